This is an optimization exercise on Yosys and OpenROAD, whose aim is a short achievable clock period and few clock cycles, not a production implementation. At most, simulation tests tie the RTL to the original design; equivalence was not proved. The runs stand in the order in which they began. Some may have run side by side, so a run need not build on the results above it, and the first need not be the original design. The series may have gaps, and a smaller design here may also do less where the tests do not look. The RTL of runs 4 to 8, 11 to 19, 21 to 30, 32 to 35, 38, 43 to 45, 50, 52 and 54 to 56 was laid out without a check of its function.

File: flow/run.sh
#!/bin/bash
# synth_recipe.tcl (not shown) runs the flow's synth.tcl, then flattens the netlist and writes it again
# the make line also repeats each setting of config.mk as NAME=value (left out here)
make -C /OpenROAD-flow-scripts/flow DESIGN_CONFIG=/design/flow/config.mk WORK_HOME=/design/flow/orfs CLKGATE_MAP_FILE= SYNTH_SCRIPT=/design/flow/synth_recipe.tcl finish
File: flow/config.mk
export PLATFORM = sky130hd
export DESIGN_NAME = datapath
export DESIGN_NICKNAME = datapath
export VERILOG_FILES = /design/flow/design.v
export SDC_FILE = /design/flow/constraint.sdc
export NUM_CORES = 8
export LEC_CHECK = 0
export CAP_MARGIN = 20
export CORE_MARGIN = 2
export CORE_UTILIZATION = 40
export SETUP_SLACK_MARGIN = 0.15
export SLEW_MARGIN = 20
File: flow/constraint.sdc
create_clock -name core_clock -period 5.8 [get_ports {clock}]
set_input_delay 1.1600 -clock core_clock [delete_from_list [all_inputs] [get_ports {clock}]]
set_output_delay 1.1600 -clock core_clock [all_outputs]
set_load 0.01 [all_outputs]
File: flow/design.v
module ALU (input [31:0] a, b,input [3:0] f, output reg [31:0] y);
  wire [31:0] BB ;
  wire [31:0] S ;
  wire   cout ;
  wire   lt ;
  assign BB = (f[3]) ? ~b : b ;
  assign {cout, S} = f[3] + a + BB ;
  assign lt = (a[31] ^ b[31]) ? a[31] : S[31] ;  
  always @ * begin
   case (f[2:0])  
    3'b000 : y = a & BB; 
    3'b001 : y = a | BB; 
    3'b010 : y = S; 
    3'b011 : y = {31'd0, lt}; 
    3'b100 : y = {31'd0, ~cout}; 
    3'b101 : y = a ^ BB ; 
    3'b110 : y = a ~^ BB;  
    default: y = 32'b0;
   endcase
  end
 endmodule
module register(input [31:0] D, input R, Clk, En, output reg [31:0] Q);  
always @(posedge Clk)
begin
	if(R==1'b1) begin
		Q <= 32'b0;
	end else if (En==1'b1) begin
		Q <= D;
	end
end
endmodule
module reg_file(input [4:0] pr1, pr2, wr, input [31:0] wd, input write, clk, reset, output [31:0] rd1, rd2);  
reg [31:0] register[31:0];
integer i;
assign rd1 = (pr1 == 5'b0) ? 32'b0 : (write == 1'b1 && wr == pr1) ? wd : register[pr1];
assign rd2 = (pr2 == 5'b0) ? 32'b0 : (write == 1'b1 && wr == pr2) ? wd : register[pr2];
always @(posedge clk)
begin
	if(reset==1'b1) begin
		for (i = 0; i < 32; i = i + 1) begin
			register[i] <= 32'b0;
		end
	end
	else if(write==1'b1 && wr != 5'b0) begin
		register[wr] <= wd;
	end
end
endmodule
module multiplier(input [31:0] a, b, input clk, reset, start, is_signed, output [63:0] s, output busy, output finish);
reg [6:0] count;
reg running;
reg [63:0] c, d, r;
assign s = r;
assign busy = running;
assign finish = running & (count == 7'd63);
always @(posedge clk)
begin
	if(reset==1'b1) begin
		running <= 1'b0;
		count <= 7'b0;
	end else if(running==1'b0) begin
		if(start==1'b1) begin
			c <= is_signed==1'b1 ? {{32{a[31]}},a} : {32'b0, a};
			d <= is_signed==1'b1 ? {{32{b[31]}},b} : {32'b0, b};
			r <= 64'b0;
			count <= 7'b0;
			running <= 1'b1;
		end
	end else begin
		if(c[0]==1'b1) r <= r + d;
		c <= c >> 1;
		d <= d << 1;
		count <= count + 7'd1;
		if(count == 7'd63) running <= 1'b0;
	end
end
endmodule
module controller(input [5:0] op,funct,
               output  memtoreg, memwrite,
               output  regdst, regwrite,
               output  jump, b_eq, b_nq,
               output  start_mult, mult_sign,
               output  [1:0] alusrc,
               output  [1:0] out_select,
               output  [3:0] aluop); 
reg [16:0] controls; 
assign {memtoreg, memwrite, regdst, regwrite, jump, b_eq, b_nq,
 start_mult, mult_sign, alusrc, out_select, aluop} = controls; 
always@(*)
case(op) 
6'b000000: begin
case(funct)
                6'b011000: controls = 17'b00000001100000111; 
                6'b011001: controls = 17'b00000001000000111; 
                6'b010000: controls = 17'b00110000000100111; 
                6'b010010: controls = 17'b00110000000110111; 
                6'b100000: controls = 17'b00110000000000010; 
                6'b100001: controls = 17'b00110000000000010; 
                6'b100010: controls = 17'b00110000000001010; 
                6'b100011: controls = 17'b00110000000001010; 
                6'b100100: controls = 17'b00110000000000000; 
                6'b100101: controls = 17'b00110000000000001; 
                6'b100110: controls = 17'b00110000000000101; 
                6'b000001: controls = 17'b00110000000000110; 
                6'b101010: controls = 17'b00110000000001011; 
                6'b101011: controls = 17'b00110000000001100; 
                default:   controls = 17'b00110000000000111;  
endcase
end
6'b001000: controls = 17'b00010000001000010;  
6'b001001: controls = 17'b00010000001000010;  
6'b001100: controls = 17'b00010000010000000;  
6'b001101: controls = 17'b00010000010000001;  
6'b001110: controls = 17'b00010000010000101;  
6'b001010: controls = 17'b00010000001001011;  
6'b001011: controls = 17'b00010000001001100;  
6'b100011: controls = 17'b10010000001000010;  
6'b101011: controls = 17'b01000000001000010;  
6'b001111: controls = 17'b00010000000010111;  
6'b000010: controls = 17'b00001000000000111;  
6'b000100: controls = 17'b00000100000000111;  
6'b000101: controls = 17'b00000010000000111;  
default:   controls = 17'b00000000000000111;  
endcase
endmodule
module hazard( 
input [4:0]rsE,rtE,rsD,rtD,
input [4:0]WriteRegM,WriteRegW,WriteRegE,
input multstall,
input BranchD,RegWriteE,RegWriteM, RegWriteW,MemtoRegE,MemtoRegM,
output flushE,stallF,stallD,stallE,ForwardAD,ForwardBD,
output reg [1:0]ForwardAE, ForwardBE);
 always @ * begin
if ((rsE != 5'b0) & (rsE== WriteRegM) & (RegWriteM == 1'b1))
                        ForwardAE = 2'b10; 
else if ((rsE != 5'b0) & (rsE== WriteRegW) & (RegWriteW == 1'b1))
                        ForwardAE = 2'b01;
else
    ForwardAE = 2'b00;
if ((rtE != 5'b0) & (rtE== WriteRegM) & (RegWriteM == 1'b1))
                        ForwardBE = 2'b10; 
else if ((rtE != 5'b0) & (rtE== WriteRegW) & (RegWriteW == 1'b1))
                        ForwardBE = 2'b01;
else
    ForwardBE = 2'b00;
end
assign ForwardAD = (rsD != 5'b0) &(rsD == WriteRegM) & RegWriteM; 
assign ForwardBD = (rtD != 5'b0) & (rtD == WriteRegM) & RegWriteM;
wire branchstall = BranchD & RegWriteE & (WriteRegE == rsD | WriteRegE == rtD) | BranchD & MemtoRegM & (WriteRegM == rsD | WriteRegM == rtD);
wire lwstall = ((rsD==rtE) | (rtD==rtE)) & MemtoRegE;
assign stallF = lwstall | branchstall | multstall;
assign stallD = stallF;
assign flushE = lwstall | branchstall;
assign stallE = multstall;
endmodule
module decodestage ( input [31:0] instr,
                     input [31:0] pcplus4f,
                     input clk, reset,
                     input enable, clear,
                     output reg[31:0] pcplus4d,
                     output reg[31:0] instrd);
always@(posedge clk)
begin
if(reset == 1'b1) begin
pcplus4d <= 32'b0;
instrd <= 32'b0;
end else if(enable == 1'b1) begin
if(clear == 1'b1) begin
pcplus4d <= 32'b0;
instrd <= 32'b0;
end else begin
pcplus4d <= pcplus4f;
instrd <= instr;
end
end
end
endmodule
module executionstage (input RegWriteD,
                      input MemtoRegD,
                      input MemWriteD,start_multD,mult_signD,
                      input [3:0] ALUControlD,
		      input [1:0] outSelectD, alusrcD,
		      input [4:0] RsD, RtD, RdD,
		      input [31:0] s_id, z_id, r_d1, r_d2,
                      input clk, reset, RegDstD,
                      input FlushE,enable,
		      output reg [31:0] s_ie, z_ie, r_e1, r_e2,
                      output reg RegWriteE,
                      output reg MemtoRegE,
                      output reg MemWriteE,start_multE,mult_signE,
		      output reg [4:0] RsE, RtE, RdE,
                      output reg [3:0] ALUControlE,
		      output reg [1:0] outSelectE, alusrcE,
                      output reg RegDstE);
always@(posedge clk)
begin
if(reset == 1'b1 || (enable == 1'b1 && FlushE == 1'b1))
begin
RegWriteE <= 1'b0;
MemtoRegE <= 1'b0;
MemWriteE <= 1'b0;
start_multE <= 1'b0;
mult_signE <= 1'b0;
ALUControlE <= 4'b0;
outSelectE <= 2'b0;
alusrcE <= 2'b0;
RegDstE <= 1'b0;
RsE <= 5'b0;
RtE <= 5'b0;
RdE <= 5'b0;
s_ie <= 32'b0;
z_ie <= 32'b0;
r_e1 <= 32'b0;
r_e2 <= 32'b0;
end
else if(enable==1'b1)
begin
 RegWriteE <= RegWriteD;
 MemtoRegE <= MemtoRegD;
 MemWriteE <= MemWriteD;
 start_multE <= start_multD;
 mult_signE <= mult_signD;
 ALUControlE <= ALUControlD;
 outSelectE <= outSelectD;
 alusrcE <= alusrcD;
 RegDstE <= RegDstD;
 RsE <= RsD;
 RtE <= RtD;
 RdE <= RdD;
 s_ie <= s_id;
 z_ie <= z_id;
 r_e1 <= r_d1;
 r_e2 <= r_d2;
end
end
endmodule
module memstage (input RegWriteE,
                 input MemtoRegE,
                 input MemWriteE,
                 input clk,enable,reset,
		 input [4:0] wr_e,
		 input [31:0] wd_e, o_e,
		 output reg [4:0] wr_m,
                 output reg RegWriteM,
                 output reg MemtoRegM,
		 output reg [31:0] wd_m, ao_m,
                 output reg MemWriteM);
always@(posedge clk)
begin
	if (reset == 1'b1) begin
		RegWriteM <= 1'b0;
		MemtoRegM <= 1'b0;
		MemWriteM <= 1'b0;
		wr_m <= 5'b0;
		wd_m <= 32'b0;
		ao_m <= 32'b0;
	end
	else begin
		RegWriteM <= RegWriteE & enable;
		MemtoRegM <= MemtoRegE & enable;
		MemWriteM <= MemWriteE & enable;
		wr_m <= wr_e;
		wd_m <= wd_e;
		ao_m <= o_e;
	end
end
endmodule
module writestage (input RegWriteM,
                   input MemtoRegM,
                   input clk,reset,
		   input [4:0] wr_m,
		   input [31:0] ao_m, rd_m,
		   output reg [4:0] wr_w,
		   output reg [31:0] ao_w, rd_w,
                   output reg RegWriteW,
                   output reg MemtoRegW);
always@(posedge clk)
begin
	if (reset == 1'b1)begin
		RegWriteW <= 1'b0;
		MemtoRegW <= 1'b0;
		wr_w <= 5'b0;
		ao_w <= 32'b0;
		rd_w <= 32'b0;
	end
	else begin
		RegWriteW <= RegWriteM;
		MemtoRegW <= MemtoRegM;
		wr_w <= wr_m;
		ao_w <= ao_m;
		rd_w <= rd_m;
	end
end
endmodule
module FourMux(input [31:0] A, B, C, D, input [1:0] Ctrl, output [31:0] sel);  
assign sel = (Ctrl[1]==1'b1) ? ((Ctrl[0]==1'b1) ? D : C) : ((Ctrl[0]==1'b1) ? B : A);
endmodule
module TwoShift(input [31:0] A, output [31:0] B);  
assign B = {A[29:0],2'b00};
endmodule
module SignExt(input [15:0] A, output [31:0] B);  
assign B = {{16{A[15]}},A};
endmodule
module ZeroExt(input [15:0] A, output [31:0] B);  
assign B = {16'b0,A};
endmodule
module datapath (input clock, reset,
		 output [31:0] imem_addr,
		 input  [31:0] imem_rdata,
		 output        dmem_we,
		 output [31:0] dmem_addr, dmem_wdata,
		 input  [31:0] dmem_rdata);
wire [31:0] pc_j, pc_f, p_c, p_pc, pc_4f, pc_4d, pc_bd, sign_id, sign_idk, zero_id, r_w, e_1, e_2, eq_1, eq_2;
wire [31:0] inst, inst_d, sign_ie, zero_ie;
wire [31:0] eq_e1, eq_e2, src_ae, wd_e, src_be, ao_e, ao_m, ao_w, wd_m, rd_m, rd_w;
wire [31:0] m_hi, m_lo, o_e;
wire [63:0] m_s;
wire [4:0] rs_d, rt_d, rd_d, rs_e, rt_e, rd_e, wr_e, wr_m, wr_w;
wire eq_r, pc_deq, pc_dne;
wire m_g, m_w, r_dst, r_wd, jump, b_eq, b_nq, start_mult, mult_sign;
wire m_ge, m_we, r_dste, r_we, start_multe, mult_signe;
wire r_wm, m_gm, m_wm, r_ww, m_gw;
wire [1:0] alusrc, out_select, alusrc_e, out_select_e;
wire [3:0] aluop, aluop_e;
wire [1:0] f_ae, f_be;
wire f_ad, f_bd, f_e, s_e, s_d, s_f;
wire m_stall, m_busy, m_finish;
reg m_done;
writestage w_stage(.RegWriteM(r_wm),.MemtoRegM(m_gm),.clk(clock),.reset(reset),.wr_m(wr_m),.wr_w(wr_w),
		   .RegWriteW(r_ww),.MemtoRegW(m_gw),.ao_m(ao_m),.rd_m(rd_m),.ao_w(ao_w),.rd_w(rd_w));
memstage m_stage(.RegWriteE(r_we),.MemtoRegE(m_ge),.MemWriteE(m_we),.clk(clock),.enable(~s_e),.wd_m(wd_m),.ao_m(ao_m),.wd_e(wd_e),.o_e(o_e),
		 .reset(reset),.wr_e(wr_e),.wr_m(wr_m),.RegWriteM(r_wm),.MemtoRegM(m_gm),.MemWriteM(m_wm));
executionstage e_stage(.RegWriteD(r_wd),.MemtoRegD(m_g),.MemWriteD(m_w),.start_multD(start_mult),.mult_signD(mult_sign),.ALUControlD(aluop),.outSelectD(out_select),
	       .RsD(rs_d),.RtD(rt_d),.RdD(rd_d),.s_id(sign_id),.z_id(zero_id),.alusrcD(alusrc),.clk(clock),.reset(reset),.RegDstD(r_dst),.FlushE(f_e),
	       .enable(~s_e),.s_ie(sign_ie),.z_ie(zero_ie),.RegWriteE(r_we),.MemtoRegE(m_ge),.MemWriteE(m_we),.start_multE(start_multe),.mult_signE(mult_signe),
	       .RsE(rs_e),.RtE(rt_e),.RdE(rd_e),.ALUControlE(aluop_e),.outSelectE(out_select_e),.alusrcE(alusrc_e),.RegDstE(r_dste),.r_d1(e_1),.r_d2(e_2),.r_e1(eq_e1),.r_e2(eq_e2));
decodestage d_stage(.instr(inst),.pcplus4f(pc_4f),.clk(clock),.reset(reset),.enable(~s_d),.clear((pc_deq|pc_dne|jump)),.pcplus4d(pc_4d),.instrd(inst_d));
register i_stage(.D(p_pc),.R(reset),.Clk(clock),.En(~s_f),.Q(pc_f));
hazard Hazard(.rsE(rs_e),.rtE(rt_e),.rsD(rs_d),.rtD(rt_d),.WriteRegM(wr_m),.WriteRegW(wr_w),.WriteRegE(wr_e),.multstall(m_stall),.BranchD((b_eq|b_nq)),
	       .RegWriteE(r_we),.RegWriteM(r_wm),.RegWriteW(r_ww),.flushE(f_e),.MemtoRegE(m_ge),.MemtoRegM(m_gm),.stallF(s_f),.stallD(s_d),.stallE(s_e),
	       .ForwardAD(f_ad),.ForwardBD(f_bd),.ForwardAE(f_ae),.ForwardBE(f_be));
controller control(.op(inst_d[31:26]),.funct(inst_d[5:0]),.memtoreg(m_g),.memwrite(m_w),.regdst(r_dst),.regwrite(r_wd),.jump(jump),
		   .b_eq(b_eq),.b_nq(b_nq),.start_mult(start_mult),.mult_sign(mult_sign),.alusrc(alusrc),.out_select(out_select),.aluop(aluop));
reg_file Register(.pr1(inst_d[25:21]),.pr2(inst_d[20:16]),.wr(wr_w),.wd(r_w),.write(r_ww),.clk(clock),.reset(reset),.rd1(e_1),.rd2(e_2));
multiplier mul(.a(src_ae),.b(wd_e),.clk(clock),.reset(reset),.start(start_multe & ~m_done),.is_signed(mult_signe),.s(m_s),.busy(m_busy),.finish(m_finish));
assign m_hi = m_s[63:32];
assign m_lo = m_s[31:0];
assign m_stall = start_multe & ~m_done;
always @(posedge clock)
begin
	if (reset == 1'b1) m_done <= 1'b0;
	else if (m_finish == 1'b1) m_done <= 1'b1;
	else if (m_stall == 1'b0) m_done <= 1'b0;
end
FourMux output_e(.A(ao_e),.B({zero_ie[15:0],16'b0}),.C(m_hi),.D(m_lo),.Ctrl(out_select_e),.sel(o_e));
ALU alunit(.a(src_ae),.b(src_be),.f(aluop_e),.y(ao_e));
FourMux out_srcb(.A(wd_e),.B(sign_ie),.C(zero_ie),.D(32'b0),.Ctrl(alusrc_e),.sel(src_be));
FourMux mux_ra(.A(eq_e1),.B(r_w),.C(ao_m),.D(32'b0),.Ctrl(f_ae),.sel(src_ae));
FourMux mux_rb(.A(eq_e2),.B(r_w),.C(ao_m),.D(32'b0),.Ctrl(f_be),.sel(wd_e));
SignExt sign_imm(.A(inst_d[15:0]),.B(sign_id));
ZeroExt zero_imm(.A(inst_d[15:0]),.B(zero_id));
TwoShift shift_imm(.A(sign_id),.B(sign_idk));
assign inst = imem_rdata;
assign imem_addr = pc_f;
assign rd_m = dmem_rdata;
assign dmem_addr = ao_m;
assign dmem_wdata = wd_m;
assign dmem_we = m_wm;
assign r_w = m_gw==1'b1 ? rd_w : ao_w;
assign wr_e = r_dste==1'b1 ? rd_e : rt_e;
assign rs_d = inst_d[25:21];
assign rt_d = inst_d[20:16];
assign rd_d = inst_d[15:11];
assign eq_1 = f_ad==1'b1 ? ao_m : e_1;
assign eq_2 = f_bd==1'b1 ? ao_m : e_2;
assign eq_r = eq_1==eq_2;
assign pc_deq = eq_r & b_eq;
assign pc_dne = ~eq_r & b_nq;
assign pc_bd = sign_idk + pc_4d;
assign pc_4f = pc_f + 32'h4;
assign p_c = (pc_deq|pc_dne)==1'b1 ? pc_bd : pc_4f;
assign pc_j = {pc_4d[31:28], inst_d[25:0],2'b00};
assign p_pc = jump==1'b1 ? pc_j : p_c;
endmodule
==> flow_metrics.py, run 1 <==
metrics = {
    "synthesis": {
        "synth_edf_count": 1216,
        "yosysTopAreaCellShare": 0.4228,
        "synthArstFlopShare": 0,
        "ys_ff_latch": 1587,
        "synthesis.area_sq_um": 86360,
        "synthTopCellsByArea": "edfxtp_1, mux4_2, dfxtp_1",
        "ys_warn_count": 11,
        "yosysTopAreaCell": "edfxtp_1",
        "synth_seq_area_share": 0.5088,
        "synth_area_per_cell_sq_um": 11.64,
        "syn_inst": 7418,
        "synth_cell_types": 94,
        "synth_ff_type": "edfxtp_1",
    },
    "clocking": {
        "h-tree-depth": 4,
        "clk_pin_slew_worst_paths_ns": 0.06,
        "insertion_delay_ns": 0.84,
        "clockBufferDepth": 3,
        "cts_sinks": 1587,
        "cts_hold_buf": 0,
        "cts_root_buf": "clkbuf_16",
        "cts_tree": "built",
        "cts_buffers": 173,
    },
    "layout": {
        "area_growth_pct": 15.35,
        "layout.cells.most_common_list": "nor2_1, edfxtp_1, nand2_1",
        "final_common_cell": "nor2_1",
        "finalNetCount": 7867,
        "final_cells": 10632,
        "drive_above_1_share": 0.2038,
    },
    "sta": {
        "final_hold_viol_count": 0,
        "drv_slew": 0,
        "worst_pin_slew_ns": 1.115,
        "setup_viol_count_final": 0,
        "fin_crit_ns": 5.507,
        "timing.final.crit_share": 0.9494,
        "fin_worst_skew_ns": 0.06865,
        "tns_ns": 0,
        "rsz0062_at_grt": "true",
        "fmax_mhz": 181.6,
        "relSlewSlack": 0.2567,
    },
    "placed_design": {
        "port-buffer-count": 162,
        "numPlacedInstances": 10280,
        "dp_hpwl_mm": 210.2,
        "gp_congestion": 0.9498,
    },
    "route": {
        "route.detailed.drc": 0,
        "routed_wl_mm": 317.7,
        "ant_nets": 0,
        "vias_per_cell": 6.162,
        "vias": 65519,
        "first_pass_iters": 8,
        "drt_iter0_drc": 8418,
        "post_drt_wl_per_cell_microns": 29.88,
    },
    "global_route": {
        "busiest_layer": "met2",
        "met1_usage": 0.3649,
        "use_met2": 0.4574,
        "grt-ovfl-total": 0,
        "met3_usage": 0.06376,
        "grt_antenna_before_repair": 13,
        "grtUsageTotal": 0.2828,
        "grt_max_degree": 110,
        "grt_pass1_wl_mm": 452.7,
        "grt_pass1_vias": 64394,
    },
    "job": {
        "max-cap-violations": 0,
    },
    "worst_setup_path": {
        "startpoint_type": "flip-flop",
        "path_max_fanout": 19,
        "path_class": "flip-flop to flip-flop",
        "critical_path_required_ns": 6.50,
        "critPathCaptureType": "flip-flop",
        "cp.arrival_ns": 6.21,
    },
    "run_status": {
        "status": "timing/DRC/antenna clean",
    },
    "floorplanning": {
        "core_area_sq_um": 214600,
        "initial_core_util": 0.4024,
        "die_area_sq_um": 219600,
        "core.rowCount": 170,
        "die_width_microns": 468.7,
        "pin_count": 163,
        "die_h_microns": 468.7,
    },
    "hold_path": {
        "hold_class": "flip-flop to flip-flop",
    },
}
layout make-up:
class                   instances  area (sq um)
multi-input cells            5096         40010
clock inverters               103         994.7
well taps                    2838          3551
fillers                     19197        115000
repair buffers                636          5763
diodes                          7         17.52
inverters                     146         555.5
flip-flops and latches       1587         43980
clock buffers                 219          4741
cells by family (layout without fill, tap and decap cells):
kind of cell | Yosys count | count (layout) | synth area share
buf+inv | 766 | 1104 | 0.03812
xor+xnor | 229 | 229 | 0.02322
simple gates | 2635 | 2635 | 0.1311
flops | 1587 | 1587 | 0.5088
compound gates | 1135 | 1135 | 0.08455
mux | 904 | 904 | 0.1906
other cells | 1 | 39 | 0.00004342
fa+ha+maj | 161 | 161 | 0.02359
flip-flops by register name (all words and copies together), names as in the netlist, 2 cells and up, named ones only:
register	cells
w_stage.rd_w	32
e_stage.RdE	5
m_stage.wd_m	32
d_stage.pcplus4d	32
i_stage.Q	32
m_stage.ao_m	32
w_stage.ao_w	32
e_stage.RtE	5
mul.d	64
e_stage.r_e2	32
e_stage.outSelectE	2
e_stage.s_ie	11
Register.register	1024
e_stage.alusrcE	2
mul.r	64
e_stage.ALUControlE	4
e_stage.r_e1	32
m_stage.wr_m	5
e_stage.RsE	5
mul.count	7
d_stage.instrd	32
mul.c	64
w_stage.wr_w	5
per-stage QoR:
stage | util | hold WS [ns] | cell area [sq um] | setup WS, ns
6_report | 0.4641 | 0.4523 | 99610 | 0.2935
5_1_grt | 0.4641 | 0.4593 | 99610 | 0.07052
4_1_cts | 0.4624 | 0.4519 | 99240 | 0.1717
3_5_place_dp | 0.4356 | 0.4455 | 93480 | -0.00007416
3_3_place_gp | 0.4355 | 0.4372 | 93470 | -0.06942
2_1_floorplan | - | 0.4267 | 86480 | 0.2347
Yosys cell counts (all sizes together) (45+ instances only):
cell type	count
xor2	94
and2	105
mux2	113
mux4	581
o21ai	291
a21o	53
edfxtp	1216
mux2i	210
buf	176
a21oi	287
dfxtp	371
nand3	103
a211oi	45
nor3	91
clkbuf	444
nand2	688
inv	143
a22oi	116
ha	158
and3	73
nor2	1330
xnor2	135
nor2b	96
per-layer routing:
metal	part of all wire	wire length (microns)
met3	0.11	33910
met5	0.00016	51
met4	0.051	16070
met1	0.38	119600
met2	0.47	148000
final timing paths:
check,slack [ns],to,cells after the start,startpoint
min,0.45,e_stage.r_e2[28]$_SDFFE_PP0N_,2,e_stage.r_e2[28]$_SDFFE_PP0N_
min reg2reg,0.45,e_stage.r_e2[28]$_SDFFE_PP0N_,2,e_stage.r_e2[28]$_SDFFE_PP0N_
max,0.29,i_stage.Q[5]$_SDFFE_PP0N_,19,flip-flop
max reg2reg,0.29,i_stage.Q[5]$_SDFFE_PP0N_,19,flip-flop
timing repair:
action	4_1_cts	5_1_grt
pin swaps	1	15
gates cloned	0	2
buffers inserted	0	20
endpoints found under the setup margin	80	92
gates resized for setup	5	44
critical path, cell delays in order (launching register included):
cell and delay, ns:
dfxtp_4 0.62, buf_12 0.23, nor2b_1 0.69, a221oi_1 0.28
a221oi_1 0.47, o32a_1 0.39, a21oi_2 0.17, mux2i_1 0.15
or4_1 0.55, o21ai_1 0.24, nor4_2 0.10, buf_4 0.17
and2_1 0.18, a22oi_4 0.22, buf_12 0.18, buf_4 0.20
nor3b_1 0.07, a21oi_1 0.13, o21ai_1 0.08, a32o_1 0.20
Testbench counts, summed over its fixed seeds: cycles 100,346.
Power of run 1 is not shown: the default activity estimate is doubtful for this run.
## Run 2: large edit since run 1, in outline
flow/design.v: 384 -> 263 lines; modules unchanged: 0
  mul_stage1: new, 38 lines, not shown
  mul_stage2: new, 19 lines, not shown
  datapath: edited, 78 -> 206 lines, shown in part
  removed: ALU, register, reg_file, multiplier, controller, hazard, decodestage, executionstage, memstage, writestage, FourMux, TwoShift, SignExt, ZeroExt
==> module datapath as of run 2, first 25 of 206 lines <==
module datapath (input clock, reset,
		 output [31:0] imem_addr,
		 input  [31:0] imem_rdata,
		 output        dmem_we,
		 output [31:0] dmem_addr, dmem_wdata,
		 input  [31:0] dmem_rdata);
reg [31:0] pc_f;
reg        v_d;
reg [31:0] ins_d, pc4_d, alt_d;
reg        pred_d;
reg [31:0] a_e, b_e, sd_e, alt_e;
reg        fa_e, fb_e, fs_e;
reg        we_e, ld_e, st_e, beq_e, bne_e, pred_e, mul_e, msg_e;
reg [4:0]  wr_e;
reg        s_add_e, s_sub_e, s_and_e, s_or_e, s_xor_e, s_xnor_e, s_slt_e, s_sltu_e, s_hi_e, s_lo_e;
reg [31:0] res_m, sd_m;
reg        we_m, ld_m, st_m;
reg [4:0]  wr_m;
reg [31:0] ma, mb;
reg        msg, mv1;
reg [383:0] mrows;
reg [63:0] cs_s, cs_c;
reg [31:0] rf [1:31];
wire stall_d, redirect;
wire [31:0] redirect_pc;
==> flow_metrics.py, run 2 <==
metrics = {
    "run_status": {
        "status": "timing/DRC/antenna clean",
    },
    "layout": {
        "final_area_sq_um": 127700,
        "final_cells": 12987,
        "largest_reg_flops": 1024,
        "final_common_cell": "edfxtp_1",
        "top_regs": "rf: 1024 flops, mrows: 278 flops, cs_s: 64 flops",
        "largest-register": "rf",
        "layout.cells.most_common_list": "edfxtp_1, nor2_1, mux4_2",
        "finalNetCount": 9984,
        "area_growth_pct": 11.91,
        "drive_above_1_share": 0.1557,
    },
    "global_route": {
        "grt-ovfl-total": 0,
        "grt_max_degree": 145,
        "grtUsageTotal": 0.2756,
        "grt_pass1_vias": 80607,
        "grt_pass1_wl_mm": 578.4,
        "grt_antenna_before_repair": 26,
    },
    "sta": {
        "rsz0062_at_grt": "false",
        "fmax_mhz": 187.3,
        "tns_ns": 0,
        "setup_slack_ns": 0.4599,
        "worst_pin_slew_ns": 1.209,
        "fin_worst_skew_ns": 0.1225,
        "relSlewSlack": 0.1943,
        "setup_viol_count_final": 0,
        "timing.final.crit_share": 0.9207,
        "fin_crit_ns": 5.340,
        "drv_slew": 0,
        "final_hold_viol_count": 0,
    },
    "synthesis": {
        "yosys.area_share.simple": 0.07671,
        "synth_edf_count": 1555,
        "ys_warn_count": 7,
        "synthesis.area_sq_um": 114100,
        "synthAdderAreaFrac": 0.1341,
        "synth_compound_area_frac": 0.08310,
        "yosysTopAreaCellShare": 0.4091,
        "synth_top_family_by_area": "multiplexers",
        "synth_area_per_cell_sq_um": 12.39,
        "synthMuxAreaShare": 0.1488,
        "ys_ff_latch": 1826,
        "synthXorXnorAreaFrac": 0.05257,
        "yosysTopAreaCell": "edfxtp_1",
        "synthTopCellsByArea": "edfxtp_1, mux4_2, fa_1",
        "synthMostInstantiatedCell": "edfxtp_1",
        "syn_inst": 9212,
        "synthTopCellsByCount": "edfxtp_1, nor2_1, clkbuf_1",
        "synth_seq_area_share": 0.4567,
        "synth_cell_types": 89,
        "synth_ff_type": "edfxtp_1",
        "synthArstFlopShare": 0,
    },
    "route": {
        "routed_wl_mm": 402.9,
        "ant_nets": 0,
        "post_drt_wl_per_cell_microns": 31.02,
        "first_pass_iters": 6,
        "drt_iter0_drc": 10322,
        "vias_per_cell": 6.156,
        "vias": 79949,
        "route.detailed.drc": 0,
    },
    "worst_setup_path": {
        "startpoint_type": "flip-flop",
        "path_class": "flip-flop to flip-flop",
        "path_max_fanout": 14,
        "critical_path_required_ns": 6.60,
        "path_common_cell": "buf_4",
        "cp_top_family": "simple AND/OR/NAND/NOR gates",
        "critPathCaptureType": "flip-flop",
        "cp.arrival_ns": 6.14,
        "worstPathCellList": "buf_4 -> buf_4 -> mux2i_1 -> ha_1 -> nor3_1 -> nand3_1 -> nor4_4 -> buf_4 -> mux2_2 -> mux2i_4 -> nand2_1 -> a2111oi_0 -> o31ai_1 -> o211a_1",
        "slowest_delay_ns": 0.54,
        "cp_slowest_cell": "nor3_1",
        "crit_buf_inv": 3,
    },
    "placed_design": {
        "post-place-ws_ns": 0.06325,
        "port-buffer-count": 162,
        "gp_congestion": 0.9423,
        "placed_area_sq_um": 120400,
        "dp_hpwl_mm": 269.6,
        "numPlacedInstances": 12575,
    },
    "clocking": {
        "cts_setup_buffers": 0,
        "clk_pin_slew_worst_paths_ns": 0.06,
        "h-tree-depth": 4,
        "cts_buffers": 211,
        "insertion_delay_ns": 0.95,
        "cts_sinks": 1826,
        "clockBufferDepth": 4,
        "cts_root_buf": "clkbuf_16",
        "cts_tree": "built",
    },
    "floorplanning": {
        "die_area_sq_um": 289600,
        "initial_core_util": 0.4012,
        "die_width_microns": 538.2,
        "core.rowCount": 196,
        "die_h_microns": 538.2,
        "pin_count": 163,
        "core_area_sq_um": 284500,
    },
    "hold_path": {
        "hold_class": "flip-flop to flip-flop",
    },
    "job": {
        "max-cap-violations": 0,
    },
}
[run 2: changes by cell type after synthesis, sizes merged, moves of 62 or more]
cell | previous run | this run
fa | 3 | 573
and2 | 105 | 43
clkbuf | 444 | 714
edfxtp | 1216 | 1555
nor2 | 1330 | 1261
xnor2 | 135 | 236
a22oi | 116 | 480
inv | 143 | 619
nand2 | 688 | 391
o21ai | 291 | 211
ha | 158 | 306
xor2 | 94 | 449
dfxtp | 371 | 271
mux2 | 113 | 50
[run 2: per-layer routing]
metal	up-vias	part of all wire	global-route usage	routed length [microns]
li1	32869	-	-	-
met1	41099	0.37	0.3601	150800
met2	4981	0.46	0.4357	186300
met3	986	0.11	0.06483	44660
met4	14	0.052	0.1267	20990
met5	-	0.00023	0	91
[run 2: final timing paths]
path                            start                     to  slack, ns  depth (start not counted)
setup / recovery         fa_e$_DFF_P_  pc_f[30]$_SDFFE_PP0P_       0.46                         14
hold / removal    alt_d[17]$_DFFE_PN_      alt_e[17]$_DFF_P_       0.34                          0
setup reg to reg         fa_e$_DFF_P_  pc_f[30]$_SDFFE_PP0P_       0.46                         14
hold reg to reg   alt_d[17]$_DFFE_PN_      alt_e[17]$_DFF_P_       0.34                          0
[run 2: what timing repair did]
| action | CTS | global route |
|---|---|---|
| setup endpoints to repair | 10 | 13 |
| gates resized for setup | 1 | 2 |
| hold buffers | 0 | 0 |
| pin swaps | 0 | 0 |
[run 2: cell type report]
class | instances | area [sq um]
antenna | 9 | 22.52
clock buffer | 284 | 5839
clock inverter | 106 | 1065
fill | 25497 | 156700
inverter | 622 | 2335
multi-input combinational | 5929 | 57260
sequential | 1826 | 52170
tap | 3762 | 4707
timing repair buffer | 449 | 4330
[run 2: stage by stage]
stage	util	hold slack [ns]
6_report	0.4490	0.3371
4_1_cts	0.4477	0.3354
2_1_floorplan	-	0.3233
3_3_place_gp	0.4232	0.3239
5_1_grt	0.4489	0.3416
3_5_place_dp	0.4234	0.3269
Testbench counts for the RTL of run 2, summed over its fixed seeds: cycles 55,984.
Power of run 2 is not shown: the default activity estimate is doubtful for this run.
==> run 3: changes to the inputs <==
--- a/flow/config.mk
+++ b/flow/config.mk
@@ -9,4 +9,4 @@
 export CORE_MARGIN = 2
 export CORE_UTILIZATION = 40
-export SETUP_SLACK_MARGIN = 0.15
+export SETUP_SLACK_MARGIN = 3.0
 export SLEW_MARGIN = 20
==> flow_metrics.py, run 3 <==
metrics = {
    "synthesis": {
        "yosysTopAreaCellShare": 0.4091,
        "ys_ff_latch": 1826,
        "synth_edf_count": 1555,
        "synthArstFlopShare": 0,
        "syn_inst": 9212,
        "synthTopCellsByArea": "edfxtp_1, mux4_2, fa_1",
        "synthTopCellsByCount": "edfxtp_1, nor2_1, clkbuf_1",
        "synth_ff_type": "edfxtp_1",
        "synth_cell_types": 89,
        "yosysTopAreaCell": "edfxtp_1",
        "synth_area_per_cell_sq_um": 12.39,
        "synthesis.area_sq_um": 114100,
        "synth_seq_area_share": 0.4567,
        "synthMostInstantiatedCell": "edfxtp_1",
        "ys_warn_count": 7,
    },
    "floorplanning": {
        "die_width_microns": 538.2,
        "initial_core_util": 0.4012,
        "pin_count": 163,
        "die_h_microns": 538.2,
        "die_area_sq_um": 289600,
        "core_area_sq_um": 284500,
        "core.rowCount": 196,
    },
    "route": {
        "route.detailed.drc": 0,
        "first_pass_iters": 8,
        "drt_iter0_drc": 11888,
        "vias_per_cell": 6.274,
        "ant_nets": 0,
        "post_drt_wl_per_cell_microns": 33.54,
        "routed_wl_mm": 461.8,
        "vias": 86398,
    },
    "sta": {
        "worst_pin_slew_ns": 1.216,
        "relSlewSlack": 0.1734,
        "tns_ns": 0,
        "timing.final.crit_share": 0.7475,
        "fin_worst_skew_ns": 0.09109,
        "fmax_mhz": 230.6,
        "fin_crit_ns": 4.336,
        "final_hold_viol_count": 0,
        "setup_viol_count_final": 0,
        "drv_slew": 0,
        "rsz0062_at_grt": "true",
    },
    "worst_setup_path": {
        "cp_top_family": "compound AO/OA/AOI/OAI gates",
        "cp.arrival_ns": 5.03,
        "critical_path_required_ns": 6.49,
        "crit_buf_inv": 0,
        "worstPathCellList": "mux2i_4 -> ha_4 -> o21ba_4 -> or4_4 -> a31oi_4 -> a221o_1 -> a221oi_4 -> o211a_1 -> o21ai_2 -> a31oi_1 -> o21bai_1 -> fa_1 -> a21oi_2 -> o311a_1 -> o21ai_1 -> a21oi_1 -> o211ai_1",
        "path_max_fanout": 7,
        "worst-path-stages": 17,
        "slowest_delay_ns": 0.48,
        "r2r-start": "fa_e$_DFF_P_",
        "path_class": "flip-flop to flip-flop",
        "startpoint_type": "flip-flop",
        "cp_slowest_cell": "dfxtp_4",
        "r2r_cells": 17,
        "r2r-end": "res_m[31]$_DFF_P_",
        "rrSetupSlack_ns": 1.46,
        "critPathCaptureType": "flip-flop",
    },
    "layout": {
        "largest_reg_flops": 1024,
        "finalNetCount": 10769,
        "final_cells": 13770,
        "area_growth_pct": 28.42,
        "layout.cells.most_common_list": "edfxtp_1, nor2_1, mux4_2",
        "top_regs": "rf: 1024 flops, mrows: 278 flops, cs_s: 64 flops",
        "drive_above_1_share": 0.3543,
        "largest-register": "rf",
        "final_common_cell": "edfxtp_1",
        "nFillCells": 23582,
    },
    "hold_path": {
        "hp-start": "alt_d[20]$_DFFE_PN_",
        "worstHoldPathCells": 0,
        "hold_class": "flip-flop to flip-flop",
        "min_to": "alt_e[20]$_DFF_P_",
    },
    "clocking": {
        "clockBufferDepth": 4,
        "cts_tree": "built",
        "cts_root_buf": "clkbuf_16",
        "cts_setup_buffers": 486,
        "cts_sinks": 1826,
        "clk_pin_slew_worst_paths_ns": 0.06,
        "ctsResizeCount": 1724,
        "h-tree-depth": 4,
        "cts_hold_buf": 0,
        "cts_buffers": 215,
        "insertion_delay_ns": 0.92,
    },
    "placed_design": {
        "numPlacedInstances": 12555,
        "port-buffer-count": 162,
        "dp_hpwl_mm": 268.1,
        "gp_congestion": 0.9284,
    },
    "global_route": {
        "grt_antenna_before_repair": 21,
        "grt_max_degree": 148,
        "grt_pass1_vias": 87115,
        "grt-ovfl-total": 0,
        "grtUsageTotal": 0.3109,
        "grt_pass1_wl_mm": 643.3,
    },
    "run_status": {
        "status": "timing/DRC/antenna clean",
    },
    "job": {
        "max-cap-violations": 0,
    },
}
## run 3: cell counts after synthesis
No cell type changed its count.
## run 3: cells by family (layout without fill, tap and decap cells)
kind of cell | count (synthesis) | count (layout) | share of synthesized area
simple gates | 2071 | 2071 | 0.07671
flops | 1826 | 1826 | 0.4567
buf+inv | 1457 | 2235 | 0.04815
compound gates | 1404 | 1406 | 0.08310
mux | 890 | 895 | 0.1488
fa+ha+maj | 879 | 879 | 0.1341
xor+xnor | 685 | 685 | 0.05257
other cells | 0 | 11 | 0
## run 3: stage by stage
| stage | hold WS [ns] | area (sq um) | setup WS [ns] | util |
|---|---|---|---|---|
| after CTS | 0.3044 | 141400 | 1.515 | 0.4969 |
| after floorplan | 0.3233 | 115000 | 1.761 | - |
| after global routing | 0.3151 | 146600 | 1.377 | 0.5152 |
| final | 0.3006 | 146600 | 1.464 | 0.5152 |
| after detailed placement | 0.3285 | 120900 | 0.7710 | 0.4250 |
| after global placement | 0.3247 | 120700 | 0.8128 | 0.4243 |
## run 3: layer usage
| layer | wire, microns | vias to the layer above | GRT usage |
|---|---|---|---|
| met3 | 57630 | 1543 | 0.09146 |
| li1 | - | 34489 | - |
| met1 | 160700 | 44103 | 0.3843 |
| met4 | 36720 | 16 | 0.2022 |
| met2 | 206700 | 6247 | 0.4753 |
| met5 | 160 | - | 0 |
## run 3: worst max-delay path by stage
stage / start / endpoint / slack [ns]
final: fa_e$_DFF_P_ / res_m[31]$_DFF_P_ / 1.46
after detailed placement: fa_e$_DFF_P_ / pc_f[23]$_SDFFE_PP0P_ / 0.77
after global placement: fa_e$_DFF_P_ / pc_f[18]$_SDFFE_PP0P_ / 0.81
after global routing: fa_e$_DFF_P_ / res_m[31]$_DFF_P_ / 1.38
after floorplan: fb_e$_DFF_P_ / res_m[31]$_DFF_P_ / 1.76
after CTS: fb_e$_DFF_P_ / res_m[31]$_DFF_P_ / 1.51
## run 3: final cells by class
cell class	instances	area, sq um	area share
Clock inverter	110	1069	0.007290
Multi-Input combinational cell	5936	64450	0.4397
Clock buffer	280	5876	0.04009
Tap cell	3762	4707	0.03211
Antenna cell	11	27.53	0.0001878
Inverter	622	2376	0.01621
Timing Repair Buffer	1223	15710	0.1072
Sequential cell	1826	52350	0.3572
Power of run 3 is not shown: the default activity estimate is doubtful for this run.
## Run 4: large edit since run 3, in outline
flow/design.v: 263 -> 324 lines; modules unchanged: 0
  csa64: new, 4 lines
  booth_enc: new, 11 lines, not shown
  mul_pp: new, 31 lines, not shown
  mul_red: new, 12 lines, not shown
  mul_fin: new, 8 lines, not shown
  datapath: edited, 206 -> 258 lines, shown in part
  removed: mul_stage1, mul_stage2
==> module csa64 as of run 4 <==
module csa64(input [63:0] x, y, z, output [63:0] s, c);
assign s = x ^ y ^ z;
assign c = ((x & y) | (x & z) | (y & z)) << 1;
endmodule
==> module datapath, changes in run 4, first 14 of 304 lines <==
@@ -6,24 +6,28 @@
 		 input  [31:0] dmem_rdata);
 reg [31:0] pc_f;
-reg        v_d;
-reg [31:0] ins_d, pc4_d, alt_d;
-reg        pred_d;
+reg        v_d, pred_d;
+reg [31:0] ins_d, pc4_d, btgt_d;
 reg [31:0] a_e, b_e, sd_e, alt_e;
-reg        fa_e, fb_e, fs_e;
-reg        we_e, ld_e, st_e, beq_e, bne_e, pred_e, mul_e, msg_e;
+reg        sld_e, lta_e, ltb_e;
+reg        we_e, ld_e, st_e, br_e, brl_e, bne_e, pred_e, mul_e, msg_e;
 reg [4:0]  wr_e;
==> flow_metrics.py, run 4 <==
metrics = {
    "job": {
        "max-cap-violations": 0,
    },
    "route": {
        "first_pass_iters": 7,
        "vias": 91641,
        "routed_wl_mm": 490.7,
        "drt_iter0_drc": 13969,
        "wl_met1_mm": 173.5,
        "highest_layer": "met5",
        "route.detailed.drc": 0,
        "post_drt_wl_per_cell_microns": 33.89,
        "met3_length_mm": 66.09,
        "ant_nets": 0,
        "met2_length_mm": 215.6,
        "vias_per_cell": 6.328,
    },
    "layout": {
        "final_common_cell": "edfxtp_1",
        "layout.cells.most_common_list": "edfxtp_1, nor2_1, buf_4",
        "finalNetCount": 11033,
        "largest_reg_flops": 1024,
        "largest-register": "rf",
        "area_growth_pct": 22.13,
        "drive_above_1_share": 0.2976,
        "top_regs": "rf: 1024 flops, mrows8: 336 flops, mrows3: 164 flops",
    },
    "worst_setup_path": {
        "worst-path-stages": 13,
        "critical_path_required_ns": 6.61,
        "r2r_cells": 13,
        "slowest_delay_ns": 0.44,
        "crit_buf_inv": 3,
        "path_class": "flip-flop to flip-flop",
        "path_max_fanout": 4,
        "worstPathCellList": "inv_2 -> ha_4 -> or4_4 -> nor3_4 -> buf_4 -> o31a_1 -> nor3_4 -> o211ai_1 -> xnor2_1 -> a222oi_1 -> buf_4 -> a311o_1 -> a311oi_2",
        "cp_slowest_cell": "or4_4",
        "critPathCaptureType": "flip-flop",
        "cp_top_family": "compound AO/OA/AOI/OAI gates",
        "startpoint_type": "flip-flop",
        "cp.arrival_ns": 4.09,
    },
    "hold_path": {
        "worstHoldPathCells": 0,
        "hold_class": "flip-flop to flip-flop",
    },
    "sta": {
        "drv_slew": 0,
        "final_hold_viol_count": 0,
        "rsz0062_at_grt": "true",
        "worst_pin_slew_ns": 1.202,
        "relSlewSlack": 0.1931,
        "fin_crit_ns": 3.287,
        "whs_ns": 0.2929,
        "tns_ns": 0,
        "timing.final.crit_share": 0.5667,
        "fmax_mhz": 304.3,
        "fin_worst_skew_ns": 0.1674,
        "setup_viol_count_final": 0,
    },
    "clocking": {
        "insertion_delay_ns": 1.02,
        "cts_buffers": 241,
        "h-tree-depth": 4,
        "clockBufferDepth": 4,
        "cts_sinks": 2172,
        "cts_root_buf": "clkbuf_16",
        "cts_tree": "built",
        "clk_pin_slew_worst_paths_ns": 0.07,
    },
    "synthesis": {
        "synth_cell_types": 98,
        "synthTopCellsByCount": "edfxtp_1, nor2_1, clkbuf_1",
        "yosysTopAreaCellShare": 0.4341,
        "synth_seq_area_share": 0.4941,
        "synth_ff_type": "edfxtp_1",
        "synthTopCellsByArea": "edfxtp_1, mux4_2, fa_1",
        "synthesis.area_sq_um": 124500,
        "syn_inst": 9684,
        "synthArstFlopShare": 0,
        "synthMostInstantiatedCell": "edfxtp_1",
        "ys_warn_count": 2,
        "synth_edf_count": 1799,
        "yosysTopAreaCell": "edfxtp_1",
        "ys_ff_latch": 2172,
        "synth_area_per_cell_sq_um": 12.85,
    },
    "floorplanning": {
        "die_h_microns": 561.8,
        "die_width_microns": 561.8,
        "pin_count": 163,
        "initial_core_util": 0.4026,
        "core_area_sq_um": 309100,
        "core.rowCount": 204,
        "die_area_sq_um": 315600,
    },
    "placed_design": {
        "gp_congestion": 0.9651,
        "port-buffer-count": 162,
        "dp_hpwl_mm": 307.2,
    },
    "run_status": {
        "status": "timing/DRC/antenna clean",
    },
    "global_route": {
        "grt_antenna_before_repair": 24,
        "grtUsageTotal": 0.3024,
        "grt-ovfl-total": 0,
        "grt_pass1_wl_mm": 682.9,
        "grt_max_degree": 84,
        "grt_pass1_vias": 91187,
    },
}
## run 4: cell count changes after synthesis, sizes merged, moves of 71 or more
cell	change
edfxtp	+244
mux2i	-106
a21oi	-94
xnor2	+214
dfxtp	+102
inv	-78
nand2	+74
o21ai	+90
a22oi	+71
## run 4: logic make-up after synthesis
logic type / share of synthesized area
other: 0.00003013
xor gates and xnor gates: 0.05848
adders and majority gates: 0.1183
DFF: 0.4941
AOI/OAI and AO/OA: 0.08577
and+or+nand+nor: 0.07004
buffers and inverters: 0.04446
muxes: 0.1288
## run 4: repair_timing
| item | 4_1_cts | 5_1_grt |
|---|---|---|
| hold buffers | 0 | 0 |
| setup buffers | 357 | 174 |
| resized for setup | 1365 | 559 |
| endpoints found under the setup margin | 1065 | 506 |
| pin swaps | 231 | 302 |
| cloned | 31 | 14 |
## run 4: routing by layer
metal	vias up	GRT usage
met5	-	0
met3	1654	0.09242
met1	46516	0.3851
li1	36211	-
met2	7250	0.4536
met4	10	0.1818
## run 4: path summary, 6_finish.rpt
path	from	slack [ns]	endpoint
worst max register to register	b_e[9]$_DFF_P_	2.51	b_e[23]$_DFF_P_
worst min-delay path	alt_e[24]$_DFF_P_	0.29	alt_l[24]$_DFF_P_
worst min register to register	alt_e[24]$_DFF_P_	0.29	alt_l[24]$_DFF_P_
worst max-delay path	b_e[9]$_DFF_P_	2.51	b_e[23]$_DFF_P_
## run 4: per-stage QoR
stage | worst slack [ns] | utilization | std cells | instance area [sq um]
floorplan | 1.681 | - | 9684 | 124700
global placement | 1.086 | 0.4243 | 13432 | 131200
detailed placement | 1.156 | 0.4245 | 13434 | 131200
CTS | 2.534 | 0.4779 | 14273 | 147700
global route | 2.462 | 0.4916 | 14463 | 152000
finish | 2.513 | 0.4917 | 14481 | 152000
## run 4: layout make-up
class	instances	area (sq um)
Clock buffer	312	6683
Inverter	542	2120
Timing Repair Buffer	1062	11000
Multi-Input combinational cell	6114	63680
Tap cell	4120	5155
Antenna cell	20	50.05
Fill cell	26254	157100
Sequential cell	2172	61810
Clock inverter	139	1496
Power of run 4 is not shown: the default activity estimate is doubtful for this run.
--- run 5: outline of the changes from run 4 ---
flow/design.v: 324 -> 335 lines; modules unchanged: 5
  datapath: edited, 258 -> 269 lines, not shown
==> flow_metrics.py, run 5 <==
metrics = {
    "synthesis": {
        "synth_seq_area_share": 0.4989,
        "synthesis.area_sq_um": 125500,
        "synth_ff_type": "edfxtp_1",
        "ys_ff_latch": 2228,
        "synthArstFlopShare": 0,
        "synth_cell_types": 89,
        "yosysTopAreaCell": "edfxtp_1",
        "yosysTopAreaCellShare": 0.4308,
        "synth_area_per_cell_sq_um": 12.93,
        "synthTopCellsByArea": "edfxtp_1, mux4_2, fa_1",
        "synthMostInstantiatedCell": "edfxtp_1",
        "synthTopCellsByCount": "edfxtp_1, nor2_1, clkbuf_1",
        "synth_edf_count": 1801,
        "syn_inst": 9706,
        "ys_warn_count": 2,
    },
    "floorplanning": {
        "die_h_microns": 564.2,
        "initial_core_util": 0.4022,
        "die_width_microns": 564.2,
        "core.rowCount": 205,
        "core_area_sq_um": 312200,
        "pin_count": 163,
        "taps": 4140,
        "die_area_sq_um": 318300,
    },
    "clocking": {
        "cts_tree": "built",
        "h-tree-depth": 5,
        "clockBufferDepth": 4,
        "cts_hold_buf": 0,
        "insertion_delay_ns": 0.92,
        "cts_buffers": 262,
        "cts_root_buf": "clkbuf_16",
        "cts_sinks": 2228,
        "clk_pin_slew_worst_paths_ns": 0.06,
    },
    "worst_setup_path": {
        "startpoint_type": "flip-flop",
        "cp_slowest_cell": "or4_4",
        "worstPathCellList": "inv_4 -> ha_4 -> or4_4 -> nor4_4 -> o31ai_4 -> a211o_4 -> buf_4 -> buf_6 -> a21oi_4 -> o21ai_2 -> xnor2_1 -> buf_4 -> mux2i_4 -> o221ai_2 -> xnor2_1",
        "cp_top_family": "compound AO/OA/AOI/OAI gates",
        "r2r_cells": 15,
        "critical_path_required_ns": 6.59,
        "r2r-start": "b_e[7]$_DFF_P_",
        "rrSetupSlack_ns": 2.42,
        "critPathCaptureType": "flip-flop",
        "r2r-end": "b_e[24]$_DFF_P_",
        "slowest_delay_ns": 0.57,
        "path_class": "flip-flop to flip-flop",
        "path_max_fanout": 6,
        "cp.arrival_ns": 4.17,
        "crit_buf_inv": 4,
    },
    "route": {
        "vias_per_cell": 6.205,
        "route.detailed.drc": 0,
        "post_drt_wl_per_cell_microns": 32.95,
        "vias": 89157,
        "drt_iter0_drc": 12481,
        "routed_wl_mm": 473.5,
        "ant_nets": 0,
        "first_pass_iters": 7,
    },
    "layout": {
        "final_common_cell": "edfxtp_1",
        "final_util": 0.4835,
        "nClkBuffers": 338,
        "largest_reg_flops": 1024,
        "nFillCells": 26765,
        "inv_count": 526,
        "area_growth_pct": 20.22,
        "largest-register": "rf",
        "final_cells": 14369,
        "seqCellArea_sq_um": 63050,
        "layout.cells.most_common_list": "edfxtp_1, nor2_1, mux4_2",
        "multi_input_area_share": 0.4143,
        "buffer_area_frac": 0.06303,
        "antenna_cells": 7,
        "buffers_excl_clock": 910,
        "largest_class": "sequential cells",
        "drive_above_1_share": 0.2784,
        "sh_seq_area": 0.4178,
        "clkCellAreaFrac": 0.05686,
        "top_regs": "rf: 1024 flops, mrows8: 336 flops, mrows3: 164 flops",
        "multi_input_gates": 6082,
        "finalNetCount": 10910,
        "nFlopsAndLatches": 2228,
        "multiInputGateArea_sq_um": 62530,
    },
    "global_route": {
        "grt_pass1_vias": 89631,
        "grt-ovfl-total": 0,
        "grtUsageTotal": 0.2892,
        "grt_pass1_wl_mm": 659.3,
        "grt_antenna_before_repair": 16,
        "grt_max_degree": 141,
    },
    "placed_design": {
        "dp_hpwl_mm": 299.1,
        "gp_congestion": 0.9955,
        "numPlacedInstances": 13427,
        "port-buffer-count": 162,
    },
    "sta": {
        "fin_crit_ns": 3.380,
        "tns_ns": 0,
        "fin_worst_skew_ns": 0.1047,
        "worst_pin_slew_ns": 1.178,
        "final_hold_viol_count": 0,
        "fmax_mhz": 295.8,
        "relSlewSlack": 0.2063,
        "timing.final.crit_share": 0.5828,
        "setup_viol_count_final": 0,
        "whs_ns": 0.3408,
        "drv_slew": 0,
        "rsz0062_at_grt": "true",
    },
    "hold_path": {
        "min_to": "alt_l[26]$_DFF_P_",
        "hold_class": "flip-flop to flip-flop",
        "worstHoldPathCells": 0,
        "hp-start": "alt_e[26]$_DFF_P_",
    },
    "job": {
        "max-cap-violations": 0,
    },
    "run_status": {
        "status": "timing/DRC/antenna clean",
    },
}
[run 5: cell count changes in the layout (fill, tap and decap cells not counted), moves of 28 or more]
cell	previous run	this run
dfxtp_4	70	98
nor2_1	1168	1250
dfxtp_1	254	285
a21oi_1	100	223
buf_12	90	53
nand2_1	371	335
buf_4	618	502
mux4_2	602	640
[run 5: how the worst max path moves through the flow]
| stage | startpoint | end | slack (ns) | cells past startpoint |
|---|---|---|---|---|
| 2_1_floorplan | mv1$_SDFF_PP0_ | pc_f[4]$_SDFFE_PP0P_ | 1.52 | 13 |
| 3_3_place_gp | imem_rdata[0] | pc_f[20]$_SDFFE_PP0P_ | 0.60 | 16 |
| 3_5_place_dp | imem_rdata[0] | pc_f[20]$_SDFFE_PP0P_ | 0.90 | 16 |
| 4_1_cts | b_e[7]$_DFF_P_ | sd_e[26]$_DFF_P_ | 2.46 | 13 |
| 5_1_grt | b_e[7]$_DFF_P_ | b_e[24]$_DFF_P_ | 2.36 | 15 |
| 6_report | b_e[7]$_DFF_P_ | b_e[24]$_DFF_P_ | 2.42 | 15 |
[run 5: repair_timing]
item | in CTS | in global routing
endpoints found under the setup margin | 1321 | 513
gates resized for setup | 1240 | 346
cloned | 23 | 21
setup buffers | 249 | 166
pin swaps | 215 | 175
[run 5: layer usage]
metal / global-route usage / vias up / share of wire
met5: 0 / - / 0.00015
met4: 0.1638 / 10 / 0.066
met3: 0.06729 / 1198 / 0.12
met2: 0.4277 / 6338 / 0.44
met1: 0.3918 / 45797 / 0.38
li1: - / 35814 / -
[run 5: cells by family after synthesis]
group | share of synthesized area
compound gates | 0.07981
xor+xnor | 0.06007
fa+ha+maj | 0.1173
buf+inv | 0.04268
flops | 0.4989
mux | 0.1341
other cells | 0.00002987
simple gates | 0.06707
[run 5: per-stage QoR]
step | setup slack, ns | area (sq um)
6_report | 2.420 | 150900
2_1_floorplan | 1.519 | 125900
4_1_cts | 2.456 | 147500
5_1_grt | 2.356 | 150900
3_5_place_dp | 0.9041 | 132300
3_3_place_gp | 0.6008 | 132200
Power of run 5 is not shown: the default activity estimate is doubtful for this run.
==> run 6: changes to the inputs <==
==> flow/flow/run.sh (new file) <==
#!/bin/bash
# Layout flow: the standard flow, with synthesis mapping the logic through ABC with a
# delay-oriented script (flow/speed.abc) in place of the default one. Everything else,
# including the registers that synthesis produces, is the standard flow's.
set -euo pipefail
here=$(pwd)
bash standard.sh SYNTH_SCRIPT=$here/flow/synth.tcl finish > $here/standard.log 2>&1
==> flow/flow/speed.abc (new file) <==
&get -n
&st
&dch
&nf
&put
buffer -c
topo
stime -c
upsize -c
dnsize -c
==> flow/flow/synth.tcl (new file) <==
# The standard flow's synthesis script, with the ABC mapping script replaced by flow/speed.abc
set ::speed_abc [file join [file dirname [file normalize [info script]]] speed.abc]
proc abc {args} {
  set i [lsearch $args -script]
  lset args [expr {$i + 1}] $::speed_abc
  yosys abc {*}$args
}
source [file join [file dirname [file dirname [file normalize [info script]]]] synth_recipe.tcl]
==> flow/standard.sh (new file) <==
#!/bin/bash
# synth_recipe.tcl (not shown) runs the flow's synth.tcl, then flattens the netlist and writes it again
# the make line also repeats each setting of config.mk as NAME=value (left out here)
make -C /OpenROAD-flow-scripts/flow DESIGN_CONFIG=/design/flow/config.mk WORK_HOME=/design/flow/orfs CLKGATE_MAP_FILE= SYNTH_SCRIPT=/design/flow/synth_recipe.tcl "${@:-finish}"
removed: flow/run.sh
==> flow_metrics.py, run 6 <==
metrics = {
    "run_status": {
        "status": "timing/DRC/antenna clean",
    },
    "layout": {
        "nClkBuffers": 325,
        "largest_reg_flops": 1024,
        "drive_above_1_share": 0.2570,
        "buffers_excl_clock": 910,
        "sh_seq_area": 0.4173,
        "nFlopsAndLatches": 2228,
        "final_common_cell": "edfxtp_1",
        "area_growth_pct": 20.08,
        "layout.cells.most_common_list": "edfxtp_1, nor2_1, fa_1",
        "finalNetCount": 11367,
        "antenna_cells": 32,
        "clkCellAreaFrac": 0.05473,
        "seqCellArea_sq_um": 62970,
        "multi_input_gates": 6543,
        "top_regs": "rf: 1024 flops, mrows8: 336 flops, mrows3: 164 flops",
        "nFillCells": 27012,
        "inv_count": 541,
        "largest_class": "sequential cells",
        "largest-register": "rf",
        "multiInputGateArea_sq_um": 62920,
        "multi_input_area_share": 0.4170,
        "buffer_area_frac": 0.06164,
    },
    "sta": {
        "rsz0062_at_grt": "true",
        "timing.final.crit_share": 0.5455,
        "relSlewSlack": 0.1328,
        "fmax_mhz": 316.1,
        "tns_ns": 0,
        "final_hold_viol_count": 0,
        "fin_worst_skew_ns": 0.1337,
        "worst_pin_slew_ns": 1.292,
        "setup_viol_count_final": 0,
        "fin_crit_ns": 3.164,
        "drv_slew": 0,
    },
    "global_route": {
        "grt_antenna_before_repair": 42,
        "grt_max_degree": 179,
        "grt_pass1_wl_mm": 697.4,
        "grt-ovfl-total": 0,
        "grt_pass1_vias": 92731,
        "grtUsageTotal": 0.3061,
    },
    "clocking": {
        "cts_hold_buf": 0,
        "cts_sinks": 2228,
        "cts_root_buf": "clkbuf_16",
        "cts_tree": "built",
        "clk_pin_slew_worst_paths_ns": 0.07,
        "insertion_delay_ns": 0.98,
        "h-tree-depth": 4,
        "cts_buffers": 243,
        "clockBufferDepth": 4,
    },
    "worst_setup_path": {
        "critPathCaptureType": "flip-flop",
        "cp.arrival_ns": 4.04,
        "slowest_delay_ns": 0.42,
        "cp_top_family": "simple AND/OR/NAND/NOR gates",
        "worstPathCellList": "buf_12 -> nand2b_4 -> or3b_4 -> or3b_4 -> and4bb_4 -> a21boi_4 -> o21a_4 -> buf_12 -> buf_12 -> inv_16 -> buf_16 -> a21oi_4 -> nand2_1 -> a31oi_1",
        "crit_buf_inv": 5,
        "critical_path_required_ns": 6.68,
        "path_max_fanout": 6,
        "path_common_cell": "buf_12",
        "path_class": "flip-flop to flip-flop",
        "cp_slowest_cell": "edfxtp_1",
        "startpoint_type": "flip-flop",
    },
    "floorplanning": {
        "die_h_microns": 564.5,
        "core.rowCount": 205,
        "taps": 4140,
        "die_area_sq_um": 318600,
        "core_area_sq_um": 312200,
        "pin_count": 163,
        "initial_core_util": 0.4026,
        "die_width_microns": 564.5,
    },
    "placed_design": {
        "gp_congestion": 0.9952,
        "dp_hpwl_mm": 327.6,
        "port-buffer-count": 162,
    },
    "synthesis": {
        "synthTopCellsByArea": "edfxtp_1, mux4_2, fa_1",
        "syn_inst": 10225,
        "synthMostInstantiatedCell": "edfxtp_1",
        "ys_warn_count": 2,
        "synthesis.area_sq_um": 125700,
        "synth_edf_count": 1801,
        "ys_ff_latch": 2228,
        "synthArstFlopShare": 0,
        "synth_area_per_cell_sq_um": 12.29,
        "synth_seq_area_share": 0.4984,
        "yosysTopAreaCellShare": 0.4304,
        "synth_ff_type": "edfxtp_1",
        "synthTopCellsByCount": "edfxtp_1, nor2_1, clkbuf_1",
        "synth_cell_types": 94,
        "yosysTopAreaCell": "edfxtp_1",
    },
    "route": {
        "post_drt_wl_per_cell_microns": 33.61,
        "routed_wl_mm": 499.0,
        "ant_nets": 0,
        "vias_per_cell": 6.346,
        "route.detailed.drc": 0,
        "vias": 94211,
        "drt_iter0_drc": 14814,
        "first_pass_iters": 8,
    },
    "job": {
        "max-cap-violations": 0,
    },
    "hold_path": {
        "hold_class": "flip-flop to flip-flop",
    },
}
## run 6: cell count changes after synthesis, sizes merged, moves of 22 or more
cell	before	now
nor2	1282	1546
o22ai	8	32
a21o	49	16
a22oi	515	546
o32ai	10	58
mux4	640	512
o21ai	266	528
a21oi	343	380
clkbuf	749	771
buf	126	152
a211oi	17	63
nand3	78	32
mux2	135	46
## run 6: repair_timing
action / 4_1_cts / 5_1_grt
gates resized for setup: 1263 / 447
endpoints found under the setup margin: 1261 / 626
gates cloned: 38 / 7
pin swaps: 176 / 182
setup buffers: 238 / 108
## run 6: per-stage QoR
stage / instances / cell area [sq um] / hold slack [ns] / worst slack, ns / utilization
after CTS: 14698 / 147800 / 0.3386 / 2.674 / 0.4734
after global placement: 13970 / 132500 / 0.3285 / 0.9797 / 0.4246
after global routing: 14835 / 150900 / 0.3524 / 2.533 / 0.4833
after detailed placement: 13970 / 132500 / 0.3348 / 1.079 / 0.4246
final: 14846 / 150900 / 0.3461 / 2.636 / 0.4834
after floorplan: 10225 / 125800 / 0.3272 / 1.769 / -
## run 6: logic make-up (layout without fill, tap and decap cells)
family,after synthesis,count (layout),synth area share
other cells,1,33,0.00002984
simple gates,2240,2243,0.07323
compound gates,1976,1976,0.1049
mux,635,637,0.1020
fa+ha+maj,834,834,0.1172
buf+inv,1459,1903,0.04482
flops,2228,2228,0.4984
xor+xnor,852,852,0.05938
## run 6: final timing paths
kind	slack (ns)	cells after the start	startpoint	end
min	0.35	0	alt_e[0]$_SDFF_PN0_	alt_l[0]$_DFF_P_
max	2.64	14	ins_d[4]$_DFFE_PP_	pc_f[1]$_SDFFE_PP0P_
min reg2reg	0.35	0	alt_e[0]$_SDFF_PN0_	alt_l[0]$_DFF_P_
max reg2reg	2.64	14	ins_d[4]$_DFFE_PP_	pc_f[1]$_SDFFE_PP0P_
## run 6: layer usage
layer / up-vias / GRT usage / wire, microns
li1: 37531 / - / -
met1: 47985 / 0.4069 / 185500
met2: 7203 / 0.4511 / 215300
met3: 1458 / 0.08493 / 64280
met4: 34 / 0.1720 / 33580
met5: - / 0.0002976 / 238
Power of run 6 is not shown: the default activity estimate is doubtful for this run.
--- run 7: outline of the changes from run 6 ---
flow/design.v: 335 -> 359 lines; modules unchanged: 5
  datapath: edited, 269 -> 293 lines, not shown
removed: flow/flow/run.sh
removed: flow/flow/speed.abc
removed: flow/flow/synth.tcl
removed: flow/standard.sh
==> flow/run.sh (new file) <==
#!/bin/bash
# synth_recipe.tcl (not shown) runs the flow's synth.tcl, then flattens the netlist and writes it again
# the make line also repeats each setting of config.mk as NAME=value (left out here)
make -C /OpenROAD-flow-scripts/flow DESIGN_CONFIG=/design/flow/config.mk WORK_HOME=/design/flow/orfs CLKGATE_MAP_FILE= SYNTH_SCRIPT=/design/flow/synth_recipe.tcl finish
--- a/flow/config.mk
+++ b/flow/config.mk
@@ -9,4 +9,4 @@
 export CORE_MARGIN = 2
 export CORE_UTILIZATION = 40
-export SETUP_SLACK_MARGIN = 3.0
+export SETUP_SLACK_MARGIN = 3.2
 export SLEW_MARGIN = 20
==> flow_metrics.py, run 7 <==
metrics = {
    "synthesis": {
        "ys_ff_latch": 2196,
        "synthTopCellsByArea": "edfxtp_1, fa_1, dfxtp_1",
        "yosysTopAreaCell": "edfxtp_1",
        "yosysTopAreaCellShare": 0.4633,
        "synth_compound_area_frac": 0.1489,
        "synthesis.area_sq_um": 118800,
        "synth_edf_count": 1832,
        "synth_area_per_cell_sq_um": 11.79,
        "synth_ff_type": "edfxtp_1",
        "synth_top_family_by_area": "compound AO/OA/AOI/OAI gates",
        "synthAdderAreaFrac": 0.1240,
        "synthArstFlopShare": 0,
        "synthMuxAreaShare": 0.01331,
        "synthXorXnorAreaFrac": 0.06238,
        "synth_seq_area_share": 0.5246,
        "synthMostInstantiatedCell": "edfxtp_1",
        "syn_inst": 10074,
        "synth_cell_types": 93,
        "yosys.area_share.simple": 0.08321,
        "synthTopCellsByCount": "edfxtp_1, nor2_1, a22oi_1",
        "ys_warn_count": 2,
    },
    "route": {
        "ant_nets": 0,
        "vias_per_cell": 6.868,
        "met2_length_mm": 228.1,
        "highest_layer": "met5",
        "met3_length_mm": 95.42,
        "drt_iter0_drc": 20194,
        "vias": 101093,
        "first_pass_iters": 11,
        "wl_met1_mm": 202.8,
        "routed_wl_mm": 580.3,
        "post_drt_wl_per_cell_microns": 39.42,
        "route.detailed.drc": 0,
    },
    "global_route": {
        "grt_pass1_wl_mm": 777.1,
        "grtUsageTotal": 0.3705,
        "grt_pass1_vias": 95644,
        "grt_max_degree": 171,
        "grt-ovfl-total": 0,
        "grt_antenna_before_repair": 37,
    },
    "layout": {
        "finalNetCount": 11431,
        "final_common_cell": "edfxtp_1",
        "area_growth_pct": 23.55,
        "largest-register": "rf",
        "final_util": 0.4956,
        "final_cells": 14720,
        "largest_reg_flops": 992,
        "layout.cells.most_common_list": "edfxtp_1, nor2_1, a22oi_1",
        "top_regs": "rf: 992 flops, mrows8: 336 flops, mrows3: 164 flops",
        "multiInputGateArea_sq_um": 57570,
        "nFillCells": 25606,
        "seqCellArea_sq_um": 62700,
        "drive_above_1_share": 0.2410,
    },
    "worst_setup_path": {
        "cp_top_family": "buffers and inverters",
        "cp.arrival_ns": 2.11,
        "worstPathCellList": "clkdlybuf4s50_1",
        "crit_buf_inv": 1,
        "critPathCaptureType": "output pin",
        "cp_slowest_cell": "clkdlybuf4s50_1",
        "slowest_delay_ns": 0.61,
        "critical_path_required_ns": 4.64,
        "path_class": "flip-flop to output pin",
        "path_max_fanout": 4,
        "startpoint_type": "flip-flop",
    },
    "placed_design": {
        "dp_hpwl_mm": 343.5,
        "gp_congestion": 0.9904,
        "numPlacedInstances": 13678,
        "port-buffer-count": 162,
    },
    "clocking": {
        "clockBufferDepth": 4,
        "cts_root_buf": "clkbuf_16",
        "insertion_delay_ns": 1.04,
        "cts_buffers": 242,
        "h-tree-depth": 4,
        "clk_pin_slew_worst_paths_ns": 0.06,
        "cts_sinks": 2196,
        "cts_hold_buf": 0,
        "cts_tree": "built",
    },
    "floorplanning": {
        "core.rowCount": 200,
        "die_h_microns": 548.9,
        "core_area_sq_um": 296000,
        "die_width_microns": 548.9,
        "pin_count": 163,
        "die_area_sq_um": 301300,
        "initial_core_util": 0.4011,
    },
    "sta": {
        "fin_crit_ns": 3.275,
        "final_hold_viol_count": 0,
        "worst_pin_slew_ns": 1.237,
        "rsz0062_at_grt": "true",
        "setup_viol_count_final": 0,
        "timing.final.crit_share": 0.5646,
        "tns_ns": 0,
        "whs_ns": 0.3526,
        "fin_worst_skew_ns": 0.1606,
        "fmax_mhz": 305.4,
        "relSlewSlack": 0.1752,
        "drv_slew": 0,
    },
    "hold_path": {
        "hold_class": "flip-flop to flip-flop",
    },
    "job": {
        "max-cap-violations": 0,
    },
    "run_status": {
        "status": "timing/DRC/antenna clean",
    },
}
-- run 7: stage by stage --
step	area [sq um]	setup slack, ns
floorplan	118900	1.861
global placement	125800	0.8606
detailed placement	125900	0.8537
CTS	143100	2.457
global route	146600	2.426
finish	146700	2.525
-- run 7: what timing repair did --
| action | 4_1_cts | 5_1_grt |
|---|---|---|
| pin swaps | 320 | 282 |
| cloned | 20 | 7 |
| setup buffers | 385 | 135 |
| gates resized for setup | 1847 | 513 |
| endpoints found under the setup margin | 1643 | 1093 |
-- run 7: path summary, 6_finish.rpt --
| path | from | end | slack (ns) | cells past startpoint |
|---|---|---|---|---|
| worst max register to register | b_e[8]$_DFF_P_ | b_e[24]$_DFF_P_ | 2.55 | 12 |
| worst min register to register | alt_e[31]$_DFF_P_ | alt_l[31]$_DFF_P_ | 0.35 | 0 |
| worst min-delay path | alt_e[31]$_DFF_P_ | alt_l[31]$_DFF_P_ | 0.35 | 0 |
| worst max-delay path | pc_f[31]$_SDFFE_PP0P_ | imem_addr[31] | 2.53 | 1 |
-- run 7: final cells by class --
cell class | instances | share of cell area
antenna | 43 | 0.0007334
clock buffer | 309 | 0.04537
clock inverter | 142 | 0.01082
inverter | 483 | 0.01289
multi-input combinational | 6518 | 0.3924
sequential | 2196 | 0.4274
tap | 3939 | 0.03359
timing repair buffer | 1090 | 0.07685
-- run 7: metal layers --
metal,vias up,global-route usage
met3,2857,0.1629
met2,10215,0.5031
met1,50131,0.4738
met5,-,0.01250
met4,47,0.2444
li1,37843,-
-- run 7: cell families after synthesis --
family          count (synthesis)
simple gates                 2285
other cells                     1
xor+xnor                      845
buf+inv                      1370
fa+ha+maj                     834
mux                           149
compound gates               2394
flops                        2196
Power of run 7 is not shown: the default activity estimate is doubtful for this run.
==> run 8: changes to the inputs <==
==> flow/flow/run.sh (new file) <==
#!/bin/bash
# Layout flow: the standard flow, with synthesis mapping the logic through ABC with a
# delay-oriented script (flow/speed.abc) in place of the default one. Everything else,
# including the registers that synthesis produces, is the standard flow's.
set -euo pipefail
here=$(pwd)
bash standard.sh SYNTH_SCRIPT=$here/flow/synth.tcl finish > $here/standard.log 2>&1
==> flow/flow/speed.abc (new file) <==
&get -n
&st
&dch
&nf
&put
buffer -c
topo
stime -c
upsize -c
dnsize -c
==> flow/flow/synth.tcl (new file) <==
# The standard flow's synthesis script, with the ABC mapping script replaced by flow/speed.abc
set ::speed_abc [file join [file dirname [file normalize [info script]]] speed.abc]
proc abc {args} {
  set i [lsearch $args -script]
  lset args [expr {$i + 1}] $::speed_abc
  yosys abc {*}$args
}
source [file join [file dirname [file dirname [file normalize [info script]]]] synth_recipe.tcl]
==> flow/standard.sh (new file) <==
#!/bin/bash
# synth_recipe.tcl (not shown) runs the flow's synth.tcl, then flattens the netlist and writes it again
# the make line also repeats each setting of config.mk as NAME=value (left out here)
make -C /OpenROAD-flow-scripts/flow DESIGN_CONFIG=/design/flow/config.mk WORK_HOME=/design/flow/orfs CLKGATE_MAP_FILE= SYNTH_SCRIPT=/design/flow/synth_recipe.tcl "${@:-finish}"
removed: flow/run.sh
==> flow_metrics.py, run 8 <==
metrics = {
    "run_status": {
        "status": "timing/DRC/antenna clean",
    },
    "global_route": {
        "grt_pass1_wl_mm": 680.8,
        "grtUsageTotal": 0.3133,
        "grt_max_degree": 124,
        "grt_pass1_vias": 91782,
        "grt-ovfl-total": 0,
        "grt_antenna_before_repair": 33,
    },
    "floorplanning": {
        "initial_core_util": 0.4022,
        "die_area_sq_um": 300100,
        "die_h_microns": 547.8,
        "core_area_sq_um": 294100,
        "die_width_microns": 547.8,
        "pin_count": 163,
        "core.rowCount": 199,
    },
    "worst_setup_path": {
        "r2r-start": "rtx_d[8]$_DFFE_PN_",
        "path_max_fanout": 2,
        "critPathCaptureType": "flip-flop",
        "rrSetupSlack_ns": 2.52,
        "cp.arrival_ns": 4.13,
        "startpoint_type": "flip-flop",
        "critical_path_required_ns": 6.65,
        "path_class": "flip-flop to flip-flop",
        "critPathLaunch": "rtx_d[8]$_DFFE_PN_",
    },
    "synthesis": {
        "synth_area_per_cell_sq_um": 11.69,
        "synth_ff_type": "edfxtp_1",
        "synth_cell_types": 90,
        "synth_seq_area_share": 0.5267,
        "synthTopCellsByArea": "edfxtp_1, fa_1, dfxtp_1",
        "synth_edf_count": 1832,
        "ys_ff_latch": 2196,
        "synthArstFlopShare": 0,
        "yosysTopAreaCellShare": 0.4651,
        "synthTopCellsByCount": "edfxtp_1, nor2_1, clkbuf_1",
        "synthMostInstantiatedCell": "edfxtp_1",
        "ys_warn_count": 2,
        "yosysTopAreaCell": "edfxtp_1",
        "syn_inst": 10116,
        "synthesis.area_sq_um": 118300,
    },
    "placed_design": {
        "post-place-ws_ns": 1.076,
        "port-buffer-count": 162,
        "placed_area_sq_um": 125000,
        "gp_congestion": 1.012,
        "dp_hpwl_mm": 322.9,
    },
    "sta": {
        "fin_crit_ns": 3.279,
        "relSlewSlack": 0.1758,
        "final_hold_viol_count": 0,
        "rsz0062_at_grt": "true",
        "timing.final.crit_share": 0.5654,
        "fin_worst_skew_ns": 0.1168,
        "setup_viol_count_final": 0,
        "fmax_mhz": 304.9,
        "worst_pin_slew_ns": 1.212,
        "setup_slack_ns": 2.521,
        "drv_slew": 0,
        "tns_ns": 0,
    },
    "route": {
        "vias_per_cell": 6.397,
        "post_drt_wl_per_cell_microns": 33.21,
        "drt_iter0_drc": 18413,
        "route.detailed.drc": 0,
        "routed_wl_mm": 491.0,
        "vias": 94575,
        "ant_nets": 0,
        "first_pass_iters": 12,
    },
    "hold_path": {
        "hold_class": "flip-flop to flip-flop",
        "hp-start": "alt_e[14]$_DFF_P_",
    },
    "layout": {
        "final_area_sq_um": 147900,
        "final_util": 0.5030,
        "largest_reg_flops": 992,
        "top_regs": "rf: 992 flops, mrows8: 336 flops, mrows3: 164 flops",
        "area_growth_pct": 25.06,
        "largest-register": "rf",
        "drive_above_1_share": 0.2564,
        "final_common_cell": "edfxtp_1",
        "layout.cells.most_common_list": "edfxtp_1, nor2_1, a22oi_1",
        "finalNetCount": 11540,
    },
    "clocking": {
        "cts_buffers": 242,
        "clk_pin_slew_worst_paths_ns": 0.06,
        "cts_root_buf": "clkbuf_16",
        "cts_hold_buf": 0,
        "clockBufferDepth": 4,
        "cts_sinks": 2196,
        "h-tree-depth": 4,
        "cts_tree": "built",
        "insertion_delay_ns": 1.00,
    },
    "job": {
        "max-cap-violations": 0,
    },
}
-- run 8: per-stage QoR --
stage	std cells	hold slack, ns
5_1_grt	14781	0.3229
4_1_cts	14515	0.3217
2_1_floorplan	10116	0.3249
6_report	14785	0.2977
3_5_place_dp	13665	0.3337
3_3_place_gp	13663	0.3267
-- run 8: cells by family after synthesis --
logic type	synth area share
AOI/OAI and AO/OA	0.1400
xor gates and xnor gates	0.06286
adders and majority gates	0.1245
buffers and inverters	0.04493
DFF	0.5267
muxes	0.01013
other	0.00003170
and+or+nand+nor	0.09083
-- run 8: cell type report --
cell class / count / area, sq um
Inverter: 508 / 1954
Clock buffer: 306 / 6570
Tap cell: 3919 / 4903
Clock inverter: 148 / 1599
Antenna cell: 16 / 40.04
Timing Repair Buffer: 1167 / 11920
Multi-Input combinational cell: 6525 / 58210
Sequential cell: 2196 / 62720
Fill cell: 25140 / 146100
-- run 8: critical path: stages (launching register included) --
cell and delay (ns):
edfxtp_1 0.57, buf_6 0.20, buf_6 0.12, a222oi_1 0.36, nand4_1 0.56, a211oi_2 0.35, nand4_1 0.31, o21ai_4 0.36
a22oi_2 0.10, a21oi_2 0.13, xnor2_1 0.11
-- run 8: routing by layer --
layer | share of wire | track usage | routed length (microns) | up-vias
met5 | 0.00014 | 0 | 69 | -
met4 | 0.078 | 0.2003 | 38370 | 10
met3 | 0.13 | 0.07669 | 64490 | 1414
met2 | 0.43 | 0.4609 | 210000 | 7488
met1 | 0.36 | 0.4138 | 178100 | 47412
li1 | - | - | - | 38251
-- run 8: worst paths after layout --
| kind | to | cells after the start |
|---|---|---|
| setup / recovery | b_e[21]$_DFF_P_ | 10 |
| hold reg to reg | alt_l[14]$_DFF_P_ | 0 |
| hold / removal | alt_l[14]$_DFF_P_ | 0 |
| setup reg to reg | b_e[21]$_DFF_P_ | 10 |
-- run 8: what timing repair did --
action / 4_1_cts / 5_1_grt
endpoints found under the setup margin: 1874 / 859
gates resized for setup: 1881 / 738
buffers inserted: 371 / 240
pin swaps: 375 / 469
cloned: 25 / 12
Power of run 8 is not shown: the default activity estimate is doubtful for this run.
==> run 9: changes to the inputs <==
--- a/flow/design.v
+++ b/flow/design.v
@@ -73,7 +73,6 @@
 reg [31:0] pc_f;
 reg        v_d, pred_d;
-reg [31:0] ins_d, pc4_d, btgt_d;
+reg [31:0] ins_d, pc4_d, btgt_d, rsv_d, rtv_d;
 reg        he_rs, he_rt, hm_rs, hm_rt;	 
-reg [31:0] rsx_d, rtx_d;		 
 reg        mf_d, ldst_d;
 reg [31:0] a_e, b_e, sd_e, alt_e;
@@ -87,4 +86,7 @@
 reg        bl_m, bne_l, pred_l;
 reg [31:0] alt_l, cmpa_l, cmpb_l;
+reg [31:0] wd_w;
+reg        we_w;
+reg [4:0]  wr_w;
 reg [31:0] ma, hi0, hi1;
 reg [32:0] lo;
@@ -139,10 +141,10 @@
 wire urt_f = ralu_f | mul_f;
 wire mf_f = rt0_f & (fn_f == 6'h10 | fn_f == 6'h12);
-reg [31:0] rsx_f, rtx_f;
-integer z;
-always @* for (z = 0; z < 32; z = z + 1) begin
-	rsx_f[z] = (rs_f == z) && (z != 0);
-	rtx_f[z] = (rt_f == z) && (z != 0);
-end
+wire [31:0] rf_rs = (rs_f == 5'b0) ? 32'b0 : rf[rs_f];
+wire [31:0] rf_rt = (rt_f == 5'b0) ? 32'b0 : rf[rt_f];
+wire [31:0] rsw_f = (we_w & (wr_w == rs_f)) ? wd_w : rf_rs;
+wire [31:0] rtw_f = (we_w & (wr_w == rt_f)) ? wd_w : rf_rt;
+wire [31:0] rsv_f = (we_m & (wr_m == rs_f)) ? memval : rsw_f;
+wire [31:0] rtv_f = (we_m & (wr_m == rt_f)) ? memval : rtw_f;
 wire [5:0] op = ins_d[31:26];
 wire [5:0] fn = ins_d[5:0];
@@ -184,16 +186,6 @@
 wire hit_e_rs = he_rs & we_e;
 wire hit_e_rt = he_rt & we_e;
-reg [31:0] rf_rs, rf_rt;
-integer y;
-always @* begin
-	rf_rs = 32'b0;
-	rf_rt = 32'b0;
-	for (y = 1; y < 32; y = y + 1) begin
-		rf_rs = rf_rs | ({32{rsx_d[y]}} & rf[y]);
-		rf_rt = rf_rt | ({32{rtx_d[y]}} & rf[y]);
-	end
-end
-wire [31:0] v_rs = (hm_rs & we_m) ? memval : rf_rs;
-wire [31:0] v_rt = (hm_rt & we_m) ? memval : rf_rt;
+wire [31:0] v_rs = (hm_rs & we_m) ? memval : rsv_d;
+wire [31:0] v_rt = (hm_rt & we_m) ? memval : rtv_d;
 wire ld_use = ldst_d & we_e;
 wire mf_wait = mf_d & (mul_e | mv1 | mv2);
@@ -206,4 +198,6 @@
 	ldst_d <= ~stall_d & v_d & i_lw & ((wr_d == rs_f & urs_f) | (wr_d == rt_f & urt_f));
 	if (stall_d) begin
+		rsv_d <= v_rs;
+		rtv_d <= v_rt;
 		hm_rs <= wr_e == rs;
 		hm_rt <= wr_e == rt;
@@ -213,6 +207,6 @@
 		btgt_d <= btgt_f;
 		pred_d <= pred_f;
-		rsx_d <= rsx_f;
-		rtx_d <= rtx_f;
+		rsv_d <= rsv_f;
+		rtv_d <= rtv_f;
 		mf_d <= mf_f;
 		he_rs <= wr_d == rs_f;
@@ -348,4 +342,11 @@
 assign dmem_wdata = sd_m;
 assign dmem_we = st_m;
+always @(posedge clock)
+begin
+	if (reset) we_w <= 1'b0;
+	else we_w <= we_m;
+	wr_w <= wr_m;
+	wd_w <= memval;
+end
 integer k;
 always @(posedge clock)
@@ -353,6 +354,6 @@
 	if (reset) begin
 		for (k = 1; k < 32; k = k + 1) rf[k] <= 32'b0;
-	end else if (we_m) begin
-		rf[wr_m] <= memval;
+	end else if (we_w) begin
+		rf[wr_w] <= wd_w;
 	end
 end
--- a/flow/config.mk
+++ b/flow/config.mk
@@ -6,7 +6,8 @@
 export NUM_CORES = 8
 export LEC_CHECK = 0
-export CAP_MARGIN = 20
+export CAP_MARGIN = 25
 export CORE_MARGIN = 2
-export CORE_UTILIZATION = 40
+export CORE_UTILIZATION = 60
+export PLACE_DENSITY = 0.68
 export SETUP_SLACK_MARGIN = 3.2
 export SLEW_MARGIN = 20
==> flow_metrics.py, run 9 <==
metrics = {
    "route": {
        "vias": 99354,
        "first_pass_iters": 11,
        "ant_nets": 0,
        "post_drt_wl_per_cell_microns": 37.24,
        "routed_wl_mm": 518.5,
        "route.detailed.drc": 0,
        "drt_iter0_drc": 17123,
        "vias_per_cell": 7.134,
    },
    "sta": {
        "fmax_mhz": 320.9,
        "setup_viol_count_final": 0,
        "fin_crit_ns": 3.116,
        "tns_ns": 0,
        "timing.final.crit_share": 0.5372,
        "rsz0062_at_grt": "true",
        "drv_slew": 0,
        "relSlewSlack": 0.1658,
        "final_hold_viol_count": 0,
        "worst_pin_slew_ns": 1.238,
        "fin_worst_skew_ns": 0.04222,
        "setup_slack_ns": 2.684,
    },
    "layout": {
        "top_regs": "rf: 1024 flops, mrows8: 336 flops, mrows3: 164 flops",
        "area_growth_pct": 21.85,
        "largest-register": "rf",
        "final_common_cell": "edfxtp_1",
        "multiInputGateArea_sq_um": 67450,
        "drive_above_1_share": 0.3003,
        "finalNetCount": 11751,
        "seqCellArea_sq_um": 63860,
        "nFillCells": 13796,
        "largest_reg_flops": 1024,
        "layout.cells.most_common_list": "edfxtp_1, and2_1, buf_4",
    },
    "worst_setup_path": {
        "crit_buf_inv": 7,
        "critical_path_required_ns": 6.45,
        "r2r-end": "mrows8[63]$_DFFE_PP_",
        "rrSetupSlack_ns": 2.68,
        "critPathCaptureType": "flip-flop",
        "startpoint_type": "flip-flop",
        "r2r-start": "ma[31]$_DFFE_PP_",
        "cp_top_family": "adder cells",
        "worst-path-stages": 12,
        "cp.arrival_ns": 3.76,
        "path_class": "flip-flop to flip-flop",
        "path_common_cell": "buf_12",
        "path_max_fanout": 6,
        "r2r_cells": 12,
        "slowest_delay_ns": 0.54,
        "critPathLaunch": "ma[31]$_DFFE_PP_",
        "cp_slowest_cell": "edfxtp_1",
        "worstPathCellList": "buf_12 -> and2_4 -> buf_12 -> buf_16 -> o21ai_4 -> xnor2_2 -> buf_12 -> inv_4 -> fa_2 -> buf_12 -> fa_2 -> inv_1",
        "cp-endpoint": "mrows8[63]$_DFFE_PP_",
    },
    "clocking": {
        "clockBufferDepth": 3,
        "cts_buffers": 239,
        "insertion_delay_ns": 0.92,
        "cts_tree": "built",
        "h-tree-depth": 4,
        "clk_pin_slew_worst_paths_ns": 0.06,
        "cts_sinks": 2268,
        "cts_root_buf": "clkbuf_16",
    },
    "floorplanning": {
        "pin_count": 163,
        "die_area_sq_um": 219700,
        "die_h_microns": 468.7,
        "initial_core_util": 0.6037,
        "die_width_microns": 468.7,
        "core_area_sq_um": 214600,
        "core.rowCount": 170,
    },
    "global_route": {
        "grt_pass1_vias": 97512,
        "use_met2": 0.6865,
        "met3_usage": 0.1416,
        "met1_usage": 0.5569,
        "grt-ovfl-total": 0,
        "busiest_layer": "met2",
        "grt_max_degree": 134,
        "grtUsageTotal": 0.4588,
        "grt_pass1_wl_mm": 710.7,
        "grt_antenna_before_repair": 34,
    },
    "placed_design": {
        "gp_congestion": 1.058,
        "dp_hpwl_mm": 310.9,
        "port-buffer-count": 162,
        "post-place-ws_ns": 1.219,
    },
    "synthesis": {
        "synthesis.area_sq_um": 129600,
        "ys_ff_latch": 2268,
        "synthTopCellsByArea": "edfxtp_1, mux4_2, fa_1",
        "synthTopCellsByCount": "edfxtp_1, and2_1, clkbuf_1",
        "yosysTopAreaCellShare": 0.4176,
        "synth_seq_area_share": 0.4896,
        "synth_ff_type": "edfxtp_1",
        "synth_area_per_cell_sq_um": 12.46,
        "syn_inst": 10400,
        "yosysTopAreaCell": "edfxtp_1",
        "synthMostInstantiatedCell": "edfxtp_1",
        "ys_warn_count": 2,
        "synth_cell_types": 90,
        "synthArstFlopShare": 0,
        "synth_edf_count": 1802,
    },
    "hold_path": {
        "hold_class": "flip-flop to flip-flop",
        "hp-start": "alt_e[21]$_DFF_P_",
        "min_to": "alt_l[21]$_DFF_P_",
        "worstHoldPathCells": 0,
    },
    "job": {
        "max-cap-violations": 0,
    },
    "run_status": {
        "status": "timing/DRC/antenna clean",
    },
}
==> run 9: worst reg2reg max path, cell delays in order (launching register included) <==
cell and delay [ns]:
edfxtp_1 0.54, buf_12 0.14, and2_4 0.17, buf_12 0.13, buf_16 0.15, o21ai_4 0.09, xnor2_2 0.22, buf_12 0.18
inv_4 0.04, fa_2 0.47, buf_12 0.17, fa_2 0.53, inv_1 0.04
==> run 9: per-stage QoR <==
step,instance area [sq um],instances,utilization,hold WS (ns)
2_1_floorplan,130100,10400,-,0.3241
3_3_place_gp,134200,12775,0.6252,0.3277
3_5_place_dp,134400,12789,0.6262,0.3319
4_1_cts,152400,13646,0.7101,0.3473
5_1_grt,157800,13902,0.7353,0.3520
6_report,157900,13926,0.7356,0.3450
==> run 9: repair_timing <==
item,in CTS,in global routing
gates resized for setup,1831,726
endpoints found under the setup margin,1633,1065
cloned,44,28
pin swaps,306,313
hold buffers,0,0
endpoints found under the hold margin,0,0
buffers inserted,360,218
==> run 9: cells by family (layout without fill, tap and decap cells) <==
logic type               after synthesis  in the layout  share of synthesized area
buffers and inverters               1489           2138                    0.04431
flip-flops                          2268           2268                     0.4896
XOR/XNOR                             868            868                    0.05867
AO/OA/AOI/OAI                       2114           2115                     0.1051
adder cells (fa/ha/maj)              834            834                     0.1137
AND/OR/NAND/NOR                     2181           2194                    0.08862
multiplexers                         645            645                    0.09991
other                                  1             26                 0.00002894
==> run 9: layout make-up <==
| cell class | count | share of cell area |
|---|---|---|
| diodes | 25 | 0.0003963 |
| clock inverters | 135 | 0.009368 |
| inverters | 539 | 0.01396 |
| multi-input cells | 6657 | 0.4272 |
| flip-flops and latches | 2268 | 0.4045 |
| repair buffers | 1144 | 0.07923 |
| repair inverters | 2 | 0.0001030 |
| well taps | 2838 | 0.02249 |
| clock buffers | 318 | 0.04272 |
==> run 9: per-layer routing <==
metal	wire (microns)	vias to the layer above
li1	-	38563
met2	227400	9077
met1	166100	49167
met3	73140	2519
met4	51690	28
met5	198	-
Testbench counts for the RTL of run 9, summed over its fixed seeds: cycles 54,880.
Power of run 9 is not shown: the default activity estimate is doubtful for this run.
==> run 10: changes to the inputs <==
--- a/flow/config.mk
+++ b/flow/config.mk
@@ -8,6 +8,5 @@
 export CAP_MARGIN = 25
 export CORE_MARGIN = 2
-export CORE_UTILIZATION = 60
-export PLACE_DENSITY = 0.68
+export CORE_UTILIZATION = 40
 export SETUP_SLACK_MARGIN = 3.2
 export SLEW_MARGIN = 20
==> flow_metrics.py, run 10 <==
metrics = {
    "run_status": {
        "status": "timing/DRC/antenna clean",
    },
    "global_route": {
        "grt_pass1_vias": 96493,
        "grtUsageTotal": 0.3093,
        "grt_antenna_before_repair": 42,
        "grt_pass1_wl_mm": 729.7,
        "grt_max_degree": 122,
        "grt-ovfl-total": 0,
    },
    "clocking": {
        "cts_setup_buffers": 314,
        "ctsResizeCount": 1886,
        "clk_pin_slew_worst_paths_ns": 0.06,
        "insertion_delay_ns": 0.92,
        "cts_root_buf": "clkbuf_16",
        "cts_buffers": 266,
        "cts_tree": "built",
        "clockBufferDepth": 4,
        "cts_sinks": 2268,
        "h-tree-depth": 5,
        "cts_hold_buf": 0,
    },
    "floorplanning": {
        "die_h_microns": 573.1,
        "die_area_sq_um": 328500,
        "pin_count": 163,
        "initial_core_util": 0.4028,
        "core_area_sq_um": 321700,
        "core.rowCount": 208,
        "die_width_microns": 573.1,
    },
    "route": {
        "ant_nets": 0,
        "vias_per_cell": 6.299,
        "vias": 96898,
        "post_drt_wl_per_cell_microns": 34.30,
        "routed_wl_mm": 527.7,
        "route.detailed.drc": 0,
        "first_pass_iters": 9,
        "drt_iter0_drc": 14223,
    },
    "placed_design": {
        "gp_congestion": 0.9874,
        "port-buffer-count": 162,
        "dp_hpwl_mm": 318.6,
    },
    "synthesis": {
        "synth_edf_count": 1802,
        "synthXorXnorAreaFrac": 0.05867,
        "ys_warn_count": 2,
        "synth_top_family_by_area": "adder cells",
        "synthTopCellsByCount": "edfxtp_1, and2_1, clkbuf_1",
        "synthMuxAreaShare": 0.09991,
        "syn_inst": 10400,
        "synthesis.area_sq_um": 129600,
        "synthMostInstantiatedCell": "edfxtp_1",
        "synthTopCellsByArea": "edfxtp_1, mux4_2, fa_1",
        "yosysTopAreaCellShare": 0.4176,
        "synth_compound_area_frac": 0.1051,
        "ys_ff_latch": 2268,
        "synth_ff_type": "edfxtp_1",
        "synth_cell_types": 90,
        "yosys.area_share.simple": 0.08862,
        "synthArstFlopShare": 0,
        "synth_seq_area_share": 0.4896,
        "yosysTopAreaCell": "edfxtp_1",
        "synthAdderAreaFrac": 0.1137,
        "synth_area_per_cell_sq_um": 12.46,
    },
    "worst_setup_path": {
        "worstPathCellList": "ha_4 -> ha_4 -> a31o_4 -> a21oi_4 -> o21ai_2 -> a21oi_2 -> o21ai_2 -> a41o_1 -> a21oi_4 -> o31ai_4 -> xor2_4",
        "path_class": "flip-flop to flip-flop",
        "cp_top_family": "compound AO/OA/AOI/OAI gates",
        "startpoint_type": "flip-flop",
        "cp.arrival_ns": 3.58,
        "crit_buf_inv": 0,
        "critical_path_required_ns": 6.41,
        "cp_slowest_cell": "edfxtp_1",
        "slowest_delay_ns": 0.42,
        "rrSetupSlack_ns": 2.82,
        "path_max_fanout": 3,
        "critPathCaptureType": "flip-flop",
    },
    "sta": {
        "setup_viol_count_final": 0,
        "drv_slew": 0,
        "timing.final.crit_share": 0.5133,
        "fmax_mhz": 335.9,
        "final_hold_viol_count": 0,
        "relSlewSlack": 0.2630,
        "fin_crit_ns": 2.977,
        "rsz0062_at_grt": "true",
        "fin_worst_skew_ns": 0.09293,
        "worst_pin_slew_ns": 1.104,
        "whs_ns": 0.3270,
        "tns_ns": 0,
    },
    "hold_path": {
        "hold_class": "flip-flop to flip-flop",
    },
    "layout": {
        "area_growth_pct": 23.45,
        "layout.cells.most_common_list": "edfxtp_1, and2_1, buf_4",
        "finalNetCount": 11739,
        "largest-register": "rf",
        "final_util": 0.4973,
        "largest_reg_flops": 1024,
        "drive_above_1_share": 0.2936,
        "final_common_cell": "edfxtp_1",
        "top_regs": "rf: 1024 flops, mrows8: 336 flops, mrows3: 164 flops",
    },
    "job": {
        "max-cap-violations": 0,
    },
}
-- run 10: cell types whose count changed in the layout (fill, tap and decap cells not counted), moves of 17 or more --
cell       delta
clkbuf_1     +29
buf_2        -43
nor2_4       +17
nor2_2       -23
fa_2         -25
clkbuf_16    +19
fa_1         +25
-- run 10: worst reg2reg max path, stage by stage (launching register included) --
cell and delay (ns):
edfxtp_1 0.42, ha_4 0.19, ha_4 0.25, a31o_4 0.25, a21oi_4 0.23, o21ai_2 0.10
a21oi_2 0.21, o21ai_2 0.12, a41o_1 0.30, a21oi_4 0.28, o31ai_4 0.12, xor2_4 0.22
-- run 10: final cells by class --
| cell class | instances | area (sq um) |
|---|---|---|
| diodes | 21 | 52.55 |
| clock buffers | 373 | 7458 |
| clock inverters | 114 | 1111 |
| fillers | 27580 | 161700 |
| inverters | 539 | 2157 |
| multi-input cells | 6655 | 67580 |
| flip-flops and latches | 2268 | 63870 |
| well taps | 4305 | 5386 |
| repair buffers | 1109 | 12340 |
-- run 10: kinds of logic after synthesis --
family	count (synthesis)
buffers and inverters	1489
adder cells (fa/ha/maj)	834
AO/OA/AOI/OAI	2114
AND/OR/NAND/NOR	2181
other	1
flip-flops	2268
XOR/XNOR	868
multiplexers	645
-- run 10: metal layers --
layer	part of all wire	track usage	routed length, microns
met2	0.44	0.4665	232000
met4	0.064	0.1677	33770
met3	0.13	0.07841	66290
met1	0.37	0.4089	195500
met5	0.00037	0.002033	194
-- run 10: final timing paths --
| path | end | from | cells after the start |
|---|---|---|---|
| min | alt_l[9]$_DFF_P_ | alt_e[9]$_DFF_P_ | 0 |
| max | lo[31]$_DFFE_PP_ | mrows3[3]$_DFFE_PP_ | 11 |
| min reg2reg | alt_l[9]$_DFF_P_ | alt_e[9]$_DFF_P_ | 0 |
| max reg2reg | lo[31]$_DFFE_PP_ | mrows3[3]$_DFFE_PP_ | 11 |
-- run 10: per-stage QoR --
stage                     area, sq um  setup WS (ns)  instances
after floorplan                130100          1.954      10400
after detailed placement       136400          1.035      14241
after CTS                      154300          2.895      15089
after global routing           159900          2.773      15364
after global placement         136100          1.015      14222
final                          160000          2.823      15384
Power of run 10 is not shown: the default activity estimate is doubtful for this run.
--- run 11: outline of the changes from run 10 ---
flow/design.v: 360 -> 372 lines; modules unchanged: 4
  mul_red3: new, 3 lines
  mul_fin: edited, 8 -> 8 lines, not shown
  datapath: edited, 294 -> 303 lines, not shown
==> module mul_red3 as of run 11 <==
module mul_red3(input [191:0] rows, output [63:0] s, c);
csa64 c0(.x(rows[0 +: 64]), .y(rows[64 +: 64]), .z(rows[128 +: 64]), .s(s), .c(c));
endmodule
==> flow_metrics.py, run 11 <==
metrics = {
    "synthesis": {
        "synthAdderAreaFrac": 0.1171,
        "synthMostInstantiatedCell": "edfxtp_1",
        "synth_seq_area_share": 0.4779,
        "synth_cell_types": 82,
        "synth_top_family_by_area": "adder cells",
        "synthesis.area_sq_um": 125800,
        "yosysTopAreaCell": "edfxtp_1",
        "yosys.area_share.simple": 0.09226,
        "yosysTopAreaCellShare": 0.2911,
        "syn_inst": 10479,
        "synth_area_per_cell_sq_um": 12.01,
        "synth_compound_area_frac": 0.1088,
        "synthArstFlopShare": 0,
        "synthTopCellsByArea": "edfxtp_1, dfxtp_1, mux4_2",
        "synth_ff_type": "edfxtp_1",
        "synth_edf_count": 1220,
        "synthTopCellsByCount": "edfxtp_1, dfxtp_1, and2_1",
        "ys_warn_count": 2,
        "ys_ff_latch": 2394,
        "synthMuxAreaShare": 0.09833,
        "synthXorXnorAreaFrac": 0.06083,
    },
    "clocking": {
        "clockBufferDepth": 4,
        "cts_tree": "built",
        "clk_pin_slew_worst_paths_ns": 0.07,
        "h-tree-depth": 5,
        "cts_sinks": 2394,
        "insertion_delay_ns": 0.93,
        "cts_buffers": 272,
        "cts_root_buf": "clkbuf_16",
    },
    "global_route": {
        "grt_pass1_vias": 94838,
        "grt_antenna_before_repair": 38,
        "grt_max_degree": 97,
        "met3_usage": 0.07468,
        "grt_pass1_wl_mm": 701.9,
        "use_met2": 0.4674,
        "grt-ovfl-total": 0,
        "grtUsageTotal": 0.3087,
        "busiest_layer": "met2",
        "met1_usage": 0.3871,
    },
    "layout": {
        "drive_above_1_share": 0.2625,
        "seqCellArea_sq_um": 60630,
        "finalNetCount": 11698,
        "area_growth_pct": 22.06,
        "final_common_cell": "edfxtp_1",
        "largest-register": "rf",
        "largest_reg_flops": 1024,
        "final_cells": 15174,
        "top_regs": "rf: 1024 flops, mrows8: 336 flops, mrows3: 164 flops",
        "multiInputGateArea_sq_um": 65630,
        "layout.cells.most_common_list": "edfxtp_1, and2_1, dfxtp_1",
        "nFillCells": 27098,
    },
    "sta": {
        "fin_crit_ns": 3.044,
        "setup_viol_count_final": 0,
        "final_hold_viol_count": 0,
        "timing.final.crit_share": 0.5248,
        "fmax_mhz": 328.5,
        "fin_worst_skew_ns": 0.1112,
        "drv_slew": 0,
        "worst_pin_slew_ns": 1.210,
        "relSlewSlack": 0.1845,
        "rsz0062_at_grt": "true",
        "tns_ns": 0,
    },
    "placed_design": {
        "dp_hpwl_mm": 313.7,
        "gp_congestion": 0.9738,
        "numPlacedInstances": 14125,
        "port-buffer-count": 162,
    },
    "floorplanning": {
        "die_area_sq_um": 319100,
        "pin_count": 163,
        "core_area_sq_um": 312400,
        "core.rowCount": 205,
        "die_width_microns": 564.9,
        "initial_core_util": 0.4028,
        "die_h_microns": 564.9,
    },
    "worst_setup_path": {
        "path_class": "flip-flop to flip-flop",
        "worstPathCellList": "inv_2 -> ha_4 -> nor4_4 -> nand4_1 -> nor3_2 -> and4b_2 -> buf_12 -> a21oi_4 -> buf_6 -> buf_6 -> buf_6 -> buf_6 -> buf_16 -> buf_8 -> nand3_1 -> a31oi_1",
        "critPathCaptureType": "flip-flop",
        "startpoint_type": "flip-flop",
        "critical_path_required_ns": 6.65,
        "r2r-start": "a_e[15]$_SDFF_PP0_",
        "r2r_cells": 16,
        "rrSetupSlack_ns": 2.76,
        "critPathLaunch": "a_e[15]$_SDFF_PP0_",
        "cp-endpoint": "pc_f[10]$_SDFFE_PP0P_",
        "slowest_delay_ns": 0.36,
        "cp_slowest_cell": "nor4_4",
        "r2r-end": "pc_f[10]$_SDFFE_PP0P_",
        "path_common_cell": "buf_6",
        "cp.arrival_ns": 3.89,
        "path_max_fanout": 6,
    },
    "route": {
        "first_pass_iters": 10,
        "drt_iter0_drc": 13528,
        "ant_nets": 0,
        "wl_met1_mm": 186.0,
        "routed_wl_mm": 507.1,
        "post_drt_wl_per_cell_microns": 33.42,
        "met3_length_mm": 56.92,
        "vias_per_cell": 6.207,
        "highest_layer": "met5",
        "route.detailed.drc": 0,
        "vias": 94191,
        "met2_length_mm": 222.4,
    },
    "hold_path": {
        "worstHoldPathCells": 0,
        "hold_class": "flip-flop to flip-flop",
    },
    "run_status": {
        "status": "timing/DRC/antenna clean",
    },
    "job": {
        "max-cap-violations": 0,
    },
}
run 11: changes by cell type in the layout (fill, tap and decap cells not counted), moves of 34 or more:
cell	change
dfxtp_1	+661
edfxtp_1	-582
buf_4	-133
a21oi_1	+55
dfxtp_2	+45
a31oi_1	+43
buf_6	-41
a221oi_2	+37
fa_1	+37
fa_2	-37
a21oi_4	-34
run 11: critical path: cells and delay by family, from the launching register on:
family	cells	cell delay, ns
simple gates	5	1.15
fa+ha+maj	1	0.25
buf+inv	8	0.84
compound gates	2	0.35
flops	1	0.35
run 11: per-stage QoR:
stage | utilization | hold WS [ns] | worst slack (ns) | instance area (sq um)
2_1_floorplan | - | 0.3096 | 2.517 | 127700
3_3_place_gp | 0.4235 | 0.3171 | 0.7888 | 132300
3_5_place_dp | 0.4245 | 0.3132 | 1.237 | 132600
4_1_cts | 0.4785 | 0.3090 | 2.874 | 149500
5_1_grt | 0.4916 | 0.3290 | 2.659 | 153600
6_report | 0.4916 | 0.3183 | 2.756 | 153600
run 11: repair_timing:
action | CTS | global route
gates cloned | 66 | 24
buffers inserted | 280 | 162
resized for setup | 1512 | 435
pin swaps | 188 | 205
hold buffers | 0 | 0
setup endpoints to repair | 1490 | 986
run 11: how the worst min path moves through the flow:
stage	from	to	slack (ns)
final	mrows8[1]$_DFF_P_	mrows3[1]$_DFF_P_	0.32
after global routing	mrows3[6]$_DFF_P_	mrows2[6]$_DFF_P_	0.33
after CTS	mrows8[1]$_DFF_P_	mrows3[1]$_DFF_P_	0.31
after detailed placement	mrows8[1]$_DFF_P_	mrows3[1]$_DFF_P_	0.31
after global placement	mrows3[0]$_DFF_P_	mrows2[0]$_DFF_P_	0.32
after floorplan	mrows3[0]$_DFF_P_	mrows2[0]$_DFF_P_	0.31
run 11: final cells by class:
type	instances	area share
flip-flops and latches	2394	0.3947
repair inverters	4	0.0006436
repair buffers	947	0.07115
clock inverters	123	0.008651
clock buffers	373	0.04968
diodes	14	0.0002281
well taps	4140	0.03373
inverters	533	0.01389
multi-input cells	6646	0.4273
Power of run 11 is not shown: the default activity estimate is doubtful for this run.
==> run 12: changes to the inputs <==
--- a/flow/config.mk
+++ b/flow/config.mk
@@ -9,4 +9,4 @@
 export CORE_MARGIN = 2
 export CORE_UTILIZATION = 40
-export SETUP_SLACK_MARGIN = 3.2
+export SETUP_SLACK_MARGIN = 3.5
 export SLEW_MARGIN = 20
==> flow_metrics.py, run 12 <==
metrics = {
    "clocking": {
        "cts_sinks": 2394,
        "cts_root_buf": "clkbuf_16",
        "cts_buffers": 277,
        "insertion_delay_ns": 0.95,
        "h-tree-depth": 5,
        "clockBufferDepth": 4,
        "clk_pin_slew_worst_paths_ns": 0.06,
        "cts_hold_buf": 0,
        "cts_tree": "built",
    },
    "sta": {
        "relSlewSlack": 0.2601,
        "timing.final.crit_share": 0.5421,
        "fin_crit_ns": 3.144,
        "fin_worst_skew_ns": 0.08048,
        "worst_pin_slew_ns": 1.108,
        "drv_slew": 0,
        "fmax_mhz": 318.1,
        "rsz0062_at_grt": "true",
        "setup_viol_count_final": 0,
        "tns_ns": 0,
        "final_hold_viol_count": 0,
    },
    "synthesis": {
        "synthesis.area_sq_um": 125800,
        "synth_seq_area_share": 0.4779,
        "syn_inst": 10479,
        "yosysTopAreaCell": "edfxtp_1",
        "synth_cell_types": 82,
        "synthTopCellsByArea": "edfxtp_1, dfxtp_1, mux4_2",
        "synth_edf_count": 1220,
        "ys_warn_count": 2,
        "synthMostInstantiatedCell": "edfxtp_1",
        "synth_ff_type": "edfxtp_1",
        "synthTopCellsByCount": "edfxtp_1, dfxtp_1, and2_1",
        "synthArstFlopShare": 0,
        "synth_area_per_cell_sq_um": 12.01,
        "yosysTopAreaCellShare": 0.2911,
        "ys_ff_latch": 2394,
    },
    "worst_setup_path": {
        "cp.arrival_ns": 3.97,
        "cp_slowest_cell": "dfxtp_4",
        "startpoint_type": "flip-flop",
        "path_common_cell": "buf_6",
        "path_max_fanout": 6,
        "critPathCaptureType": "flip-flop",
        "worstPathCellList": "inv_6 -> ha_4 -> nor4_4 -> nand4_1 -> nor3_2 -> and4b_2 -> buf_12 -> a21oi_4 -> buf_6 -> buf_6 -> buf_12 -> o21ai_4 -> buf_6 -> nor2_4 -> a21oi_2 -> a21oi_1",
        "r2r-start": "b_e[19]$_DFF_P_",
        "slowest_delay_ns": 0.39,
        "critical_path_required_ns": 6.63,
        "path_class": "flip-flop to flip-flop",
        "critPathLaunch": "b_e[19]$_DFF_P_",
    },
    "layout": {
        "layout.cells.most_common_list": "edfxtp_1, and2_1, dfxtp_1",
        "drive_above_1_share": 0.3188,
        "multiInputGateArea_sq_um": 68520,
        "top_regs": "rf: 1024 flops, mrows8: 336 flops, mrows3: 164 flops",
        "largest-register": "rf",
        "final_common_cell": "edfxtp_1",
        "nFillCells": 26100,
        "seqCellArea_sq_um": 60730,
        "largest_reg_flops": 1024,
        "finalNetCount": 11999,
        "area_growth_pct": 28.19,
    },
    "floorplanning": {
        "pin_count": 163,
        "die_width_microns": 564.9,
        "die_area_sq_um": 319100,
        "initial_core_util": 0.4028,
        "core_area_sq_um": 312400,
        "die_h_microns": 564.9,
        "core.rowCount": 205,
    },
    "route": {
        "vias": 97165,
        "first_pass_iters": 6,
        "post_drt_wl_per_cell_microns": 34.20,
        "routed_wl_mm": 529.6,
        "ant_nets": 0,
        "route.detailed.drc": 0,
        "vias_per_cell": 6.276,
        "drt_iter0_drc": 14546,
    },
    "global_route": {
        "grt_max_degree": 70,
        "grt-ovfl-total": 0,
        "grt_pass1_wl_mm": 725.8,
        "grt_antenna_before_repair": 40,
        "grt_pass1_vias": 96471,
        "grtUsageTotal": 0.3208,
    },
    "run_status": {
        "status": "timing/DRC/antenna clean",
    },
    "placed_design": {
        "dp_hpwl_mm": 306.4,
        "gp_congestion": 0.9644,
        "port-buffer-count": 162,
    },
    "hold_path": {
        "hold_class": "flip-flop to flip-flop",
        "hp-start": "alt_e[19]$_DFF_P_",
    },
    "job": {
        "max-cap-violations": 0,
    },
}
[run 12: cell counts after synthesis]
No cell type changed its count.
[run 12: worst paths after layout]
kind / slack [ns] / cells after the start / end
min: 0.32 / 0 / alt_l[19]$_DFF_P_
max reg2reg: 2.66 / 16 / pc_f[31]$_SDFFE_PP0P_
max: 2.66 / 16 / pc_f[31]$_SDFFE_PP0P_
min reg2reg: 0.32 / 0 / alt_l[19]$_DFF_P_
[run 12: cells by family after synthesis]
logic type                 share of synthesized area
DFF                                           0.4779
adders and majority gates                     0.1171
buffers and inverters                        0.04474
muxes                                        0.09833
and+or+nand+nor                              0.09226
other                                     0.00002980
AOI/OAI and AO/OA                             0.1088
xor gates and xnor gates                     0.06083
[run 12: repair_timing]
action | 4_1_cts | 5_1_grt
cloned | 107 | 25
pin swaps | 367 | 407
resized for setup | 2204 | 716
setup buffers | 487 | 271
hold endpoints to repair | 0 | 0
setup endpoints to repair | 2154 | 1459
[run 12: layout make-up]
type / instances / share of cell area
Multi-Input combinational cell: 6652 / 0.4248
Inverter: 533 / 0.01329
Timing Repair inverter: 5 / 0.0006826
Timing Repair Buffer: 1236 / 0.09691
Clock buffer: 359 / 0.04639
Clock inverter: 143 / 0.009013
Tap cell: 4140 / 0.03211
Sequential cell: 2394 / 0.3765
Antenna cell: 20 / 0.0003103
[run 12: critical path, delay by kind of cell, from the launching register on]
kind | cells | cell delay (ns)
compound gates | 4 | 0.45
fa+ha+maj | 1 | 0.25
buf+inv | 6 | 0.68
flops | 1 | 0.39
simple gates | 5 | 1.30
[run 12: per-layer routing]
metal | share of wire | up-vias | track usage
met4 | 0.074 | 22 | 0.1956
met3 | 0.13 | 1605 | 0.09578
met5 | 0.00028 | - | 0
met1 | 0.37 | 49414 | 0.4172
li1 | - | 38753 | -
met2 | 0.43 | 7371 | 0.4702
[run 12: stage by stage]
stage	std cells	area, sq um	setup WS (ns)	hold WS (ns)	util
floorplan	10479	128700	2.517	0.3096	-
global placement	14056	132400	1.025	0.3151	0.4237
detailed placement	14067	132600	1.108	0.3121	0.4244
CTS	15163	155300	2.757	0.3153	0.4970
global route	15471	161300	2.568	0.3321	0.5162
finish	15482	161300	2.656	0.3156	0.5163
Power of run 12 is not shown: the default activity estimate is doubtful for this run.
==> run 13: changes to the inputs <==
--- a/flow/config.mk
+++ b/flow/config.mk
@@ -9,4 +9,6 @@
 export CORE_MARGIN = 2
 export CORE_UTILIZATION = 40
-export SETUP_SLACK_MARGIN = 3.5
+export CTS_CLUSTER_DIAMETER = 120
+export CTS_CLUSTER_SIZE = 25
+export SETUP_SLACK_MARGIN = 3.2
 export SLEW_MARGIN = 20
==> flow_metrics.py, run 13 <==
metrics = {
    "run_status": {
        "status": "timing/DRC/antenna clean",
    },
    "layout": {
        "finalNetCount": 11455,
        "layout.cells.most_common_list": "edfxtp_1, and2_1, dfxtp_1",
        "final_util": 0.4686,
        "final_area_sq_um": 146400,
        "largest-register": "rf",
        "area_growth_pct": 16.34,
        "final_common_cell": "edfxtp_1",
        "nFillCells": 27775,
        "final_cells": 14784,
        "largest_reg_flops": 1024,
        "drive_above_1_share": 0.2360,
        "top_regs": "rf: 1024 flops, mrows8: 336 flops, mrows3: 164 flops",
    },
    "route": {
        "routed_wl_mm": 495.4,
        "route.detailed.drc": 0,
        "post_drt_wl_per_cell_microns": 33.51,
        "ant_nets": 0,
        "drt_iter0_drc": 12823,
        "vias_per_cell": 6.214,
        "first_pass_iters": 9,
        "vias": 91861,
    },
    "clocking": {
        "insertion_delay_ns": 0.97,
        "cts_sinks": 2394,
        "clk_pin_slew_worst_paths_ns": 0.10,
        "cts_tree": "built",
        "clockBufferDepth": 4,
        "h-tree-depth": 3,
        "cts_root_buf": "clkbuf_16",
        "cts_buffers": 112,
    },
    "synthesis": {
        "synth_seq_area_share": 0.4779,
        "ys_warn_count": 2,
        "synth_ff_type": "edfxtp_1",
        "synthAdderAreaFrac": 0.1171,
        "synthXorXnorAreaFrac": 0.06083,
        "syn_inst": 10479,
        "synthTopCellsByCount": "edfxtp_1, dfxtp_1, and2_1",
        "synth_compound_area_frac": 0.1088,
        "synth_edf_count": 1220,
        "ys_ff_latch": 2394,
        "synthMuxAreaShare": 0.09833,
        "yosysTopAreaCell": "edfxtp_1",
        "yosysTopAreaCellShare": 0.2911,
        "synth_cell_types": 82,
        "synthTopCellsByArea": "edfxtp_1, dfxtp_1, mux4_2",
        "synthMostInstantiatedCell": "edfxtp_1",
        "synthArstFlopShare": 0,
        "synth_top_family_by_area": "adder cells",
        "synth_area_per_cell_sq_um": 12.01,
        "yosys.area_share.simple": 0.09226,
        "synthesis.area_sq_um": 125800,
    },
    "placed_design": {
        "numPlacedInstances": 14125,
        "placed_area_sq_um": 132600,
        "post-place-ws_ns": 1.237,
        "dp_hpwl_mm": 313.7,
        "gp_congestion": 0.9738,
        "port-buffer-count": 162,
    },
    "floorplanning": {
        "initial_core_util": 0.4028,
        "core_area_sq_um": 312400,
        "die_width_microns": 564.9,
        "pin_count": 163,
        "die_h_microns": 564.9,
        "die_area_sq_um": 319100,
        "core.rowCount": 205,
    },
    "global_route": {
        "grt_pass1_wl_mm": 690.1,
        "grt_pass1_vias": 92838,
        "grt_antenna_before_repair": 29,
        "grt-ovfl-total": 0,
        "grt_max_degree": 97,
        "grtUsageTotal": 0.3034,
    },
    "sta": {
        "fin_crit_ns": 2.976,
        "whs_ns": 0.3403,
        "timing.final.crit_share": 0.5132,
        "fin_worst_skew_ns": 0.1453,
        "worst_pin_slew_ns": 1.038,
        "tns_ns": 0,
        "fmax_mhz": 336.0,
        "final_hold_viol_count": 0,
        "drv_slew": 0,
        "rsz0062_at_grt": "true",
        "relSlewSlack": 0.3005,
        "setup_slack_ns": 2.824,
        "setup_viol_count_final": 0,
    },
    "worst_setup_path": {
        "cp.arrival_ns": 3.82,
        "r2r-start": "b_e[26]$_DFF_P_",
        "r2r_cells": 15,
        "path_max_fanout": 5,
        "critPathCaptureType": "flip-flop",
        "path_class": "input port to flip-flop",
        "startpoint_type": "input port",
        "critical_path_required_ns": 6.65,
        "r2r-end": "pc_f[25]$_SDFFE_PP0P_",
        "rrSetupSlack_ns": 2.84,
    },
    "hold_path": {
        "worstHoldPathCells": 0,
        "hold_class": "flip-flop to flip-flop",
        "min_to": "mrows2[4]$_DFF_P_",
        "hp-start": "mrows3[4]$_DFF_P_",
    },
    "job": {
        "max-cap-violations": 0,
    },
}
[run 13: cell types whose count changed in the layout (fill, tap and decap cells not counted), moves of 46 or more]
cell       before  now
buf_12        201   76
buf_16         88   36
buf_4         526  433
buf_6         269  183
clkbuf_16     300  126
o21ai_0       291  387
o21ai_2        92   46
[run 13: layout make-up]
cell class	instances	area, sq um	area share
clock inverter	9	167.7	0.001145
timing repair inverter	4	87.58	0.0005983
timing repair buffer	866	9786	0.06684
tap	4140	5180	0.03538
antenna	13	32.53	0.0002222
multi-input combinational	6644	65220	0.4455
clock buffer	181	3114	0.02127
sequential	2394	60670	0.4144
inverter	533	2136	0.01459
[run 13: layer usage]
layer / part of all wire / GRT usage / up-vias
met4: 0.081 / 0.2064 / 8
met5: 0.000091 / 0.0005952 / -
met1: 0.37 / 0.3854 / 46996
met3: 0.11 / 0.06457 / 1409
met2: 0.44 / 0.4654 / 6074
li1: - / - / 37374
[run 13: how the worst max path moves through the flow]
stage | start | to | slack (ns) | cells after the start
2_1_floorplan | imem_rdata[0] | pc_f[26]$_SDFFE_PP0P_ | 2.52 | 15
3_3_place_gp | ma[31]$_DFF_P_ | mrows8[37]$_DFF_P_ | 0.79 | 8
3_5_place_dp | imem_rdata[0] | pc_f[19]$_SDFFE_PP0P_ | 1.24 | 15
4_1_cts | b_e[25]$_DFF_P_ | pc_f[31]$_SDFFE_PP0P_ | 2.88 | 16
5_1_grt | b_e[30]$_DFF_P_ | pc_f[28]$_SDFFE_PP0P_ | 2.69 | 15
6_report | dmem_rdata[28] | b_e[28]$_DFF_P_ | 2.82 | 7
[run 13: worst max-delay path, cell delays in order]
cell and delay, ns:
clkdlybuf4s50_1 0.73, mux2i_2 0.60, nor2_1 0.08, a21oi_1 0.69
a21oi_1 0.15, o22ai_1 0.24, xnor2_2 0.15
[run 13: repair_timing]
item                                     CTS  global route
hold buffers                               0             0
endpoints found under the setup margin  1490           663
gates resized for setup                 1524           371
cloned                                    60            13
pin swaps                                182           180
setup buffers                            260           115
endpoints found under the hold margin      0             0
Power of run 13 is not shown: the default activity estimate is doubtful for this run.
==> run 14: changes to the inputs <==
--- a/flow/design.v
+++ b/flow/design.v
@@ -74,5 +74,6 @@
 		 output [31:0] dmem_addr, dmem_wdata,
 		 input  [31:0] dmem_rdata);
-reg [31:0] pc_f;
+reg [31:2] pcw;		 
+wire [31:0] pc_f = {pcw, 2'b00};
 reg        v_d, pred_d;
 reg [31:0] ins_d, pc4_d, rsv_d, rtv_d;
@@ -85,5 +86,5 @@
 reg        we_e, ld_e, st_e, br_e, brl_e, bne_e, pred_e, mul_e, msg_e, kill_e;
 reg [4:0]  wr_e;
-reg        arith_e, sub_e, xp_e, xg_e, xt_e, xn_e, sls_e, slu_e, mhi_e, mlo_e;
+reg        arith_e, sub_e, xp_e, xg_e, xt_e, xn_e, xb_e, sls_e, slu_e, mhi_e, mlo_e;
 reg [31:0] res_m, sd_m;
 reg        we_m, ld_m, st_m;
@@ -122,7 +123,7 @@
 always @(posedge clock)
 begin
-	if (reset) pc_f <= 32'b0;
-	else if (redirect | stall_d) pc_f <= redirect ? redirect_pc : pc_f;
-	else pc_f <= npc_f;
+	if (reset) pcw <= 30'b0;
+	else if (redirect) pcw <= redirect_pc[31:2];
+	else if (~stall_d) pcw <= npc_f[31:2];
 end
 assign imem_addr = pc_f;
@@ -247,5 +248,5 @@
 	pred_e <= pred_d;
 	alt_e <= pred_d ? pc4_d : btgt_d;
-	a_e <= i_lui ? 32'b0 : hit_e_rs ? res_e : v_rs;
+	a_e <= hit_e_rs ? res_e : v_rs;
 	b_e <= fbp ? res_e : fbn ? ~res_e : bpre;
 	sd_e <= hit_e_rt ? res_e : v_rt;
@@ -258,6 +259,7 @@
 	xp_e <= f_add | i_add | i_lw | i_sw | f_sub | f_xor | i_xor;
 	xg_e <= f_and | i_and;
-	xt_e <= f_or | i_or | i_lui;
+	xt_e <= f_or | i_or;
 	xn_e <= f_xnor;
+	xb_e <= i_lui;
 	sls_e <= f_slt | i_slt;
 	slu_e <= f_sltu | i_sltu;
@@ -272,5 +274,5 @@
 wire [31:0] hi = lo[32] ? hi1 : hi0;
 wire [31:0] x = ({32{xp_e}} & p0) | ({32{xg_e}} & g0) | ({32{xt_e}} & t0) | ({32{xn_e}} & ~p0)
-	      | ({32{mhi_e}} & hi) | ({32{mlo_e}} & lo[31:0]);
+	      | ({32{xb_e}} & b_e) | ({32{mhi_e}} & hi) | ({32{mlo_e}} & lo[31:0]);
 reg [31:0] g, p, gn, pn;
 integer i, l;
--- a/flow/config.mk
+++ b/flow/config.mk
@@ -9,6 +9,4 @@
 export CORE_MARGIN = 2
 export CORE_UTILIZATION = 40
-export CTS_CLUSTER_DIAMETER = 120
-export CTS_CLUSTER_SIZE = 25
 export SETUP_SLACK_MARGIN = 3.2
 export SLEW_MARGIN = 20
==> flow_metrics.py, run 14 <==
metrics = {
    "run_status": {
        "status": "timing/DRC/antenna clean",
    },
    "route": {
        "post_drt_wl_per_cell_microns": 33.25,
        "vias": 93770,
        "vias_per_cell": 6.235,
        "routed_wl_mm": 500.1,
        "first_pass_iters": 10,
        "ant_nets": 0,
        "route.detailed.drc": 0,
        "drt_iter0_drc": 13494,
    },
    "layout": {
        "nFlopsAndLatches": 2387,
        "nFillCells": 27145,
        "finalNetCount": 11575,
        "largest_class": "multi-input combinational cells",
        "sh_seq_area": 0.3992,
        "nClkBuffers": 344,
        "multi_input_gates": 6613,
        "top_regs": "rf: 1024 flops, mrows8: 336 flops, mrows3: 164 flops",
        "seqCellArea_sq_um": 60470,
        "final_area_sq_um": 151500,
        "layout.cells.most_common_list": "edfxtp_1, and2_1, dfxtp_1",
        "buffer_area_frac": 0.06147,
        "inv_count": 533,
        "multi_input_area_share": 0.4313,
        "multiInputGateArea_sq_um": 65330,
        "drive_above_1_share": 0.2518,
        "clkCellAreaFrac": 0.05984,
        "largest_reg_flops": 1024,
        "largest-register": "rf",
        "buffers_excl_clock": 871,
        "final_common_cell": "edfxtp_1",
        "area_growth_pct": 20.45,
        "antenna_cells": 12,
    },
    "worst_setup_path": {
        "path_max_fanout": 6,
        "cp.arrival_ns": 3.73,
        "path_class": "flip-flop to flip-flop",
        "critical_path_required_ns": 6.61,
        "critPathCaptureType": "flip-flop",
        "startpoint_type": "flip-flop",
    },
    "clocking": {
        "cts_sinks": 2387,
        "cts_tree": "built",
        "clk_pin_slew_worst_paths_ns": 0.07,
        "clockBufferDepth": 4,
        "cts_hold_buf": 0,
        "insertion_delay_ns": 0.96,
        "cts_buffers": 269,
        "h-tree-depth": 5,
        "cts_root_buf": "clkbuf_16",
    },
    "synthesis": {
        "synth_ff_type": "edfxtp_1",
        "synth_cell_types": 86,
        "ys_warn_count": 2,
        "synthMostInstantiatedCell": "edfxtp_1",
        "yosysTopAreaCellShare": 0.2909,
        "synth_edf_count": 1218,
        "synthesis.area_sq_um": 125700,
        "synth_seq_area_share": 0.4770,
        "synthTopCellsByArea": "edfxtp_1, dfxtp_1, mux4_2",
        "syn_inst": 10449,
        "synthArstFlopShare": 0,
        "yosysTopAreaCell": "edfxtp_1",
        "synthTopCellsByCount": "edfxtp_1, dfxtp_1, and2_1",
        "ys_ff_latch": 2387,
        "synth_area_per_cell_sq_um": 12.03,
    },
    "floorplanning": {
        "taps": 4140,
        "die_area_sq_um": 318900,
        "die_h_microns": 564.7,
        "core.rowCount": 205,
        "core_area_sq_um": 312400,
        "pin_count": 163,
        "die_width_microns": 564.7,
        "initial_core_util": 0.4025,
    },
    "global_route": {
        "grt_antenna_before_repair": 39,
        "grt_pass1_vias": 92587,
        "grtUsageTotal": 0.3028,
        "grt_max_degree": 72,
        "grt_pass1_wl_mm": 691.3,
        "grt-ovfl-total": 0,
    },
    "sta": {
        "fmax_mhz": 342.8,
        "setup_viol_count_final": 0,
        "worst_pin_slew_ns": 1.059,
        "timing.final.crit_share": 0.5029,
        "fin_worst_skew_ns": 0.1118,
        "whs_ns": 0.2989,
        "fin_crit_ns": 2.917,
        "rsz0062_at_grt": "true",
        "tns_ns": 0,
        "drv_slew": 0,
        "relSlewSlack": 0.2889,
        "final_hold_viol_count": 0,
    },
    "job": {
        "max-cap-violations": 0,
    },
    "placed_design": {
        "gp_congestion": 0.9702,
        "placed_area_sq_um": 132300,
        "port-buffer-count": 160,
        "dp_hpwl_mm": 306.8,
    },
    "hold_path": {
        "hold_class": "flip-flop to flip-flop",
    },
}
## run 14: cell count changes after synthesis, moves of 21 or more
cell / previous run / this run
nand2b_1: 9 / 37
a21o_1: 63 / 41
a211oi_1: 72 / 15
o21ai_0: 482 / 541
o21ai_1: 107 / 5
o211ai_1: 71 / 98
a222oi_1: 32 / 64
nor2_1: 493 / 522
a221oi_1: 106 / 85
a31oi_1: 60 / 30
## run 14: repair_timing
action	in CTS	in global routing
gates cloned	30	17
endpoints found under the setup margin	1264	390
setup buffers	246	147
pin swaps	172	192
gates resized for setup	1383	512
## run 14: final timing paths
check / to / depth (start not counted) / start / slack [ns]
hold reg to reg: mrows2[0]$_DFF_P_ / 0 / mrows3[0]$_DFF_P_ / 0.30
hold / removal: mrows2[0]$_DFF_P_ / 0 / mrows3[0]$_DFF_P_ / 0.30
setup reg to reg: pcw[11]$_SDFFE_PP0P_ / 11 / cmpa_l[7]$_DFF_P_ / 2.88
setup / recovery: pcw[11]$_SDFFE_PP0P_ / 11 / cmpa_l[7]$_DFF_P_ / 2.88
## run 14: worst max-delay path, cell delays in order (launching register included)
cell and delay, ns:
dfxtp_1 0.35, xnor2_2 0.12, nand4_1 0.28, nor4_4 0.60, buf_4 0.23, a31oi_4 0.13, a21oi_4 0.22, buf_12 0.13
and2_4 0.20, o21ai_2 0.07, or3_4 0.39, a21oi_2 0.14
## run 14: stage by stage
| step | setup slack (ns) | instances | util |
|---|---|---|---|
| after detailed placement | 1.373 | 14102 | 0.4234 |
| final | 2.883 | 15040 | 0.4848 |
| after CTS | 2.867 | 14862 | 0.4726 |
| after global placement | 1.114 | 14091 | 0.4227 |
| after floorplan | 2.737 | 10451 | - |
| after global routing | 2.823 | 15035 | 0.4848 |
## run 14: cells by family after synthesis
logic type | synth area share
AOI/OAI and AO/OA | 0.1062
xor gates and xnor gates | 0.06053
adders and majority gates | 0.1171
buffers and inverters | 0.04432
DFF | 0.4770
muxes | 0.09982
other | 0.00002982
and+or+nand+nor | 0.09497
## run 14: layer usage
metal	GRT usage	up-vias	share of wire
met4	0.1545	22	0.060
met1	0.3999	47674	0.37
met2	0.4504	6882	0.43
li1	-	37756	-
met3	0.09044	1436	0.13
met5	0	-	0.00032
Power of run 14 is not shown: the default activity estimate is doubtful for this run.
==> run 15: changes to the inputs <==
--- a/flow/design.v
+++ b/flow/design.v
@@ -77,5 +77,5 @@
 wire [31:0] pc_f = {pcw, 2'b00};
 reg        v_d, pred_d;
-reg [31:0] ins_d, pc4_d, rsv_d, rtv_d;
+reg [31:0] ins_d, pc4_d, pcj_d, rsv_d, rtv_d;
 reg [16:0] blo_d;
 reg [13:0] pch_d;
@@ -120,5 +120,22 @@
 wire pred_f = ((beq_f & (same_f | ins_f[15])) | (bne_f & ~same_f)) & (blo_f[16] == ins_f[15]);
 wire [31:0] jtgt_f = {pc4_f[31:28], ins_f[25:0], 2'b00};
-wire [31:0] npc_f = jmp_f ? jtgt_f : pred_f ? btgt_f : pc4_f;
+localparam NJ = 4;
+localparam NJB = 2;
+reg [NJ-1:0] jv;
+reg [29:0] jtag [0:NJ-1];
+reg [29:0] jdst [0:NJ-1];
+reg [NJ-1:0] jhit_f;
+reg [29:0] jt_f;
+integer u;
+always @* begin
+	jt_f = 30'b0;
+	for (u = 0; u < NJ; u = u + 1) begin
+		jhit_f[u] = jv[u] & (jtag[u] == pc4_f[31:2]);
+		jt_f = jt_f | ({30{jhit_f[u]}} & jdst[u]);
+	end
+end
+wire fold_f = |jhit_f;
+wire [31:0] seq_f = fold_f ? {jt_f, 2'b00} : pc4_f;
+wire [31:0] npc_f = jmp_f ? jtgt_f : pred_f ? btgt_f : seq_f;
 always @(posedge clock)
 begin
@@ -201,5 +218,6 @@
 	end else begin
 		ins_d <= ins_f;
-		pc4_d <= pc4_f;
+		pc4_d <= seq_f;
+		pcj_d <= pc4_f;
 		blo_d <= blo_f;
 		pch_d <= pc_f[31:18];
@@ -214,4 +232,22 @@
 	end
 end
+wire i_j = op == 6'b000010;
+wire [29:0] jpc_d = pcj_d[31:2] - 30'd1;
+reg [NJ-1:0] jdup;
+integer w;
+always @* for (w = 0; w < NJ; w = w + 1) jdup[w] = jv[w] & (jtag[w] == jpc_d);
+reg [NJB-1:0] jptr;
+always @(posedge clock)
+begin
+	if (reset) begin
+		jv <= {NJ{1'b0}};
+		jptr <= {NJB{1'b0}};
+	end else if (v_d & i_j & ~(|jdup)) begin
+		jv[jptr] <= 1'b1;
+		jtag[jptr] <= jpc_d;
+		jdst[jptr] <= {pcj_d[31:28], ins_d[25:0]};
+		jptr <= jptr + 1'b1;
+	end
+end
 wire [31:0] res_e;
 wire fb_d = hit_e_rt & ~use_imm;
==> flow_metrics.py, run 15 <==
metrics = {
    "run_status": {
        "status": "timing/DRC/antenna clean",
    },
    "synthesis": {
        "synth_compound_area_frac": 0.09743,
        "syn_inst": 11391,
        "synth_ff_type": "edfxtp_1",
        "synthAdderAreaFrac": 0.1062,
        "synth_area_per_cell_sq_um": 12.23,
        "yosysTopAreaCellShare": 0.3207,
        "synth_edf_count": 1488,
        "synthTopCellsByArea": "edfxtp_1, dfxtp_1, mux4_2",
        "synth_cell_types": 94,
        "synthXorXnorAreaFrac": 0.07749,
        "synthTopCellsByCount": "edfxtp_1, dfxtp_1, and2_1",
        "synthArstFlopShare": 0,
        "synthMostInstantiatedCell": "edfxtp_1",
        "synth_top_family_by_area": "adder cells",
        "ys_warn_count": 2,
        "yosys.area_share.simple": 0.09472,
        "ys_ff_latch": 2663,
        "synthesis.area_sq_um": 139300,
        "yosysTopAreaCell": "edfxtp_1",
        "synth_seq_area_share": 0.4896,
        "synthMuxAreaShare": 0.09184,
    },
    "clocking": {
        "h-tree-depth": 5,
        "cts_root_buf": "clkbuf_16",
        "cts_buffers": 299,
        "ctsResizeCount": 1811,
        "clockBufferDepth": 4,
        "cts_hold_buf": 0,
        "cts_tree": "built",
        "cts_sinks": 2663,
        "insertion_delay_ns": 0.95,
        "cts_setup_buffers": 439,
        "clk_pin_slew_worst_paths_ns": 0.07,
    },
    "worst_setup_path": {
        "critical_path_required_ns": 6.41,
        "critPathCaptureType": "flip-flop",
        "r2r_cells": 15,
        "r2r-start": "pcj_d[12]$_DFFE_PN_",
        "rrSetupSlack_ns": 1.80,
        "path_class": "flip-flop to flip-flop",
        "startpoint_type": "flip-flop",
        "path_max_fanout": 6,
        "cp.arrival_ns": 4.61,
        "r2r-end": "jdst[0][6]$_DFFE_PP_",
    },
    "global_route": {
        "grt_pass1_vias": 102176,
        "grt_pass1_wl_mm": 756.7,
        "grt-ovfl-total": 0,
        "grtUsageTotal": 0.2965,
        "grt_antenna_before_repair": 31,
        "grt_max_degree": 95,
    },
    "layout": {
        "largest_reg_flops": 1024,
        "layout.cells.most_common_list": "edfxtp_1, dfxtp_1, and2_1",
        "drive_above_1_share": 0.2771,
        "largest-register": "rf",
        "final_area_sq_um": 172900,
        "finalNetCount": 12897,
        "final_cells": 16831,
        "area_growth_pct": 24.08,
        "top_regs": "rf: 1024 flops, mrows8: 336 flops, mrows3: 164 flops",
        "final_util": 0.4989,
        "final_common_cell": "edfxtp_1",
    },
    "hold_path": {
        "hold_class": "flip-flop to flip-flop",
        "hp-start": "alt_e[18]$_DFF_P_",
        "min_to": "alt_l[18]$_DFF_P_",
        "worstHoldPathCells": 0,
    },
    "sta": {
        "setup_slack_ns": 1.800,
        "final_hold_viol_count": 0,
        "relSlewSlack": 0.2299,
        "worst_pin_slew_ns": 1.143,
        "setup_viol_count_final": 0,
        "fin_crit_ns": 4.000,
        "fmax_mhz": 250.0,
        "fin_worst_skew_ns": 0.05898,
        "timing.final.crit_share": 0.6897,
        "whs_ns": 0.3246,
        "rsz0062_at_grt": "true",
        "tns_ns": 0,
        "drv_slew": 0,
    },
    "route": {
        "ant_nets": 0,
        "routed_wl_mm": 541.5,
        "vias": 102053,
        "route.detailed.drc": 0,
        "post_drt_wl_per_cell_microns": 32.17,
        "drt_iter0_drc": 14270,
        "vias_per_cell": 6.063,
        "first_pass_iters": 7,
    },
    "floorplanning": {
        "initial_core_util": 0.4021,
        "die_width_microns": 594.2,
        "core.rowCount": 216,
        "die_area_sq_um": 353000,
        "core_area_sq_um": 346500,
        "pin_count": 163,
        "die_h_microns": 594.2,
    },
    "placed_design": {
        "gp_congestion": 0.9451,
        "placed_area_sq_um": 147400,
        "dp_hpwl_mm": 345.3,
        "port-buffer-count": 160,
        "post-place-ws_ns": 0.8794,
        "numPlacedInstances": 15513,
    },
    "job": {
        "max-cap-violations": 0,
    },
}
run 15: changes by cell type after synthesis, sizes merged, moves of 49 or more:
cell,before,now
xnor3,0,56
xor2,405,525
inv,531,582
nor2,523,611
nand4,51,112
edfxtp,1218,1488
xnor2,464,562
clkbuf,794,843
run 15: cells by family (layout without fill, tap and decap cells):
| logic type | Yosys count | after routing |
|---|---|---|
| DFF | 2663 | 2663 |
| and+or+nand+nor | 2493 | 2503 |
| AOI/OAI and AO/OA | 2043 | 2043 |
| buffers and inverters | 1575 | 2408 |
| xor gates and xnor gates | 1143 | 1143 |
| adders and majority gates | 839 | 839 |
| muxes | 634 | 634 |
| other | 1 | 20 |
run 15: cell type report:
cell class	count	area, sq um
Clock buffer	423	8502
Timing Repair Buffer	1279	14380
Antenna cell	17	42.54
Tap cell	4578	5728
Clock inverter	122	1341
Inverter	584	2321
Multi-Input combinational cell	7165	71880
Fill cell	29572	173600
Sequential cell	2663	68670
run 15: layer usage:
layer	GRT usage	vias up	part of all wire
li1	-	41942	-
met4	0.1636	6	0.065
met3	0.05906	1430	0.11
met5	0	-	0.000076
met2	0.4616	6662	0.45
met1	0.3888	52013	0.38
run 15: worst max-delay path, stage by stage (launching register included):
cell	delay, ns
edfxtp_1	0.46
buf_4	0.17
or4_4	0.52
nor4_4	0.41
nand3_2	0.18
xor2_4	0.22
buf_4	0.17
xor2_1	0.13
nand4_1	0.17
nor3_2	0.08
nand4_1	0.10
nand2_2	0.08
nor3_4	0.31
and3_4	0.33
buf_8	0.17
buf_12	0.14
run 15: worst max-delay path by stage:
stage	to	depth (start not counted)	startpoint
final	jdst[0][6]$_DFFE_PP_	15	pcj_d[12]$_DFFE_PN_
after global routing	jtag[0][5]$_DFFE_PP_	15	pcj_d[12]$_DFFE_PN_
after CTS	jdst[3][10]$_DFFE_PP_	13	pcj_d[12]$_DFFE_PN_
after detailed placement	pcw[2]$_SDFFE_PP0P_	16	imem_rdata[0]
after global placement	pcw[17]$_SDFFE_PP0P_	14	imem_rdata[1]
after floorplan	pcw[13]$_SDFFE_PP0P_	17	imem_rdata[0]
Power of run 15 is not shown: the default activity estimate is doubtful for this run.
==> run 16: changes to the inputs <==
--- a/flow/design.v
+++ b/flow/design.v
@@ -77,5 +77,7 @@
 wire [31:0] pc_f = {pcw, 2'b00};
 reg        v_d, pred_d;
-reg [31:0] ins_d, pc4_d, pcj_d, rsv_d, rtv_d;
+reg [31:0] ins_d, pc4_d, rsv_d, rtv_d;
+reg [31:2] pcs_d;
+reg [3:0]  pj4_d;
 reg [16:0] blo_d;
 reg [13:0] pch_d;
@@ -131,5 +133,5 @@
 	jt_f = 30'b0;
 	for (u = 0; u < NJ; u = u + 1) begin
-		jhit_f[u] = jv[u] & (jtag[u] == pc4_f[31:2]);
+		jhit_f[u] = jv[u] & (jtag[u] == pcw);
 		jt_f = jt_f | ({30{jhit_f[u]}} & jdst[u]);
 	end
@@ -219,5 +221,6 @@
 		ins_d <= ins_f;
 		pc4_d <= seq_f;
-		pcj_d <= pc4_f;
+		pcs_d <= pcw;
+		pj4_d <= pc4_f[31:28];
 		blo_d <= blo_f;
 		pch_d <= pc_f[31:18];
@@ -233,19 +236,26 @@
 end
 wire i_j = op == 6'b000010;
-wire [29:0] jpc_d = pcj_d[31:2] - 30'd1;
+reg        jq_v;
+reg [29:0] jq_tag, jq_dst;
 reg [NJ-1:0] jdup;
 integer w;
-always @* for (w = 0; w < NJ; w = w + 1) jdup[w] = jv[w] & (jtag[w] == jpc_d);
+always @* for (w = 0; w < NJ; w = w + 1) jdup[w] = jv[w] & (jtag[w] == jq_tag);
 reg [NJB-1:0] jptr;
 always @(posedge clock)
 begin
+	jq_tag <= pcs_d - 30'd1;
+	jq_dst <= {pj4_d, ins_d[25:0]};
 	if (reset) begin
+		jq_v <= 1'b0;
 		jv <= {NJ{1'b0}};
 		jptr <= {NJB{1'b0}};
-	end else if (v_d & i_j & ~(|jdup)) begin
-		jv[jptr] <= 1'b1;
-		jtag[jptr] <= jpc_d;
-		jdst[jptr] <= {pcj_d[31:28], ins_d[25:0]};
-		jptr <= jptr + 1'b1;
+	end else begin
+		jq_v <= v_d & i_j;
+		if (jq_v & ~(|jdup)) begin
+			jv[jptr] <= 1'b1;
+			jtag[jptr] <= jq_tag;
+			jdst[jptr] <= jq_dst;
+			jptr <= jptr + 1'b1;
+		end
 	end
 end
==> flow_metrics.py, run 16 <==
metrics = {
    "worst_setup_path": {
        "critPathLaunch": "jtag[2][7]$_DFFE_PP_",
        "worstPathCellList": "xor2_2 -> or4_1 -> or4_4 -> nor3_4 -> buf_6 -> buf_8 -> buf_12 -> or4_4 -> o211ai_1 -> or2_4 -> o211ai_1 -> a31oi_1",
        "r2r_cells": 12,
        "critical_path_required_ns": 6.60,
        "cp_slowest_cell": "or4_1",
        "slowest_delay_ns": 0.54,
        "cp_top_family": "simple AND/OR/NAND/NOR gates",
        "r2r-start": "jtag[2][7]$_DFFE_PP_",
        "rrSetupSlack_ns": 2.53,
        "path_max_fanout": 7,
        "cp-endpoint": "pcw[11]$_SDFFE_PP0P_",
        "worst-path-stages": 12,
        "startpoint_type": "flip-flop",
        "r2r-end": "pcw[11]$_SDFFE_PP0P_",
        "cp.arrival_ns": 4.07,
        "path_class": "flip-flop to flip-flop",
        "critPathCaptureType": "flip-flop",
        "crit_buf_inv": 3,
    },
    "sta": {
        "whs_ns": 0.3266,
        "fin_crit_ns": 3.269,
        "final_hold_viol_count": 0,
        "timing.final.crit_share": 0.5636,
        "rsz0062_at_grt": "true",
        "setup_viol_count_final": 0,
        "fin_worst_skew_ns": 0.07647,
        "fmax_mhz": 305.9,
        "tns_ns": 0,
        "worst_pin_slew_ns": 1.230,
        "drv_slew": 0,
        "relSlewSlack": 0.1710,
    },
    "placed_design": {
        "gp_congestion": 0.9801,
        "dp_hpwl_mm": 346.9,
        "placed_area_sq_um": 148200,
        "port-buffer-count": 160,
    },
    "route": {
        "first_pass_iters": 8,
        "post_drt_wl_per_cell_microns": 32.29,
        "routed_wl_mm": 552.3,
        "vias_per_cell": 6.168,
        "route.detailed.drc": 0,
        "ant_nets": 0,
        "drt_iter0_drc": 15358,
        "vias": 105498,
    },
    "floorplanning": {
        "initial_core_util": 0.4018,
        "core_area_sq_um": 349400,
        "die_area_sq_um": 355800,
        "core.rowCount": 217,
        "die_width_microns": 596.5,
        "pin_count": 163,
        "die_h_microns": 596.5,
    },
    "layout": {
        "top_regs": "rf: 1024 flops, mrows8: 336 flops, mrows3: 164 flops",
        "drive_above_1_share": 0.2702,
        "layout.cells.most_common_list": "edfxtp_1, dfxtp_1, and2_1",
        "area_growth_pct": 23.69,
        "largest-register": "rf",
        "final_common_cell": "edfxtp_1",
        "final_area_sq_um": 173700,
        "largest_reg_flops": 1024,
        "finalNetCount": 13145,
        "nFillCells": 29881,
    },
    "global_route": {
        "grt_antenna_before_repair": 23,
        "grt_pass1_wl_mm": 768.4,
        "grtUsageTotal": 0.2992,
        "grt-ovfl-total": 0,
        "grt_pass1_vias": 104341,
        "grt_max_degree": 99,
    },
    "synthesis": {
        "syn_inst": 11658,
        "ys_warn_count": 2,
        "synth_edf_count": 1478,
        "synthTopCellsByCount": "edfxtp_1, dfxtp_1, and2_1",
        "synth_area_per_cell_sq_um": 12.04,
        "synth_seq_area_share": 0.4923,
        "synth_ff_type": "edfxtp_1",
        "synth_cell_types": 88,
        "yosysTopAreaCell": "edfxtp_1",
        "yosysTopAreaCellShare": 0.3161,
        "synthesis.area_sq_um": 140400,
        "synthArstFlopShare": 0,
        "ys_ff_latch": 2714,
        "synthTopCellsByArea": "edfxtp_1, dfxtp_1, mux4_2",
        "synthMostInstantiatedCell": "edfxtp_1",
    },
    "clocking": {
        "insertion_delay_ns": 0.97,
        "cts_hold_buf": 0,
        "cts_sinks": 2714,
        "clockBufferDepth": 4,
        "clk_pin_slew_worst_paths_ns": 0.06,
        "cts_tree": "built",
        "h-tree-depth": 5,
        "cts_root_buf": "clkbuf_16",
        "cts_buffers": 301,
    },
    "job": {
        "max-cap-violations": 0,
    },
    "hold_path": {
        "hp-start": "mrows3[0]$_DFF_P_",
        "worstHoldPathCells": 0,
        "hold_class": "flip-flop to flip-flop",
        "min_to": "mrows2[0]$_DFF_P_",
    },
    "run_status": {
        "status": "timing/DRC/antenna clean",
    },
}
==> run 16: timing repair <==
item / 4_1_cts / 5_1_grt
gates resized for setup: 1741 / 679
setup endpoints to repair: 1997 / 1188
buffers inserted: 387 / 272
pin swaps: 279 / 296
gates cloned: 66 / 27
==> run 16: cell type report <==
cell class	instances	area, sq um	area share
Sequential cell	2714	69700	0.4013
Inverter	602	2407	0.01386
Clock inverter	150	1568	0.009027
Multi-Input combinational cell	7379	72070	0.4150
Timing Repair inverter	1	6.256	0.00003602
Clock buffer	403	8352	0.04809
Antenna cell	15	37.54	0.0002161
Timing Repair Buffer	1241	13790	0.07939
Tap cell	4599	5754	0.03313
==> run 16: stage by stage <==
step / utilization / setup slack [ns] / cells
2_1_floorplan: - / 2.565 / 11660
3_3_place_gp: 0.4230 / 0.9392 / 15761
3_5_place_dp: 0.4242 / 1.013 / 15780
4_1_cts: 0.4814 / 2.623 / 16786
5_1_grt: 0.4969 / 2.503 / 17091
6_report: 0.4970 / 2.531 / 17104
==> run 16: worst reg2reg max path: cells and delay by family, from the launching register on <==
kind                   cells  cell delay (ns)
AND/OR/NAND/NOR            5             1.73
flip-flops                 1             0.45
AO/OA/AOI/OAI              3             0.42
buffers and inverters      3             0.35
XOR/XNOR                   1             0.18
==> run 16: per-layer routing <==
layer | up-vias | track usage | wire, microns
met5 | - | 0 | 41
met3 | 1506 | 0.06032 | 63510
li1 | 42986 | - | -
met1 | 53669 | 0.4024 | 208800
met4 | 6 | 0.1713 | 38000
met2 | 7331 | 0.4503 | 241900
==> run 16: cell families (layout without fill, tap and decap cells) <==
kind of cell / Yosys count / in the layout / synth area share
flip-flops: 2714 / 2714 / 0.4923
AO/OA/AOI/OAI: 2214 / 2216 / 0.1046
XOR/XNOR: 1068 / 1068 / 0.06662
other: 1 / 18 / 0.00002671
AND/OR/NAND/NOR: 2599 / 2628 / 0.09688
multiplexers: 625 / 625 / 0.09036
buffers and inverters: 1598 / 2397 / 0.04383
adder cells (fa/ha/maj): 839 / 839 / 0.1053
Power of run 16 is not shown: the default activity estimate is doubtful for this run.
==> run 17: changes to the inputs <==
--- a/flow/design.v
+++ b/flow/design.v
@@ -78,8 +78,6 @@
 reg        v_d, pred_d;
 reg [31:0] ins_d, pc4_d, rsv_d, rtv_d;
-reg [31:2] pcs_d;
-reg [3:0]  pj4_d;
 reg [16:0] blo_d;
-reg [13:0] pch_d;
+reg [13:0] pch_d, pchi_d, pchd_d;
 reg        he_rs, he_rt, hm_rs, hm_rt;	 
 reg        mf_d, ldst_d;
@@ -100,5 +98,5 @@
 reg [32:0] lo;
 reg [50:0] mdig;
-reg        msg, mv1, mv2, mv3, mv4;
+reg        msg, mv1, mv2, mv3;
 reg [511:0] mrows8;
 reg [191:0] mrows3;
@@ -122,22 +120,5 @@
 wire pred_f = ((beq_f & (same_f | ins_f[15])) | (bne_f & ~same_f)) & (blo_f[16] == ins_f[15]);
 wire [31:0] jtgt_f = {pc4_f[31:28], ins_f[25:0], 2'b00};
-localparam NJ = 4;
-localparam NJB = 2;
-reg [NJ-1:0] jv;
-reg [29:0] jtag [0:NJ-1];
-reg [29:0] jdst [0:NJ-1];
-reg [NJ-1:0] jhit_f;
-reg [29:0] jt_f;
-integer u;
-always @* begin
-	jt_f = 30'b0;
-	for (u = 0; u < NJ; u = u + 1) begin
-		jhit_f[u] = jv[u] & (jtag[u] == pcw);
-		jt_f = jt_f | ({30{jhit_f[u]}} & jdst[u]);
-	end
-end
-wire fold_f = |jhit_f;
-wire [31:0] seq_f = fold_f ? {jt_f, 2'b00} : pc4_f;
-wire [31:0] npc_f = jmp_f ? jtgt_f : pred_f ? btgt_f : seq_f;
+wire [31:0] npc_f = jmp_f ? jtgt_f : pred_f ? btgt_f : pc4_f;
 always @(posedge clock)
 begin
@@ -220,9 +201,9 @@
 	end else begin
 		ins_d <= ins_f;
-		pc4_d <= seq_f;
-		pcs_d <= pcw;
-		pj4_d <= pc4_f[31:28];
+		pc4_d <= pc4_f;
 		blo_d <= blo_f;
 		pch_d <= pc_f[31:18];
+		pchi_d <= pc_f[31:18] + 14'd1;
+		pchd_d <= pc_f[31:18] - 14'd1;
 		pred_d <= pred_f;
 		rsv_d <= rsv_f;
@@ -235,41 +216,8 @@
 	end
 end
-wire i_j = op == 6'b000010;
-reg        jq_v;
-reg [29:0] jq_tag, jq_dst;
-reg [NJ-1:0] jdup;
-integer w;
-always @* for (w = 0; w < NJ; w = w + 1) jdup[w] = jv[w] & (jtag[w] == jq_tag);
-reg [NJB-1:0] jptr;
-always @(posedge clock)
-begin
-	jq_tag <= pcs_d - 30'd1;
-	jq_dst <= {pj4_d, ins_d[25:0]};
-	if (reset) begin
-		jq_v <= 1'b0;
-		jv <= {NJ{1'b0}};
-		jptr <= {NJB{1'b0}};
-	end else begin
-		jq_v <= v_d & i_j;
-		if (jq_v & ~(|jdup)) begin
-			jv[jptr] <= 1'b1;
-			jtag[jptr] <= jq_tag;
-			jdst[jptr] <= jq_dst;
-			jptr <= jptr + 1'b1;
-		end
-	end
-end
 wire [31:0] res_e;
 wire fb_d = hit_e_rt & ~use_imm;
 wire [31:0] v_b = use_imm ? imm_d : v_rt;
-reg  [13:0] bhi_inc, bhi_dec;
-integer q;
-always @* begin
-	for (q = 0; q < 14; q = q + 1) begin
-		bhi_inc[q] = pch_d[q] ^ ((pch_d & ((14'd1 << q) - 14'd1)) == ((14'd1 << q) - 14'd1));
-		bhi_dec[q] = pch_d[q] ^ ((pch_d & ((14'd1 << q) - 14'd1)) == 14'd0);
-	end
-end
-wire [13:0] bhi_d = (blo_d[16] == ins_d[15]) ? pch_d : blo_d[16] ? bhi_inc : bhi_dec;
+wire [13:0] bhi_d = (blo_d[16] == ins_d[15]) ? pch_d : blo_d[16] ? pchi_d : pchd_d;
 wire [31:0] btgt_d = {bhi_d, blo_d[15:0], 2'b00};
 wire [31:0] bpre = sub_d ? ~v_b : v_b;
@@ -380,10 +328,9 @@
 begin
 	if (reset) begin
-		mv1 <= 1'b0; mv2 <= 1'b0; mv3 <= 1'b0; mv4 <= 1'b0;
+		mv1 <= 1'b0; mv2 <= 1'b0; mv3 <= 1'b0;
 	end else begin
 		mv1 <= mul_e & go_e;
 		mv2 <= mv1;
 		mv3 <= mv2;
-		mv4 <= mv3;
 	end
 	ma <= a_e;
@@ -392,10 +339,8 @@
 	mrows8 <= rows8;
 	mrows3 <= rows3;
-	mrows2 <= rows2;
-	if (mv4) begin
-		lo <= plo;
-		hi0 <= phi0;
-		hi1 <= phi1;
-	end
+	if (mv3) mrows2 <= rows2;
+	lo <= plo;
+	hi0 <= phi0;
+	hi1 <= phi1;
 end
 assign dmem_addr = res_m;
==> flow_metrics.py, run 17 <==
metrics = {
    "route": {
        "post_drt_wl_per_cell_microns": 32.87,
        "vias_per_cell": 6.182,
        "route.detailed.drc": 0,
        "routed_wl_mm": 502.1,
        "wl_met1_mm": 186.6,
        "highest_layer": "met5",
        "drt_iter0_drc": 13691,
        "met2_length_mm": 218.6,
        "ant_nets": 0,
        "first_pass_iters": 9,
        "met3_length_mm": 64.41,
        "vias": 94421,
    },
    "clocking": {
        "cts_tree": "built",
        "cts_setup_buffers": 235,
        "cts_root_buf": "clkbuf_16",
        "cts_hold_buf": 0,
        "cts_buffers": 275,
        "cts_sinks": 2413,
        "clk_pin_slew_worst_paths_ns": 0.06,
        "clockBufferDepth": 4,
        "insertion_delay_ns": 0.90,
        "ctsResizeCount": 1399,
        "h-tree-depth": 5,
    },
    "worst_setup_path": {
        "critPathLaunch": "b_e[26]$_DFF_P_",
        "worstPathCellList": "inv_4 -> ha_4 -> nor4_4 -> nand4_1 -> buf_4 -> nor3_4 -> and4b_2 -> or2_4 -> buf_12 -> nor2_4 -> a22oi_2 -> a211oi_2",
        "slowest_delay_ns": 0.36,
        "critical_path_required_ns": 6.59,
        "r2r-start": "b_e[26]$_DFF_P_",
        "startpoint_type": "flip-flop",
        "rrSetupSlack_ns": 2.71,
        "r2r-end": "pcw[29]$_SDFFE_PP0P_",
        "cp-endpoint": "pcw[29]$_SDFFE_PP0P_",
        "path_class": "flip-flop to flip-flop",
        "cp_slowest_cell": "dfxtp_4",
        "critPathCaptureType": "flip-flop",
        "r2r_cells": 12,
        "cp.arrival_ns": 3.88,
        "path_max_fanout": 6,
    },
    "synthesis": {
        "yosysTopAreaCellShare": 0.2994,
        "synthMostInstantiatedCell": "edfxtp_1",
        "synth_ff_type": "edfxtp_1",
        "ys_ff_latch": 2413,
        "synthTopCellsByArea": "edfxtp_1, dfxtp_1, mux4_2",
        "synth_cell_types": 86,
        "synthArstFlopShare": 0,
        "synthTopCellsByCount": "edfxtp_1, dfxtp_1, and2_1",
        "synth_edf_count": 1271,
        "ys_warn_count": 2,
        "synth_seq_area_share": 0.4788,
        "yosysTopAreaCell": "edfxtp_1",
        "syn_inst": 10577,
        "synthesis.area_sq_um": 127500,
        "synth_area_per_cell_sq_um": 12.05,
    },
    "layout": {
        "nFillCells": 27673,
        "final_cells": 15274,
        "final_common_cell": "edfxtp_1",
        "finalNetCount": 11770,
        "final_area_sq_um": 153200,
        "largest_reg_flops": 1024,
        "top_regs": "rf: 1024 flops, mrows8: 336 flops, mrows3: 164 flops",
        "area_growth_pct": 20.22,
        "largest-register": "rf",
        "layout.cells.most_common_list": "edfxtp_1, and2_1, dfxtp_1",
        "drive_above_1_share": 0.2518,
        "final_util": 0.4826,
    },
    "sta": {
        "setup_viol_count_final": 0,
        "rsz0062_at_grt": "true",
        "drv_slew": 0,
        "relSlewSlack": 0.2983,
        "final_hold_viol_count": 0,
        "worst_pin_slew_ns": 1.048,
        "timing.final.crit_share": 0.5333,
        "fmax_mhz": 323.3,
        "tns_ns": 0,
        "fin_crit_ns": 3.093,
        "setup_slack_ns": 2.707,
        "whs_ns": 0.3174,
        "fin_worst_skew_ns": 0.07818,
    },
    "global_route": {
        "use_met2": 0.4436,
        "grt_antenna_before_repair": 40,
        "met3_usage": 0.09093,
        "grt_pass1_wl_mm": 690.5,
        "met1_usage": 0.3858,
        "grt-ovfl-total": 0,
        "grt_pass1_vias": 93542,
        "grtUsageTotal": 0.2971,
        "grt_max_degree": 67,
        "busiest_layer": "met2",
    },
    "floorplanning": {
        "pin_count": 163,
        "die_width_microns": 568.5,
        "core.rowCount": 207,
        "initial_core_util": 0.4014,
        "die_h_microns": 568.5,
        "die_area_sq_um": 323200,
        "core_area_sq_um": 317500,
    },
    "placed_design": {
        "post-place-ws_ns": 1.119,
        "numPlacedInstances": 14273,
        "dp_hpwl_mm": 307.8,
        "placed_area_sq_um": 133600,
        "port-buffer-count": 160,
        "gp_congestion": 0.9771,
    },
    "job": {
        "max-cap-violations": 0,
    },
    "run_status": {
        "status": "timing/DRC/antenna clean",
    },
    "hold_path": {
        "hold_class": "flip-flop to flip-flop",
    },
}
==> run 17: cell types whose count changed after synthesis, sizes merged, moves of 75 or more <==
| cell | previous run | this run |
|---|---|---|
| nand2 | 475 | 368 |
| edfxtp | 1478 | 1271 |
| xor2 | 516 | 418 |
| dfxtp | 1236 | 1142 |
| inv | 601 | 526 |
| xnor2 | 552 | 455 |
==> run 17: critical path, delay by kind of cell, from the launching register on <==
family / cells / cell delay (ns)
buffers and inverters: 3 / 0.39
AO/OA/AOI/OAI: 2 / 0.38
AND/OR/NAND/NOR: 6 / 1.64
flip-flops: 1 / 0.36
adder cells (fa/ha/maj): 1 / 0.25
==> run 17: how the worst min path moves through the flow <==
stage,end,start,cells after the start,slack (ns)
after global placement,mrows3[1]$_DFF_P_,mrows8[1]$_DFF_P_,0,0.31
after floorplan,mrows3[1]$_DFF_P_,mrows8[1]$_DFF_P_,0,0.31
after CTS,alt_l[15]$_DFF_P_,alt_e[15]$_DFF_P_,0,0.31
after global routing,alt_l[15]$_DFF_P_,alt_e[15]$_DFF_P_,0,0.33
final,alt_l[15]$_DFF_P_,alt_e[15]$_DFF_P_,0,0.32
after detailed placement,mrows3[3]$_DFF_P_,mrows8[3]$_DFF_P_,0,0.31
==> run 17: logic make-up (layout without fill, tap and decap cells) <==
| group | after synthesis | in the layout | share of synthesized area |
|---|---|---|---|
| AND/OR/NAND/NOR | 2326 | 2336 | 0.09523 |
| multiplexers | 659 | 659 | 0.1034 |
| XOR/XNOR | 873 | 873 | 0.06004 |
| buffers and inverters | 1474 | 1958 | 0.04444 |
| other | 1 | 22 | 0.00002942 |
| AO/OA/AOI/OAI | 1995 | 1997 | 0.1023 |
| flip-flops | 2413 | 2413 | 0.4788 |
| adder cells (fa/ha/maj) | 836 | 836 | 0.1157 |
==> run 17: cell type report <==
cell class | instances | area (sq um) | share of cell area
antenna | 19 | 47.55 | 0.0003103
sequential | 2413 | 61520 | 0.4014
clock inverter | 109 | 1081 | 0.007054
timing repair buffer | 946 | 9993 | 0.06521
multi-input combinational | 6704 | 65410 | 0.4268
inverter | 527 | 2137 | 0.01395
timing repair inverter | 1 | 8.758 | 0.00005715
tap | 4180 | 5230 | 0.03413
clock buffer | 375 | 7818 | 0.05101
Power of run 17 is not shown: the default activity estimate is doubtful for this run.
==> run 18: changes to the inputs <==
--- a/flow/design.v
+++ b/flow/design.v
@@ -78,4 +78,6 @@
 reg        v_d, pred_d;
 reg [31:0] ins_d, pc4_d, rsv_d, rtv_d;
+reg [31:2] pcs_d;
+reg [3:0]  pj4_d;
 reg [16:0] blo_d;
 reg [13:0] pch_d, pchi_d, pchd_d;
@@ -120,5 +122,29 @@
 wire pred_f = ((beq_f & (same_f | ins_f[15])) | (bne_f & ~same_f)) & (blo_f[16] == ins_f[15]);
 wire [31:0] jtgt_f = {pc4_f[31:28], ins_f[25:0], 2'b00};
-wire [31:0] npc_f = jmp_f ? jtgt_f : pred_f ? btgt_f : pc4_f;
+localparam NJ = 4;
+localparam NJB = 2;
+reg [NJ-1:0] jv;
+reg [29:0] jtag [0:NJ-1];
+reg [29:0] jdst [0:NJ-1];
+reg [NJ-1:0] jhit_f;
+reg [29:0] jt_f;
+integer u;
+always @* begin
+	jt_f = 30'b0;
+	for (u = 0; u < NJ; u = u + 1) begin
+		jhit_f[u] = jv[u] & (jtag[u] == pcw);
+		jt_f = jt_f | ({30{jhit_f[u]}} & jdst[u]);
+	end
+end
+reg        fold_q;
+reg [29:0] fdst_q;
+wire [31:0] seq_f = fold_q ? {fdst_q, 2'b00} : pc4_f;
+wire [31:0] npc_f = jmp_f ? jtgt_f : pred_f ? btgt_f : seq_f;
+always @(posedge clock)
+begin
+	if (reset | redirect) fold_q <= 1'b0;
+	else if (~stall_d) fold_q <= (|jhit_f) & ~fold_q & ~jmp_f & ~pred_f;
+	if (~stall_d) fdst_q <= jt_f;
+end
 always @(posedge clock)
 begin
@@ -201,5 +227,7 @@
 	end else begin
 		ins_d <= ins_f;
-		pc4_d <= pc4_f;
+		pc4_d <= seq_f;
+		pcs_d <= pcw;
+		pj4_d <= pc4_f[31:28];
 		blo_d <= blo_f;
 		pch_d <= pc_f[31:18];
@@ -216,4 +244,33 @@
 	end
 end
+wire i_j = op == 6'b000010;
+reg        jq_v, jq2_v;
+reg [29:0] jq_tag, jq_dst, jq2_tag, jq2_dst;
+reg [NJ-1:0] jdup;
+integer w;
+always @* for (w = 0; w < NJ; w = w + 1) jdup[w] = jv[w] & (jtag[w] == jq_tag);
+reg [NJB-1:0] jptr;
+always @(posedge clock)
+begin
+	jq_tag <= pcs_d - 30'd2;
+	jq_dst <= {pj4_d, ins_d[25:0]};
+	jq2_tag <= jq_tag;
+	jq2_dst <= jq_dst;
+	if (reset) begin
+		jq_v <= 1'b0;
+		jq2_v <= 1'b0;
+		jv <= {NJ{1'b0}};
+		jptr <= {NJB{1'b0}};
+	end else begin
+		jq_v <= v_d & i_j;
+		jq2_v <= jq_v & ~(|jdup);
+		if (jq2_v) begin
+			jv[jptr] <= 1'b1;
+			jtag[jptr] <= jq2_tag;
+			jdst[jptr] <= jq2_dst;
+			jptr <= jptr + 1'b1;
+		end
+	end
+end
 wire [31:0] res_e;
 wire fb_d = hit_e_rt & ~use_imm;
==> flow_metrics.py, run 18 <==
metrics = {
    "clocking": {
        "cts_sinks": 2832,
        "cts_tree": "built",
        "h-tree-depth": 5,
        "clockBufferDepth": 4,
        "cts_buffers": 322,
        "clk_pin_slew_worst_paths_ns": 0.06,
        "insertion_delay_ns": 0.97,
        "cts_root_buf": "clkbuf_16",
    },
    "layout": {
        "top_regs": "rf: 1024 flops, mrows8: 336 flops, mrows3: 164 flops",
        "final_area_sq_um": 173800,
        "drive_above_1_share": 0.2520,
        "final_common_cell": "edfxtp_1",
        "largest-register": "rf",
        "final_cells": 17201,
        "finalNetCount": 13059,
        "final_util": 0.4882,
        "area_growth_pct": 21.49,
        "layout.cells.most_common_list": "edfxtp_1, dfxtp_1, and2_1",
        "largest_reg_flops": 1024,
        "nFillCells": 30878,
    },
    "global_route": {
        "grt_pass1_wl_mm": 808.6,
        "grt_max_degree": 118,
        "grt_antenna_before_repair": 42,
        "grt_pass1_vias": 105186,
        "grtUsageTotal": 0.3148,
        "grt-ovfl-total": 0,
    },
    "synthesis": {
        "synth_cell_types": 84,
        "synth_seq_area_share": 0.5056,
        "synth_edf_count": 1561,
        "ys_ff_latch": 2832,
        "synthArstFlopShare": 0,
        "syn_inst": 11708,
        "synthesis.area_sq_um": 143000,
        "synthTopCellsByCount": "edfxtp_1, dfxtp_1, and2_1",
        "synthTopCellsByArea": "edfxtp_1, dfxtp_1, mux4_2",
        "ys_warn_count": 2,
        "synthMostInstantiatedCell": "edfxtp_1",
        "synth_ff_type": "edfxtp_1",
        "yosysTopAreaCell": "edfxtp_1",
        "yosysTopAreaCellShare": 0.3277,
        "synth_area_per_cell_sq_um": 12.22,
    },
    "route": {
        "vias": 105564,
        "first_pass_iters": 9,
        "routed_wl_mm": 588.5,
        "vias_per_cell": 6.137,
        "post_drt_wl_per_cell_microns": 34.21,
        "drt_iter0_drc": 15275,
        "ant_nets": 0,
        "route.detailed.drc": 0,
    },
    "worst_setup_path": {
        "path_max_fanout": 6,
        "path_class": "input port to flip-flop",
        "startpoint_type": "input port",
        "critPathCaptureType": "flip-flop",
        "cp.arrival_ns": 3.85,
        "critical_path_required_ns": 6.59,
    },
    "floorplanning": {
        "core.rowCount": 219,
        "die_area_sq_um": 362400,
        "die_h_microns": 602.0,
        "core_area_sq_um": 355900,
        "die_width_microns": 602.0,
        "initial_core_util": 0.4018,
        "pin_count": 163,
    },
    "sta": {
        "whs_ns": 0.3251,
        "setup_slack_ns": 2.746,
        "final_hold_viol_count": 0,
        "fmax_mhz": 327.5,
        "worst_pin_slew_ns": 1.273,
        "fin_crit_ns": 3.054,
        "fin_worst_skew_ns": 0.09394,
        "relSlewSlack": 0.1458,
        "tns_ns": 0,
        "drv_slew": 0,
        "setup_viol_count_final": 0,
        "timing.final.crit_share": 0.5265,
        "rsz0062_at_grt": "true",
    },
    "run_status": {
        "status": "timing/DRC/antenna clean",
    },
    "placed_design": {
        "dp_hpwl_mm": 380.6,
        "post-place-ws_ns": 1.002,
        "port-buffer-count": 160,
        "numPlacedInstances": 16021,
        "gp_congestion": 0.9703,
        "placed_area_sq_um": 151000,
    },
    "job": {
        "max-cap-violations": 0,
    },
    "hold_path": {
        "hold_class": "flip-flop to flip-flop",
    },
}
## run 18: repair_timing
item / in CTS / in global routing
endpoints found under the setup margin: 1666 / 745
setup buffers: 311 / 190
cloned: 38 / 17
resized for setup: 1506 / 588
hold buffers: 0 / 0
pin swaps: 183 / 271
## run 18: routing by layer
layer | up-vias | share of wire | global-route usage | wire length [microns]
li1 | 42941 | - | - | -
met1 | 54009 | 0.37 | 0.4067 | 220600
met2 | 7048 | 0.44 | 0.4755 | 258200
met3 | 1554 | 0.11 | 0.07851 | 66580
met4 | 12 | 0.073 | 0.1943 | 42980
met5 | - | 0.00012 | 0 | 69
## run 18: cells by family (layout without fill, tap and decap cells)
group,Yosys count,in the layout,synth area share
AO/OA/AOI/OAI,2318,2318,0.1067
AND/OR/NAND/NOR,2453,2455,0.08934
buffers and inverters,1622,2328,0.04347
flip-flops,2832,2832,0.5056
multiplexers,645,645,0.09022
adder cells (fa/ha/maj),841,841,0.1036
XOR/XNOR,996,996,0.06099
other,1,35,0.00002622
## run 18: final cells by class
type / count / area [sq um] / share of cell area
clock inverters: 163 / 1609 / 0.009260
flip-flops and latches: 2832 / 72860 / 0.4193
repair buffers: 1107 / 12090 / 0.06958
diodes: 32 / 80.08 / 0.0004608
clock buffers: 427 / 8980 / 0.05168
multi-input cells: 7258 / 69630 / 0.4007
inverters: 631 / 2570 / 0.01479
well taps: 4751 / 5944 / 0.03421
## run 18: final timing paths
check                 startpoint                   end  slack, ns  depth (start not counted)
max                imem_rdata[5]  pcw[22]$_SDFFE_PP0P_       2.75                         13
min           jq_dst[11]$_DFF_P_   jq2_dst[11]$_DFF_P_       0.33                          0
max reg2reg  pcw[2]$_SDFFE_PP0P_  pcw[22]$_SDFFE_PP0P_       2.83                         16
min reg2reg   jq_dst[11]$_DFF_P_   jq2_dst[11]$_DFF_P_       0.33                          0
## run 18: critical path, stage by stage
cell and delay (ns):
clkdlybuf4s15_2 0.43, ha_4 0.29, a21o_1 0.18, a31o_2 0.29, o211ai_4 0.24, a21oi_2 0.10
a311oi_4 0.29, nor2_4 0.12, buf_4 0.18, buf_16 0.13, a22o_1 0.19, a21oi_2 0.15
nor3_1 0.06
Power of run 18 is not shown: the default activity estimate is doubtful for this run.
==> run 19: changes to the inputs <==
--- a/flow/design.v
+++ b/flow/design.v
@@ -86,5 +86,5 @@
 reg [31:0] a_e, b_e, sd_e, alt_e;
 reg        sld_e, lta_e, ltb_e;
-reg        we_e, ld_e, st_e, br_e, brl_e, bne_e, pred_e, mul_e, msg_e, kill_e;
+reg        we_e, ld_e, st_e, br_e, brl_e, inv_e, eq_e, mul_e, msg_e, kill_e;
 reg [4:0]  wr_e;
 reg        arith_e, sub_e, xp_e, xg_e, xt_e, xn_e, xb_e, sls_e, slu_e, mhi_e, mlo_e;
@@ -92,6 +92,6 @@
 reg        we_m, ld_m, st_m;
 reg [4:0]  wr_m;
-reg        bl_m, bne_l, pred_l;
-reg [31:0] alt_l, cmpa_l, cmpb_l;
+reg        bl_m, inv_l, eq_l;
+reg [31:0] alt_l;
 reg [31:0] wd_w;
 reg        we_w;
@@ -295,7 +295,7 @@
 	end
 	wr_e <= wr_d;
-	bne_e <= i_bne;
+	inv_e <= i_bne ^ pred_d;	 
+	eq_e <= v_rs == v_rt;
 	msg_e <= ~fn[0];
-	pred_e <= pred_d;
 	alt_e <= pred_d ? pc4_d : btgt_d;
 	a_e <= hit_e_rs ? res_e : v_rs;
@@ -305,5 +305,5 @@
 	lta_e <= hit_e_rs & ld_e;
 	ltb_e <= hit_e_rt & ld_e;
-	brl_e <= ld_e & (hit_e_rs | hit_e_rt);
+	brl_e <= hit_e_rs | hit_e_rt;
 	arith_e <= f_add | i_add | i_lw | i_sw | f_sub;
 	sub_e <= sub_d;
@@ -344,10 +344,7 @@
 wire lt = (sls_e & (p0[31] ? ~g[30] : a[31])) | (slu_e & ~g[31]);
 assign res_e = {r[31:1], r[0] | lt};
-wire eq = a_e == b_e;
-wire taken_e = bne_e ^ eq;
-wire redirect_e = br_e & ~kill_e & ~brl_e & (taken_e != pred_e);
+wire redirect_e = br_e & ~kill_e & ~brl_e & (eq_e ^ inv_e);
 wire go_e = ~kill_e & ~redirect_m;	 
-wire eq_l = cmpa_l == cmpb_l;
-assign redirect_m = bl_m & ((bne_l ^ eq_l) != pred_l);
+assign redirect_m = bl_m & (eq_l ^ inv_l);
 assign redirect = redirect_m | redirect_e;
 assign redirect_pc = redirect_m ? alt_l : alt_e;
@@ -365,9 +362,7 @@
 	res_m <= res_e;
 	sd_m <= sld_e ? dmem_rdata : sd_e;
-	bne_l <= bne_e;
-	pred_l <= pred_e;
+	inv_l <= inv_e;
 	alt_l <= alt_e;
-	cmpa_l <= lta_e ? dmem_rdata : a_e;
-	cmpb_l <= ltb_e ? dmem_rdata : b_e;
+	eq_l <= (lta_e ? dmem_rdata : a_e) == (ltb_e ? dmem_rdata : b_e);
 end
 wire [50:0] dig;
==> flow_metrics.py, run 19 <==
metrics = {
    "run_status": {
        "status": "timing/DRC/antenna clean",
    },
    "placed_design": {
        "dp_hpwl_mm": 353.9,
        "numPlacedInstances": 15859,
        "post-place-ws_ns": 1.053,
        "gp_congestion": 0.9634,
        "placed_area_sq_um": 149700,
        "port-buffer-count": 160,
    },
    "global_route": {
        "grt-ovfl-total": 0,
        "grt_antenna_before_repair": 44,
        "grt_pass1_wl_mm": 778.8,
        "grt_pass1_vias": 104315,
        "grtUsageTotal": 0.3026,
        "grt_max_degree": 69,
    },
    "floorplanning": {
        "initial_core_util": 0.4025,
        "die_width_microns": 600.2,
        "core.rowCount": 218,
        "core_area_sq_um": 353200,
        "pin_count": 163,
        "die_h_microns": 600.2,
        "die_area_sq_um": 360200,
    },
    "synthesis": {
        "synth_ff_type": "edfxtp_1",
        "synth_edf_count": 1561,
        "synth_area_per_cell_sq_um": 12.28,
        "yosysTopAreaCell": "edfxtp_1",
        "synthTopCellsByArea": "edfxtp_1, dfxtp_1, mux4_2",
        "ys_warn_count": 2,
        "synth_cell_types": 85,
        "synthTopCellsByCount": "edfxtp_1, dfxtp_1, and2_1",
        "syn_inst": 11578,
        "synthesis.area_sq_um": 142200,
        "synth_seq_area_share": 0.4997,
        "synthArstFlopShare": 0,
        "ys_ff_latch": 2768,
        "yosysTopAreaCellShare": 0.3297,
        "synthMostInstantiatedCell": "edfxtp_1",
    },
    "clocking": {
        "insertion_delay_ns": 0.96,
        "cts_root_buf": "clkbuf_16",
        "cts_tree": "built",
        "cts_sinks": 2768,
        "clk_pin_slew_worst_paths_ns": 0.06,
        "cts_buffers": 311,
        "h-tree-depth": 5,
        "clockBufferDepth": 4,
    },
    "worst_setup_path": {
        "startpoint_type": "input port",
        "critPathCaptureType": "flip-flop",
        "critical_path_required_ns": 6.64,
        "r2r_cells": 15,
        "path_class": "input port to flip-flop",
        "worstPathCellList": "buf_2 -> inv_12 -> ha_4 -> inv_4 -> fa_2 -> nand3_4 -> a21oi_4 -> o211ai_1 -> a21o_1 -> nand3_4 -> buf_12 -> buf_12 -> o21ai_4 -> buf_6 -> a21oi_2 -> a211oi_1",
        "worst-path-stages": 16,
        "cp_top_family": "compound AO/OA/AOI/OAI gates",
        "crit_buf_inv": 6,
        "cp.arrival_ns": 3.73,
        "cp_slowest_cell": "fa_2",
        "path_max_fanout": 8,
        "slowest_delay_ns": 0.42,
    },
    "hold_path": {
        "worstHoldPathCells": 0,
        "hold_class": "flip-flop to flip-flop",
    },
    "sta": {
        "final_hold_viol_count": 0,
        "fmax_mhz": 345.9,
        "relSlewSlack": 0.2828,
        "setup_slack_ns": 2.909,
        "timing.final.crit_share": 0.4984,
        "worst_pin_slew_ns": 1.071,
        "setup_viol_count_final": 0,
        "drv_slew": 0,
        "fin_worst_skew_ns": 0.06919,
        "fin_crit_ns": 2.891,
        "rsz0062_at_grt": "true",
        "tns_ns": 0,
    },
    "route": {
        "route.detailed.drc": 0,
        "vias": 105030,
        "post_drt_wl_per_cell_microns": 33.06,
        "drt_iter0_drc": 15019,
        "routed_wl_mm": 565.3,
        "first_pass_iters": 9,
        "vias_per_cell": 6.141,
        "ant_nets": 0,
    },
    "layout": {
        "final_area_sq_um": 173400,
        "layout.cells.most_common_list": "edfxtp_1, dfxtp_1, and2_1",
        "nFillCells": 30490,
        "area_growth_pct": 21.99,
        "final_cells": 17102,
        "final_common_cell": "edfxtp_1",
        "finalNetCount": 12986,
        "seqCellArea_sq_um": 71540,
        "largest_reg_flops": 1024,
        "drive_above_1_share": 0.2567,
        "top_regs": "rf: 1024 flops, mrows8: 336 flops, mrows3: 164 flops",
        "largest-register": "rf",
        "multiInputGateArea_sq_um": 70370,
    },
    "job": {
        "max-cap-violations": 0,
    },
}
==> run 19: cell types whose count changed after synthesis, sizes merged, moves of 35 or more <==
cell and change:
inv -36, dfxtp -64, o21ai -187, a22o -39
nand2 -83, nor2 +70, xor2 +35, a21oi +39
a22oi +43, mux2i +59
==> run 19: per-stage QoR <==
step,util,hold slack [ns]
2_1_floorplan,-,0.3096
3_3_place_gp,0.4227,0.3097
3_5_place_dp,0.4238,0.3121
4_1_cts,0.4762,0.3229
5_1_grt,0.4909,0.3303
6_report,0.4910,0.3187
==> run 19: per-layer routing <==
layer  up-vias  wire [microns]  GRT usage
met5         -             199  0.0008021
met4        24           40940     0.1848
met3      1646           62460    0.07055
met2      7245          254900     0.4704
met1     53379          206900     0.3831
li1      42736               -          -
==> run 19: final cells by class <==
| type | count | area share |
|---|---|---|
| Inverter | 596 | 0.01369 |
| Tap cell | 4730 | 0.03413 |
| Timing Repair inverter | 1 | 0.00005050 |
| Clock inverter | 154 | 0.009148 |
| Clock buffer | 422 | 0.05102 |
| Timing Repair Buffer | 1153 | 0.07320 |
| Sequential cell | 2768 | 0.4125 |
| Antenna cell | 30 | 0.0004329 |
| Multi-Input combinational cell | 7248 | 0.4058 |
==> run 19: timing repair <==
action | CTS | global route
hold buffers | 0 | 0
pin swaps | 205 | 279
cloned | 38 | 20
setup buffers | 298 | 281
resized for setup | 1576 | 591
endpoints found under the setup margin | 1312 | 680
==> run 19: cell families (layout without fill, tap and decap cells) <==
family,Yosys count,after routing,synth area share
DFF,2768,2768,0.4997
and+or+nand+nor,2478,2485,0.09113
AOI/OAI and AO/OA,2156,2156,0.1016
buffers and inverters,1571,2326,0.04247
xor gates and xnor gates,1026,1026,0.06326
adders and majority gates,841,841,0.1042
muxes,737,737,0.09756
other,1,33,0.00002638
==> run 19: path summary, 6_finish.rpt <==
path                                           from                   end  slack, ns
worst max-delay path                  imem_rdata[0]  pcw[24]$_SDFFE_PP0P_       2.91
worst min-delay path             jq_dst[26]$_DFF_P_   jq2_dst[26]$_DFF_P_       0.32
worst max register to register  pcw[2]$_SDFFE_PP0P_  pcw[24]$_SDFFE_PP0P_       2.94
worst min register to register   jq_dst[26]$_DFF_P_   jq2_dst[26]$_DFF_P_       0.32
Power of run 19 is not shown: the default activity estimate is doubtful for this run.
==> run 20: changes to the inputs <==
--- a/flow/design.v
+++ b/flow/design.v
@@ -78,6 +78,4 @@
 reg        v_d, pred_d;
 reg [31:0] ins_d, pc4_d, rsv_d, rtv_d;
-reg [31:2] pcs_d;
-reg [3:0]  pj4_d;
 reg [16:0] blo_d;
 reg [13:0] pch_d, pchi_d, pchd_d;
@@ -122,29 +120,5 @@
 wire pred_f = ((beq_f & (same_f | ins_f[15])) | (bne_f & ~same_f)) & (blo_f[16] == ins_f[15]);
 wire [31:0] jtgt_f = {pc4_f[31:28], ins_f[25:0], 2'b00};
-localparam NJ = 4;
-localparam NJB = 2;
-reg [NJ-1:0] jv;
-reg [29:0] jtag [0:NJ-1];
-reg [29:0] jdst [0:NJ-1];
-reg [NJ-1:0] jhit_f;
-reg [29:0] jt_f;
-integer u;
-always @* begin
-	jt_f = 30'b0;
-	for (u = 0; u < NJ; u = u + 1) begin
-		jhit_f[u] = jv[u] & (jtag[u] == pcw);
-		jt_f = jt_f | ({30{jhit_f[u]}} & jdst[u]);
-	end
-end
-reg        fold_q;
-reg [29:0] fdst_q;
-wire [31:0] seq_f = fold_q ? {fdst_q, 2'b00} : pc4_f;
-wire [31:0] npc_f = jmp_f ? jtgt_f : pred_f ? btgt_f : seq_f;
-always @(posedge clock)
-begin
-	if (reset | redirect) fold_q <= 1'b0;
-	else if (~stall_d) fold_q <= (|jhit_f) & ~fold_q & ~jmp_f & ~pred_f;
-	if (~stall_d) fdst_q <= jt_f;
-end
+wire [31:0] npc_f = jmp_f ? jtgt_f : pred_f ? btgt_f : pc4_f;
 always @(posedge clock)
 begin
@@ -227,7 +201,5 @@
 	end else begin
 		ins_d <= ins_f;
-		pc4_d <= seq_f;
-		pcs_d <= pcw;
-		pj4_d <= pc4_f[31:28];
+		pc4_d <= pc4_f;
 		blo_d <= blo_f;
 		pch_d <= pc_f[31:18];
@@ -244,33 +216,4 @@
 	end
 end
-wire i_j = op == 6'b000010;
-reg        jq_v, jq2_v;
-reg [29:0] jq_tag, jq_dst, jq2_tag, jq2_dst;
-reg [NJ-1:0] jdup;
-integer w;
-always @* for (w = 0; w < NJ; w = w + 1) jdup[w] = jv[w] & (jtag[w] == jq_tag);
-reg [NJB-1:0] jptr;
-always @(posedge clock)
-begin
-	jq_tag <= pcs_d - 30'd2;
-	jq_dst <= {pj4_d, ins_d[25:0]};
-	jq2_tag <= jq_tag;
-	jq2_dst <= jq_dst;
-	if (reset) begin
-		jq_v <= 1'b0;
-		jq2_v <= 1'b0;
-		jv <= {NJ{1'b0}};
-		jptr <= {NJB{1'b0}};
-	end else begin
-		jq_v <= v_d & i_j;
-		jq2_v <= jq_v & ~(|jdup);
-		if (jq2_v) begin
-			jv[jptr] <= 1'b1;
-			jtag[jptr] <= jq2_tag;
-			jdst[jptr] <= jq2_dst;
-			jptr <= jptr + 1'b1;
-		end
-	end
-end
 wire [31:0] res_e;
 wire fb_d = hit_e_rt & ~use_imm;
==> flow_metrics.py, run 20 <==
metrics = {
    "floorplanning": {
        "core_area_sq_um": 315000,
        "die_h_microns": 566.5,
        "pin_count": 163,
        "die_width_microns": 566.5,
        "initial_core_util": 0.4019,
        "core.rowCount": 206,
        "die_area_sq_um": 321000,
    },
    "synthesis": {
        "synth_seq_area_share": 0.4720,
        "synthTopCellsByCount": "edfxtp_1, dfxtp_1, and2_1",
        "ys_warn_count": 2,
        "synth_ff_type": "edfxtp_1",
        "synth_area_per_cell_sq_um": 12.08,
        "synthTopCellsByArea": "edfxtp_1, dfxtp_1, mux4_2",
        "synthesis.area_sq_um": 126600,
        "syn_inst": 10478,
        "synthMostInstantiatedCell": "edfxtp_1",
        "yosysTopAreaCellShare": 0.3015,
        "synth_cell_types": 90,
        "synth_edf_count": 1271,
        "yosysTopAreaCell": "edfxtp_1",
        "synthArstFlopShare": 0,
        "ys_ff_latch": 2349,
    },
    "worst_setup_path": {
        "cp.arrival_ns": 3.59,
        "path_max_fanout": 10,
        "worstPathCellList": "buf_12 -> mux2i_4 -> o21ai_4 -> xor2_1 -> nor4_2 -> nand4_1 -> nor2_2",
        "r2r-start": "ld_m$_SDFF_PP0_",
        "startpoint_type": "flip-flop",
        "cp_slowest_cell": "nand4_1",
        "critPathLaunch": "ld_m$_SDFF_PP0_",
        "critPathCaptureType": "flip-flop",
        "cp-endpoint": "eq_e$_DFF_P_",
        "r2r-end": "eq_e$_DFF_P_",
        "r2r_cells": 7,
        "slowest_delay_ns": 0.49,
        "path_class": "flip-flop to flip-flop",
        "rrSetupSlack_ns": 3.01,
        "critical_path_required_ns": 6.59,
    },
    "route": {
        "ant_nets": 0,
        "drt_iter0_drc": 12192,
        "vias_per_cell": 5.995,
        "first_pass_iters": 10,
        "route.detailed.drc": 0,
        "vias": 91053,
        "routed_wl_mm": 457.0,
        "post_drt_wl_per_cell_microns": 30.09,
    },
    "layout": {
        "final_cells": 15187,
        "final_common_cell": "edfxtp_1",
        "nFillCells": 27487,
        "finalNetCount": 11651,
        "drive_above_1_share": 0.2539,
        "seqCellArea_sq_um": 60240,
        "multiInputGateArea_sq_um": 66330,
        "largest_reg_flops": 1024,
        "area_growth_pct": 20.48,
        "final_area_sq_um": 152500,
        "top_regs": "rf: 1024 flops, mrows8: 336 flops, mrows3: 164 flops",
        "final_util": 0.4842,
        "largest-register": "rf",
        "layout.cells.most_common_list": "edfxtp_1, and2_1, dfxtp_1",
    },
    "sta": {
        "setup_slack_ns": 3.007,
        "final_hold_viol_count": 0,
        "fin_crit_ns": 2.793,
        "whs_ns": 0.3277,
        "timing.final.crit_share": 0.4816,
        "setup_viol_count_final": 0,
        "relSlewSlack": 0.3332,
        "tns_ns": 0,
        "drv_slew": 0,
        "fin_worst_skew_ns": 0.06099,
        "fmax_mhz": 358.0,
        "rsz0062_at_grt": "true",
        "worst_pin_slew_ns": 1.000,
    },
    "global_route": {
        "grt_antenna_before_repair": 51,
        "grt_max_degree": 84,
        "grtUsageTotal": 0.2757,
        "grt_pass1_vias": 91675,
        "grt_pass1_wl_mm": 649.4,
        "grt-ovfl-total": 0,
    },
    "placed_design": {
        "placed_area_sq_um": 133200,
        "gp_congestion": 0.9201,
        "post-place-ws_ns": 1.147,
        "dp_hpwl_mm": 294.4,
        "port-buffer-count": 160,
        "numPlacedInstances": 14153,
    },
    "clocking": {
        "clockBufferDepth": 4,
        "cts_root_buf": "clkbuf_16",
        "cts_hold_buf": 0,
        "cts_buffers": 273,
        "cts_tree": "built",
        "clk_pin_slew_worst_paths_ns": 0.06,
        "h-tree-depth": 5,
        "cts_sinks": 2349,
        "insertion_delay_ns": 0.92,
    },
    "hold_path": {
        "hold_class": "flip-flop to flip-flop",
        "worstHoldPathCells": 0,
    },
    "run_status": {
        "status": "timing/DRC/antenna clean",
    },
    "job": {
        "max-cap-violations": 0,
    },
}
run 20: worst min-delay path by stage:
stage,to,slack [ns],start
after floorplan,mrows3[1]$_DFF_P_,0.31,mrows8[1]$_DFF_P_
after CTS,mrows3[3]$_DFF_P_,0.33,mrows8[3]$_DFF_P_
after detailed placement,mrows3[3]$_DFF_P_,0.32,mrows8[3]$_DFF_P_
after global placement,mrows3[1]$_DFF_P_,0.32,mrows8[1]$_DFF_P_
final,mrows3[3]$_DFF_P_,0.33,mrows8[3]$_DFF_P_
after global routing,mrows3[3]$_DFF_P_,0.33,mrows8[3]$_DFF_P_
run 20: area by class of cell:
cell class,instances,share of cell area
Antenna cell,55,0.0009025
Clock buffer,364,0.04986
Clock inverter,134,0.008344
Inverter,496,0.01290
Multi-Input combinational cell,6704,0.4350
Sequential cell,2349,0.3950
Tap cell,4160,0.03413
Timing Repair Buffer,924,0.06383
Timing Repair inverter,1,0.00005743
run 20: critical path: cells and delay by family, from the launching register on:
kind / cells / cell delay, ns
AND/OR/NAND/NOR: 3 / 1.24
flip-flops: 1 / 0.45
multiplexers: 1 / 0.41
buffers and inverters: 1 / 0.21
XOR/XNOR: 1 / 0.20
AO/OA/AOI/OAI: 1 / 0.16
run 20: metal layers:
metal	part of all wire	up-vias	GRT usage
met5	0.00013	-	0
met3	0.098	1007	0.05232
met2	0.44	5516	0.4127
met4	0.058	8	0.1521
li1	-	38000	-
met1	0.40	46522	0.3770
run 20: timing repair:
item,in CTS,in global routing
pin swaps,153,219
endpoints found under the setup margin,1846,519
setup buffers,253,176
cloned,30,17
gates resized for setup,1493,460
run 20: logic make-up after synthesis:
family                   Yosys count  share of synthesized area
XOR/XNOR                         911                    0.06303
other                              1                 0.00002963
multiplexers                     755                     0.1110
AND/OR/NAND/NOR                 2247                    0.09297
buffers and inverters           1435                    0.04403
adder cells (fa/ha/maj)          836                     0.1166
flip-flops                      2349                     0.4720
AO/OA/AOI/OAI                   1944                     0.1004
Testbench counts for the RTL of run 20, summed over its fixed seeds: cycles 55,593.
Power of run 20 is not shown: the default activity estimate is doubtful for this run.
--- run 21: outline of the changes from run 20 ---
flow/design.v: 360 -> 423 lines; modules unchanged: 6
  datapath: edited, 291 -> 354 lines, not shown
==> flow_metrics.py, run 21 <==
metrics = {
    "run_status": {
        "status": "timing/DRC/antenna clean",
    },
    "layout": {
        "final_common_cell": "edfxtp_1",
        "nFillCells": 31144,
        "finalNetCount": 12880,
        "largest-register": "rf",
        "area_growth_pct": 20.21,
        "drive_above_1_share": 0.2431,
        "layout.cells.most_common_list": "edfxtp_1, dfxtp_1, and2_1",
        "top_regs": "rf: 1024 flops, mrows8: 336 flops, mrows3: 164 flops",
        "largest_reg_flops": 1024,
    },
    "worst_setup_path": {
        "path_max_fanout": 8,
        "critPathCaptureType": "flip-flop",
        "rrSetupSlack_ns": 2.96,
        "critical_path_required_ns": 6.55,
        "startpoint_type": "input port",
        "r2r-start": "pcw[8]$_SDFFE_PP0P_",
        "r2r_cells": 12,
        "critPathLaunch": "imem_rdata[16]",
        "cp.arrival_ns": 3.76,
        "r2r-end": "pcw[28]$_SDFFE_PP0P_",
        "path_class": "input port to flip-flop",
        "cp-endpoint": "rtv_d[15]$_DFF_P_",
    },
    "synthesis": {
        "syn_inst": 11639,
        "synthArstFlopShare": 0,
        "synth_area_per_cell_sq_um": 12.36,
        "synthTopCellsByArea": "edfxtp_1, dfxtp_1, mux4_2",
        "yosysTopAreaCell": "edfxtp_1",
        "synth_edf_count": 1561,
        "synthMostInstantiatedCell": "edfxtp_1",
        "synth_seq_area_share": 0.5025,
        "synth_cell_types": 87,
        "ys_warn_count": 2,
        "synth_ff_type": "edfxtp_1",
        "yosysTopAreaCellShare": 0.3259,
        "synthesis.area_sq_um": 143900,
        "synthTopCellsByCount": "edfxtp_1, dfxtp_1, and2_1",
        "ys_ff_latch": 2830,
    },
    "floorplanning": {
        "die_h_microns": 603.7,
        "core_area_sq_um": 358700,
        "initial_core_util": 0.4011,
        "core.rowCount": 220,
        "pin_count": 163,
        "die_area_sq_um": 364400,
        "die_width_microns": 603.7,
    },
    "route": {
        "vias_per_cell": 6.163,
        "first_pass_iters": 10,
        "routed_wl_mm": 568.2,
        "ant_nets": 0,
        "vias": 105227,
        "post_drt_wl_per_cell_microns": 33.28,
        "route.detailed.drc": 0,
        "drt_iter0_drc": 14646,
    },
    "sta": {
        "final_hold_viol_count": 0,
        "tns_ns": 0,
        "drv_slew": 0,
        "fin_crit_ns": 3.014,
        "timing.final.crit_share": 0.5196,
        "worst_pin_slew_ns": 1.302,
        "fin_worst_skew_ns": 0.1028,
        "setup_viol_count_final": 0,
        "rsz0062_at_grt": "true",
        "fmax_mhz": 331.8,
        "relSlewSlack": 0.1285,
    },
    "clocking": {
        "clockBufferDepth": 4,
        "cts_tree": "built",
        "clk_pin_slew_worst_paths_ns": 0.06,
        "cts_sinks": 2830,
        "insertion_delay_ns": 0.97,
        "cts_hold_buf": 0,
        "cts_buffers": 311,
        "h-tree-depth": 5,
        "cts_root_buf": "clkbuf_16",
    },
    "placed_design": {
        "gp_congestion": 0.9795,
        "port-buffer-count": 160,
        "dp_hpwl_mm": 349.0,
    },
    "hold_path": {
        "hp-start": "jq_dst[22]$_DFF_P_",
        "min_to": "jq2_dst[22]$_DFF_P_",
        "hold_class": "flip-flop to flip-flop",
        "worstHoldPathCells": 0,
    },
    "job": {
        "max-cap-violations": 0,
    },
    "global_route": {
        "grt_pass1_vias": 104904,
        "grt_antenna_before_repair": 58,
        "grt_pass1_wl_mm": 782.5,
        "met3_usage": 0.07163,
        "busiest_layer": "met2",
        "grt_max_degree": 103,
        "met1_usage": 0.3789,
        "grtUsageTotal": 0.3000,
        "use_met2": 0.4549,
        "grt-ovfl-total": 0,
    },
}
run 21: kinds of logic after synthesis:
family / Yosys count / share of synthesized area
other cells: 1 / 0.00002607
mux: 758 / 0.09794
flops: 2830 / 0.5025
simple gates: 2430 / 0.08872
compound gates: 2173 / 0.1029
fa+ha+maj: 841 / 0.1030
xor+xnor: 1031 / 0.06277
buf+inv: 1575 / 0.04221
run 21: metal layers:
layer	vias to the layer above	share of wire	routed length, microns
met5	-	0.00014	79
met4	14	0.080	45490
met3	1713	0.11	62600
met2	7243	0.44	252000
met1	53552	0.37	208100
li1	42705	-	-
run 21: layout make-up:
| cell class | instances | area [sq um] | area share |
|---|---|---|---|
| clock buffer | 441 | 8959 | 0.05181 |
| multi-input combinational | 7241 | 70320 | 0.4067 |
| antenna | 71 | 177.7 | 0.001027 |
| timing repair inverter | 1 | 11.26 | 0.00006512 |
| tap | 4773 | 5972 | 0.03454 |
| sequential | 2830 | 72760 | 0.4208 |
| clock inverter | 130 | 1229 | 0.007105 |
| inverter | 585 | 2362 | 0.01366 |
| timing repair buffer | 1003 | 11130 | 0.06435 |
run 21: through the flow:
stage | utilization | setup WS (ns) | instance area (sq um) | cells | hold WS [ns]
after floorplan | - | 2.611 | 145200 | 11641 | 0.3096
after global placement | 0.4215 | 1.129 | 151200 | 15918 | 0.3096
after detailed placement | 0.4220 | 1.145 | 151400 | 15927 | 0.3121
after CTS | 0.4702 | 2.918 | 168600 | 16794 | 0.3059
after global routing | 0.4820 | 2.930 | 172900 | 17063 | 0.3119
final | 0.4821 | 2.786 | 172900 | 17075 | 0.3109
run 21: worst max-delay path: stages:
cell and delay [ns]:
buf_16 0.14, buf_16 0.17, buf_16 0.14, mux4_2 0.51, nor2_1 0.10, o32ai_1 0.09
o211ai_1 1.04, a221o_1 0.28, o21ai_1 0.07
run 21: repair_timing:
action | 4_1_cts | 5_1_grt
gates cloned | 33 | 18
pin swaps | 181 | 223
endpoints found under the setup margin | 1020 | 742
gates resized for setup | 1471 | 494
setup buffers | 263 | 182
Power of run 21 is not shown: the default activity estimate is doubtful for this run.
==> run 22: changes to the inputs <==
--- a/flow/design.v
+++ b/flow/design.v
@@ -76,5 +76,5 @@
 reg [31:2] pcw;		 
 wire [31:0] pc_f = {pcw, 2'b00};
-reg        v_d, pred_d;
+reg        v_d, pred_d, spred_d, lpf_d;
 reg [31:0] ins_d, pc4_d, rsv_d, rtv_d;
 reg [31:2] pcs_d;
@@ -112,4 +112,12 @@
 wire [4:0]  rt_f = ins_f[20:16];
 wire [31:0] pc4_f = pc_f + 32'd4;
+localparam NL = 8;
+reg [NL-1:0] lv, lconf;
+reg [29:0] ltag [0:NL-1];
+reg [7:0]  lcnt [0:NL-1];
+reg [7:0]  ltrip [0:NL-1];
+reg        lflip_q;
+reg [29:0] pcs_e, pcs_l;
+reg        cinv_e, cinv_l, lpf_e, lpf_l;
 wire [5:0]  op_f = ins_f[31:26];
 wire jmp_f = op_f == 6'b000010;
@@ -120,5 +128,7 @@
 wire [16:0] blo_f = blo_x[17:1];
 wire [31:0] btgt_f = {pc_f[31:18], blo_f[15:0], 2'b00};
-wire pred_f = (beq_f & (same_f | ins_f[15])) | (bne_f & ~same_f);
+wire spred_f = (beq_f & (same_f | ins_f[15])) | (bne_f & ~same_f);
+wire lpf_f = lflip_q & (beq_f | bne_f);	 
+wire pred_f = spred_f ^ lpf_f;
 wire [31:0] jtgt_f = {pc4_f[31:28], ins_f[25:0], 2'b00};
 localparam NJ = 4;
@@ -147,4 +157,17 @@
 	if (~stall_d) fdst_q <= jt_f;
 end
+wire [29:0] lkey = fold_q ? fdst_q : pcw + 30'd1;
+reg lflip_n;
+integer li;
+always @* begin
+	lflip_n = 1'b0;
+	for (li = 0; li < NL; li = li + 1)
+		lflip_n = lflip_n | (lv[li] & lconf[li] & (ltag[li] == lkey) & (lcnt[li] == ltrip[li]));
+end
+always @(posedge clock)
+begin
+	if (reset | redirect) lflip_q <= 1'b0;
+	else if (~stall_d) lflip_q <= lflip_n & ~jmp_f & ~pred_f;
+end
 always @(posedge clock)
 begin
@@ -235,4 +258,6 @@
 		pchd_d <= pc_f[31:18] - 14'd1;
 		pred_d <= pred_f;
+		spred_d <= spred_f;
+		lpf_d <= lpf_f;
 		rsv_d <= rsv_f;
 		rtv_d <= rtv_f;
@@ -296,4 +321,7 @@
 	wr_e <= wr_d;
 	inv_e <= i_bne ^ pred_d;	 
+	cinv_e <= i_bne ^ spred_d;	 
+	lpf_e <= lpf_d;
+	pcs_e <= pcs_d;
 	eq_e <= v_rs == v_rt;
 	msg_e <= ~fn[0];
@@ -352,4 +380,41 @@
 assign redirect_m = bl_m & (misp_l | crs_l);
 assign redirect = redirect_m | redirect_e;
+wire lu_m = bl_m;
+wire lu_e = br_e & ~kill_e & ~brl_e & ~redirect_m;
+wire lu_v = lu_m | lu_e;
+wire [29:0] lu_pc = lu_m ? pcs_l : pcs_e;
+wire lu_go = lu_m ? ~(eq_l ^ cinv_l) : ~(eq_e ^ cinv_e);	 
+wire lu_lpf = lu_m ? lpf_l : lpf_e;
+reg [NL-1:0] lu_hit;
+integer lj;
+always @* for (lj = 0; lj < NL; lj = lj + 1) lu_hit[lj] = lv[lj] & (ltag[lj] == lu_pc);
+reg [2:0] lptr;
+integer lk;
+always @(posedge clock)
+begin
+	if (reset) begin
+		lv <= {NL{1'b0}};
+		lptr <= 3'b0;
+	end else if (lu_v) begin
+		if (|lu_hit) begin
+			for (lk = 0; lk < NL; lk = lk + 1) if (lu_hit[lk]) begin
+				if (lu_go) begin
+					if (lcnt[lk] != 8'hff) lcnt[lk] <= lcnt[lk] + 8'd1;
+					if (lu_lpf) lconf[lk] <= 1'b0;
+				end else begin
+					ltrip[lk] <= lcnt[lk];
+					lconf[lk] <= lcnt[lk] != 8'hff;
+					lcnt[lk] <= 8'd0;
+				end
+			end
+		end else if (~lu_go) begin
+			lv[lptr] <= 1'b1;
+			lconf[lptr] <= 1'b0;
+			ltag[lptr] <= lu_pc;
+			lcnt[lptr] <= 8'd0;
+			lptr <= lptr + 3'd1;
+		end
+	end
+end
 assign redirect_pc = redirect_m ? ((crs_l & ~misp_l) ? bt_l : alt_l) : ((crs_e & ~misp_e) ? bt_e : alt_e);
 always @(posedge clock)
@@ -367,4 +432,7 @@
 	sd_m <= sld_e ? dmem_rdata : sd_e;
 	inv_l <= inv_e;
+	cinv_l <= cinv_e;
+	lpf_l <= lpf_e;
+	pcs_l <= pcs_e;
 	alt_l <= alt_e;
 	bt_l <= bt_e;
==> flow_metrics.py, run 22 <==
metrics = {
    "sta": {
        "rsz0062_at_grt": "true",
        "fmax_mhz": 247.5,
        "fin_crit_ns": 4.040,
        "timing.final.crit_share": 0.6965,
        "worst_pin_slew_ns": 1.188,
        "setup_viol_count_final": 0,
        "relSlewSlack": 0.2059,
        "drv_slew": 0,
        "tns_ns": 0,
        "fin_worst_skew_ns": 0.1106,
        "setup_slack_ns": 1.760,
        "final_hold_viol_count": 0,
    },
    "worst_setup_path": {
        "r2r_cells": 20,
        "path_max_fanout": 12,
        "critical_path_required_ns": 6.45,
        "cp_slowest_cell": "dfxtp_4",
        "path_class": "flip-flop to flip-flop",
        "r2r-start": "bl_m$_SDFF_PP0_",
        "cp.arrival_ns": 4.69,
        "critPathLaunch": "bl_m$_SDFF_PP0_",
        "startpoint_type": "flip-flop",
        "rrSetupSlack_ns": 1.76,
        "slowest_delay_ns": 0.36,
        "worstPathCellList": "buf_12 -> buf_12 -> buf_4 -> mux2i_4 -> buf_4 -> clkbuf_16 -> nor2_2 -> a21oi_1 -> nand4_1 -> nor4_4 -> buf_4 -> nor3_4 -> nand3b_4 -> nor3b_4 -> nand2_4 -> or2_4 -> buf_6 -> nor2_4 -> buf_12 -> buf_16",
        "critPathCaptureType": "flip-flop",
        "r2r-end": "ltag[5][6]$_DFFE_PP_",
    },
    "layout": {
        "final_cells": 20439,
        "nFillCells": 35979,
        "sh_seq_area": 0.4151,
        "inv_count": 684,
        "area_growth_pct": 22.56,
        "seqCellArea_sq_um": 84950,
        "final_area_sq_um": 204600,
        "nClkBuffers": 511,
        "multiInputGateArea_sq_um": 82020,
        "drive_above_1_share": 0.2472,
        "largest_class": "sequential cells",
        "antenna_cells": 75,
        "finalNetCount": 15471,
        "clkCellAreaFrac": 0.06017,
        "buffers_excl_clock": 1428,
        "multi_input_area_share": 0.4008,
        "largest-register": "rf",
        "top_regs": "rf: 1024 flops, mrows8: 336 flops, ltag: 240 flops",
        "layout.cells.most_common_list": "edfxtp_1, dfxtp_1, and2_1",
        "nFlopsAndLatches": 3282,
        "largest_reg_flops": 1024,
        "final_common_cell": "edfxtp_1",
        "buffer_area_frac": 0.07623,
        "multi_input_gates": 8791,
    },
    "hold_path": {
        "hp-start": "jq_dst[17]$_DFF_P_",
        "hold_class": "flip-flop to flip-flop",
        "min_to": "jq2_dst[17]$_DFF_P_",
        "worstHoldPathCells": 0,
    },
    "synthesis": {
        "synthesis.area_sq_um": 167000,
        "yosysTopAreaCell": "edfxtp_1",
        "synth_area_per_cell_sq_um": 12.08,
        "synthTopCellsByArea": "edfxtp_1, dfxtp_1, mux4_2",
        "synth_seq_area_share": 0.5059,
        "yosysTopAreaCellShare": 0.3372,
        "ys_warn_count": 3,
        "synthMostInstantiatedCell": "edfxtp_1",
        "synth_ff_type": "edfxtp_1",
        "synth_edf_count": 1875,
        "syn_inst": 13824,
        "ys_ff_latch": 3282,
        "synthTopCellsByCount": "edfxtp_1, dfxtp_1, and2_1",
        "synthArstFlopShare": 0,
        "synth_cell_types": 102,
    },
    "placed_design": {
        "port-buffer-count": 160,
        "gp_congestion": 0.9543,
        "numPlacedInstances": 18871,
        "post-place-ws_ns": 0.6231,
        "dp_hpwl_mm": 427.8,
        "placed_area_sq_um": 176100,
    },
    "clocking": {
        "cts_buffers": 365,
        "cts_sinks": 3282,
        "cts_hold_buf": 0,
        "h-tree-depth": 5,
        "clockBufferDepth": 4,
        "clk_pin_slew_worst_paths_ns": 0.06,
        "cts_tree": "built",
        "insertion_delay_ns": 1.03,
        "cts_root_buf": "clkbuf_16",
    },
    "floorplanning": {
        "taps": 5497,
        "core_area_sq_um": 416000,
        "initial_core_util": 0.4014,
        "die_width_microns": 650.1,
        "die_h_microns": 650.1,
        "die_area_sq_um": 422600,
        "core.rowCount": 237,
        "pin_count": 163,
    },
    "route": {
        "drt_iter0_drc": 16731,
        "vias_per_cell": 6.082,
        "ant_nets": 0,
        "routed_wl_mm": 670.0,
        "first_pass_iters": 11,
        "route.detailed.drc": 0,
        "vias": 124310,
        "post_drt_wl_per_cell_microns": 32.78,
    },
    "global_route": {
        "grt_pass1_vias": 121211,
        "grt_antenna_before_repair": 68,
        "grt-ovfl-total": 0,
        "grt_max_degree": 136,
        "grt_pass1_wl_mm": 921.0,
        "grtUsageTotal": 0.3042,
    },
    "run_status": {
        "status": "timing/DRC/antenna clean",
    },
    "job": {
        "max-cap-violations": 0,
    },
}
run 22: cell types whose count changed after synthesis, sizes merged, moves of 61 or more:
cell and delta:
a21oi +108, nand2 +175, xnor2 +284, edfxtp +314, nor2 +177, dfxtp +138
a22oi +78, nand4 +76, o21ai +72, o2bb2ai +61, xor2 +71, inv +95
nor4 +89
run 22: how the worst max path moves through the flow:
stage | depth (start not counted) | to
after global placement | 10 | ltag[0][23]$_DFFE_PP_
after CTS | 19 | ltag[5][2]$_DFFE_PP_
final | 20 | ltag[5][6]$_DFFE_PP_
after floorplan | 14 | ltag[1][0]$_DFFE_PP_
after global routing | 18 | lcnt[6][4]$_SDFFE_PP0P_
after detailed placement | 14 | lcnt[6][4]$_SDFFE_PP0P_
run 22: metrics by stage:
stage | hold WS [ns] | utilization
3_5_place_dp | 0.3121 | 0.4234
3_3_place_gp | 0.3105 | 0.4231
2_1_floorplan | 0.3096 | -
4_1_cts | 0.3206 | 0.4796
5_1_grt | 0.3249 | 0.4918
6_report | 0.3194 | 0.4919
run 22: what timing repair did:
item / 4_1_cts / 5_1_grt
endpoints found under the setup margin: 2277 / 1303
resized for setup: 1775 / 645
gates cloned: 49 / 21
pin swaps: 275 / 287
setup buffers: 519 / 221
run 22: cell families (layout without fill, tap and decap cells):
group           count (synthesis)  count (layout)  synth area share
fa+ha+maj                     853             853           0.08963
flops                        3282            3282            0.5059
other cells                     1              78        0.00002246
mux                           768             769           0.08589
simple gates                 3150            3158           0.09834
xor+xnor                     1386            1386           0.07270
compound gates               2621            2622            0.1069
buf+inv                      1763            2794           0.04063
run 22: critical path: cells and delay by family (launching register included):
family / cells / cell delay [ns]
mux: 1 / 0.19
simple gates: 9 / 1.57
buf+inv: 9 / 1.43
flops: 1 / 0.36
compound gates: 1 / 0.06
run 22: per-layer routing:
layer / vias up / global-route usage / routed length (microns)
met3: 1786 / 0.06937 / 68760
met2: 7990 / 0.4676 / 298100
li1: 51653 / - / -
met5: - / 0 / 211
met1: 62857 / 0.3834 / 248500
met4: 24 / 0.2053 / 54430
Power of run 22 is not shown: the default activity estimate is doubtful for this run.
==> run 23: changes to the inputs <==
==> flow/flow/run.sh (replaced) <==
#!/bin/bash
# Layout flow: the standard flow, with synthesis mapping the logic through ABC with a
# delay-oriented script (flow/speed.abc) in place of the default one, and the timing
# repair after global routing run with pessimistic wire parasitics (flow/pre_grt.tcl).
# Everything else, including the registers that synthesis produces, is the standard flow's.
set -euo pipefail
here=$(pwd)
bash standard.sh SYNTH_SCRIPT=$here/flow/synth.tcl PRE_GLOBAL_ROUTE_TCL=$here/flow/pre_grt.tcl finish > $here/standard.log 2>&1
==> flow/flow/pre_grt.tcl (new file) <==
set rc_scale 1.25
foreach {layer c r} {li1 1.499e-04 7.176e-02 met1 1.72375e-04 8.929e-04 met2 1.36233e-04 8.929e-04
                     met3 2.14962e-04 1.567e-04 met4 1.48128e-04 1.567e-04 met5 1.54087e-04 1.781e-05} {
  set_layer_rc -layer $layer -capacitance [expr {$c * $rc_scale}] -resistance [expr {$r * $rc_scale}]
}
set_wire_rc -signal -layer met1
set_wire_rc -clock -layer met3
==> flow_metrics.py, run 23 <==
metrics = {
    "route": {
        "ant_nets": 0,
        "post_drt_wl_per_cell_microns": 32.97,
        "drt_iter0_drc": 17522,
        "vias": 125757,
        "vias_per_cell": 6.096,
        "route.detailed.drc": 0,
        "first_pass_iters": 12,
        "routed_wl_mm": 680.2,
    },
    "synthesis": {
        "yosysTopAreaCellShare": 0.3372,
        "yosysTopAreaCell": "edfxtp_1",
        "synthXorXnorAreaFrac": 0.07270,
        "synth_compound_area_frac": 0.1069,
        "yosys.area_share.simple": 0.09834,
        "synthAdderAreaFrac": 0.08963,
        "synth_area_per_cell_sq_um": 12.08,
        "synthMuxAreaShare": 0.08589,
        "ys_ff_latch": 3282,
        "synth_cell_types": 102,
        "synthesis.area_sq_um": 167000,
        "synthArstFlopShare": 0,
        "synthMostInstantiatedCell": "edfxtp_1",
        "synthTopCellsByArea": "edfxtp_1, dfxtp_1, mux4_2",
        "synth_edf_count": 1875,
        "synth_seq_area_share": 0.5059,
        "synth_ff_type": "edfxtp_1",
        "synthTopCellsByCount": "edfxtp_1, dfxtp_1, and2_1",
        "syn_inst": 13824,
        "ys_warn_count": 3,
        "synth_top_family_by_area": "compound AO/OA/AOI/OAI gates",
    },
    "worst_setup_path": {
        "critPathCaptureType": "flip-flop",
        "startpoint_type": "flip-flop",
        "cp.arrival_ns": 4.71,
        "path_class": "flip-flop to flip-flop",
        "path_max_fanout": 7,
        "r2r_cells": 18,
        "rrSetupSlack_ns": 1.75,
        "critical_path_required_ns": 6.46,
        "r2r-end": "ltag[5][6]$_DFFE_PP_",
        "r2r-start": "bl_m$_SDFF_PP0_",
    },
    "sta": {
        "drv_slew": 0,
        "fin_crit_ns": 4.053,
        "fmax_mhz": 246.7,
        "final_hold_viol_count": 0,
        "worst_pin_slew_ns": 1.063,
        "timing.final.crit_share": 0.6989,
        "tns_ns": 0,
        "rsz0062_at_grt": "true",
        "setup_viol_count_final": 0,
        "fin_worst_skew_ns": 0.1035,
        "relSlewSlack": 0.2883,
    },
    "global_route": {
        "grt_antenna_before_repair": 66,
        "grt-ovfl-total": 0,
        "grt_pass1_wl_mm": 921.0,
        "grtUsageTotal": 0.3042,
        "grt_max_degree": 136,
        "grt_pass1_vias": 121211,
    },
    "layout": {
        "area_growth_pct": 25.43,
        "buffers_excl_clock": 1619,
        "buffer_area_frac": 0.08784,
        "nFlopsAndLatches": 3282,
        "final_cells": 20631,
        "clkCellAreaFrac": 0.05879,
        "largest_reg_flops": 1024,
        "nFillCells": 35379,
        "multiInputGateArea_sq_um": 83940,
        "final_util": 0.5034,
        "inv_count": 685,
        "antenna_cells": 73,
        "top_regs": "rf: 1024 flops, mrows8: 336 flops, ltag: 240 flops",
        "sh_seq_area": 0.4058,
        "drive_above_1_share": 0.2742,
        "final_common_cell": "edfxtp_1",
        "layout.cells.most_common_list": "edfxtp_1, dfxtp_1, and2_1",
        "multi_input_gates": 8793,
        "multi_input_area_share": 0.4008,
        "finalNetCount": 15665,
        "nClkBuffers": 511,
        "largest-register": "rf",
        "seqCellArea_sq_um": 84990,
        "largest_class": "sequential cells",
    },
    "clocking": {
        "cts_tree": "built",
        "clk_pin_slew_worst_paths_ns": 0.06,
        "clockBufferDepth": 4,
        "h-tree-depth": 5,
        "cts_root_buf": "clkbuf_16",
        "cts_sinks": 3282,
        "cts_buffers": 365,
        "insertion_delay_ns": 1.04,
    },
    "hold_path": {
        "hp-start": "pj4_d[2]$_DFFE_PN_",
        "worstHoldPathCells": 0,
        "min_to": "jq_dst[28]$_DFF_P_",
        "hold_class": "flip-flop to flip-flop",
    },
    "floorplanning": {
        "pin_count": 163,
        "initial_core_util": 0.4014,
        "taps": 5497,
        "core_area_sq_um": 416000,
        "die_h_microns": 650.1,
        "die_area_sq_um": 422600,
        "die_width_microns": 650.1,
        "core.rowCount": 237,
    },
    "placed_design": {
        "numPlacedInstances": 18871,
        "gp_congestion": 0.9543,
        "port-buffer-count": 160,
        "dp_hpwl_mm": 427.8,
    },
    "run_status": {
        "status": "timing/DRC/antenna clean",
    },
    "job": {
        "max-cap-violations": 0,
    },
}
==> run 23: worst max-delay path by stage <==
stage | startpoint | slack [ns] | end | depth (start not counted)
after floorplan | bl_m$_SDFF_PP0_ | 2.18 | ltag[1][0]$_DFFE_PP_ | 14
after global placement | bl_m$_SDFF_PP0_ | 0.60 | ltag[0][23]$_DFFE_PP_ | 10
after detailed placement | bl_m$_SDFF_PP0_ | 0.62 | lcnt[6][4]$_SDFFE_PP0P_ | 14
after CTS | bl_m$_SDFF_PP0_ | 1.92 | ltag[5][2]$_DFFE_PP_ | 19
after global routing | bl_m$_SDFF_PP0_ | 1.55 | ltag[5][4]$_DFFE_PP_ | 19
final | bl_m$_SDFF_PP0_ | 1.75 | ltag[5][6]$_DFFE_PP_ | 18
==> run 23: stage by stage <==
| step | setup WS [ns] | cell area (sq um) | hold slack [ns] |
|---|---|---|---|
| 6_report | 1.747 | 209400 | 0.3186 |
| 5_1_grt | 1.548 | 209400 | 0.3261 |
| 4_1_cts | 1.923 | 199500 | 0.3206 |
| 3_5_place_dp | 0.6231 | 176100 | 0.3121 |
| 3_3_place_gp | 0.6028 | 176000 | 0.3105 |
| 2_1_floorplan | 2.177 | 168600 | 0.3096 |
==> run 23: worst max-delay path: stages, from the launching register on <==
cell,delay [ns]
dfxtp_4,0.36
buf_12,0.15
buf_4,0.14
mux2i_4,0.18
buf_12,0.16
buf_4,0.17
xnor2_1,0.55
nor4_1,0.12
o2111ai_1,0.19
nor4_4,0.12
nor3_4,0.18
nand3b_4,0.13
nor3b_4,0.28
nand2_4,0.07
or2_4,0.30
buf_6,0.15
nor2_4,0.12
buf_12,0.14
buf_16,0.14
==> run 23: per-layer routing <==
metal | vias to the layer above | wire length [microns] | GRT usage
met4 | 16 | 55180 | 0.2053
met2 | 8215 | 303800 | 0.4676
li1 | 52091 | - | -
met5 | - | 88 | 0
met1 | 63521 | 248900 | 0.3834
met3 | 1914 | 72270 | 0.06937
==> run 23: timing repair <==
item	in CTS	in global routing
pin swaps	275	408
buffers inserted	519	396
resized for setup	1775	1289
endpoints found under the setup margin	2277	2133
endpoints found under the hold margin	0	0
hold buffers	0	0
gates cloned	49	39
Power of run 23 is not shown: the default activity estimate is doubtful for this run.
==> run 24: changes to the inputs <==
--- a/flow/design.v
+++ b/flow/design.v
@@ -120,4 +120,7 @@
 reg [29:0] pcs_e, pcs_l;
 reg        cinv_e, cinv_l, lpf_e, lpf_l;
+reg [NL-1:0] lhit_d, lhit_e, lhit_l;
+integer lh;
+always @* for (lh = 0; lh < NL; lh = lh + 1) lhit_d[lh] = lv[lh] & (ltag[lh] == pcs_d);
 wire [5:0]  op_f = ins_f[31:26];
 wire jmp_f = op_f == 6'b000010;
@@ -324,4 +327,5 @@
 	lpf_e <= lpf_d;
 	pcs_e <= pcs_d;
+	lhit_e <= lhit_d;
 	eq_e <= v_rs == v_rt;
 	msg_e <= ~fn[0];
@@ -386,7 +390,5 @@
 wire lu_go = lu_m ? ~(eq_l ^ cinv_l) : ~(eq_e ^ cinv_e);	 
 wire lu_lpf = lu_m ? lpf_l : lpf_e;
-reg [NL-1:0] lu_hit;
-integer lj;
-always @* for (lj = 0; lj < NL; lj = lj + 1) lu_hit[lj] = lv[lj] & (ltag[lj] == lu_pc);
+wire [NL-1:0] lu_hit = lu_m ? lhit_l : lhit_e;	 
 reg [2:0] lptr;
 integer lk;
@@ -435,4 +437,5 @@
 	lpf_l <= lpf_e;
 	pcs_l <= pcs_e;
+	lhit_l <= lhit_e;
 	alt_l <= alt_e;
 	bt_l <= bt_e;
==> flow/flow/run.sh (replaced) <==
#!/bin/bash
# Layout flow: the standard flow, with synthesis mapping the logic through ABC with a
# delay-oriented script (flow/speed.abc) in place of the default one. Everything else,
# including the registers that synthesis produces, is the standard flow's.
set -euo pipefail
here=$(pwd)
bash standard.sh SYNTH_SCRIPT=$here/flow/synth.tcl finish > $here/standard.log 2>&1
removed: flow/flow/pre_grt.tcl
==> flow_metrics.py, run 24 <==
metrics = {
    "run_status": {
        "status": "timing/DRC/antenna clean",
    },
    "placed_design": {
        "numPlacedInstances": 18496,
        "dp_hpwl_mm": 418.0,
        "placed_area_sq_um": 173900,
        "port-buffer-count": 160,
        "gp_congestion": 1.006,
        "post-place-ws_ns": 1.090,
    },
    "worst_setup_path": {
        "startpoint_type": "flip-flop",
        "path_common_cell": "buf_4",
        "critPathCaptureType": "flip-flop",
        "critical_path_required_ns": 6.74,
        "path_class": "flip-flop to flip-flop",
        "cp_slowest_cell": "a2111oi_4",
        "worstPathCellList": "buf_12 -> ha_4 -> mux2i_2 -> buf_4 -> a2111oi_1 -> buf_4 -> o2111ai_1 -> nor4_2 -> nand4b_1 -> a2111oi_4 -> nand4_1 -> nor4bb_4 -> nor4_1 -> a211o_1 -> a21boi_2",
        "slowest_delay_ns": 0.47,
        "path_max_fanout": 17,
        "cp.arrival_ns": 4.77,
    },
    "clocking": {
        "cts_hold_buf": 0,
        "clockBufferDepth": 4,
        "cts_sinks": 3298,
        "cts_buffers": 361,
        "cts_tree": "built",
        "insertion_delay_ns": 1.01,
        "cts_root_buf": "clkbuf_16",
        "h-tree-depth": 5,
        "clk_pin_slew_worst_paths_ns": 0.07,
    },
    "floorplanning": {
        "core.rowCount": 235,
        "pin_count": 163,
        "die_h_microns": 646.6,
        "die_width_microns": 646.6,
        "core_area_sq_um": 410500,
        "die_area_sq_um": 418100,
        "initial_core_util": 0.4024,
    },
    "sta": {
        "worst_pin_slew_ns": 1.014,
        "drv_slew": 0,
        "setup_viol_count_final": 0,
        "fmax_mhz": 261.6,
        "fin_worst_skew_ns": 0.07783,
        "timing.final.crit_share": 0.6590,
        "tns_ns": 0,
        "whs_ns": 0.3194,
        "final_hold_viol_count": 0,
        "rsz0062_at_grt": "true",
        "setup_slack_ns": 1.978,
        "fin_crit_ns": 3.822,
        "relSlewSlack": 0.3178,
    },
    "layout": {
        "drive_above_1_share": 0.2390,
        "layout.cells.most_common_list": "edfxtp_1, dfxtp_1, and2_1",
        "final_cells": 19933,
        "seqCellArea_sq_um": 85220,
        "final_area_sq_um": 200100,
        "final_util": 0.4876,
        "finalNetCount": 15008,
        "largest-register": "rf",
        "area_growth_pct": 21.15,
        "nFillCells": 35683,
        "final_common_cell": "edfxtp_1",
        "multiInputGateArea_sq_um": 79020,
        "top_regs": "rf: 1024 flops, mrows8: 336 flops, ltag: 240 flops",
        "largest_reg_flops": 1024,
    },
    "route": {
        "routed_wl_mm": 647.6,
        "drt_iter0_drc": 16921,
        "first_pass_iters": 14,
        "route.detailed.drc": 0,
        "vias": 121798,
        "vias_per_cell": 6.110,
        "ant_nets": 0,
        "post_drt_wl_per_cell_microns": 32.49,
    },
    "synthesis": {
        "synth_compound_area_frac": 0.1064,
        "synthTopCellsByArea": "edfxtp_1, dfxtp_1, mux4_2",
        "ys_ff_latch": 3298,
        "synthAdderAreaFrac": 0.09061,
        "yosys.area_share.simple": 0.09220,
        "synthMuxAreaShare": 0.08683,
        "synth_top_family_by_area": "compound AO/OA/AOI/OAI gates",
        "synthMostInstantiatedCell": "edfxtp_1",
        "synthTopCellsByCount": "edfxtp_1, dfxtp_1, and2_1",
        "yosysTopAreaCell": "edfxtp_1",
        "synth_edf_count": 1875,
        "synth_ff_type": "edfxtp_1",
        "synth_cell_types": 88,
        "syn_inst": 13530,
        "synth_seq_area_share": 0.5133,
        "ys_warn_count": 3,
        "synthArstFlopShare": 0,
        "synth_area_per_cell_sq_um": 12.21,
        "yosysTopAreaCellShare": 0.3409,
        "synthesis.area_sq_um": 165200,
        "synthXorXnorAreaFrac": 0.06872,
    },
    "job": {
        "max-cap-violations": 0,
    },
    "global_route": {
        "grt_antenna_before_repair": 70,
        "grt_max_degree": 78,
        "grt_pass1_wl_mm": 895.9,
        "grt-ovfl-total": 0,
        "grtUsageTotal": 0.2987,
        "grt_pass1_vias": 117990,
    },
    "hold_path": {
        "hold_class": "flip-flop to flip-flop",
    },
}
run 24: cell count changes in the layout (fill, tap and decap cells not counted), sizes merged, moves of 52 or more:
| cell | delta |
|---|---|
| clkbuf | -87 |
| a221oi | +69 |
| xnor2 | -66 |
| a21oi | -52 |
| buf | -327 |
| nor2 | -154 |
| inv | +54 |
| nand2 | -54 |
| o22ai | +68 |
run 24: repair_timing:
item / CTS / global route
hold endpoints to repair: 0 / 0
gates cloned: 41 / 15
setup endpoints to repair: 1570 / 957
gates resized for setup: 1715 / 544
pin swaps: 244 / 236
buffers inserted: 403 / 220
run 24: worst max-delay path: cells and delay by family (launching register included):
kind	cells	cell delay (ns)
DFF	1	0.34
adders and majority gates	1	0.25
buffers and inverters	3	0.56
AOI/OAI and AO/OA	5	1.40
muxes	1	0.07
and+or+nand+nor	5	1.12
run 24: layout make-up:
type	count	share of cell area
antenna	86	0.001075
clock buffer	459	0.04979
clock inverter	211	0.01151
inverter	758	0.01514
multi-input combinational	8415	0.3948
sequential	3298	0.4258
tap	5451	0.03408
timing repair buffer	1254	0.06772
timing repair inverter	1	0.00004376
run 24: path summary, 6_finish.rpt:
path / start / slack (ns) / endpoint / depth (start not counted)
max reg2reg: pcw[3]$_SDFFE_PP0P_ / 1.98 / lflip_q$_SDFFE_PP0N_ / 15
min reg2reg: mrows8[3]$_DFF_P_ / 0.32 / mrows3[3]$_DFF_P_ / 0
min: mrows8[3]$_DFF_P_ / 0.32 / mrows3[3]$_DFF_P_ / 0
max: pcw[3]$_SDFFE_PP0P_ / 1.98 / lflip_q$_SDFFE_PP0N_ / 15
run 24: cells by family after synthesis:
family | Yosys count
AOI/OAI and AO/OA | 2576
xor gates and xnor gates | 1296
adders and majority gates | 853
buffers and inverters | 1833
DFF | 3298
muxes | 780
other | 1
and+or+nand+nor | 2893
run 24: per-layer routing:
metal | track usage | part of all wire
met4 | 0.2110 | 0.082
met2 | 0.4505 | 0.44
met3 | 0.06393 | 0.10
met5 | 0 | 0.00019
met1 | 0.3825 | 0.37
Power of run 24 is not shown: the default activity estimate is doubtful for this run.
==> run 25: changes to the inputs <==
==> flow/flow/run.sh (replaced) <==
#!/bin/bash
# Layout flow: the standard flow, with synthesis mapping the logic through ABC with a
# delay-oriented script (flow/speed.abc) in place of the default one, and the timing
# repair after global routing run with pessimistic wire parasitics (flow/pre_grt.tcl).
# Everything else, including the registers that synthesis produces, is the standard flow's.
set -euo pipefail
here=$(pwd)
bash standard.sh SYNTH_SCRIPT=$here/flow/synth.tcl PRE_GLOBAL_ROUTE_TCL=$here/flow/pre_grt.tcl finish > $here/standard.log 2>&1
==> flow/flow/pre_grt.tcl (new file) <==
set rc_scale 1.25
foreach {layer c r} {li1 1.499e-04 7.176e-02 met1 1.72375e-04 8.929e-04 met2 1.36233e-04 8.929e-04
                     met3 2.14962e-04 1.567e-04 met4 1.48128e-04 1.567e-04 met5 1.54087e-04 1.781e-05} {
  set_layer_rc -layer $layer -capacitance [expr {$c * $rc_scale}] -resistance [expr {$r * $rc_scale}]
}
set_wire_rc -signal -layer met1
set_wire_rc -clock -layer met3
==> flow_metrics.py, run 25 <==
metrics = {
    "layout": {
        "final_area_sq_um": 204100,
        "drive_above_1_share": 0.2640,
        "largest-register": "rf",
        "top_regs": "rf: 1024 flops, mrows8: 336 flops, ltag: 240 flops",
        "final_cells": 20129,
        "finalNetCount": 15194,
        "final_util": 0.4972,
        "layout.cells.most_common_list": "edfxtp_1, dfxtp_1, and2_1",
        "nFillCells": 35228,
        "largest_reg_flops": 1024,
        "final_common_cell": "edfxtp_1",
        "area_growth_pct": 23.55,
    },
    "synthesis": {
        "synthMostInstantiatedCell": "edfxtp_1",
        "synthArstFlopShare": 0,
        "ys_ff_latch": 3298,
        "synthesis.area_sq_um": 165200,
        "yosysTopAreaCellShare": 0.3409,
        "synthTopCellsByCount": "edfxtp_1, dfxtp_1, and2_1",
        "synth_area_per_cell_sq_um": 12.21,
        "yosysTopAreaCell": "edfxtp_1",
        "synth_ff_type": "edfxtp_1",
        "synth_seq_area_share": 0.5133,
        "syn_inst": 13530,
        "synth_cell_types": 88,
        "ys_warn_count": 3,
        "synth_edf_count": 1875,
        "synthTopCellsByArea": "edfxtp_1, dfxtp_1, mux4_2",
    },
    "sta": {
        "tns_ns": 0,
        "fin_crit_ns": 3.906,
        "worst_pin_slew_ns": 0.9613,
        "timing.final.crit_share": 0.6734,
        "fmax_mhz": 256.0,
        "drv_slew": 0,
        "final_hold_viol_count": 0,
        "fin_worst_skew_ns": 0.07238,
        "setup_viol_count_final": 0,
        "relSlewSlack": 0.3591,
        "rsz0062_at_grt": "true",
    },
    "hold_path": {
        "hold_class": "flip-flop to flip-flop",
        "hp-start": "alt_e[28]$_DFF_P_",
    },
    "clocking": {
        "insertion_delay_ns": 1.00,
        "cts_root_buf": "clkbuf_16",
        "cts_tree": "built",
        "cts_buffers": 361,
        "clk_pin_slew_worst_paths_ns": 0.07,
        "cts_sinks": 3298,
        "h-tree-depth": 5,
        "clockBufferDepth": 4,
    },
    "worst_setup_path": {
        "cp_slowest_cell": "o21ai_0",
        "critPathLaunch": "pcw[3]$_SDFFE_PP0P_",
        "path_class": "flip-flop to flip-flop",
        "slowest_delay_ns": 0.65,
        "path_common_cell": "nor4_2",
        "r2r-start": "pcw[3]$_SDFFE_PP0P_",
        "critical_path_required_ns": 6.74,
        "cp.arrival_ns": 4.85,
        "worstPathCellList": "buf_12 -> ha_4 -> buf_6 -> and4_1 -> a21oi_1 -> o21a_1 -> o21ai_0 -> nand4_1 -> nor4_2 -> o2111ai_1 -> nor4_2 -> nor4_4 -> a211o_1 -> a21boi_2",
        "path_max_fanout": 4,
        "startpoint_type": "flip-flop",
        "critPathCaptureType": "flip-flop",
    },
    "floorplanning": {
        "die_width_microns": 646.6,
        "core.rowCount": 235,
        "pin_count": 163,
        "die_h_microns": 646.6,
        "initial_core_util": 0.4024,
        "die_area_sq_um": 418100,
        "core_area_sq_um": 410500,
    },
    "route": {
        "routed_wl_mm": 653.9,
        "ant_nets": 0,
        "vias": 123126,
        "drt_iter0_drc": 17385,
        "first_pass_iters": 13,
        "vias_per_cell": 6.117,
        "post_drt_wl_per_cell_microns": 32.48,
        "route.detailed.drc": 0,
    },
    "placed_design": {
        "gp_congestion": 1.006,
        "dp_hpwl_mm": 418.0,
        "numPlacedInstances": 18496,
        "port-buffer-count": 160,
        "placed_area_sq_um": 173900,
    },
    "global_route": {
        "grt_max_degree": 78,
        "grt_pass1_wl_mm": 895.9,
        "grtUsageTotal": 0.2987,
        "grt_pass1_vias": 117990,
        "grt_antenna_before_repair": 76,
        "grt-ovfl-total": 0,
    },
    "run_status": {
        "status": "timing/DRC/antenna clean",
    },
    "job": {
        "max-cap-violations": 0,
    },
}
[run 25: cell counts after synthesis]
Identical to the previous run, type by type.
[run 25: path summary, 6_finish.rpt]
| kind | end | slack [ns] | cells after the start |
|---|---|---|---|
| setup reg to reg | lflip_q$_SDFFE_PP0N_ | 1.89 | 14 |
| hold reg to reg | alt_l[28]$_DFF_P_ | 0.32 | 0 |
| setup / recovery | lflip_q$_SDFFE_PP0N_ | 1.89 | 14 |
| hold / removal | alt_l[28]$_DFF_P_ | 0.32 | 0 |
[run 25: logic make-up after synthesis]
kind of cell	count (synthesis)	synth area share
mux	780	0.08683
buf+inv	1833	0.04196
compound gates	2576	0.1064
fa+ha+maj	853	0.09061
other cells	1	0.00002270
simple gates	2893	0.09220
flops	3298	0.5133
xor+xnor	1296	0.06872
[run 25: metrics by stage]
step	hold slack (ns)	worst slack, ns
floorplan	0.3096	2.254
global placement	0.3099	0.9353
detailed placement	0.3121	1.090
CTS	0.3236	2.130
global route	0.3297	1.533
finish	0.3189	1.894
[run 25: timing repair]
item / CTS / global route
endpoints found under the setup margin: 1570 / 1413
hold buffers: 0 / 0
setup buffers: 403 / 392
pin swaps: 244 / 295
gates cloned: 41 / 30
gates resized for setup: 1715 / 1032
[run 25: area by class of cell]
| class | count | area, sq um | share of cell area |
|---|---|---|---|
| clock buffer | 459 | 9965 | 0.04883 |
| tap | 5451 | 6820 | 0.03342 |
| multi-input combinational | 8421 | 80530 | 0.3946 |
| inverter | 758 | 3090 | 0.01514 |
| timing repair inverter | 1 | 8.758 | 0.00004292 |
| timing repair buffer | 1434 | 15860 | 0.07773 |
| clock inverter | 211 | 2303 | 0.01129 |
| sequential | 3298 | 85260 | 0.4178 |
| antenna | 96 | 240.2 | 0.001177 |
[run 25: metal layers]
layer / track usage / routed length (microns)
met1: 0.3825 / 241600
met2: 0.4505 / 289300
met3: 0.06393 / 68550
met4: 0.2110 / 54210
met5: 0 / 293
[run 25: worst max-delay path: cells and delay by family (launching register included)]
| family | cells | cell delay (ns) |
|---|---|---|
| AOI/OAI and AO/OA | 6 | 1.69 |
| and+or+nand+nor | 5 | 1.40 |
| DFF | 1 | 0.36 |
| buffers and inverters | 2 | 0.22 |
| adders and majority gates | 1 | 0.16 |
Power of run 25 is not shown: the default activity estimate is doubtful for this run.
--- run 26: outline of the changes from run 25 ---
flow/design.v: 494 -> 456 lines; modules unchanged: 6
  datapath: edited, 425 -> 387 lines, not shown
removed: flow/flow/pre_grt.tcl
==> flow/flow/run.sh (replaced) <==
#!/bin/bash
# Layout flow: the standard flow, with synthesis mapping the logic through ABC with a
# delay-oriented script (flow/speed.abc) in place of the default one. Everything else,
# including the registers that synthesis produces, is the standard flow's.
set -euo pipefail
here=$(pwd)
bash standard.sh SYNTH_SCRIPT=$here/flow/synth.tcl finish > $here/standard.log 2>&1
==> flow_metrics.py, run 26 <==
metrics = {
    "sta": {
        "fmax_mhz": 344.2,
        "fin_worst_skew_ns": 0.1044,
        "rsz0062_at_grt": "true",
        "fin_crit_ns": 2.905,
        "timing.final.crit_share": 0.5009,
        "final_hold_viol_count": 0,
        "relSlewSlack": 0.2308,
        "worst_pin_slew_ns": 1.154,
        "tns_ns": 0,
        "setup_viol_count_final": 0,
        "drv_slew": 0,
    },
    "clocking": {
        "cts_sinks": 2736,
        "cts_root_buf": "clkbuf_16",
        "clk_pin_slew_worst_paths_ns": 0.06,
        "h-tree-depth": 5,
        "cts_tree": "built",
        "clockBufferDepth": 4,
        "cts_hold_buf": 0,
        "insertion_delay_ns": 0.97,
        "cts_buffers": 315,
    },
    "worst_setup_path": {
        "path_max_fanout": 5,
        "critical_path_required_ns": 6.53,
        "critPathCaptureType": "flip-flop",
        "startpoint_type": "flip-flop",
        "r2r-start": "b_e[9]$_DFF_P_",
        "crit_buf_inv": 4,
        "cp.arrival_ns": 3.64,
        "cp_top_family": "compound AO/OA/AOI/OAI gates",
        "path_class": "flip-flop to flip-flop",
        "cp_slowest_cell": "a2111oi_4",
        "worstPathCellList": "buf_6 -> clkinvlp_4 -> ha_4 -> nor2_4 -> nand4_1 -> a21oi_4 -> o31ai_4 -> buf_6 -> a2111oi_4 -> o21ai_1 -> o211ai_1 -> and3_1 -> buf_6 -> o21ai_2",
        "slowest_delay_ns": 0.35,
        "critPathLaunch": "b_e[9]$_DFF_P_",
        "path_common_cell": "buf_6",
    },
    "layout": {
        "nFillCells": 30813,
        "finalNetCount": 13041,
        "seqCellArea_sq_um": 69900,
        "largest-register": "rf",
        "area_growth_pct": 20.40,
        "layout.cells.most_common_list": "edfxtp_1, dfxtp_1, and2_1",
        "drive_above_1_share": 0.2413,
        "final_common_cell": "edfxtp_1",
        "largest_reg_flops": 1024,
        "top_regs": "rf: 1024 flops, mrows8: 336 flops, mrows3: 164 flops",
        "multiInputGateArea_sq_um": 71890,
    },
    "floorplanning": {
        "core_area_sq_um": 353000,
        "core.rowCount": 218,
        "initial_core_util": 0.4024,
        "die_area_sq_um": 359900,
        "die_width_microns": 599.9,
        "pin_count": 163,
        "die_h_microns": 599.9,
    },
    "global_route": {
        "grt_antenna_before_repair": 51,
        "grtUsageTotal": 0.2967,
        "grt_pass1_wl_mm": 769.2,
        "grt_pass1_vias": 105651,
        "grt_max_degree": 93,
        "grt-ovfl-total": 0,
    },
    "route": {
        "first_pass_iters": 10,
        "vias": 105634,
        "ant_nets": 0,
        "wl_met1_mm": 209.0,
        "route.detailed.drc": 0,
        "vias_per_cell": 6.159,
        "met3_length_mm": 66.37,
        "met2_length_mm": 234.5,
        "routed_wl_mm": 547.2,
        "post_drt_wl_per_cell_microns": 31.90,
        "drt_iter0_drc": 15154,
        "highest_layer": "met5",
    },
    "job": {
        "max-cap-violations": 0,
    },
    "synthesis": {
        "synthArstFlopShare": 0,
        "synth_seq_area_share": 0.4880,
        "yosysTopAreaCell": "edfxtp_1",
        "synthTopCellsByCount": "edfxtp_1, dfxtp_1, and2_1",
        "synth_ff_type": "edfxtp_1",
        "synthMostInstantiatedCell": "edfxtp_1",
        "yosysTopAreaCellShare": 0.3072,
        "synth_area_per_cell_sq_um": 12.03,
        "syn_inst": 11805,
        "synth_cell_types": 89,
        "ys_ff_latch": 2736,
        "ys_warn_count": 3,
        "synth_edf_count": 1453,
        "synthesis.area_sq_um": 142000,
        "synthTopCellsByArea": "edfxtp_1, dfxtp_1, mux4_2",
    },
    "placed_design": {
        "gp_congestion": 0.9666,
        "port-buffer-count": 160,
        "dp_hpwl_mm": 339.3,
    },
    "run_status": {
        "status": "timing/DRC/antenna clean",
    },
    "hold_path": {
        "hold_class": "flip-flop to flip-flop",
        "hp-start": "a_e[6]$_DFF_P_",
    },
}
[run 26: changes by cell type in the layout (fill, tap and decap cells not counted), moves of 78 or more]
cell	change
o22ai_1	-102
buf_12	-101
xnor2_1	-88
edfxtp_1	-422
inv_1	-118
buf_6	-97
a22oi_1	-78
dfxtp_1	-166
mux2i_1	-78
buf_4	-237
[run 26: final timing paths]
check                                 endpoint  slack (ns)  cells past startpoint
worst max register to register  a_e[0]$_DFF_P_        2.89                     14
worst min register to register   ma[6]$_DFF_P_        0.30                      0
worst max-delay path            a_e[0]$_DFF_P_        2.89                     14
worst min-delay path             ma[6]$_DFF_P_        0.30                      0
[run 26: routing by layer]
layer / vias to the layer above / GRT usage
li1: 43177 / -
met1: 53692 / 0.3936
met2: 7234 / 0.4374
met3: 1515 / 0.07908
met4: 16 / 0.1708
met5: - / 0.002005
[run 26: cell type report]
cell class | instances | share of cell area
Clock inverter | 143 | 0.009145
Antenna cell | 41 | 0.0005999
Inverter | 588 | 0.01342
Clock buffer | 429 | 0.05113
Sequential cell | 2736 | 0.4087
Timing Repair Buffer | 970 | 0.06205
Tap cell | 4730 | 0.03461
Multi-Input combinational cell | 7515 | 0.4203
[run 26: repair_timing]
item,4_1_cts,5_1_grt
resized for setup,1508,533
endpoints found under the setup margin,1507,866
setup buffers,251,177
cloned,51,10
pin swaps,169,245
[run 26: kinds of logic after synthesis]
kind of cell	Yosys count	synth area share
other	1	0.00002640
buffers and inverters	1565	0.04202
adder cells (fa/ha/maj)	849	0.1050
XOR/XNOR	1122	0.06937
AO/OA/AOI/OAI	2231	0.1059
AND/OR/NAND/NOR	2632	0.09644
multiplexers	669	0.09326
flip-flops	2736	0.4880
[run 26: metrics by stage]
stage	area (sq um)	hold slack [ns]	setup WS, ns	std cells	util
floorplan	143400	0.3096	2.684	11807	-
global placement	149200	0.3149	0.8124	16039	0.4227
detailed placement	149400	0.3158	1.143	16048	0.4232
CTS	167000	0.2979	2.924	16922	0.4731
global route	171000	0.3058	2.827	17150	0.4845
finish	171000	0.3026	2.895	17152	0.4845
Power of run 26 is not shown: the default activity estimate is doubtful for this run.
--- run 27: outline of the changes from run 26 ---
flow/design.v: 456 -> 509 lines; modules unchanged: 6
  datapath: edited, 387 -> 440 lines, not shown
==> flow_metrics.py, run 27 <==
metrics = {
    "job": {
        "max-cap-violations": 0,
    },
    "sta": {
        "timing.final.crit_share": 0.5206,
        "relSlewSlack": 0.2233,
        "drv_slew": 0,
        "setup_viol_count_final": 0,
        "fin_crit_ns": 3.020,
        "final_hold_viol_count": 0,
        "fin_worst_skew_ns": 0.1056,
        "rsz0062_at_grt": "true",
        "fmax_mhz": 331.2,
        "tns_ns": 0,
        "worst_pin_slew_ns": 1.164,
    },
    "hold_path": {
        "hp-start": "jq_dst[13]$_DFF_P_",
        "min_to": "jq2_dst[13]$_DFF_P_",
        "worstHoldPathCells": 0,
        "hold_class": "flip-flop to flip-flop",
    },
    "global_route": {
        "met3_usage": 0.06396,
        "grtUsageTotal": 0.2932,
        "met1_usage": 0.3788,
        "grt_antenna_before_repair": 47,
        "grt_max_degree": 98,
        "grt_pass1_wl_mm": 856.9,
        "busiest_layer": "met2",
        "grt-ovfl-total": 0,
        "use_met2": 0.4453,
        "grt_pass1_vias": 113789,
    },
    "worst_setup_path": {
        "critical_path_required_ns": 4.64,
        "cp.arrival_ns": 1.86,
        "r2r_cells": 8,
        "path_max_fanout": 8,
        "startpoint_type": "flip-flop",
        "path_class": "flip-flop to output pin",
        "rrSetupSlack_ns": 2.84,
        "critPathCaptureType": "output pin",
        "slowest_delay_ns": 0.37,
        "r2r-end": "mrows2[50]$_DFFE_PP_",
        "cp_slowest_cell": "dfxtp_4",
        "worstPathCellList": "buf_6 -> clkdlybuf4s15_1",
        "critPathLaunch": "pcw[10]$_SDFFE_PP0P_",
        "r2r-start": "mrows8[191]$_DFF_P_",
    },
    "route": {
        "first_pass_iters": 9,
        "post_drt_wl_per_cell_microns": 31.75,
        "route.detailed.drc": 0,
        "vias": 117030,
        "vias_per_cell": 6.019,
        "highest_layer": "met5",
        "met2_length_mm": 270.9,
        "routed_wl_mm": 617.3,
        "wl_met1_mm": 231.8,
        "drt_iter0_drc": 15711,
        "ant_nets": 0,
        "met3_length_mm": 65.01,
    },
    "floorplanning": {
        "die_width_microns": 636.3,
        "core_area_sq_um": 398600,
        "die_h_microns": 636.3,
        "pin_count": 163,
        "die_area_sq_um": 404900,
        "initial_core_util": 0.4013,
        "core.rowCount": 232,
    },
    "synthesis": {
        "synth_cell_types": 106,
        "ys_ff_latch": 3072,
        "synth_area_per_cell_sq_um": 12.02,
        "yosysTopAreaCellShare": 0.3430,
        "synth_edf_count": 1827,
        "synth_seq_area_share": 0.4989,
        "synthMostInstantiatedCell": "edfxtp_1",
        "synth_ff_type": "edfxtp_1",
        "synthTopCellsByCount": "edfxtp_1, dfxtp_1, and2_1",
        "ys_warn_count": 3,
        "yosysTopAreaCell": "edfxtp_1",
        "synthesis.area_sq_um": 159900,
        "synthArstFlopShare": 0,
        "synthTopCellsByArea": "edfxtp_1, dfxtp_1, mux4_2",
        "syn_inst": 13305,
    },
    "clocking": {
        "h-tree-depth": 5,
        "cts_sinks": 3072,
        "cts_buffers": 345,
        "cts_root_buf": "clkbuf_16",
        "clk_pin_slew_worst_paths_ns": 0.06,
        "clockBufferDepth": 4,
        "cts_tree": "built",
        "insertion_delay_ns": 1.01,
        "cts_hold_buf": 0,
    },
    "layout": {
        "top_regs": "rf: 1024 flops, mrows8: 336 flops, mrows2: 123 flops",
        "seqCellArea_sq_um": 80300,
        "final_util": 0.4887,
        "final_cells": 19443,
        "multiInputGateArea_sq_um": 78840,
        "largest_reg_flops": 1024,
        "finalNetCount": 14785,
        "area_growth_pct": 21.77,
        "final_common_cell": "edfxtp_1",
        "layout.cells.most_common_list": "edfxtp_1, dfxtp_1, and2_1",
        "nFillCells": 34625,
        "largest-register": "rf",
        "drive_above_1_share": 0.2511,
    },
    "placed_design": {
        "numPlacedInstances": 18107,
        "port-buffer-count": 160,
        "gp_congestion": 0.9992,
        "dp_hpwl_mm": 395.2,
    },
    "run_status": {
        "status": "timing/DRC/antenna clean",
    },
}
## run 27: cell types whose count changed after synthesis, moves of 63 or more
| cell | before | now |
|---|---|---|
| inv_1 | 581 | 861 |
| edfxtp_1 | 1453 | 1827 |
| xor2_1 | 513 | 811 |
| buf_2 | 63 | 137 |
| nor4_1 | 78 | 184 |
| a22oi_1 | 536 | 599 |
| o21ai_0 | 486 | 556 |
| nor2_1 | 617 | 695 |
## run 27: final cells by class
type	instances	share of cell area
timing repair buffer	1251	0.07113
antenna	26	0.0003341
inverter	872	0.01761
clock buffer	463	0.05023
sequential	3072	0.4123
multi-input combinational	8322	0.4048
clock inverter	172	0.009752
tap	5265	0.03382
## run 27: how the worst max path moves through the flow
stage | slack [ns] | cells past startpoint | endpoint
after CTS | 2.73 | 2 | imem_addr[10]
after floorplan | 2.72 | 12 | pcw[24]$_SDFFE_PP0P_
after global routing | 2.77 | 2 | imem_addr[10]
after global placement | 1.06 | 11 | pcw[18]$_SDFFE_PP0P_
final | 2.78 | 2 | imem_addr[10]
after detailed placement | 1.07 | 11 | pcw[20]$_SDFFE_PP0P_
## run 27: repair_timing
item | CTS | global route
endpoints found under the setup margin | 2466 | 1033
cloned | 50 | 18
pin swaps | 235 | 284
gates resized for setup | 1713 | 641
buffers inserted | 396 | 210
## run 27: stage by stage
step	cell area [sq um]	hold slack, ns	setup slack, ns
4_1_cts	190000	0.3246	2.726
3_5_place_dp	168700	0.3121	1.066
2_1_floorplan	161400	0.3096	2.724
6_report	194800	0.3196	2.780
5_1_grt	194700	0.3302	2.768
3_3_place_gp	168500	0.3098	1.061
## run 27: kinds of logic (layout without fill, tap and decap cells)
logic type,count (synthesis),after routing,synth area share
adders and majority gates,855,855,0.09374
buffers and inverters,1928,2758,0.04704
xor gates and xnor gates,1443,1443,0.07919
AOI/OAI and AO/OA,2419,2421,0.1012
and+or+nand+nor,2877,2890,0.09467
DFF,3072,3072,0.4989
muxes,710,710,0.08529
other,1,29,0.00002345
## run 27: critical path, delay by kind of cell (launching register included)
family   cells  cell delay (ns)
buf+inv      2             0.48
flops        1             0.37
Power of run 27 is not shown: the default activity estimate is doubtful for this run.
==> run 28: changes to the inputs <==
--- a/flow/design.v
+++ b/flow/design.v
@@ -79,5 +79,4 @@
 reg [31:0] ins_d, pc4_d, rsv_d, rtv_d;
 reg [31:2] pcs_d;
-reg [3:0]  pj4_d;
 reg [16:0] blo_d;
 reg [13:0] pch_d, pchi_d, pchd_d;
@@ -136,29 +135,5 @@
 wire pred_f = spred_f ^ lpf_f;
 wire [31:0] jtgt_f = {pc4_f[31:28], ins_f[25:0], 2'b00};
-localparam NJ = 4;
-localparam NJB = 2;
-reg [NJ-1:0] jv;
-reg [29:0] jtag [0:NJ-1];
-reg [29:0] jdst [0:NJ-1];
-reg [NJ-1:0] jhit_f;
-reg [29:0] jt_f;
-integer u;
-always @* begin
-	jt_f = 30'b0;
-	for (u = 0; u < NJ; u = u + 1) begin
-		jhit_f[u] = jv[u] & (jtag[u] == pcw);
-		jt_f = jt_f | ({30{jhit_f[u]}} & jdst[u]);
-	end
-end
-reg        fold_q;
-reg [29:0] fdst_q;
-wire [31:0] seq_f = fold_q ? {fdst_q, 2'b00} : pc4_f;
-wire [31:0] npc_f = jmp_f ? jtgt_f : pred_f ? btgt_f : seq_f;
-always @(posedge clock)
-begin
-	if (reset | redirect) fold_q <= 1'b0;
-	else if (~stall_d) fold_q <= (|jhit_f) & ~fold_q & ~jmp_f & ~pred_f;
-	if (~stall_d) fdst_q <= jt_f;
-end
+wire [31:0] npc_f = jmp_f ? jtgt_f : pred_f ? btgt_f : pc4_f;
 reg lflip_n;
 integer li;
@@ -166,5 +141,5 @@
 	lflip_n = 1'b0;
 	for (li = 0; li < NL; li = li + 1)
-		lflip_n = lflip_n | (lv[li] & lconf[li] & (fold_q ? (ltag[li] == fdst_q[LTB-1:0]) : (ltagp[li] == pcw[LTB+1:2])) & (lcnt[li] == ltrip[li]));
+		lflip_n = lflip_n | (lv[li] & lconf[li] & (ltagp[li] == pcw[LTB+1:2]) & (lcnt[li] == ltrip[li]));
 end
 always @(posedge clock)
@@ -262,7 +237,6 @@
 	end else begin
 		ins_d <= ins_f;
-		pc4_d <= seq_f;
+		pc4_d <= pc4_f;
 		pcs_d <= pcw;
-		pj4_d <= pc4_f[31:28];
 		blo_d <= blo_f;
 		pch_d <= pc_f[31:18];
@@ -281,33 +255,4 @@
 	end
 end
-wire i_j = op == 6'b000010;
-reg        jq_v, jq2_v;
-reg [29:0] jq_tag, jq_dst, jq2_tag, jq2_dst;
-reg [NJ-1:0] jdup;
-integer w;
-always @* for (w = 0; w < NJ; w = w + 1) jdup[w] = jv[w] & (jtag[w] == jq_tag);
-reg [NJB-1:0] jptr;
-always @(posedge clock)
-begin
-	jq_tag <= pcs_d - 30'd2;
-	jq_dst <= {pj4_d, ins_d[25:0]};
-	jq2_tag <= jq_tag;
-	jq2_dst <= jq_dst;
-	if (reset) begin
-		jq_v <= 1'b0;
-		jq2_v <= 1'b0;
-		jv <= {NJ{1'b0}};
-		jptr <= {NJB{1'b0}};
-	end else begin
-		jq_v <= v_d & i_j;
-		jq2_v <= jq_v & ~(|jdup);
-		if (jq2_v) begin
-			jv[jptr] <= 1'b1;
-			jtag[jptr] <= jq2_tag;
-			jdst[jptr] <= jq2_dst;
-			jptr <= jptr + 1'b1;
-		end
-	end
-end
 wire [31:0] res_e;
 wire fb_d = hit_e_rt & ~use_imm;
==> flow_metrics.py, run 28 <==
metrics = {
    "placed_design": {
        "gp_congestion": 1.002,
        "dp_hpwl_mm": 345.3,
        "post-place-ws_ns": 0.8601,
        "port-buffer-count": 160,
    },
    "floorplanning": {
        "die_area_sq_um": 362700,
        "die_h_microns": 602.2,
        "core_area_sq_um": 355900,
        "initial_core_util": 0.4022,
        "pin_count": 163,
        "die_width_microns": 602.2,
        "core.rowCount": 219,
    },
    "global_route": {
        "busiest_layer": "met2",
        "use_met2": 0.4460,
        "grt_pass1_wl_mm": 768.7,
        "grt_pass1_vias": 105771,
        "grt-ovfl-total": 0,
        "grtUsageTotal": 0.2907,
        "met1_usage": 0.3759,
        "grt_antenna_before_repair": 27,
        "met3_usage": 0.06547,
        "grt_max_degree": 77,
    },
    "layout": {
        "layout.cells.most_common_list": "edfxtp_1, and2_1, dfxtp_1",
        "final_common_cell": "edfxtp_1",
        "area_growth_pct": 20.50,
        "largest_reg_flops": 1024,
        "largest-register": "rf",
        "finalNetCount": 13357,
        "top_regs": "rf: 1024 flops, mrows8: 336 flops, mrows2: 123 flops",
        "drive_above_1_share": 0.2488,
        "nFillCells": 30925,
        "multiInputGateArea_sq_um": 72340,
        "seqCellArea_sq_um": 69460,
    },
    "worst_setup_path": {
        "critPathLaunch": "imem_rdata[16]",
        "cp_slowest_cell": "o211ai_1",
        "r2r_cells": 7,
        "critPathCaptureType": "flip-flop",
        "cp_top_family": "compound AO/OA/AOI/OAI gates",
        "worst-path-stages": 11,
        "slowest_delay_ns": 0.56,
        "rrSetupSlack_ns": 2.77,
        "path_max_fanout": 6,
        "crit_buf_inv": 5,
        "cp.arrival_ns": 3.81,
        "r2r-end": "mrows2[59]$_DFFE_PP_",
        "path_class": "input port to flip-flop",
        "critical_path_required_ns": 6.55,
        "cp-endpoint": "rtv_d[3]$_DFF_P_",
        "startpoint_type": "input port",
        "worstPathCellList": "buf_16 -> buf_12 -> buf_16 -> buf_12 -> buf_16 -> mux4_2 -> nand2_1 -> o211ai_1 -> o211ai_1 -> a221o_1 -> o21ai_1",
        "r2r-start": "mrows8[127]$_DFF_P_",
        "path_common_cell": "buf_16",
    },
    "route": {
        "wl_met1_mm": 206.0,
        "drt_iter0_drc": 14028,
        "route.detailed.drc": 0,
        "vias_per_cell": 6.064,
        "first_pass_iters": 8,
        "ant_nets": 0,
        "highest_layer": "met5",
        "post_drt_wl_per_cell_microns": 31.04,
        "met3_length_mm": 56.78,
        "vias": 105897,
        "met2_length_mm": 242.4,
        "routed_wl_mm": 542.0,
    },
    "synthesis": {
        "yosys.area_share.simple": 0.09800,
        "synth_cell_types": 86,
        "yosysTopAreaCell": "edfxtp_1",
        "synthTopCellsByArea": "edfxtp_1, dfxtp_1, mux4_2",
        "synthMostInstantiatedCell": "edfxtp_1",
        "synth_top_family_by_area": "adder cells",
        "synthXorXnorAreaFrac": 0.07446,
        "synthesis.area_sq_um": 143200,
        "synth_edf_count": 1549,
        "synthTopCellsByCount": "edfxtp_1, dfxtp_1, and2_1",
        "ys_ff_latch": 2667,
        "yosysTopAreaCellShare": 0.3249,
        "synth_area_per_cell_sq_um": 11.87,
        "ys_warn_count": 3,
        "synth_ff_type": "edfxtp_1",
        "synth_seq_area_share": 0.4813,
        "synthMuxAreaShare": 0.09435,
        "synth_compound_area_frac": 0.09976,
        "synthAdderAreaFrac": 0.1042,
        "synthArstFlopShare": 0,
        "syn_inst": 12063,
    },
    "clocking": {
        "cts_hold_buf": 0,
        "clk_pin_slew_worst_paths_ns": 0.06,
        "cts_sinks": 2667,
        "cts_tree": "built",
        "cts_root_buf": "clkbuf_16",
        "insertion_delay_ns": 0.94,
        "clockBufferDepth": 4,
        "cts_buffers": 304,
        "h-tree-depth": 5,
    },
    "sta": {
        "drv_slew": 0,
        "worst_pin_slew_ns": 1.189,
        "fin_crit_ns": 3.060,
        "setup_slack_ns": 2.740,
        "final_hold_viol_count": 0,
        "rsz0062_at_grt": "true",
        "tns_ns": 0,
        "setup_viol_count_final": 0,
        "timing.final.crit_share": 0.5275,
        "relSlewSlack": 0.2070,
        "fin_worst_skew_ns": 0.07380,
        "fmax_mhz": 326.8,
    },
    "run_status": {
        "status": "timing/DRC/antenna clean",
    },
    "job": {
        "max-cap-violations": 0,
    },
    "hold_path": {
        "hold_class": "flip-flop to flip-flop",
    },
}
[run 28: cell count changes in the layout (fill, tap and decap cells not counted), moves of 56 or more]
cell,previous run,this run
dfxtp_1,1028,906
inv_1,776,713
xor2_1,774,553
edfxtp_1,1827,1549
nand2_1,398,342
a22oi_1,576,518
buf_4,722,613
[run 28: cells by family (layout without fill, tap and decap cells)]
family | count (synthesis) | after routing
other cells | 1 | 22
xor+xnor | 1217 | 1217
buf+inv | 1790 | 2414
simple gates | 2687 | 2690
flops | 2667 | 2667
fa+ha+maj | 849 | 849
mux | 698 | 698
compound gates | 2154 | 2156
[run 28: layout make-up]
class                   count  share of cell area
repair inverters            1          0.00005077
clock inverters           126            0.007152
diodes                     19           0.0002756
inverters                 794             0.01790
flip-flops and latches   2667              0.4027
multi-input cells        7613              0.4194
well taps                4751             0.03446
clock buffers             432             0.05103
repair buffers           1061             0.06708
[run 28: repair_timing]
action,in CTS,in global routing
pin swaps,223,344
gates resized for setup,1551,587
cloned,40,16
setup endpoints to repair,1586,591
setup buffers,278,181
[run 28: how the worst min path moves through the flow]
stage / start / endpoint / slack (ns) / cells after the start
2_1_floorplan: mrows2[0]$_DFFE_PP_ / lo[0]$_DFF_P_ / 0.32 / 0
3_3_place_gp: bt_e[5]$_DFF_P_ / bt_l[5]$_DFF_P_ / 0.33 / 0
3_5_place_dp: bt_e[26]$_DFF_P_ / bt_l[26]$_DFF_P_ / 0.33 / 0
4_1_cts: ltg_e[5]$_DFF_P_ / ltg_l[5]$_DFF_P_ / 0.34 / 0
5_1_grt: bt_e[26]$_DFF_P_ / bt_l[26]$_DFF_P_ / 0.35 / 0
6_report: ltg_e[5]$_DFF_P_ / ltg_l[5]$_DFF_P_ / 0.34 / 0
[run 28: metrics by stage]
step | hold WS, ns | cells | util | area, sq um
after floorplan | 0.3233 | 12065 | - | 144500
after CTS | 0.3424 | 17244 | 0.4726 | 168200
after detailed placement | 0.3322 | 16368 | 0.4236 | 150800
final | 0.3417 | 17464 | 0.4846 | 172500
after global placement | 0.3274 | 16357 | 0.4230 | 150600
after global routing | 0.3516 | 17459 | 0.4846 | 172500
Power of run 28 is not shown: the default activity estimate is doubtful for this run.
==> run 29: changes to the inputs <==
--- a/flow/design.v
+++ b/flow/design.v
@@ -79,4 +79,5 @@
 reg [31:0] ins_d, pc4_d, rsv_d, rtv_d;
 reg [31:2] pcs_d;
+reg [3:0]  pj4_d;
 reg [16:0] blo_d;
 reg [13:0] pch_d, pchi_d, pchd_d;
@@ -135,5 +136,29 @@
 wire pred_f = spred_f ^ lpf_f;
 wire [31:0] jtgt_f = {pc4_f[31:28], ins_f[25:0], 2'b00};
-wire [31:0] npc_f = jmp_f ? jtgt_f : pred_f ? btgt_f : pc4_f;
+localparam NJ = 4;
+localparam NJB = 2;
+reg [NJ-1:0] jv;
+reg [29:0] jtag [0:NJ-1];
+reg [29:0] jdst [0:NJ-1];
+reg [NJ-1:0] jhit_f;
+reg [29:0] jt_f;
+integer u;
+always @* begin
+	jt_f = 30'b0;
+	for (u = 0; u < NJ; u = u + 1) begin
+		jhit_f[u] = jv[u] & (jtag[u] == pcw);
+		jt_f = jt_f | ({30{jhit_f[u]}} & jdst[u]);
+	end
+end
+reg        fold_q;
+reg [29:0] fdst_q;
+wire [31:0] seq_f = fold_q ? {fdst_q, 2'b00} : pc4_f;
+wire [31:0] npc_f = jmp_f ? jtgt_f : pred_f ? btgt_f : seq_f;
+always @(posedge clock)
+begin
+	if (reset | redirect) fold_q <= 1'b0;
+	else if (~stall_d) fold_q <= (|jhit_f) & ~fold_q & ~jmp_f & ~pred_f;
+	if (~stall_d) fdst_q <= jt_f;
+end
 reg lflip_n;
 integer li;
@@ -141,5 +166,5 @@
 	lflip_n = 1'b0;
 	for (li = 0; li < NL; li = li + 1)
-		lflip_n = lflip_n | (lv[li] & lconf[li] & (ltagp[li] == pcw[LTB+1:2]) & (lcnt[li] == ltrip[li]));
+		lflip_n = lflip_n | (lv[li] & lconf[li] & (fold_q ? (ltag[li] == fdst_q[LTB-1:0]) : (ltagp[li] == pcw[LTB+1:2])) & (lcnt[li] == ltrip[li]));
 end
 always @(posedge clock)
@@ -237,6 +262,7 @@
 	end else begin
 		ins_d <= ins_f;
-		pc4_d <= pc4_f;
+		pc4_d <= seq_f;
 		pcs_d <= pcw;
+		pj4_d <= pc4_f[31:28];
 		blo_d <= blo_f;
 		pch_d <= pc_f[31:18];
@@ -255,4 +281,33 @@
 	end
 end
+wire i_j = op == 6'b000010;
+reg        jq_v, jq2_v;
+reg [29:0] jq_tag, jq_dst, jq2_tag, jq2_dst;
+reg [NJ-1:0] jdup;
+integer w;
+always @* for (w = 0; w < NJ; w = w + 1) jdup[w] = jv[w] & (jtag[w] == jq_tag);
+reg [NJB-1:0] jptr;
+always @(posedge clock)
+begin
+	jq_tag <= pcs_d - 30'd2;
+	jq_dst <= {pj4_d, ins_d[25:0]};
+	jq2_tag <= jq_tag;
+	jq2_dst <= jq_dst;
+	if (reset) begin
+		jq_v <= 1'b0;
+		jq2_v <= 1'b0;
+		jv <= {NJ{1'b0}};
+		jptr <= {NJB{1'b0}};
+	end else begin
+		jq_v <= v_d & i_j;
+		jq2_v <= jq_v & ~(|jdup);
+		if (jq2_v) begin
+			jv[jptr] <= 1'b1;
+			jtag[jptr] <= jq2_tag;
+			jdst[jptr] <= jq2_dst;
+			jptr <= jptr + 1'b1;
+		end
+	end
+end
 wire [31:0] res_e;
 wire fb_d = hit_e_rt & ~use_imm;
@@ -424,9 +479,11 @@
 		mv2 <= mv1;
 	end
-	ma <= a_e;
-	mdig <= dig;
-	msg <= msg_e;
+	if (mul_e & go_e) begin
+		ma <= a_e;
+		mdig <= dig;
+		msg <= msg_e;
+	end
 	mrows8 <= rows8;
-	if (mv2) mrows2 <= rows2;
+	mrows2 <= rows2;
 	lo <= plo;
 	hi0 <= phi0;
==> flow_metrics.py, run 29 <==
metrics = {
    "run_status": {
        "status": "timing/DRC/antenna clean",
    },
    "synthesis": {
        "synthTopCellsByCount": "edfxtp_1, dfxtp_1, and2_1",
        "ys_warn_count": 3,
        "synthMuxAreaShare": 0.08511,
        "synthArstFlopShare": 0,
        "synthTopCellsByArea": "edfxtp_1, dfxtp_1, mux4_2",
        "syn_inst": 13293,
        "synth_compound_area_frac": 0.1020,
        "synthesis.area_sq_um": 159300,
        "ys_ff_latch": 3072,
        "synth_cell_types": 93,
        "synthXorXnorAreaFrac": 0.07933,
        "synth_ff_type": "edfxtp_1",
        "yosys.area_share.simple": 0.09517,
        "yosysTopAreaCellShare": 0.3368,
        "synth_edf_count": 1787,
        "synth_seq_area_share": 0.4983,
        "synth_area_per_cell_sq_um": 11.99,
        "synthAdderAreaFrac": 0.09402,
        "yosysTopAreaCell": "edfxtp_1",
        "synth_top_family_by_area": "compound AO/OA/AOI/OAI gates",
        "synthMostInstantiatedCell": "edfxtp_1",
    },
    "clocking": {
        "clk_pin_slew_worst_paths_ns": 0.07,
        "insertion_delay_ns": 1.06,
        "cts_root_buf": "clkbuf_16",
        "cts_hold_buf": 0,
        "cts_buffers": 346,
        "clockBufferDepth": 4,
        "cts_tree": "built",
        "cts_sinks": 3072,
        "h-tree-depth": 5,
    },
    "layout": {
        "final_common_cell": "edfxtp_1",
        "drive_above_1_share": 0.2362,
        "layout.cells.most_common_list": "edfxtp_1, dfxtp_1, and2_1",
        "finalNetCount": 14745,
        "area_growth_pct": 21.27,
        "largest-register": "rf",
        "top_regs": "rf: 1024 flops, mrows8: 336 flops, mrows2: 123 flops",
        "largest_reg_flops": 1024,
    },
    "floorplanning": {
        "die_h_microns": 635.1,
        "die_width_microns": 635.1,
        "pin_count": 163,
        "core.rowCount": 231,
        "core_area_sq_um": 396300,
        "die_area_sq_um": 403400,
        "initial_core_util": 0.4021,
    },
    "sta": {
        "setup_viol_count_final": 0,
        "fmax_mhz": 332.4,
        "tns_ns": 0,
        "fin_crit_ns": 3.009,
        "timing.final.crit_share": 0.5187,
        "worst_pin_slew_ns": 1.276,
        "rsz0062_at_grt": "true",
        "final_hold_viol_count": 0,
        "relSlewSlack": 0.1416,
        "fin_worst_skew_ns": 0.1235,
        "drv_slew": 0,
    },
    "route": {
        "first_pass_iters": 9,
        "ant_nets": 0,
        "drt_iter0_drc": 15547,
        "vias": 116516,
        "routed_wl_mm": 607.0,
        "route.detailed.drc": 0,
        "post_drt_wl_per_cell_microns": 31.35,
        "vias_per_cell": 6.018,
    },
    "global_route": {
        "grtUsageTotal": 0.2873,
        "grt-ovfl-total": 0,
        "grt_max_degree": 100,
        "grt_antenna_before_repair": 31,
        "grt_pass1_vias": 113493,
        "grt_pass1_wl_mm": 843.2,
    },
    "worst_setup_path": {
        "cp_slowest_cell": "dfxtp_4",
        "critPathCaptureType": "flip-flop",
        "path_max_fanout": 6,
        "critical_path_required_ns": 6.61,
        "crit_buf_inv": 5,
        "slowest_delay_ns": 0.37,
        "startpoint_type": "flip-flop",
        "cp_top_family": "buffers and inverters",
        "cp.arrival_ns": 3.82,
        "worstPathCellList": "buf_12 -> buf_12 -> nand4_1 -> buf_6 -> nor4_4 -> buf_4 -> and3_4 -> buf_6 -> nand2_4 -> xnor2_2 -> mux2_4 -> a221o_1 -> o211ai_1 -> a21oi_1",
        "path_class": "flip-flop to flip-flop",
    },
    "placed_design": {
        "gp_congestion": 1.014,
        "port-buffer-count": 160,
        "dp_hpwl_mm": 372.1,
    },
    "job": {
        "max-cap-violations": 0,
    },
    "hold_path": {
        "hold_class": "flip-flop to flip-flop",
    },
}
-- run 29: cell types whose count changed in the layout (fill, tap and decap cells not counted), moves of 40 or more --
cell	before	now
edfxtp_1	1549	1787
dfxtp_1	906	1103
xor2_1	553	729
o21ai_0	316	405
buf_4	613	696
inv_1	713	779
o22ai_1	87	146
clkbuf_16	336	386
a22o_1	1	45
nor2_2	63	19
a21oi_1	318	359
nand2_1	342	382
nor4_1	71	111
-- run 29: final timing paths --
check	from	to	slack, ns	cells after the start
worst max-delay path	pcw[8]$_SDFFE_PP0P_	pcw[20]$_SDFFE_PP0P_	2.79	14
worst max register to register	pcw[8]$_SDFFE_PP0P_	pcw[20]$_SDFFE_PP0P_	2.79	14
worst min register to register	jq_dst[24]$_DFF_P_	jq2_dst[24]$_DFF_P_	0.25	0
worst min-delay path	jq_dst[24]$_DFF_P_	jq2_dst[24]$_DFF_P_	0.25	0
-- run 29: area by class of cell --
cell class | count | area, sq um
antenna | 12 | 30.03
clock buffer | 474 | 9686
clock inverter | 156 | 1772
fill | 34279 | 203000
inverter | 864 | 3415
multi-input combinational | 8327 | 78230
sequential | 3072 | 79840
tap | 5242 | 6559
timing repair buffer | 1214 | 13680
-- run 29: per-layer routing --
layer | track usage | up-vias | share of wire
met2 | 0.4403 | 7246 | 0.44
li1 | - | 48674 | -
met4 | 0.1750 | 16 | 0.074
met1 | 0.3733 | 58824 | 0.38
met3 | 0.06135 | 1756 | 0.11
met5 | 0.002481 | - | 0.00038
-- run 29: per-stage QoR --
stage               setup slack [ns]  cells  hold slack (ns)  cell area [sq um]  utilization
floorplan                      2.389  13295           0.3096             160400            -
global placement               1.322  17997           0.3100             166900       0.4213
detailed placement             1.349  18009           0.3121             167100       0.4217
CTS                            2.825  19066           0.2395             187900       0.4742
global route                   2.779  19353           0.2336             193200       0.4875
finish                         2.791  19361           0.2508             193200       0.4876
-- run 29: timing repair --
action,4_1_cts,5_1_grt
gates cloned,51,38
pin swaps,240,299
endpoints found under the hold margin,0,0
setup endpoints to repair,1773,803
buffers inserted,376,245
gates resized for setup,1659,584
Power of run 29 is not shown: the default activity estimate is doubtful for this run.
==> run 30: changes to the inputs <==
==> flow/flow/run.sh (replaced) <==
#!/bin/bash
# Layout flow: the standard flow, with synthesis mapping the logic through ABC with a
# delay-oriented script (flow/speed.abc) in place of the default one, and the timing
# repair after global routing run with pessimistic wire parasitics (flow/pre_grt.tcl).
# Everything else, including the registers that synthesis produces, is the standard flow's.
set -euo pipefail
here=$(pwd)
bash standard.sh SYNTH_SCRIPT=$here/flow/synth.tcl PRE_GLOBAL_ROUTE_TCL=$here/flow/pre_grt.tcl finish > $here/standard.log 2>&1
==> flow/flow/pre_grt.tcl (new file) <==
set rc_scale 1.25
foreach {layer c r} {li1 1.499e-04 7.176e-02 met1 1.72375e-04 8.929e-04 met2 1.36233e-04 8.929e-04
                     met3 2.14962e-04 1.567e-04 met4 1.48128e-04 1.567e-04 met5 1.54087e-04 1.781e-05} {
  set_layer_rc -layer $layer -capacitance [expr {$c * $rc_scale}] -resistance [expr {$r * $rc_scale}]
}
set_wire_rc -signal -layer met1
set_wire_rc -clock -layer met3
==> flow_metrics.py, run 30 <==
metrics = {
    "placed_design": {
        "gp_congestion": 1.014,
        "dp_hpwl_mm": 372.1,
        "port-buffer-count": 160,
        "numPlacedInstances": 18009,
    },
    "clocking": {
        "cts_hold_buf": 0,
        "clockBufferDepth": 4,
        "h-tree-depth": 5,
        "cts_sinks": 3072,
        "cts_root_buf": "clkbuf_16",
        "cts_tree": "built",
        "cts_buffers": 346,
        "clk_pin_slew_worst_paths_ns": 0.07,
        "insertion_delay_ns": 1.05,
    },
    "synthesis": {
        "synth_top_family_by_area": "compound AO/OA/AOI/OAI gates",
        "synthMostInstantiatedCell": "edfxtp_1",
        "synth_area_per_cell_sq_um": 11.99,
        "synth_seq_area_share": 0.4983,
        "yosysTopAreaCell": "edfxtp_1",
        "synthXorXnorAreaFrac": 0.07933,
        "yosys.area_share.simple": 0.09517,
        "yosysTopAreaCellShare": 0.3368,
        "synth_edf_count": 1787,
        "synthAdderAreaFrac": 0.09402,
        "synth_compound_area_frac": 0.1020,
        "synthesis.area_sq_um": 159300,
        "synthTopCellsByArea": "edfxtp_1, dfxtp_1, mux4_2",
        "synth_ff_type": "edfxtp_1",
        "ys_ff_latch": 3072,
        "ys_warn_count": 3,
        "synthMuxAreaShare": 0.08511,
        "synthTopCellsByCount": "edfxtp_1, dfxtp_1, and2_1",
        "syn_inst": 13293,
        "synth_cell_types": 93,
        "synthArstFlopShare": 0,
    },
    "layout": {
        "area_growth_pct": 23.73,
        "largest-register": "rf",
        "largest_reg_flops": 1024,
        "drive_above_1_share": 0.2632,
        "finalNetCount": 14917,
        "final_common_cell": "edfxtp_1",
        "layout.cells.most_common_list": "edfxtp_1, dfxtp_1, and2_1",
        "nFillCells": 33801,
        "final_cells": 19535,
        "top_regs": "rf: 1024 flops, mrows8: 336 flops, mrows2: 123 flops",
    },
    "global_route": {
        "grt_max_degree": 100,
        "grt_antenna_before_repair": 25,
        "grt_pass1_vias": 113485,
        "grtUsageTotal": 0.2873,
        "grt_pass1_wl_mm": 843.1,
        "grt-ovfl-total": 0,
    },
    "floorplanning": {
        "core_area_sq_um": 396300,
        "die_width_microns": 635.1,
        "die_h_microns": 635.1,
        "die_area_sq_um": 403400,
        "pin_count": 163,
        "initial_core_util": 0.4021,
        "core.rowCount": 231,
    },
    "sta": {
        "worst_pin_slew_ns": 1.094,
        "final_hold_viol_count": 0,
        "rsz0062_at_grt": "true",
        "fin_crit_ns": 2.990,
        "timing.final.crit_share": 0.5155,
        "fmax_mhz": 334.4,
        "relSlewSlack": 0.2710,
        "tns_ns": 0,
        "fin_worst_skew_ns": 0.1225,
        "drv_slew": 0,
        "setup_viol_count_final": 0,
    },
    "run_status": {
        "status": "timing/DRC/antenna clean",
    },
    "route": {
        "ant_nets": 0,
        "first_pass_iters": 10,
        "post_drt_wl_per_cell_microns": 31.41,
        "vias_per_cell": 6.026,
        "routed_wl_mm": 613.5,
        "route.detailed.drc": 0,
        "vias": 117724,
        "drt_iter0_drc": 15854,
    },
    "hold_path": {
        "hold_class": "flip-flop to flip-flop",
        "worstHoldPathCells": 0,
        "min_to": "jq2_dst[24]$_DFF_P_",
        "hp-start": "jq_dst[24]$_DFF_P_",
    },
    "worst_setup_path": {
        "cp_slowest_cell": "dfxtp_4",
        "cp_top_family": "simple AND/OR/NAND/NOR gates",
        "cp.arrival_ns": 3.80,
        "critPathCaptureType": "flip-flop",
        "r2r_cells": 14,
        "r2r-start": "pcw[8]$_SDFFE_PP0P_",
        "crit_buf_inv": 5,
        "startpoint_type": "flip-flop",
        "worstPathCellList": "buf_12 -> buf_12 -> nand4_1 -> buf_6 -> nor4_4 -> buf_4 -> and3_4 -> buf_6 -> nand2_2 -> xnor2_1 -> mux2_4 -> a221o_1 -> o211ai_1 -> a21oi_1",
        "slowest_delay_ns": 0.36,
        "critical_path_required_ns": 6.61,
        "path_max_fanout": 6,
        "rrSetupSlack_ns": 2.81,
        "path_class": "flip-flop to flip-flop",
        "r2r-end": "pcw[20]$_SDFFE_PP0P_",
    },
    "job": {
        "max-cap-violations": 0,
    },
}
run 30: cell counts after synthesis:
Identical to the previous run, type by type.
run 30: worst max path at each step:
stage                              startpoint                   end  slack, ns  cells past startpoint
after global placement         imem_rdata[16]  pcw[31]$_SDFFE_PP0P_       1.32                      9
after detailed placement       imem_rdata[16]      rtv_d[5]$_DFF_P_       1.35                      9
final                     pcw[8]$_SDFFE_PP0P_  pcw[20]$_SDFFE_PP0P_       2.81                     14
after global routing      pcw[3]$_SDFFE_PP0P_  lflip_q$_SDFFE_PP0N_       2.56                     11
after CTS                 mrows8[127]$_DFF_P_    mrows2[62]$_DFF_P_       2.83                      7
after floorplan                 inv_l$_DFF_P_       ma[0]$_DFFE_PP_       2.39                      4
run 30: logic make-up after synthesis:
group,after synthesis
flops,3072
simple gates,2880
compound gates,2424
buf+inv,1919
xor+xnor,1441
fa+ha+maj,854
mux,702
other cells,1
run 30: cell type report:
class                           count  area (sq um)  area share
Multi-Input combinational cell   8324         79820      0.4049
Clock inverter                    156          1772    0.008988
Clock buffer                      474          9686     0.04913
Sequential cell                  3072         79880      0.4052
Antenna cell                       14         35.03   0.0001777
Tap cell                         5242          6559     0.03327
Inverter                          864          3442     0.01746
Timing Repair inverter              1         11.26  0.00005713
Timing Repair Buffer             1388         15910     0.08072
run 30: through the flow:
step | setup WS [ns] | cell area [sq um] | hold WS, ns | util
2_1_floorplan | 2.389 | 160400 | 0.3096 | -
3_3_place_gp | 1.322 | 166900 | 0.3100 | 0.4213
3_5_place_dp | 1.349 | 167100 | 0.3121 | 0.4217
4_1_cts | 2.825 | 187900 | 0.2395 | 0.4742
5_1_grt | 2.557 | 197100 | 0.2292 | 0.4974
6_report | 2.810 | 197100 | 0.2569 | 0.4975
run 30: metal layers:
metal	global-route usage	vias to the layer above	wire length (microns)
met5	0.002481	-	194
met4	0.1751	10	46540
met3	0.06113	1869	64350
met2	0.4403	7365	271200
met1	0.3733	59472	231300
li1	-	49008	-
run 30: what timing repair did:
item / CTS / global route
buffers inserted: 376 / 405
gates cloned: 51 / 44
setup endpoints to repair: 1773 / 1678
pin swaps: 240 / 394
resized for setup: 1659 / 1141
Power of run 30 is not shown: the default activity estimate is doubtful for this run.
==> run 31: changes to the inputs <==
--- a/flow/design.v
+++ b/flow/design.v
@@ -100,6 +100,7 @@
 reg [32:0] lo;
 reg [50:0] mdig;
-reg        msg, mv1, mv2;
+reg        msg, mv1, mv2, mv3;
 reg [511:0] mrows8;
+reg [191:0] mrows3;
 reg [127:0] mrows2;
 reg [31:0] rf [1:31];
@@ -115,5 +116,4 @@
 reg [NL-1:0] lv, lconf;
 reg [LTB-1:0] ltag [0:NL-1];
-reg [LTB-1:0] ltagp [0:NL-1];	 
 reg [7:0]  lcnt [0:NL-1];
 reg [7:0]  ltrip [0:NL-1];
@@ -161,4 +161,5 @@
 	if (~stall_d) fdst_q <= jt_f;
 end
+wire [LTB-1:0] lkey = fold_q ? fdst_q[LTB-1:0] : pcw[LTB+1:2] + 1'b1;
 reg lflip_n;
 integer li;
@@ -166,5 +167,5 @@
 	lflip_n = 1'b0;
 	for (li = 0; li < NL; li = li + 1)
-		lflip_n = lflip_n | (lv[li] & lconf[li] & (fold_q ? (ltag[li] == fdst_q[LTB-1:0]) : (ltagp[li] == pcw[LTB+1:2])) & (lcnt[li] == ltrip[li]));
+		lflip_n = lflip_n | (lv[li] & lconf[li] & (ltag[li] == lkey) & (lcnt[li] == ltrip[li]));
 end
 always @(posedge clock)
@@ -247,5 +248,5 @@
 	    (~hs & ~ht & eq_rr);
 wire ld_use = ldst_d & we_e;
-wire mf_wait = mf_d & (mul_e | mv1 | mv2);
+wire mf_wait = mf_d & (mul_e | mv1 | mv2 | mv3);
 assign stall_d = v_d & (ld_use | mf_wait);
 wire go_d = v_d & ~stall_d;
@@ -428,5 +429,4 @@
 				lconf[lptr] <= 1'b0;
 				ltag[lptr] <= lq_tag;
-				ltagp[lptr] <= lq_tag - 1'b1;
 				lcnt[lptr] <= 8'd0;
 				lptr <= lptr + 3'd1;
@@ -469,21 +469,21 @@
 mul_pp  mpp(.a(ma), .sgn(msg), .dig(mdig), .rows(rows8));
 mul_red mrd(.rows(mrows8), .out(rows3));
-mul_red3 mr3(.rows(rows3), .s(rows2[63:0]), .c(rows2[127:64]));
+mul_red3 mr3(.rows(mrows3), .s(rows2[63:0]), .c(rows2[127:64]));
 mul_fin mfn(.rows(mrows2), .lo(plo), .hi0(phi0), .hi1(phi1));
 always @(posedge clock)
 begin
 	if (reset) begin
-		mv1 <= 1'b0; mv2 <= 1'b0;
+		mv1 <= 1'b0; mv2 <= 1'b0; mv3 <= 1'b0;
 	end else begin
 		mv1 <= mul_e & go_e;
 		mv2 <= mv1;
+		mv3 <= mv2;
 	end
-	if (mul_e & go_e) begin
-		ma <= a_e;
-		mdig <= dig;
-		msg <= msg_e;
-	end
+	ma <= a_e;
+	mdig <= dig;
+	msg <= msg_e;
 	mrows8 <= rows8;
-	mrows2 <= rows2;
+	mrows3 <= rows3;
+	if (mv3) mrows2 <= rows2;
 	lo <= plo;
 	hi0 <= phi0;
==> flow/flow/run.sh (replaced) <==
#!/bin/bash
# Layout flow: the standard flow, with synthesis mapping the logic through ABC with a
# delay-oriented script (flow/speed.abc) in place of the default one. Everything else,
# including the registers that synthesis produces, is the standard flow's.
set -euo pipefail
here=$(pwd)
bash standard.sh SYNTH_SCRIPT=$here/flow/synth.tcl finish > $here/standard.log 2>&1
removed: flow/flow/pre_grt.tcl
==> flow_metrics.py, run 31 <==
metrics = {
    "layout": {
        "largest_class": "sequential cells",
        "buffer_area_frac": 0.06268,
        "largest_reg_flops": 1024,
        "layout.cells.most_common_list": "edfxtp_1, dfxtp_1, and2_1",
        "nFillCells": 34551,
        "multi_input_gates": 8174,
        "finalNetCount": 14370,
        "inv_count": 695,
        "area_growth_pct": 19.76,
        "sh_seq_area": 0.4255,
        "final_common_cell": "edfxtp_1",
        "final_cells": 19030,
        "buffers_excl_clock": 1089,
        "final_area_sq_um": 189800,
        "largest-register": "rf",
        "seqCellArea_sq_um": 80760,
        "nClkBuffers": 451,
        "drive_above_1_share": 0.2273,
        "nFlopsAndLatches": 3141,
        "multi_input_area_share": 0.4010,
        "antenna_cells": 42,
        "top_regs": "rf: 1024 flops, mrows8: 336 flops, mrows3: 164 flops",
        "multiInputGateArea_sq_um": 76100,
        "clkCellAreaFrac": 0.06125,
        "final_util": 0.4804,
    },
    "worst_setup_path": {
        "path_class": "flip-flop to flip-flop",
        "startpoint_type": "flip-flop",
        "worstPathCellList": "buf_8 -> buf_6 -> and4_1 -> and4_1 -> o31ai_4 -> buf_6 -> xnor2_1 -> o2111ai_1 -> nor4_2 -> nor4bb_4 -> a31o_1 -> a21boi_1",
        "r2r-end": "lflip_q$_SDFFE_PP0N_",
        "crit_buf_inv": 3,
        "cp_slowest_cell": "nor4_2",
        "slowest_delay_ns": 0.39,
        "r2r_cells": 12,
        "critPathCaptureType": "flip-flop",
        "cp_top_family": "simple AND/OR/NAND/NOR gates",
        "critPathLaunch": "pcw[10]$_SDFFE_PP0P_",
        "rrSetupSlack_ns": 2.89,
        "critical_path_required_ns": 6.70,
        "worst-path-stages": 12,
        "r2r-start": "pcw[10]$_SDFFE_PP0P_",
        "cp-endpoint": "lflip_q$_SDFFE_PP0N_",
        "path_max_fanout": 8,
        "cp.arrival_ns": 3.81,
    },
    "floorplanning": {
        "initial_core_util": 0.4011,
        "die_h_microns": 633.4,
        "taps": 5242,
        "pin_count": 163,
        "core.rowCount": 231,
        "core_area_sq_um": 395100,
        "die_width_microns": 633.4,
        "die_area_sq_um": 401200,
    },
    "synthesis": {
        "synthTopCellsByCount": "edfxtp_1, dfxtp_1, and2_1",
        "yosysTopAreaCellShare": 0.3280,
        "synthMostInstantiatedCell": "edfxtp_1",
        "synthesis.area_sq_um": 158500,
        "yosysTopAreaCell": "edfxtp_1",
        "synth_ff_type": "edfxtp_1",
        "syn_inst": 13042,
        "synthArstFlopShare": 0,
        "synth_seq_area_share": 0.5061,
        "synthTopCellsByArea": "edfxtp_1, dfxtp_1, mux4_2",
        "synth_area_per_cell_sq_um": 12.15,
        "synth_edf_count": 1731,
        "ys_warn_count": 3,
        "ys_ff_latch": 3141,
        "synth_cell_types": 106,
    },
    "clocking": {
        "clk_pin_slew_worst_paths_ns": 0.06,
        "h-tree-depth": 5,
        "cts_tree": "built",
        "cts_buffers": 348,
        "cts_root_buf": "clkbuf_16",
        "clockBufferDepth": 4,
        "cts_sinks": 3141,
        "insertion_delay_ns": 1.06,
    },
    "placed_design": {
        "dp_hpwl_mm": 389.0,
        "numPlacedInstances": 17783,
        "placed_area_sq_um": 166300,
        "post-place-ws_ns": 1.204,
        "gp_congestion": 1.006,
        "port-buffer-count": 160,
    },
    "global_route": {
        "grt_antenna_before_repair": 76,
        "grt-ovfl-total": 0,
        "grt_pass1_wl_mm": 842.2,
        "grtUsageTotal": 0.2924,
        "grt_pass1_vias": 111620,
        "grt_max_degree": 71,
    },
    "route": {
        "vias_per_cell": 6.120,
        "post_drt_wl_per_cell_microns": 32.02,
        "routed_wl_mm": 609.3,
        "route.detailed.drc": 0,
        "first_pass_iters": 10,
        "ant_nets": 0,
        "vias": 116469,
        "drt_iter0_drc": 17111,
    },
    "run_status": {
        "status": "timing/DRC/antenna clean",
    },
    "sta": {
        "fmax_mhz": 344.1,
        "setup_slack_ns": 2.894,
        "relSlewSlack": 0.1959,
        "setup_viol_count_final": 0,
        "fin_worst_skew_ns": 0.1397,
        "drv_slew": 0,
        "worst_pin_slew_ns": 1.176,
        "whs_ns": 0.3221,
        "tns_ns": 0,
        "final_hold_viol_count": 0,
        "fin_crit_ns": 2.906,
        "timing.final.crit_share": 0.5010,
        "rsz0062_at_grt": "true",
    },
    "hold_path": {
        "hold_class": "flip-flop to flip-flop",
    },
    "job": {
        "max-cap-violations": 0,
    },
}
## run 31: cell count changes after synthesis, moves of 28 or more
| cell | delta |
|---|---|
| xor2_1 | -267 |
| inv_1 | -171 |
| dfxtp_1 | +125 |
| edfxtp_1 | -56 |
| a22oi_1 | +55 |
| nor4_1 | -55 |
| a221o_1 | -51 |
| o21ai_1 | -51 |
| o22ai_1 | +45 |
| xnor2_1 | +41 |
| o221ai_1 | +34 |
| mux2i_1 | +32 |
| o32ai_1 | +29 |
| nand3_1 | -28 |
## run 31: repair_timing
| item | in CTS | in global routing |
|---|---|---|
| hold buffers | 0 | 0 |
| gates cloned | 30 | 25 |
| resized for setup | 1607 | 489 |
| setup endpoints to repair | 1812 | 775 |
| setup buffers | 306 | 197 |
| pin swaps | 191 | 212 |
## run 31: logic make-up (layout without fill, tap and decap cells)
family	count (synthesis)	count (layout)	synth area share
xor+xnor	1215	1215	0.06727
simple gates	2888	2894	0.09538
mux	732	733	0.08761
buf+inv	1737	2431	0.04237
flops	3141	3141	0.5061
compound gates	2473	2474	0.1066
fa+ha+maj	855	855	0.09460
other cells	1	45	0.00002366
## run 31: worst min-delay path by stage
stage / start / end / slack, ns / cells after the start
final: jq_dst[10]$_DFF_P_ / jq2_dst[10]$_DFF_P_ / 0.32 / 0
after global placement: jq_dst[8]$_DFF_P_ / jq2_dst[8]$_DFF_P_ / 0.31 / 0
after global routing: jq_dst[22]$_DFF_P_ / jq2_dst[22]$_DFF_P_ / 0.33 / 0
after CTS: jq_dst[10]$_DFF_P_ / jq2_dst[10]$_DFF_P_ / 0.32 / 0
after floorplan: jq_dst[0]$_DFF_P_ / jq2_dst[0]$_DFF_P_ / 0.31 / 0
after detailed placement: mrows8[3]$_DFF_P_ / mrows3[3]$_DFF_P_ / 0.31 / 0
## run 31: layer usage
metal	GRT usage	wire (microns)
met1	0.3829	228600
met2	0.4342	264000
met3	0.06684	68650
met4	0.1926	47770
met5	0	353
Testbench counts for the RTL of run 31, summed over its fixed seeds: cycles 52,628.
Power of run 31 is not shown: the default activity estimate is doubtful for this run.
==> run 32: changes to the inputs <==
--- a/flow/design.v
+++ b/flow/design.v
@@ -100,7 +100,6 @@
 reg [32:0] lo;
 reg [50:0] mdig;
-reg        msg, mv1, mv2, mv3;
+reg        msg, mv1, mv2;
 reg [511:0] mrows8;
-reg [191:0] mrows3;
 reg [127:0] mrows2;
 reg [31:0] rf [1:31];
@@ -116,4 +115,5 @@
 reg [NL-1:0] lv, lconf;
 reg [LTB-1:0] ltag [0:NL-1];
+reg [LTB-1:0] ltagp [0:NL-1];	 
 reg [7:0]  lcnt [0:NL-1];
 reg [7:0]  ltrip [0:NL-1];
@@ -161,5 +161,4 @@
 	if (~stall_d) fdst_q <= jt_f;
 end
-wire [LTB-1:0] lkey = fold_q ? fdst_q[LTB-1:0] : pcw[LTB+1:2] + 1'b1;
 reg lflip_n;
 integer li;
@@ -167,5 +166,5 @@
 	lflip_n = 1'b0;
 	for (li = 0; li < NL; li = li + 1)
-		lflip_n = lflip_n | (lv[li] & lconf[li] & (ltag[li] == lkey) & (lcnt[li] == ltrip[li]));
+		lflip_n = lflip_n | (lv[li] & lconf[li] & (fold_q ? (ltag[li] == fdst_q[LTB-1:0]) : (ltagp[li] == pcw[LTB+1:2])) & (lcnt[li] == ltrip[li]));
 end
 always @(posedge clock)
@@ -248,5 +247,5 @@
 	    (~hs & ~ht & eq_rr);
 wire ld_use = ldst_d & we_e;
-wire mf_wait = mf_d & (mul_e | mv1 | mv2 | mv3);
+wire mf_wait = mf_d & (mul_e | mv1 | mv2);
 assign stall_d = v_d & (ld_use | mf_wait);
 wire go_d = v_d & ~stall_d;
@@ -429,4 +428,5 @@
 				lconf[lptr] <= 1'b0;
 				ltag[lptr] <= lq_tag;
+				ltagp[lptr] <= lq_tag - 1'b1;
 				lcnt[lptr] <= 8'd0;
 				lptr <= lptr + 3'd1;
@@ -469,14 +469,13 @@
 mul_pp  mpp(.a(ma), .sgn(msg), .dig(mdig), .rows(rows8));
 mul_red mrd(.rows(mrows8), .out(rows3));
-mul_red3 mr3(.rows(mrows3), .s(rows2[63:0]), .c(rows2[127:64]));
+mul_red3 mr3(.rows(rows3), .s(rows2[63:0]), .c(rows2[127:64]));
 mul_fin mfn(.rows(mrows2), .lo(plo), .hi0(phi0), .hi1(phi1));
 always @(posedge clock)
 begin
 	if (reset) begin
-		mv1 <= 1'b0; mv2 <= 1'b0; mv3 <= 1'b0;
+		mv1 <= 1'b0; mv2 <= 1'b0;
 	end else begin
 		mv1 <= mul_e & go_e;
 		mv2 <= mv1;
-		mv3 <= mv2;
 	end
 	ma <= a_e;
@@ -484,6 +483,5 @@
 	msg <= msg_e;
 	mrows8 <= rows8;
-	mrows3 <= rows3;
-	if (mv3) mrows2 <= rows2;
+	if (mv2) mrows2 <= rows2;
 	lo <= plo;
 	hi0 <= phi0;
--- a/flow/config.mk
+++ b/flow/config.mk
@@ -9,4 +9,5 @@
 export CORE_MARGIN = 2
 export CORE_UTILIZATION = 40
+export PLACE_DENSITY = 0.72
 export SETUP_SLACK_MARGIN = 3.2
 export SLEW_MARGIN = 20
==> flow_metrics.py, run 32 <==
metrics = {
    "placed_design": {
        "placed_area_sq_um": 168400,
        "gp_congestion": 1.031,
        "post-place-ws_ns": 1.293,
        "dp_hpwl_mm": 392.4,
        "port-buffer-count": 160,
    },
    "synthesis": {
        "synthArstFlopShare": 0,
        "syn_inst": 13305,
        "ys_ff_latch": 3072,
        "synth_ff_type": "edfxtp_1",
        "yosysTopAreaCell": "edfxtp_1",
        "ys_warn_count": 3,
        "synthMostInstantiatedCell": "edfxtp_1",
        "synthXorXnorAreaFrac": 0.07919,
        "synth_compound_area_frac": 0.1012,
        "yosysTopAreaCellShare": 0.3430,
        "synthMuxAreaShare": 0.08529,
        "synth_cell_types": 106,
        "synthesis.area_sq_um": 159900,
        "synth_seq_area_share": 0.4989,
        "synthTopCellsByCount": "edfxtp_1, dfxtp_1, and2_1",
        "synth_top_family_by_area": "compound AO/OA/AOI/OAI gates",
        "synthTopCellsByArea": "edfxtp_1, dfxtp_1, mux4_2",
        "yosys.area_share.simple": 0.09467,
        "synth_area_per_cell_sq_um": 12.02,
        "synth_edf_count": 1827,
        "synthAdderAreaFrac": 0.09374,
    },
    "sta": {
        "fin_crit_ns": 3.008,
        "final_hold_viol_count": 0,
        "setup_slack_ns": 2.792,
        "tns_ns": 0,
        "fmax_mhz": 332.4,
        "timing.final.crit_share": 0.5187,
        "worst_pin_slew_ns": 1.089,
        "fin_worst_skew_ns": 0.06092,
        "rsz0062_at_grt": "true",
        "drv_slew": 0,
        "relSlewSlack": 0.2706,
        "setup_viol_count_final": 0,
    },
    "clocking": {
        "h-tree-depth": 5,
        "cts_tree": "built",
        "cts_hold_buf": 0,
        "clockBufferDepth": 4,
        "insertion_delay_ns": 0.99,
        "cts_sinks": 3072,
        "cts_buffers": 322,
        "clk_pin_slew_worst_paths_ns": 0.06,
        "cts_root_buf": "clkbuf_16",
    },
    "layout": {
        "drive_above_1_share": 0.2484,
        "layout.cells.most_common_list": "edfxtp_1, dfxtp_1, and2_1",
        "top_regs": "rf: 1024 flops, mrows8: 336 flops, mrows2: 123 flops",
        "final_area_sq_um": 193600,
        "largest_reg_flops": 1024,
        "area_growth_pct": 21.04,
        "final_common_cell": "edfxtp_1",
        "largest-register": "rf",
        "finalNetCount": 14779,
        "final_util": 0.4857,
    },
    "worst_setup_path": {
        "startpoint_type": "flip-flop",
        "cp.arrival_ns": 3.68,
        "path_max_fanout": 3,
        "cp_slowest_cell": "fa_2",
        "critical_path_required_ns": 6.47,
        "critPathCaptureType": "flip-flop",
        "path_common_cell": "fa_2",
        "cp_top_family": "adder cells",
        "worstPathCellList": "fa_2 -> buf_12 -> inv_8 -> fa_1 -> inv_2 -> fa_2 -> fa_2",
        "path_class": "flip-flop to flip-flop",
        "slowest_delay_ns": 0.65,
        "crit_buf_inv": 3,
    },
    "route": {
        "post_drt_wl_per_cell_microns": 31.30,
        "ant_nets": 0,
        "first_pass_iters": 12,
        "vias_per_cell": 6.153,
        "vias": 119554,
        "drt_iter0_drc": 18174,
        "routed_wl_mm": 608.1,
        "route.detailed.drc": 0,
    },
    "hold_path": {
        "hold_class": "flip-flop to flip-flop",
    },
    "global_route": {
        "grt_antenna_before_repair": 60,
        "grtUsageTotal": 0.2854,
        "grt_pass1_wl_mm": 838.8,
        "grt_max_degree": 74,
        "grt-ovfl-total": 0,
        "grt_pass1_vias": 114955,
    },
    "floorplanning": {
        "initial_core_util": 0.4013,
        "pin_count": 163,
        "die_width_microns": 636.3,
        "die_h_microns": 636.3,
        "die_area_sq_um": 404900,
        "core_area_sq_um": 398600,
        "core.rowCount": 232,
    },
    "run_status": {
        "status": "timing/DRC/antenna clean",
    },
    "job": {
        "max-cap-violations": 0,
    },
}
run 32: cell count changes in the layout (fill, tap and decap cells not counted), sizes merged, moves of 30 or more:
cell | before | now
buf | 997 | 1188
dfxtp | 1410 | 1245
edfxtp | 1731 | 1827
inv | 701 | 863
nand4 | 109 | 79
nor2 | 735 | 698
nor4 | 127 | 188
o21ai | 494 | 578
o22ai | 205 | 146
or2 | 53 | 17
xnor2 | 709 | 632
xor2 | 506 | 811
run 32: worst paths after layout:
kind	start	end	depth (start not counted)	slack (ns)
setup / recovery	mrows8[127]$_DFF_P_	mrows2[62]$_DFFE_PP_	7	2.79
hold / removal	jq_dst[20]$_DFF_P_	jq2_dst[20]$_DFF_P_	0	0.32
setup reg to reg	mrows8[127]$_DFF_P_	mrows2[62]$_DFFE_PP_	7	2.79
hold reg to reg	jq_dst[20]$_DFF_P_	jq2_dst[20]$_DFF_P_	0	0.32
run 32: final cells by class:
type,instances,area (sq um)
Fill cell,33520,205000
Sequential cell,3072,80360
Multi-Input combinational cell,8314,78850
Timing Repair Buffer,1275,13640
Clock buffer,439,9112
Tap cell,5265,6588
Inverter,872,3438
Clock inverter,152,1496
Antenna cell,40,100.1
Timing Repair inverter,1,8.758
run 32: kinds of logic after synthesis:
group                      Yosys count
buffers and inverters             1928
other                                1
DFF                               3072
xor gates and xnor gates          1443
AOI/OAI and AO/OA                 2419
muxes                              710
adders and majority gates          855
and+or+nand+nor                   2877
run 32: per-stage QoR:
| step | hold WS, ns | instances |
|---|---|---|
| 2_1_floorplan | 0.3096 | 13307 |
| 3_5_place_dp | 0.3121 | 18080 |
| 4_1_cts | 0.3141 | 19052 |
| 5_1_grt | 0.3185 | 19416 |
| 3_3_place_gp | 0.3101 | 18063 |
| 6_report | 0.3214 | 19430 |
run 32: timing repair:
action                      CTS  global route
gates cloned                 28            23
resized for setup          1648           679
pin swaps                   206           282
setup endpoints to repair  1761          1351
buffers inserted            353           313
run 32: metal layers:
layer,vias to the layer above,part of all wire,track usage
li1,48739,-,-
met1,59503,0.36,0.3646
met2,9058,0.43,0.4171
met4,30,0.087,0.2057
met3,2224,0.13,0.07854
met5,-,0.00034,0
Power of run 32 is not shown: the default activity estimate is doubtful for this run.
==> run 33: changes to the inputs <==
--- a/flow/design.v
+++ b/flow/design.v
@@ -479,9 +479,11 @@
 		mv2 <= mv1;
 	end
-	ma <= a_e;
-	mdig <= dig;
-	msg <= msg_e;
+	if (mul_e & go_e) begin
+		ma <= a_e;
+		mdig <= dig;
+		msg <= msg_e;
+	end
 	mrows8 <= rows8;
-	if (mv2) mrows2 <= rows2;
+	mrows2 <= rows2;
 	lo <= plo;
 	hi0 <= phi0;
--- a/flow/config.mk
+++ b/flow/config.mk
@@ -9,5 +9,6 @@
 export CORE_MARGIN = 2
 export CORE_UTILIZATION = 40
-export PLACE_DENSITY = 0.72
+export CTS_CLUSTER_DIAMETER = 120
+export CTS_CLUSTER_SIZE = 25
 export SETUP_SLACK_MARGIN = 3.2
 export SLEW_MARGIN = 20
==> flow_metrics.py, run 33 <==
metrics = {
    "route": {
        "vias_per_cell": 6.042,
        "ant_nets": 0,
        "post_drt_wl_per_cell_microns": 31.64,
        "drt_iter0_drc": 15802,
        "route.detailed.drc": 0,
        "first_pass_iters": 8,
        "vias": 115002,
        "routed_wl_mm": 602.4,
    },
    "synthesis": {
        "synthArstFlopShare": 0,
        "synth_edf_count": 1787,
        "yosysTopAreaCell": "edfxtp_1",
        "synthTopCellsByArea": "edfxtp_1, dfxtp_1, mux4_2",
        "synth_area_per_cell_sq_um": 11.99,
        "yosysTopAreaCellShare": 0.3368,
        "synth_ff_type": "edfxtp_1",
        "synthesis.area_sq_um": 159300,
        "synthTopCellsByCount": "edfxtp_1, dfxtp_1, and2_1",
        "synthMostInstantiatedCell": "edfxtp_1",
        "syn_inst": 13293,
        "synth_cell_types": 93,
        "ys_warn_count": 3,
        "synth_seq_area_share": 0.4983,
        "ys_ff_latch": 3072,
    },
    "floorplanning": {
        "core_area_sq_um": 396300,
        "die_area_sq_um": 403400,
        "pin_count": 163,
        "die_h_microns": 635.1,
        "core.rowCount": 231,
        "initial_core_util": 0.4021,
        "die_width_microns": 635.1,
    },
    "clocking": {
        "insertion_delay_ns": 0.98,
        "cts_hold_buf": 0,
        "cts_tree": "built",
        "cts_root_buf": "clkbuf_16",
        "clk_pin_slew_worst_paths_ns": 0.11,
        "cts_buffers": 149,
        "cts_sinks": 3072,
        "h-tree-depth": 4,
        "clockBufferDepth": 4,
    },
    "global_route": {
        "grt_pass1_wl_mm": 838.4,
        "met3_usage": 0.06200,
        "use_met2": 0.4428,
        "busiest_layer": "met2",
        "grt_max_degree": 100,
        "met1_usage": 0.3722,
        "grtUsageTotal": 0.2865,
        "grt_pass1_vias": 111643,
        "grt-ovfl-total": 0,
        "grt_antenna_before_repair": 30,
    },
    "run_status": {
        "status": "timing/DRC/antenna clean",
    },
    "layout": {
        "layout.cells.most_common_list": "edfxtp_1, dfxtp_1, and2_1",
        "top_regs": "rf: 1024 flops, mrows8: 336 flops, mrows2: 123 flops",
        "final_common_cell": "edfxtp_1",
        "largest-register": "rf",
        "area_growth_pct": 17.19,
        "drive_above_1_share": 0.2249,
        "largest_reg_flops": 1024,
        "finalNetCount": 14615,
    },
    "sta": {
        "tns_ns": 0,
        "setup_viol_count_final": 0,
        "relSlewSlack": 0.2262,
        "drv_slew": 0,
        "final_hold_viol_count": 0,
        "timing.final.crit_share": 0.5067,
        "rsz0062_at_grt": "true",
        "fin_crit_ns": 2.939,
        "worst_pin_slew_ns": 1.151,
        "fmax_mhz": 340.2,
        "fin_worst_skew_ns": 0.08921,
    },
    "worst_setup_path": {
        "path_class": "flip-flop to flip-flop",
        "startpoint_type": "flip-flop",
        "cp.arrival_ns": 3.79,
        "cp_slowest_cell": "fa_2",
        "slowest_delay_ns": 0.57,
        "path_max_fanout": 6,
        "rrSetupSlack_ns": 2.86,
        "critPathCaptureType": "flip-flop",
        "worstPathCellList": "clkinvlp_4 -> buf_6 -> fa_2 -> fa_1 -> fa_1 -> inv_1 -> fa_2",
        "critical_path_required_ns": 6.65,
    },
    "placed_design": {
        "gp_congestion": 1.014,
        "dp_hpwl_mm": 372.1,
        "port-buffer-count": 160,
    },
    "hold_path": {
        "hold_class": "flip-flop to flip-flop",
    },
    "job": {
        "max-cap-violations": 0,
    },
}
run 33: routing by layer:
layer | part of all wire | routed length (microns)
met1 | 0.38 | 228600
met2 | 0.44 | 267600
met3 | 0.11 | 63300
met4 | 0.071 | 42660
met5 | 0.00034 | 205
run 33: kinds of logic after synthesis:
family / synth area share
mux: 0.08511
compound gates: 0.1020
flops: 0.4983
simple gates: 0.09517
xor+xnor: 0.07933
fa+ha+maj: 0.09402
other cells: 0.00002354
buf+inv: 0.04609
run 33: what timing repair did:
action                                  4_1_cts  5_1_grt
endpoints found under the setup margin     1852      678
gates cloned                                 64       25
pin swaps                                   248      324
setup buffers                               397      291
resized for setup                          1638      639
endpoints found under the hold margin         0        0
run 33: critical path: cells and delay by family (launching register included):
kind | cells | cell delay, ns
adders and majority gates | 4 | 2.07
buffers and inverters | 3 | 0.41
DFF | 1 | 0.40
run 33: stage by stage:
| stage | worst slack, ns | hold slack [ns] | instance area, sq um | utilization | std cells |
|---|---|---|---|---|---|
| floorplan | 2.389 | 0.3096 | 160400 | - | 13295 |
| CTS | 2.865 | 0.2937 | 181000 | 0.4568 | 18708 |
| global route | 2.805 | 0.3092 | 186700 | 0.4711 | 19028 |
| detailed placement | 1.349 | 0.3121 | 167100 | 0.4217 | 18009 |
| finish | 2.861 | 0.3030 | 186700 | 0.4712 | 19035 |
| global placement | 1.322 | 0.3100 | 166900 | 0.4213 | 17997 |
run 33: worst paths after layout:
check | start | endpoint | cells after the start
setup / recovery | mrows8[63]$_DFF_P_ | mrows2[45]$_DFF_P_ | 7
hold / removal | bt_e[18]$_DFF_P_ | bt_l[18]$_DFF_P_ | 0
setup reg to reg | mrows8[63]$_DFF_P_ | mrows2[45]$_DFF_P_ | 7
hold reg to reg | bt_e[18]$_DFF_P_ | bt_l[18]$_DFF_P_ | 0
run 33: final cells by class:
cell class	count	area, sq um
Fill cell	34960	209600
Sequential cell	3072	79850
Multi-Input combinational cell	8323	78270
Timing Repair Buffer	1285	14280
Tap cell	5242	6559
Clock buffer	215	4061
Inverter	864	3397
Clock inverter	23	266.5
Antenna cell	11	27.53
Power of run 33 is not shown: the default activity estimate is doubtful for this run.
==> run 34: changes to the inputs <==
--- a/flow/design.v
+++ b/flow/design.v
@@ -79,5 +79,4 @@
 reg [31:0] ins_d, pc4_d, rsv_d, rtv_d;
 reg [31:2] pcs_d;
-reg [3:0]  pj4_d;
 reg [16:0] blo_d;
 reg [13:0] pch_d, pchi_d, pchd_d;
@@ -136,29 +135,5 @@
 wire pred_f = spred_f ^ lpf_f;
 wire [31:0] jtgt_f = {pc4_f[31:28], ins_f[25:0], 2'b00};
-localparam NJ = 4;
-localparam NJB = 2;
-reg [NJ-1:0] jv;
-reg [29:0] jtag [0:NJ-1];
-reg [29:0] jdst [0:NJ-1];
-reg [NJ-1:0] jhit_f;
-reg [29:0] jt_f;
-integer u;
-always @* begin
-	jt_f = 30'b0;
-	for (u = 0; u < NJ; u = u + 1) begin
-		jhit_f[u] = jv[u] & (jtag[u] == pcw);
-		jt_f = jt_f | ({30{jhit_f[u]}} & jdst[u]);
-	end
-end
-reg        fold_q;
-reg [29:0] fdst_q;
-wire [31:0] seq_f = fold_q ? {fdst_q, 2'b00} : pc4_f;
-wire [31:0] npc_f = jmp_f ? jtgt_f : pred_f ? btgt_f : seq_f;
-always @(posedge clock)
-begin
-	if (reset | redirect) fold_q <= 1'b0;
-	else if (~stall_d) fold_q <= (|jhit_f) & ~fold_q & ~jmp_f & ~pred_f;
-	if (~stall_d) fdst_q <= jt_f;
-end
+wire [31:0] npc_f = jmp_f ? jtgt_f : pred_f ? btgt_f : pc4_f;
 reg lflip_n;
 integer li;
@@ -166,5 +141,5 @@
 	lflip_n = 1'b0;
 	for (li = 0; li < NL; li = li + 1)
-		lflip_n = lflip_n | (lv[li] & lconf[li] & (fold_q ? (ltag[li] == fdst_q[LTB-1:0]) : (ltagp[li] == pcw[LTB+1:2])) & (lcnt[li] == ltrip[li]));
+		lflip_n = lflip_n | (lv[li] & lconf[li] & (ltagp[li] == pcw[LTB+1:2]) & (lcnt[li] == ltrip[li]));
 end
 always @(posedge clock)
@@ -262,7 +237,6 @@
 	end else begin
 		ins_d <= ins_f;
-		pc4_d <= seq_f;
+		pc4_d <= pc4_f;
 		pcs_d <= pcw;
-		pj4_d <= pc4_f[31:28];
 		blo_d <= blo_f;
 		pch_d <= pc_f[31:18];
@@ -281,33 +255,4 @@
 	end
 end
-wire i_j = op == 6'b000010;
-reg        jq_v, jq2_v;
-reg [29:0] jq_tag, jq_dst, jq2_tag, jq2_dst;
-reg [NJ-1:0] jdup;
-integer w;
-always @* for (w = 0; w < NJ; w = w + 1) jdup[w] = jv[w] & (jtag[w] == jq_tag);
-reg [NJB-1:0] jptr;
-always @(posedge clock)
-begin
-	jq_tag <= pcs_d - 30'd2;
-	jq_dst <= {pj4_d, ins_d[25:0]};
-	jq2_tag <= jq_tag;
-	jq2_dst <= jq_dst;
-	if (reset) begin
-		jq_v <= 1'b0;
-		jq2_v <= 1'b0;
-		jv <= {NJ{1'b0}};
-		jptr <= {NJB{1'b0}};
-	end else begin
-		jq_v <= v_d & i_j;
-		jq2_v <= jq_v & ~(|jdup);
-		if (jq2_v) begin
-			jv[jptr] <= 1'b1;
-			jtag[jptr] <= jq2_tag;
-			jdst[jptr] <= jq2_dst;
-			jptr <= jptr + 1'b1;
-		end
-	end
-end
 wire [31:0] res_e;
 wire fb_d = hit_e_rt & ~use_imm;
--- a/flow/config.mk
+++ b/flow/config.mk
@@ -9,6 +9,4 @@
 export CORE_MARGIN = 2
 export CORE_UTILIZATION = 40
-export CTS_CLUSTER_DIAMETER = 120
-export CTS_CLUSTER_SIZE = 25
 export SETUP_SLACK_MARGIN = 3.2
 export SLEW_MARGIN = 20
==> flow_metrics.py, run 34 <==
metrics = {
    "worst_setup_path": {
        "critPathCaptureType": "flip-flop",
        "startpoint_type": "flip-flop",
        "r2r-start": "mrows8[63]$_DFF_P_",
        "rrSetupSlack_ns": 2.92,
        "cp.arrival_ns": 3.64,
        "r2r_cells": 8,
        "critical_path_required_ns": 6.56,
        "critPathLaunch": "mrows8[63]$_DFF_P_",
        "path_max_fanout": 9,
        "path_class": "flip-flop to flip-flop",
        "r2r-end": "mrows2[58]$_DFF_P_",
    },
    "clocking": {
        "clockBufferDepth": 4,
        "insertion_delay_ns": 0.97,
        "cts_root_buf": "clkbuf_16",
        "h-tree-depth": 5,
        "cts_tree": "built",
        "clk_pin_slew_worst_paths_ns": 0.06,
        "cts_buffers": 300,
        "cts_sinks": 2667,
    },
    "layout": {
        "clkCellAreaFrac": 0.05634,
        "multi_input_gates": 7582,
        "final_common_cell": "edfxtp_1",
        "nFillCells": 31252,
        "top_regs": "rf: 1024 flops, mrows8: 336 flops, mrows2: 123 flops",
        "inv_count": 845,
        "largest-register": "rf",
        "finalNetCount": 13414,
        "multiInputGateArea_sq_um": 72640,
        "buffers_excl_clock": 1102,
        "layout.cells.most_common_list": "edfxtp_1, and2_1, dfxtp_1",
        "nClkBuffers": 396,
        "sh_seq_area": 0.4001,
        "largest_class": "multi-input combinational cells",
        "seqCellArea_sq_um": 68950,
        "drive_above_1_share": 0.2485,
        "largest_reg_flops": 1024,
        "nFlopsAndLatches": 2667,
        "area_growth_pct": 20.63,
        "final_area_sq_um": 172300,
        "multi_input_area_share": 0.4215,
        "buffer_area_frac": 0.06821,
        "antenna_cells": 17,
    },
    "synthesis": {
        "synthMuxAreaShare": 0.09557,
        "synth_cell_types": 96,
        "synth_ff_type": "edfxtp_1",
        "synthArstFlopShare": 0,
        "ys_ff_latch": 2667,
        "synth_compound_area_frac": 0.1044,
        "synthXorXnorAreaFrac": 0.06951,
        "syn_inst": 12065,
        "synthesis.area_sq_um": 142900,
        "synthAdderAreaFrac": 0.1045,
        "yosysTopAreaCell": "edfxtp_1",
        "synth_top_family_by_area": "adder cells",
        "yosysTopAreaCellShare": 0.3172,
        "ys_warn_count": 3,
        "yosys.area_share.simple": 0.09760,
        "synthTopCellsByArea": "edfxtp_1, dfxtp_1, mux4_2",
        "synth_seq_area_share": 0.4795,
        "synth_edf_count": 1509,
        "synthTopCellsByCount": "edfxtp_1, dfxtp_1, and2_1",
        "synth_area_per_cell_sq_um": 11.84,
        "synthMostInstantiatedCell": "edfxtp_1",
    },
    "sta": {
        "rsz0062_at_grt": "true",
        "drv_slew": 0,
        "relSlewSlack": 0.1858,
        "fin_worst_skew_ns": 0.09054,
        "final_hold_viol_count": 0,
        "setup_viol_count_final": 0,
        "tns_ns": 0,
        "worst_pin_slew_ns": 1.221,
        "fmax_mhz": 346.9,
        "timing.final.crit_share": 0.4969,
        "fin_crit_ns": 2.882,
    },
    "floorplanning": {
        "core.rowCount": 219,
        "pin_count": 163,
        "taps": 4751,
        "die_h_microns": 601.6,
        "die_area_sq_um": 361900,
        "die_width_microns": 601.6,
        "core_area_sq_um": 355700,
        "initial_core_util": 0.4017,
    },
    "global_route": {
        "grt_max_degree": 71,
        "met1_usage": 0.3735,
        "met3_usage": 0.07023,
        "use_met2": 0.4714,
        "grt_antenna_before_repair": 29,
        "grt_pass1_vias": 107126,
        "grt-ovfl-total": 0,
        "busiest_layer": "met2",
        "grtUsageTotal": 0.3001,
        "grt_pass1_wl_mm": 787.8,
    },
    "hold_path": {
        "hp-start": "ltg_e[3]$_DFF_P_",
        "hold_class": "flip-flop to flip-flop",
        "worstHoldPathCells": 0,
        "min_to": "ltg_l[3]$_DFF_P_",
    },
    "route": {
        "vias": 107228,
        "drt_iter0_drc": 14967,
        "post_drt_wl_per_cell_microns": 32.25,
        "route.detailed.drc": 0,
        "vias_per_cell": 6.123,
        "routed_wl_mm": 564.7,
        "first_pass_iters": 14,
        "ant_nets": 0,
    },
    "placed_design": {
        "placed_area_sq_um": 150500,
        "gp_congestion": 1.001,
        "port-buffer-count": 160,
        "dp_hpwl_mm": 349.7,
    },
    "run_status": {
        "status": "timing/DRC/antenna clean",
    },
    "job": {
        "max-cap-violations": 0,
    },
}
## run 34: cell count changes after synthesis, sizes merged, moves of 27 or more
cell    previous run  this run
a221o             94        52
a22o              45        13
buf              174       147
clkbuf           881       842
dfxtp           1285      1158
edfxtp          1787      1509
nand2            408       364
nand3            158       122
nor2             720       682
nor4             181        92
o21ai            555       473
o22ai            160        98
xnor2            668       637
xor2             773       495
## run 34: logic make-up after synthesis
group | Yosys count
AO/OA/AOI/OAI | 2214
XOR/XNOR | 1132
adder cells (fa/ha/maj) | 850
buffers and inverters | 1833
flip-flops | 2667
multiplexers | 710
other | 1
AND/OR/NAND/NOR | 2658
## run 34: per-layer routing
layer / wire length, microns / vias up
li1: - / 43980
met1: 205400 / 54489
met2: 255300 / 6937
met3: 60510 / 1807
met4: 43230 / 15
met5: 260 / -
## run 34: worst max path at each step
stage	endpoint	slack, ns
global placement	rtv_d[11]$_DFF_P_	0.41
detailed placement	rtv_d[11]$_DFF_P_	0.94
finish	mrows2[58]$_DFF_P_	2.92
CTS	rtv_d[11]$_DFF_P_	2.89
floorplan	ma[0]$_DFFE_PP_	2.35
global route	mrows2[57]$_DFF_P_	2.87
## run 34: what timing repair did
| item | 4_1_cts | 5_1_grt |
|---|---|---|
| hold buffers | 0 | 0 |
| setup endpoints to repair | 1626 | 947 |
| resized for setup | 1419 | 607 |
| pin swaps | 160 | 265 |
| gates cloned | 43 | 28 |
| setup buffers | 275 | 231 |
## run 34: critical path, cell delays in order (launching register included)
cell and delay [ns]:
dfxtp_4 0.40, fa_1 0.48, buf_12 0.19, buf_12 0.13
fa_1 0.48, inv_1 0.06, fa_1 0.48, inv_1 0.06
fa_1 0.45
## run 34: per-stage QoR
step,hold WS (ns),util,setup slack (ns),cells
2_1_floorplan,0.3096,-,2.348,12067
3_3_place_gp,0.3246,0.4226,0.4065,16356
3_5_place_dp,0.3179,0.4232,0.9353,16366
4_1_cts,0.3431,0.4699,2.895,17232
5_1_grt,0.3510,0.4844,2.872,17500
6_report,0.3441,0.4845,2.918,17512
Power of run 34 is not shown: the default activity estimate is doubtful for this run.
==> run 35: changes to the inputs <==
--- a/flow/design.v
+++ b/flow/design.v
@@ -75,8 +75,10 @@
 		 input  [31:0] dmem_rdata);
 reg [31:2] pcw;		 
-wire [31:0] pc_f = {pcw, 2'b00};
+reg [31:2] pcx;		 
+wire [31:0] pc_f = {pcx, 2'b00};
 reg        v_d, pred_d, spred_d, lpf_d;
 reg [31:0] ins_d, pc4_d, rsv_d, rtv_d;
 reg [31:2] pcs_d;
+reg [3:0]  pj4_d;
 reg [16:0] blo_d;
 reg [13:0] pch_d, pchi_d, pchd_d;
@@ -135,5 +137,29 @@
 wire pred_f = spred_f ^ lpf_f;
 wire [31:0] jtgt_f = {pc4_f[31:28], ins_f[25:0], 2'b00};
-wire [31:0] npc_f = jmp_f ? jtgt_f : pred_f ? btgt_f : pc4_f;
+localparam NJ = 4;
+localparam NJB = 2;
+reg [NJ-1:0] jv;
+reg [29:0] jtag [0:NJ-1];
+reg [29:0] jdst [0:NJ-1];
+reg [NJ-1:0] jhit_f;
+reg [29:0] jt_f;
+integer u;
+always @* begin
+	jt_f = 30'b0;
+	for (u = 0; u < NJ; u = u + 1) begin
+		jhit_f[u] = jv[u] & (jtag[u] == pcx);
+		jt_f = jt_f | ({30{jhit_f[u]}} & jdst[u]);
+	end
+end
+reg        fold_q;
+reg [29:0] fdst_q;
+wire [31:0] seq_f = fold_q ? {fdst_q, 2'b00} : pc4_f;
+wire [31:0] npc_f = jmp_f ? jtgt_f : pred_f ? btgt_f : seq_f;
+always @(posedge clock)
+begin
+	if (reset | redirect) fold_q <= 1'b0;
+	else if (~stall_d) fold_q <= (|jhit_f) & ~fold_q & ~jmp_f & ~pred_f;
+	if (~stall_d) fdst_q <= jt_f;
+end
 reg lflip_n;
 integer li;
@@ -141,5 +167,5 @@
 	lflip_n = 1'b0;
 	for (li = 0; li < NL; li = li + 1)
-		lflip_n = lflip_n | (lv[li] & lconf[li] & (ltagp[li] == pcw[LTB+1:2]) & (lcnt[li] == ltrip[li]));
+		lflip_n = lflip_n | (lv[li] & lconf[li] & (fold_q ? (ltag[li] == fdst_q[LTB-1:0]) : (ltagp[li] == pcx[LTB+1:2])) & (lcnt[li] == ltrip[li]));
 end
 always @(posedge clock)
@@ -154,5 +180,11 @@
 	else if (~stall_d) pcw <= npc_f[31:2];
 end
-assign imem_addr = pc_f;
+always @(posedge clock or posedge reset)
+begin
+	if (reset) pcx <= 30'b0;
+	else if (redirect) pcx <= redirect_pc[31:2];
+	else if (~stall_d) pcx <= npc_f[31:2];
+end
+assign imem_addr = {pcw, 2'b00};
 wire rt0_f = op_f == 6'b000000;
 wire [5:0] fn_f = ins_f[5:0];
@@ -237,6 +269,7 @@
 	end else begin
 		ins_d <= ins_f;
-		pc4_d <= pc4_f;
-		pcs_d <= pcw;
+		pc4_d <= seq_f;
+		pcs_d <= pcx;
+		pj4_d <= pc4_f[31:28];
 		blo_d <= blo_f;
 		pch_d <= pc_f[31:18];
@@ -255,4 +288,33 @@
 	end
 end
+wire i_j = op == 6'b000010;
+reg        jq_v, jq2_v;
+reg [29:0] jq_tag, jq_dst, jq2_tag, jq2_dst;
+reg [NJ-1:0] jdup;
+integer w;
+always @* for (w = 0; w < NJ; w = w + 1) jdup[w] = jv[w] & (jtag[w] == jq_tag);
+reg [NJB-1:0] jptr;
+always @(posedge clock)
+begin
+	jq_tag <= pcs_d - 30'd2;
+	jq_dst <= {pj4_d, ins_d[25:0]};
+	jq2_tag <= jq_tag;
+	jq2_dst <= jq_dst;
+	if (reset) begin
+		jq_v <= 1'b0;
+		jq2_v <= 1'b0;
+		jv <= {NJ{1'b0}};
+		jptr <= {NJB{1'b0}};
+	end else begin
+		jq_v <= v_d & i_j;
+		jq2_v <= jq_v & ~(|jdup);
+		if (jq2_v) begin
+			jv[jptr] <= 1'b1;
+			jtag[jptr] <= jq2_tag;
+			jdst[jptr] <= jq2_dst;
+			jptr <= jptr + 1'b1;
+		end
+	end
+end
 wire [31:0] res_e;
 wire fb_d = hit_e_rt & ~use_imm;
==> flow_metrics.py, run 35 <==
metrics = {
    "run_status": {
        "status": "timing/DRC/antenna clean",
    },
    "clocking": {
        "clk_pin_slew_worst_paths_ns": 0.06,
        "h-tree-depth": 5,
        "cts_hold_buf": 0,
        "cts_sinks": 3102,
        "cts_buffers": 349,
        "insertion_delay_ns": 1.00,
        "cts_root_buf": "clkbuf_16",
        "clockBufferDepth": 4,
        "cts_tree": "built",
    },
    "worst_setup_path": {
        "r2r-start": "pcx[12]$_DFFE_PP0P_",
        "startpoint_type": "flip-flop",
        "cp-endpoint": "lflip_q$_SDFFE_PP0N_",
        "path_max_fanout": 10,
        "r2r-end": "lflip_q$_SDFFE_PP0N_",
        "r2r_cells": 10,
        "path_class": "flip-flop to flip-flop",
        "critPathLaunch": "pcx[12]$_DFFE_PP0P_",
        "critical_path_required_ns": 6.67,
        "cp.arrival_ns": 3.84,
        "critPathCaptureType": "flip-flop",
        "rrSetupSlack_ns": 2.83,
    },
    "synthesis": {
        "synthMostInstantiatedCell": "edfxtp_1",
        "synthTopCellsByArea": "edfxtp_1, dfxtp_1, mux4_2",
        "ys_warn_count": 3,
        "synth_cell_types": 85,
        "synth_area_per_cell_sq_um": 12.03,
        "yosysTopAreaCell": "edfxtp_1",
        "syn_inst": 13334,
        "ys_ff_latch": 3102,
        "synth_ff_type": "edfxtp_1",
        "synth_edf_count": 1787,
        "synth_seq_area_share": 0.4994,
        "yosysTopAreaCellShare": 0.3344,
        "synthesis.area_sq_um": 160500,
        "synthTopCellsByCount": "edfxtp_1, dfxtp_1, and2_1",
        "synthArstFlopShare": 0.009671,
    },
    "floorplanning": {
        "die_area_sq_um": 406200,
        "die_h_microns": 637.4,
        "core.rowCount": 232,
        "initial_core_util": 0.4017,
        "pin_count": 163,
        "die_width_microns": 637.4,
        "core_area_sq_um": 399400,
    },
    "route": {
        "routed_wl_mm": 619.0,
        "ant_nets": 0,
        "first_pass_iters": 12,
        "vias_per_cell": 6.070,
        "post_drt_wl_per_cell_microns": 31.70,
        "vias": 118530,
        "drt_iter0_drc": 16308,
        "route.detailed.drc": 0,
    },
    "placed_design": {
        "port-buffer-count": 160,
        "gp_congestion": 1.052,
        "dp_hpwl_mm": 395.4,
    },
    "sta": {
        "fin_crit_ns": 2.966,
        "fin_worst_skew_ns": 0.1061,
        "relSlewSlack": 0.1374,
        "final_hold_viol_count": 0,
        "setup_viol_count_final": 0,
        "whs_ns": 0.2849,
        "tns_ns": 0,
        "fmax_mhz": 337.2,
        "timing.final.crit_share": 0.5114,
        "rsz0062_at_grt": "true",
        "worst_pin_slew_ns": 1.282,
        "drv_slew": 0,
    },
    "hold_path": {
        "worstHoldPathCells": 0,
        "min_to": "bt_l[16]$_DFF_P_",
        "hold_class": "flip-flop to flip-flop",
        "hp-start": "bt_e[16]$_DFF_P_",
    },
    "layout": {
        "layout.cells.most_common_list": "edfxtp_1, dfxtp_1, and2_1",
        "drive_above_1_share": 0.2451,
        "finalNetCount": 14869,
        "final_common_cell": "edfxtp_1",
        "largest_reg_flops": 1024,
        "largest-register": "rf",
        "area_growth_pct": 21.74,
        "top_regs": "rf: 1024 flops, mrows8: 336 flops, mrows2: 123 flops",
    },
    "global_route": {
        "grt_pass1_wl_mm": 855.2,
        "grt_pass1_vias": 114097,
        "grt-ovfl-total": 0,
        "grtUsageTotal": 0.2910,
        "grt_max_degree": 95,
        "grt_antenna_before_repair": 30,
    },
    "job": {
        "max-cap-violations": 0,
    },
}
## run 35: changes by cell type after synthesis, sizes merged, moves of 44 or more
cell,before,now
clkbuf,842,888
dfxtp,1158,1285
edfxtp,1509,1787
nor2,682,638
nor4,92,180
o21ai,473,526
xor2,495,804
## run 35: cell type report
| class | instances | area [sq um] |
|---|---|---|
| Inverter | 873 | 3518 |
| Clock inverter | 168 | 1919 |
| Timing Repair inverter | 5 | 55.05 |
| Timing Repair Buffer | 1310 | 14000 |
| Tap cell | 5265 | 6588 |
| Clock buffer | 482 | 9828 |
| Multi-Input combinational cell | 8307 | 78830 |
| Antenna cell | 15 | 37.54 |
| Fill cell | 34755 | 204100 |
| Sequential cell | 3102 | 80560 |
## run 35: stage by stage
step / cell area [sq um] / utilization / setup slack [ns] / instances
2_1_floorplan: 161300 / - / 2.382 / 13336
4_1_cts: 189500 / 0.4745 / 2.740 / 19229
6_report: 195300 / 0.4890 / 2.834 / 19527
5_1_grt: 195300 / 0.4890 / 2.804 / 19515
3_5_place_dp: 169100 / 0.4234 / 0.9926 / 18138
3_3_place_gp: 168800 / 0.4227 / 0.9568 / 18124
## run 35: kinds of logic after synthesis
logic type / after synthesis / synth area share
simple gates: 2785 / 0.09188
other cells: 1 / 0.00002337
xor+xnor: 1444 / 0.07882
buf+inv: 1934 / 0.04611
mux: 711 / 0.08499
flops: 3102 / 0.4994
compound gates: 2502 / 0.1053
fa+ha+maj: 855 / 0.09343
## run 35: layer usage
metal	track usage	wire length (microns)
met1	0.3834	235700
met2	0.4301	265900
met3	0.07305	71120
met4	0.1804	46170
met5	0	54
## run 35: timing repair
action,CTS,global route
setup buffers,409,251
gates resized for setup,1534,696
endpoints found under the setup margin,2810,1185
gates cloned,32,32
pin swaps,230,336
## run 35: worst max-delay path, cell delays in order (launching register included)
cell	delay [ns]
dfrtp_2	0.44
buf_4	0.29
xor2_1	0.31
nor4_4	0.11
a31oi_4	0.23
nor4_2	0.06
a31oi_1	0.24
nand4_1	0.22
nand4b_1	0.53
nand4_1	0.30
a21boi_1	0.11
Power of run 35 is not shown: the default activity estimate is doubtful for this run.
==> run 36: changes to the inputs <==
==> flow/design.v: back to that of run 31 <==
--- a/flow/config.mk
+++ b/flow/config.mk
@@ -9,4 +9,4 @@
 export CORE_MARGIN = 2
 export CORE_UTILIZATION = 40
-export SETUP_SLACK_MARGIN = 3.2
+export SETUP_SLACK_MARGIN = 3.0
 export SLEW_MARGIN = 20
==> flow_metrics.py, run 36 <==
metrics = {
    "route": {
        "route.detailed.drc": 0,
        "vias_per_cell": 6.015,
        "ant_nets": 0,
        "drt_iter0_drc": 14253,
        "post_drt_wl_per_cell_microns": 31.14,
        "vias": 112968,
        "first_pass_iters": 10,
        "routed_wl_mm": 584.9,
    },
    "synthesis": {
        "synth_ff_type": "edfxtp_1",
        "yosysTopAreaCellShare": 0.3280,
        "synthTopCellsByCount": "edfxtp_1, dfxtp_1, and2_1",
        "ys_ff_latch": 3141,
        "yosysTopAreaCell": "edfxtp_1",
        "synth_seq_area_share": 0.5061,
        "synth_edf_count": 1731,
        "syn_inst": 13042,
        "synthesis.area_sq_um": 158500,
        "ys_warn_count": 3,
        "synthTopCellsByArea": "edfxtp_1, dfxtp_1, mux4_2",
        "synthMostInstantiatedCell": "edfxtp_1",
        "synthArstFlopShare": 0,
        "synth_area_per_cell_sq_um": 12.15,
        "synth_cell_types": 106,
    },
    "floorplanning": {
        "die_area_sq_um": 401200,
        "die_h_microns": 633.4,
        "core.rowCount": 231,
        "core_area_sq_um": 395100,
        "die_width_microns": 633.4,
        "initial_core_util": 0.4011,
        "pin_count": 163,
    },
    "clocking": {
        "cts_tree": "built",
        "clockBufferDepth": 4,
        "cts_hold_buf": 0,
        "clk_pin_slew_worst_paths_ns": 0.06,
        "cts_root_buf": "clkbuf_16",
        "h-tree-depth": 5,
        "cts_sinks": 3141,
        "cts_buffers": 340,
        "insertion_delay_ns": 1.00,
    },
    "global_route": {
        "grt_antenna_before_repair": 52,
        "grt_max_degree": 93,
        "grt_pass1_wl_mm": 820.9,
        "grt_pass1_vias": 110135,
        "grt-ovfl-total": 0,
        "grtUsageTotal": 0.2838,
    },
    "worst_setup_path": {
        "critical_path_required_ns": 6.67,
        "worst-path-stages": 12,
        "path_class": "flip-flop to flip-flop",
        "cp_top_family": "compound AO/OA/AOI/OAI gates",
        "cp_slowest_cell": "dfxtp_4",
        "slowest_delay_ns": 0.42,
        "path_common_cell": "buf_4",
        "critPathCaptureType": "flip-flop",
        "crit_buf_inv": 3,
        "r2r_cells": 12,
        "startpoint_type": "flip-flop",
        "worstPathCellList": "buf_4 -> nand4_4 -> nor3_1 -> o31a_1 -> buf_4 -> inv_2 -> a22oi_1 -> o2111ai_1 -> nor4_2 -> a32oi_1 -> a31o_1 -> a21boi_1",
        "path_max_fanout": 9,
        "cp.arrival_ns": 4.00,
    },
    "sta": {
        "fin_crit_ns": 3.131,
        "whs_ns": 0.3063,
        "rsz0062_at_grt": "true",
        "fmax_mhz": 319.4,
        "final_hold_viol_count": 0,
        "drv_slew": 0,
        "worst_pin_slew_ns": 1.227,
        "timing.final.crit_share": 0.5398,
        "fin_worst_skew_ns": 0.08922,
        "relSlewSlack": 0.1612,
        "setup_viol_count_final": 0,
        "tns_ns": 0,
    },
    "layout": {
        "drive_above_1_share": 0.1929,
        "largest-register": "rf",
        "finalNetCount": 14113,
        "area_growth_pct": 16.28,
        "layout.cells.most_common_list": "edfxtp_1, dfxtp_1, and2_1",
        "top_regs": "rf: 1024 flops, mrows8: 336 flops, mrows3: 164 flops",
        "largest_reg_flops": 1024,
        "final_common_cell": "edfxtp_1",
        "final_util": 0.4664,
    },
    "placed_design": {
        "port-buffer-count": 160,
        "dp_hpwl_mm": 387.0,
        "gp_congestion": 1.022,
    },
    "hold_path": {
        "hold_class": "flip-flop to flip-flop",
        "worstHoldPathCells": 0,
    },
    "job": {
        "max-cap-violations": 0,
    },
    "run_status": {
        "status": "timing/DRC/antenna clean",
    },
}
## run 36: metal layers
layer / vias up / wire length, microns / track usage
li1: 47427 / - / -
met1: 57393 / 223600 / 0.3685
met2: 6718 / 259500 / 0.4339
met3: 1410 / 59690 / 0.06058
met4: 20 / 41900 / 0.1747
met5: - / 139 / 0
## run 36: path summary, 6_finish.rpt
path,from,endpoint,slack (ns)
worst max register to register,pcw[4]$_SDFFE_PP0P_,lflip_q$_SDFFE_PP0N_,2.67
worst max-delay path,pcw[4]$_SDFFE_PP0P_,lflip_q$_SDFFE_PP0N_,2.67
worst min register to register,jq_dst[7]$_DFF_P_,jq2_dst[7]$_DFF_P_,0.31
worst min-delay path,jq_dst[7]$_DFF_P_,jq2_dst[7]$_DFF_P_,0.31
## run 36: layout make-up
| cell class | count | area, sq um |
|---|---|---|
| inverters | 694 | 2699 |
| flip-flops and latches | 3141 | 80560 |
| diodes | 56 | 140.1 |
| repair buffers | 847 | 8210 |
| multi-input cells | 8167 | 74510 |
| fillers | 35119 | 210800 |
| clock buffers | 455 | 9644 |
| well taps | 5242 | 6559 |
| clock inverters | 177 | 1934 |
| repair inverters | 1 | 5.005 |
## run 36: logic make-up after synthesis
family	after synthesis	share of synthesized area
xor gates and xnor gates	1215	0.06727
other	1	0.00002366
adders and majority gates	855	0.09460
muxes	732	0.08761
buffers and inverters	1737	0.04237
and+or+nand+nor	2888	0.09538
AOI/OAI and AO/OA	2473	0.1066
DFF	3141	0.5061
## run 36: what timing repair did
item,in CTS,in global routing
pin swaps,69,125
buffers inserted,178,96
endpoints found under the setup margin,745,489
gates resized for setup,930,344
cloned,11,12
## run 36: through the flow
| stage | cell area [sq um] | std cells | setup WS (ns) |
|---|---|---|---|
| 2_1_floorplan | 159500 | 13044 | 2.465 |
| 3_3_place_gp | 166100 | 17786 | 0.9692 |
| 3_5_place_dp | 166300 | 17794 | 1.056 |
| 4_1_cts | 181700 | 18615 | 2.800 |
| 5_1_grt | 184200 | 18773 | 2.652 |
| 6_report | 184300 | 18780 | 2.669 |
Testbench counts for the RTL of run 36, summed over its fixed seeds: cycles 52,628.
Power of run 36 is not shown: the default activity estimate is doubtful for this run.
--- run 37: outline of the changes from run 36 ---
flow/design.v: 511 -> 466 lines; modules unchanged: 6
  datapath: edited, 442 -> 397 lines, not shown
--- a/flow/config.mk
+++ b/flow/config.mk
@@ -9,4 +9,4 @@
 export CORE_MARGIN = 2
 export CORE_UTILIZATION = 40
-export SETUP_SLACK_MARGIN = 3.0
+export SETUP_SLACK_MARGIN = 3.2
 export SLEW_MARGIN = 20
==> flow_metrics.py, run 37 <==
metrics = {
    "run_status": {
        "status": "timing/DRC/antenna clean",
    },
    "worst_setup_path": {
        "slowest_delay_ns": 0.60,
        "path_max_fanout": 8,
        "critical_path_required_ns": 6.68,
        "critPathLaunch": "imem_rdata[17]",
        "startpoint_type": "input port",
        "crit_buf_inv": 4,
        "cp_slowest_cell": "nor4_4",
        "worstPathCellList": "buf_16 -> xor2_4 -> nor4_4 -> buf_4 -> a21oi_2 -> o21bai_4 -> xnor2_4 -> buf_8 -> buf_12 -> o21ai_2 -> o21bai_1 -> a221o_1 -> a21oi_2",
        "r2r-start": "mrows8[63]$_DFF_P_",
        "cp.arrival_ns": 3.82,
        "path_class": "input port to flip-flop",
        "path_common_cell": "a21oi_2",
        "cp_top_family": "compound AO/OA/AOI/OAI gates",
        "critPathCaptureType": "flip-flop",
    },
    "synthesis": {
        "synth_cell_types": 90,
        "synthTopCellsByCount": "edfxtp_1, dfxtp_1, and2_1",
        "synthesis.area_sq_um": 143600,
        "ys_ff_latch": 2665,
        "synthTopCellsByArea": "edfxtp_1, dfxtp_1, mux4_2",
        "ys_warn_count": 3,
        "synth_seq_area_share": 0.4759,
        "syn_inst": 12234,
        "synth_area_per_cell_sq_um": 11.74,
        "yosysTopAreaCellShare": 0.3101,
        "synth_ff_type": "edfxtp_1",
        "synthMostInstantiatedCell": "edfxtp_1",
        "synthArstFlopShare": 0.01126,
        "synth_edf_count": 1483,
        "yosysTopAreaCell": "edfxtp_1",
    },
    "sta": {
        "fin_crit_ns": 2.938,
        "worst_pin_slew_ns": 1.101,
        "tns_ns": 0,
        "timing.final.crit_share": 0.5066,
        "final_hold_viol_count": 0,
        "setup_slack_ns": 2.862,
        "rsz0062_at_grt": "true",
        "drv_slew": 0,
        "whs_ns": 0.3255,
        "relSlewSlack": 0.2653,
        "setup_viol_count_final": 0,
        "fmax_mhz": 340.3,
        "fin_worst_skew_ns": 0.07602,
    },
    "placed_design": {
        "numPlacedInstances": 16510,
        "post-place-ws_ns": 0.9092,
        "port-buffer-count": 160,
        "gp_congestion": 0.9711,
        "dp_hpwl_mm": 326.2,
        "placed_area_sq_um": 151100,
    },
    "global_route": {
        "grt_pass1_vias": 103535,
        "grt_antenna_before_repair": 43,
        "grtUsageTotal": 0.2838,
        "grt-ovfl-total": 0,
        "grt_max_degree": 78,
        "grt_pass1_wl_mm": 749.1,
    },
    "layout": {
        "final_area_sq_um": 172500,
        "largest_reg_flops": 1024,
        "drive_above_1_share": 0.2340,
        "final_util": 0.4816,
        "final_cells": 17623,
        "layout.cells.most_common_list": "edfxtp_1, and2_1, dfxtp_1",
        "final_common_cell": "edfxtp_1",
        "area_growth_pct": 20.10,
        "top_regs": "rf: 1024 flops, mrows8: 336 flops, mrows2: 123 flops",
        "nFillCells": 31331,
        "largest-register": "rf",
        "finalNetCount": 13510,
    },
    "floorplanning": {
        "die_area_sq_um": 363800,
        "die_h_microns": 603.2,
        "core_area_sq_um": 358100,
        "core.rowCount": 220,
        "initial_core_util": 0.4010,
        "die_width_microns": 603.2,
        "pin_count": 163,
    },
    "clocking": {
        "clk_pin_slew_worst_paths_ns": 0.06,
        "cts_sinks": 2665,
        "cts_hold_buf": 0,
        "cts_root_buf": "clkbuf_16",
        "cts_buffers": 298,
        "cts_tree": "built",
        "insertion_delay_ns": 0.98,
        "clockBufferDepth": 4,
        "h-tree-depth": 5,
    },
    "route": {
        "ant_nets": 0,
        "drt_iter0_drc": 14492,
        "first_pass_iters": 9,
        "vias_per_cell": 6.009,
        "vias": 105899,
        "post_drt_wl_per_cell_microns": 30.47,
        "routed_wl_mm": 536.9,
        "route.detailed.drc": 0,
    },
    "job": {
        "max-cap-violations": 0,
    },
    "hold_path": {
        "hold_class": "flip-flop to flip-flop",
        "hp-start": "mrows2[0]$_DFF_P_",
    },
}
==> run 37: cell types whose count changed in the layout (fill, tap and decap cells not counted), sizes merged, moves of 72 or more <==
cell	previous run	this run
dfxtp	1410	1152
edfxtp	1731	1483
buf	737	942
o22ai	205	103
inv	697	791
o21ai	494	566
==> run 37: final cells by class <==
| type | instances | area (sq um) | share of cell area |
|---|---|---|---|
| clock buffer | 416 | 8562 | 0.04964 |
| tap | 4773 | 5972 | 0.03463 |
| sequential | 2665 | 68800 | 0.3989 |
| clock inverter | 125 | 1331 | 0.007719 |
| inverter | 786 | 3073 | 0.01782 |
| timing repair buffer | 1036 | 11400 | 0.06607 |
| multi-input combinational | 7800 | 73280 | 0.4249 |
| antenna | 22 | 55.05 | 0.0003192 |
==> run 37: cells by family (layout without fill, tap and decap cells) <==
kind of cell | count (synthesis) | count (layout) | synth area share
fa+ha+maj | 857 | 857 | 0.1046
mux | 750 | 750 | 0.09785
flops | 2665 | 2665 | 0.4759
buf+inv | 1789 | 2363 | 0.04775
simple gates | 2716 | 2734 | 0.09781
compound gates | 2241 | 2241 | 0.1018
other cells | 1 | 25 | 0.00002611
xor+xnor | 1215 | 1215 | 0.07423
==> run 37: path summary, 6_finish.rpt <==
path,end,slack [ns],cells past startpoint
max in group asynchronous,pcx[11]$_DFFE_PP0P_,4.07,4
min reg2reg,lo[0]$_DFF_P_,0.33,0
max reg2reg,mrows2[61]$_DFF_P_,2.92,8
min in group asynchronous,pcx[22]$_DFFE_PP0P_,1.23,4
min,lo[0]$_DFF_P_,0.33,0
max,pcw[11]$_SDFFE_PP0P_,2.86,13
==> run 37: per-layer routing <==
| metal | vias to the layer above | share of wire | track usage |
|---|---|---|---|
| li1 | 44124 | - | - |
| met1 | 53087 | 0.36 | 0.3543 |
| met2 | 6910 | 0.44 | 0.4377 |
| met3 | 1742 | 0.11 | 0.07089 |
| met4 | 36 | 0.079 | 0.1860 |
| met5 | - | 0.00066 | 0 |
==> run 37: timing repair <==
action | CTS | global route
pin swaps | 239 | 239
buffers inserted | 270 | 198
setup endpoints to repair | 2155 | 1029
gates resized for setup | 1432 | 546
gates cloned | 46 | 33
Testbench counts for the RTL of run 37, summed over its fixed seeds: cycles 54,305.
Power of run 37 is not shown: the default activity estimate is doubtful for this run.
==> run 38: changes to the inputs <==
--- a/flow/design.v
+++ b/flow/design.v
@@ -80,4 +80,5 @@
 reg [31:0] ins_d, pc4_d, rsv_d, rtv_d;
 reg [31:2] pcs_d;
+reg [3:0]  pj4_d;
 reg [16:0] blo_d;
 reg [13:0] pch_d, pchi_d, pchd_d;
@@ -136,5 +137,29 @@
 wire pred_f = spred_f ^ lpf_f;
 wire [31:0] jtgt_f = {pc4_f[31:28], ins_f[25:0], 2'b00};
-wire [31:0] npc_f = jmp_f ? jtgt_f : pred_f ? btgt_f : pc4_f;
+localparam NJ = 4;
+localparam NJB = 2;
+reg [NJ-1:0] jv;
+reg [29:0] jtag [0:NJ-1];
+reg [29:0] jdst [0:NJ-1];
+reg [NJ-1:0] jhit_f;
+reg [29:0] jt_f;
+integer u;
+always @* begin
+	jt_f = 30'b0;
+	for (u = 0; u < NJ; u = u + 1) begin
+		jhit_f[u] = jv[u] & (jtag[u] == pcx);
+		jt_f = jt_f | ({30{jhit_f[u]}} & jdst[u]);
+	end
+end
+reg        fold_q;
+reg [29:0] fdst_q;
+wire [31:0] seq_f = fold_q ? {fdst_q, 2'b00} : pc4_f;
+wire [31:0] npc_f = jmp_f ? jtgt_f : pred_f ? btgt_f : seq_f;
+always @(posedge clock)
+begin
+	if (reset | redirect) fold_q <= 1'b0;
+	else if (~stall_d) fold_q <= (|jhit_f) & ~fold_q & ~jmp_f & ~pred_f;
+	if (~stall_d) fdst_q <= jt_f;
+end
 reg lflip_n;
 integer li;
@@ -142,5 +167,5 @@
 	lflip_n = 1'b0;
 	for (li = 0; li < NL; li = li + 1)
-		lflip_n = lflip_n | (lv[li] & lconf[li] & (ltagp[li] == pcx[LTB+1:2]) & lex[li]);
+		lflip_n = lflip_n | (lv[li] & lconf[li] & (fold_q ? (ltag[li] == fdst_q[LTB-1:0]) : (ltagp[li] == pcx[LTB+1:2])) & lex[li]);
 end
 always @(posedge clock)
@@ -244,6 +269,7 @@
 	end else begin
 		ins_d <= ins_f;
-		pc4_d <= pc4_f;
+		pc4_d <= seq_f;
 		pcs_d <= pcx;
+		pj4_d <= pc4_f[31:28];
 		blo_d <= blo_f;
 		pch_d <= pc_f[31:18];
@@ -262,4 +288,45 @@
 	end
 end
+wire i_j = op == 6'b000010;
+reg        jq_v, jq2_v;
+wire [29:0] jx = pcs_d;
+reg  [29:0] jdec2;
+reg         jzero;
+integer jz;
+always @* begin
+	jdec2[0] = jx[0];
+	jzero = 1'b1;			 
+	for (jz = 1; jz < 30; jz = jz + 1) begin
+		jdec2[jz] = jx[jz] ^ jzero;
+		jzero = jzero & ~jx[jz];
+	end
+end
+reg [29:0] jq_tag, jq_dst, jq2_tag, jq2_dst;
+reg [NJ-1:0] jdup;
+integer w;
+always @* for (w = 0; w < NJ; w = w + 1) jdup[w] = jv[w] & (jtag[w] == jq_tag);
+reg [NJB-1:0] jptr;
+always @(posedge clock)
+begin
+	jq_tag <= jdec2;
+	jq_dst <= {pj4_d, ins_d[25:0]};
+	jq2_tag <= jq_tag;
+	jq2_dst <= jq_dst;
+	if (reset) begin
+		jq_v <= 1'b0;
+		jq2_v <= 1'b0;
+		jv <= {NJ{1'b0}};
+		jptr <= {NJB{1'b0}};
+	end else begin
+		jq_v <= v_d & i_j;
+		jq2_v <= jq_v & ~(|jdup);
+		if (jq2_v) begin
+			jv[jptr] <= 1'b1;
+			jtag[jptr] <= jq2_tag;
+			jdst[jptr] <= jq2_dst;
+			jptr <= jptr + 1'b1;
+		end
+	end
+end
 wire [31:0] res_e;
 wire fb_d = hit_e_rt & ~use_imm;
==> flow_metrics.py, run 38 <==
metrics = {
    "synthesis": {
        "ys_ff_latch": 3072,
        "yosysTopAreaCell": "edfxtp_1",
        "synth_cell_types": 99,
        "synthTopCellsByArea": "edfxtp_1, dfxtp_1, mux4_2",
        "synth_edf_count": 1763,
        "synthesis.area_sq_um": 160300,
        "synth_area_per_cell_sq_um": 11.94,
        "ys_warn_count": 3,
        "yosysTopAreaCellShare": 0.3303,
        "synthMostInstantiatedCell": "edfxtp_1",
        "syn_inst": 13426,
        "synthArstFlopShare": 0.009766,
        "synth_ff_type": "edfxtp_1",
        "synth_seq_area_share": 0.4948,
        "synthTopCellsByCount": "edfxtp_1, dfxtp_1, and2_1",
    },
    "layout": {
        "final_common_cell": "edfxtp_1",
        "drive_above_1_share": 0.2333,
        "largest_reg_flops": 1024,
        "nFillCells": 34875,
        "area_growth_pct": 20.02,
        "largest-register": "rf",
        "top_regs": "rf: 1024 flops, mrows8: 336 flops, mrows2: 123 flops",
        "layout.cells.most_common_list": "edfxtp_1, dfxtp_1, and2_1",
        "finalNetCount": 14791,
    },
    "global_route": {
        "met3_usage": 0.04552,
        "use_met2": 0.4329,
        "busiest_layer": "met2",
        "grt_pass1_wl_mm": 817.9,
        "met1_usage": 0.3664,
        "grt_max_degree": 107,
        "grt_pass1_vias": 112927,
        "grt_antenna_before_repair": 32,
        "grt-ovfl-total": 0,
        "grtUsageTotal": 0.2759,
    },
    "worst_setup_path": {
        "critical_path_required_ns": 6.65,
        "worst-path-stages": 29,
        "slowest_delay_ns": 0.40,
        "crit_buf_inv": 1,
        "r2r_cells": 29,
        "critPathCaptureType": "flip-flop",
        "cp_slowest_cell": "edfxtp_1",
        "path_max_fanout": 2,
        "r2r-start": "pcs_d[3]$_DFFE_PN_",
        "path_common_cell": "ha_4",
        "cp.arrival_ns": 5.84,
        "r2r-end": "jq_tag[29]$_DFF_P_",
        "startpoint_type": "flip-flop",
        "path_class": "flip-flop to flip-flop",
        "cp_top_family": "adder cells",
        "rrSetupSlack_ns": 0.81,
    },
    "sta": {
        "rsz0062_at_grt": "true",
        "relSlewSlack": 0.2557,
        "fin_crit_ns": 4.990,
        "fmax_mhz": 200.4,
        "final_hold_viol_count": 0,
        "fin_worst_skew_ns": 0.07536,
        "setup_viol_count_final": 0,
        "tns_ns": 0,
        "timing.final.crit_share": 0.8603,
        "worst_pin_slew_ns": 1.106,
        "drv_slew": 0,
    },
    "route": {
        "ant_nets": 0,
        "met3_length_mm": 53.86,
        "highest_layer": "met5",
        "vias": 115018,
        "vias_per_cell": 5.924,
        "post_drt_wl_per_cell_microns": 29.90,
        "drt_iter0_drc": 14377,
        "wl_met1_mm": 225.3,
        "met2_length_mm": 264.4,
        "routed_wl_mm": 580.6,
        "first_pass_iters": 12,
        "route.detailed.drc": 0,
    },
    "run_status": {
        "status": "timing/DRC/antenna clean",
    },
    "floorplanning": {
        "core_area_sq_um": 399100,
        "core.rowCount": 232,
        "die_width_microns": 637.0,
        "pin_count": 163,
        "initial_core_util": 0.4015,
        "die_h_microns": 637.0,
        "die_area_sq_um": 405700,
    },
    "hold_path": {
        "hp-start": "mrows2[0]$_DFF_P_",
        "worstHoldPathCells": 0,
        "hold_class": "flip-flop to flip-flop",
        "min_to": "lo[0]$_DFF_P_",
    },
    "clocking": {
        "insertion_delay_ns": 0.98,
        "cts_root_buf": "clkbuf_16",
        "h-tree-depth": 5,
        "cts_setup_buffers": 396,
        "ctsResizeCount": 1605,
        "clk_pin_slew_worst_paths_ns": 0.06,
        "cts_tree": "built",
        "clockBufferDepth": 4,
        "cts_hold_buf": 0,
        "cts_buffers": 348,
        "cts_sinks": 3072,
    },
    "job": {
        "max-cap-violations": 0,
    },
    "placed_design": {
        "gp_congestion": 0.9733,
        "dp_hpwl_mm": 371.1,
        "port-buffer-count": 160,
    },
}
==> run 38: layout make-up <==
class / instances / area, sq um / share of cell area
Timing Repair Buffer: 1112 / 11670 / 0.06066
Tap cell: 5265 / 6588 / 0.03425
Clock inverter: 161 / 1928 / 0.01002
Clock buffer: 487 / 9857 / 0.05125
Multi-Input combinational cell: 8373 / 78890 / 0.4101
Inverter: 930 / 3640 / 0.01892
Antenna cell: 16 / 40.04 / 0.0002082
Sequential cell: 3072 / 79740 / 0.4146
==> run 38: per-stage QoR <==
| stage | utilization | setup WS [ns] | hold slack (ns) | std cells | cell area [sq um] |
|---|---|---|---|---|---|
| floorplan | - | 0.8564 | 0.3096 | 13428 | 161300 |
| global placement | 0.4218 | 0.6734 | 0.3097 | 18147 | 168400 |
| detailed placement | 0.4221 | 0.6278 | 0.3121 | 18154 | 168500 |
| CTS | 0.4716 | 0.8295 | 0.2827 | 19223 | 188200 |
| global route | 0.4819 | 0.7051 | 0.2947 | 19409 | 192300 |
| finish | 0.4819 | 0.8105 | 0.3056 | 19416 | 192300 |
==> run 38: cell families (layout without fill, tap and decap cells) <==
kind of cell             count (synthesis)  count (layout)  synth area share
XOR/XNOR                              1386            1386           0.07579
AND/OR/NAND/NOR                       2824            2832           0.09170
flip-flops                            3072            3072            0.4948
multiplexers                           771             771           0.08987
adder cells (fa/ha/maj)                888             888           0.09612
other                                    1              19        0.00002340
AO/OA/AOI/OAI                         2493            2493            0.1036
buffers and inverters                 1991            2690           0.04809
==> run 38: worst max path at each step <==
| stage | startpoint | end | slack [ns] |
|---|---|---|---|
| finish | pcs_d[3]$_DFFE_PN_ | jq_tag[29]$_DFF_P_ | 0.81 |
| CTS | pcs_d[3]$_DFFE_PN_ | jq_tag[29]$_DFF_P_ | 0.83 |
| global placement | pcs_d[3]$_DFFE_PN_ | jq_tag[28]$_DFF_P_ | 0.67 |
| detailed placement | pcs_d[3]$_DFFE_PN_ | jq_tag[29]$_DFF_P_ | 0.63 |
| global route | pcs_d[3]$_DFFE_PN_ | jq_tag[29]$_DFF_P_ | 0.71 |
| floorplan | pcs_d[3]$_DFFE_PN_ | jq_tag[29]$_DFF_P_ | 0.86 |
Power of run 38 is not shown: the default activity estimate is doubtful for this run.
==> run 39: changes to the inputs <==
--- a/flow/design.v
+++ b/flow/design.v
@@ -289,40 +289,35 @@
 end
 wire i_j = op == 6'b000010;
-reg        jq_v, jq2_v;
-wire [29:0] jx = pcs_d;
-reg  [29:0] jdec2;
-reg         jzero;
-integer jz;
-always @* begin
-	jdec2[0] = jx[0];
-	jzero = 1'b1;			 
-	for (jz = 1; jz < 30; jz = jz + 1) begin
-		jdec2[jz] = jx[jz] ^ jzero;
-		jzero = jzero & ~jx[jz];
-	end
-end
-reg [29:0] jq_tag, jq_dst, jq2_tag, jq2_dst;
+reg        jq_v, jq2_v, jq3_v;
+reg [16:0] jq_lo;
+reg [13:0] jq_hi;
+reg [29:0] jq_dst, jq2_tag, jq2_dst, jq3_tag, jq3_dst;
 reg [NJ-1:0] jdup;
 integer w;
-always @* for (w = 0; w < NJ; w = w + 1) jdup[w] = jv[w] & (jtag[w] == jq_tag);
+always @* for (w = 0; w < NJ; w = w + 1) jdup[w] = jv[w] & (jtag[w] == jq2_tag);
 reg [NJB-1:0] jptr;
 always @(posedge clock)
 begin
-	jq_tag <= jdec2;
+	jq_lo <= {1'b0, pcs_d[17:2]} - 17'd2;
+	jq_hi <= pcs_d[31:18];
 	jq_dst <= {pj4_d, ins_d[25:0]};
-	jq2_tag <= jq_tag;
+	jq2_tag <= {jq_hi - {13'b0, jq_lo[16]}, jq_lo[15:0]};
 	jq2_dst <= jq_dst;
+	jq3_tag <= jq2_tag;
+	jq3_dst <= jq2_dst;
 	if (reset) begin
 		jq_v <= 1'b0;
 		jq2_v <= 1'b0;
+		jq3_v <= 1'b0;
 		jv <= {NJ{1'b0}};
 		jptr <= {NJB{1'b0}};
 	end else begin
 		jq_v <= v_d & i_j;
-		jq2_v <= jq_v & ~(|jdup);
-		if (jq2_v) begin
+		jq2_v <= jq_v;
+		jq3_v <= jq2_v & ~(|jdup);
+		if (jq3_v) begin
 			jv[jptr] <= 1'b1;
-			jtag[jptr] <= jq2_tag;
-			jdst[jptr] <= jq2_dst;
+			jtag[jptr] <= jq3_tag;
+			jdst[jptr] <= jq3_dst;
 			jptr <= jptr + 1'b1;
 		end
==> flow_metrics.py, run 39 <==
metrics = {
    "synthesis": {
        "synthMostInstantiatedCell": "edfxtp_1",
        "synth_ff_type": "edfxtp_1",
        "yosysTopAreaCell": "edfxtp_1",
        "syn_inst": 13435,
        "synth_cell_types": 93,
        "synth_edf_count": 1763,
        "ys_ff_latch": 3134,
        "synth_seq_area_share": 0.5014,
        "yosysTopAreaCellShare": 0.3296,
        "synth_area_per_cell_sq_um": 11.96,
        "ys_warn_count": 3,
        "synthTopCellsByArea": "edfxtp_1, dfxtp_1, mux4_2",
        "synthesis.area_sq_um": 160600,
        "synthTopCellsByCount": "edfxtp_1, dfxtp_1, and2_1",
        "synthArstFlopShare": 0.009572,
    },
    "hold_path": {
        "hold_class": "flip-flop to flip-flop",
    },
    "worst_setup_path": {
        "startpoint_type": "flip-flop",
        "critPathCaptureType": "flip-flop",
        "slowest_delay_ns": 0.54,
        "crit_buf_inv": 5,
        "cp_top_family": "simple AND/OR/NAND/NOR gates",
        "path_max_fanout": 3,
        "path_common_cell": "buf_4",
        "rrSetupSlack_ns": 2.89,
        "worstPathCellList": "inv_4 -> ha_4 -> or4_4 -> nand3b_1 -> a211oi_4 -> buf_4 -> o31ai_4 -> o22ai_4 -> a22oi_2 -> xor2_2 -> buf_4 -> buf_6 -> inv_2",
        "cp.arrival_ns": 3.80,
        "cp_slowest_cell": "or4_4",
        "path_class": "flip-flop to flip-flop",
        "critical_path_required_ns": 6.69,
    },
    "sta": {
        "worst_pin_slew_ns": 1.188,
        "final_hold_viol_count": 0,
        "rsz0062_at_grt": "true",
        "drv_slew": 0,
        "timing.final.crit_share": 0.5017,
        "fin_crit_ns": 2.910,
        "fin_worst_skew_ns": 0.05757,
        "tns_ns": 0,
        "relSlewSlack": 0.2073,
        "setup_viol_count_final": 0,
        "fmax_mhz": 343.7,
    },
    "global_route": {
        "grt_pass1_vias": 112204,
        "grtUsageTotal": 0.2807,
        "met1_usage": 0.3731,
        "met3_usage": 0.05656,
        "grt_pass1_wl_mm": 830.9,
        "grt_max_degree": 84,
        "grt-ovfl-total": 0,
        "grt_antenna_before_repair": 23,
        "busiest_layer": "met2",
        "use_met2": 0.4378,
    },
    "floorplanning": {
        "die_width_microns": 637.7,
        "die_h_microns": 637.7,
        "core.rowCount": 232,
        "pin_count": 163,
        "die_area_sq_um": 406700,
        "initial_core_util": 0.4022,
        "core_area_sq_um": 399400,
    },
    "layout": {
        "largest-register": "rf",
        "drive_above_1_share": 0.2271,
        "nFillCells": 34936,
        "area_growth_pct": 20.26,
        "final_common_cell": "edfxtp_1",
        "layout.cells.most_common_list": "edfxtp_1, dfxtp_1, and2_1",
        "top_regs": "rf: 1024 flops, mrows8: 336 flops, mrows2: 123 flops",
        "finalNetCount": 14800,
        "largest_reg_flops": 1024,
    },
    "route": {
        "drt_iter0_drc": 15133,
        "met2_length_mm": 268.4,
        "met3_length_mm": 58.62,
        "first_pass_iters": 10,
        "ant_nets": 0,
        "vias": 115702,
        "vias_per_cell": 5.952,
        "post_drt_wl_per_cell_microns": 30.68,
        "route.detailed.drc": 0,
        "routed_wl_mm": 596.4,
        "highest_layer": "met5",
        "wl_met1_mm": 231.5,
    },
    "clocking": {
        "cts_root_buf": "clkbuf_16",
        "h-tree-depth": 5,
        "insertion_delay_ns": 1.01,
        "cts_buffers": 346,
        "cts_sinks": 3134,
        "clk_pin_slew_worst_paths_ns": 0.07,
        "cts_tree": "built",
        "cts_hold_buf": 0,
        "clockBufferDepth": 4,
    },
    "placed_design": {
        "dp_hpwl_mm": 392.5,
        "port-buffer-count": 160,
        "gp_congestion": 1.005,
    },
    "job": {
        "max-cap-violations": 0,
    },
    "run_status": {
        "status": "timing/DRC/antenna clean",
    },
}
run 39: cell count changes in the layout (fill, tap and decap cells not counted), sizes merged, moves of 25 or more:
cell,change
nor2,+61
mux2i,-76
o221a,-25
inv,-32
xor2,+34
dfxtp,+62
o211ai,+37
run 39: logic make-up (layout without fill, tap and decap cells):
kind of cell	after synthesis	count (layout)	share of synthesized area
AO/OA/AOI/OAI	2516	2520	0.1037
XOR/XNOR	1425	1425	0.07770
adder cells (fa/ha/maj)	865	865	0.09411
buffers and inverters	1927	2622	0.04604
flip-flops	3134	3134	0.5014
multiplexers	695	695	0.08387
other	1	18	0.00002335
AND/OR/NAND/NOR	2872	2895	0.09314
run 39: through the flow:
stage	setup slack, ns	util	std cells	cell area [sq um]	hold slack, ns
after CTS	2.928	0.4726	19220	188800	0.2868
after global routing	2.891	0.4835	19425	193100	0.2933
after floorplan	2.393	-	13437	161400	0.3096
after global placement	1.616	0.4219	18173	168500	0.3107
final	2.890	0.4836	19439	193200	0.2843
after detailed placement	1.545	0.4225	18189	168800	0.3121
run 39: what timing repair did:
item	4_1_cts	5_1_grt
gates cloned	32	29
gates resized for setup	1559	601
setup endpoints to repair	2763	1009
pin swaps	256	246
buffers inserted	361	173
run 39: final cells by class:
cell class              instances  area [sq um]  share of cell area
flip-flops and latches       3134         81060              0.4196
clock buffers                 469          9866             0.05107
well taps                    5265          6588             0.03410
inverters                     890          3496             0.01810
multi-input cells            8403         77980              0.4037
diodes                         15         37.54           0.0001943
clock inverters               169          2197             0.01137
repair inverters                1         6.256          0.00003239
repair buffers               1093         11940             0.06180
run 39: final timing paths:
| check | startpoint | to | cells past startpoint |
|---|---|---|---|
| setup / recovery | b_e[12]$_DFF_P_ | res_m[25]$_DFF_P_ | 13 |
| hold / removal | jq2_dst[23]$_DFF_P_ | jq3_dst[23]$_DFF_P_ | 0 |
| setup reg to reg | b_e[12]$_DFF_P_ | res_m[25]$_DFF_P_ | 13 |
| hold reg to reg | jq2_dst[23]$_DFF_P_ | jq3_dst[23]$_DFF_P_ | 0 |
| max in group asynchronous | reset | pcx[4]$_DFFE_PP0P_ | 3 |
| min in group asynchronous | reset | pcx[10]$_DFFE_PP0P_ | 3 |
Testbench counts for the RTL of run 39, summed over its fixed seeds: cycles 52,403.
Power of run 39 is not shown: the default activity estimate is doubtful for this run.
==> run 40: changes to the inputs <==
--- a/flow/config.mk
+++ b/flow/config.mk
@@ -6,7 +6,7 @@
 export NUM_CORES = 8
 export LEC_CHECK = 0
-export CAP_MARGIN = 25
+export CAP_MARGIN = 20
 export CORE_MARGIN = 2
 export CORE_UTILIZATION = 40
-export SETUP_SLACK_MARGIN = 3.2
+export SETUP_SLACK_MARGIN = 3.3
 export SLEW_MARGIN = 20
==> flow_metrics.py, run 40 <==
metrics = {
    "run_status": {
        "status": "timing/DRC/antenna clean",
    },
    "hold_path": {
        "hold_class": "input port to async pin",
    },
    "layout": {
        "area_growth_pct": 22.94,
        "seqCellArea_sq_um": 81070,
        "final_area_sq_um": 197500,
        "final_util": 0.4944,
        "drive_above_1_share": 0.2625,
        "largest-register": "rf",
        "finalNetCount": 15038,
        "final_common_cell": "edfxtp_1",
        "layout.cells.most_common_list": "edfxtp_1, dfxtp_1, and2_1",
        "nFillCells": 34367,
        "top_regs": "rf: 1024 flops, mrows8: 336 flops, mrows2: 123 flops",
        "multiInputGateArea_sq_um": 79690,
        "largest_reg_flops": 1024,
    },
    "sta": {
        "setup_viol_count_final": 0,
        "rsz0062_at_grt": "true",
        "tns_ns": 0,
        "final_hold_viol_count": 0,
        "setup_slack_ns": 2.940,
        "worst_pin_slew_ns": 1.171,
        "fin_worst_skew_ns": 0.05325,
        "timing.final.crit_share": 0.4930,
        "fin_crit_ns": 2.860,
        "drv_slew": 0,
        "fmax_mhz": 349.7,
        "relSlewSlack": 0.2184,
    },
    "clocking": {
        "insertion_delay_ns": 0.97,
        "cts_root_buf": "clkbuf_16",
        "h-tree-depth": 5,
        "cts_tree": "built",
        "clockBufferDepth": 4,
        "clk_pin_slew_worst_paths_ns": 0.07,
        "cts_hold_buf": 0,
        "cts_sinks": 3134,
        "cts_buffers": 342,
    },
    "route": {
        "first_pass_iters": 8,
        "drt_iter0_drc": 15580,
        "vias_per_cell": 6.013,
        "routed_wl_mm": 612.6,
        "route.detailed.drc": 0,
        "ant_nets": 0,
        "vias": 118263,
        "post_drt_wl_per_cell_microns": 31.15,
    },
    "placed_design": {
        "placed_area_sq_um": 168600,
        "post-place-ws_ns": 1.278,
        "dp_hpwl_mm": 383.6,
        "gp_congestion": 1.029,
        "port-buffer-count": 160,
    },
    "floorplanning": {
        "core.rowCount": 232,
        "initial_core_util": 0.4022,
        "pin_count": 163,
        "die_h_microns": 637.7,
        "core_area_sq_um": 399400,
        "die_width_microns": 637.7,
        "die_area_sq_um": 406700,
    },
    "job": {
        "max-cap-violations": 0,
    },
    "worst_setup_path": {
        "path_class": "flip-flop to flip-flop",
        "startpoint_type": "flip-flop",
        "path_max_fanout": 3,
        "cp.arrival_ns": 3.69,
        "critPathCaptureType": "flip-flop",
        "critical_path_required_ns": 6.64,
    },
    "synthesis": {
        "yosysTopAreaCellShare": 0.3296,
        "synthArstFlopShare": 0.009572,
        "synth_ff_type": "edfxtp_1",
        "synthesis.area_sq_um": 160600,
        "synthTopCellsByArea": "edfxtp_1, dfxtp_1, mux4_2",
        "synth_area_per_cell_sq_um": 11.96,
        "synthMostInstantiatedCell": "edfxtp_1",
        "syn_inst": 13435,
        "yosysTopAreaCell": "edfxtp_1",
        "synth_cell_types": 93,
        "ys_warn_count": 3,
        "synth_seq_area_share": 0.5014,
        "synthTopCellsByCount": "edfxtp_1, dfxtp_1, and2_1",
        "synth_edf_count": 1763,
        "ys_ff_latch": 3134,
    },
    "global_route": {
        "grtUsageTotal": 0.2887,
        "grt_pass1_wl_mm": 848.9,
        "grt_pass1_vias": 115559,
        "grt-ovfl-total": 0,
        "grt_antenna_before_repair": 38,
        "grt_max_degree": 83,
    },
}
## run 40: cell counts after synthesis
Identical to the previous run, type by type.
## run 40: routing by layer
layer  GRT usage  up-vias  share of wire
met1      0.3673    59632           0.37
met5           0        -        0.00023
li1            -    49400              -
met2      0.4476     7398           0.45
met4      0.1774       22          0.076
met3     0.06613     1811           0.11
## run 40: path summary, 6_finish.rpt
path                                     start                  end  slack, ns  cells after the start
hold / removal                           reset  pcx[12]$_DFFE_PP0P_       0.28                      2
hold reg to reg              jq_dst[9]$_DFF_P_   jq2_dst[9]$_DFF_P_       0.28                      0
setup / recovery           mrows8[127]$_DFF_P_   mrows2[62]$_DFF_P_       2.94                      6
max in group asynchronous                reset  pcx[22]$_DFFE_PP0P_       5.24                      2
min in group core_clock      jq_dst[9]$_DFF_P_   jq2_dst[9]$_DFF_P_       0.28                      0
setup reg to reg           mrows8[127]$_DFF_P_   mrows2[62]$_DFF_P_       2.94                      6
## run 40: timing repair
action | CTS | global route
endpoints found under the setup margin | 2889 | 1231
gates resized for setup | 1976 | 811
setup buffers | 474 | 277
pin swaps | 389 | 386
cloned | 68 | 25
## run 40: area by class of cell
type                       instances  area share
multi-input combinational       8400      0.4035
antenna                           14   0.0001774
sequential                      3134      0.4105
tap                             5265     0.03336
inverter                         890     0.01811
clock buffer                     454     0.04897
timing repair buffer            1337     0.07520
timing repair inverter             2   0.0001394
clock inverter                   173    0.009979
## run 40: cells by family after synthesis
| group | share of synthesized area |
|---|---|
| DFF | 0.5014 |
| adders and majority gates | 0.09411 |
| buffers and inverters | 0.04604 |
| muxes | 0.08387 |
| xor gates and xnor gates | 0.07770 |
| other | 0.00002335 |
| AOI/OAI and AO/OA | 0.1037 |
| and+or+nand+nor | 0.09314 |
## run 40: worst max-delay path, stage by stage, from the launching register on
cell     delay, ns
dfxtp_4       0.36
fa_2          0.68
inv_2         0.10
fa_1          0.50
inv_2         0.05
fa_2          0.55
fa_2          0.48
## run 40: stage by stage
step / cells / hold slack (ns)
global route: 19657 / 0.2751
finish: 19669 / 0.2841
CTS: 19353 / 0.2531
floorplan: 13437 / 0.3096
detailed placement: 18184 / 0.3121
global placement: 18180 / 0.3100
Power of run 40 is not shown: the default activity estimate is doubtful for this run.
==> run 41: changes to the inputs <==
==> flow/flow/run.sh (replaced) <==
#!/bin/bash
# Layout flow: the standard flow, with synthesis mapping the logic through ABC with a
# delay-oriented script (flow/speed.abc) in place of the default one, and the ports
# buffered with sky130_fd_sc_hd__buf_8 (the default choice is a slow delay cell).
# Everything else, including the registers that synthesis produces, is the standard flow's.
set -euo pipefail
here=$(pwd)
bash standard.sh SYNTH_SCRIPT=$here/flow/synth.tcl "BUFFER_PORTS_ARGS=-buffer_cell sky130_fd_sc_hd__buf_8" finish > $here/standard.log 2>&1
--- a/flow/config.mk
+++ b/flow/config.mk
@@ -6,7 +6,7 @@
 export NUM_CORES = 8
 export LEC_CHECK = 0
-export CAP_MARGIN = 20
+export CAP_MARGIN = 25
 export CORE_MARGIN = 2
 export CORE_UTILIZATION = 40
-export SETUP_SLACK_MARGIN = 3.3
+export SETUP_SLACK_MARGIN = 3.2
 export SLEW_MARGIN = 20
==> flow_metrics.py, run 41 <==
metrics = {
    "layout": {
        "final_cells": 19430,
        "final_area_sq_um": 193000,
        "drive_above_1_share": 0.2305,
        "largest_reg_flops": 1024,
        "final_common_cell": "edfxtp_1",
        "final_util": 0.4833,
        "nFillCells": 34891,
        "top_regs": "rf: 1024 flops, mrows8: 336 flops, mrows2: 123 flops",
        "layout.cells.most_common_list": "edfxtp_1, dfxtp_1, and2_1",
        "area_growth_pct": 20.18,
        "largest-register": "rf",
        "finalNetCount": 14793,
    },
    "placed_design": {
        "placed_area_sq_um": 169600,
        "port-buffer-count": 160,
        "numPlacedInstances": 18197,
        "post-place-ws_ns": 1.272,
        "dp_hpwl_mm": 386.6,
        "gp_congestion": 0.9815,
    },
    "worst_setup_path": {
        "crit_buf_inv": 3,
        "startpoint_type": "flip-flop",
        "slowest_delay_ns": 0.54,
        "worstPathCellList": "inv_4 -> ha_4 -> or4_4 -> nand3b_1 -> a211oi_4 -> o31ai_4 -> o22ai_4 -> xor2_2 -> buf_4 -> buf_6 -> nor2_4 -> a21oi_2",
        "worst-path-stages": 12,
        "cp.arrival_ns": 3.77,
        "path_class": "flip-flop to flip-flop",
        "cp_top_family": "compound AO/OA/AOI/OAI gates",
        "path_max_fanout": 3,
        "cp_slowest_cell": "or4_4",
        "critPathCaptureType": "flip-flop",
        "critical_path_required_ns": 6.66,
        "r2r_cells": 12,
    },
    "sta": {
        "whs_ns": 0.3157,
        "fmax_mhz": 343.8,
        "timing.final.crit_share": 0.5015,
        "setup_viol_count_final": 0,
        "final_hold_viol_count": 0,
        "drv_slew": 0,
        "fin_worst_skew_ns": 0.05766,
        "rsz0062_at_grt": "true",
        "relSlewSlack": 0.3054,
        "setup_slack_ns": 2.891,
        "worst_pin_slew_ns": 1.042,
        "fin_crit_ns": 2.909,
        "tns_ns": 0,
    },
    "route": {
        "ant_nets": 0,
        "vias": 116829,
        "vias_per_cell": 6.013,
        "drt_iter0_drc": 15233,
        "routed_wl_mm": 600.8,
        "post_drt_wl_per_cell_microns": 30.92,
        "route.detailed.drc": 0,
        "first_pass_iters": 9,
    },
    "clocking": {
        "cts_hold_buf": 0,
        "clk_pin_slew_worst_paths_ns": 0.06,
        "h-tree-depth": 5,
        "cts_sinks": 3134,
        "insertion_delay_ns": 0.98,
        "clockBufferDepth": 4,
        "ctsResizeCount": 1042,
        "cts_setup_buffers": 324,
        "cts_root_buf": "clkbuf_16",
        "cts_tree": "built",
        "cts_buffers": 344,
    },
    "floorplanning": {
        "pin_count": 163,
        "die_h_microns": 637.7,
        "initial_core_util": 0.4022,
        "core.rowCount": 232,
        "die_width_microns": 637.7,
        "die_area_sq_um": 406700,
        "core_area_sq_um": 399400,
    },
    "job": {
        "max-cap-violations": 0,
    },
    "hold_path": {
        "hold_class": "flip-flop to flip-flop",
        "worstHoldPathCells": 0,
    },
    "global_route": {
        "grt_pass1_vias": 114583,
        "grt_pass1_wl_mm": 844.0,
        "grtUsageTotal": 0.2866,
        "grt-ovfl-total": 0,
        "grt_max_degree": 110,
        "grt_antenna_before_repair": 27,
    },
    "run_status": {
        "status": "timing/DRC/antenna clean",
    },
    "synthesis": {
        "synthesis.area_sq_um": 160600,
        "synthArstFlopShare": 0.009572,
        "synthMostInstantiatedCell": "edfxtp_1",
        "synthTopCellsByArea": "edfxtp_1, dfxtp_1, mux4_2",
        "ys_warn_count": 3,
        "synth_seq_area_share": 0.5014,
        "synthTopCellsByCount": "edfxtp_1, dfxtp_1, and2_1",
        "synth_ff_type": "edfxtp_1",
        "ys_ff_latch": 3134,
        "yosysTopAreaCellShare": 0.3296,
        "synth_area_per_cell_sq_um": 11.96,
        "synth_cell_types": 93,
        "synth_edf_count": 1763,
        "yosysTopAreaCell": "edfxtp_1",
        "syn_inst": 13435,
    },
}
[run 41: cell types whose count changed in the layout (fill, tap and decap cells not counted), sizes merged, moves of 4 or more]
cell | previous run | this run
dlygate4sd2 | 15 | 0
dlymetal6s2s | 10 | 0
diode | 14 | 7
inv | 880 | 876
clkdlybuf4s50 | 24 | 0
buf | 1241 | 1077
clkinvlp | 29 | 37
clkinv | 125 | 121
bufbuf | 15 | 11
bufinv | 31 | 22
[run 41: routing by layer]
layer / part of all wire / vias to the layer above / GRT usage
met5: 0.00016 / - / 0
met3: 0.11 / 1687 / 0.06638
met2: 0.44 / 7279 / 0.4407
met1: 0.38 / 58978 / 0.3738
met4: 0.066 / 14 / 0.1595
li1: - / 48871 / -
[run 41: final timing paths]
kind | end | slack [ns] | startpoint
max | a_e[21]$_DFF_P_ | 2.89 | b_e[12]$_DFF_P_
min | jq2_dst[28]$_DFF_P_ | 0.32 | jq_dst[28]$_DFF_P_
max reg2reg | a_e[21]$_DFF_P_ | 2.89 | b_e[12]$_DFF_P_
min reg2reg | jq2_dst[28]$_DFF_P_ | 0.32 | jq_dst[28]$_DFF_P_
max in group asynchronous | pcx[20]$_DFFE_PP0P_ | 4.39 | reset
min in group asynchronous | pcx[3]$_DFFE_PP0P_ | 0.83 | reset
[run 41: final cells by class]
type | instances | area (sq um) | area share
clock buffer | 476 | 9956 | 0.05157
multi-input combinational | 8395 | 77750 | 0.4028
inverter | 890 | 3513 | 0.01820
tap | 5265 | 6588 | 0.03412
clock inverter | 166 | 1677 | 0.008685
timing repair buffer | 1097 | 12490 | 0.06468
sequential | 3134 | 81060 | 0.4199
antenna | 7 | 17.52 | 0.00009074
[run 41: cells by family (layout without fill, tap and decap cells)]
logic type               count (synthesis)  in the layout  share of synthesized area
flip-flops                            3134           3134                     0.5014
AO/OA/AOI/OAI                         2516           2517                     0.1037
XOR/XNOR                              1425           1425                    0.07770
multiplexers                           695            695                    0.08387
AND/OR/NAND/NOR                       2872           2890                    0.09314
other                                    1             10                 0.00002335
adder cells (fa/ha/maj)                865            865                    0.09411
buffers and inverters                 1927           2629                    0.04604
Power of run 41 is not shown: the default activity estimate is doubtful for this run.
==> run 42: changes to the inputs <==
--- a/flow/design.v
+++ b/flow/design.v
@@ -121,5 +121,5 @@
 reg        lflip_q;
 reg [LTB-1:0] ltg_e, ltg_l;
-reg        cinv_e, cinv_l, lpf_e, lpf_l;
+reg        cinv_e, cinv_l, lpf_e, lpf_l, lbw_e, lbw_l, lq_bw;
 reg [NL-1:0] lhit_d, lhit_e, lhit_l;
 integer lh;
@@ -350,4 +350,5 @@
 	lpf_e <= lpf_d;
 	ltg_e <= pcs_d[LTB+1:2];
+	lbw_e <= ins_d[15];
 	lhit_e <= lhit_d;
 	eq_e <= eq_d;
@@ -420,4 +421,5 @@
 	lq_lpf <= lu_m ? lpf_l : lpf_e;
 	lq_tag <= lu_m ? ltg_l : ltg_e;
+	lq_bw <= lu_m ? lbw_l : lbw_e;
 	if (reset) begin
 		lq_v <= 1'b0;
@@ -440,5 +442,5 @@
 					end
 				end
-			end else if (~lq_go) begin
+			end else if (~lq_go | lq_bw) begin
 				lv[lptr] <= 1'b1;
 				lconf[lptr] <= 1'b0;
@@ -446,5 +448,5 @@
 				ltag[lptr] <= lq_tag;
 				ltagp[lptr] <= lq_tag - 1'b1;
-				lcnt[lptr] <= 8'd0;
+				lcnt[lptr] <= {7'd0, lq_go};
 				lptr <= lptr + 3'd1;
 			end
@@ -470,4 +472,5 @@
 	lpf_l <= lpf_e;
 	ltg_l <= ltg_e;
+	lbw_l <= lbw_e;
 	lhit_l <= lhit_e;
 	alt_l <= alt_e;
==> flow_metrics.py, run 42 <==
metrics = {
    "run_status": {
        "status": "timing/DRC/antenna clean",
    },
    "clocking": {
        "cts_buffers": 349,
        "insertion_delay_ns": 1.00,
        "clockBufferDepth": 4,
        "clk_pin_slew_worst_paths_ns": 0.06,
        "cts_tree": "built",
        "h-tree-depth": 5,
        "cts_root_buf": "clkbuf_16",
        "cts_hold_buf": 0,
        "cts_sinks": 3135,
    },
    "worst_setup_path": {
        "worstPathCellList": "fa_2 -> buf_12 -> buf_12 -> fa_1 -> inv_1 -> fa_1 -> inv_2 -> fa_2",
        "cp_slowest_cell": "fa_2",
        "r2r-start": "mrows8[127]$_DFF_P_",
        "r2r-end": "mrows2[51]$_DFF_P_",
        "critPathLaunch": "mrows8[127]$_DFF_P_",
        "cp_top_family": "adder cells",
        "critical_path_required_ns": 6.72,
        "worst-path-stages": 8,
        "rrSetupSlack_ns": 2.93,
        "startpoint_type": "flip-flop",
        "r2r_cells": 8,
        "crit_buf_inv": 4,
        "cp-endpoint": "mrows2[51]$_DFF_P_",
        "slowest_delay_ns": 0.56,
        "path_class": "flip-flop to flip-flop",
        "cp.arrival_ns": 3.78,
        "path_max_fanout": 5,
        "critPathCaptureType": "flip-flop",
    },
    "floorplanning": {
        "die_area_sq_um": 408200,
        "initial_core_util": 0.4011,
        "core.rowCount": 233,
        "core_area_sq_um": 402000,
        "die_h_microns": 638.9,
        "pin_count": 163,
        "die_width_microns": 638.9,
    },
    "sta": {
        "whs_ns": 0.3085,
        "tns_ns": 0,
        "worst_pin_slew_ns": 1.197,
        "timing.final.crit_share": 0.4944,
        "rsz0062_at_grt": "true",
        "final_hold_viol_count": 0,
        "relSlewSlack": 0.2021,
        "fmax_mhz": 348.7,
        "setup_viol_count_final": 0,
        "fin_crit_ns": 2.868,
        "fin_worst_skew_ns": 0.08535,
        "drv_slew": 0,
    },
    "route": {
        "met2_length_mm": 263.3,
        "first_pass_iters": 12,
        "post_drt_wl_per_cell_microns": 30.84,
        "highest_layer": "met5",
        "route.detailed.drc": 0,
        "vias_per_cell": 5.995,
        "ant_nets": 0,
        "wl_met1_mm": 230.8,
        "met3_length_mm": 66.15,
        "drt_iter0_drc": 16059,
        "routed_wl_mm": 601.8,
        "vias": 116986,
    },
    "hold_path": {
        "hold_class": "input port to async pin",
    },
    "layout": {
        "layout.cells.most_common_list": "edfxtp_1, dfxtp_1, and2_1",
        "top_regs": "rf: 1024 flops, mrows8: 336 flops, mrows2: 123 flops",
        "finalNetCount": 14846,
        "largest_reg_flops": 1024,
        "area_growth_pct": 20.72,
        "largest-register": "rf",
        "drive_above_1_share": 0.2363,
        "final_common_cell": "edfxtp_1",
    },
    "global_route": {
        "grt_antenna_before_repair": 24,
        "use_met2": 0.4263,
        "busiest_layer": "met2",
        "met3_usage": 0.06936,
        "grt_max_degree": 102,
        "grt_pass1_wl_mm": 835.3,
        "grtUsageTotal": 0.2827,
        "met1_usage": 0.3725,
        "grt_pass1_vias": 113265,
        "grt-ovfl-total": 0,
    },
    "placed_design": {
        "dp_hpwl_mm": 381.6,
        "port-buffer-count": 160,
        "gp_congestion": 0.9800,
    },
    "synthesis": {
        "synthesis.area_sq_um": 161200,
        "yosysTopAreaCellShare": 0.3298,
        "synth_edf_count": 1771,
        "ys_ff_latch": 3135,
        "synth_area_per_cell_sq_um": 11.96,
        "ys_warn_count": 3,
        "yosysTopAreaCell": "edfxtp_1",
        "synthTopCellsByArea": "edfxtp_1, dfxtp_1, mux4_2",
        "synthArstFlopShare": 0.009569,
        "syn_inst": 13486,
        "synthMostInstantiatedCell": "edfxtp_1",
        "synthTopCellsByCount": "edfxtp_1, dfxtp_1, and2_1",
        "synth_ff_type": "edfxtp_1",
        "synth_cell_types": 91,
        "synth_seq_area_share": 0.5001,
    },
    "job": {
        "max-cap-violations": 0,
    },
}
-- run 42: cell types whose count changed after synthesis, moves of 26 or more --
cell / change
nor2_1: -65
xnor2_1: +64
a221oi_1: -57
a22oi_1: -48
clkbuf_1: +42
xor2_1: -42
o21ai_0: +36
inv_1: -35
o22a_1: +35
mux2i_1: +33
o211ai_1: -26
-- run 42: cell families after synthesis --
family,after synthesis,share of synthesized area
flops,3135,0.5001
simple gates,2858,0.09278
mux,734,0.08603
xor+xnor,1449,0.07887
fa+ha+maj,865,0.09376
buf+inv,1927,0.04585
other cells,1,0.00002326
compound gates,2517,0.1026
-- run 42: final cells by class --
cell class                 count  area [sq um]
fill                       34914        207400
timing repair buffer        1135         12930
sequential                  3135         81200
timing repair inverter         1         8.758
inverter                     856          3396
clock inverter               180          2133
clock buffer                 471          9783
multi-input combinational   8437         78540
antenna                       13         32.53
tap                         5287          6615
-- run 42: worst register-to-register path: stages, from the launching register on --
cell     delay [ns]
dfxtp_2        0.39
fa_2           0.48
buf_12         0.17
buf_12         0.14
fa_1           0.48
inv_1          0.05
fa_1           0.49
inv_2          0.05
fa_2           0.56
-- run 42: worst min-delay path by stage --
stage	startpoint	endpoint	slack (ns)	cells after the start
after floorplan	jq_dst[0]$_DFF_P_	jq2_dst[0]$_DFF_P_	0.31	0
after global placement	jq2_dst[4]$_DFF_P_	jq3_dst[4]$_DFF_P_	0.31	0
after detailed placement	jq_dst[3]$_DFF_P_	jq2_dst[3]$_DFF_P_	0.31	0
after CTS	reset	pcx[13]$_DFFE_PP0P_	0.27	2
after global routing	reset	pcx[2]$_DFFE_PP0P_	0.31	2
final	reset	pcx[20]$_DFFE_PP0P_	0.31	2
-- run 42: repair_timing --
action / in CTS / in global routing
gates resized for setup: 1075 / 511
setup buffers: 354 / 210
endpoints found under the setup margin: 2298 / 1134
cloned: 30 / 28
pin swaps: 271 / 270
-- run 42: through the flow --
step                      cells  cell area [sq um]    util  setup WS, ns
after floorplan           13488             162100       -         2.377
final                     19515             194600  0.4842         2.932
after CTS                 19261             190100  0.4728         2.868
after global placement    18203             169700  0.4221        0.8249
after global routing      19504             194600  0.4841         2.850
after detailed placement  18226             170200  0.4234        0.8670
Testbench counts for the RTL of run 42, summed over its fixed seeds: cycles 52,274.
Power of run 42 is not shown: the default activity estimate is doubtful for this run.
==> run 43: changes to the inputs <==
--- a/flow/design.v
+++ b/flow/design.v
@@ -137,6 +137,6 @@
 wire pred_f = spred_f ^ lpf_f;
 wire [31:0] jtgt_f = {pc4_f[31:28], ins_f[25:0], 2'b00};
-localparam NJ = 4;
-localparam NJB = 2;
+localparam NJ = 8;
+localparam NJB = 3;
 reg [NJ-1:0] jv;
 reg [29:0] jtag [0:NJ-1];
==> flow_metrics.py, run 43 <==
metrics = {
    "synthesis": {
        "synthTopCellsByArea": "edfxtp_1, dfxtp_1, mux4_2",
        "synth_area_per_cell_sq_um": 12.09,
        "ys_ff_latch": 3380,
        "yosysTopAreaCell": "edfxtp_1",
        "synthTopCellsByCount": "edfxtp_1, dfxtp_1, and2_1",
        "synthArstFlopShare": 0.008876,
        "syn_inst": 14210,
        "synth_ff_type": "edfxtp_1",
        "synth_edf_count": 2011,
        "synth_seq_area_share": 0.5121,
        "synthesis.area_sq_um": 171700,
        "synth_cell_types": 96,
        "ys_warn_count": 3,
        "yosysTopAreaCellShare": 0.3516,
        "synthMostInstantiatedCell": "edfxtp_1",
    },
    "worst_setup_path": {
        "cp.arrival_ns": 3.86,
        "worstPathCellList": "buf_6 -> buf_12 -> ha_4 -> nand4_1 -> buf_4 -> nor4_4 -> nand4_4 -> buf_6 -> buf_6 -> a21oi_2 -> o21ai_2 -> nand2_2 -> o21ai_2 -> a221oi_2 -> o21a_1",
        "path_class": "flip-flop to flip-flop",
        "cp_slowest_cell": "dfrtp_2",
        "r2r-start": "pcx[3]$_DFFE_PP0P_",
        "startpoint_type": "flip-flop",
        "path_max_fanout": 6,
        "slowest_delay_ns": 0.38,
        "critPathCaptureType": "flip-flop",
        "crit_buf_inv": 5,
        "cp_top_family": "simple AND/OR/NAND/NOR gates",
        "path_common_cell": "buf_6",
        "critical_path_required_ns": 6.74,
        "critPathLaunch": "pcx[3]$_DFFE_PP0P_",
    },
    "sta": {
        "timing.final.crit_share": 0.5032,
        "relSlewSlack": 0.1265,
        "fin_crit_ns": 2.919,
        "drv_slew": 0,
        "setup_viol_count_final": 0,
        "final_hold_viol_count": 0,
        "worst_pin_slew_ns": 1.309,
        "rsz0062_at_grt": "true",
        "tns_ns": 0,
        "fmax_mhz": 342.6,
        "fin_worst_skew_ns": 0.05715,
    },
    "layout": {
        "sh_seq_area": 0.4237,
        "area_growth_pct": 21.58,
        "finalNetCount": 15721,
        "top_regs": "rf: 1024 flops, mrows8: 336 flops",
        "nFlopsAndLatches": 3380,
        "multiInputGateArea_sq_um": 81220,
        "largest_class": "sequential cells",
        "layout.cells.most_common_list": "edfxtp_1, dfxtp_1, and2_1",
        "antenna_cells": 18,
        "final_common_cell": "edfxtp_1",
        "largest-register": "rf",
        "buffer_area_frac": 0.07460,
        "multi_input_area_share": 0.3890,
        "drive_above_1_share": 0.2383,
        "buffers_excl_clock": 1316,
        "clkCellAreaFrac": 0.05985,
        "seqCellArea_sq_um": 88470,
        "inv_count": 953,
        "nClkBuffers": 506,
        "nFillCells": 36996,
        "final_util": 0.4886,
        "largest_reg_flops": 1024,
        "multi_input_gates": 8775,
    },
    "route": {
        "routed_wl_mm": 684.7,
        "route.detailed.drc": 0,
        "drt_iter0_drc": 18948,
        "post_drt_wl_per_cell_microns": 32.91,
        "ant_nets": 0,
        "vias_per_cell": 6.166,
        "first_pass_iters": 10,
        "vias": 128301,
    },
    "floorplanning": {
        "die_width_microns": 659.2,
        "taps": 5687,
        "pin_count": 163,
        "die_h_microns": 659.2,
        "core_area_sq_um": 427300,
        "die_area_sq_um": 434600,
        "core.rowCount": 240,
        "initial_core_util": 0.4019,
    },
    "clocking": {
        "insertion_delay_ns": 1.01,
        "clockBufferDepth": 4,
        "cts_sinks": 3380,
        "cts_hold_buf": 0,
        "clk_pin_slew_worst_paths_ns": 0.07,
        "cts_buffers": 364,
        "cts_tree": "built",
        "h-tree-depth": 5,
        "cts_root_buf": "clkbuf_16",
    },
    "global_route": {
        "grtUsageTotal": 0.3031,
        "grt_pass1_wl_mm": 943.3,
        "grt_pass1_vias": 123736,
        "grt_antenna_before_repair": 46,
        "grt_max_degree": 99,
        "grt-ovfl-total": 0,
    },
    "run_status": {
        "status": "timing/DRC/antenna clean",
    },
    "hold_path": {
        "hold_class": "input port to async pin",
    },
    "placed_design": {
        "gp_congestion": 1.007,
        "port-buffer-count": 160,
        "dp_hpwl_mm": 422.8,
    },
    "job": {
        "max-cap-violations": 0,
    },
}
==> run 43: cell types whose count changed after synthesis, moves of 32 or more <==
cell,change
edfxtp_1,+240
a221oi_1,+142
inv_1,+83
xor2_1,+68
nand3_1,+60
xnor2_1,-59
buf_2,+55
o22ai_1,+54
o211ai_1,+35
a22oi_1,+33
mux2i_1,-32
==> run 43: final timing paths <==
check,to,slack (ns),cells past startpoint
max,pcw[26]$_SDFFE_PP0P_,2.88,15
min,pcx[29]$_DFFE_PP0P_,0.24,2
max reg2reg,pcw[26]$_SDFFE_PP0P_,2.88,15
min reg2reg,jq3_dst[2]$_DFF_P_,0.30,0
max in group asynchronous,pcx[24]$_DFFE_PP0P_,5.27,2
min in group core_clock,jq3_dst[2]$_DFF_P_,0.30,0
==> run 43: layer usage <==
metal  vias to the layer above  GRT usage  wire, microns
met5                         -          0            168
met3                      2329    0.07997          85480
met4                        24     0.1792          51830
met1                     64335     0.3939         252400
li1                      52471          -              -
met2                      9142     0.4554         294800
==> run 43: cell families after synthesis <==
kind of cell             synth area share
adder cells (fa/ha/maj)           0.08802
flip-flops                         0.5121
AND/OR/NAND/NOR                   0.09104
other                          0.00002184
AO/OA/AOI/OAI                      0.1087
XOR/XNOR                          0.07435
buffers and inverters             0.04685
multiplexers                      0.07890
==> run 43: repair_timing <==
action / 4_1_cts / 5_1_grt
resized for setup: 1094 / 672
pin swaps: 211 / 361
setup buffers: 406 / 271
cloned: 39 / 20
endpoints found under the setup margin: 2146 / 1214
==> run 43: metrics by stage <==
step           std cells  cell area (sq um)  hold WS, ns  setup slack [ns]
2_1_floorplan      14212             172600       0.3096             2.308
3_3_place_gp       19351             181200       0.3100             1.310
3_5_place_dp       19372             181600       0.3121             1.362
4_1_cts            20495             203100       0.1978             2.882
5_1_grt            20792             208800       0.2239             2.803
6_report           20807             208800       0.2406             2.881
==> run 43: worst register-to-register path: stages (launching register included) <==
cell and delay [ns]:
dfrtp_2 0.38, buf_6 0.11, buf_12 0.11, ha_4 0.14, nand4_1 0.17, buf_4 0.20, nor4_4 0.30, nand4_4 0.24
buf_6 0.19, buf_6 0.11, a21oi_2 0.14, o21ai_2 0.08, nand2_2 0.17, o21ai_2 0.07, a221oi_2 0.29, o21a_1 0.15
Power of run 43 is not shown: the default activity estimate is doubtful for this run.
==> run 44: changes to the inputs <==
--- a/flow/design.v
+++ b/flow/design.v
@@ -80,5 +80,4 @@
 reg [31:0] ins_d, pc4_d, rsv_d, rtv_d;
 reg [31:2] pcs_d;
-reg [3:0]  pj4_d;
 reg [16:0] blo_d;
 reg [13:0] pch_d, pchi_d, pchd_d;
@@ -137,29 +136,5 @@
 wire pred_f = spred_f ^ lpf_f;
 wire [31:0] jtgt_f = {pc4_f[31:28], ins_f[25:0], 2'b00};
-localparam NJ = 8;
-localparam NJB = 3;
-reg [NJ-1:0] jv;
-reg [29:0] jtag [0:NJ-1];
-reg [29:0] jdst [0:NJ-1];
-reg [NJ-1:0] jhit_f;
-reg [29:0] jt_f;
-integer u;
-always @* begin
-	jt_f = 30'b0;
-	for (u = 0; u < NJ; u = u + 1) begin
-		jhit_f[u] = jv[u] & (jtag[u] == pcx);
-		jt_f = jt_f | ({30{jhit_f[u]}} & jdst[u]);
-	end
-end
-reg        fold_q;
-reg [29:0] fdst_q;
-wire [31:0] seq_f = fold_q ? {fdst_q, 2'b00} : pc4_f;
-wire [31:0] npc_f = jmp_f ? jtgt_f : pred_f ? btgt_f : seq_f;
-always @(posedge clock)
-begin
-	if (reset | redirect) fold_q <= 1'b0;
-	else if (~stall_d) fold_q <= (|jhit_f) & ~fold_q & ~jmp_f & ~pred_f;
-	if (~stall_d) fdst_q <= jt_f;
-end
+wire [31:0] npc_f = jmp_f ? jtgt_f : pred_f ? btgt_f : pc4_f;
 reg lflip_n;
 integer li;
@@ -167,5 +142,5 @@
 	lflip_n = 1'b0;
 	for (li = 0; li < NL; li = li + 1)
-		lflip_n = lflip_n | (lv[li] & lconf[li] & (fold_q ? (ltag[li] == fdst_q[LTB-1:0]) : (ltagp[li] == pcx[LTB+1:2])) & lex[li]);
+		lflip_n = lflip_n | (lv[li] & lconf[li] & (ltagp[li] == pcx[LTB+1:2]) & lex[li]);
 end
 always @(posedge clock)
@@ -269,7 +244,6 @@
 	end else begin
 		ins_d <= ins_f;
-		pc4_d <= seq_f;
+		pc4_d <= pc4_f;
 		pcs_d <= pcx;
-		pj4_d <= pc4_f[31:28];
 		blo_d <= blo_f;
 		pch_d <= pc_f[31:18];
@@ -288,40 +262,4 @@
 	end
 end
-wire i_j = op == 6'b000010;
-reg        jq_v, jq2_v, jq3_v;
-reg [16:0] jq_lo;
-reg [13:0] jq_hi;
-reg [29:0] jq_dst, jq2_tag, jq2_dst, jq3_tag, jq3_dst;
-reg [NJ-1:0] jdup;
-integer w;
-always @* for (w = 0; w < NJ; w = w + 1) jdup[w] = jv[w] & (jtag[w] == jq2_tag);
-reg [NJB-1:0] jptr;
-always @(posedge clock)
-begin
-	jq_lo <= {1'b0, pcs_d[17:2]} - 17'd2;
-	jq_hi <= pcs_d[31:18];
-	jq_dst <= {pj4_d, ins_d[25:0]};
-	jq2_tag <= {jq_hi - {13'b0, jq_lo[16]}, jq_lo[15:0]};
-	jq2_dst <= jq_dst;
-	jq3_tag <= jq2_tag;
-	jq3_dst <= jq2_dst;
-	if (reset) begin
-		jq_v <= 1'b0;
-		jq2_v <= 1'b0;
-		jq3_v <= 1'b0;
-		jv <= {NJ{1'b0}};
-		jptr <= {NJB{1'b0}};
-	end else begin
-		jq_v <= v_d & i_j;
-		jq2_v <= jq_v;
-		jq3_v <= jq2_v & ~(|jdup);
-		if (jq3_v) begin
-			jv[jptr] <= 1'b1;
-			jtag[jptr] <= jq3_tag;
-			jdst[jptr] <= jq3_dst;
-			jptr <= jptr + 1'b1;
-		end
-	end
-end
 wire [31:0] res_e;
 wire fb_d = hit_e_rt & ~use_imm;
==> flow_metrics.py, run 44 <==
metrics = {
    "run_status": {
        "status": "timing/DRC/antenna clean",
    },
    "floorplanning": {
        "die_area_sq_um": 363100,
        "initial_core_util": 0.4023,
        "core.rowCount": 219,
        "pin_count": 163,
        "die_width_microns": 602.6,
        "core_area_sq_um": 356200,
        "die_h_microns": 602.6,
    },
    "layout": {
        "finalNetCount": 13352,
        "nFillCells": 31158,
        "largest_reg_flops": 1024,
        "drive_above_1_share": 0.2316,
        "layout.cells.most_common_list": "edfxtp_1, and2_1, dfxtp_1",
        "seqCellArea_sq_um": 68910,
        "area_growth_pct": 19.86,
        "top_regs": "rf: 1024 flops, mrows8: 336 flops, mrows2: 123 flops",
        "multiInputGateArea_sq_um": 72500,
        "largest-register": "rf",
        "final_common_cell": "edfxtp_1",
    },
    "clocking": {
        "cts_sinks": 2668,
        "cts_root_buf": "clkbuf_16",
        "cts_hold_buf": 0,
        "clockBufferDepth": 4,
        "h-tree-depth": 5,
        "cts_tree": "built",
        "insertion_delay_ns": 0.96,
        "clk_pin_slew_worst_paths_ns": 0.06,
        "cts_buffers": 305,
    },
    "job": {
        "max-cap-violations": 0,
    },
    "global_route": {
        "grt_pass1_wl_mm": 767.4,
        "grt_max_degree": 86,
        "grt_antenna_before_repair": 19,
        "grtUsageTotal": 0.2902,
        "grt-ovfl-total": 0,
        "grt_pass1_vias": 107119,
    },
    "synthesis": {
        "synthTopCellsByArea": "edfxtp_1, dfxtp_1, mux4_2",
        "synth_area_per_cell_sq_um": 11.78,
        "synthAdderAreaFrac": 0.1049,
        "yosysTopAreaCellShare": 0.3124,
        "synth_ff_type": "edfxtp_1",
        "ys_ff_latch": 2668,
        "synth_top_family_by_area": "adder cells",
        "yosys.area_share.simple": 0.09768,
        "synth_cell_types": 85,
        "synthTopCellsByCount": "edfxtp_1, dfxtp_1, and2_1",
        "synthMuxAreaShare": 0.09460,
        "synth_edf_count": 1491,
        "synthXorXnorAreaFrac": 0.07320,
        "synth_seq_area_share": 0.4779,
        "yosysTopAreaCell": "edfxtp_1",
        "syn_inst": 12167,
        "synthArstFlopShare": 0.01124,
        "synth_compound_area_frac": 0.1037,
        "synthesis.area_sq_um": 143300,
        "ys_warn_count": 3,
        "synthMostInstantiatedCell": "edfxtp_1",
    },
    "sta": {
        "final_hold_viol_count": 0,
        "fmax_mhz": 332.8,
        "rsz0062_at_grt": "true",
        "drv_slew": 0,
        "relSlewSlack": 0.2088,
        "fin_crit_ns": 3.005,
        "setup_slack_ns": 2.795,
        "fin_worst_skew_ns": 0.08689,
        "timing.final.crit_share": 0.5180,
        "tns_ns": 0,
        "whs_ns": 0.2920,
        "worst_pin_slew_ns": 1.174,
        "setup_viol_count_final": 0,
    },
    "route": {
        "post_drt_wl_per_cell_microns": 31.19,
        "drt_iter0_drc": 12859,
        "route.detailed.drc": 0,
        "first_pass_iters": 10,
        "routed_wl_mm": 544.0,
        "vias": 105655,
        "ant_nets": 0,
        "vias_per_cell": 6.057,
    },
    "placed_design": {
        "post-place-ws_ns": 1.530,
        "port-buffer-count": 160,
        "dp_hpwl_mm": 341.4,
        "gp_congestion": 0.9903,
    },
    "worst_setup_path": {
        "path_class": "flip-flop to flip-flop",
        "startpoint_type": "flip-flop",
        "critical_path_required_ns": 6.62,
        "r2r_cells": 12,
        "critPathCaptureType": "flip-flop",
        "cp.arrival_ns": 3.82,
        "path_max_fanout": 5,
    },
    "hold_path": {
        "hold_class": "input port to async pin",
    },
}
run 44: cell count changes in the layout (fill, tap and decap cells not counted), sizes merged, moves of 60 or more:
cell and delta:
buf -366, nor4 -67, a22oi -80, edfxtp -520, o22ai -138, dfxtp -192
xor2 -133, inv -113, o21ai -60, clkbuf -97, a221oi -121, xnor2 -127
run 44: through the flow:
stage / instance area (sq um) / instances / utilization
floorplan: 144200 / 12169 / -
global placement: 151300 / 16410 / 0.4246
detailed placement: 151600 / 16430 / 0.4257
CTS: 168700 / 17284 / 0.4735
global route: 171800 / 17437 / 0.4822
finish: 171800 / 17444 / 0.4822
run 44: final timing paths:
path	slack, ns	from	endpoint
max reg2reg	2.80	b_e[11]$_DFF_P_	b_e[23]$_DFF_P_
min in group core_clock	0.33	mrows2[0]$_DFF_P_	lo[0]$_DFF_P_
min reg2reg	0.33	mrows2[0]$_DFF_P_	lo[0]$_DFF_P_
max in group asynchronous	5.20	reset	pcx[6]$_DFFE_PP0P_
min	0.29	reset	pcx[16]$_DFFE_PP0P_
max	2.80	b_e[11]$_DFF_P_	b_e[23]$_DFF_P_
run 44: final cells by class:
type,count,area share
antenna,10,0.0001457
clock buffer,410,0.05112
sequential,2668,0.4012
timing repair buffer,947,0.06470
tap,4751,0.03461
clock inverter,152,0.008121
timing repair inverter,1,0.00006555
multi-input combinational,7711,0.4220
inverter,794,0.01803
run 44: what timing repair did:
item | CTS | global route
endpoints found under the setup margin | 1963 | 999
buffers inserted | 264 | 125
pin swaps | 194 | 198
gates cloned | 28 | 16
resized for setup | 946 | 438
run 44: critical path: stages (launching register included):
cell and delay (ns):
dfxtp_4 0.42, inv_4 0.06, ha_4 0.19, buf_6 0.13, nor4_4 0.37, buf_4 0.20, a21boi_2 0.21, o21bai_1 0.14
a31oi_2 0.29, xor2_2 0.34, mux2_4 0.30, a21oi_4 0.08, xnor2_2 0.16
run 44: layer usage:
layer	share of wire	global-route usage
met5	0.000085	0
met4	0.082	0.2039
met1	0.35	0.3418
met2	0.47	0.4759
met3	0.095	0.05897
Power of run 44 is not shown: the default activity estimate is doubtful for this run.
==> run 45: changes to the inputs <==
--- a/flow/design.v
+++ b/flow/design.v
@@ -80,4 +80,5 @@
 reg [31:0] ins_d, pc4_d, rsv_d, rtv_d;
 reg [31:2] pcs_d;
+reg [3:0]  pj4_d;
 reg [16:0] blo_d;
 reg [13:0] pch_d, pchi_d, pchd_d;
@@ -136,5 +137,29 @@
 wire pred_f = spred_f ^ lpf_f;
 wire [31:0] jtgt_f = {pc4_f[31:28], ins_f[25:0], 2'b00};
-wire [31:0] npc_f = jmp_f ? jtgt_f : pred_f ? btgt_f : pc4_f;
+localparam NJ = 4;
+localparam NJB = 2;
+reg [NJ-1:0] jv;
+reg [29:0] jtag [0:NJ-1];
+reg [29:0] jdst [0:NJ-1];
+reg [NJ-1:0] jhit_f;
+reg [29:0] jt_f;
+integer u;
+always @* begin
+	jt_f = 30'b0;
+	for (u = 0; u < NJ; u = u + 1) begin
+		jhit_f[u] = jv[u] & (jtag[u] == pcx);
+		jt_f = jt_f | ({30{jhit_f[u]}} & jdst[u]);
+	end
+end
+reg        fold_q;
+reg [29:0] fdst_q;
+wire [31:0] seq_f = fold_q ? {fdst_q, 2'b00} : pc4_f;
+wire [31:0] npc_f = jmp_f ? jtgt_f : pred_f ? btgt_f : seq_f;
+always @(posedge clock)
+begin
+	if (reset | redirect) fold_q <= 1'b0;
+	else if (~stall_d) fold_q <= (|jhit_f) & ~fold_q & ~jmp_f & ~pred_f;
+	if (~stall_d) fdst_q <= jt_f;
+end
 reg lflip_n;
 integer li;
@@ -142,5 +167,5 @@
 	lflip_n = 1'b0;
 	for (li = 0; li < NL; li = li + 1)
-		lflip_n = lflip_n | (lv[li] & lconf[li] & (ltagp[li] == pcx[LTB+1:2]) & lex[li]);
+		lflip_n = lflip_n | (lv[li] & lconf[li] & (fold_q ? (ltag[li] == fdst_q[LTB-1:0]) : (ltagp[li] == pcx[LTB+1:2])) & lex[li]);
 end
 always @(posedge clock)
@@ -244,6 +269,7 @@
 	end else begin
 		ins_d <= ins_f;
-		pc4_d <= pc4_f;
+		pc4_d <= seq_f;
 		pcs_d <= pcx;
+		pj4_d <= pc4_f[31:28];
 		blo_d <= blo_f;
 		pch_d <= pc_f[31:18];
@@ -262,4 +288,40 @@
 	end
 end
+wire i_j = op == 6'b000010;
+reg        jq_v, jq2_v, jq3_v;
+reg [16:0] jq_lo;
+reg [13:0] jq_hi;
+reg [29:0] jq_dst, jq2_tag, jq2_dst, jq3_tag, jq3_dst;
+reg [NJ-1:0] jdup;
+integer w;
+always @* for (w = 0; w < NJ; w = w + 1) jdup[w] = jv[w] & (jtag[w] == jq2_tag);
+reg [NJB-1:0] jptr;
+always @(posedge clock)
+begin
+	jq_lo <= {1'b0, pcs_d[17:2]} - 17'd2;
+	jq_hi <= pcs_d[31:18];
+	jq_dst <= {pj4_d, ins_d[25:0]};
+	jq2_tag <= {jq_hi - {13'b0, jq_lo[16]}, jq_lo[15:0]};
+	jq2_dst <= jq_dst;
+	jq3_tag <= jq2_tag;
+	jq3_dst <= jq2_dst;
+	if (reset) begin
+		jq_v <= 1'b0;
+		jq2_v <= 1'b0;
+		jq3_v <= 1'b0;
+		jv <= {NJ{1'b0}};
+		jptr <= {NJB{1'b0}};
+	end else begin
+		jq_v <= v_d & i_j;
+		jq2_v <= jq_v;
+		jq3_v <= jq2_v & ~(|jdup);
+		if (jq3_v) begin
+			jv[jptr] <= 1'b1;
+			jtag[jptr] <= jq3_tag;
+			jdst[jptr] <= jq3_dst;
+			jptr <= jptr + 1'b1;
+		end
+	end
+end
 wire [31:0] res_e;
 wire fb_d = hit_e_rt & ~use_imm;
@@ -288,5 +350,5 @@
 	lpf_e <= lpf_d;
 	ltg_e <= pcs_d[LTB+1:2];
-	lbw_e <= ins_d[15];
+	lbw_e <= ins_d[15] | (ins_d[20:16] == 5'd0);
 	lhit_e <= lhit_d;
 	eq_e <= eq_d;
==> flow_metrics.py, run 45 <==
metrics = {
    "route": {
        "drt_iter0_drc": 15958,
        "routed_wl_mm": 610.0,
        "vias_per_cell": 6.013,
        "vias": 118011,
        "route.detailed.drc": 0,
        "first_pass_iters": 9,
        "post_drt_wl_per_cell_microns": 31.08,
        "ant_nets": 0,
    },
    "job": {
        "max-cap-violations": 0,
    },
    "layout": {
        "multiInputGateArea_sq_um": 78120,
        "final_util": 0.4874,
        "finalNetCount": 14976,
        "seqCellArea_sq_um": 81170,
        "largest_reg_flops": 1024,
        "area_growth_pct": 21.15,
        "final_area_sq_um": 195000,
        "drive_above_1_share": 0.2363,
        "layout.cells.most_common_list": "edfxtp_1, dfxtp_1, and2_1",
        "largest-register": "rf",
        "nFillCells": 34901,
        "final_common_cell": "edfxtp_1",
        "top_regs": "rf: 1024 flops, mrows8: 336 flops, mrows2: 123 flops",
    },
    "synthesis": {
        "synth_cell_types": 89,
        "synth_ff_type": "edfxtp_1",
        "yosysTopAreaCellShare": 0.3305,
        "synthTopCellsByCount": "edfxtp_1, dfxtp_1, and2_1",
        "synthMostInstantiatedCell": "edfxtp_1",
        "syn_inst": 13563,
        "ys_warn_count": 3,
        "synth_edf_count": 1771,
        "synthArstFlopShare": 0.009563,
        "synth_seq_area_share": 0.5013,
        "yosysTopAreaCell": "edfxtp_1",
        "ys_ff_latch": 3137,
        "synthesis.area_sq_um": 160900,
        "synth_area_per_cell_sq_um": 11.87,
        "synthTopCellsByArea": "edfxtp_1, dfxtp_1, mux4_2",
    },
    "placed_design": {
        "dp_hpwl_mm": 383.8,
        "port-buffer-count": 160,
        "gp_congestion": 0.9809,
        "placed_area_sq_um": 169800,
    },
    "global_route": {
        "grtUsageTotal": 0.2897,
        "grt_max_degree": 71,
        "grt_pass1_vias": 115125,
        "grt-ovfl-total": 0,
        "grt_antenna_before_repair": 25,
        "grt_pass1_wl_mm": 854.7,
    },
    "sta": {
        "setup_viol_count_final": 0,
        "worst_pin_slew_ns": 1.308,
        "rsz0062_at_grt": "true",
        "drv_slew": 0,
        "fin_crit_ns": 2.970,
        "whs_ns": 0.1963,
        "final_hold_viol_count": 0,
        "timing.final.crit_share": 0.5120,
        "relSlewSlack": 0.1268,
        "fmax_mhz": 336.7,
        "tns_ns": 0,
        "fin_worst_skew_ns": 0.09710,
    },
    "worst_setup_path": {
        "startpoint_type": "flip-flop",
        "cp.arrival_ns": 3.85,
        "path_max_fanout": 5,
        "critPathCaptureType": "flip-flop",
        "cp_slowest_cell": "fa_2",
        "critical_path_required_ns": 6.68,
        "path_common_cell": "fa_2",
        "path_class": "flip-flop to flip-flop",
        "worstPathCellList": "fa_2 -> buf_12 -> buf_12 -> buf_16 -> fa_1 -> inv_2 -> fa_2 -> inv_2 -> fa_2",
        "slowest_delay_ns": 0.52,
    },
    "floorplanning": {
        "die_h_microns": 638.3,
        "core.rowCount": 232,
        "core_area_sq_um": 400000,
        "pin_count": 163,
        "die_width_microns": 638.3,
        "die_area_sq_um": 407400,
        "initial_core_util": 0.4023,
    },
    "clocking": {
        "h-tree-depth": 5,
        "cts_buffers": 351,
        "cts_tree": "built",
        "cts_sinks": 3137,
        "cts_hold_buf": 0,
        "clockBufferDepth": 4,
        "ctsResizeCount": 1031,
        "clk_pin_slew_worst_paths_ns": 0.06,
        "cts_setup_buffers": 337,
        "cts_root_buf": "clkbuf_16",
        "insertion_delay_ns": 1.02,
    },
    "run_status": {
        "status": "timing/DRC/antenna clean",
    },
    "hold_path": {
        "hold_class": "input port to async pin",
    },
}
## run 45: worst max-delay path, delay by kind of cell (launching register included)
kind                     cells  cell delay [ns]
adder cells (fa/ha/maj)      4             1.99
flip-flops                   1             0.39
buffers and inverters        5             0.49
## run 45: kinds of logic (layout without fill, tap and decap cells)
logic type,Yosys count,count (layout),share of synthesized area
other cells,1,19,0.00002330
simple gates,3005,3015,0.09660
mux,690,690,0.08346
fa+ha+maj,865,865,0.09394
flops,3137,3137,0.5013
buf+inv,1954,2722,0.04639
xor+xnor,1390,1390,0.07574
compound gates,2521,2522,0.1025
## run 45: final timing paths
check / from / depth (start not counted) / slack (ns) / to
setup / recovery: mrows8[63]$_DFF_P_ / 9 / 2.83 / mrows2[56]$_DFF_P_
hold reg to reg: alt_e[4]$_DFF_P_ / 0 / 0.31 / alt_l[4]$_DFF_P_
hold / removal: reset / 2 / 0.20 / pcx[3]$_DFFE_PP0P_
max in group asynchronous: reset / 3 / 4.21 / pcx[26]$_DFFE_PP0P_
setup reg to reg: mrows8[63]$_DFF_P_ / 9 / 2.83 / mrows2[56]$_DFF_P_
min in group core_clock: alt_e[4]$_DFF_P_ / 0 / 0.31 / alt_l[4]$_DFF_P_
## run 45: layout make-up
| cell class | instances | area share |
|---|---|---|
| inverter | 908 | 0.01828 |
| timing repair buffer | 1162 | 0.06827 |
| sequential | 3137 | 0.4164 |
| clock buffer | 468 | 0.05128 |
| multi-input combinational | 8485 | 0.4007 |
| antenna | 16 | 0.0002054 |
| tap | 5265 | 0.03379 |
| clock inverter | 184 | 0.01108 |
## run 45: metrics by stage
stage / instances / setup WS (ns)
global placement: 18307 / 1.457
floorplan: 13565 / 2.382
global route: 19612 / 2.761
finish: 19625 / 2.830
CTS: 19354 / 2.764
detailed placement: 18324 / 1.426
## run 45: layer usage
layer | share of wire | vias to the layer above | wire [microns] | GRT usage
met1 | 0.38 | 59606 | 233100 | 0.3794
met4 | 0.070 | 12 | 42950 | 0.1665
met2 | 0.44 | 7236 | 270300 | 0.4427
li1 | - | 49383 | - | -
met5 | 0.00013 | - | 77 | 0.0004726
met3 | 0.10 | 1774 | 63600 | 0.06530
Power of run 45 is not shown: the default activity estimate is doubtful for this run.
==> run 46: changes to the inputs <==
==> flow/design.v: back to that of run 37 <==
==> flow_metrics.py, run 46 <==
metrics = {
    "route": {
        "vias": 106807,
        "routed_wl_mm": 552.5,
        "post_drt_wl_per_cell_microns": 31.26,
        "met3_length_mm": 56.56,
        "wl_met1_mm": 201.7,
        "ant_nets": 0,
        "met2_length_mm": 254.3,
        "drt_iter0_drc": 13938,
        "route.detailed.drc": 0,
        "highest_layer": "met5",
        "first_pass_iters": 10,
        "vias_per_cell": 6.043,
    },
    "layout": {
        "largest-register": "rf",
        "layout.cells.most_common_list": "edfxtp_1, and2_1, dfxtp_1",
        "final_area_sq_um": 173900,
        "multiInputGateArea_sq_um": 73560,
        "drive_above_1_share": 0.2462,
        "final_cells": 17674,
        "largest_reg_flops": 1024,
        "seqCellArea_sq_um": 68820,
        "final_util": 0.4855,
        "final_common_cell": "edfxtp_1",
        "finalNetCount": 13570,
        "nFillCells": 31058,
        "top_regs": "rf: 1024 flops, mrows8: 336 flops, mrows2: 123 flops",
        "area_growth_pct": 21.08,
    },
    "floorplanning": {
        "core.rowCount": 220,
        "die_width_microns": 603.2,
        "die_h_microns": 603.2,
        "core_area_sq_um": 358100,
        "pin_count": 163,
        "die_area_sq_um": 363800,
        "initial_core_util": 0.4010,
    },
    "worst_setup_path": {
        "critPathCaptureType": "flip-flop",
        "path_max_fanout": 4,
        "critical_path_required_ns": 6.62,
        "cp.arrival_ns": 3.73,
        "startpoint_type": "flip-flop",
        "path_class": "flip-flop to flip-flop",
    },
    "sta": {
        "tns_ns": 0,
        "drv_slew": 0,
        "rsz0062_at_grt": "true",
        "final_hold_viol_count": 0,
        "fmax_mhz": 344.4,
        "setup_slack_ns": 2.896,
        "relSlewSlack": 0.2550,
        "timing.final.crit_share": 0.5006,
        "setup_viol_count_final": 0,
        "worst_pin_slew_ns": 1.118,
        "whs_ns": 0.3344,
        "fin_crit_ns": 2.904,
        "fin_worst_skew_ns": 0.1138,
    },
    "placed_design": {
        "gp_congestion": 0.9786,
        "placed_area_sq_um": 151900,
        "numPlacedInstances": 16531,
        "port-buffer-count": 160,
        "post-place-ws_ns": 1.170,
        "dp_hpwl_mm": 344.6,
    },
    "synthesis": {
        "synthMostInstantiatedCell": "edfxtp_1",
        "yosysTopAreaCellShare": 0.3101,
        "synthTopCellsByArea": "edfxtp_1, dfxtp_1, mux4_2",
        "synth_seq_area_share": 0.4759,
        "ys_ff_latch": 2665,
        "synth_area_per_cell_sq_um": 11.74,
        "synthTopCellsByCount": "edfxtp_1, dfxtp_1, and2_1",
        "synth_edf_count": 1483,
        "syn_inst": 12234,
        "synth_cell_types": 90,
        "ys_warn_count": 3,
        "synthArstFlopShare": 0.01126,
        "synth_ff_type": "edfxtp_1",
        "yosysTopAreaCell": "edfxtp_1",
        "synthesis.area_sq_um": 143600,
    },
    "global_route": {
        "grt_pass1_wl_mm": 777.0,
        "grt_antenna_before_repair": 28,
        "met3_usage": 0.06213,
        "busiest_layer": "met2",
        "grt_pass1_vias": 107397,
        "met1_usage": 0.3659,
        "grt-ovfl-total": 0,
        "grtUsageTotal": 0.2941,
        "grt_max_degree": 88,
        "use_met2": 0.4686,
    },
    "job": {
        "max-cap-violations": 0,
    },
    "clocking": {
        "insertion_delay_ns": 0.98,
        "cts_root_buf": "clkbuf_16",
        "cts_sinks": 2665,
        "cts_tree": "built",
        "h-tree-depth": 5,
        "clockBufferDepth": 4,
        "clk_pin_slew_worst_paths_ns": 0.06,
        "cts_buffers": 304,
    },
    "hold_path": {
        "hold_class": "flip-flop to flip-flop",
    },
    "run_status": {
        "status": "timing/DRC/antenna clean",
    },
}
## run 46: changes by cell type in the layout (fill, tap and decap cells not counted), sizes merged, moves of 64 or more
| cell | previous run | this run |
|---|---|---|
| dfxtp | 1336 | 1152 |
| edfxtp | 1771 | 1483 |
| inv | 895 | 791 |
| nand2 | 590 | 423 |
| nor2 | 690 | 754 |
| o21ai | 651 | 566 |
| xnor2 | 727 | 640 |
| xor2 | 663 | 575 |
## run 46: what timing repair did
action,in CTS,in global routing
gates resized for setup,984,597
gates cloned,31,12
pin swaps,213,315
hold buffers,0,0
buffers inserted,294,244
endpoints found under the setup margin,1643,1057
## run 46: worst max-delay path: stages (launching register included)
cell	delay, ns
dfxtp_4	0.36
fa_2	0.59
buf_6	0.18
buf_16	0.13
fa_1	0.47
inv_1	0.05
fa_2	0.52
inv_2	0.04
fa_2	0.51
## run 46: logic make-up after synthesis
family	after synthesis	share of synthesized area
other	1	0.00002611
and+or+nand+nor	2716	0.09781
muxes	750	0.09785
xor gates and xnor gates	1215	0.07423
adders and majority gates	857	0.1046
AOI/OAI and AO/OA	2241	0.1018
DFF	2665	0.4759
buffers and inverters	1789	0.04775
## run 46: final timing paths
kind                                     start                  end  slack (ns)  cells after the start
hold reg to reg              mrows2[0]$_DFF_P_        lo[0]$_DFF_P_        0.33                      0
setup / recovery           mrows8[127]$_DFF_P_   mrows2[52]$_DFF_P_        2.90                      8
setup reg to reg           mrows8[127]$_DFF_P_   mrows2[52]$_DFF_P_        2.90                      8
hold / removal               mrows2[0]$_DFF_P_        lo[0]$_DFF_P_        0.33                      0
min in group asynchronous                reset  pcx[24]$_DFFE_PP0P_        1.22                      4
max in group asynchronous                reset   pcx[5]$_DFFE_PP0P_        4.10                      4
## run 46: final cells by class
| cell class | instances | share of cell area |
|---|---|---|
| timing repair inverter | 3 | 0.0002878 |
| timing repair buffer | 1099 | 0.07054 |
| multi-input combinational | 7788 | 0.4231 |
| antenna | 13 | 0.0001871 |
| tap | 4773 | 0.03435 |
| clock inverter | 136 | 0.009110 |
| clock buffer | 411 | 0.04903 |
| sequential | 2665 | 0.3958 |
| inverter | 786 | 0.01762 |
Testbench counts for the RTL of run 46, summed over its fixed seeds: cycles 54,305.
Power of run 46 is not shown: the default activity estimate is doubtful for this run.
==> run 47: changes to the inputs <==
==> flow/design.v: back to that of run 42 <==
==> flow/flow/run.sh (replaced) <==
#!/bin/bash
# Layout flow: the standard flow, with synthesis mapping all the logic, adders
# included, through ABC with a delay-oriented script (flow/speed.abc) in place of the
# default one and without the fixed full/half-adder cells, and the ports buffered with
# sky130_fd_sc_hd__buf_8 (the default choice is a slow delay cell). Everything else,
# including the registers that synthesis produces, is the standard flow's.
set -euo pipefail
here=$(pwd)
bash standard.sh SYNTH_SCRIPT=$here/flow/synth.tcl ADDER_MAP_FILE= "BUFFER_PORTS_ARGS=-buffer_cell sky130_fd_sc_hd__buf_8" finish > $here/standard.log 2>&1
==> flow_metrics.py, run 47 <==
metrics = {
    "run_status": {
        "status": "timing/DRC/antenna clean",
    },
    "global_route": {
        "grtUsageTotal": 0.2921,
        "grt_max_degree": 84,
        "grt_pass1_wl_mm": 868.3,
        "grt_pass1_vias": 118072,
        "grt-ovfl-total": 0,
        "grt_antenna_before_repair": 30,
    },
    "layout": {
        "layout.cells.most_common_list": "edfxtp_1, xnor2_1, dfxtp_1",
        "finalNetCount": 15038,
        "top_regs": "rf: 1024 flops, mrows8: 336 flops, mrows2: 123 flops",
        "largest_reg_flops": 1024,
        "area_growth_pct": 19.29,
        "final_cells": 20691,
        "largest-register": "rf",
        "final_common_cell": "edfxtp_1",
        "final_area_sq_um": 193400,
        "drive_above_1_share": 0.2031,
    },
    "sta": {
        "drv_slew": 0,
        "relSlewSlack": 0.1610,
        "fmax_mhz": 356.4,
        "whs_ns": 0.3186,
        "fin_crit_ns": 2.806,
        "worst_pin_slew_ns": 1.250,
        "rsz0062_at_grt": "true",
        "final_hold_viol_count": 0,
        "fin_worst_skew_ns": 0.07699,
        "setup_viol_count_final": 0,
        "tns_ns": 0,
        "timing.final.crit_share": 0.4838,
    },
    "worst_setup_path": {
        "r2r_cells": 9,
        "cp.arrival_ns": 3.61,
        "path_max_fanout": 3,
        "critical_path_required_ns": 6.60,
        "r2r-end": "sd_e[26]$_DFF_P_",
        "rrSetupSlack_ns": 2.99,
        "cp_slowest_cell": "maj3_2",
        "startpoint_type": "flip-flop",
        "path_common_cell": "maj3_2",
        "r2r-start": "b_e[0]$_DFF_P_",
        "worstPathCellList": "maj3_2 -> maj3_2 -> a221oi_4 -> o21a_2 -> nor3_2 -> o21ai_2 -> xor2_2 -> nor2_2 -> a21oi_4",
        "path_class": "flip-flop to flip-flop",
        "slowest_delay_ns": 0.38,
        "critPathCaptureType": "flip-flop",
    },
    "synthesis": {
        "synth_seq_area_share": 0.4974,
        "yosysTopAreaCellShare": 0.3280,
        "synth_ff_type": "edfxtp_1",
        "synth_compound_area_frac": 0.1173,
        "synthTopCellsByCount": "edfxtp_1, xnor2_1, dfxtp_1",
        "ys_warn_count": 3,
        "synthMostInstantiatedCell": "edfxtp_1",
        "yosysTopAreaCell": "edfxtp_1",
        "yosys.area_share.simple": 0.1185,
        "synth_edf_count": 1771,
        "synthTopCellsByArea": "edfxtp_1, dfxtp_1, xnor2_1",
        "synth_area_per_cell_sq_um": 11.08,
        "synthMuxAreaShare": 0.08305,
        "synthXorXnorAreaFrac": 0.1295,
        "synthArstFlopShare": 0.009569,
        "synth_cell_types": 112,
        "syn_inst": 14631,
        "synthAdderAreaFrac": 0.02268,
        "synth_top_family_by_area": "XOR/XNOR gates",
        "ys_ff_latch": 3135,
        "synthesis.area_sq_um": 162100,
    },
    "job": {
        "max-cap-violations": 0,
    },
    "floorplanning": {
        "die_h_microns": 640.6,
        "core.rowCount": 233,
        "die_area_sq_um": 410400,
        "die_width_microns": 640.6,
        "initial_core_util": 0.4021,
        "pin_count": 163,
        "core_area_sq_um": 403200,
    },
    "route": {
        "ant_nets": 0,
        "highest_layer": "met5",
        "routed_wl_mm": 627.9,
        "vias": 125405,
        "vias_per_cell": 6.061,
        "first_pass_iters": 8,
        "drt_iter0_drc": 16918,
        "wl_met1_mm": 245.3,
        "met3_length_mm": 71.92,
        "met2_length_mm": 271.5,
        "post_drt_wl_per_cell_microns": 30.35,
        "route.detailed.drc": 0,
    },
    "placed_design": {
        "placed_area_sq_um": 171300,
        "port-buffer-count": 160,
        "dp_hpwl_mm": 400.9,
        "gp_congestion": 1.020,
        "numPlacedInstances": 19532,
    },
    "clocking": {
        "clockBufferDepth": 4,
        "h-tree-depth": 5,
        "insertion_delay_ns": 1.01,
        "cts_root_buf": "clkbuf_16",
        "cts_sinks": 3135,
        "cts_tree": "built",
        "clk_pin_slew_worst_paths_ns": 0.06,
        "cts_buffers": 347,
    },
    "hold_path": {
        "worstHoldPathCells": 0,
        "hold_class": "flip-flop to flip-flop",
        "min_to": "jq3_dst[13]$_DFF_P_",
        "hp-start": "jq2_dst[13]$_DFF_P_",
    },
}
==> run 47: area by class of cell <==
| type | instances | area (sq um) |
|---|---|---|
| diodes | 19 | 47.55 |
| clock buffers | 471 | 9697 |
| clock inverters | 173 | 2022 |
| fillers | 35918 | 209800 |
| inverters | 223 | 970.9 |
| multi-input cells | 10220 | 80760 |
| flip-flops and latches | 3135 | 81090 |
| well taps | 5405 | 6763 |
| repair buffers | 1041 | 12000 |
| repair inverters | 4 | 35.03 |
==> run 47: routing by layer <==
metal | global-route usage | vias up
met1 | 0.3915 | 62233
li1 | - | 53624
met2 | 0.4373 | 7853
met5 | 0 | -
met4 | 0.1567 | 24
met3 | 0.06846 | 1671
==> run 47: cells by family after synthesis <==
family,count (synthesis)
buffers and inverters,1285
DFF,3135
and+or+nand+nor,3816
other,1
muxes,692
adders and majority gates,367
xor gates and xnor gates,2386
AOI/OAI and AO/OA,2949
==> run 47: critical path: cells and delay by family (launching register included) <==
| kind | cells | cell delay, ns |
|---|---|---|
| AND/OR/NAND/NOR | 2 | 0.14 |
| XOR/XNOR | 1 | 0.31 |
| AO/OA/AOI/OAI | 4 | 1.13 |
| flip-flops | 1 | 0.36 |
| adder cells (fa/ha/maj) | 2 | 0.72 |
==> run 47: stage by stage <==
step / worst slack (ns) / util
after floorplan: 2.021 / -
after global placement: 1.270 / 0.4242
after detailed placement: 1.369 / 0.4248
after CTS: 3.039 / 0.4691
after global routing: 2.940 / 0.4796
final: 2.994 / 0.4797
==> run 47: worst max path at each step <==
stage	from	endpoint
after CTS	b_e[0]$_DFF_P_	sd_e[26]$_DFF_P_
after detailed placement	imem_rdata[21]	rsv_d[15]$_DFF_P_
after floorplan	reset	jdst[0][0]$_DFFE_PP_
after global routing	b_e[0]$_DFF_P_	sd_e[26]$_DFF_P_
after global placement	imem_rdata[21]	rsv_d[15]$_DFF_P_
final	b_e[0]$_DFF_P_	sd_e[26]$_DFF_P_
==> run 47: what timing repair did <==
item,4_1_cts,5_1_grt
hold endpoints to repair,0,0
cloned,29,17
gates resized for setup,784,486
setup endpoints to repair,2179,1037
hold buffers,0,0
pin swaps,143,174
setup buffers,265,180
Testbench counts for the RTL of run 47, summed over its fixed seeds: cycles 52,274.
Power of run 47 is not shown: the default activity estimate is doubtful for this run.
==> run 48: changes to the inputs <==
==> flow/design.v: back to that of run 37 <==
==> flow_metrics.py, run 48 <==
metrics = {
    "synthesis": {
        "synthMostInstantiatedCell": "xnor2_1",
        "synth_cell_types": 90,
        "synth_area_per_cell_sq_um": 10.79,
        "syn_inst": 13362,
        "synthTopCellsByArea": "edfxtp_1, dfxtp_1, xnor2_1",
        "ys_ff_latch": 2665,
        "synth_edf_count": 1483,
        "synth_ff_type": "edfxtp_1",
        "synth_seq_area_share": 0.4738,
        "synthArstFlopShare": 0.01126,
        "yosysTopAreaCell": "edfxtp_1",
        "ys_warn_count": 3,
        "synthesis.area_sq_um": 144200,
        "yosysTopAreaCellShare": 0.3087,
        "synthTopCellsByCount": "xnor2_1, edfxtp_1, dfxtp_1",
    },
    "sta": {
        "setup_viol_count_final": 0,
        "final_hold_viol_count": 0,
        "relSlewSlack": 0.2180,
        "rsz0062_at_grt": "true",
        "fin_crit_ns": 2.791,
        "worst_pin_slew_ns": 1.161,
        "timing.final.crit_share": 0.4813,
        "whs_ns": 0.3273,
        "tns_ns": 0,
        "fmax_mhz": 358.3,
        "setup_slack_ns": 3.009,
        "drv_slew": 0,
        "fin_worst_skew_ns": 0.07060,
    },
    "global_route": {
        "grtUsageTotal": 0.2956,
        "grt_max_degree": 70,
        "grt-ovfl-total": 0,
        "grt_pass1_vias": 106463,
        "busiest_layer": "met2",
        "grt_antenna_before_repair": 31,
        "use_met2": 0.4628,
        "met1_usage": 0.3669,
        "met3_usage": 0.06467,
        "grt_pass1_wl_mm": 780.7,
    },
    "placed_design": {
        "placed_area_sq_um": 152600,
        "numPlacedInstances": 17679,
        "post-place-ws_ns": 1.389,
        "dp_hpwl_mm": 352.6,
        "port-buffer-count": 160,
        "gp_congestion": 1.002,
    },
    "floorplanning": {
        "die_area_sq_um": 365400,
        "core.rowCount": 220,
        "die_h_microns": 604.5,
        "initial_core_util": 0.4018,
        "die_width_microns": 604.5,
        "core_area_sq_um": 358900,
        "taps": 4773,
        "pin_count": 163,
    },
    "hold_path": {
        "worstHoldPathCells": 0,
        "min_to": "lo[0]$_DFF_P_",
        "hold_class": "flip-flop to flip-flop",
        "hp-start": "mrows2[0]$_DFF_P_",
    },
    "route": {
        "routed_wl_mm": 558.9,
        "route.detailed.drc": 0,
        "post_drt_wl_per_cell_microns": 30.08,
        "vias": 111908,
        "vias_per_cell": 6.024,
        "ant_nets": 0,
        "first_pass_iters": 6,
        "drt_iter0_drc": 14146,
    },
    "clocking": {
        "clk_pin_slew_worst_paths_ns": 0.06,
        "insertion_delay_ns": 0.97,
        "cts_tree": "built",
        "cts_sinks": 2665,
        "cts_root_buf": "clkbuf_16",
        "cts_buffers": 307,
        "clockBufferDepth": 4,
        "h-tree-depth": 5,
    },
    "run_status": {
        "status": "timing/DRC/antenna clean",
    },
    "layout": {
        "buffers_excl_clock": 856,
        "buffer_area_frac": 0.05617,
        "layout.cells.most_common_list": "xnor2_1, edfxtp_1, and2_1",
        "antenna_cells": 24,
        "nFillCells": 32489,
        "top_regs": "rf: 1024 flops, mrows8: 336 flops, mrows2: 123 flops",
        "largest_reg_flops": 1024,
        "final_common_cell": "xnor2_1",
        "final_util": 0.4749,
        "finalNetCount": 13589,
        "largest-register": "rf",
        "multi_input_area_share": 0.4403,
        "inv_count": 145,
        "multiInputGateArea_sq_um": 75060,
        "multi_input_gates": 9548,
        "seqCellArea_sq_um": 68740,
        "final_area_sq_um": 170500,
        "final_cells": 18578,
        "area_growth_pct": 18.17,
        "largest_class": "multi-input combinational cells",
        "nClkBuffers": 434,
        "nFlopsAndLatches": 2665,
        "sh_seq_area": 0.4033,
        "drive_above_1_share": 0.1960,
        "clkCellAreaFrac": 0.06135,
    },
    "worst_setup_path": {
        "rrSetupSlack_ns": 3.01,
        "critPathLaunch": "a_e[0]$_DFF_P_",
        "r2r-start": "a_e[0]$_DFF_P_",
        "slowest_delay_ns": 0.35,
        "critical_path_required_ns": 6.66,
        "worstPathCellList": "maj3_2 -> maj3_2 -> buf_4 -> buf_6 -> a21oi_4 -> o21ai_4 -> a31oi_4 -> buf_6 -> xor2_4 -> o21a_1 -> a21o_1 -> xor2_1",
        "cp.arrival_ns": 3.65,
        "r2r-end": "b_e[12]$_DFF_P_",
        "cp_slowest_cell": "maj3_2",
        "r2r_cells": 12,
        "critPathCaptureType": "flip-flop",
        "path_max_fanout": 3,
        "startpoint_type": "flip-flop",
        "path_class": "flip-flop to flip-flop",
    },
    "job": {
        "max-cap-violations": 0,
    },
}
[run 48: changes by cell type in the layout (fill, tap and decap cells not counted), moves of 36 or more]
cell       previous run  this run
o22ai_1             131        71
nand2_1             818       717
dfxtp_1            1183      1005
nor2_1              828       897
buf_4               607       502
edfxtp_1           1771      1483
xor2_1              605       452
nand4_1             126        86
a21oi_1             485       447
buf_12              111        41
inv_1               185       130
o21ai_0             709       673
clkbuf_16           374       330
a221oi_1            148        81
[run 48: how the worst max path moves through the flow]
stage | slack, ns | end | cells past startpoint
after CTS | 2.97 | ldst_d$_DFF_P_ | 9
after detailed placement | 1.39 | rsv_d[30]$_DFF_P_ | 8
after floorplan | 2.38 | ma[0]$_DFFE_PP_ | 4
after global routing | 2.95 | b_e[12]$_DFF_P_ | 12
after global placement | 1.38 | rsv_d[30]$_DFF_P_ | 8
final | 3.01 | b_e[12]$_DFF_P_ | 12
[run 48: logic make-up (layout without fill, tap and decap cells)]
kind of cell / after synthesis / in the layout / share of synthesized area
AND/OR/NAND/NOR: 3666 / 3672 / 0.1266
flip-flops: 2665 / 2665 / 0.4738
AO/OA/AOI/OAI: 2648 / 2649 / 0.1178
XOR/XNOR: 2163 / 2163 / 0.1315
buffers and inverters: 1158 / 1568 / 0.03111
multiplexers: 697 / 697 / 0.09388
adder cells (fa/ha/maj): 364 / 364 / 0.02528
other: 1 / 27 / 0.00002600
[run 48: repair_timing]
action,4_1_cts,5_1_grt
pin swaps,81,154
cloned,30,9
buffers inserted,136,129
setup endpoints to repair,1616,930
resized for setup,579,454
hold buffers,0,0
[run 48: metal layers]
| layer | up-vias | part of all wire |
|---|---|---|
| li1 | 48487 | - |
| met1 | 54916 | 0.37 |
| met2 | 6696 | 0.45 |
| met3 | 1799 | 0.10 |
| met4 | 10 | 0.076 |
| met5 | - | 0.000098 |
[run 48: worst max-delay path: cells and delay by family (launching register included)]
kind / cells / cell delay, ns
flip-flops: 1 / 0.34
XOR/XNOR: 2 / 0.43
adder cells (fa/ha/maj): 2 / 0.69
AO/OA/AOI/OAI: 5 / 0.88
buffers and inverters: 3 / 0.41
Testbench counts for the RTL of run 48, summed over its fixed seeds: cycles 54,305.
Power of run 48 is not shown: the default activity estimate is doubtful for this run.
==> run 49: changes to the inputs <==
==> flow/design.v: back to that of run 42 <==
==> flow/flow/speed.abc (replaced) <==
strash
dch
map -D 1000
buffer -c
topo
stime -c
upsize -c
dnsize -c
==> flow_metrics.py, run 49 <==
metrics = {
    "route": {
        "route.detailed.drc": 0,
        "post_drt_wl_per_cell_microns": 28.42,
        "vias_per_cell": 6.058,
        "ant_nets": 0,
        "vias": 164511,
        "drt_iter0_drc": 21228,
        "first_pass_iters": 7,
        "routed_wl_mm": 771.8,
    },
    "hold_path": {
        "hold_class": "input port to async pin",
    },
    "global_route": {
        "met3_usage": 0.07544,
        "grtUsageTotal": 0.3321,
        "busiest_layer": "met2",
        "met1_usage": 0.4183,
        "use_met2": 0.5090,
        "grt_pass1_wl_mm": 1076,
        "grt_antenna_before_repair": 52,
        "grt-ovfl-total": 0,
        "grt_max_degree": 182,
        "grt_pass1_vias": 151288,
    },
    "sta": {
        "fin_crit_ns": 2.747,
        "fin_worst_skew_ns": 0.07598,
        "relSlewSlack": 0.2233,
        "rsz0062_at_grt": "true",
        "worst_pin_slew_ns": 1.162,
        "fmax_mhz": 364.1,
        "drv_slew": 0,
        "final_hold_viol_count": 0,
        "tns_ns": 0,
        "timing.final.crit_share": 0.4736,
        "setup_viol_count_final": 0,
        "whs_ns": 0.2803,
    },
    "worst_setup_path": {
        "path_max_fanout": 11,
        "worstPathCellList": "clkinvlp_4 -> buf_4 -> a22o_1 -> nor4_2 -> nand3_1 -> nand2_2 -> nand4_1 -> nand4_1 -> o21ai_1 -> a21boi_1",
        "slowest_delay_ns": 0.44,
        "critical_path_required_ns": 6.72,
        "cp_slowest_cell": "dfrtp_4",
        "path_common_cell": "nand4_1",
        "path_class": "flip-flop to flip-flop",
        "startpoint_type": "flip-flop",
        "critPathCaptureType": "flip-flop",
        "rrSetupSlack_ns": 3.05,
        "cp.arrival_ns": 3.66,
    },
    "floorplanning": {
        "die_area_sq_um": 439100,
        "die_h_microns": 662.7,
        "pin_count": 163,
        "die_width_microns": 662.7,
        "core.rowCount": 241,
        "core_area_sq_um": 431500,
        "initial_core_util": 0.4022,
    },
    "clocking": {
        "cts_root_buf": "clkbuf_16",
        "cts_tree": "built",
        "cts_hold_buf": 0,
        "clk_pin_slew_worst_paths_ns": 0.07,
        "h-tree-depth": 5,
        "insertion_delay_ns": 0.99,
        "cts_buffers": 350,
        "clockBufferDepth": 4,
        "cts_sinks": 3135,
    },
    "layout": {
        "drive_above_1_share": 0.1071,
        "largest-register": "rf",
        "area_growth_pct": 15.63,
        "final_common_cell": "nand2_1",
        "final_area_sq_um": 200600,
        "layout.cells.most_common_list": "nand2_1, nor2_1, edfxtp_1",
        "finalNetCount": 21201,
        "final_cells": 27154,
        "largest_reg_flops": 1024,
        "top_regs": "rf: 1024 flops, mrows8: 336 flops, mrows2: 123 flops",
        "nFillCells": 41170,
    },
    "synthesis": {
        "ys_ff_latch": 3135,
        "synth_seq_area_share": 0.4647,
        "synth_area_per_cell_sq_um": 8.172,
        "syn_inst": 21234,
        "synthesis.area_sq_um": 173500,
        "synthTopCellsByArea": "edfxtp_1, dfxtp_1, nand2_1",
        "synth_ff_type": "edfxtp_1",
        "synth_cell_types": 94,
        "synthMostInstantiatedCell": "nand2_1",
        "yosysTopAreaCell": "edfxtp_1",
        "yosysTopAreaCellShare": 0.3065,
        "synthTopCellsByCount": "nand2_1, nor2_1, o21ai_0",
        "synth_edf_count": 1771,
        "synthArstFlopShare": 0.009569,
        "ys_warn_count": 3,
    },
    "placed_design": {
        "port-buffer-count": 160,
        "placed_area_sq_um": 181700,
        "numPlacedInstances": 26227,
        "dp_hpwl_mm": 521.0,
        "gp_congestion": 1.047,
    },
    "run_status": {
        "status": "timing/DRC/antenna clean",
    },
    "job": {
        "max-cap-violations": 0,
    },
}
run 49: final cells by class:
cell class,count,area (sq um),area share
multi-input combinational,15401,85140,0.4243
clock inverter,157,1809,0.009017
clock buffer,488,10070,0.05017
timing repair inverter,9,75.07,0.0003742
tap,5710,7144,0.03561
sequential,3135,81110,0.4043
inverter,1438,5894,0.02938
timing repair buffer,800,9363,0.04666
antenna,16,40.04,0.0001995
run 49: kinds of logic after synthesis:
| group | synth area share |
|---|---|
| adder cells (fa/ha/maj) | 0.003346 |
| AND/OR/NAND/NOR | 0.2067 |
| flip-flops | 0.4647 |
| other | 0.00002161 |
| multiplexers | 0.0008147 |
| XOR/XNOR | 0.08031 |
| buffers and inverters | 0.06123 |
| AO/OA/AOI/OAI | 0.1829 |
run 49: repair_timing:
item                       in CTS  in global routing
setup endpoints to repair    1497               1128
buffers inserted              127                 91
resized for setup             713                512
pin swaps                      25                 60
gates cloned                   17                 23
run 49: path summary, 6_finish.rpt:
check,end,cells after the start,from
min in group core_clock,jq3_dst[13]$_DFF_P_,0,jq2_dst[13]$_DFF_P_
worst max register to register,lflip_q$_SDFFE_PP0N_,10,pcx[11]$_DFFE_PP0P_
worst min register to register,jq3_dst[13]$_DFF_P_,0,jq2_dst[13]$_DFF_P_
max in group asynchronous,pcx[27]$_DFFE_PP0P_,2,reset
worst max-delay path,lflip_q$_SDFFE_PP0N_,10,pcx[11]$_DFFE_PP0P_
worst min-delay path,pcx[9]$_DFFE_PP0P_,2,reset
run 49: critical path: cells and delay by family, from the launching register on:
| family | cells | cell delay, ns |
|---|---|---|
| buffers and inverters | 2 | 0.48 |
| and+or+nand+nor | 5 | 1.24 |
| DFF | 1 | 0.44 |
| AOI/OAI and AO/OA | 3 | 0.51 |
run 49: routing by layer:
metal	part of all wire	wire length, microns	vias up
li1	-	-	73348
met3	0.11	85010	2512
met4	0.080	62040	18
met2	0.43	332100	10209
met5	0.00015	119	-
met1	0.38	292500	78424
run 49: through the flow:
step,setup WS (ns),utilization
after floorplan,2.530,-
after global placement,1.481,0.4205
after detailed placement,1.448,0.4211
after CTS,3.035,0.4571
after global routing,3.055,0.4649
final,3.053,0.4650
Testbench counts for the RTL of run 49, summed over its fixed seeds: cycles 52,274.
Power of run 49 is not shown: the default activity estimate is doubtful for this run.
==> run 50: changes to the inputs <==
--- a/flow/design.v
+++ b/flow/design.v
@@ -520,12 +520,19 @@
 	wd_w <= memval;
 end
+reg        rst_q;
+reg [31:1] wrx_w;
 integer k;
 always @(posedge clock)
 begin
-	if (reset) begin
-		for (k = 1; k < 32; k = k + 1) rf[k] <= 32'b0;
-	end else if (we_w) begin
-		rf[wr_w] <= wd_w;
-	end
+	rst_q <= reset;
+	for (k = 1; k < 32; k = k + 1) wrx_w[k] <= ~reset & we_m & (wr_m == k);
 end
+genvar gk;
+generate
+	for (gk = 1; gk < 32; gk = gk + 1) begin : rfw
+		always @(posedge clock)
+			if (rst_q) rf[gk] <= 32'b0;
+			else if (wrx_w[gk]) rf[gk] <= wd_w;
+	end
+endgenerate
 endmodule
==> flow_metrics.py, run 50 <==
metrics = {
    "run_status": {
        "status": "timing/DRC/antenna clean",
    },
    "route": {
        "routed_wl_mm": 806.6,
        "drt_iter0_drc": 24135,
        "vias": 166204,
        "post_drt_wl_per_cell_microns": 29.98,
        "route.detailed.drc": 0,
        "vias_per_cell": 6.176,
        "ant_nets": 0,
        "first_pass_iters": 7,
    },
    "synthesis": {
        "synthArstFlopShare": 0.009569,
        "synth_ff_type": "dfxtp_1",
        "synth_edf_count": 747,
        "syn_inst": 20956,
        "synthesis.area_sq_um": 164700,
        "synthTopCellsByArea": "dfxtp_1, edfxtp_1, nand2_1",
        "ys_ff_latch": 3135,
        "yosysTopAreaCell": "dfxtp_1",
        "synthMostInstantiatedCell": "nand2_1",
        "yosysTopAreaCellShare": 0.2865,
        "ys_warn_count": 36,
        "synthTopCellsByCount": "nand2_1, dfxtp_1, o21ai_0",
        "synth_cell_types": 99,
        "synth_area_per_cell_sq_um": 7.861,
        "synth_seq_area_share": 0.4273,
    },
    "clocking": {
        "cts_sinks": 3135,
        "h-tree-depth": 5,
        "cts_hold_buf": 0,
        "clockBufferDepth": 4,
        "cts_tree": "built",
        "cts_buffers": 348,
        "ctsResizeCount": 754,
        "clk_pin_slew_worst_paths_ns": 0.06,
        "cts_setup_buffers": 283,
        "insertion_delay_ns": 1.03,
        "cts_root_buf": "clkbuf_16",
    },
    "floorplanning": {
        "die_area_sq_um": 417000,
        "initial_core_util": 0.4019,
        "pin_count": 163,
        "core.rowCount": 235,
        "die_width_microns": 645.8,
        "die_h_microns": 645.8,
        "core_area_sq_um": 409900,
    },
    "worst_setup_path": {
        "critical_path_required_ns": 6.69,
        "r2r-start": "pcx[2]$_DFFE_PP0P_",
        "cp_top_family": "simple AND/OR/NAND/NOR gates",
        "startpoint_type": "flip-flop",
        "crit_buf_inv": 5,
        "critPathCaptureType": "flip-flop",
        "critPathLaunch": "pcx[2]$_DFFE_PP0P_",
        "slowest_delay_ns": 0.71,
        "cp_slowest_cell": "nand4_1",
        "path_max_fanout": 6,
        "cp.arrival_ns": 3.82,
        "path_class": "flip-flop to flip-flop",
        "worstPathCellList": "buf_12 -> clkinvlp_4 -> buf_12 -> buf_6 -> buf_4 -> o21ai_2 -> nor4_1 -> nand3_1 -> nand2_1 -> nand4_1 -> nand4_1 -> o21ai_1 -> a21boi_1",
    },
    "sta": {
        "fin_crit_ns": 2.932,
        "drv_slew": 0,
        "timing.final.crit_share": 0.5056,
        "setup_viol_count_final": 0,
        "rsz0062_at_grt": "true",
        "relSlewSlack": 0.1087,
        "whs_ns": 0.3116,
        "worst_pin_slew_ns": 1.337,
        "tns_ns": 0,
        "fin_worst_skew_ns": 0.09879,
        "fmax_mhz": 341.0,
        "final_hold_viol_count": 0,
    },
    "layout": {
        "final_common_cell": "nand2_1",
        "top_regs": "rf: 992 flops, mrows8: 336 flops, mrows2: 123 flops",
        "layout.cells.most_common_list": "nand2_1, dfxtp_1, o21ai_0",
        "area_growth_pct": 17.56,
        "final_cells": 26910,
        "drive_above_1_share": 0.1236,
        "finalNetCount": 21184,
        "largest-register": "rf",
        "largest_reg_flops": 992,
    },
    "hold_path": {
        "hp-start": "jq_dst[21]$_DFF_P_",
        "hold_class": "flip-flop to flip-flop",
    },
    "placed_design": {
        "dp_hpwl_mm": 545.3,
        "port-buffer-count": 160,
        "numPlacedInstances": 25735,
        "gp_congestion": 1.055,
    },
    "global_route": {
        "grt-ovfl-total": 0,
        "grt_antenna_before_repair": 67,
        "grt_max_degree": 231,
        "grt_pass1_wl_mm": 1111,
        "grt_pass1_vias": 150453,
        "grtUsageTotal": 0.3675,
    },
    "job": {
        "max-cap-violations": 0,
    },
}
==> run 50: cell count changes after synthesis, moves of 77 or more <==
cell	previous run	this run
nand4_1	234	328
o22ai_1	958	785
dfxtp_1	1334	2358
a21oi_1	929	1802
clkbuf_1	842	712
nor2_1	3138	1527
nand3_1	849	772
nand2_1	3754	3842
o211ai_1	236	138
a22oi_1	168	705
edfxtp_1	1771	747
o221ai_1	247	57
==> run 50: layout make-up <==
cell class                      instances  area (sq um)
Antenna cell                           45         112.6
Clock buffer                          489         10150
Clock inverter                        157          1846
Fill cell                           39598        216200
Inverter                             1476          6351
Multi-Input combinational cell      15128         86300
Sequential cell                      3135         70880
Tap cell                             5451          6820
Timing Repair Buffer                 1014         11080
Timing Repair inverter                 15         142.6
==> run 50: cell families after synthesis <==
kind of cell               synth area share
AOI/OAI and AO/OA                    0.2272
xor gates and xnor gates            0.08442
adders and majority gates          0.003463
buffers and inverters               0.06586
DFF                                  0.4273
muxes                             0.0007898
other                            0.00002276
and+or+nand+nor                      0.1910
==> run 50: final timing paths <==
| path | slack [ns] | endpoint | cells past startpoint |
|---|---|---|---|
| max in group asynchronous | 5.11 | pcx[26]$_DFFE_PP0P_ | 2 |
| min in group asynchronous | 0.34 | pcx[16]$_DFFE_PP0P_ | 2 |
| max reg2reg | 2.87 | lflip_q$_SDFFE_PP0N_ | 13 |
| min | 0.31 | jq2_dst[21]$_DFF_P_ | 0 |
| max | 2.87 | lflip_q$_SDFFE_PP0N_ | 13 |
| min reg2reg | 0.31 | jq2_dst[21]$_DFF_P_ | 0 |
==> run 50: metal layers <==
layer,track usage,up-vias,wire [microns]
met4,0.2801,12,74910
met1,0.4515,78502,301000
li1,-,73371,-
met5,0.001850,-,76
met3,0.1061,3267,96990
met2,0.5422,11052,333700
==> run 50: metrics by stage <==
stage	util	worst slack (ns)	cell area, sq um
5_1_grt	0.4723	2.997	193600
3_5_place_dp	0.4218	1.305	172900
2_1_floorplan	-	2.635	165900
3_3_place_gp	0.4214	1.333	172700
4_1_cts	0.4643	2.997	190300
6_report	0.4725	2.868	193700
Power of run 50 is not shown: the default activity estimate is doubtful for this run.
==> run 51: changes to the inputs <==
==> flow/design.v: back to that of run 37 <==
==> flow_metrics.py, run 51 <==
metrics = {
    "worst_setup_path": {
        "r2r-start": "we_m$_SDFF_PP0_",
        "cp.arrival_ns": 1.54,
        "r2r-end": "a_e[2]$_DFF_P_",
        "worstPathCellList": "buf_8",
        "critPathLaunch": "res_m[15]$_DFF_P_",
        "cp_top_family": "flip-flops",
        "crit_buf_inv": 1,
        "worst-path-stages": 1,
        "cp_slowest_cell": "dfxtp_4",
        "path_class": "flip-flop to output pin",
        "cp-endpoint": "dmem_addr[15]",
        "r2r_cells": 6,
        "slowest_delay_ns": 0.46,
        "rrSetupSlack_ns": 3.12,
        "critPathCaptureType": "output pin",
        "startpoint_type": "flip-flop",
        "path_max_fanout": 2,
        "critical_path_required_ns": 4.64,
    },
    "clocking": {
        "insertion_delay_ns": 1.01,
        "cts_hold_buf": 0,
        "cts_sinks": 2665,
        "cts_tree": "built",
        "clockBufferDepth": 4,
        "clk_pin_slew_worst_paths_ns": 0.06,
        "cts_root_buf": "clkbuf_16",
        "h-tree-depth": 5,
        "cts_buffers": 306,
    },
    "synthesis": {
        "synthesis.area_sq_um": 155300,
        "synth_cell_types": 88,
        "synthTopCellsByArea": "edfxtp_1, dfxtp_1, nand2_1",
        "yosysTopAreaCell": "edfxtp_1",
        "synthMostInstantiatedCell": "nand2_1",
        "synthTopCellsByCount": "nand2_1, nor2_1, o21ai_0",
        "synth_ff_type": "edfxtp_1",
        "synthArstFlopShare": 0.01126,
        "yosysTopAreaCellShare": 0.2867,
        "ys_warn_count": 3,
        "synth_edf_count": 1483,
        "syn_inst": 19709,
        "ys_ff_latch": 2665,
        "synth_area_per_cell_sq_um": 7.882,
        "synth_seq_area_share": 0.4400,
    },
    "route": {
        "wl_met1_mm": 243.4,
        "routed_wl_mm": 651.3,
        "met2_length_mm": 283.3,
        "highest_layer": "met5",
        "ant_nets": 0,
        "first_pass_iters": 9,
        "met3_length_mm": 71.66,
        "vias": 148856,
        "route.detailed.drc": 0,
        "vias_per_cell": 5.968,
        "drt_iter0_drc": 20293,
        "post_drt_wl_per_cell_microns": 26.11,
    },
    "placed_design": {
        "numPlacedInstances": 24209,
        "post-place-ws_ns": 1.178,
        "placed_area_sq_um": 162900,
        "gp_congestion": 1.068,
        "port-buffer-count": 160,
        "dp_hpwl_mm": 428.8,
    },
    "layout": {
        "drive_above_1_share": 0.09876,
        "nFillCells": 37481,
        "largest_reg_flops": 1024,
        "finalNetCount": 19574,
        "area_growth_pct": 14.68,
        "final_area_sq_um": 178100,
        "final_util": 0.4612,
        "final_common_cell": "nand2_1",
        "final_cells": 24944,
        "layout.cells.most_common_list": "nand2_1, nor2_1, o21ai_0",
        "top_regs": "rf: 1024 flops, mrows8: 336 flops, mrows2: 123 flops",
        "largest-register": "rf",
    },
    "sta": {
        "drv_slew": 0,
        "worst_pin_slew_ns": 1.212,
        "setup_viol_count_final": 0,
        "tns_ns": 0,
        "setup_slack_ns": 3.096,
        "timing.final.crit_share": 0.4662,
        "relSlewSlack": 0.1922,
        "fin_worst_skew_ns": 0.08617,
        "fmax_mhz": 369.8,
        "whs_ns": 0.3353,
        "rsz0062_at_grt": "true",
        "fin_crit_ns": 2.704,
        "final_hold_viol_count": 0,
    },
    "floorplanning": {
        "core_area_sq_um": 386300,
        "core.rowCount": 228,
        "die_area_sq_um": 393400,
        "die_width_microns": 627.2,
        "pin_count": 163,
        "initial_core_util": 0.4022,
        "die_h_microns": 627.2,
    },
    "global_route": {
        "grt_antenna_before_repair": 26,
        "grt-ovfl-total": 0,
        "grt_pass1_vias": 136913,
        "grt_pass1_wl_mm": 925.7,
        "grt_max_degree": 186,
        "grtUsageTotal": 0.3161,
    },
    "job": {
        "max-cap-violations": 0,
    },
    "run_status": {
        "status": "timing/DRC/antenna clean",
    },
    "hold_path": {
        "hold_class": "flip-flop to flip-flop",
    },
}
## run 51: cell types whose count changed after synthesis, moves of 192 or more
cell	previous run	this run
nor2_1	1527	3077
a22oi_1	705	88
edfxtp_1	747	1483
nand2_1	3842	3584
inv_1	1382	1190
a21oi_1	1802	981
dfxtp_1	2358	1152
## run 51: how the worst min path moves through the flow
stage / from / to / slack (ns) / cells after the start
after global placement: mrows2[0]$_DFF_P_ / lo[0]$_DFF_P_ / 0.32 / 0
after floorplan: mrows2[0]$_DFF_P_ / lo[0]$_DFF_P_ / 0.31 / 0
after detailed placement: mrows2[0]$_DFF_P_ / lo[0]$_DFF_P_ / 0.31 / 0
after CTS: mrows2[0]$_DFF_P_ / lo[0]$_DFF_P_ / 0.34 / 0
after global routing: bt_e[31]$_DFF_P_ / bt_l[31]$_DFF_P_ / 0.34 / 0
final: mrows2[0]$_DFF_P_ / lo[0]$_DFF_P_ / 0.34 / 0
## run 51: layout make-up
class	instances	area, sq um	area share
inverter	1245	4975	0.02793
multi-input combinational	14623	79890	0.4484
antenna	3	7.507	0.00004214
timing repair inverter	3	21.27	0.0001194
clock inverter	150	1744	0.009791
timing repair buffer	664	7722	0.04335
clock buffer	416	8583	0.04818
tap	5175	6475	0.03635
sequential	2665	68730	0.3858
## run 51: layer usage
| metal | up-vias | GRT usage |
|---|---|---|
| li1 | 67475 | - |
| met1 | 70178 | 0.3948 |
| met2 | 8987 | 0.4898 |
| met3 | 2186 | 0.06801 |
| met4 | 30 | 0.2138 |
| met5 | - | 0 |
## run 51: cell families after synthesis
logic type / Yosys count / synth area share
buf+inv: 2430 / 0.06128
fa+ha+maj: 64 / 0.004124
flops: 2665 / 0.4400
other cells: 1 / 0.00002414
simple gates: 8264 / 0.2204
xor+xnor: 1380 / 0.08488
compound gates: 4892 / 0.1885
mux: 13 / 0.0008376
## run 51: what timing repair did
| item | CTS | global route |
|---|---|---|
| endpoints found under the setup margin | 1412 | 1014 |
| endpoints found under the hold margin | 0 | 0 |
| resized for setup | 562 | 396 |
| gates cloned | 14 | 13 |
| setup buffers | 69 | 64 |
| pin swaps | 30 | 37 |
Testbench counts for the RTL of run 51, summed over its fixed seeds: cycles 54,305.
Power of run 51 is not shown: the default activity estimate is doubtful for this run.
==> run 52: changes to the inputs <==
--- a/flow/design.v
+++ b/flow/design.v
@@ -455,12 +455,19 @@
 	wd_w <= memval;
 end
+reg        rst_q;
+reg [31:1] wrx_w;
 integer k;
 always @(posedge clock)
 begin
-	if (reset) begin
-		for (k = 1; k < 32; k = k + 1) rf[k] <= 32'b0;
-	end else if (we_w) begin
-		rf[wr_w] <= wd_w;
-	end
+	rst_q <= reset;
+	for (k = 1; k < 32; k = k + 1) wrx_w[k] <= ~reset & we_m & (wr_m == k);
 end
+genvar gk;
+generate
+	for (gk = 1; gk < 32; gk = gk + 1) begin : rfw
+		always @(posedge clock)
+			if (rst_q) rf[gk] <= 32'b0;
+			else if (wrx_w[gk]) rf[gk] <= wd_w;
+	end
+endgenerate
 endmodule
==> flow_metrics.py, run 52 <==
metrics = {
    "run_status": {
        "status": "timing/DRC/antenna clean",
    },
    "clocking": {
        "cts_sinks": 2665,
        "cts_tree": "built",
        "ctsResizeCount": 429,
        "cts_setup_buffers": 116,
        "h-tree-depth": 5,
        "clockBufferDepth": 4,
        "clk_pin_slew_worst_paths_ns": 0.06,
        "cts_root_buf": "clkbuf_16",
        "cts_buffers": 305,
        "insertion_delay_ns": 1.04,
        "cts_hold_buf": 0,
    },
    "route": {
        "drt_iter0_drc": 21012,
        "vias": 151145,
        "post_drt_wl_per_cell_microns": 29.20,
        "first_pass_iters": 10,
        "vias_per_cell": 6.143,
        "routed_wl_mm": 718.3,
        "route.detailed.drc": 0,
        "ant_nets": 0,
    },
    "sta": {
        "fin_crit_ns": 3.213,
        "drv_slew": 0,
        "relSlewSlack": 0.1407,
        "rsz0062_at_grt": "true",
        "setup_viol_count_final": 0,
        "tns_ns": 0,
        "fmax_mhz": 311.2,
        "fin_worst_skew_ns": 0.1040,
        "worst_pin_slew_ns": 1.275,
        "timing.final.crit_share": 0.5540,
        "final_hold_viol_count": 0,
        "whs_ns": 0.3225,
    },
    "synthesis": {
        "ys_warn_count": 36,
        "syn_inst": 19442,
        "synth_cell_types": 89,
        "synthMostInstantiatedCell": "nand2_1",
        "synth_ff_type": "dfxtp_1",
        "synthArstFlopShare": 0.01126,
        "synth_seq_area_share": 0.3966,
        "synthTopCellsByArea": "dfxtp_1, nand2_1, edfxtp_1",
        "yosysTopAreaCell": "dfxtp_1",
        "synthTopCellsByCount": "nand2_1, dfxtp_1, o21ai_0",
        "synthesis.area_sq_um": 146500,
        "synth_edf_count": 459,
        "yosysTopAreaCellShare": 0.2974,
        "synth_area_per_cell_sq_um": 7.534,
        "ys_ff_latch": 2665,
    },
    "placed_design": {
        "placed_area_sq_um": 154100,
        "gp_congestion": 1.078,
        "dp_hpwl_mm": 482.9,
        "port-buffer-count": 160,
    },
    "global_route": {
        "grt-ovfl-total": 0,
        "grt_pass1_vias": 135386,
        "grt_pass1_wl_mm": 996.2,
        "grt_max_degree": 264,
        "grtUsageTotal": 0.3672,
        "grt_antenna_before_repair": 61,
    },
    "floorplanning": {
        "core.rowCount": 222,
        "core_area_sq_um": 365000,
        "pin_count": 163,
        "die_area_sq_um": 371000,
        "die_h_microns": 609.1,
        "die_width_microns": 609.1,
        "initial_core_util": 0.4013,
    },
    "layout": {
        "layout.cells.most_common_list": "nand2_1, dfxtp_1, o21ai_0",
        "final_common_cell": "nand2_1",
        "largest-register": "rf",
        "nFillCells": 35843,
        "drive_above_1_share": 0.1092,
        "finalNetCount": 19525,
        "area_growth_pct": 16.84,
        "multiInputGateArea_sq_um": 80770,
        "final_area_sq_um": 171100,
        "largest_reg_flops": 992,
        "top_regs": "rf: 992 flops, mrows8: 336 flops, mrows2: 123 flops",
        "seqCellArea_sq_um": 58440,
    },
    "worst_setup_path": {
        "path_class": "input port to flip-flop",
        "cp.arrival_ns": 4.04,
        "cp_top_family": "simple AND/OR/NAND/NOR gates",
        "cp_slowest_cell": "nand4_1",
        "critPathCaptureType": "flip-flop",
        "critical_path_required_ns": 6.62,
        "worstPathCellList": "buf_12 -> nor2_4 -> nand2_8 -> nor3_4 -> buf_12 -> a22oi_2 -> o211ai_1 -> nor2_1 -> nand4_1 -> a221oi_2 -> o22ai_1",
        "crit_buf_inv": 2,
        "startpoint_type": "input port",
        "slowest_delay_ns": 0.82,
        "path_common_cell": "buf_12",
        "path_max_fanout": 29,
    },
    "job": {
        "max-cap-violations": 0,
    },
    "hold_path": {
        "hold_class": "flip-flop to flip-flop",
    },
}
[run 52: cell types whose count changed after synthesis, sizes merged, moves of 79 or more]
cell / before / now
nor2: 3094 / 1467
dfxtp: 1152 / 2176
edfxtp: 1483 / 459
a21oi: 986 / 1739
a22oi: 89 / 670
o22ai: 852 / 671
nand2: 3592 / 3753
o221ai: 209 / 55
inv: 1213 / 1321
clkbuf: 809 / 712
xor2: 1069 / 1161
nand4: 213 / 298
nand3: 793 / 714
[run 52: area by class of cell]
type | count | share of cell area
repair buffers | 839 | 0.05495
flip-flops and latches | 2665 | 0.3415
inverters | 1346 | 0.03404
clock buffers | 424 | 0.05176
repair inverters | 8 | 0.0004825
diodes | 83 | 0.001214
well taps | 4816 | 0.03521
multi-input cells | 14294 | 0.4719
clock inverters | 128 | 0.008948
[run 52: worst paths after layout]
path	from	to	slack (ns)	depth (start not counted)
max in group asynchronous	reset	pcx[11]$_DFFE_PP0P_	5.03	2
worst max register to register	rf[15][5]$_SDFFE_PP0P_	rsv_d[5]$_DFF_P_	3.09	5
worst min register to register	mrows2[0]$_DFF_P_	lo[0]$_DFF_P_	0.32	0
min in group asynchronous	reset	pcx[3]$_DFFE_PP0P_	0.42	2
worst max-delay path	imem_rdata[23]	rsv_d[5]$_DFF_P_	2.59	11
worst min-delay path	mrows2[0]$_DFF_P_	lo[0]$_DFF_P_	0.32	0
[run 52: routing by layer]
metal / track usage / vias to the layer above / routed length (microns)
met2: 0.5446 / 9559 / 297200
met4: 0.2623 / 34 / 63900
met3: 0.09793 / 2749 / 80270
met1: 0.4603 / 71289 / 276500
met5: 0.003229 / - / 393
li1: - / 67514 / -
[run 52: kinds of logic (layout without fill, tap and decap cells)]
logic type,after synthesis,count (layout),synth area share
simple gates,6820,6835,0.1979
compound gates,5982,5982,0.2426
flops,2665,2665,0.3966
buf+inv,2500,2745,0.06772
xor+xnor,1410,1410,0.09076
fa+ha+maj,51,51,0.003485
mux,13,13,0.0008883
other cells,1,86,0.00002560
[run 52: through the flow]
stage	instances	utilization	setup WS, ns
after floorplan	19444	-	2.661
after global placement	23595	0.4216	1.606
after detailed placement	23607	0.4221	1.576
after CTS	24291	0.4577	3.100
after global routing	24571	0.4687	2.660
final	24603	0.4689	2.587
Power of run 52 is not shown: the default activity estimate is doubtful for this run.
--- run 53: outline of the changes from run 52 ---
flow/design.v: 473 -> 539 lines; modules unchanged: 6
  datapath: edited, 404 -> 470 lines, not shown
==> flow_metrics.py, run 53 <==
metrics = {
    "global_route": {
        "grtUsageTotal": 0.3694,
        "grt_max_degree": 206,
        "grt_antenna_before_repair": 54,
        "grt_pass1_vias": 147574,
        "grt-ovfl-total": 0,
        "grt_pass1_wl_mm": 1097,
    },
    "worst_setup_path": {
        "path_class": "flip-flop to output pin",
        "worstPathCellList": "buf_8",
        "cp_top_family": "flip-flops",
        "r2r-end": "st_m$_SDFF_PP0_",
        "rrSetupSlack_ns": 3.10,
        "crit_buf_inv": 1,
        "critPathCaptureType": "output pin",
        "cp_slowest_cell": "dfxtp_4",
        "r2r_cells": 8,
        "slowest_delay_ns": 0.47,
        "cp.arrival_ns": 1.63,
        "critical_path_required_ns": 4.64,
        "r2r-start": "bl_m$_SDFF_PP0_",
        "critPathLaunch": "sd_m[21]$_DFF_P_",
        "worst-path-stages": 1,
        "startpoint_type": "flip-flop",
        "cp-endpoint": "dmem_wdata[21]",
        "path_max_fanout": 1,
    },
    "layout": {
        "drive_above_1_share": 0.1129,
        "final_common_cell": "nand2_1",
        "largest_reg_flops": 992,
        "top_regs": "rf: 992 flops, mrows8: 336 flops, mrows2: 123 flops",
        "finalNetCount": 20870,
        "multiInputGateArea_sq_um": 85100,
        "seqCellArea_sq_um": 69660,
        "nFillCells": 39306,
        "layout.cells.most_common_list": "nand2_1, dfxtp_1, o21ai_0",
        "area_growth_pct": 16.73,
        "largest-register": "rf",
    },
    "synthesis": {
        "synth_edf_count": 707,
        "yosysTopAreaCell": "dfxtp_1",
        "syn_inst": 20771,
        "synth_cell_types": 91,
        "synth_ff_type": "dfxtp_1",
        "synthArstFlopShare": 0.009687,
        "synthTopCellsByCount": "nand2_1, dfxtp_1, o21ai_0",
        "synthTopCellsByArea": "dfxtp_1, edfxtp_1, nand2_1",
        "synthMostInstantiatedCell": "nand2_1",
        "yosysTopAreaCellShare": 0.2907,
        "synth_seq_area_share": 0.4260,
        "synthesis.area_sq_um": 162500,
        "ys_warn_count": 36,
        "synth_area_per_cell_sq_um": 7.824,
        "ys_ff_latch": 3097,
    },
    "sta": {
        "setup_viol_count_final": 0,
        "worst_pin_slew_ns": 1.188,
        "fin_worst_skew_ns": 0.07536,
        "relSlewSlack": 0.2030,
        "rsz0062_at_grt": "true",
        "fmax_mhz": 358.6,
        "timing.final.crit_share": 0.4809,
        "tns_ns": 0,
        "drv_slew": 0,
        "fin_crit_ns": 2.789,
        "final_hold_viol_count": 0,
    },
    "route": {
        "route.detailed.drc": 0,
        "ant_nets": 0,
        "first_pass_iters": 8,
        "routed_wl_mm": 792.8,
        "vias": 161924,
        "drt_iter0_drc": 21028,
        "vias_per_cell": 6.094,
        "post_drt_wl_per_cell_microns": 29.84,
    },
    "placed_design": {
        "gp_congestion": 1.038,
        "port-buffer-count": 160,
        "dp_hpwl_mm": 545.2,
    },
    "floorplanning": {
        "initial_core_util": 0.4008,
        "die_area_sq_um": 411400,
        "pin_count": 163,
        "core.rowCount": 234,
        "core_area_sq_um": 405500,
        "die_h_microns": 641.4,
        "die_width_microns": 641.4,
    },
    "run_status": {
        "status": "timing/DRC/antenna clean",
    },
    "clocking": {
        "cts_hold_buf": 0,
        "cts_tree": "built",
        "h-tree-depth": 5,
        "cts_root_buf": "clkbuf_16",
        "clk_pin_slew_worst_paths_ns": 0.06,
        "cts_sinks": 3097,
        "insertion_delay_ns": 1.06,
        "cts_buffers": 351,
        "clockBufferDepth": 4,
    },
    "job": {
        "max-cap-violations": 0,
    },
    "hold_path": {
        "hold_class": "input port to async pin",
    },
}
[run 53: kinds of logic (layout without fill, tap and decap cells)]
| logic type | Yosys count | count (layout) | synth area share |
|---|---|---|---|
| compound gates | 6236 | 6236 | 0.2271 |
| xor+xnor | 1523 | 1523 | 0.09005 |
| fa+ha+maj | 54 | 54 | 0.003326 |
| buf+inv | 2704 | 3027 | 0.06544 |
| flops | 3097 | 3097 | 0.4260 |
| mux | 12 | 12 | 0.0007391 |
| other cells | 1 | 50 | 0.00002307 |
| simple gates | 7144 | 7144 | 0.1874 |
[run 53: layout make-up]
type                            instances  area share
Clock buffer                          483     0.05216
Timing Repair Buffer                  884     0.05211
Multi-Input combinational cell      14972      0.4486
Sequential cell                      3097      0.3672
Tap cell                             5428     0.03580
Clock inverter                        162     0.01066
Timing Repair inverter                  3   0.0001187
Antenna cell                           47   0.0006200
Inverter                             1495     0.03277
[run 53: repair_timing]
item                       CTS  global route
pin swaps                   40            54
setup endpoints to repair  891           754
gates cloned                 5             6
resized for setup          532           432
buffers inserted           169           156
[run 53: per-stage QoR]
step,hold slack [ns],utilization,std cells,setup WS (ns),area (sq um)
6_report,0.2449,0.4678,26571,3.011,189700
5_1_grt,0.2130,0.4676,26535,3.005,189600
4_1_cts,0.1876,0.4593,26342,2.924,186200
3_5_place_dp,0.3121,0.4217,25523,1.543,171000
3_3_place_gp,0.3100,0.4210,25506,1.355,170700
2_1_floorplan,0.3096,-,20773,2.635,164000
[run 53: metal layers]
metal  routed length, microns  share of wire  track usage
met1                   303500           0.38       0.4533
met2                   333500           0.42       0.5540
met3                    82520           0.10      0.09886
met4                    72960          0.092       0.2766
met5                      321        0.00040     0.002363
Testbench counts for the RTL of run 53, summed over its fixed seeds: cycles 52,274.
Power of run 53 is not shown: the default activity estimate is doubtful for this run.
==> run 54: changes to the inputs <==
--- a/flow/design.v
+++ b/flow/design.v
@@ -84,4 +84,5 @@
 reg [13:0] pch_d, pchi_d, pchd_d;
 reg        he_rs, he_rt, hm_rs, hm_rt;	 
+reg        hmw_rs, hmw_rt, hww_rs, hww_rt;	 
 reg        mf_d, ldst_d;
 reg [31:0] a_e, b_e, sd_e, alt_e, bt_e;
@@ -95,5 +96,5 @@
 reg        bl_m, inv_l, eq_l, crs_l;
 reg [31:0] alt_l, bt_l;
-reg [31:0] wd_w;
+reg [31:0] wd_w, wdq;
 reg        we_w;
 reg [4:0]  wr_w;
@@ -199,8 +200,4 @@
 wire [31:0] rf_rs = (rs_f == 5'b0) ? 32'b0 : rf[rs_f];
 wire [31:0] rf_rt = (rt_f == 5'b0) ? 32'b0 : rf[rt_f];
-wire [31:0] rsw_f = (we_w & (wr_w == rs_f)) ? wd_w : rf_rs;
-wire [31:0] rtw_f = (we_w & (wr_w == rt_f)) ? wd_w : rf_rt;
-wire [31:0] rsv_f = (we_m & (wr_m == rs_f)) ? memval : rsw_f;
-wire [31:0] rtv_f = (we_m & (wr_m == rt_f)) ? memval : rtw_f;
 wire [5:0] op = ins_d[31:26];
 wire [5:0] fn = ins_d[5:0];
@@ -242,13 +239,15 @@
 wire hit_e_rs = he_rs & we_e;
 wire hit_e_rt = he_rt & we_e;
-wire [31:0] v_rs = (hm_rs & we_m) ? memval : rsv_d;
-wire [31:0] v_rt = (hm_rt & we_m) ? memval : rtv_d;
+wire [31:0] rsb = hmw_rs ? wd_w : hww_rs ? wdq : rsv_d;
+wire [31:0] rtb = hmw_rt ? wd_w : hww_rt ? wdq : rtv_d;
+wire [31:0] v_rs = (hm_rs & we_m) ? memval : rsb;
+wire [31:0] v_rt = (hm_rt & we_m) ? memval : rtb;
 wire hs = hm_rs & we_m;
 wire ht = hm_rt & we_m;
-wire eq_rr = rsv_d == rtv_d;
-wire eq_ar = res_m == rtv_d;
-wire eq_dr = dmem_rdata == rtv_d;
-wire eq_ra = rsv_d == res_m;
-wire eq_rd = rsv_d == dmem_rdata;
+wire eq_rr = rsb == rtb;
+wire eq_ar = res_m == rtb;
+wire eq_dr = dmem_rdata == rtb;
+wire eq_ra = rsb == res_m;
+wire eq_rd = rsb == dmem_rdata;
 wire eq_d = (hs & ht) | (hs & ~ht & (ld_m ? eq_dr : eq_ar)) | (~hs & ht & (ld_m ? eq_rd : eq_ra)) |
 	    (~hs & ~ht & eq_rr);
@@ -265,4 +264,8 @@
 		rsv_d <= v_rs;
 		rtv_d <= v_rt;
+		hmw_rs <= 1'b0;
+		hmw_rt <= 1'b0;
+		hww_rs <= 1'b0;
+		hww_rt <= 1'b0;
 		hm_rs <= wr_e == rs;
 		hm_rt <= wr_e == rt;
@@ -279,6 +282,10 @@
 		spred_d <= spred_f;
 		lpf_d <= lpf_f;
-		rsv_d <= rsv_f;
-		rtv_d <= rtv_f;
+		rsv_d <= rf_rs;
+		rtv_d <= rf_rt;
+		hmw_rs <= we_m & (wr_m == rs_f);
+		hmw_rt <= we_m & (wr_m == rt_f);
+		hww_rs <= we_w & (wr_w == rs_f);
+		hww_rt <= we_w & (wr_w == rt_f);
 		mf_d <= mf_f;
 		he_rs <= wr_d == rs_f;
@@ -520,4 +527,5 @@
 	wr_w <= wr_m;
 	wd_w <= memval;
+	wdq <= wd_w;
 end
 reg        rst_q;
==> flow_metrics.py, run 54 <==
metrics = {
    "clocking": {
        "cts_tree": "built",
        "clk_pin_slew_worst_paths_ns": 0.06,
        "cts_sinks": 3133,
        "cts_hold_buf": 0,
        "clockBufferDepth": 4,
        "h-tree-depth": 5,
        "cts_root_buf": "clkbuf_16",
        "cts_buffers": 347,
        "insertion_delay_ns": 1.02,
    },
    "layout": {
        "final_common_cell": "nand2_1",
        "largest-register": "rf",
        "finalNetCount": 20444,
        "final_cells": 26161,
        "drive_above_1_share": 0.1172,
        "final_area_sq_um": 188800,
        "area_growth_pct": 15.94,
        "layout.cells.most_common_list": "nand2_1, dfxtp_1, o21ai_0",
        "top_regs": "rf: 992 flops, mrows8: 336 flops, mrows2: 123 flops",
        "largest_reg_flops": 992,
    },
    "synthesis": {
        "ys_warn_count": 36,
        "synth_seq_area_share": 0.4294,
        "synth_ff_type": "dfxtp_1",
        "synth_edf_count": 707,
        "yosysTopAreaCell": "dfxtp_1",
        "synthTopCellsByCount": "nand2_1, dfxtp_1, o21ai_0",
        "syn_inst": 20471,
        "synth_area_per_cell_sq_um": 7.957,
        "synthesis.area_sq_um": 162900,
        "yosysTopAreaCellShare": 0.2945,
        "synthMostInstantiatedCell": "nand2_1",
        "synth_cell_types": 100,
        "synthArstFlopShare": 0.009575,
        "ys_ff_latch": 3133,
        "synthTopCellsByArea": "dfxtp_1, edfxtp_1, nand2_1",
    },
    "worst_setup_path": {
        "path_max_fanout": 2,
        "startpoint_type": "flip-flop",
        "cp_slowest_cell": "dfxtp_4",
        "cp_top_family": "flip-flops",
        "critical_path_required_ns": 4.64,
        "critPathCaptureType": "output pin",
        "critPathLaunch": "res_m[24]$_DFF_P_",
        "crit_buf_inv": 1,
        "path_class": "flip-flop to output pin",
        "worstPathCellList": "buf_8",
        "r2r-start": "pcx[14]$_DFFE_PP0P_",
        "slowest_delay_ns": 0.47,
        "cp.arrival_ns": 1.61,
    },
    "sta": {
        "drv_slew": 0,
        "final_hold_viol_count": 0,
        "timing.final.crit_share": 0.4775,
        "relSlewSlack": 0.2244,
        "worst_pin_slew_ns": 1.163,
        "setup_viol_count_final": 0,
        "whs_ns": 0.2737,
        "fin_crit_ns": 2.770,
        "fin_worst_skew_ns": 0.09108,
        "rsz0062_at_grt": "true",
        "fmax_mhz": 361.1,
        "tns_ns": 0,
    },
    "route": {
        "post_drt_wl_per_cell_microns": 27.81,
        "routed_wl_mm": 727.6,
        "vias": 158003,
        "first_pass_iters": 9,
        "ant_nets": 0,
        "vias_per_cell": 6.040,
        "route.detailed.drc": 0,
        "drt_iter0_drc": 19935,
    },
    "placed_design": {
        "placed_area_sq_um": 170200,
        "numPlacedInstances": 25143,
        "port-buffer-count": 160,
        "dp_hpwl_mm": 514.3,
        "gp_congestion": 1.051,
    },
    "hold_path": {
        "hp-start": "jq2_dst[2]$_DFF_P_",
        "hold_class": "flip-flop to flip-flop",
    },
    "global_route": {
        "grtUsageTotal": 0.3340,
        "grt_antenna_before_repair": 47,
        "grt-ovfl-total": 0,
        "grt_pass1_wl_mm": 1024,
        "grt_pass1_vias": 144003,
        "grt_max_degree": 184,
    },
    "floorplanning": {
        "pin_count": 163,
        "die_h_microns": 642.1,
        "die_width_microns": 642.1,
        "core_area_sq_um": 405800,
        "core.rowCount": 234,
        "initial_core_util": 0.4014,
        "die_area_sq_um": 412300,
    },
    "run_status": {
        "status": "timing/DRC/antenna clean",
    },
    "job": {
        "max-cap-violations": 0,
    },
}
[run 54: cell type report]
type                       count  area (sq um)
fill                       39809        216900
multi-input combinational  14630         84890
sequential                  3133         70450
clock buffer                 471          9928
timing repair buffer         758          8177
tap                         5428          6792
inverter                    1500          6236
clock inverter               172          2161
antenna                       61         152.6
timing repair inverter         8         61.31
[run 54: logic make-up after synthesis]
logic type               share of synthesized area
AO/OA/AOI/OAI                               0.2318
XOR/XNOR                                   0.08599
adder cells (fa/ha/maj)                   0.003196
buffers and inverters                      0.06662
flip-flops                                  0.4294
multiplexers                             0.0009371
other                                   0.00002302
AND/OR/NAND/NOR                             0.1819
[run 54: final timing paths]
path | endpoint | slack, ns | cells past startpoint
max | dmem_addr[24] | 3.03 | 1
min | jq3_dst[2]$_DFF_P_ | 0.27 | 0
max reg2reg | fdst_q[22]$_DFFE_PN_ | 3.07 | 9
min reg2reg | jq3_dst[2]$_DFF_P_ | 0.27 | 0
max in group asynchronous | pcx[22]$_DFFE_PP0P_ | 4.08 | 3
min in group asynchronous | pcx[6]$_DFFE_PP0P_ | 1.06 | 3
[run 54: metrics by stage]
| stage | utilization | worst slack [ns] |
|---|---|---|
| finish | 0.4654 | 3.030 |
| global route | 0.4652 | 3.035 |
| CTS | 0.4565 | 2.997 |
| detailed placement | 0.4194 | 1.224 |
| global placement | 0.4191 | 1.299 |
| floorplan | - | 2.606 |
[run 54: timing repair]
item | 4_1_cts | 5_1_grt
endpoints found under the setup margin | 947 | 566
resized for setup | 610 | 474
setup buffers | 114 | 175
cloned | 9 | 9
pin swaps | 27 | 62
[run 54: metal layers]
| layer | global-route usage | up-vias | wire length, microns |
|---|---|---|---|
| met4 | 0.2391 | 30 | 60740 |
| met3 | 0.06915 | 2372 | 70320 |
| met2 | 0.5046 | 8965 | 310100 |
| met5 | 0.002197 | - | 356 |
| met1 | 0.4240 | 75065 | 286100 |
| li1 | - | 71571 | - |
Power of run 54 is not shown: the default activity estimate is doubtful for this run.
==> run 55: changes to the inputs <==
--- a/flow/design.v
+++ b/flow/design.v
@@ -80,5 +80,4 @@
 reg [31:0] ins_d, pc4_d, rsv_d, rtv_d;
 reg [31:2] pcs_d;
-reg [3:0]  pj4_d;
 reg [16:0] blo_d;
 reg [13:0] pch_d, pchi_d, pchd_d;
@@ -138,29 +137,5 @@
 wire pred_f = spred_f ^ lpf_f;
 wire [31:0] jtgt_f = {pc4_f[31:28], ins_f[25:0], 2'b00};
-localparam NJ = 4;
-localparam NJB = 2;
-reg [NJ-1:0] jv;
-reg [29:0] jtag [0:NJ-1];
-reg [29:0] jdst [0:NJ-1];
-reg [NJ-1:0] jhit_f;
-reg [29:0] jt_f;
-integer u;
-always @* begin
-	jt_f = 30'b0;
-	for (u = 0; u < NJ; u = u + 1) begin
-		jhit_f[u] = jv[u] & (jtag[u] == pcx);
-		jt_f = jt_f | ({30{jhit_f[u]}} & jdst[u]);
-	end
-end
-reg        fold_q;
-reg [29:0] fdst_q;
-wire [31:0] seq_f = fold_q ? {fdst_q, 2'b00} : pc4_f;
-wire [31:0] npc_f = jmp_f ? jtgt_f : pred_f ? btgt_f : seq_f;
-always @(posedge clock)
-begin
-	if (reset | redirect) fold_q <= 1'b0;
-	else if (~stall_d) fold_q <= (|jhit_f) & ~fold_q & ~jmp_f & ~pred_f;
-	if (~stall_d) fdst_q <= jt_f;
-end
+wire [31:0] npc_f = jmp_f ? jtgt_f : pred_f ? btgt_f : pc4_f;
 reg lflip_n;
 integer li;
@@ -168,5 +143,5 @@
 	lflip_n = 1'b0;
 	for (li = 0; li < NL; li = li + 1)
-		lflip_n = lflip_n | (lex[li] & (fold_q ? (ltag[li] == fdst_q[LTB-1:0]) : (ltagp[li] == pcx[LTB+1:2])));
+		lflip_n = lflip_n | (lex[li] & (ltagp[li] == pcx[LTB+1:2]));
 end
 always @(posedge clock)
@@ -272,7 +247,6 @@
 	end else begin
 		ins_d <= ins_f;
-		pc4_d <= seq_f;
+		pc4_d <= pc4_f;
 		pcs_d <= pcx;
-		pj4_d <= pc4_f[31:28];
 		blo_d <= blo_f;
 		pch_d <= pc_f[31:18];
@@ -295,40 +269,4 @@
 	end
 end
-wire i_j = op == 6'b000010;
-reg        jq_v, jq2_v, jq3_v;
-reg [16:0] jq_lo;
-reg [13:0] jq_hi;
-reg [29:0] jq_dst, jq2_tag, jq2_dst, jq3_tag, jq3_dst;
-reg [NJ-1:0] jdup;
-integer w;
-always @* for (w = 0; w < NJ; w = w + 1) jdup[w] = jv[w] & (jtag[w] == jq2_tag);
-reg [NJB-1:0] jptr;
-always @(posedge clock)
-begin
-	jq_lo <= {1'b0, pcs_d[17:2]} - 17'd2;
-	jq_hi <= pcs_d[31:18];
-	jq_dst <= {pj4_d, ins_d[25:0]};
-	jq2_tag <= {jq_hi - {13'b0, jq_lo[16]}, jq_lo[15:0]};
-	jq2_dst <= jq_dst;
-	jq3_tag <= jq2_tag;
-	jq3_dst <= jq2_dst;
-	if (reset) begin
-		jq_v <= 1'b0;
-		jq2_v <= 1'b0;
-		jq3_v <= 1'b0;
-		jv <= {NJ{1'b0}};
-		jptr <= {NJB{1'b0}};
-	end else begin
-		jq_v <= v_d & i_j;
-		jq2_v <= jq_v;
-		jq3_v <= jq2_v & ~(|jdup);
-		if (jq3_v) begin
-			jv[jptr] <= 1'b1;
-			jtag[jptr] <= jq3_tag;
-			jdst[jptr] <= jq3_dst;
-			jptr <= jptr + 1'b1;
-		end
-	end
-end
 wire [31:0] res_e;
 wire fb_d = hit_e_rt & ~use_imm;
==> flow_metrics.py, run 55 <==
metrics = {
    "sta": {
        "drv_slew": 0,
        "fin_crit_ns": 2.824,
        "timing.final.crit_share": 0.4869,
        "setup_viol_count_final": 0,
        "fmax_mhz": 354.1,
        "worst_pin_slew_ns": 1.087,
        "tns_ns": 0,
        "fin_worst_skew_ns": 0.09411,
        "rsz0062_at_grt": "true",
        "relSlewSlack": 0.2706,
        "final_hold_viol_count": 0,
        "setup_slack_ns": 2.976,
    },
    "clocking": {
        "cts_tree": "built",
        "h-tree-depth": 5,
        "clk_pin_slew_worst_paths_ns": 0.06,
        "cts_buffers": 303,
        "clockBufferDepth": 4,
        "cts_sinks": 2664,
        "cts_root_buf": "clkbuf_16",
        "cts_hold_buf": 0,
        "insertion_delay_ns": 0.99,
    },
    "layout": {
        "clkCellAreaFrac": 0.05983,
        "finalNetCount": 18990,
        "largest-register": "rf",
        "area_growth_pct": 15.25,
        "nFlopsAndLatches": 2664,
        "seqCellArea_sq_um": 58130,
        "final_cells": 23970,
        "antenna_cells": 5,
        "largest_reg_flops": 992,
        "final_common_cell": "nand2_1",
        "multi_input_gates": 13936,
        "buffer_area_frac": 0.04314,
        "nFillCells": 35734,
        "layout.cells.most_common_list": "nand2_1, dfxtp_1, a21oi_1",
        "largest_class": "multi-input combinational cells",
        "drive_above_1_share": 0.1101,
        "nClkBuffers": 429,
        "multiInputGateArea_sq_um": 80510,
        "multi_input_area_share": 0.4802,
        "inv_count": 1346,
        "sh_seq_area": 0.3468,
        "top_regs": "rf: 992 flops, mrows8: 336 flops, mrows2: 123 flops",
        "buffers_excl_clock": 673,
        "final_area_sq_um": 167700,
    },
    "worst_setup_path": {
        "worst-path-stages": 5,
        "slowest_delay_ns": 0.77,
        "worstPathCellList": "xnor2_1 -> nand4_1 -> nor4_1 -> a31oi_1 -> o32ai_1",
        "path_class": "flip-flop to flip-flop",
        "cp_slowest_cell": "nor4_1",
        "critical_path_required_ns": 6.59,
        "cp_top_family": "simple AND/OR/NAND/NOR gates",
        "path_max_fanout": 7,
        "startpoint_type": "flip-flop",
        "cp.arrival_ns": 3.61,
        "r2r_cells": 5,
        "critPathCaptureType": "flip-flop",
        "crit_buf_inv": 0,
    },
    "placed_design": {
        "numPlacedInstances": 23191,
        "post-place-ws_ns": 1.800,
        "gp_congestion": 1.025,
        "port-buffer-count": 160,
        "dp_hpwl_mm": 443.3,
        "placed_area_sq_um": 152600,
    },
    "floorplanning": {
        "die_area_sq_um": 368500,
        "core_area_sq_um": 362200,
        "die_width_microns": 607.1,
        "taps": 4794,
        "initial_core_util": 0.4016,
        "die_h_microns": 607.1,
        "pin_count": 163,
        "core.rowCount": 221,
    },
    "synthesis": {
        "synth_edf_count": 425,
        "yosysTopAreaCellShare": 0.3040,
        "synthArstFlopShare": 0.01126,
        "synth_ff_type": "dfxtp_1",
        "synthMostInstantiatedCell": "nand2_1",
        "yosysTopAreaCell": "dfxtp_1",
        "synth_seq_area_share": 0.3969,
        "syn_inst": 19091,
        "synthesis.area_sq_um": 145500,
        "synthTopCellsByCount": "nand2_1, dfxtp_1, o21ai_0",
        "ys_warn_count": 36,
        "ys_ff_latch": 2664,
        "synth_area_per_cell_sq_um": 7.620,
        "synthTopCellsByArea": "dfxtp_1, nand2_1, edfxtp_1",
        "synth_cell_types": 99,
    },
    "route": {
        "post_drt_wl_per_cell_microns": 26.42,
        "route.detailed.drc": 0,
        "vias": 144129,
        "routed_wl_mm": 633.3,
        "first_pass_iters": 9,
        "drt_iter0_drc": 18044,
        "ant_nets": 0,
        "vias_per_cell": 6.013,
    },
    "run_status": {
        "status": "timing/DRC/antenna clean",
    },
    "global_route": {
        "grtUsageTotal": 0.3282,
        "grt-ovfl-total": 0,
        "grt_pass1_wl_mm": 900.9,
        "grt_max_degree": 215,
        "grt_antenna_before_repair": 27,
        "grt_pass1_vias": 131472,
    },
    "hold_path": {
        "hold_class": "flip-flop to flip-flop",
        "worstHoldPathCells": 0,
    },
    "job": {
        "max-cap-violations": 0,
    },
}
==> run 55: what timing repair did <==
item,CTS,global route
gates resized for setup,464,445
pin swaps,26,68
gates cloned,7,13
endpoints found under the setup margin,940,487
buffers inserted,62,135
==> run 55: worst reg2reg max path: stages (launching register included) <==
cell,delay (ns)
dfxtp_1,0.43
xnor2_1,0.69
nand4_1,0.20
nor4_1,0.77
a31oi_1,0.31
o32ai_1,0.29
==> run 55: final timing paths <==
check / startpoint / slack [ns] / endpoint
min in group asynchronous: reset / 0.68 / pcx[8]$_DFFE_PP0P_
worst min-delay path: bt_e[20]$_DFF_P_ / 0.33 / bt_l[20]$_DFF_P_
worst max register to register: b_e[31]$_DFF_P_ / 2.98 / eq_l$_DFF_P_
max in group asynchronous: reset / 4.56 / pcx[6]$_DFFE_PP0P_
worst max-delay path: b_e[31]$_DFF_P_ / 2.98 / eq_l$_DFF_P_
worst min register to register: bt_e[20]$_DFF_P_ / 0.33 / bt_l[20]$_DFF_P_
==> run 55: metal layers <==
layer  GRT usage  vias up  part of all wire
met3     0.07149     2112             0.095
met2      0.5145     7871              0.44
met5           0        -           0.00039
li1            -    66366                 -
met1      0.4053    67747              0.39
met4      0.2179       33             0.078
==> run 55: kinds of logic after synthesis <==
| logic type | count (synthesis) | share of synthesized area |
|---|---|---|
| xor+xnor | 1369 | 0.08964 |
| compound gates | 6022 | 0.2480 |
| simple gates | 6468 | 0.1922 |
| mux | 16 | 0.001101 |
| other cells | 1 | 0.00002578 |
| flops | 2664 | 0.3969 |
| fa+ha+maj | 52 | 0.003578 |
| buf+inv | 2499 | 0.06856 |
==> run 55: metrics by stage <==
stage               hold WS [ns]  utilization
floorplan                 0.3096            -
global placement          0.3135       0.4210
detailed placement        0.3227       0.4213
CTS                       0.3356       0.4546
global route              0.3366       0.4628
finish                    0.3304       0.4628
Power of run 55 is not shown: the default activity estimate is doubtful for this run.
--- run 56: outline of the changes from run 55 ---
flow/design.v: 485 -> 539 lines; modules unchanged: 6
  datapath: edited, 416 -> 470 lines, not shown
==> flow_metrics.py, run 56 <==
metrics = {
    "placed_design": {
        "dp_hpwl_mm": 578.7,
        "port-buffer-count": 160,
        "post-place-ws_ns": 1.416,
        "gp_congestion": 1.068,
    },
    "floorplanning": {
        "die_area_sq_um": 440900,
        "pin_count": 163,
        "die_width_microns": 664.0,
        "initial_core_util": 0.4013,
        "core_area_sq_um": 434200,
        "core.rowCount": 242,
        "die_h_microns": 664.0,
    },
    "layout": {
        "largest-register": "rf",
        "final_common_cell": "nand2_1",
        "layout.cells.most_common_list": "nand2_1, dfxtp_1, o21ai_0",
        "drive_above_1_share": 0.1313,
        "area_growth_pct": 18.52,
        "top_regs": "rf: 992 flops, mrows8: 336 flops",
        "finalNetCount": 21989,
        "largest_reg_flops": 992,
        "final_util": 0.4756,
    },
    "sta": {
        "fin_worst_skew_ns": 0.1268,
        "tns_ns": 0,
        "drv_slew": 0,
        "setup_slack_ns": 3.019,
        "final_hold_viol_count": 0,
        "rsz0062_at_grt": "true",
        "worst_pin_slew_ns": 1.233,
        "fin_crit_ns": 2.781,
        "fmax_mhz": 359.6,
        "setup_viol_count_final": 0,
        "timing.final.crit_share": 0.4795,
        "relSlewSlack": 0.1778,
    },
    "route": {
        "vias": 174208,
        "ant_nets": 0,
        "vias_per_cell": 6.219,
        "first_pass_iters": 13,
        "routed_wl_mm": 861.3,
        "drt_iter0_drc": 24811,
        "route.detailed.drc": 0,
        "post_drt_wl_per_cell_microns": 30.75,
    },
    "synthesis": {
        "synth_ff_type": "dfxtp_1",
        "yosysTopAreaCell": "dfxtp_1",
        "synthAdderAreaFrac": 0.003167,
        "synth_compound_area_frac": 0.2257,
        "synthMostInstantiatedCell": "nand2_1",
        "ys_ff_latch": 3344,
        "yosys.area_share.simple": 0.1802,
        "ys_warn_count": 36,
        "synthTopCellsByCount": "nand2_1, dfxtp_1, o21ai_0",
        "synth_top_family_by_area": "compound AO/OA/AOI/OAI gates",
        "synthTopCellsByArea": "dfxtp_1, edfxtp_1, nand2_1",
        "synth_edf_count": 947,
        "synthArstFlopShare": 0.008971,
        "syn_inst": 21651,
        "synth_cell_types": 95,
        "synthesis.area_sq_um": 174200,
        "yosysTopAreaCellShare": 0.2720,
        "synth_area_per_cell_sq_um": 8.047,
        "synthMuxAreaShare": 0.0006894,
        "synthXorXnorAreaFrac": 0.08532,
        "synth_seq_area_share": 0.4395,
    },
    "worst_setup_path": {
        "path_max_fanout": 2,
        "r2r-start": "pcx[20]$_DFFE_PP0P_",
        "slowest_delay_ns": 0.44,
        "path_class": "flip-flop to output pin",
        "cp_slowest_cell": "dfxtp_4",
        "cp-endpoint": "dmem_addr[6]",
        "r2r_cells": 12,
        "r2r-end": "fdst_q[29]$_DFFE_PN_",
        "cp_top_family": "flip-flops",
        "critical_path_required_ns": 4.64,
        "rrSetupSlack_ns": 3.10,
        "critPathLaunch": "res_m[6]$_DFF_P_",
        "worstPathCellList": "buf_8",
        "critPathCaptureType": "output pin",
        "startpoint_type": "flip-flop",
        "worst-path-stages": 1,
        "crit_buf_inv": 1,
        "cp.arrival_ns": 1.62,
    },
    "global_route": {
        "grt_pass1_vias": 157709,
        "grt_antenna_before_repair": 62,
        "grt-ovfl-total": 0,
        "grt_pass1_wl_mm": 1179,
        "grtUsageTotal": 0.3682,
        "grt_max_degree": 271,
    },
    "clocking": {
        "h-tree-depth": 5,
        "clockBufferDepth": 4,
        "cts_sinks": 3344,
        "cts_tree": "built",
        "insertion_delay_ns": 1.07,
        "clk_pin_slew_worst_paths_ns": 0.07,
        "cts_buffers": 375,
        "ctsResizeCount": 720,
        "cts_hold_buf": 0,
        "cts_root_buf": "clkbuf_16",
        "cts_setup_buffers": 258,
    },
    "hold_path": {
        "hold_class": "input port to async pin",
    },
    "job": {
        "max-cap-violations": 0,
    },
    "run_status": {
        "status": "timing/DRC/antenna clean",
    },
}
-- run 56: metrics by stage --
step / instance area [sq um] / hold WS (ns) / instances
global placement: 182700 / 0.3102 / 26721
floorplan: 174900 / 0.3096 / 21653
finish: 206500 / 0.2910 / 28014
global route: 206400 / 0.2291 / 27990
CTS: 201400 / 0.2212 / 27711
detailed placement: 183100 / 0.3121 / 26742
-- run 56: area by class of cell --
class                      instances  area (sq um)
clock inverter                   175          2265
multi-input combinational      15468         89530
timing repair inverter             6         56.30
clock buffer                     522         10900
sequential                      3344         77000
tap                             5734          7174
inverter                        1568          6669
antenna                           37         92.59
fill                           41714        227700
timing repair buffer            1160         12810
-- run 56: worst reg2reg max path, stage by stage, from the launching register on --
cell and delay (ns):
dfrtp_1 0.38, buf_12 0.16, clkinvlp_4 0.18, buf_6 0.18, buf_8 0.14, or2_4 0.23
nand4_1 0.24, nor4_2 0.10, nand4_1 0.13, buf_12 0.22, clkinv_16 0.13, a22oi_2 0.20
nand4_1 0.15
-- run 56: layer usage --
layer / vias up / track usage / part of all wire
li1: 76367 / - / -
met1: 82174 / 0.4505 / 0.37
met2: 11927 / 0.5465 / 0.41
met3: 3708 / 0.1140 / 0.12
met4: 32 / 0.2673 / 0.094
met5: - / 0.003147 / 0.00058
-- run 56: worst min path at each step --
stage	end	cells after the start	slack [ns]	from
after floorplan	jq2_dst[0]$_DFF_P_	0	0.31	jq_dst[0]$_DFF_P_
after global placement	jq2_tag[12]$_DFF_P_	0	0.31	jq_lo[12]$_DFF_P_
after detailed placement	jq3_dst[21]$_DFF_P_	0	0.31	jq2_dst[21]$_DFF_P_
after CTS	pcx[10]$_DFFE_PP0P_	2	0.22	reset
after global routing	pcx[10]$_DFFE_PP0P_	2	0.23	reset
final	pcx[10]$_DFFE_PP0P_	2	0.29	reset
-- run 56: cells by family (layout without fill, tap and decap cells) --
| family | after synthesis | after routing |
|---|---|---|
| buffers and inverters | 2851 | 3431 |
| adder cells (fa/ha/maj) | 55 | 55 |
| flip-flops | 3344 | 3344 |
| AO/OA/AOI/OAI | 6547 | 6549 |
| other | 1 | 40 |
| XOR/XNOR | 1549 | 1549 |
| multiplexers | 12 | 12 |
| AND/OR/NAND/NOR | 7292 | 7300 |
Power of run 56 is not shown: the default activity estimate is doubtful for this run.

afterwards: timing with drivers on the ports:
How much do the figures lean on ideal ports? The routed layouts below were timed once more, with nothing changed but the port constraints. Step 1: set_driving_cell puts a clkbuf_16 on clock and a buf_2 on each other input, an assumption about the parent block. Step 2 moves the port delays by t, midway between the first and last clock arrival at a register: inputs arrive t later, outputs are due t later. That takes back most of the time a late clock gives input paths. Slacks: no drivers / after step 1 / after step 2; pairs: no drivers / after step 1.
| run | t, ns | setup WS [ns] | worst data-port slew with drivers (ns) |
|---|---|---|---|
| run 1 | 0.896 | 0.293 / 0.293 / 0.293 | 0.11 |
| run 2 | 0.999 | 0.460 / 0.460 / 0.460 | 0.26 |
| run 3 | 0.979 | 1.464 / 1.464 / 1.165 | 0.15 |
| run 4 | 1.052 | 2.513 / 2.513 / 1.729 | 0.21 |
| run 5 | 0.974 | 2.420 / 2.420 / 1.668 | 0.48 |
| run 6 | 1.014 | 2.636 / 2.636 / 1.703 | 0.15 |
| run 7 | 1.061 | 2.525 / 2.421 / 1.546 | 0.19 |
| run 8 | 1.043 | 2.521 / 2.521 / 1.983 | 0.21 |
| run 9 | 1.005 | 2.684 / 2.684 / 1.732 | 0.34 |
| run 10 | 0.990 | 2.823 / 2.823 / 1.905 | 0.31 |
| run 11 | 0.995 | 2.756 / 2.756 / 1.846 | 0.32 |
| run 12 | 1.028 | 2.656 / 2.656 / 1.936 | 0.23 |
| run 13 | 1.016 | 2.824 / 2.841 / 1.887 | 0.32 |
| run 14 | 0.998 | 2.883 / 2.883 / 1.913 | 0.33 |
| run 15 | 1.027 | 1.800 / 1.800 / 1.299 | 0.25 |
| run 16 | 1.051 | 2.531 / 2.531 / 1.742 | 0.31 |
| run 17 | 0.953 | 2.707 / 2.707 / 1.843 | 0.29 |
| run 18 | 1.050 | 2.746 / 2.723 / 1.768 | 0.56 |
| run 19 | 1.030 | 2.909 / 2.645 / 1.615 | 0.52 |
| run 20 | 0.994 | 3.007 / 2.871 / 1.877 | 0.41 |
| run 21 | 1.028 | 2.786 / 2.624 / 1.596 | 0.32 |
| run 22 | 1.099 | 1.760 / 1.760 / 1.555 | 0.41 |
| run 23 | 1.101 | 1.747 / 1.747 / 1.540 | 0.41 |
| run 24 | 1.079 | 1.978 / 1.978 / 1.800 | 0.34 |
| run 25 | 1.096 | 1.894 / 1.894 / 1.760 | 0.38 |
| run 26 | 1.034 | 2.895 / 2.781 / 1.747 | 0.40 |
| run 27 | 1.078 | 2.780 / 2.665 / 1.770 | 0.35 |
| run 28 | 1.036 | 2.740 / 2.583 / 1.547 | 0.38 |
| run 29 | 1.098 | 2.791 / 2.746 / 1.766 | 0.45 |
| run 30 | 1.103 | 2.810 / 2.729 / 1.847 | 0.37 |
| run 31 | 1.097 | 2.894 / 2.840 / 1.818 | 0.36 |
| run 32 | 1.082 | 2.792 / 2.771 / 1.783 | 0.44 |
| run 33 | 1.046 | 2.861 / 2.783 / 1.785 | 0.41 |
| run 34 | 1.030 | 2.918 / 2.793 / 1.763 | 0.31 |
| run 35 | 1.062 | 2.834 / 2.834 / 1.868 | 0.37 |
| run 36 | 1.064 | 2.669 / 2.669 / 1.747 | 0.34 |
| run 37 | 1.053 | 2.862 / 2.598 / 1.545 | 0.52 |
| run 38 | 1.076 | 0.810 / 0.810 / 0.810 | 0.46 |
| run 39 | 1.085 | 2.890 / 2.890 / 1.892 | 0.40 |
| run 40 | 1.067 | 2.940 / 2.868 / 1.801 | 0.33 |
| run 41 | 1.084 | 2.891 / 2.891 / 1.870 | 0.33 |
| run 42 | 1.070 | 2.932 / 2.849 / 1.780 | 0.53 |
| run 43 | 1.103 | 2.881 / 2.829 / 1.726 | 0.48 |
| run 44 | 1.023 | 2.795 / 2.795 / 1.814 | 0.41 |
| run 45 | 1.081 | 2.830 / 2.830 / 1.755 | 0.55 |
| run 46 | 1.022 | 2.896 / 2.896 / 1.895 | 0.41 |
| run 47 | 1.075 | 2.994 / 2.946 / 1.870 | 0.48 |
| run 48 | 1.038 | 3.009 / 2.713 / 1.675 | 0.61 |
| run 49 | 1.079 | 3.053 / 2.943 / 1.909 | 0.46 |
| run 50 | 1.125 | 2.868 / 2.868 / 2.040 | 0.37 |
| run 51 | 1.073 | 3.096 / 2.933 / 1.860 | 0.48 |
| run 52 | 1.095 | 2.587 / 2.533 / 1.437 | 0.28 |
| run 53 | 1.126 | 3.011 / 2.890 / 2.039 | 0.28 |
| run 54 | 1.103 | 3.030 / 2.906 / 2.021 | 0.20 |
| run 55 | 1.059 | 2.976 / 2.976 / 2.068 | 0.18 |
| run 56 | 1.145 | 3.019 / 2.883 / 1.858 | 0.34 |
After both steps setup and hold are still met in every run listed. The setup slack of run 48, which loses most, moves by -0.296 ns with the drivers and by -1.334 ns with both steps.
